Background: an optimization exercise with open tools, aiming at small area, a short achievable clock period and few clock cycles per item. Do not read the settings as production practice.
Where RTL was checked, it was by simulation tests only, not by an equivalence proof against the original.
The runs stand in the order in which they began. Some may have run side by side, so a run need not build on the results above it, and the first need not be the original design.
Some runs may be left out. An edit can pass the tests and still lose a function that they never use.
The RTL of runs 2 to 5 was laid out without a check of its function.
No activity file was given, so power comes from the tool's default toggle rates.

## design/flow/config.mk

```make
export PLATFORM = sky130hd
export DESIGN_NAME = MIPS_DLX
export DESIGN_NICKNAME = MIPS_DLX
export VERILOG_FILES = /design/flow/design.v
export SDC_FILE = /design/flow/constraint.sdc
export NUM_CORES = 8
export LEC_CHECK = 0
export CAP_MARGIN = 20
export CORE_MARGIN = 2
export CORE_UTILIZATION = 40
export SLEW_MARGIN = 20
```

## design/flow/constraint.sdc

```tcl
create_clock -name core_clock -period 9.0 [get_ports {clock}]
set_input_delay 1.8000 -clock core_clock [delete_from_list [all_inputs] [get_ports {clock}]]
set_output_delay 1.8000 -clock core_clock [all_outputs]
set_load 0.01 [all_outputs]
```

## design/flow/run.sh

```bash
#!/bin/bash
# synth_recipe.tcl (not shown) runs the flow's synth.tcl, then flattens the netlist and writes it again
# the make line also repeats each setting of config.mk as NAME=value (left out here)
make -C /OpenROAD-flow-scripts/flow DESIGN_CONFIG=/design/flow/config.mk WORK_HOME=/design/flow/orfs CLKGATE_MAP_FILE= SYNTH_SCRIPT=/design/flow/synth_recipe.tcl finish
```

## design/flow/design.v

```verilog
`timescale 1ps / 1ps
module adder(
							in_a,
							in_b,
							sum
							);
parameter width = 10;
input  [width-1:0]in_a;
input  [width-1:0]in_b;
output [width-1:0]sum;
assign sum = in_a + in_b;
endmodule
`timescale 1ps / 1ps
module mux_2to1(in_a,in_b,sel,out);
parameter bus_size = 10;
input [bus_size-1:0]in_a;
input [bus_size-1:0]in_b;
input sel;
output reg [bus_size-1:0]out;
always@(sel,in_a,in_b)
begin
	case (sel)
	1'b0: out = in_a;
	1'b1: out = in_b;
	endcase
end
endmodule
`timescale 1ns / 1ps
module mux_3to1(in_a,in_b,in_c,sel,out);
parameter bus_size = 10;
input [bus_size-1:0]in_a;
input [bus_size-1:0]in_b;
input [bus_size-1:0]in_c;
input [1:0]sel;
output reg [bus_size-1:0]out;
always@(sel,in_a,in_b, in_c)
begin
	case (sel)
	2'b00: out = in_a;	
	2'b10: out = in_b;
	2'b01: out = in_c;
	default: out = in_a;
	endcase
end
endmodule
`timescale 1ps / 1ps
module PC(
					input clock,
					input reset,
					input PC_write,
					input [9:0] PC_new,			 
					output reg [9:0]PC_current		 
					);
always@ (posedge clock)
begin
	if(reset)
		PC_current<=0;
	else if(PC_write)
		PC_current<=PC_new;
	else
		PC_current<=PC_current;
end
endmodule
`timescale 1ns / 1ps
module instruction_fetch(
												input clock,
												input reset,
												input PC_sel,
												input jump_sel,
												input PC_write,
												input [9:0] branch_address,
												input [9:0] jump_address,
												input [31:0] imem_data,
												output [9:0] imem_addr,
												output [31:0]instruc,
												output [9:0]PC_current
												);
wire [9:0] PC;
wire [9:0] PC_plus_1;
assign imem_addr = PC_current;
assign instruc = imem_data;
mux_3to1 #(10) mux_PC (
    .in_a(PC_plus_1),
    .in_b(branch_address),
    .in_c(jump_address),
    .sel({PC_sel,jump_sel}),
    .out(PC)
    );
PC pc_reg(
					.clock(clock),
					.reset(reset),
					.PC_write(PC_write),
					.PC_new(PC),			 
					.PC_current(PC_current)		 
					 );
adder #(10) add_1(
									.in_a(PC_current),
									.in_b(10'b1),
									.sum(PC_plus_1)
									 );
endmodule
`timescale 1ns / 1ps
module IF_ID(
							input clock,
							input reset,
							input [31:0]instruc_in,
							input [9:0]PC_plus_1_in,
							input IF_ID_write,
							input branch_taken,
							input jump_sel,
							output reg[31:0]instruc_out,
							output reg[9:0]PC_plus_1_out
							);
always@(posedge clock)
begin
	if(reset || branch_taken || jump_sel)  
		begin
			instruc_out <= 0;
			PC_plus_1_out <= 0;
		end
	else
		begin
			if(!IF_ID_write)
				begin
					instruc_out <= instruc_out;
					PC_plus_1_out <= PC_plus_1_out;
				end
			else
				begin
					instruc_out <= instruc_in;
					PC_plus_1_out <= PC_plus_1_in;  
				end
		end
end
endmodule
`timescale 1ns / 1ps
module comparer(a,b,cmp_out);
parameter BUS_SIZE = 10;
input [BUS_SIZE-1:0] a,b;
output cmp_out;
assign cmp_out = (a == b);
endmodule
`timescale 1ns / 1ps
module branch_logic(
							input [1:0] DE_control,
							input cmp,
							output reg PC_sel
							);
always @(*)
PC_sel = ((DE_control[0] ~^ cmp) & DE_control[1]);
endmodule
`timescale 1ps / 1ps
module control_unit(input [5:0] opcode,
							output reg [1:0] DE_control,	 
							output reg [3:0] EX_control,	 
							output reg [1:0] M_control,	 
							output reg [1:0] WB_control	 
    );
always@(opcode)
begin
	case (opcode)
	6'b100011:  
		begin
			EX_control = 4'b0100;
			M_control = 2'b10;
			WB_control = 2'b10;
			DE_control = 2'b00;
		end
	6'b101011:   
		begin
			EX_control = 4'b0100;
			M_control = 2'b01;
			WB_control = 2'b00;
			DE_control = 2'b00;
		end
	6'b000100:  
		begin
			EX_control = 4'b0001;
			M_control = 2'b00;
			WB_control = 2'b00;
			DE_control = 2'b11;
		end
	6'b000101:  
		begin
			EX_control = 4'b0001;
			M_control = 2'b00;
			WB_control = 2'b00;
			DE_control = 2'b10;
		end
	6'b000000:  
		begin
			EX_control = 4'b1010;
			M_control = 2'b00;
			WB_control = 2'b11;
			DE_control = 2'b00;
		end
	6'b001000,  
	6'b001100,  
	6'b001010,  
	6'b001101,  
	6'b001110:  
		begin
			EX_control = 4'b0111;  
			M_control = 2'b00;
			WB_control = 2'b11;
			DE_control = 2'b00;
		end
	default:
		begin
			EX_control = 4'b0000;
			M_control = 2'b00;
			WB_control = 2'b00;
			DE_control = 2'b00;
		end
	endcase
end
endmodule
`timescale 1ns / 1ps
module jump_decode(
											input [5:0] opcode,
											output reg jump_sel
										);
always@(opcode)
begin
	case (opcode)
	6'b000010:  
		begin
			jump_sel = 1;
		end
	default:
		begin
			jump_sel = 0;
		end
	endcase
end
endmodule
`timescale 1ps / 1ps
module register_bank(input reg_write,
							input clock,
							input [4:0] ra,
							input [4:0] rb,
							input [4:0] rw,
							input [31:0] busw,
							output [31:0] bus_a,
							output [31:0] bus_b
    );
reg [31:0] registro[1:31];  
wire write_ok = reg_write && (rw != 0);
assign bus_a = (ra == 0) ? 32'b0 : (write_ok && (rw == ra)) ? busw : registro[ra];
assign bus_b = (rb == 0) ? 32'b0 : (write_ok && (rw == rb)) ? busw : registro[rb];
always @(posedge clock)
	begin
		if(write_ok)
			registro[rw] <= busw;
	end
endmodule
`timescale 1ps / 1ps
module instruction_decode(
									input [31:0] instruc,
									input clock,
									input [9:0] current_PC,
									input [4:0] rw,
									input reg_write,
									input [31:0] busw,
									input mux_ctrl_signal_sel,
									output [3:0] EX_control,
									output [1:0] M_control,
									output [1:0] WB_control,
									output [31:0] bus_a,
									output [31:0] bus_b,
									output reg [31:0] immed_ext,
									output [9:0] branch_address,
									output [9:0] jump_address,
									output branch_sel, 
									output jump_sel,
									output is_branch
									);
always @(instruc)  
begin
	if(instruc[31:28] == 4'b0011)
		immed_ext = {16'b0,{instruc[15:0]}};
	else
		immed_ext = {{16{instruc[15]}},{instruc[15:0]}};
end
wire cmp_out;
wire [1:0] DE_control;
wire branch_out;
wire jump_out;
comparer #(32) branch_cmp(
														.a(bus_a),
														.b(bus_b),
														.cmp_out(cmp_out)
														);
branch_logic branch_log(
							.DE_control(DE_control),
							.cmp(cmp_out),
							.PC_sel(branch_out)
							);
adder #(10) add(
								.in_a(current_PC),
								.in_b(immed_ext[9:0]),
								.sum(branch_address)
								 );
register_bank registers(
							.reg_write(reg_write),
							.clock(clock),
							.ra(instruc[25:21]),
							.rb(instruc[20:16]),
							.rw(rw),
							.busw(busw),
							.bus_a(bus_a),
							.bus_b(bus_b)
    );
wire [3:0] EX_control_out;
wire [1:0] M_control_out;
wire [1:0] WB_control_out;
control_unit ctrl_unit( .opcode(instruc[31:26]),
							.DE_control(DE_control),
							.EX_control(EX_control_out),
							.M_control(M_control_out),
							.WB_control(WB_control_out)
    );
wire [7:0] control;
mux_2to1 #(8) mux_ctrl_signal (
    .in_a(8'b0),
    .in_b({EX_control_out,M_control_out,WB_control_out}),
    .sel(mux_ctrl_signal_sel),
    .out(control)
    );
assign EX_control = control[7:4];
assign M_control = control[3:2];
assign WB_control = control[1:0];
jump_decode jump_decode (
													 .opcode(instruc[31:26]),
													 .jump_sel(jump_out)
													 );
assign jump_address = instruc[9:0];
assign is_branch = DE_control[1];
assign branch_sel = branch_out & mux_ctrl_signal_sel;
assign jump_sel = jump_out & mux_ctrl_signal_sel;
endmodule
`timescale 1ns / 1ps
module ID_EX(
							input clock,
							input reset,
							input [3:0] EX_control_in,
							input [1:0] M_control_in,
							input [1:0] WB_control_in,
							input [31:0] bus_a_in,
							input [31:0] bus_b_in,
							input [31:0] immed_ext_in,
							input [31:0] instruc_in,
							output reg [3:0] EX_control_out,
							output reg [1:0] M_control_out,
							output reg [1:0] WB_control_out,
							output reg [31:0] bus_a_out,
							output reg [31:0] bus_b_out,
							output reg [31:0] immed_ext_out,
							output reg [31:0] instruc_out
							);
always@(posedge clock)
	begin
		if(reset)
			begin
				EX_control_out <= 0;
				M_control_out <= 0;
				WB_control_out <= 0;
				bus_a_out <= 0;
				bus_b_out <= 0;
				immed_ext_out <= 0;
				instruc_out <= 0;
			end
		else
			begin
				EX_control_out <= EX_control_in;
				M_control_out <= M_control_in;
				WB_control_out <= WB_control_in;
				bus_a_out <= bus_a_in;
				bus_b_out <= bus_b_in;
				immed_ext_out <= immed_ext_in;
				instruc_out <= instruc_in;
			end
	end
endmodule
`timescale 1ps / 1ps
module alu(a,b,op,rdo,zero);
	parameter b_dat = 32;
	parameter b_op = 4;
	input [b_dat-1:0] a,b;
	output [b_dat-1:0] rdo; 
	output zero ; 
	input [b_op-1:0] op ; 
	wire [b_dat:0] resultado;
	assign resultado = funcion_alu(a,b,op);
	assign rdo = resultado[b_dat-1:0]; 
	assign zero = bandera_Z(rdo) ; 
function [b_dat:0] funcion_alu; 
	input [b_dat-1:0] a,b ;
	input [b_op-1:0] op ; 
	case ( op ) 
		4'b0010: funcion_alu = a + b;
		4'b0110: funcion_alu = a - b;
		4'b0000: funcion_alu = a & b;
		4'b0001: funcion_alu = a | b;
		4'b0011: funcion_alu = {1'b0,~(a | b)}; 
		4'b0100: funcion_alu = a ^ b;
		4'b1100: funcion_alu = $signed(a) >>> b;
		4'b1010: funcion_alu = a >> b;
		4'b0101: funcion_alu = a << b;
		4'b1001: funcion_alu = $signed(a) << b[4:0];
		4'b1011: funcion_alu = a >> b[4:0];
		4'b1101: funcion_alu = $signed(a) >>> b[4:0];
		4'b1110: funcion_alu = $unsigned(a) + $unsigned(b);
		4'b1111: funcion_alu = $unsigned(a) - $unsigned(b);
		4'b0111: funcion_alu = $signed(a) < $signed(b);
		4'b1000: funcion_alu = $unsigned(a) < $unsigned(b);
		default : begin
			funcion_alu = {b_dat+1{1'b0}};
			$display("Operacion Ilegal Detectada!!"); 
		end
	endcase
endfunction
function bandera_Z ; 
	input [b_dat-1:0] res ;
	begin
		bandera_Z = (res == {b_dat+1{1'b0}});
	end 
endfunction 
endmodule
`timescale 1ps / 1ps
module ALU_ctrl(input [5:0] op,
					input [5:0] funct,
					input [1:0] ALU_op,
					output reg [3:0] ALU_ctrl
    );
always@(op, funct, ALU_op)
begin
	casez({funct,ALU_op})
	8'b??????00:  
		begin
			ALU_ctrl = 4'b0010;
		end
	8'b??????01:  
		begin
			ALU_ctrl = 4'b0110;
		end
	8'b??????11:  
		begin
			case (op)
			6'b001100: ALU_ctrl = 4'b0000;	 
			6'b001101: ALU_ctrl = 4'b0001;		 
			6'b001110: ALU_ctrl = 4'b0100;	 
			6'b001010: ALU_ctrl = 4'b0111;	 
			default:   ALU_ctrl = 4'b0010;	 
			endcase
		end
	8'b10000010:  
		begin
			ALU_ctrl = 4'b0010;
		end
	8'b10001010:  
		begin
			ALU_ctrl = 4'b0110;
		end
	8'b10010010:  
		begin
			ALU_ctrl = 4'b0000;
		end
	8'b10010110:  
		begin
			ALU_ctrl = 4'b0001;
		end
	8'b10101010:  
		begin
			ALU_ctrl = 4'b0111;
		end
	8'b00010010:  
		begin
			ALU_ctrl = 4'b1001;
		end
	8'b10011110:  
		begin
			ALU_ctrl = 4'b0011;
		end
	8'b10011010:  
		begin
			ALU_ctrl = 4'b0100;
		end
	8'b00011010:  
		begin
			ALU_ctrl = 4'b1011;
		end
	8'b00011110:  
		begin
			ALU_ctrl = 4'b1101;
		end
	8'b00000010:  
		begin
			ALU_ctrl = 4'b0101;
		end
	8'b00001010:  
		begin
			ALU_ctrl = 4'b1010;
		end
	8'b00001110:  
		begin
			ALU_ctrl = 4'b1100;
		end
	8'b10000110:  
		begin
			ALU_ctrl = 4'b1110;
		end
	8'b10001110:  
		begin
			ALU_ctrl = 4'b1111;
		end
	8'b10101110:  
		begin
			ALU_ctrl = 4'b1000;
		end
	default:
		begin
			ALU_ctrl = 4'b0000; 
		end
	endcase
end
endmodule
`timescale 1ps / 1ps
module execution( 
									input  [3:0] EX_control,
									input  [1:0] sel_a_forwarding,
									input  [1:0] sel_b_forwarding,
									input [31:0] bus_a,
									input [31:0] bus_b,
									input	[31:0] alu_out_forwarded,
									input	[31:0] bus_w_forwarded,
									input [31:0] immed_ext,
									input [31:0] instruc,
									output zero,
									output [31:0] ALU_out,
									output [31:0] data_write,  
									output [4:0] WB_register  
									);
wire [3:0] ALU_ctrl;
wire [31:0] ALU_a;
wire [31:0] ALU_b;
wire [31:0] mux_b_mux;
assign data_write=mux_b_mux;
alu ALU(
				.a(ALU_a),
				.b(ALU_b),
				.op(ALU_ctrl),
				.rdo(ALU_out),
				.zero(zero)
				);
mux_3to1 #(32) mux_op_a (
													 .in_a(bus_a), 
													 .in_b(alu_out_forwarded), 
													 .in_c(bus_w_forwarded), 
													 .sel(sel_a_forwarding), 
													 .out(ALU_a)
													 );
mux_3to1 #(32) mux_op_b (
													 .in_a(bus_b), 
													 .in_b(alu_out_forwarded), 
													 .in_c(bus_w_forwarded), 
													 .sel(sel_b_forwarding), 
													 .out(mux_b_mux)
													 );
mux_2to1 #(32) mux_alu_src (
														.in_a(mux_b_mux),
														.in_b(immed_ext),
														.sel(EX_control[2]), 
														.out(ALU_b)
														 );
mux_2to1 #(5) mux_reg_dst (
														.in_a(instruc[20:16]),
														.in_b(instruc[15:11]),
														.sel(EX_control[3]),
														.out(WB_register)
														 );
ALU_ctrl alu_ctrl(
								.op(instruc[31:26]),
								.funct(instruc[5:0]),
								.ALU_op(EX_control[1:0]),
								.ALU_ctrl(ALU_ctrl)
								);
endmodule
`timescale 1ns / 1ps
module EX_MEM(
								input clock,
								input reset,
								input [1:0] M_control_in,
								input [1:0] WB_control_in,
								input [31:0] ALU_out_in,
								input [31:0] data_write_in,
								input [4:0] rw_in,
								output reg [1:0] M_control_out,
								output reg [1:0] WB_control_out,
								output reg [31:0] ALU_out_out,
								output reg [31:0] data_write_out,
								output reg [4:0] rw_out
								);
always@(posedge clock)
	begin
		if(reset)
			begin
				M_control_out <= 0;
				WB_control_out <= 0;
				ALU_out_out <= 0;
				data_write_out <= 0;
				rw_out <= 0;
			end
		else
			begin
				M_control_out <= M_control_in;
				WB_control_out <= WB_control_in;
				ALU_out_out <= ALU_out_in;
				data_write_out <= data_write_in;
				rw_out <= rw_in;
			end
	end
endmodule
`timescale 1ns / 1ps
module data_memory(
						input [1:0]M_control,
						input [31:0]data_write,
						input [31:0]ALU_out,	 
						input [31:0]dmem_rdata,
						output [9:0]dmem_addr,
						output [31:0]dmem_wdata,
						output dmem_we,
						output [31:0]data_from_mem,
						output [31:0]data_from_ALU
    );
assign data_from_ALU=ALU_out;  
assign dmem_addr = ALU_out[9:0];
assign dmem_wdata = data_write;
assign dmem_we = M_control[0];  
assign data_from_mem = dmem_rdata;
endmodule
`timescale 1ns / 1ps
module MEM_WB(
									input clock,
									input reset,
									input [1:0] WB_control_in,
									input [31:0] data_from_mem_in,
									input [31:0] data_from_ALU_in,
									input [4:0] rw_in,
									output reg[1:0] WB_control_out,
									output reg[31:0] data_from_mem_out,
									output reg[31:0] data_from_ALU_out,
									output reg [4:0] rw_out
									);
always@(posedge clock)
	begin
		if(reset)
			begin
				WB_control_out <= 0;
				data_from_mem_out <= 0;
				data_from_ALU_out <= 0;
				rw_out <= 0;
			end
		else
			begin
				WB_control_out <= WB_control_in;
				data_from_mem_out <= data_from_mem_in;
				data_from_ALU_out <= data_from_ALU_in;
				rw_out <= rw_in;
			end
	end
endmodule
`timescale 1ns / 1ps
module write_back(
						input WB_control,
						input [31:0]data_from_mem,
						input [31:0]data_from_ALU,
						output [31:0]bus_w
    );
mux_2to1 #(32) mux (
	.in_a(data_from_mem),
	.in_b(data_from_ALU),
	.sel(WB_control),
	.out(bus_w)
    );
endmodule
`timescale 1ns / 1ps
module forwarding_unit(input [4:0] rt,
							  input [4:0] rs,
							  input [4:0] rw_EX_MEM,
							  input [4:0] rw_MEM_WB,
							  input reg_write_MEM_ctrl,
							  input write_reg_WB_ctrl,
							  output reg [1:0] mux_ALU_a,
							  output reg [1:0] mux_ALU_b);
	always @ (*)
	begin
		if(reg_write_MEM_ctrl
		&& (rw_EX_MEM !=0)
		&& (rw_EX_MEM == rs))
			mux_ALU_a = 2'b10;
		else if(write_reg_WB_ctrl
				&& (rw_MEM_WB !=0)
				&& (rw_MEM_WB == rs))
					mux_ALU_a = 2'b01;
		else
			mux_ALU_a = 2'b00;
		if(reg_write_MEM_ctrl
			&& (rw_EX_MEM !=0)
			&& (rw_EX_MEM == rt))
			mux_ALU_b = 2'b10;
		else if(write_reg_WB_ctrl
			&& (rw_MEM_WB !=0)
			&& (rw_MEM_WB == rt))
			mux_ALU_b = 2'b01;
		else
			mux_ALU_b = 2'b00;
	end
endmodule
`timescale 1ns / 1ps
module hazard_detection_unit(input mem_read_MEM_ctrl,
										input [4:0] rs_IF_ID,
										input [4:0] rt_IF_ID,
										input [4:0] rt_ID_EX,
										input is_branch,
										input reg_write_EX,
										input [4:0] rw_EX,
										input reg_write_MEM,
										input [4:0] rw_MEM,
										output reg PC_write,
										output reg mux_ctrl_signal_sel,
										output reg IF_ID_write
										);
wire branch_hazard = is_branch
	&& ((reg_write_EX && (rw_EX != 0) && ((rw_EX == rs_IF_ID) || (rw_EX == rt_IF_ID)))
	|| (reg_write_MEM && (rw_MEM != 0) && ((rw_MEM == rs_IF_ID) || (rw_MEM == rt_IF_ID))));
always @ *
begin
	if( (mem_read_MEM_ctrl
	&& ((rt_ID_EX == rs_IF_ID)
	||(rt_ID_EX == rt_IF_ID)))
	|| branch_hazard)
		begin
			PC_write = 0;
			mux_ctrl_signal_sel = 0;
			IF_ID_write = 0;
		end
	else
		begin
			PC_write = 1;
			mux_ctrl_signal_sel = 1;
			IF_ID_write = 1;
		end
end
endmodule
`timescale 1ns / 1ps
module MIPS_DLX(
									input clock,
									input reset,
									output [9:0] imem_addr,
									input [31:0] imem_data,
									output [9:0] dmem_addr,
									output [31:0] dmem_wdata,
									output dmem_we,
									input [31:0] dmem_rdata
									);
wire [31:0] instruc;
wire [9:0] PC_plus_1;
wire [9:0] branch_address;
wire [9:0] jump_address;
wire PC_sel;
wire jump_sel;
wire PC_write;
instruction_fetch IF_instance (
														.clock(clock),
														.reset(reset),
														.PC_sel(PC_sel),
														.jump_sel(jump_sel),
														.PC_write(PC_write),
														.branch_address(branch_address),
														.jump_address(jump_address),
														.imem_data(imem_data),
														.imem_addr(imem_addr),
														.instruc(instruc),
														.PC_current(PC_plus_1)
														);
wire [31:0] instruc_latch_IF_ID;
wire [9:0] PC_plus_1_latch;
wire IF_ID_write;
IF_ID IF_ID_latch(
								.clock(clock),
								.reset(reset),
								.instruc_in(instruc),
								.IF_ID_write(IF_ID_write),
								.branch_taken(PC_sel),
								.jump_sel(jump_sel),
								.PC_plus_1_in(PC_plus_1),
								.instruc_out(instruc_latch_IF_ID),
								.PC_plus_1_out(PC_plus_1_latch)
								);
wire [31:0] bus_a, bus_b, immed_ext;
wire [3:0]EX_control;
wire [1:0]M_control;
wire [1:0]WB_control;
wire [31:0] busw;
wire [4:0] rw_latch_MEM_WB;
wire [1:0] WB_control_latch_MEM_WB;
wire mux_ctrl_signal_sel;
wire branch_stall;
wire is_branch;
instruction_decode ID_instance(
									.instruc(instruc_latch_IF_ID),
									.clock(clock),
									.rw(rw_latch_MEM_WB),
									.current_PC(PC_plus_1_latch),
									.busw(busw),
									.mux_ctrl_signal_sel(mux_ctrl_signal_sel),
									.reg_write(WB_control_latch_MEM_WB[1]),
									.EX_control(EX_control),
									.M_control(M_control),
									.WB_control(WB_control),
									.bus_a(bus_a),
									.bus_b(bus_b),
									.immed_ext(immed_ext),
									.branch_address(branch_address),
									.jump_address(jump_address),
									.branch_sel(PC_sel),
									.jump_sel(jump_sel),
									.is_branch(is_branch)
    );
wire [31:0] instruc_latch_ID_EX;
wire [31:0] bus_a_latch, bus_b_latch, immed_ext_latch;
wire [3:0]EX_control_latch;
wire [1:0]M_control_latch_ID_EX;
wire [1:0]WB_control_latch_ID_EX;
ID_EX ID_EX_latch (
									.clock(clock),
									.reset(reset),
									.EX_control_in(EX_control),
									.M_control_in(M_control),
									.WB_control_in(WB_control),
									.bus_a_in(bus_a),
									.bus_b_in(bus_b),
									.immed_ext_in(immed_ext),
									.instruc_in(instruc_latch_IF_ID),
									.EX_control_out(EX_control_latch),
									.M_control_out(M_control_latch_ID_EX),
									.WB_control_out(WB_control_latch_ID_EX),
									.bus_a_out(bus_a_latch),
									.bus_b_out(bus_b_latch),
									.immed_ext_out(immed_ext_latch),
									.instruc_out(instruc_latch_ID_EX)
									);
wire [31:0] data_write;
wire [31:0]ALU_out;
wire [31:0] ALU_out_latch;
wire [4:0] rw;
wire [1:0] forward_sel_a;
wire [1:0] forward_sel_b;
execution EX_instance (
							 .EX_control(EX_control_latch),
							 .sel_a_forwarding(forward_sel_a),
							 .sel_b_forwarding(forward_sel_b),
							 .bus_a(bus_a_latch),
							 .bus_b(bus_b_latch),
							 .alu_out_forwarded(ALU_out_latch),
							 .bus_w_forwarded(busw),
							 .immed_ext(immed_ext_latch),
							 .instruc(instruc_latch_ID_EX),
							 .zero(),
							 .ALU_out(ALU_out),
							 .data_write(data_write),
							 .WB_register(rw)
							 );
wire [31:0] data_write_latch;
wire [1:0] M_control_latch_EX_MEM;
wire [1:0] WB_control_latch_EX_MEM;
wire [4:0] rw_latch_EX_MEM;
EX_MEM EX_MEM_latch (
												.clock(clock),
												.reset(reset),
												.M_control_in(M_control_latch_ID_EX),
												.WB_control_in(WB_control_latch_ID_EX),
												.ALU_out_in(ALU_out),
												.data_write_in(data_write),
												.rw_in(rw),
												.M_control_out(M_control_latch_EX_MEM),
												.WB_control_out(WB_control_latch_EX_MEM),
												.ALU_out_out(ALU_out_latch),
												.data_write_out(data_write_latch),
												.rw_out(rw_latch_EX_MEM)
												);
wire[31:0]data_from_mem;
wire[31:0]data_from_ALU;
data_memory DM_instance(
													.M_control(M_control_latch_EX_MEM),
													.data_write(data_write_latch),
													.ALU_out(ALU_out_latch),	 
													.dmem_rdata(dmem_rdata),
													.dmem_addr(dmem_addr),
													.dmem_wdata(dmem_wdata),
													.dmem_we(dmem_we),
													.data_from_mem(data_from_mem),
													.data_from_ALU(data_from_ALU)
													);
wire[31:0] data_from_mem_latch;
wire[31:0] data_from_ALU_latch;
MEM_WB MEM_WB_latch  (
													.clock(clock),
													.reset(reset),
													.WB_control_in(WB_control_latch_EX_MEM),
													.data_from_mem_in(data_from_mem),
													.data_from_ALU_in(data_from_ALU),
													.rw_in(rw_latch_EX_MEM),
													.WB_control_out(WB_control_latch_MEM_WB),
													.data_from_mem_out(data_from_mem_latch),
													.data_from_ALU_out(data_from_ALU_latch),
													.rw_out(rw_latch_MEM_WB)
													);
write_back WB_instance(
												.WB_control(WB_control_latch_MEM_WB[0]),
												.data_from_mem(data_from_mem_latch),
												.data_from_ALU(data_from_ALU_latch),
												.bus_w(busw)
												);
forwarding_unit forward_unit (
														 .rt(instruc_latch_ID_EX[20:16]),
														 .rs(instruc_latch_ID_EX[25:21]),
														 .rw_EX_MEM(rw_latch_EX_MEM),
														 .rw_MEM_WB(rw_latch_MEM_WB),
														 .reg_write_MEM_ctrl(WB_control_latch_EX_MEM[1]),
														 .write_reg_WB_ctrl(WB_control_latch_MEM_WB[1]),
														 .mux_ALU_a(forward_sel_a),
														 .mux_ALU_b(forward_sel_b)
														 );
hazard_detection_unit hazard_detection_unit (
																					 .mem_read_MEM_ctrl(M_control_latch_ID_EX[1]),
																					 .rs_IF_ID(instruc_latch_IF_ID[25:21]),
																					 .rt_IF_ID(instruc_latch_IF_ID[20:16]),
																					 .rt_ID_EX(instruc_latch_ID_EX[20:16]),
																					 .is_branch(is_branch),
																					 .reg_write_EX(WB_control_latch_ID_EX[1]),
																					 .rw_EX(rw),
																					 .reg_write_MEM(WB_control_latch_EX_MEM[1]),
																					 .rw_MEM(rw_latch_EX_MEM),
																					 .PC_write(PC_write),
																					 .mux_ctrl_signal_sel(mux_ctrl_signal_sel),
																					 .IF_ID_write(IF_ID_write)
																					 );
endmodule
```

==> summary.txt, run 1 <==
Netlist Area Pre-Place: 69200 µm²
Startpoint Class: flop
Worst-skew pair later-pin latency: 0.82 ns
Clock Pin Slew Worst Setup and Hold Paths: 0.06 ns
Setup violators final: 0
Reg power frac: 0.428
Hold slack: 0.444 ns
Syn Inst Count: 5149
Hold WC Path Type: reg -> reg
Crit path arrival time: 8.47 ns
Crit path cell chain: or3_1 -> o31ai_1 -> buf_4 -> or4_1 -> or2_2 -> o221ai_1 -> inv_1 -> ha_1 -> o21ai_0 -> nand2b_1 -> a2111oi_0 -> o41ai_1 -> buf_4 -> a31oi_1 -> a21oi_1 -> and3_1 -> a31oi_1 -> nor2_1 -> a2111oi_0 -> a221oi_1
Max VDD drop: 0.189 mV
Io pins: 119
Maximum clock frequency: 0.127 GHz
Top delay family on crit path: compound AO/OA/AOI/OAI gates
Total number of H-tree levels: 4
Largest family of logic cells by synthesized area: multiplexers
Port bufs: 118
Top FF cell, synth: edfxtp_1
Row count: 152
Unrepaired setup endpoints after global routing: no
Final worst path period need: 7.85 ns
DR vias: 49056
Initial antenna violation count: 13
Share of cells above drive strength 1: 0.203
Mux cell area share after synthesis: 0.236
Post-Synth Adder-Cell Area: 0.0206
Yosys warning count: 19
Layout area overhead: 13.1%
DRT iter0 DRCs: 7174
CP max stage cell: a2111oi_0
Post-CTS Resized: 0
Initial Utilization: 0.403
Setup tns final: 0 ns
Leak pwr: 0.0264 µW
Worst reg-to-reg path cell count: 20
Cts hold-fix bufs: 0
Post-CTS Setup Bufs: 0
CP Buf/Inv Count: 3
Relative slew margins: 0.178
Max cap viols: 0
Post-route setup slack: 1.15 ns
Clock tree buffer depth: 3
DRC violation count after routing: 0
CP Class: reg -> reg
FILL cells: 15130
Setup Skew: 0.0376 ns
Vias in the first global route: 47505
Clock root cell: clkbuf_16
Combinational fraction of design power: 0.186
# nets final: 5341
GRT overflow: 0
Outcome: no timing/DRC/antenna violations
Synth Area in Simple Gates: 0.0786
Clock power frac: 0.386
Synth async-reset ratio: 0
Switching Fraction: 0.291
Internal: 11300 µW
Sink Count: 1302
Die Ht: 420 µm
Routed WL: 252000 µm
Post-synthesis net count: 5327
Tcrit/Tclk final: 0.872
Largest net degree at the start of global routing: 90
Routed Antenna Nets: 0
Psw: 4630 µW
Design Area, Final: 78200 µm²
Die Wd: 420 µm
Tot GR Track Use: 0.283
Core Box Area: 172000 µm²
Worst Path Required: 9.63 ns
Vias per cell: 6.46
Commonest non-fill, non-tap cell in the layout: edfxtp_1
Slew @ Worst Pin: 1.23 ns
Sequential fraction of the synthesis area: 0.520
Hold path depth: 1
Dpl hpwl: 162000 µm
Power per cell area: 204 nW/µm²
First-pass GRT wire length: 356000 µm
Crit-path max FO: 32
Routability cong.: 1.07
Most frequent cells in the layout: edfxtp_1 (992), mux4_2 (550), nor2_1 (382)
DP Worst Slack: 1.39 ns
Worst path max stage delay: 0.95 ns
Synth Register Bits: 1302
Critical Path End Type: flop
Final core occ: 0.455
CTS tree: yes
Wire length per cell: 33.2 µm
Yosys cell types: 94
Area post-placement: 73300 µm²
Drt first pass iters: 6
Die ar.: 176000 µm²
XOR/XNOR share of the synthesized area: 0.0137
Critical path depth: 20
Complex-gate fraction of the synthesized area: 0.0982
Syn Area/Cell: 13.4 µm²
Flop-to-flop setup slack: 1.15 ns
Max Transition Viols Final: 0
Number of synthesized flops with an enable pin: 992
Total CTS buffers: 144
Final Hold Viols: 0
==> layout make-up <==
cell class                 instances  area, µm²  area share
timing repair buffer             288       2600      0.0333
inverter                         123        462     0.00590
sequential                      1302      36000       0.461
antenna                            6       15.0    0.000192
tap                             2310       2890      0.0370
clock buffer                     192       3960      0.0507
clock inverter                    69        887      0.0113
multi-input combinational       3304      31300       0.401
==> synthesized netlist by cell type, types with 10 or more instances <==
cell type / number / share of area
mux4_2: 550 / 0.18
ha_1: 109 / 0.020
o221ai_1: 45 / 0.0057
edfxtp_1: 992 / 0.43
and2_1: 79 / 0.0071
o211ai_1: 23 / 0.0025
a21o_1: 19 / 0.0021
clkbuf_1: 267 / 0.014
buf_4: 14 / 0.0015
xnor2_1: 72 / 0.0091
a211o_1: 10 / 0.0013
nand2b_1: 49 / 0.0044
buf_2: 88 / 0.0064
a22oi_1: 26 / 0.0028
a211oi_1: 115 / 0.012
a311oi_1: 14 / 0.0018
a2111oi_0: 17 / 0.0022
xor2_1: 36 / 0.0046
mux2_2: 41 / 0.0067
nand3_1: 60 / 0.0043
buf_1: 48 / 0.0026
nor4_1: 22 / 0.0020
a221o_1: 13 / 0.0019
or3_1: 16 / 0.0014
o21bai_1: 24 / 0.0026
o31ai_1: 42 / 0.0046
nand4_1: 17 / 0.0015
o221a_2: 12 / 0.0020
o32ai_1: 17 / 0.0022
dfxtp_1: 310 / 0.090
inv_1: 121 / 0.0066
a21oi_1: 221 / 0.016
o2111ai_1: 14 / 0.0018
o21a_1: 21 / 0.0023
a221oi_1: 13 / 0.0016
o21ai_0: 220 / 0.016
a31oi_1: 31 / 0.0028
nand2_1: 216 / 0.012
nor2_1: 416 / 0.023
o22ai_1: 38 / 0.0034
nor2b_1: 110 / 0.010
nor3_1: 78 / 0.0056
mux2i_1: 347 / 0.050
and3_1: 26 / 0.0024
==> metrics by stage <==
| step | std cells | power, µW |
|---|---|---|
| floorplan | 5149 | 8680 |
| global placement | 7325 | 9800 |
| detailed placement | 7326 | 9790 |
| CTS | 7587 | 15900 |
| global route | 7589 | 16400 |
| finish | 7594 | 15900 |
==> layer usage <==
layer | track usage | wire, µm | up-vias
li1 | - | - | 20346
met4 | 0.132 | 13500 | 8
met2 | 0.453 | 118000 | 2832
met3 | 0.0577 | 22900 | 628
met1 | 0.370 | 97800 | 25242
met5 | 0 | 57 | -
==> worst paths after layout <==
check / startpoint / end
setup / recovery: MEM_WB_latch.rw_out[4]$_SDFF_PP0_ / EX_MEM_latch.ALU_out_out[25]$_SDFF_PP0_
hold / removal: EX_MEM_latch.WB_control_out[0]$_SDFF_PP0_ / MEM_WB_latch.WB_control_out[0]$_SDFF_PP0_
setup reg to reg: MEM_WB_latch.rw_out[4]$_SDFF_PP0_ / EX_MEM_latch.ALU_out_out[25]$_SDFF_PP0_
hold reg to reg: EX_MEM_latch.WB_control_out[0]$_SDFF_PP0_ / MEM_WB_latch.WB_control_out[0]$_SDFF_PP0_
==> registers in the layout (all words and copies together) (netlist names), 10 cells and up, named ones only <==
signal / count
IF_ID_latch.PC_plus_1_out: 10
ID_instance.registers.registro: 992
ID_EX_latch.immed_ext_out: 16
ID_EX_latch.bus_a_out: 32
EX_MEM_latch.ALU_out_out: 32
ID_EX_latch.bus_b_out: 32
EX_MEM_latch.data_write_out: 32
IF_ID_latch.instruc_out: 32
MEM_WB_latch.data_from_mem_out: 32
MEM_WB_latch.data_from_ALU_out: 32
IF_instance.pc_reg.PC_current: 10
ID_EX_latch.instruc_out: 17
==> power by group through the flow <==
stage               Sequential, µW  Clock (µW)  Combinational [µW]
finish                        6810        6150                2970
global route                  6810        6440                3100
CTS                           6800        6210                2870
detailed placement            6930           0                2860
global placement              6930           0                2870
floorplan                     6770           0                1910
==> kinds of logic after synthesis <==
family	Yosys count
buf+inv	543
compound gates	1008
fa+ha+maj	112
mux	940
flops	1302
simple gates	1136
xor+xnor	108
Testbench counts, summed over its fixed seeds: cycles 176,310, instrs 122,234.
==> inputs of run 2 (changes only) <==
==> design/flow/design.v (replaced) <==
`timescale 1ns / 1ps
module register_bank(
	input clock,
	input we,
	input [4:0] wa,
	input [31:0] wd,
	input [4:0] ra,
	input [4:0] rb,
	output reg [31:0] qa,
	output reg [31:0] qb
	);
reg [31:0] r [1:31];
genvar g;
generate
	for (g = 1; g < 32; g = g + 1) begin : wr
		always @(posedge clock)
			if (we && wa == g)
				r[g] <= wd;
	end
endgenerate
integer i;
always @* begin
	qa = 32'b0;
	qb = 32'b0;
	for (i = 1; i < 32; i = i + 1) begin
		qa = qa | ({32{ra == i}} & r[i]);
		qb = qb | ({32{rb == i}} & r[i]);
	end
end
endmodule
`timescale 1ns / 1ps
module alu(
	input [31:0] a,
	input [31:0] b,       
	input [31:0] sh_b,    
	input sub,
	input sel_add,
	input sel_logic,
	input sel_shift,
	input sel_slt,
	input [1:0] lop,
	input sltu,
	input sleft,
	input sarith,
	input sfull,
	output [31:0] sum,
	output [31:0] y
	);
wire [31:0] bx = b ^ {32{sub}};
wire [32:0] s33 = {1'b0, a} + {1'b0, bx} + {32'b0, sub};
assign sum = s33[31:0];
wire lt = sltu ? ~s33[32] : ((a[31] ^ b[31]) ? a[31] : s33[31]);
reg [31:0] lg;
always @* begin
	case (lop)
		2'b00: lg = a & b;
		2'b01: lg = a | b;
		2'b10: lg = a ^ b;
		default: lg = ~(a | b);
	endcase
end
wire fill = sarith & a[31];
wire big = sfull & (|sh_b[31:5]);
reg [31:0] xin, xout;
integer k;
always @* begin
	for (k = 0; k < 32; k = k + 1)
		xin[k] = sleft ? a[31-k] : a[k];
end
wire [63:0] xs = {{32{fill}}, xin} >> sh_b[4:0];
always @* begin
	for (k = 0; k < 32; k = k + 1)
		xout[k] = sleft ? xs[31-k] : xs[k];
end
wire [31:0] shr = big ? {32{fill}} : xout;
assign y = ({32{sel_add}} & sum)
         | ({32{sel_logic}} & lg)
         | ({32{sel_shift}} & shr)
         | {31'b0, sel_slt & lt};
endmodule
`timescale 1ns / 1ps
module MIPS_DLX(
	input clock,
	input reset,
	output [9:0] imem_addr,
	input [31:0] imem_data,
	output [9:0] dmem_addr,
	output [31:0] dmem_wdata,
	output dmem_we,
	input [31:0] dmem_rdata
	);
reg        e_wen;           
reg [4:0]  e_wa;
reg        e_load, e_store, e_br, e_bne, e_pt;
reg [9:0]  e_alt;           
reg [31:0] e_a, e_b;
reg [15:0] e_imm;
reg        e_useimm, e_sext;
reg        e_sub, e_sadd, e_slog, e_ssh, e_sslt, e_sltu, e_sleft, e_sarith, e_sfull;
reg [1:0]  e_lop;
wire [31:0] e_bop = e_useimm ? {{16{e_sext & e_imm[15]}}, e_imm} : e_b;
wire [31:0] alu_sum, alu_y;
alu ALU (
	.a(e_a), .b(e_bop), .sh_b(e_b),
	.sub(e_sub), .sel_add(e_sadd), .sel_logic(e_slog), .sel_shift(e_ssh), .sel_slt(e_sslt),
	.lop(e_lop), .sltu(e_sltu), .sleft(e_sleft), .sarith(e_sarith), .sfull(e_sfull),
	.sum(alu_sum), .y(alu_y)
	);
assign dmem_addr  = alu_sum[9:0];
assign dmem_wdata = e_b;
assign dmem_we    = e_store;
wire [31:0] e_res = e_load ? dmem_rdata : alu_y;
wire e_taken = e_bne ^ (e_a == e_b);
wire mispredict = e_br & (e_taken ^ e_pt);
reg [9:0] pc;
assign imem_addr = pc;
wire [31:0] ins = imem_data;
wire [5:0] op = ins[31:26];
wire [4:0] rs = ins[25:21];
wire [4:0] rt = ins[20:16];
wire [4:0] rd = ins[15:11];
wire [5:0] fn = ins[5:0];
wire d_rtype = ~op[5] & ~op[3] & ~op[2] & ~op[1];
wire d_j     = ~op[5] & ~op[3] & ~op[2] &  op[1];
wire d_br    = ~op[5] & ~op[3] &  op[2];
wire d_immal = ~op[5] &  op[3];
wire d_load  =  op[5] & ~op[3];
wire d_store =  op[5] &  op[3];
wire [4:0] d_wa = d_rtype ? rd : rt;
wire d_wen = (d_rtype | d_immal | d_load) & (d_wa != 5'd0);
wire valid = ~mispredict;
wire [31:0] rf_a, rf_b;
register_bank RF (
	.clock(clock),
	.we(e_wen), .wa(e_wa), .wd(e_res),
	.ra(rs), .rb(rt),
	.qa(rf_a), .qb(rf_b)
	);
wire byp_a = e_wen & (e_wa == rs);
wire byp_b = e_wen & (e_wa == rt);
wire [31:0] d_a = byp_a ? e_res : rf_a;
wire [31:0] d_b = byp_b ? e_res : rf_b;
wire [9:0] pc_inc = pc + 10'd1;
wire [9:0] pc_br  = pc + ins[9:0];
wire d_pt = ins[9] | (op[0] ^ (rs == rt));
reg [9:0] pc_next;
always @* begin
	if (mispredict)            pc_next = e_alt;
	else if (d_j)              pc_next = ins[9:0];
	else if (d_br & d_pt)      pc_next = pc_br;
	else                       pc_next = pc_inc;
end
always @(posedge clock) begin
	if (reset)
		pc <= 10'd0;
	else
		pc <= pc_next;
end
always @(posedge clock) begin
	if (reset) begin
		e_wen   <= 1'b0;
		e_load  <= 1'b0;
		e_store <= 1'b0;
		e_br    <= 1'b0;
	end else begin
		e_wen   <= valid & d_wen;
		e_load  <= valid & d_load;
		e_store <= valid & d_store;
		e_br    <= valid & d_br;
	end
end
always @(posedge clock) begin
	e_wa     <= d_wa;
	e_bne    <= op[0];
	e_pt     <= d_pt;
	e_alt    <= d_pt ? pc_inc : pc_br;
	e_a      <= d_a;
	e_b      <= d_b;
	e_imm    <= ins[15:0];
	e_useimm <= ~d_rtype;
	e_sext   <= ~(d_immal & op[2]);
	e_sub    <= d_rtype ? fn[1] : (d_immal & ~op[2] & op[1]);
	e_sadd   <= d_rtype ? (fn[5] & ~fn[3] & ~fn[2]) : ~(d_immal & (op[2] | op[1]));
	e_slog   <= d_rtype ? (fn[5] & ~fn[3] & fn[2]) : (d_immal & op[2]);
	e_ssh    <= d_rtype & ~fn[5];
	e_sslt   <= d_rtype ? (fn[5] & fn[3]) : (d_immal & ~op[2] & op[1]);
	e_lop    <= d_rtype ? fn[1:0] : op[1:0];
	e_sltu   <= d_rtype & fn[0];
	e_sleft  <= ~fn[1];
	e_sarith <= fn[0];
	e_sfull  <= ~fn[2];
end
endmodule
==> summary.txt, run 2 <==
Outcome: no timing/DRC/antenna violations (unchanged)
Hold WC Path Type: reg -> reg (unchanged)
Clock tree buffer depth: 3 (unchanged)
Wire length per cell: 42.1 µm (was 33.2 µm)
Area post-placement: 59400 µm² (was 73300 µm²)
Most used cell, CP: nand2_1
Sink Count: 1115 (was 1302)
Initial antenna violation count: 13 (unchanged)
Core Box Area: 137000 µm² (was 172000 µm²)
Flop-to-flop setup slack: 2.71 ns (was 1.15 ns)
DRT iter0 DRCs: 10116 (was 7174)
Vias in the first global route: 45122 (was 47505)
DRC violation count after routing: 0 (unchanged)
Io pins: 119 (unchanged)
Post-Synth Adder-Cell Area: 0.0246 (was 0.0206)
Switching Fraction: 0.309 (was 0.291)
XOR/XNOR share of the synthesized area: 0.0179 (was 0.0137)
Setup tns final: 0 ns (unchanged)
Leak pwr: 0.0218 µW (was 0.0264 µW)
Top FF cell, synth: edfxtp_1 (unchanged)
CP Buf/Inv Count: 1 (was 3)
Fin cells: 6534 (was 7594)
Largest net degree at the start of global routing: 59 (was 90)
Sequential fraction of the synthesis area: 0.585 (was 0.520)
Hold Startpoint: e_alt[1]$_DFF_P_ (was EX_MEM_latch.WB_control_out[0]$_SDFF_PP0_)
Setup violators final: 0 (unchanged)
Routed Antenna Nets: 0 (unchanged)
CP max stage cell: o41ai_2 (was a2111oi_0)
Combinational fraction of design power: 0.211 (was 0.186)
FILL cells: 12363 (was 15130)
Largest registers: RF.r: 992 flops, e_a: 32 flops, e_b: 32 flops
Layout area overhead: 14.6% (was 13.1%)
Hold EP: pc[1]$_SDFF_PP0_ (was MEM_WB_latch.WB_control_out[0]$_SDFF_PP0_)
Crit path arrival time: 6.56 ns (was 8.47 ns)
Slew @ Worst Pin: 1.24 ns (was 1.23 ns)
FF-to-FF Start: e_imm[15]$_DFF_P_ (was MEM_WB_latch.rw_out[4]$_SDFF_PP0_)
Mux cell area share after synthesis: 0.0455 (was 0.236)
Design Area, Final: 63200 µm² (was 78200 µm²)
Synth async-reset ratio: 0 (unchanged)
Critical Path End Type: flop (unchanged)
Syn Area/Cell: 12.1 µm² (was 13.4 µm²)
Post-synthesis net count: 4737 (was 5327)
Tcrit/Tclk final: 0.699 (was 0.872)
Synth Area in Simple Gates: 0.0966 (was 0.0786)
Dpl hpwl: 159000 µm (was 162000 µm)
Die Wd: 375 µm (was 420 µm)
Share of cells above drive strength 1: 0.123 (was 0.203)
Startpoint Class: flop (unchanged)
Area leader, netlist: edfxtp_1 (unchanged)
Clock root cell: clkbuf_16 (unchanged)
Yosys warning count: 4 (was 19)
Commonest non-fill, non-tap cell in the layout: edfxtp_1 (unchanged)
Power per cell area: 228 nW/µm² (was 204 nW/µm²)
Max cap viols: 0 (unchanged)
CTS tree: yes (unchanged)
Maximum clock frequency: 0.159 GHz (was 0.127 GHz)
Final worst path period need: 6.29 ns (was 7.85 ns)
Area contributors post-synth: edfxtp_1 (54%), a22oi_1 (12%), dfxtp_1 (4.5%), nand2_1 (2.6%), ha_1 (2.4%) (was edfxtp_1 (43%), mux4_2 (18%), dfxtp_1 (9.0%), mux2i_1 (5.0%), nor2_1 (2.3%))
Crit-path max FO: 31 (was 32)
Syn Inst Count: 4564 (was 5149)
Netlist Area Pre-Place: 55100 µm² (was 69200 µm²)
Max VDD drop: 0.165 mV (was 0.189 mV)
Post-CTS Resized: 0 (unchanged)
Row count: 136 (was 152)
Port bufs: 117 (was 118)
Post-CTS Setup Bufs: 0 (unchanged)
Setup Skew: 0.0434 ns (was 0.0376 ns)
Drt first pass iters: 13 (was 6)
Relative slew margins: 0.169 (was 0.178)
Total number of H-tree levels: 3 (was 4)
Worst reg-to-reg path cell count: 12 (was 20)
Top reg by flops: RF.r (was ID_instance.registers.registro)
Worst path max stage delay: 0.98 ns (was 0.95 ns)
CP Class: reg -> reg (unchanged)
Largest family of logic cells by synthesized area: compound AO/OA/AOI/OAI gates (was multiplexers)
Routability cong.: 0.996 (was 1.07)
Routed WL: 275000 µm (was 252000 µm)
Crit Reg-Reg Endpoint: RF.r[16][25]$_DFFE_PP_ (was EX_MEM_latch.ALU_out_out[25]$_SDFF_PP0_)
Synth top cells by count: edfxtp_1 (992), a22oi_1 (879), nand2_1 (378) (was edfxtp_1 (992), mux4_2 (550), nor2_1 (416))
Total CTS buffers: 109 (was 144)
GRT overflow: 0 (unchanged)
Yosys cell types: 98 (was 94)
Internal: 9970 µW (was 11300 µW)
Reg power frac: 0.453 (was 0.428)
Psw: 4450 µW (was 4630 µW)
Hold path depth: 2 (was 1)
Area share of the largest cell type after synthesis: 0.540 (was 0.431)
Post-placement cell count: 6323 (was 7326)
Max reg flops: 992 (unchanged)
Unrepaired setup endpoints after global routing: no (unchanged)
Most frequent cells in the layout: edfxtp_1 (992), a22oi_1 (879), nand2_1 (378) (was edfxtp_1 (992), mux4_2 (550), nor2_1 (382))
Top delay family on crit path: compound AO/OA/AOI/OAI gates (unchanged)
Worst-skew pair later-pin latency: 0.75 ns (was 0.82 ns)
Total power: 14400 µW (was 15900 µW)
Vias per cell: 7.35 (was 6.46)
DR vias: 48049 (was 49056)
Cts hold-fix bufs: 0 (unchanged)
Die ar.: 141000 µm² (was 176000 µm²)
Tot GR Track Use: 0.379 (was 0.283)
Number of synthesized flops with an enable pin: 992 (unchanged)
First-pass GRT wire length: 370000 µm (was 356000 µm)
# nets final: 4814 (was 5341)
Max Transition Viols Final: 0 (unchanged)
Complex-gate fraction of the synthesized area: 0.198 (was 0.0982)
Synth Register Bits: 1115 (was 1302)
Most numerous cell in the Yosys netlist: edfxtp_1 (unchanged)
Clock Pin Slew Worst Setup and Hold Paths: 0.06 ns (about the same)
Crit path cell chain: nand2_1 -> nand2_1 -> o21ai_0 -> xnor2_1 -> ha_1 -> nand2_1 -> a211o_1 -> a31oi_1 -> o21ai_0 -> o2111a_1 -> o41ai_2 -> inv_1 (was or3_1 -> o31ai_1 -> buf_4 -> or4_1 -> or2_2 -> o221ai_1 -> inv_1 -> ha_1 -> o21ai_0 -> nand2b_1 -> a2111oi_0 -> o41ai_1 -> buf_4 -> a31oi_1 -> a21oi_1 -> and3_1 -> a31oi_1 -> nor2_1 -> a2111oi_0 -> a221oi_1)
Final Hold Viols: 0 (unchanged)
Die Ht: 375 µm (was 420 µm)
Initial Utilization: 0.402 (was 0.403)
Worst Path Required: 9.27 ns (was 9.63 ns)
Clock power frac: 0.336 (was 0.386)
## run 2: cell count changes after synthesis, moves of 62 or more
cell	delta
a22oi_1	+853
mux4_2	-503
mux2i_1	-236
nor2_1	-194
dfxtp_1	-187
nand2_1	+162
o21ai_0	-112
a21oi_1	-105
nor2b_1	-99
a211oi_1	-91
buf_2	-77
nand4_1	+66
and2_1	-63
a222oi_1	+62
## run 2: cell type report
cell class,instances,area (µm²),area share
Inverter,140,526,0.00832
Clock buffer,125,2930,0.0463
Timing Repair Buffer,286,2480,0.0393
Multi-Input combinational cell,2989,21900,0.347
Clock inverter,79,817,0.0129
Sequential cell,1115,32300,0.511
Tap cell,1794,2240,0.0355
Antenna cell,6,15.0,0.000238
## run 2: layer usage
metal | vias up | share of wire | global-route usage
li1 | 18463 | - | -
met1 | 23031 | 0.33 | 0.449
met2 | 4987 | 0.41 | 0.549
met3 | 1554 | 0.17 | 0.170
met4 | 14 | 0.094 | 0.260
met5 | - | 0.00059 | 0
## run 2: worst max path at each step
stage	start	endpoint	cells after the start
2_1_floorplan	e_b[2]$_DFF_P_	RF.r[10][0]$_DFFE_PP_	14
5_1_grt	e_useimm$_DFF_P_	RF.r[5][29]$_DFFE_PP_	12
6_report	e_imm[15]$_DFF_P_	RF.r[16][25]$_DFFE_PP_	12
4_1_cts	e_b[2]$_DFF_P_	dmem_addr[8]	10
3_3_place_gp	e_useimm$_DFF_P_	RF.r[28][29]$_DFFE_PP_	11
3_5_place_dp	e_useimm$_DFF_P_	RF.r[24][29]$_DFFE_PP_	11
## run 2: cell families after synthesis
kind of cell | Yosys count
AOI/OAI and AO/OA | 1473
xor gates and xnor gates | 112
adders and majority gates | 107
buffers and inverters | 460
DFF | 1115
muxes | 187
and+or+nand+nor | 1110
## run 2: worst register-to-register path, cell delays in order, from the launching register on
cell and delay (ns):
dfxtp_1 0.49, nand2_1 0.10, nand2_1 0.55, o21ai_0 0.37, xnor2_1 0.21, ha_1 0.42
nand2_1 0.22, a211o_1 0.31, a31oi_1 0.70, o21ai_0 0.39, o2111a_1 0.34, o41ai_2 0.98
inv_1 0.72
## run 2: per-stage QoR
stage	hold slack [ns]	util	setup slack, ns
2_1_floorplan	0.446	-	3.85
3_3_place_gp	0.451	0.433	3.04
3_5_place_dp	0.463	0.433	3.04
4_1_cts	0.469	0.460	2.97
5_1_grt	0.510	0.461	2.57
6_report	0.472	0.461	2.71
## run 2: power groups by stage
stage                     Sequential, µW  Clock, µW  Combinational [µW]
final                               6530       4840                3050
after global routing                6540       5030                3190
after CTS                           6520       4820                2910
after detailed placement            6630          0                2900
after global placement              6630          0                2890
after floorplan                     6530          0                1680
==> inputs of run 3 (changes only) <==
--- a/design/flow/config.mk
+++ b/design/flow/config.mk
@@ -5,7 +5,9 @@
 export SDC_FILE = /design/flow/constraint.sdc
 export NUM_CORES = 8
 export LEC_CHECK = 0
+export ABC_CLOCK_PERIOD_IN_PS = 4000
 export CAP_MARGIN = 20
 export CORE_MARGIN = 2
 export CORE_UTILIZATION = 40
+export SETUP_SLACK_MARGIN = 5
 export SLEW_MARGIN = 20
==> summary.txt, run 3 <==
Clock root cell: clkbuf_16 (unchanged)
Area contributors post-synth: edfxtp_1 (54%), a22oi_1 (12%), dfxtp_1 (4.5%), nand2_1 (2.6%), ha_1 (2.4%) (unchanged)
Final worst path period need: 5.09 ns (was 6.29 ns)
DRT iter0 DRCs: 10614 (was 10116)
DRC violation count after routing: 0 (unchanged)
Top reg by flops: RF.r (unchanged)
Most numerous cell in the Yosys netlist: edfxtp_1 (unchanged)
Max reg flops: 992 (unchanged)
Hold slack: 0.466 ns (was 0.472 ns)
Routed WL: 287000 µm (was 275000 µm)
Synth top cells by count: edfxtp_1 (992), a22oi_1 (879), nand2_1 (378) (unchanged)
Worst Path Required: 7.20 ns (was 9.27 ns)
Yosys warning count: 4 (unchanged)
Setup tns final: 0 ns (unchanged)
Share of cells above drive strength 1: 0.205 (was 0.123)
Slew @ Worst Pin: 1.20 ns (was 1.24 ns)
Routability cong.: 1.03 (was 0.996)
Crit path cell chain: buf_12 -> mux2i_4 -> nor2_2 -> a21oi_2 -> fa_2 -> nor2b_4 -> o31a_1 -> a221o_1 -> a21oi_2 -> xnor2_2 -> buf_4 (was nand2_1 -> nand2_1 -> o21ai_0 -> xnor2_1 -> ha_1 -> nand2_1 -> a211o_1 -> a31oi_1 -> o21ai_0 -> o2111a_1 -> o41ai_2 -> inv_1)
Max VDD drop: 0.159 mV (was 0.165 mV)
Area post-placement: 59400 µm² (about the same)
Total CTS buffers: 110 (was 109)
Post-synthesis net count: 4737 (unchanged)
Initial Utilization: 0.402 (unchanged)
CP Buf/Inv Count: 2 (was 1)
Relative slew margins: 0.199 (was 0.169)
Die ar.: 141000 µm² (unchanged)
Worst path max stage delay: 0.42 ns (was 0.98 ns)
Worst reg-to-reg path cell count: 19 (was 12)
Max cap viols: 0 (unchanged)
Outcome: no timing/DRC/antenna violations (unchanged)
Commonest non-fill, non-tap cell in the layout: edfxtp_1 (unchanged)
Die Wd: 375 µm (unchanged)
Top delay family on crit path: compound AO/OA/AOI/OAI gates (unchanged)
FILL cells: 11869 (was 12363)
Hold path depth: 2 (unchanged)
Vias per cell: 7.49 (was 7.35)
Critical path depth: 11 (was 12)
Top FF cell, synth: edfxtp_1 (unchanged)
Sink Count: 1115 (unchanged)
Drt first pass iters: 14 (was 13)
Setup Skew: 0.0339 ns (was 0.0434 ns)
Area leader, netlist: edfxtp_1 (unchanged)
Synth async-reset ratio: 0 (unchanged)
CTS tree: yes (unchanged)
Sequential Area: 32300 µm² (about the same)
Wire length per cell: 42.4 µm (was 42.1 µm)
Largest registers: RF.r: 992 flops, e_a: 32 flops, e_b: 32 flops (unchanged)
Most used cell, CP: a21oi_2 (was nand2_1)
Multi-input logic area: 23500 µm² (was 21900 µm²)
Vias in the first global route: 46381 (was 45122)
Tcrit/Tclk final: 0.565 (was 0.699)
First-pass GRT wire length: 380000 µm (was 370000 µm)
Tot GR Track Use: 0.388 (was 0.379)
Dpl hpwl: 161000 µm (was 159000 µm)
Crit path arrival time: 3.29 ns (was 6.56 ns)
Power per cell area: 229 nW/µm² (was 228 nW/µm²)
Startpoint Class: flop (unchanged)
Total number of H-tree levels: 3 (unchanged)
DR vias: 50627 (was 48049)
Netlist Area Pre-Place: 55100 µm² (unchanged)
Routed Antenna Nets: 0 (unchanged)
Row count: 136 (unchanged)
Initial antenna violation count: 13 (unchanged)
Area share of the largest cell type after synthesis: 0.540 (unchanged)
Unrepaired setup endpoints after global routing: yes (was no)
Syn Inst Count: 4564 (unchanged)
Crit-path max FO: 5 (was 31)
Leak pwr: 0.0233 µW (was 0.0218 µW)
Number of synthesized flops with an enable pin: 992 (unchanged)
Worst-skew pair later-pin latency: 0.74 ns (was 0.75 ns)
Largest net degree at the start of global routing: 47 (was 59)
Yosys cell types: 98 (unchanged)
Design Area, Final: 67500 µm² (was 63200 µm²)
Sequential fraction of the synthesis area: 0.585 (unchanged)
Synth Register Bits: 1115 (unchanged)
Final Hold Viols: 0 (unchanged)
Port bufs: 117 (unchanged)
CP Class: reg -> out (was reg -> reg)
CP max stage cell: dfxtp_4 (was o41ai_2)
Most frequent cells in the layout: edfxtp_1 (992), a22oi_1 (877), nand2_1 (372) (was edfxtp_1 (992), a22oi_1 (879), nand2_1 (378))
Maximum clock frequency: 0.197 GHz (was 0.159 GHz)
Io pins: 119 (unchanged)
Final core occ: 0.492 (was 0.461)
Syn Area/Cell: 12.1 µm² (unchanged)
Core Box Area: 137000 µm² (unchanged)
# nets final: 5033 (was 4814)
Die Ht: 375 µm (unchanged)
Clock Pin Slew Worst Setup and Hold Paths: 0.06 ns (about the same)
Cts hold-fix bufs: 0 (unchanged)
Hold WC Path Type: reg -> reg (unchanged)
Max Transition Viols Final: 0 (unchanged)
Clock tree buffer depth: 3 (unchanged)
GRT overflow: 0 (unchanged)
Layout area overhead: 22.3% (was 14.6%)
Setup violators final: 0 (unchanged)
Critical Path End Type: output pin (was flop)
run 3: cells by family (layout without fill, tap and decap cells):
| family | after synthesis | count (layout) | synth area share |
|---|---|---|---|
| adder cells (fa/ha/maj) | 107 | 107 | 0.0246 |
| buffers and inverters | 460 | 844 | 0.0329 |
| AND/OR/NAND/NOR | 1110 | 1110 | 0.0966 |
| multiplexers | 187 | 187 | 0.0455 |
| flip-flops | 1115 | 1115 | 0.585 |
| AO/OA/AOI/OAI | 1473 | 1478 | 0.198 |
| XOR/XNOR | 112 | 112 | 0.0179 |
| other | 0 | 9 | 0 |
run 3: power by group:
| group | leakage, µW | switching [µW] | internal, µW |
|---|---|---|---|
| Combinational | 0.0115 | 2560 | 1500 |
| Sequential | 0.00997 | 227 | 6300 |
| Clock | 0.00182 | 2090 | 2810 |
| Total | 0.0233 | 4880 | 10600 |
run 3: path summary, 6_finish.rpt:
path	slack (ns)	startpoint	endpoint
setup / recovery	3.91	e_useimm$_DFF_P_	dmem_addr[8]
hold / removal	0.47	e_alt[0]$_DFF_P_	pc[0]$_SDFF_PP0_
setup reg to reg	4.72	e_useimm$_DFF_P_	RF.r[23][25]$_DFFE_PP_
hold reg to reg	0.47	e_alt[0]$_DFF_P_	pc[0]$_SDFF_PP0_
run 3: tightest hold or removal path, stage by stage, from the launching register on:
cell and delay (ns):
dfxtp_1 0.30, nand2b_1 0.05, o22ai_1 0.06
run 3: layout make-up:
class / instances / share of cell area
Antenna cell: 9 / 0.000334
Clock buffer: 135 / 0.0441
Clock inverter: 70 / 0.0119
Inverter: 140 / 0.00868
Multi-Input combinational cell: 2994 / 0.349
Sequential cell: 1115 / 0.478
Tap cell: 1794 / 0.0333
Timing Repair Buffer: 474 / 0.0715
Timing Repair inverter: 25 / 0.00278
run 3: repair_timing:
| item | in CTS | in global routing |
|---|---|---|
| setup endpoints to repair | 915 | 696 |
| pin swaps | 62 | 58 |
| gates resized for setup | 294 | 232 |
| buffers inserted | 115 | 64 |
| gates cloned | 27 | 16 |
run 3: layer usage:
layer	share of wire	up-vias	global-route usage
li1	-	18929	-
met5	0.0019	-	0.00858
met2	0.40	5696	0.560
met3	0.17	1747	0.168
met1	0.32	24227	0.458
met4	0.10	28	0.285
run 3: through the flow:
| step | power [µW] | std cells | setup slack, ns |
|---|---|---|---|
| global route | 15800 | 6749 | 3.84 |
| detailed placement | 9530 | 6318 | 3.04 |
| global placement | 9500 | 6318 | 3.06 |
| finish | 15500 | 6756 | 3.91 |
| CTS | 14800 | 6665 | 3.82 |
| floorplan | 8240 | 4564 | 4.72 |
==> inputs of run 4 (changes only) <==
--- a/design/flow/config.mk
+++ b/design/flow/config.mk
@@ -8,6 +8,7 @@
 export ABC_CLOCK_PERIOD_IN_PS = 4000
 export CAP_MARGIN = 20
 export CORE_MARGIN = 2
-export CORE_UTILIZATION = 40
+export CORE_UTILIZATION = 50
+export CTS_BUF_LIST = sky130_fd_sc_hd__clkbuf_8
 export SETUP_SLACK_MARGIN = 5
 export SLEW_MARGIN = 20
==> summary.txt, run 4 <==
Relative slew margins: 0.212 (was 0.199)
Fin cells: 6643 (was 6756)
Internal: 10200 µW (was 10600 µW)
Final Hold Viols: 0 (unchanged)
Post-route setup slack: 3.71 ns (was 3.91 ns)
M2 GR Usage: 0.709 (was 0.560)
Die Ht: 336 µm (was 375 µm)
Vias per cell: 7.76 (was 7.49)
Reg power frac: 0.424 (was 0.421)
Area share of the largest cell type after synthesis: 0.540 (unchanged)
Port bufs: 117 (unchanged)
Area post-placement: 59100 µm² (was 59400 µm²)
Synth async-reset ratio: 0 (unchanged)
Sink Count: 1115 (unchanged)
Clock power frac: 0.281 (was 0.316)
CP Class: reg -> out (unchanged)
Initial antenna violation count: 15 (was 13)
Wire length per cell: 44.4 µm (was 42.4 µm)
CP max stage cell: dfxtp_4 (unchanged)
Max reg flops: 992 (unchanged)
Total number of H-tree levels: 4 (was 3)
DR vias: 51544 (was 50627)
Vias in the first global route: 47418 (was 46381)
Switching Fraction: 0.339 (was 0.315)
Maximum clock frequency: 0.189 GHz (was 0.197 GHz)
Clock Pin Slew Worst Setup and Hold Paths: 0.06 ns (about the same)
CTS tree: yes (unchanged)
Synth top cells by count: edfxtp_1 (992), a22oi_1 (879), nand2_1 (378) (unchanged)
Area leader, netlist: edfxtp_1 (unchanged)
Yosys warning count: 4 (unchanged)
Area contributors post-synth: edfxtp_1 (54%), a22oi_1 (12%), dfxtp_1 (4.5%), nand2_1 (2.6%), ha_1 (2.4%) (unchanged)
Dpl hpwl: 160000 µm (was 161000 µm)
Clock root cell: clkbuf_8 (was clkbuf_16)
Largest registers: RF.r: 992 flops, e_a: 32 flops, e_b: 32 flops (unchanged)
Setup Skew: 0.0447 ns (was 0.0339 ns)
Clock tree buffer depth: 3 (unchanged)
Crit path arrival time: 3.49 ns (was 3.29 ns)
Worst-skew pair later-pin latency: 0.91 ns (was 0.74 ns)
Final core occ: 0.619 (was 0.492)
DRC violation count after routing: 0 (unchanged)
Syn Inst Count: 4564 (unchanged)
Sequential fraction of the synthesis area: 0.585 (unchanged)
Top delay family on crit path: buffers and inverters (was compound AO/OA/AOI/OAI gates)
Io pins: 119 (unchanged)
Top reg by flops: RF.r (unchanged)
Commonest non-fill, non-tap cell in the layout: edfxtp_1 (unchanged)
Startpoint Class: flop (unchanged)
Setup tns final: 0 ns (unchanged)
Core Box Area: 109000 µm² (was 137000 µm²)
Design Area, Final: 67600 µm² (was 67500 µm²)
Routed Antenna Nets: 0 (unchanged)
Die Wd: 336 µm (was 375 µm)
Max VDD drop: 0.136 mV (was 0.159 mV)
Setup violators final: 0 (unchanged)
Number of synthesized flops with an enable pin: 992 (unchanged)
Tot GR Track Use: 0.508 (was 0.388)
Largest net degree at the start of global routing: 52 (was 47)
Layout area overhead: 22.6% (was 22.3%)
Netlist Area Pre-Place: 55100 µm² (unchanged)
Worst Path Required: 7.20 ns (about the same)
Slew @ Worst Pin: 1.18 ns (was 1.20 ns)
Psw: 5220 µW (was 4880 µW)
Power per cell area: 228 nW/µm² (was 229 nW/µm²)
Met3 Track Usage GR: 0.258 (was 0.168)
Worst path max stage delay: 0.37 ns (was 0.42 ns)
CP Buf/Inv Count: 5 (was 2)
Die ar.: 113000 µm² (was 141000 µm²)
Outcome: no timing/DRC/antenna violations (unchanged)
Crit path cell chain: buf_12 -> mux2i_4 -> xnor2_2 -> ha_1 -> buf_6 -> buf_6 -> buf_6 -> nand4b_1 -> and3b_2 -> o21bai_1 -> xor2_1 -> buf_2 (was buf_12 -> mux2i_4 -> nor2_2 -> a21oi_2 -> fa_2 -> nor2b_4 -> o31a_1 -> a221o_1 -> a21oi_2 -> xnor2_2 -> buf_4)
Max cap viols: 0 (unchanged)
Syn Area/Cell: 12.1 µm² (unchanged)
First-pass GRT wire length: 389000 µm (was 380000 µm)
DRT iter0 DRCs: 10841 (was 10614)
Top FF cell, synth: edfxtp_1 (unchanged)
Critical Path End Type: output pin (unchanged)
Combinational fraction of design power: 0.295 (was 0.262)
Row count: 121 (was 136)
Final worst path period need: 5.29 ns (was 5.09 ns)
Routability cong.: 1.04 (was 1.03)
Yosys cell types: 98 (unchanged)
Most used cell, CP: buf_6 (was a21oi_2)
Most Used Layer, Global Route: met2 (unchanged)
Met1 layer usage reported by global route: 0.595 (was 0.458)
Share of cells above drive strength 1: 0.226 (was 0.205)
Post-synthesis net count: 4737 (unchanged)
Total CTS buffers: 181 (was 110)
Most numerous cell in the Yosys netlist: edfxtp_1 (unchanged)
Flop-to-flop setup slack: 4.52 ns (was 4.72 ns)
Max Transition Viols Final: 0 (unchanged)
Crit-path max FO: 6 (was 5)
Routed WL: 295000 µm (was 287000 µm)
DP Worst Slack: 2.84 ns (was 3.04 ns)
Post-placement cell count: 6009 (was 6318)
# nets final: 5177 (was 5033)
GRT overflow: 0 (unchanged)
Unrepaired setup endpoints after global routing: yes (unchanged)
Hold WC Path Type: reg -> reg (unchanged)
Synth Register Bits: 1115 (unchanged)
Leak pwr: 0.0238 µW (was 0.0233 µW)
Initial Utilization: 0.505 (was 0.402)
Drt first pass iters: 16 (was 14)
Tcrit/Tclk final: 0.588 (was 0.565)
Most frequent cells in the layout: edfxtp_1 (992), a22oi_1 (875), nand2_1 (369) (was edfxtp_1 (992), a22oi_1 (877), nand2_1 (372))
==> run 4: cell types whose count changed in the layout (fill, tap and decap cells not counted), sizes merged <==
| cell | delta |
|---|---|
| buf | +65 |
| bufinv | -10 |
| clkbuf | +54 |
| clkdlybuf4s15 | -4 |
| clkdlybuf4s50 | -1 |
| clkinv | +26 |
| clkinvlp | +2 |
| diode | +8 |
| dlygate4sd2 | +3 |
| dlymetal6s2s | +3 |
| inv | +60 |
| nand3 | +1 |
| o32a | -2 |
==> run 4: power groups by stage <==
stage          Combinational [µW]  Clock (µW)  Sequential, µW
5_1_grt                      4620        4520            6530
6_report                     4540        4330            6530
3_5_place_dp                 2970           0            6640
3_3_place_gp                 2960           0            6630
2_1_floorplan                1710           0            6530
4_1_cts                      3730        4290            6510
==> run 4: layout make-up <==
class                           count  area [µm²]
Antenna cell                       17        42.5
Clock buffer                      191        2630
Clock inverter                    138         828
Fill cell                        8551       41600
Inverter                          140         604
Multi-Input combinational cell   2993       23600
Sequential cell                  1115       32300
Tap cell                         1476        1850
Timing Repair Buffer              538        5510
Timing Repair inverter             35         279
==> run 4: worst paths after layout <==
check | depth (start not counted) | to | start
worst max-delay path | 12 | dmem_addr[5] | e_useimm$_DFF_P_
worst min-delay path | 2 | pc[0]$_SDFF_PP0_ | e_alt[0]$_DFF_P_
worst max register to register | 23 | RF.r[15][25]$_DFFE_PP_ | e_useimm$_DFF_P_
worst min register to register | 2 | pc[0]$_SDFF_PP0_ | e_alt[0]$_DFF_P_
==> run 4: kinds of logic (layout without fill, tap and decap cells) <==
group           Yosys count  in the layout  synth area share
compound gates         1473           1476             0.198
xor+xnor                112            112            0.0179
fa+ha+maj               107            107            0.0246
buf+inv                 460           1042            0.0329
flops                  1115           1115             0.585
mux                     187            187            0.0455
other cells               0             17                 0
simple gates           1110           1111            0.0966
==> run 4: timing repair <==
| item | in CTS | in global routing |
|---|---|---|
| buffers inserted | 184 | 52 |
| resized for setup | 377 | 205 |
| gates cloned | 29 | 23 |
| hold buffers | 0 | 0 |
| setup endpoints to repair | 1047 | 712 |
| pin swaps | 92 | 65 |
==> run 4: worst reg2reg max path: stages (launching register included) <==
cell and delay (ns):
dfxtp_4 0.36, buf_6 0.14, buf_6 0.11, buf_6 0.11
buf_12 0.13, buf_12 0.12, buf_4 0.16, nand2_2 0.08
buf_12 0.15, o21ai_4 0.09, xnor2_1 0.22, ha_2 0.33
buf_4 0.18, a21oi_4 0.17, nand2_1 0.06, o21ai_0 0.16
buf_4 0.22, nand2_1 0.08, o21ai_2 0.21, o41ai_2 0.12
o41ai_4 0.40, buf_12 0.21, buf_12 0.17, clkinvlp_4 0.18
==> run 4: metrics by stage <==
stage	power, µW	hold slack, ns
3_3_place_gp	9590	0.451
3_5_place_dp	9600	0.458
2_1_floorplan	8240	0.446
6_report	15400	0.465
4_1_cts	14500	0.464
5_1_grt	15700	0.485
==> run 4: metal layers <==
layer  wire length (µm)  vias up  share of wire
met3              53500     1793           0.18
li1                   -    19278              -
met1              93900    24557           0.32
met5                728        -         0.0025
met4              29600       28           0.10
met2             117000     5888           0.40
==> inputs of run 5 (changes only) <==
==> design/flow/design.v (replaced) <==
`timescale 1ns / 1ps
module ksadd #(parameter W = 32) (
	input [W-1:0] a,
	input [W-1:0] b,
	input ci,
	output [W-1:0] s,
	output co
	);
localparam L = $clog2(W);
wire [W-1:0] p0 = a ^ b;
wire [W-1:0] g [0:L];
wire [W-1:0] p [0:L];
assign g[0] = (a & b) | {{(W-1){1'b0}}, p0[0] & ci};
assign p[0] = p0;
genvar l, i;
generate
	for (l = 0; l < L; l = l + 1) begin : lvl
		for (i = 0; i < W; i = i + 1) begin : bit_
			if (i >= (1 << l)) begin : m
				assign g[l+1][i] = g[l][i] | (p[l][i] & g[l][i-(1<<l)]);
				assign p[l+1][i] = p[l][i] & p[l][i-(1<<l)];
			end else begin : c
				assign g[l+1][i] = g[l][i];
				assign p[l+1][i] = p[l][i];
			end
		end
	end
endgenerate
wire [W:0] c = {g[L], ci};
assign s = p0 ^ c[W-1:0];
assign co = c[W];
endmodule
`timescale 1ns / 1ps
module register_bank(
	input clock,
	input we,
	input [4:0] wa,
	input [31:0] wd,
	input [4:0] ra,
	input [4:0] rb,
	output reg [31:0] qa,
	output reg [31:0] qb
	);
reg [31:0] r [1:31];
genvar g;
generate
	for (g = 1; g < 32; g = g + 1) begin : wr
		always @(posedge clock)
			if (we && wa == g)
				r[g] <= wd;
	end
endgenerate
integer i;
always @* begin
	qa = 32'b0;
	qb = 32'b0;
	for (i = 1; i < 32; i = i + 1) begin
		qa = qa | ({32{ra == i}} & r[i]);
		qb = qb | ({32{rb == i}} & r[i]);
	end
end
endmodule
`timescale 1ns / 1ps
module alu(
	input [31:0] a,
	input [31:0] bx,
	input sub,
	input sel_add,
	input sel_logic,
	input sel_shift,
	input sel_slt,
	input [1:0] lop,
	input sltu,
	input sleft,
	input sarith,
	input sfull,
	output [31:0] y
	);
wire [31:0] sum;
wire cout;
ksadd #(32) add (.a(a), .b(bx), .ci(sub), .s(sum), .co(cout));
wire [32:0] s33 = {cout, sum};
wire b31 = bx[31] ^ sub;
wire lt = sltu ? ~s33[32] : ((a[31] ^ b31) ? a[31] : s33[31]);
reg [31:0] lg;
always @* begin
	case (lop)
		2'b00: lg = a & bx;
		2'b01: lg = a | bx;
		2'b10: lg = a ^ bx;
		default: lg = ~(a | bx);
	endcase
end
wire fill = sarith & a[31];
wire big = sfull & (|bx[31:5]);
reg [31:0] xin, xout;
integer k;
always @* begin
	for (k = 0; k < 32; k = k + 1)
		xin[k] = sleft ? a[31-k] : a[k];
end
wire [63:0] xs = {{32{fill}}, xin} >> bx[4:0];
always @* begin
	for (k = 0; k < 32; k = k + 1)
		xout[k] = sleft ? xs[31-k] : xs[k];
end
wire [31:0] shr = big ? {32{fill}} : xout;
assign y = ({32{sel_add}} & sum)
         | ({32{sel_logic}} & lg)
         | ({32{sel_shift}} & shr)
         | {31'b0, sel_slt & lt};
endmodule
`timescale 1ns / 1ps
module MIPS_DLX(
	input clock,
	input reset,
	output [9:0] imem_addr,
	input [31:0] imem_data,
	output [9:0] dmem_addr,
	output [31:0] dmem_wdata,
	output dmem_we,
	input [31:0] dmem_rdata
	);
reg [9:0]  pc;
reg        d_v;             
reg [31:0] d_ir;
reg        d_bpa, d_bpb;    
reg        d_wen;           
reg [4:0]  d_wa;
reg        d_pt;            
reg [9:0]  d_alt;           
reg        e_wen;
reg [4:0]  e_wa;
reg        e_load, e_store, e_br, e_bne, e_pt;
reg [9:0]  e_alt;
reg [9:0]  e_addr;          
reg [31:0] e_a;             
reg [31:0] e_b;             
reg        e_sub, e_sadd, e_slog, e_ssh, e_sslt, e_sltu, e_sleft, e_sarith, e_sfull;
reg [1:0]  e_lop;
wire [31:0] alu_y;
alu ALU (
	.a(e_a), .bx(e_b),
	.sub(e_sub), .sel_add(e_sadd), .sel_logic(e_slog), .sel_shift(e_ssh), .sel_slt(e_sslt),
	.lop(e_lop), .sltu(e_sltu), .sleft(e_sleft), .sarith(e_sarith), .sfull(e_sfull),
	.y(alu_y)
	);
assign dmem_addr  = e_addr;
assign dmem_wdata = e_b;
assign dmem_we    = e_store;
wire [31:0] e_res = e_load ? dmem_rdata : alu_y;
wire e_taken = e_bne ^ (e_a == e_b);
wire mispredict = e_br & (e_taken ^ e_pt);
wire [5:0] op = d_ir[31:26];
wire [5:0] fn = d_ir[5:0];
wire d_rtype = ~op[5] & ~op[3] & ~op[2] & ~op[1];
wire d_br    = ~op[5] & ~op[3] &  op[2];
wire d_immal = ~op[5] &  op[3];
wire d_load  =  op[5] & ~op[3];
wire d_store =  op[5] &  op[3];
wire [31:0] rf_a, rf_b;
register_bank RF (
	.clock(clock),
	.we(e_wen), .wa(e_wa), .wd(e_res),
	.ra(d_ir[25:21]), .rb(d_ir[20:16]),
	.qa(rf_a), .qb(rf_b)
	);
wire byp_a = d_bpa & e_wen;
wire byp_b = d_bpb & e_wen;
wire stall = d_v & op[5] & byp_a;
wire go = d_v & ~stall & ~mispredict;
wire [31:0] d_a = byp_a ? e_res : rf_a;
wire [31:0] d_rtv = byp_b ? e_res : rf_b;
wire d_useimm = d_immal | d_load;
wire d_sext = ~(d_immal & op[2]);
wire d_sub = d_rtype ? (fn[5] & fn[1] & (fn[3] | ~fn[2])) : (d_immal & ~op[2] & op[1]);
wire [31:0] d_imm = {{16{d_sext & d_ir[15]}}, d_ir[15:0]};
wire [31:0] d_b = (d_useimm ? d_imm : d_rtv) ^ {32{d_sub}};
wire [9:0] d_addr;
ksadd #(10) add_ad (.a(rf_a[9:0]), .b(d_ir[9:0]), .ci(1'b0), .s(d_addr), .co());
always @(posedge clock) begin
	if (reset) begin
		e_wen   <= 1'b0;
		e_load  <= 1'b0;
		e_store <= 1'b0;
		e_br    <= 1'b0;
	end else begin
		e_wen   <= go & d_wen;
		e_load  <= go & d_load;
		e_store <= go & d_store;
		e_br    <= go & d_br;
	end
end
always @(posedge clock) begin
	e_wa     <= d_wa;
	e_bne    <= op[0];
	e_pt     <= d_pt;
	e_alt    <= d_alt;
	e_addr   <= d_addr;
	e_a      <= d_a;
	e_b      <= d_b;
	e_sub    <= d_sub;
	e_sadd   <= d_rtype ? (fn[5] & ~fn[3] & ~fn[2]) : ~(d_immal & (op[2] | op[1]));
	e_slog   <= d_rtype ? (fn[5] & ~fn[3] & fn[2]) : (d_immal & op[2]);
	e_ssh    <= d_rtype & ~fn[5];
	e_sslt   <= d_rtype ? (fn[5] & fn[3]) : (d_immal & ~op[2] & op[1]);
	e_lop    <= d_rtype ? fn[1:0] : op[1:0];
	e_sltu   <= d_rtype & fn[0];
	e_sleft  <= ~fn[1];
	e_sarith <= fn[0];
	e_sfull  <= ~fn[2];
end
assign imem_addr = pc;
wire [31:0] ins = imem_data;
wire [5:0] f_op = ins[31:26];
wire [4:0] f_rs = ins[25:21];
wire [4:0] f_rt = ins[20:16];
wire [4:0] f_rd = ins[15:11];
wire f_rtype = ~f_op[5] & ~f_op[3] & ~f_op[2] & ~f_op[1];
wire f_j     = ~f_op[5] & ~f_op[3] & ~f_op[2] &  f_op[1];
wire f_br    = ~f_op[5] & ~f_op[3] &  f_op[2];
wire f_writes = f_rtype | (~f_op[5] & f_op[3]) | (f_op[5] & ~f_op[3]);
wire [4:0] f_wa = f_rtype ? f_rd : f_rt;
wire f_wen = f_writes & (f_wa != 5'd0);
wire [9:0] pc_inc = pc + 10'd1;
wire [9:0] pc_br;
ksadd #(10) add_br (.a(pc), .b(ins[9:0]), .ci(1'b0), .s(pc_br), .co());
wire f_pt = ins[9] | (f_op[0] ^ (f_rs == f_rt));
reg [9:0] pc_next;
always @* begin
	if (mispredict)            pc_next = e_alt;
	else if (stall)            pc_next = pc;
	else if (f_j)              pc_next = ins[9:0];
	else if (f_br & f_pt)      pc_next = pc_br;
	else                       pc_next = pc_inc;
end
always @(posedge clock) begin
	if (reset) begin
		pc  <= 10'd0;
		d_v <= 1'b0;
	end else begin
		pc <= pc_next;
		if (mispredict)
			d_v <= 1'b0;
		else if (!stall)
			d_v <= 1'b1;
	end
end
always @(posedge clock) begin
	if (!stall) begin
		d_ir  <= ins;
		d_bpa <= d_v & d_wen & (d_wa == f_rs);
		d_bpb <= d_v & d_wen & (d_wa == f_rt);
		d_wen <= f_wen;
		d_wa  <= f_wa;
		d_pt  <= f_pt;
		d_alt <= f_pt ? pc_inc : pc_br;
	end
end
endmodule
==> design/flow/config.mk (replaced) <==
export PLATFORM = sky130hd
export DESIGN_NAME = MIPS_DLX
export DESIGN_NICKNAME = MIPS_DLX
export VERILOG_FILES = /design/flow/design.v
export SDC_FILE = /design/flow/constraint.sdc
export NUM_CORES = 8
export LEC_CHECK = 0
export CAP_MARGIN = 20
export CORE_MARGIN = 2
export CORE_UTILIZATION = 40
export SETUP_SLACK_MARGIN = 5
export SLEW_MARGIN = 20
==> summary.txt, run 5 <==
Routed Antenna Nets: 0 (unchanged)
Maximum clock frequency: 0.248 GHz (was 0.189 GHz)
Cts hold-fix bufs: 0 (unchanged)
Tot GR Track Use: 0.370 (was 0.508)
Flop-to-flop setup slack: 4.97 ns (was 4.52 ns)
Die ar.: 140000 µm² (was 113000 µm²)
Yosys warning count: 6 (was 4)
Startpoint Class: flop (unchanged)
Syn Area/Cell: 13.1 µm² (was 12.1 µm²)
Vias in the first global route: 43866 (was 47418)
Post-placement cell count: 5950 (was 6009)
Area post-placement: 59100 µm² (about the same)
Tcrit/Tclk final: 0.448 (was 0.588)
DP Worst Slack: 3.26 ns (was 2.84 ns)
DRC violation count after routing: 0 (unchanged)
DR vias: 47517 (was 51544)
Synth async-reset ratio: 0 (unchanged)
Die Wd: 375 µm (was 336 µm)
Wire length per cell: 43.1 µm (was 44.4 µm)
Design Area, Final: 65500 µm² (was 67600 µm²)
Initial Utilization: 0.404 (was 0.505)
Slew @ Worst Pin: 1.23 ns (was 1.18 ns)
Most frequent cells in the layout: edfxtp_1 (1042), a221oi_1 (332), a22o_1 (323) (was edfxtp_1 (992), a22oi_1 (875), nand2_1 (369))
Worst path max stage delay: 0.57 ns (was 0.37 ns)
Worst Path Required: 9.63 ns (was 7.20 ns)
Die Ht: 375 µm (was 336 µm)
Total CTS buffers: 118 (was 181)
CP Launch Point: e_b[0]$_DFF_P_ (was e_useimm$_DFF_P_)
Final Hold Viols: 0 (unchanged)
CTS tree: yes (unchanged)
Total number of H-tree levels: 3 (was 4)
Number of synthesized flops with an enable pin: 1042 (was 992)
Netlist Area Pre-Place: 54900 µm² (was 55100 µm²)
Hold WC Path Type: reg -> reg (unchanged)
Routed WL: 272000 µm (was 295000 µm)
Crit path cell chain: buf_12 -> buf_4 -> mux4_2 -> mux2_4 -> o21a_1 -> mux4_2 -> o211ai_1 -> nand4_1 -> buf_4 -> mux2_4 -> nor2_1 -> nor2_1 (was buf_12 -> mux2i_4 -> xnor2_2 -> ha_1 -> buf_6 -> buf_6 -> buf_6 -> nand4b_1 -> and3b_2 -> o21bai_1 -> xor2_1 -> buf_2)
Power per cell area: 237 nW/µm² (was 228 nW/µm²)
GRT overflow: 0 (unchanged)
Share of cells above drive strength 1: 0.181 (was 0.226)
Drt first pass iters: 11 (was 16)
Sequential fraction of the synthesis area: 0.612 (was 0.585)
Crit Reg-Reg Endpoint: e_a[4]$_DFF_P_ (was RF.r[15][25]$_DFFE_PP_)
Layout area overhead: 19.1% (was 22.6%)
Critical Path End Type: flop (was output pin)
Post-synthesis net count: 4350 (was 4737)
FILL cells: 11680 (was 8551)
Relative slew margins: 0.177 (was 0.212)
Setup violators final: 0 (unchanged)
Commonest non-fill, non-tap cell in the layout: edfxtp_1 (unchanged)
Hold path depth: 0 (was 2)
Vias per cell: 7.55 (was 7.76)
Fin cells: 6296 (was 6643)
Row count: 135 (was 121)
Clock Pin Slew Worst Setup and Hold Paths: 0.06 ns (about the same)
Area share of the largest cell type after synthesis: 0.569 (was 0.540)
Unrepaired setup endpoints after global routing: yes (unchanged)
Worst-skew pair later-pin latency: 0.76 ns (was 0.91 ns)
Crit path arrival time: 4.66 ns (was 3.49 ns)
Synth Register Bits: 1159 (was 1115)
Post-route setup slack: 4.97 ns (was 3.71 ns)
Yosys cell types: 92 (was 98)
# nets final: 4557 (was 5177)
Top FF cell, synth: edfxtp_1 (unchanged)
Most numerous cell in the Yosys netlist: edfxtp_1 (unchanged)
Final worst path period need: 4.03 ns (was 5.29 ns)
CP max stage cell: mux4_2 (was dfxtp_4)
DRT iter0 DRCs: 10086 (was 10841)
Max VDD drop: 0.167 mV (was 0.136 mV)
Max Transition Viols Final: 0 (unchanged)
Dpl hpwl: 151000 µm (was 160000 µm)
Worst setup endpoint: e_a[4]$_DFF_P_ (was dmem_addr[5])
Routability cong.: 0.993 (was 1.04)
Largest net degree at the start of global routing: 72 (was 52)
Port bufs: 117 (unchanged)
Clock root cell: clkbuf_16 (was clkbuf_8)
Top reg by flops: RF.r (unchanged)
Worst reg-to-reg path cell count: 12 (was 23)
Crit-path max FO: 10 (was 6)
Synth top cells by count: edfxtp_1 (1042), a221oi_1 (341), a22o_1 (323) (was edfxtp_1 (992), a22oi_1 (879), nand2_1 (378))
Setup tns final: 0 ns (unchanged)
Area leader, netlist: edfxtp_1 (unchanged)
Outcome: no timing/DRC/antenna violations (unchanged)
Max reg flops: 992 (unchanged)
Clock tree buffer depth: 3 (unchanged)
Setup Skew: 0.0329 ns (was 0.0447 ns)
Sink Count: 1159 (was 1115)
First-pass GRT wire length: 359000 µm (was 389000 µm)
Largest registers: RF.r: 992 flops, e_a: 32 flops, e_b: 32 flops (unchanged)
FF-to-FF Start: e_b[0]$_DFF_P_ (was e_useimm$_DFF_P_)
Core Box Area: 136000 µm² (was 109000 µm²)
Leak pwr: 0.0219 µW (was 0.0238 µW)
Syn Inst Count: 4193 (was 4564)
Io pins: 119 (unchanged)
Max cap viols: 0 (unchanged)
Initial antenna violation count: 9 (was 15)
Area contributors post-synth: edfxtp_1 (57%), a221oi_1 (5.4%), a22o_1 (5.1%), dfxtp_1 (4.3%), a22oi_1 (4.1%) (was edfxtp_1 (54%), a22oi_1 (12%), dfxtp_1 (4.5%), nand2_1 (2.6%), ha_1 (2.4%))
CP Class: reg -> reg (was reg -> out)
run 5: cell types whose count changed after synthesis, moves of 38 or more:
cell,delta
a221oi_1,+313
a22o_1,+308
a222oi_1,-49
mux2i_1,-57
nand2_1,-210
nor3_1,-38
a22oi_1,-581
edfxtp_1,+50
clkbuf_1,-39
run 5: critical path, delay by kind of cell (launching register included):
family | cells | cell delay [ns]
buffers and inverters | 3 | 0.58
AND/OR/NAND/NOR | 3 | 0.51
multiplexers | 4 | 1.79
AO/OA/AOI/OAI | 2 | 0.62
flip-flops | 1 | 0.41
run 5: per-stage QoR:
step           power, µW  utilization  hold slack (ns)
2_1_floorplan       8590            -            0.323
3_3_place_gp        9830        0.435            0.325
3_5_place_dp        9850        0.435            0.328
4_1_cts            15200        0.474            0.339
5_1_grt            15800        0.481            0.339
6_report           15500        0.481            0.336
run 5: how the worst min path moves through the flow:
stage                             startpoint               end  slack (ns)
after floorplan           d_alt[0]$_DFFE_PN_  e_alt[0]$_DFF_P_        0.32
after global placement    d_alt[1]$_DFFE_PN_  e_alt[1]$_DFF_P_        0.32
after detailed placement  d_alt[1]$_DFFE_PN_  e_alt[1]$_DFF_P_        0.33
after CTS                 d_alt[9]$_DFFE_PN_  e_alt[9]$_DFF_P_        0.34
after global routing      d_alt[9]$_DFFE_PN_  e_alt[9]$_DFF_P_        0.34
final                     d_alt[9]$_DFFE_PN_  e_alt[9]$_DFF_P_        0.34
run 5: repair_timing:
action	4_1_cts	5_1_grt
cloned	9	6
buffers inserted	52	44
gates resized for setup	162	113
pin swaps	27	31
endpoints found under the setup margin	913	330
run 5: metal layers:
layer / track usage / up-vias / wire length (µm)
li1: - / 17763 / -
met1: 0.445 / 23043 / 88800
met2: 0.523 / 5026 / 108000
met3: 0.178 / 1655 / 48600
met4: 0.246 / 30 / 25100
met5: 0.00617 / - / 724
run 5: cell type report:
cell class	count	area, µm²	area share
Sequential cell	1159	33700	0.514
Multi-Input combinational cell	2610	21100	0.322
Timing Repair Buffer	376	3790	0.0580
Clock buffer	141	3190	0.0487
Tap cell	1781	2230	0.0340
Clock inverter	83	932	0.0142
Inverter	132	523	0.00799
Antenna cell	11	27.5	0.000421
Timing Repair inverter	3	20.0	0.000306
run 5: logic make-up after synthesis:
logic type,after synthesis,synth area share
adder cells (fa/ha/maj),92,0.0215
buffers and inverters,428,0.0310
XOR/XNOR,91,0.0145
multiplexers,154,0.0437
flip-flops,1159,0.612
AND/OR/NAND/NOR,790,0.0696
AO/OA/AOI/OAI,1479,0.208
run 5: power by group:
group          total (µW)  internal (µW)  switching, µW
Clock                5280           3040           2240
Sequential           6860           6660            198
Combinational        3380           1130           2250
==> inputs of run 6 (changes only) <==
--- a/design/flow/design.v
+++ b/design/flow/design.v
@@ -1,12 +1,11 @@
 `timescale 1ns / 1ps
-module ksadd #(parameter W = 32) (
+module ksadd #(parameter W = 32, parameter L = 5) (   
 	input [W-1:0] a,
 	input [W-1:0] b,
 	input ci,
 	output [W-1:0] s,
 	output co
 	);
-localparam L = $clog2(W);
 wire [W-1:0] p0 = a ^ b;
 wire [W-1:0] g [0:L];
 wire [W-1:0] p [0:L];
@@ -148,7 +147,7 @@
 assign dmem_addr  = e_addr;
 assign dmem_wdata = e_b;
 assign dmem_we    = e_store;
-wire [31:0] e_res = e_load ? dmem_rdata : alu_y;
+wire [31:0] e_res = alu_y | (dmem_rdata & {32{e_load}});
 wire e_taken = e_bne ^ (e_a == e_b);
 wire mispredict = e_br & (e_taken ^ e_pt);
 wire [5:0] op = d_ir[31:26];
@@ -177,7 +176,7 @@
 wire [31:0] d_imm = {{16{d_sext & d_ir[15]}}, d_ir[15:0]};
 wire [31:0] d_b = (d_useimm ? d_imm : d_rtv) ^ {32{d_sub}};
 wire [9:0] d_addr;
-ksadd #(10) add_ad (.a(rf_a[9:0]), .b(d_ir[9:0]), .ci(1'b0), .s(d_addr), .co());
+ksadd #(10, 4) add_ad (.a(rf_a[9:0]), .b(d_ir[9:0]), .ci(1'b0), .s(d_addr), .co());
 always @(posedge clock) begin
 	if (reset) begin
 		e_wen   <= 1'b0;
@@ -200,7 +199,7 @@
 	e_a      <= d_a;
 	e_b      <= d_b;
 	e_sub    <= d_sub;
-	e_sadd   <= d_rtype ? (fn[5] & ~fn[3] & ~fn[2]) : ~(d_immal & (op[2] | op[1]));
+	e_sadd   <= d_rtype ? (fn[5] & ~fn[3] & ~fn[2]) : (d_immal & ~op[2] & ~op[1]);
 	e_slog   <= d_rtype ? (fn[5] & ~fn[3] & fn[2]) : (d_immal & op[2]);
 	e_ssh    <= d_rtype & ~fn[5];
 	e_sslt   <= d_rtype ? (fn[5] & fn[3]) : (d_immal & ~op[2] & op[1]);
@@ -224,7 +223,7 @@
 wire f_wen = f_writes & (f_wa != 5'd0);
 wire [9:0] pc_inc = pc + 10'd1;
 wire [9:0] pc_br;
-ksadd #(10) add_br (.a(pc), .b(ins[9:0]), .ci(1'b0), .s(pc_br), .co());
+ksadd #(10, 4) add_br (.a(pc), .b(ins[9:0]), .ci(1'b0), .s(pc_br), .co());
 wire f_pt = ins[9] | (f_op[0] ^ (f_rs == f_rt));
 reg [9:0] pc_next;
 always @* begin
--- a/design/flow/config.mk
+++ b/design/flow/config.mk
@@ -8,5 +8,7 @@
 export CAP_MARGIN = 20
 export CORE_MARGIN = 2
 export CORE_UTILIZATION = 40
+export CTS_CLUSTER_DIAMETER = 100
+export CTS_CLUSTER_SIZE = 20
 export SETUP_SLACK_MARGIN = 5
 export SLEW_MARGIN = 20
==> summary.txt, run 6 <==
Startpoint Class: flop (unchanged)
Max cap viols: 0 (unchanged)
Yosys warning count: 6 (unchanged)
Slew @ Worst Pin: 1.29 ns (was 1.23 ns)
GRT overflow: 0 (unchanged)
Critical path depth: 9 (was 12)
Dpl hpwl: 150000 µm (was 151000 µm)
Drt first pass iters: 9 (was 11)
Clock Pin Slew Worst Setup and Hold Paths: 0.08 ns (was 0.06 ns)
Most frequent cells in the layout: edfxtp_1 (1042), a22oi_1 (642), nand2_1 (407) (was edfxtp_1 (1042), a221oi_1 (332), a22o_1 (323))
Setup tns final: 0 ns (unchanged)
Number of synthesized flops with an enable pin: 1042 (unchanged)
Core Box Area: 137000 µm² (was 136000 µm²)
Worst reg-to-reg path cell count: 9 (was 12)
Area contributors post-synth: edfxtp_1 (57%), a22oi_1 (8.7%), dfxtp_1 (4.2%), nand2_1 (2.8%), a221oi_1 (2.7%) (was edfxtp_1 (57%), a221oi_1 (5.4%), a22o_1 (5.1%), dfxtp_1 (4.3%), a22oi_1 (4.1%))
# nets final: 4718 (was 4557)
Synth top cells by count: edfxtp_1 (1042), a22oi_1 (644), nand2_1 (414) (was edfxtp_1 (1042), a221oi_1 (341), a22o_1 (323))
Hold WC Path Type: reg -> reg (unchanged)
Final worst path period need: 4.17 ns (was 4.03 ns)
Vias in the first global route: 43932 (was 43866)
Die ar.: 141000 µm² (was 140000 µm²)
Complex-gate fraction of the synthesized area: 0.200 (was 0.208)
Crit-path max FO: 20 (was 10)
Die Wd: 376 µm (was 375 µm)
Routed Antenna Nets: 0 (unchanged)
Max VDD drop: 0.138 mV (was 0.167 mV)
Mux cell area share after synthesis: 0.0397 (was 0.0437)
Top delay family on crit path: simple AND/OR/NAND/NOR gates (was multiplexers)
Largest family of logic cells by synthesized area: compound AO/OA/AOI/OAI gates (unchanged)
CP Buf/Inv Count: 1 (was 3)
Share of cells above drive strength 1: 0.134 (was 0.181)
Sequential fraction of the synthesis area: 0.608 (was 0.612)
Largest net degree at the start of global routing: 68 (was 72)
Crit path arrival time: 4.74 ns (was 4.66 ns)
Maximum clock frequency: 0.240 GHz (was 0.248 GHz)
Area share of the largest cell type after synthesis: 0.566 (was 0.569)
Largest registers: RF.r: 992 flops, e_a: 32 flops, e_b: 32 flops (unchanged)
Crit path cell chain: or3b_2 -> nor2_4 -> buf_4 -> a22oi_1 -> nand2_1 -> nor4_1 -> a21oi_1 -> o21ai_1 -> xnor2_1 (was buf_12 -> buf_4 -> mux4_2 -> mux2_4 -> o21a_1 -> mux4_2 -> o211ai_1 -> nand4_1 -> buf_4 -> mux2_4 -> nor2_1 -> nor2_1)
Io pins: 119 (unchanged)
Row count: 136 (was 135)
Layout area overhead: 14.4% (was 19.1%)
Syn Inst Count: 4432 (was 4193)
Initial Utilization: 0.403 (was 0.404)
Synth Register Bits: 1159 (unchanged)
Syn Area/Cell: 12.5 µm² (was 13.1 µm²)
Synth Area in Simple Gates: 0.0883 (was 0.0696)
Post-Synth Adder-Cell Area: 0.0211 (was 0.0215)
DRT iter0 DRCs: 10195 (was 10086)
DRC violation count after routing: 0 (unchanged)
Setup violators final: 0 (unchanged)
Synth async-reset ratio: 0 (unchanged)
Tcrit/Tclk final: 0.463 (was 0.448)
Outcome: no timing/DRC/antenna violations (unchanged)
Area leader, netlist: edfxtp_1 (unchanged)
Max reg flops: 992 (unchanged)
Routability cong.: 1.01 (was 0.993)
CP Class: reg -> reg (unchanged)
Top FF cell, synth: edfxtp_1 (unchanged)
Top reg by flops: RF.r (unchanged)
Post-synthesis net count: 4589 (was 4350)
Area post-placement: 59500 µm² (was 59100 µm²)
Hold path depth: 0 (unchanged)
Flop-to-flop setup slack: 4.83 ns (was 4.97 ns)
Commonest non-fill, non-tap cell in the layout: edfxtp_1 (unchanged)
Worst path max stage delay: 0.72 ns (was 0.57 ns)
Setup Skew: 0.0564 ns (was 0.0329 ns)
Yosys cell types: 90 (was 92)
Worst Path Required: 9.57 ns (was 9.63 ns)
Final Hold Viols: 0 (unchanged)
Total CTS buffers: 69 (was 118)
Vias per cell: 7.46 (was 7.55)
First-pass GRT wire length: 361000 µm (was 359000 µm)
Design Area, Final: 63200 µm² (was 65500 µm²)
Cts hold-fix bufs: 0 (unchanged)
Max Transition Viols Final: 0 (unchanged)
Power per cell area: 191 nW/µm² (was 237 nW/µm²)
Critical Path End Type: flop (unchanged)
Port bufs: 117 (unchanged)
CP max stage cell: a21oi_1 (was mux4_2)
CTS tree: yes (unchanged)
Routed WL: 271000 µm (was 272000 µm)
XOR/XNOR share of the synthesized area: 0.0133 (was 0.0145)
Unrepaired setup endpoints after global routing: yes (unchanged)
DR vias: 47787 (was 47517)
Clock root cell: clkbuf_16 (unchanged)
Netlist Area Pre-Place: 55300 µm² (was 54900 µm²)
Tot GR Track Use: 0.370 (about the same)
Clock tree buffer depth: 3 (unchanged)
Die Ht: 376 µm (was 375 µm)
Leak pwr: 0.0216 µW (was 0.0219 µW)
Total number of H-tree levels: 3 (unchanged)
Most numerous cell in the Yosys netlist: edfxtp_1 (unchanged)
Relative slew margins: 0.134 (was 0.177)
Sink Count: 1159 (unchanged)
Worst-skew pair later-pin latency: 0.73 ns (was 0.76 ns)
Initial antenna violation count: 5 (was 9)
Wire length per cell: 42.3 µm (was 43.1 µm)
[run 6: metal layers]
| metal | vias up | routed length (µm) | GRT usage |
|---|---|---|---|
| li1 | 18121 | - | - |
| met1 | 23256 | 90000 | 0.453 |
| met2 | 4942 | 108000 | 0.521 |
| met3 | 1457 | 48700 | 0.176 |
| met4 | 11 | 23400 | 0.230 |
| met5 | - | 416 | 0.0151 |
[run 6: area by class of cell]
type / instances / area (µm²)
tap: 1794 / 2240
timing repair inverter: 3 / 20.0
inverter: 110 / 443
multi-input combinational: 2860 / 21300
timing repair buffer: 358 / 3470
clock inverter: 9 / 170
antenna: 14 / 35.0
sequential: 1159 / 33700
fill: 12211 / 74100
clock buffer: 95 / 1870
[run 6: power by group]
group	internal [µW]	switching, µW
combinational	888	1550
sequential	6080	203
clock	1510	1880
total	8480	3630
[run 6: repair_timing]
item | 4_1_cts | 5_1_grt
pin swaps | 15 | 23
setup endpoints to repair | 877 | 303
gates resized for setup | 131 | 59
gates cloned | 7 | 3
buffers inserted | 44 | 41
[run 6: through the flow]
step | total power, µW | cells | utilization | worst slack [ns] | hold slack, ns
6_report | 12100 | 6402 | 0.460 | 4.83 | 0.345
5_1_grt | 12400 | 6397 | 0.460 | 4.78 | 0.352
4_1_cts | 11900 | 6344 | 0.456 | 5.00 | 0.346
3_5_place_dp | 8600 | 6189 | 0.433 | 3.81 | 0.327
3_3_place_gp | 8580 | 6189 | 0.433 | 3.79 | 0.324
2_1_floorplan | 7660 | 4432 | - | 5.00 | 0.323
[run 6: path summary, 6_finish.rpt]
path	from	to
worst max-delay path	d_ir[20]$_DFFE_PN_	e_b[23]$_DFF_P_
worst min-delay path	d_alt[7]$_DFFE_PN_	e_alt[7]$_DFF_P_
worst max register to register	d_ir[20]$_DFFE_PN_	e_b[23]$_DFF_P_
worst min register to register	d_alt[7]$_DFFE_PN_	e_alt[7]$_DFF_P_
[run 6: logic make-up (layout without fill, tap and decap cells)]
family                   count (synthesis)  in the layout
AND/OR/NAND/NOR                       1059           1061
multiplexers                           136            136
adder cells (fa/ha/maj)                 91             91
AO/OA/AOI/OAI                         1488           1488
other                                    0             14
flip-flops                            1159           1159
buffers and inverters                  415            575
XOR/XNOR                                84             84
Testbench counts for the RTL of run 6, summed over its fixed seeds: cycles 134,075, instrs 122,234.
==> inputs of run 7 (changes only) <==
--- a/design/flow/design.v
+++ b/design/flow/design.v
@@ -35,7 +35,7 @@
 	input we,
 	input [4:0] wa,
 	input [31:0] wd,
-	input [4:0] ra,
+	input [31:1] sa,      
 	input [4:0] rb,
 	output reg [31:0] qa,
 	output reg [31:0] qb
@@ -54,7 +54,7 @@
 	qa = 32'b0;
 	qb = 32'b0;
 	for (i = 1; i < 32; i = i + 1) begin
-		qa = qa | ({32{ra == i}} & r[i]);
+		qa = qa | ({32{sa[i]}} & r[i]);
 		qb = qb | ({32{rb == i}} & r[i]);
 	end
 end
@@ -92,7 +92,7 @@
 end
 wire fill = sarith & a[31];
 wire big = sfull & (|bx[31:5]);
-reg [31:0] xin, xout;
+reg [31:0] xin, xrev;
 integer k;
 always @* begin
 	for (k = 0; k < 32; k = k + 1)
@@ -101,12 +101,16 @@
 wire [63:0] xs = {{32{fill}}, xin} >> bx[4:0];
 always @* begin
 	for (k = 0; k < 32; k = k + 1)
-		xout[k] = sleft ? xs[31-k] : xs[k];
-end
-wire [31:0] shr = big ? {32{fill}} : xout;
+		xrev[k] = xs[31-k];
+end
+wire shr = sel_shift & ~sleft & ~big;
+wire shl = sel_shift & sleft & ~big;
+wire shf = sel_shift & big & fill;
 assign y = ({32{sel_add}} & sum)
          | ({32{sel_logic}} & lg)
-         | ({32{sel_shift}} & shr)
+         | ({32{shr}} & xs[31:0])
+         | ({32{shl}} & xrev)
+         | {32{shf}}
          | {31'b0, sel_slt & lt};
 endmodule
 `timescale 1ns / 1ps
@@ -123,6 +127,7 @@
 reg [9:0]  pc;
 reg        d_v;             
 reg [31:0] d_ir;
+reg [31:1] d_sa;            
 reg        d_bpa, d_bpb;    
 reg        d_wen;           
 reg [4:0]  d_wa;
@@ -161,20 +166,22 @@
 register_bank RF (
 	.clock(clock),
 	.we(e_wen), .wa(e_wa), .wd(e_res),
-	.ra(d_ir[25:21]), .rb(d_ir[20:16]),
+	.sa(d_sa), .rb(d_ir[20:16]),
 	.qa(rf_a), .qb(rf_b)
 	);
 wire byp_a = d_bpa & e_wen;
 wire byp_b = d_bpb & e_wen;
 wire stall = d_v & op[5] & byp_a;
 wire go = d_v & ~stall & ~mispredict;
-wire [31:0] d_a = byp_a ? e_res : rf_a;
-wire [31:0] d_rtv = byp_b ? e_res : rf_b;
+wire [31:0] d_a = ({32{byp_a}} & e_res) | ({32{~byp_a}} & rf_a);
 wire d_useimm = d_immal | d_load;
 wire d_sext = ~(d_immal & op[2]);
 wire d_sub = d_rtype ? (fn[5] & fn[1] & (fn[3] | ~fn[2])) : (d_immal & ~op[2] & op[1]);
 wire [31:0] d_imm = {{16{d_sext & d_ir[15]}}, d_ir[15:0]};
-wire [31:0] d_b = (d_useimm ? d_imm : d_rtv) ^ {32{d_sub}};
+wire bpb_n = byp_b & ~d_useimm & ~d_sub;
+wire bpb_i = byp_b & ~d_useimm & d_sub;
+wire [31:0] d_b0 = ((d_useimm ? d_imm : rf_b) ^ {32{d_sub}}) & {32{~(byp_b & ~d_useimm)}};
+wire [31:0] d_b = ({32{bpb_n}} & e_res) | ({32{bpb_i}} & ~e_res) | d_b0;
 wire [9:0] d_addr;
 ksadd #(10, 4) add_ad (.a(rf_a[9:0]), .b(d_ir[9:0]), .ci(1'b0), .s(d_addr), .co());
 always @(posedge clock) begin
@@ -225,6 +232,12 @@
 wire [9:0] pc_br;
 ksadd #(10, 4) add_br (.a(pc), .b(ins[9:0]), .ci(1'b0), .s(pc_br), .co());
 wire f_pt = ins[9] | (f_op[0] ^ (f_rs == f_rt));
+reg [31:1] f_sa;
+integer k;
+always @* begin
+	for (k = 1; k < 32; k = k + 1)
+		f_sa[k] = (f_rs == k);
+end
 reg [9:0] pc_next;
 always @* begin
 	if (mispredict)            pc_next = e_alt;
@@ -248,6 +261,7 @@
 always @(posedge clock) begin
 	if (!stall) begin
 		d_ir  <= ins;
+		d_sa  <= f_sa;
 		d_bpa <= d_v & d_wen & (d_wa == f_rs);
 		d_bpb <= d_v & d_wen & (d_wa == f_rt);
 		d_wen <= f_wen;
==> summary.txt, run 7 <==
Outcome: no timing/DRC/antenna violations (unchanged)
# nets final: 4665 (was 4718)
DR vias: 47429 (was 47787)
Die Ht: 377 µm (was 376 µm)
M2 GR Usage: 0.519 (was 0.521)
Most Used Layer, Global Route: met2 (unchanged)
CP max stage cell: o21ai_2 (was a21oi_1)
Initial Utilization: 0.401 (was 0.403)
Clock Pin Slew Worst Setup and Hold Paths: 0.08 ns (about the same)
Tot GR Track Use: 0.365 (was 0.370)
Top reg by flops: RF.r (unchanged)
Vias per cell: 7.37 (was 7.46)
CTS tree: yes (unchanged)
Port bufs: 117 (unchanged)
Met1 layer usage reported by global route: 0.444 (was 0.453)
Netlist Area Pre-Place: 55800 µm² (was 55300 µm²)
Setup Skew: 0.0412 ns (was 0.0564 ns)
Post-placement cell count: 6263 (was 6189)
Row count: 137 (was 136)
Max cap viols: 0 (unchanged)
GRT overflow: 0 (unchanged)
Slew @ Worst Pin: 1.16 ns (was 1.29 ns)
Fin cells: 6432 (was 6402)
Hold WC Path Type: reg -> reg (unchanged)
Max Transition Viols Final: 0 (unchanged)
Setup tns final: 0 ns (unchanged)
Unrepaired setup endpoints after global routing: yes (unchanged)
Routed WL: 269000 µm (was 271000 µm)
DRC violation count after routing: 0 (unchanged)
Met3 Track Usage GR: 0.153 (was 0.176)
Yosys cell types: 84 (was 90)
Number of synthesized flops with an enable pin: 1068 (was 1042)
Initial antenna violation count: 21 (was 5)
Core Box Area: 139000 µm² (was 137000 µm²)
Dpl hpwl: 144000 µm (was 150000 µm)
Most frequent cells in the layout: edfxtp_1 (1068), a22oi_1 (614), nand2_1 (384) (was edfxtp_1 (1042), a22oi_1 (642), nand2_1 (407))
Die Wd: 377 µm (was 376 µm)
Tcrit/Tclk final: 0.453 (was 0.463)
Total power: 12400 µW (was 12100 µW)
Worst-skew pair later-pin latency: 0.72 ns (was 0.73 ns)
Layout area overhead: 13.0% (was 14.4%)
Io pins: 119 (unchanged)
Commonest non-fill, non-tap cell in the layout: edfxtp_1 (unchanged)
CP Class: reg -> reg (unchanged)
Top FF cell, synth: edfxtp_1 (unchanged)
Worst Path Required: 9.56 ns (was 9.57 ns)
Syn Area/Cell: 12.6 µm² (was 12.5 µm²)
First-pass GRT wire length: 358000 µm (was 361000 µm)
Synth Register Bits: 1185 (was 1159)
DRT iter0 DRCs: 10239 (was 10195)
Final Hold Viols: 0 (unchanged)
Setup violators final: 0 (unchanged)
Top delay family on crit path: multiplexers (was simple AND/OR/NAND/NOR gates)
Routed Antenna Nets: 0 (unchanged)
Largest net degree at the start of global routing: 77 (was 68)
Sequential Area: 34400 µm² (was 33700 µm²)
Wire length per cell: 41.9 µm (was 42.3 µm)
Die ar.: 143000 µm² (was 141000 µm²)
Critical Path End Type: flop (unchanged)
Clock tree buffer depth: 3 (unchanged)
Drt first pass iters: 10 (was 9)
Largest registers: RF.r: 992 flops, e_a: 32 flops, e_b: 32 flops (unchanged)
Sink Count: 1185 (was 1159)
Total CTS buffers: 70 (was 69)
Area contributors post-synth: edfxtp_1 (57%), a22oi_1 (8.3%), dfxtp_1 (4.2%), a221oi_1 (3.1%), nand2_1 (2.6%) (was edfxtp_1 (57%), a22oi_1 (8.7%), dfxtp_1 (4.2%), nand2_1 (2.8%), a221oi_1 (2.7%))
Most numerous cell in the Yosys netlist: edfxtp_1 (unchanged)
Clock root cell: clkbuf_16 (unchanged)
Sequential fraction of the synthesis area: 0.617 (was 0.608)
FILL cells: 12436 (was 12211)
Max VDD drop: 0.143 mV (was 0.138 mV)
Worst path max stage delay: 0.81 ns (was 0.72 ns)
Final worst path period need: 4.08 ns (was 4.17 ns)
Synth top cells by count: edfxtp_1 (1068), a22oi_1 (614), nand2_1 (390) (was edfxtp_1 (1042), a22oi_1 (644), nand2_1 (414))
Vias in the first global route: 43792 (was 43932)
Area share of the largest cell type after synthesis: 0.575 (was 0.566)
Share of cells above drive strength 1: 0.123 (was 0.134)
Routability cong.: 0.996 (was 1.01)
Relative slew margins: 0.218 (was 0.134)
Multi-input logic area: 20600 µm² (was 21300 µm²)
Syn Inst Count: 4414 (was 4432)
Crit path arrival time: 4.64 ns (was 4.74 ns)
Maximum clock frequency: 0.245 GHz (was 0.240 GHz)
Max reg flops: 992 (unchanged)
Power per cell area: 197 nW/µm² (was 191 nW/µm²)
Area leader, netlist: edfxtp_1 (unchanged)
Crit-path max FO: 42 (was 20)
Post-synthesis net count: 4571 (was 4589)
Startpoint Class: flop (unchanged)
Leak pwr: 0.0214 µW (was 0.0216 µW)
Synth async-reset ratio: 0 (unchanged)
CP Buf/Inv Count: 2 (was 1)
Total number of H-tree levels: 3 (unchanged)
Crit path cell chain: buf_12 -> mux2_2 -> mux4_2 -> mux2i_1 -> mux2i_1 -> o21ai_2 -> mux2_2 -> o211ai_1 -> buf_4 -> a21oi_1 -> xnor2_1 (was or3b_2 -> nor2_4 -> buf_4 -> a22oi_1 -> nand2_1 -> nor4_1 -> a21oi_1 -> o21ai_1 -> xnor2_1)
Yosys warning count: 6 (unchanged)
[run 7: area by class of cell]
| class | instances | share of cell area |
|---|---|---|
| sequential | 1185 | 0.546 |
| multi-input combinational | 2795 | 0.327 |
| timing repair buffer | 315 | 0.0464 |
| tap | 1876 | 0.0372 |
| clock buffer | 107 | 0.0313 |
| inverter | 132 | 0.00861 |
| clock inverter | 6 | 0.00153 |
| timing repair inverter | 9 | 0.00103 |
| antenna | 7 | 0.000278 |
[run 7: timing repair]
item / 4_1_cts / 5_1_grt
setup endpoints to repair: 1067 / 301
pin swaps: 11 / 22
resized for setup: 73 / 85
buffers inserted: 13 / 21
cloned: 6 / 9
hold buffers: 0 / 0
[run 7: final timing paths]
check                                        end  slack [ns]  depth (start not counted)               start
worst max register to register    e_b[6]$_DFF_P_        4.92                         11     e_sleft$_DFF_P_
worst min-delay path            e_alt[4]$_DFF_P_        0.35                          0  d_alt[4]$_DFFE_PN_
worst max-delay path              e_b[6]$_DFF_P_        4.92                         11     e_sleft$_DFF_P_
worst min register to register  e_alt[4]$_DFF_P_        0.35                          0  d_alt[4]$_DFFE_PN_
[run 7: kinds of logic after synthesis]
family / after synthesis / synth area share
AOI/OAI and AO/OA: 1498 / 0.198
xor gates and xnor gates: 96 / 0.0151
adders and majority gates: 91 / 0.0209
buffers and inverters: 438 / 0.0314
DFF: 1185 / 0.617
muxes: 145 / 0.0382
and+or+nand+nor: 961 / 0.0795
[run 7: metrics by stage]
step                instance area [µm²]  worst slack (ns)  utilization  hold WS, ns
finish                            63100              4.92        0.454        0.345
global route                      63100              4.88        0.454        0.356
CTS                               62500              5.01        0.449        0.348
detailed placement                59900              3.49        0.431        0.327
global placement                  59900              3.46        0.431        0.325
floorplan                         55900              4.97            -        0.323
[run 7: report_power, final]
part | internal (µW) | switching [µW] | leakage [µW] | total (µW)
logic | 905 | 1630 | 0.00937 | 2530
registers | 6210 | 218 | 0.0110 | 6430
clock network | 1560 | 1880 | 0.000996 | 3440
total | 8680 | 3720 | 0.0214 | 12400
[run 7: per-layer routing]
layer	wire, µm	part of all wire	vias to the layer above
met4	26300	0.098	18
met2	108000	0.40	5102
met1	87700	0.33	22760
met5	368	0.0014	-
li1	-	-	17947
met3	47300	0.18	1602
Testbench counts for the RTL of run 7, summed over its fixed seeds: cycles 134,075, instrs 122,234.
==> inputs of run 8 (changes only) <==
==> design/flow/flow/run.sh (new file) <==
#!/bin/bash
set -euo pipefail
cd "$(dirname "$0")/.."
bash standard.sh ADDER_MAP_FILE= SETUP_SLACK_MARGIN=5.4 finish > orfs_make.log 2>&1
==> design/flow/standard.sh (new file) <==
#!/bin/bash
# synth_recipe.tcl (not shown) runs the flow's synth.tcl, then flattens the netlist and writes it again
# the make line also repeats each setting of config.mk as NAME=value (left out here)
make -C /OpenROAD-flow-scripts/flow DESIGN_CONFIG=/design/flow/config.mk WORK_HOME=/design/flow/orfs CLKGATE_MAP_FILE= SYNTH_SCRIPT=/design/flow/synth_recipe.tcl "${@:-finish}"
removed: design/flow/run.sh
==> summary.txt, run 8 <==
Outcome: no timing/DRC/antenna violations (unchanged)
Crit path cell chain: buf_12 -> mux4_1 -> mux2i_2 -> mux2_2 -> nor2_1 -> a31oi_2 -> mux2_2 -> o22a_1 -> nand3_2 -> or3_4 -> o22a_1 (was buf_12 -> mux2_2 -> mux4_2 -> mux2i_1 -> mux2i_1 -> o21ai_2 -> mux2_2 -> o211ai_1 -> buf_4 -> a21oi_1 -> xnor2_1)
Yosys cell types: 84 (unchanged)
Synth top cells by count: edfxtp_1 (1068), a22oi_1 (493), nand2_1 (299) (was edfxtp_1 (1068), a22oi_1 (614), nand2_1 (390))
FILL cells: 12485 (was 12436)
Relative slew margins: 0.172 (was 0.218)
Drt first pass iters: 8 (was 10)
Vias in the first global route: 44307 (was 43792)
Die Ht: 378 µm (was 377 µm)
Switching Fraction: 0.301 (was 0.300)
Sequential fraction of the synthesis area: 0.615 (was 0.617)
Syn Inst Count: 4370 (was 4414)
Top FF cell, synth: edfxtp_1 (unchanged)
Routed Antenna Nets: 0 (unchanged)
Worst Path Required: 9.54 ns (was 9.56 ns)
Largest family of logic cells by synthesized area: compound AO/OA/AOI/OAI gates (unchanged)
Most numerous cell in the Yosys netlist: edfxtp_1 (unchanged)
CP Class: reg -> reg (unchanged)
Psw: 3760 µW (was 3720 µW)
Setup Skew: 0.0537 ns (was 0.0412 ns)
Initial Utilization: 0.402 (was 0.401)
Setup violators final: 0 (unchanged)
Startpoint Class: flop (unchanged)
Crit-path max FO: 11 (was 42)
Crit path arrival time: 4.21 ns (was 4.64 ns)
Die ar.: 143000 µm² (about the same)
Met1 layer usage reported by global route: 0.447 (was 0.444)
Clock Pin Slew Worst Setup and Hold Paths: 0.09 ns (was 0.08 ns)
Port bufs: 117 (unchanged)
Share of cells above drive strength 1: 0.163 (was 0.123)
Synth async-reset ratio: 0 (unchanged)
XOR/XNOR share of the synthesized area: 0.0291 (was 0.0151)
CP max stage cell: mux4_1 (was o21ai_2)
Unrepaired setup endpoints after global routing: yes (unchanged)
Most Used Layer, Global Route: met2 (unchanged)
CTS tree: yes (unchanged)
Vias per cell: 7.57 (was 7.37)
Area contributors post-synth: edfxtp_1 (57%), a22oi_1 (6.6%), dfxtp_1 (4.2%), a22o_1 (3.8%), a221oi_1 (3.1%) (was edfxtp_1 (57%), a22oi_1 (8.3%), dfxtp_1 (4.2%), a221oi_1 (3.1%), nand2_1 (2.6%))
Layout area overhead: 15.0% (was 13.0%)
Slew @ Worst Pin: 1.24 ns (was 1.16 ns)
Clock power frac: 0.272 (was 0.278)
Design Area, Final: 64300 µm² (was 63100 µm²)
Area post-placement: 59900 µm² (about the same)
Power per cell area: 194 nW/µm² (was 197 nW/µm²)
Met3 Track Usage GR: 0.170 (was 0.153)
# nets final: 4541 (was 4665)
Post-synthesis net count: 4436 (was 4571)
Yosys warning count: 6 (unchanged)
Final worst path period need: 3.67 ns (was 4.08 ns)
Synth Register Bits: 1185 (unchanged)
Total power: 12500 µW (was 12400 µW)
Core Box Area: 139000 µm² (about the same)
Internal: 8720 µW (was 8680 µW)
Complex-gate fraction of the synthesized area: 0.213 (was 0.198)
Final Hold Viols: 0 (unchanged)
Worst-skew pair later-pin latency: 0.72 ns (about the same)
Clock root cell: clkbuf_16 (unchanged)
Hold WC Path Type: reg -> reg (unchanged)
Die Wd: 378 µm (was 377 µm)
Total number of H-tree levels: 3 (unchanged)
Total CTS buffers: 70 (unchanged)
Max reg flops: 992 (unchanged)
Reg power frac: 0.521 (was 0.518)
Top reg by flops: RF.r (unchanged)
Routability cong.: 0.976 (was 0.996)
Wire length per cell: 42.7 µm (was 41.9 µm)
Largest registers: RF.r: 992 flops, e_a: 32 flops, e_b: 32 flops (unchanged)
Maximum clock frequency: 0.272 GHz (was 0.245 GHz)
Clock tree buffer depth: 3 (unchanged)
Max VDD drop: 0.137 mV (was 0.143 mV)
Sink Count: 1185 (unchanged)
First-pass GRT wire length: 364000 µm (was 358000 µm)
Max cap viols: 0 (unchanged)
Dpl hpwl: 147000 µm (was 144000 µm)
Post-Synth Adder-Cell Area: 0.00324 (was 0.0209)
Tcrit/Tclk final: 0.408 (was 0.453)
Area share of the largest cell type after synthesis: 0.573 (was 0.575)
Leak pwr: 0.0214 µW (about the same)
DR vias: 48431 (was 47429)
GRT overflow: 0 (unchanged)
DRT iter0 DRCs: 9773 (was 10239)
Netlist Area Pre-Place: 55900 µm² (was 55800 µm²)
Hold slack: 0.340 ns (was 0.345 ns)
Largest net degree at the start of global routing: 70 (was 77)
Critical Path End Type: flop (unchanged)
DRC violation count after routing: 0 (unchanged)
Worst path max stage delay: 0.67 ns (was 0.81 ns)
Max Transition Viols Final: 0 (unchanged)
Io pins: 119 (unchanged)
Row count: 137 (unchanged)
Syn Area/Cell: 12.8 µm² (was 12.6 µm²)
Tot GR Track Use: 0.369 (was 0.365)
Most frequent cells in the layout: edfxtp_1 (1068), a22oi_1 (490), nand2_1 (291) (was edfxtp_1 (1068), a22oi_1 (614), nand2_1 (384))
Synth Area in Simple Gates: 0.0753 (was 0.0795)
Commonest non-fill, non-tap cell in the layout: edfxtp_1 (unchanged)
Routed WL: 273000 µm (was 269000 µm)
Area leader, netlist: edfxtp_1 (unchanged)
Setup tns final: 0 ns (unchanged)
Initial antenna violation count: 13 (was 21)
Mux cell area share after synthesis: 0.0364 (was 0.0382)
M2 GR Usage: 0.524 (was 0.519)
Combinational fraction of design power: 0.207 (was 0.204)
Number of synthesized flops with an enable pin: 1068 (unchanged)
run 8: cell count changes in the layout (fill, tap and decap cells not counted), sizes merged, moves of 32 or more:
cell,before,now
a22oi,614,493
xor2,16,90
ha,87,0
buf,196,253
nand2,390,302
a221o,15,82
inv,126,36
a22o,161,243
a21oi,170,138
run 8: path summary, 6_finish.rpt:
check                           slack, ns  depth (start not counted)               start                to
worst max-delay path                 5.33                         11      e_b[0]$_DFF_P_   e_a[25]$_DFF_P_
worst min-delay path                 0.34                          0  d_alt[3]$_DFFE_PN_  e_alt[3]$_DFF_P_
worst max register to register       5.33                         11      e_b[0]$_DFF_P_   e_a[25]$_DFF_P_
worst min register to register       0.34                          0  d_alt[3]$_DFFE_PN_  e_alt[3]$_DFF_P_
run 8: repair_timing:
action / in CTS / in global routing
setup endpoints to repair: 903 / 554
buffers inserted: 51 / 40
resized for setup: 271 / 156
hold buffers: 0 / 0
gates cloned: 17 / 12
endpoints found under the hold margin: 0 / 0
pin swaps: 38 / 43
run 8: cell type report:
class                      instances  area [µm²]  area share
antenna                           15        37.5    0.000583
timing repair buffer             372        3680      0.0573
inverter                          40         190     0.00296
clock buffer                      98        1900      0.0295
clock inverter                     8         133     0.00206
multi-input combinational       2795       21400       0.333
tap                             1876        2350      0.0365
timing repair inverter            11        82.6     0.00128
sequential                      1185       34500       0.537
run 8: critical path: cells and delay by family (launching register included):
family,cells,cell delay [ns]
compound gates,3,0.74
buf+inv,1,0.16
flops,1,0.39
mux,4,1.38
simple gates,3,0.84
run 8: kinds of logic after synthesis:
group | after synthesis
XOR/XNOR | 186
buffers and inverters | 400
AO/OA/AOI/OAI | 1551
AND/OR/NAND/NOR | 893
multiplexers | 137
flip-flops | 1185
adder cells (fa/ha/maj) | 18
run 8: through the flow:
step	utilization	setup WS, ns	cells
2_1_floorplan	-	5.10	4370
3_3_place_gp	0.430	3.95	6159
3_5_place_dp	0.430	3.88	6159
4_1_cts	0.456	5.40	6333
5_1_grt	0.462	5.30	6389
6_report	0.462	5.33	6400
run 8: layer usage:
metal | wire length [µm] | vias to the layer above
li1 | - | 18067
met1 | 89100 | 23445
met2 | 110000 | 5261
met3 | 47900 | 1642
met4 | 26300 | 16
met5 | 228 | -
run 8: power by group through the flow:
stage	Combinational, µW	Sequential [µW]	Clock (µW)
global route	2670	6510	3560
CTS	2360	6500	3380
finish	2590	6500	3400
global placement	2130	6610	0
floorplan	1440	6440	0
detailed placement	2140	6620	0
==> inputs of run 9 (changes only) <==
--- a/design/flow/design.v
+++ b/design/flow/design.v
@@ -28,36 +28,6 @@
 wire [W:0] c = {g[L], ci};
 assign s = p0 ^ c[W-1:0];
 assign co = c[W];
-endmodule
-`timescale 1ns / 1ps
-module register_bank(
-	input clock,
-	input we,
-	input [4:0] wa,
-	input [31:0] wd,
-	input [31:1] sa,      
-	input [4:0] rb,
-	output reg [31:0] qa,
-	output reg [31:0] qb
-	);
-reg [31:0] r [1:31];
-genvar g;
-generate
-	for (g = 1; g < 32; g = g + 1) begin : wr
-		always @(posedge clock)
-			if (we && wa == g)
-				r[g] <= wd;
-	end
-endgenerate
-integer i;
-always @* begin
-	qa = 32'b0;
-	qb = 32'b0;
-	for (i = 1; i < 32; i = i + 1) begin
-		qa = qa | ({32{sa[i]}} & r[i]);
-		qb = qb | ({32{rb == i}} & r[i]);
-	end
-end
 endmodule
 `timescale 1ns / 1ps
 module alu(
@@ -128,10 +98,13 @@
 reg        d_v;             
 reg [31:0] d_ir;
 reg [31:1] d_sa;            
+reg        d_lbyp;          
 reg        d_bpa, d_bpb;    
 reg        d_wen;           
 reg [4:0]  d_wa;
 reg        d_pt;            
+reg        d_fuse;          
+reg        d_azero;         
 reg [9:0]  d_alt;           
 reg        e_wen;
 reg [4:0]  e_wa;
@@ -155,6 +128,7 @@
 wire [31:0] e_res = alu_y | (dmem_rdata & {32{e_load}});
 wire e_taken = e_bne ^ (e_a == e_b);
 wire mispredict = e_br & (e_taken ^ e_pt);
+wire d_redirect;
 wire [5:0] op = d_ir[31:26];
 wire [5:0] fn = d_ir[5:0];
 wire d_rtype = ~op[5] & ~op[3] & ~op[2] & ~op[1];
@@ -162,16 +136,29 @@
 wire d_immal = ~op[5] &  op[3];
 wire d_load  =  op[5] & ~op[3];
 wire d_store =  op[5] &  op[3];
-wire [31:0] rf_a, rf_b;
-register_bank RF (
-	.clock(clock),
-	.we(e_wen), .wa(e_wa), .wd(e_res),
-	.sa(d_sa), .rb(d_ir[20:16]),
-	.qa(rf_a), .qb(rf_b)
-	);
+reg [31:0] rf [1:31];
+genvar g;
+generate
+	for (g = 1; g < 32; g = g + 1) begin : wr
+		always @(posedge clock)
+			if (e_wen && e_wa == g)
+				rf[g] <= e_res;
+	end
+endgenerate
+reg [31:0] rf_a, rf_b;
+integer i;
+always @* begin
+	rf_a = 32'b0;
+	rf_b = 32'b0;
+	for (i = 1; i < 32; i = i + 1) begin
+		rf_a = rf_a | ({32{d_sa[i]}} & rf[i]);
+	rf_a = rf_a | ({32{d_lbyp}} & dmem_rdata);
+		rf_b = rf_b | ({32{d_ir[20:16] == i}} & rf[i]);
+	end
+end
 wire byp_a = d_bpa & e_wen;
 wire byp_b = d_bpb & e_wen;
-wire stall = d_v & op[5] & byp_a;
+wire stall = d_v & op[5] & byp_a & ~e_load;
 wire go = d_v & ~stall & ~mispredict;
 wire [31:0] d_a = ({32{byp_a}} & e_res) | ({32{~byp_a}} & rf_a);
 wire d_useimm = d_immal | d_load;
@@ -182,6 +169,11 @@
 wire bpb_i = byp_b & ~d_useimm & d_sub;
 wire [31:0] d_b0 = ((d_useimm ? d_imm : rf_b) ^ {32{d_sub}}) & {32{~(byp_b & ~d_useimm)}};
 wire [31:0] d_b = ({32{bpb_n}} & e_res) | ({32{bpb_i}} & ~e_res) | d_b0;
+wire d_addi = d_immal & ~op[2] & ~op[1];
+wire d_fuse_ok = d_v & d_addi & (d_ir[15:0] == 16'hffff) & d_wen & ~byp_a;
+wire d_addi_zero = (rf_a == 32'd1);
+wire d_fpt = op[0] ^ d_azero;
+assign d_redirect = d_v & d_fuse & (d_fpt ^ d_pt) & ~mispredict;
 wire [9:0] d_addr;
 ksadd #(10, 4) add_ad (.a(rf_a[9:0]), .b(d_ir[9:0]), .ci(1'b0), .s(d_addr), .co());
 always @(posedge clock) begin
@@ -200,8 +192,8 @@
 always @(posedge clock) begin
 	e_wa     <= d_wa;
 	e_bne    <= op[0];
-	e_pt     <= d_pt;
-	e_alt    <= d_alt;
+	e_pt     <= d_fuse ? d_fpt : d_pt;
+	e_alt    <= d_redirect ? pc : d_alt;
 	e_addr   <= d_addr;
 	e_a      <= d_a;
 	e_b      <= d_b;
@@ -231,7 +223,9 @@
 wire [9:0] pc_inc = pc + 10'd1;
 wire [9:0] pc_br;
 ksadd #(10, 4) add_br (.a(pc), .b(ins[9:0]), .ci(1'b0), .s(pc_br), .co());
+wire f_fuse = f_br & (f_rt == 5'd0) & (f_rs == d_wa) & d_fuse_ok;
 wire f_pt = ins[9] | (f_op[0] ^ (f_rs == f_rt));
+wire f_lbyp = d_v & d_load & d_wen & (d_wa == f_rs);
 reg [31:1] f_sa;
 integer k;
 always @* begin
@@ -241,6 +235,7 @@
 reg [9:0] pc_next;
 always @* begin
 	if (mispredict)            pc_next = e_alt;
+	else if (d_redirect)       pc_next = d_alt;
 	else if (stall)            pc_next = pc;
 	else if (f_j)              pc_next = ins[9:0];
 	else if (f_br & f_pt)      pc_next = pc_br;
@@ -252,22 +247,26 @@
 		d_v <= 1'b0;
 	end else begin
 		pc <= pc_next;
-		if (mispredict)
+		if (mispredict | d_redirect)
 			d_v <= 1'b0;
 		else if (!stall)
 			d_v <= 1'b1;
 	end
 end
+always @(posedge clock)
+	d_azero <= d_addi_zero;
 always @(posedge clock) begin
 	if (!stall) begin
 		d_ir  <= ins;
-		d_sa  <= f_sa;
+		d_sa  <= f_sa & ~{31{f_lbyp}};
+		d_lbyp <= f_lbyp;
 		d_bpa <= d_v & d_wen & (d_wa == f_rs);
 		d_bpb <= d_v & d_wen & (d_wa == f_rt);
 		d_wen <= f_wen;
 		d_wa  <= f_wa;
 		d_pt  <= f_pt;
 		d_alt <= f_pt ? pc_inc : pc_br;
+		d_fuse <= f_fuse;
 	end
 end
 endmodule
==> design/flow/flow/run.sh (replaced) <==
#!/bin/bash
set -euo pipefail
cd "$(dirname "$0")/.."
bash standard.sh SETUP_SLACK_MARGIN=5.4 finish > orfs_make.log 2>&1
==> summary.txt, run 9 <==
Die ar.: 144000 µm² (was 143000 µm²)
Wire length per cell: 44.0 µm (was 42.7 µm)
Sink Count: 1188 (was 1185)
Critical Path End Type: flop (unchanged)
Setup violators final: 0 (unchanged)
DP Worst Slack: 3.77 ns (was 3.88 ns)
Worst path max stage delay: 0.76 ns (was 0.67 ns)
Port bufs: 117 (unchanged)
Max Transition Viols Final: 0 (unchanged)
Post-route setup slack: 5.21 ns (was 5.33 ns)
Yosys warning count: 5 (was 6)
GRT overflow: 0 (unchanged)
Clock power frac: 0.265 (was 0.272)
Power per cell area: 196 nW/µm² (was 194 nW/µm²)
Io pins: 119 (unchanged)
Unrepaired setup endpoints after global routing: yes (unchanged)
CTS tree: yes (unchanged)
Combinational fraction of design power: 0.231 (was 0.207)
Most used cell, CP: a21oi_1
# nets final: 4839 (was 4541)
Tcrit/Tclk final: 0.421 (was 0.408)
Crit path cell chain: nand3b_1 -> nor2_4 -> buf_6 -> a22oi_1 -> nand2_1 -> nor4_1 -> a21oi_1 -> a21oi_1 -> xnor2_1 (was buf_12 -> mux4_1 -> mux2i_2 -> mux2_2 -> nor2_1 -> a31oi_2 -> mux2_2 -> o22a_1 -> nand3_2 -> or3_4 -> o22a_1)
Syn Inst Count: 4525 (was 4370)
Clock tree buffer depth: 3 (unchanged)
Synth async-reset ratio: 0 (unchanged)
Max VDD drop: 0.159 mV (was 0.137 mV)
Reg power frac: 0.504 (was 0.521)
Maximum clock frequency: 0.264 GHz (was 0.272 GHz)
Crit-path max FO: 24 (was 11)
Area share of the largest cell type after synthesis: 0.569 (was 0.573)
Max cap viols: 0 (unchanged)
DRC violation count after routing: 0 (unchanged)
Most frequent cells in the layout: edfxtp_1 (1070), a22oi_1 (865), nand2_1 (358) (was edfxtp_1 (1068), a22oi_1 (490), nand2_1 (291))
First-pass GRT wire length: 384000 µm (was 364000 µm)
Routed WL: 291000 µm (was 273000 µm)
Netlist Area Pre-Place: 56500 µm² (was 55900 µm²)
Layout area overhead: 15.7% (was 15.0%)
Yosys cell types: 86 (was 84)
Dpl hpwl: 158000 µm (was 147000 µm)
Clock Pin Slew Worst Setup and Hold Paths: 0.09 ns (about the same)
Setup Skew: 0.0423 ns (was 0.0537 ns)
Largest registers: rf: 992 flops, e_a: 32 flops, e_b: 32 flops (was RF.r: 992 flops, e_a: 32 flops, e_b: 32 flops)
Startpoint Class: flop (unchanged)
Total number of H-tree levels: 3 (unchanged)
Setup tns final: 0 ns (unchanged)
Internal: 8790 µW (was 8720 µW)
Initial Utilization: 0.404 (was 0.402)
Routability cong.: 1.02 (was 0.976)
Post-synthesis net count: 4682 (was 4436)
Synth top cells by count: edfxtp_1 (1070), a22oi_1 (868), nand2_1 (361) (was edfxtp_1 (1068), a22oi_1 (493), nand2_1 (299))
Area leader, netlist: edfxtp_1 (unchanged)
Top FF cell, synth: edfxtp_1 (unchanged)
Vias in the first global route: 45618 (was 44307)
Die Wd: 380 µm (was 378 µm)
Final worst path period need: 3.79 ns (was 3.67 ns)
Commonest non-fill, non-tap cell in the layout: edfxtp_1 (unchanged)
Crit path arrival time: 4.39 ns (was 4.21 ns)
Worst-skew pair later-pin latency: 0.74 ns (was 0.72 ns)
CP Class: reg -> reg (unchanged)
Worst Path Required: 9.60 ns (was 9.54 ns)
Row count: 137 (unchanged)
Relative slew margins: 0.212 (was 0.172)
Total power: 12800 µW (was 12500 µW)
Routed Antenna Nets: 0 (unchanged)
Area contributors post-synth: edfxtp_1 (57%), a22oi_1 (12%), dfxtp_1 (4.2%), nand2_1 (2.4%), ha_1 (1.9%) (was edfxtp_1 (57%), a22oi_1 (6.6%), dfxtp_1 (4.2%), a22o_1 (3.8%), a221oi_1 (3.1%))
Clock root cell: clkbuf_16 (unchanged)
Psw: 4020 µW (was 3760 µW)
Largest net degree at the start of global routing: 80 (was 70)
Slew @ Worst Pin: 1.18 ns (was 1.24 ns)
Leak pwr: 0.0221 µW (was 0.0214 µW)
Sequential fraction of the synthesis area: 0.611 (was 0.615)
Cts hold-fix bufs: 0 (unchanged)
Syn Area/Cell: 12.5 µm² (was 12.8 µm²)
Outcome: no timing/DRC/antenna violations (unchanged)
Tot GR Track Use: 0.384 (was 0.369)
Vias per cell: 7.62 (was 7.57)
Number of synthesized flops with an enable pin: 1070 (was 1068)
Switching Fraction: 0.314 (was 0.301)
Share of cells above drive strength 1: 0.173 (was 0.163)
Die Ht: 380 µm (was 378 µm)
DR vias: 50406 (was 48431)
Initial antenna violation count: 23 (was 13)
CP max stage cell: a21oi_1 (was mux4_1)
Synth Register Bits: 1188 (was 1185)
Final Hold Viols: 0 (unchanged)
DRT iter0 DRCs: 11620 (was 9773)
Max reg flops: 992 (unchanged)
Total CTS buffers: 70 (unchanged)
Core Box Area: 140000 µm² (was 139000 µm²)
Drt first pass iters: 10 (was 8)
Top reg by flops: rf (was RF.r)
Hold WC Path Type: reg -> reg (unchanged)
Most numerous cell in the Yosys netlist: edfxtp_1 (unchanged)
-- run 9: changes by cell type after synthesis, moves of 26 or more --
cell and delta:
nor2_1 -42, a221oi_1 -96, ha_1 +87, xor2_1 -68, a22oi_1 +375, inv_1 +87
buf_1 -56, mux2_2 +37, nand3_1 +53, o21ai_0 -26, a22o_1 -177, or4_1 +31
nand2_1 +62, a221o_1 -72
-- run 9: cells by family after synthesis --
logic type,after synthesis,synth area share
AO/OA/AOI/OAI,1518,0.195
adder cells (fa/ha/maj),91,0.0207
buffers and inverters,435,0.0300
AND/OR/NAND/NOR,1030,0.0880
multiplexers,167,0.0406
XOR/XNOR,96,0.0149
flip-flops,1188,0.611
-- run 9: routing by layer --
layer	routed length [µm]	vias up	track usage
li1	-	18596	-
met1	94500	24341	0.460
met2	116000	5700	0.545
met3	52900	1741	0.183
met4	26900	28	0.259
met5	495	-	0.00926
-- run 9: worst paths after layout --
kind	start	to	slack, ns	depth (start not counted)
hold reg to reg	e_alt[0]$_DFF_P_	pc[0]$_SDFFE_PP0P_	0.45	2
hold / removal	e_alt[0]$_DFF_P_	pc[0]$_SDFFE_PP0P_	0.45	2
setup reg to reg	d_ir[18]$_DFFE_PN_	e_b[25]$_DFF_P_	5.21	9
setup / recovery	d_ir[18]$_DFFE_PN_	e_b[25]$_DFF_P_	5.21	9
-- run 9: cell type report --
cell class | instances | area, µm²
diodes | 19 | 47.5
flip-flops and latches | 1188 | 34600
fillers | 12430 | 74500
clock buffers | 96 | 1870
repair inverters | 2 | 10.0
clock inverters | 10 | 135
multi-input cells | 2912 | 22100
repair buffers | 381 | 3680
inverters | 127 | 505
well taps | 1876 | 2350
-- run 9: what timing repair did --
item / 4_1_cts / 5_1_grt
buffers inserted: 64 / 34
setup endpoints to repair: 1072 / 357
resized for setup: 227 / 190
cloned: 14 / 7
pin swaps: 48 / 41
-- run 9: per-stage QoR --
stage	cell area [µm²]	std cells	hold slack, ns	util
2_1_floorplan	56800	4525	0.385	-
3_3_place_gp	60700	6366	0.432	0.434
3_5_place_dp	60800	6367	0.444	0.434
4_1_cts	64200	6551	0.455	0.459
5_1_grt	65300	6592	0.484	0.467
6_report	65300	6611	0.450	0.467
-- run 9: power groups by stage --
stage	sequential, µW	clock, µW	combinational, µW
detailed placement	6580	0	2350
floorplan	6470	0	1460
global placement	6580	0	2340
finish	6460	3400	2960
global route	6460	3540	3030
CTS	6440	3360	2640
-- run 9: worst max-delay path, delay by kind of cell (launching register included) --
kind,cells,cell delay [ns]
compound gates,3,1.09
xor+xnor,1,0.17
flops,1,0.52
simple gates,4,1.26
buf+inv,1,0.56
Testbench counts for the RTL of run 9, summed over its fixed seeds: cycles 129,100, instrs 122,234.
==> inputs of run 10 (changes only) <==
==> design/flow/flow/run.sh (replaced) <==
#!/bin/bash
set -euo pipefail
cd "$(dirname "$0")/.."
bash standard.sh SETUP_SLACK_MARGIN=5.55 finish > orfs_make.log 2>&1
==> summary.txt, run 10 <==
Outcome: no timing/DRC/antenna violations (unchanged)
M2 GR Usage: 0.544 (was 0.545)
Vias per cell: 7.61 (was 7.62)
Final core occ: 0.477 (was 0.467)
Max reg flops: 992 (unchanged)
CTS tree: yes (unchanged)
Routability cong.: 0.994 (was 1.02)
Drt first pass iters: 11 (was 10)
Die Ht: 380 µm (unchanged)
Largest registers: rf: 992 flops, e_a: 32 flops, e_b: 32 flops (unchanged)
Switching Fraction: 0.316 (was 0.314)
Clock power frac: 0.255 (was 0.265)
Syn Inst Count: 4525 (unchanged)
Dpl hpwl: 154000 µm (was 158000 µm)
Clock Pin Slew Worst Setup and Hold Paths: 0.09 ns (about the same)
DRT iter0 DRCs: 11506 (was 11620)
Clock tree buffer depth: 3 (unchanged)
Worst Path Required: 9.62 ns (was 9.60 ns)
Commonest non-fill, non-tap cell in the layout: edfxtp_1 (unchanged)
Total number of H-tree levels: 3 (unchanged)
Most frequent cells in the layout: edfxtp_1 (1070), a22oi_1 (866), nand2_1 (349) (was edfxtp_1 (1070), a22oi_1 (865), nand2_1 (358))
Fin cells: 6654 (was 6611)
Area leader, netlist: edfxtp_1 (unchanged)
Core Box Area: 140000 µm² (unchanged)
Yosys cell types: 86 (unchanged)
Total power: 13000 µW (was 12800 µW)
Design Area, Final: 66700 µm² (was 65300 µm²)
Final worst path period need: 3.80 ns (was 3.79 ns)
Crit-path max FO: 22 (was 24)
DR vias: 50662 (was 50406)
# nets final: 4882 (was 4839)
Max VDD drop: 0.143 mV (was 0.159 mV)
Met1 layer usage reported by global route: 0.463 (was 0.460)
Port bufs: 117 (unchanged)
Critical Path End Type: flop (unchanged)
Tot GR Track Use: 0.389 (was 0.384)
Largest net degree at the start of global routing: 81 (was 80)
Clock root cell: clkbuf_16 (unchanged)
Unrepaired setup endpoints after global routing: yes (unchanged)
Synth async-reset ratio: 0 (unchanged)
Crit path arrival time: 4.42 ns (was 4.39 ns)
Worst-skew pair later-pin latency: 0.71 ns (was 0.74 ns)
Vias in the first global route: 46077 (was 45618)
Post-placement cell count: 6356 (was 6367)
Routed Antenna Nets: 0 (unchanged)
Post-synthesis net count: 4682 (unchanged)
Die ar.: 144000 µm² (unchanged)
Max cap viols: 0 (unchanged)
Slew @ Worst Pin: 1.44 ns (was 1.18 ns)
Syn Area/Cell: 12.5 µm² (unchanged)
Setup Skew: 0.0415 ns (was 0.0423 ns)
Leak pwr: 0.0226 µW (was 0.0221 µW)
Hold WC Path Type: reg -> reg (unchanged)
Power per cell area: 196 nW/µm² (about the same)
Number of synthesized flops with an enable pin: 1070 (unchanged)
Hold Startpoint: e_alt[0]$_DFF_P_ (unchanged)
Yosys warning count: 5 (unchanged)
Maximum clock frequency: 0.263 GHz (was 0.264 GHz)
Initial antenna violation count: 19 (was 23)
Layout area overhead: 18.1% (was 15.7%)
Internal: 8920 µW (was 8790 µW)
Area share of the largest cell type after synthesis: 0.569 (unchanged)
Synth top cells by count: edfxtp_1 (1070), a22oi_1 (868), nand2_1 (361) (unchanged)
Synth Register Bits: 1188 (unchanged)
Met3 Track Usage GR: 0.191 (was 0.183)
Setup violators final: 0 (unchanged)
Max Transition Viols Final: 0 (unchanged)
FF-to-FF Start: d_sa[19]$_DFFE_PN_ (was d_ir[18]$_DFFE_PN_)
Setup tns final: 0 ns (unchanged)
Reg power frac: 0.496 (was 0.504)
Combinational fraction of design power: 0.249 (was 0.231)
Startpoint Class: flop (unchanged)
Initial Utilization: 0.404 (unchanged)
Sink Count: 1188 (unchanged)
Most numerous cell in the Yosys netlist: edfxtp_1 (unchanged)
GRT overflow: 0 (unchanged)
Sequential fraction of the synthesis area: 0.611 (unchanged)
First-pass GRT wire length: 389000 µm (was 384000 µm)
Share of cells above drive strength 1: 0.198 (was 0.173)
Most Used Layer, Global Route: met2 (unchanged)
CP Launch Point: d_sa[19]$_DFFE_PN_ (was d_ir[18]$_DFFE_PN_)
Wire length per cell: 44.2 µm (was 44.0 µm)
Area contributors post-synth: edfxtp_1 (57%), a22oi_1 (12%), dfxtp_1 (4.2%), nand2_1 (2.4%), ha_1 (1.9%) (unchanged)
Row count: 137 (unchanged)
Io pins: 119 (unchanged)
Total CTS buffers: 69 (was 70)
Tcrit/Tclk final: 0.423 (was 0.421)
Routed WL: 294000 µm (was 291000 µm)
Relative slew margins: 0.0407 (was 0.212)
Area post-placement: 60800 µm² (about the same)
CP Class: reg -> reg (unchanged)
Final Hold Viols: 0 (unchanged)
Netlist Area Pre-Place: 56500 µm² (unchanged)
Top FF cell, synth: edfxtp_1 (unchanged)
Top reg by flops: rf (unchanged)
Die Wd: 380 µm (unchanged)
Psw: 4120 µW (was 4020 µW)
DRC violation count after routing: 0 (unchanged)
## run 10: cell counts after synthesis
No cell type changed its count.
## run 10: layout make-up
type | instances | area (µm²)
flip-flops and latches | 1188 | 34700
repair buffers | 418 | 4310
inverters | 127 | 517
multi-input cells | 2921 | 22900
diodes | 16 | 40.0
well taps | 1876 | 2350
clock inverters | 6 | 75.1
clock buffers | 102 | 1850
fillers | 12416 | 73200
## run 10: critical path, cell delays in order, from the launching register on
cell and delay, ns:
edfxtp_1 0.38, buf_4 0.25, buf_4 0.44, a22oi_1 0.30, nand3_1 0.13, or4_4 0.59
ha_4 0.20, fa_2 0.37, a21oi_2 0.16, nor2_2 0.06, nor2_2 0.12, o21bai_1 0.11
a21oi_2 0.16, o21bai_1 0.09, a21oi_1 0.18, xnor2_1 0.16
## run 10: worst paths after layout
kind / slack (ns) / depth (start not counted) / to
worst max-delay path: 5.20 / 15 / e_addr[8]$_DFF_P_
worst min-delay path: 0.47 / 2 / pc[0]$_SDFFE_PP0P_
worst max register to register: 5.20 / 15 / e_addr[8]$_DFF_P_
worst min register to register: 0.47 / 2 / pc[0]$_SDFFE_PP0P_
## run 10: timing repair
action / 4_1_cts / 5_1_grt
pin swaps: 65 / 88
setup buffers: 93 / 44
gates cloned: 25 / 12
setup endpoints to repair: 1169 / 468
hold buffers: 0 / 0
resized for setup: 421 / 250
## run 10: per-layer routing
| metal | routed length [µm] | vias up | part of all wire |
|---|---|---|---|
| li1 | - | 18721 | - |
| met1 | 94700 | 24457 | 0.32 |
| met2 | 117000 | 5760 | 0.40 |
| met3 | 54000 | 1697 | 0.18 |
| met4 | 28000 | 27 | 0.095 |
| met5 | 269 | - | 0.00091 |
## run 10: through the flow
step / hold slack [ns] / worst slack [ns]
2_1_floorplan: 0.385 / 5.08
6_report: 0.468 / 5.20
5_1_grt: 0.503 / 5.19
4_1_cts: 0.446 / 5.32
3_3_place_gp: 0.435 / 3.36
3_5_place_dp: 0.442 / 3.38
## run 10: kinds of logic after synthesis
kind of cell,share of synthesized area
buffers and inverters,0.0300
adders and majority gates,0.0207
xor gates and xnor gates,0.0149
muxes,0.0406
and+or+nand+nor,0.0880
AOI/OAI and AO/OA,0.195
DFF,0.611
## run 10: power groups by stage
stage,Sequential [µW],Combinational [µW],Clock (µW)
2_1_floorplan,6480,1490,0
3_3_place_gp,6590,2360,0
3_5_place_dp,6590,2360,0
4_1_cts,6450,2830,3280
5_1_grt,6470,3340,3450
6_report,6470,3250,3330
==> inputs of run 11 (changes only) <==
==> design/flow/flow/run.sh (replaced) <==
#!/bin/bash
set -euo pipefail
cd "$(dirname "$0")/.."
bash standard.sh ADDER_MAP_FILE= SETUP_SLACK_MARGIN=5.4 finish > orfs_make.log 2>&1
==> summary.txt, run 11 <==
Outcome: no timing/DRC/antenna violations (unchanged)
Worst-skew pair later-pin latency: 0.71 ns (about the same)
Die Wd: 376 µm (was 380 µm)
CP Buf/Inv Count: 1 (was 2)
Routability cong.: 0.994 (unchanged)
DR vias: 48621 (was 50662)
Final worst path period need: 4.23 ns (was 3.80 ns)
CP Class: in -> reg (was reg -> reg)
Total number of H-tree levels: 3 (unchanged)
Hold WC Path Type: reg -> reg (unchanged)
Cts hold-fix bufs: 0 (unchanged)
Switching Fraction: 0.300 (was 0.316)
Synth top cells by count: edfxtp_1 (1070), a22oi_1 (606), clkbuf_1 (327) (was edfxtp_1 (1070), a22oi_1 (868), nand2_1 (361))
Area share of the largest cell type after synthesis: 0.581 (was 0.569)
Routed WL: 276000 µm (was 294000 µm)
Top delay family on crit path: adder cells (was compound AO/OA/AOI/OAI gates)
Design Area, Final: 63600 µm² (was 66700 µm²)
Top FF cell, synth: edfxtp_1 (unchanged)
Number of synthesized flops with an enable pin: 1070 (unchanged)
Flop-to-flop setup slack: 5.10 ns (was 5.20 ns)
Commonest non-fill, non-tap cell in the layout: edfxtp_1 (unchanged)
Sink Count: 1188 (unchanged)
Crit path arrival time: 4.81 ns (was 4.42 ns)
Critical Path End Type: flop (unchanged)
Largest registers: rf: 992 flops, e_a: 32 flops, e_b: 32 flops (unchanged)
Yosys cell types: 75 (was 86)
Area post-placement: 59500 µm² (was 60800 µm²)
Netlist Area Pre-Place: 55300 µm² (was 56500 µm²)
Met1 layer usage reported by global route: 0.447 (was 0.463)
M2 GR Usage: 0.526 (was 0.544)
Crit-path max FO: 3 (was 22)
Slew @ Worst Pin: 1.24 ns (was 1.44 ns)
Met3 Track Usage GR: 0.195 (was 0.191)
Startpoint Class: primary input (was flop)
CP Launch Point: imem_data[1] (was d_sa[19]$_DFFE_PN_)
Die ar.: 141000 µm² (was 144000 µm²)
Max VDD drop: 0.137 mV (was 0.143 mV)
Max Transition Viols Final: 0 (unchanged)
Hold Startpoint: e_alt[3]$_DFF_P_ (was e_alt[0]$_DFF_P_)
Initial antenna violation count: 16 (was 19)
CP max stage cell: maj3_2 (was or4_4)
Setup Skew: 0.0405 ns (was 0.0415 ns)
Post-synthesis net count: 4410 (was 4682)
Leak pwr: 0.0206 µW (was 0.0226 µW)
Area contributors post-synth: edfxtp_1 (58%), a22oi_1 (8.2%), dfxtp_1 (4.3%), a221oi_1 (3.5%), a22o_1 (3.5%) (was edfxtp_1 (57%), a22oi_1 (12%), dfxtp_1 (4.2%), nand2_1 (2.4%), ha_1 (1.9%))
Top reg by flops: rf (unchanged)
GRT overflow: 0 (unchanged)
Initial Utilization: 0.403 (was 0.404)
Most used cell, CP: maj3_2
Reg power frac: 0.524 (was 0.496)
Setup violators final: 0 (unchanged)
Synth async-reset ratio: 0 (unchanged)
Tcrit/Tclk final: 0.470 (was 0.423)
Core Box Area: 137000 µm² (was 140000 µm²)
Dpl hpwl: 158000 µm (was 154000 µm)
# nets final: 4495 (was 4882)
Clock root cell: clkbuf_16 (unchanged)
Wire length per cell: 44.1 µm (was 44.2 µm)
Final Hold Viols: 0 (unchanged)
CTS tree: yes (unchanged)
Worst path max stage delay: 0.35 ns (was 0.59 ns)
Layout area overhead: 15.0% (was 18.1%)
Hold path depth: 2 (unchanged)
First-pass GRT wire length: 366000 µm (was 389000 µm)
Internal: 8720 µW (was 8920 µW)
Maximum clock frequency: 0.236 GHz (was 0.263 GHz)
Clock tree buffer depth: 3 (unchanged)
DRC violation count after routing: 0 (unchanged)
Routed Antenna Nets: 0 (unchanged)
Total CTS buffers: 69 (unchanged)
Die Ht: 376 µm (was 380 µm)
Worst reg-to-reg path cell count: 14 (was 15)
Drt first pass iters: 12 (was 11)
Power per cell area: 196 nW/µm² (about the same)
DRT iter0 DRCs: 10657 (was 11506)
Worst Path Required: 9.57 ns (was 9.62 ns)
FILL cells: 12066 (was 12416)
Max cap viols: 0 (unchanged)
Vias per cell: 7.76 (was 7.61)
Port bufs: 117 (unchanged)
Psw: 3740 µW (was 4120 µW)
Tot GR Track Use: 0.375 (was 0.389)
Row count: 136 (was 137)
FF-to-FF Start: d_sa[3]$_DFFE_PN_ (was d_sa[19]$_DFFE_PN_)
Relative slew margins: 0.171 (was 0.0407)
Syn Area/Cell: 12.7 µm² (was 12.5 µm²)
Synth Register Bits: 1188 (unchanged)
Area leader, netlist: edfxtp_1 (unchanged)
Yosys warning count: 5 (unchanged)
Sequential fraction of the synthesis area: 0.624 (was 0.611)
Vias in the first global route: 43733 (was 46077)
Clock Pin Slew Worst Setup and Hold Paths: 0.09 ns (about the same)
Syn Inst Count: 4344 (was 4525)
Crit path cell chain: buf_12 -> a22oi_2 -> o21ai_2 -> a31o_4 -> maj3_2 -> maj3_2 -> maj3_2 -> maj3_2 -> maj3_2 -> xor2_1 -> a21oi_2 -> mux2i_1 -> a211oi_1 (was buf_4 -> buf_4 -> a22oi_1 -> nand3_1 -> or4_4 -> ha_4 -> fa_2 -> a21oi_2 -> nor2_2 -> nor2_2 -> o21bai_1 -> a21oi_2 -> o21bai_1 -> a21oi_1 -> xnor2_1)
Unrepaired setup endpoints after global routing: yes (unchanged)
Largest net degree at the start of global routing: 73 (was 81)
Io pins: 119 (unchanged)
Critical path depth: 13 (was 15)
Share of cells above drive strength 1: 0.160 (was 0.198)
Max reg flops: 992 (unchanged)
Most numerous cell in the Yosys netlist: edfxtp_1 (unchanged)
Combinational fraction of design power: 0.207 (was 0.249)
Most frequent cells in the layout: edfxtp_1 (1070), a22oi_1 (600), nor2_1 (218), a22o_1 (218), a221oi_1 (218) (was edfxtp_1 (1070), a22oi_1 (866), nand2_1 (349))
Clock power frac: 0.269 (was 0.255)
Most Used Layer, Global Route: met2 (unchanged)
Setup tns final: 0 ns (unchanged)
[run 11: cell types whose count changed after synthesis, sizes merged, moves of 87 or more]
| cell | before | now |
|---|---|---|
| inv | 126 | 28 |
| nor2 | 179 | 287 |
| a22o | 66 | 218 |
| nand2 | 361 | 176 |
| a221oi | 101 | 221 |
| ha | 87 | 0 |
| a22oi | 868 | 607 |
[run 11: area by class of cell]
type | count | area [µm²] | area share
sequential | 1188 | 34600 | 0.544
multi-input combinational | 2769 | 21000 | 0.331
timing repair buffer | 368 | 3550 | 0.0558
tap | 1794 | 2240 | 0.0353
clock buffer | 95 | 1890 | 0.0297
inverter | 29 | 121 | 0.00191
clock inverter | 6 | 81.3 | 0.00128
antenna | 13 | 32.5 | 0.000511
timing repair inverter | 4 | 30.0 | 0.000472
[run 11: cell families after synthesis]
logic type / after synthesis / share of synthesized area
and+or+nand+nor: 906 / 0.0794
AOI/OAI and AO/OA: 1514 / 0.204
xor gates and xnor gates: 196 / 0.0310
DFF: 1188 / 0.624
buffers and inverters: 391 / 0.0266
adders and majority gates: 26 / 0.00482
muxes: 123 / 0.0301
[run 11: worst paths after layout]
path	endpoint
worst max-delay path	pc[9]$_SDFFE_PP0P_
worst min-delay path	pc[3]$_SDFFE_PP0P_
worst min register to register	pc[3]$_SDFFE_PP0P_
worst max register to register	e_addr[9]$_DFF_P_
[run 11: per-layer routing]
metal  vias up  part of all wire
li1      17893                 -
met1     23478              0.32
met2      5534              0.40
met3      1696              0.18
met4        20             0.091
met5         -            0.0024
[run 11: what timing repair did]
item                       CTS  global route
hold endpoints to repair     0             0
pin swaps                   39            53
setup endpoints to repair  767           291
resized for setup          261           137
setup buffers               38            36
cloned                       8             5
[run 11: power by group through the flow]
stage          clock [µW]  sequential (µW)  combinational (µW)
2_1_floorplan           0             6460                1360
3_3_place_gp            0             6640                2080
3_5_place_dp            0             6640                2090
4_1_cts              3320             6520                2340
5_1_grt              3520             6540                2650
6_report             3350             6530                2580
[run 11: worst reg2reg max path, delay by kind of cell (launching register included)]
family / cells / cell delay (ns)
adders and majority gates: 2 / 0.62
DFF: 1 / 0.38
buffers and inverters: 2 / 0.64
xor gates and xnor gates: 1 / 0.12
and+or+nand+nor: 2 / 0.60
AOI/OAI and AO/OA: 7 / 1.42
[run 11: stage by stage]
stage               std cells  utilization  hold WS [ns]  setup slack [ns]  total power, µW
CTS                      6210        0.457         0.482              4.83            12200
floorplan                4344            -         0.385              4.24             7820
detailed placement       6063        0.434         0.458              3.41             8730
global route             6254        0.463         0.499              4.66            12700
global placement         6061        0.433         0.459              3.40             8710
finish                   6266        0.463         0.478              4.77            12500
==> inputs of run 12 (changes only) <==
--- a/design/flow/design.v
+++ b/design/flow/design.v
@@ -103,12 +103,11 @@
 reg        d_wen;           
 reg [4:0]  d_wa;
 reg        d_pt;            
-reg        d_fuse;          
-reg        d_azero;         
 reg [9:0]  d_alt;           
 reg        e_wen;
 reg [4:0]  e_wa;
 reg        e_load, e_store, e_br, e_bne, e_pt;
+reg        e_addi;          
 reg [9:0]  e_alt;
 reg [9:0]  e_addr;          
 reg [31:0] e_a;             
@@ -128,7 +127,18 @@
 wire [31:0] e_res = alu_y | (dmem_rdata & {32{e_load}});
 wire e_taken = e_bne ^ (e_a == e_b);
 wire mispredict = e_br & (e_taken ^ e_pt);
-wire d_redirect;
+wire [31:0] o_x = e_a ^ e_b;
+wire [31:0] o_c = {e_a[30:1] | e_b[30:1], e_a[0] & e_b[0], 1'b1};
+wire e_one = e_addi & (o_x == o_c);
+reg [31:1] one_r;
+genvar go_;
+generate
+	for (go_ = 1; go_ < 32; go_ = go_ + 1) begin : one_w
+		always @(posedge clock)
+			if (e_wen && e_wa == go_)
+				one_r[go_] <= e_one;
+	end
+endgenerate
 wire [5:0] op = d_ir[31:26];
 wire [5:0] fn = d_ir[5:0];
 wire d_rtype = ~op[5] & ~op[3] & ~op[2] & ~op[1];
@@ -145,17 +155,17 @@
 				rf[g] <= e_res;
 	end
 endgenerate
-reg [31:0] rf_a, rf_b;
+reg [31:0] rf_a0, rf_b;
 integer i;
 always @* begin
-	rf_a = 32'b0;
+	rf_a0 = 32'b0;
 	rf_b = 32'b0;
 	for (i = 1; i < 32; i = i + 1) begin
-		rf_a = rf_a | ({32{d_sa[i]}} & rf[i]);
-	rf_a = rf_a | ({32{d_lbyp}} & dmem_rdata);
+		rf_a0 = rf_a0 | ({32{d_sa[i]}} & rf[i]);
 		rf_b = rf_b | ({32{d_ir[20:16] == i}} & rf[i]);
 	end
 end
+wire [31:0] rf_a = rf_a0 | ({32{d_lbyp}} & dmem_rdata);
 wire byp_a = d_bpa & e_wen;
 wire byp_b = d_bpb & e_wen;
 wire stall = d_v & op[5] & byp_a & ~e_load;
@@ -171,9 +181,7 @@
 wire [31:0] d_b = ({32{bpb_n}} & e_res) | ({32{bpb_i}} & ~e_res) | d_b0;
 wire d_addi = d_immal & ~op[2] & ~op[1];
 wire d_fuse_ok = d_v & d_addi & (d_ir[15:0] == 16'hffff) & d_wen & ~byp_a;
-wire d_addi_zero = (rf_a == 32'd1);
-wire d_fpt = op[0] ^ d_azero;
-assign d_redirect = d_v & d_fuse & (d_fpt ^ d_pt) & ~mispredict;
+wire d_addi_zero = |(d_sa & one_r);
 wire [9:0] d_addr;
 ksadd #(10, 4) add_ad (.a(rf_a[9:0]), .b(d_ir[9:0]), .ci(1'b0), .s(d_addr), .co());
 always @(posedge clock) begin
@@ -192,8 +200,9 @@
 always @(posedge clock) begin
 	e_wa     <= d_wa;
 	e_bne    <= op[0];
-	e_pt     <= d_fuse ? d_fpt : d_pt;
-	e_alt    <= d_redirect ? pc : d_alt;
+	e_addi   <= d_addi;
+	e_pt     <= d_pt;
+	e_alt    <= d_alt;
 	e_addr   <= d_addr;
 	e_a      <= d_a;
 	e_b      <= d_b;
@@ -224,7 +233,8 @@
 wire [9:0] pc_br;
 ksadd #(10, 4) add_br (.a(pc), .b(ins[9:0]), .ci(1'b0), .s(pc_br), .co());
 wire f_fuse = f_br & (f_rt == 5'd0) & (f_rs == d_wa) & d_fuse_ok;
-wire f_pt = ins[9] | (f_op[0] ^ (f_rs == f_rt));
+wire f_pt_static = ins[9] | (f_op[0] ^ (f_rs == f_rt));
+wire f_pt = f_fuse ? (f_op[0] ^ d_addi_zero) : f_pt_static;
 wire f_lbyp = d_v & d_load & d_wen & (d_wa == f_rs);
 reg [31:1] f_sa;
 integer k;
@@ -235,7 +245,6 @@
 reg [9:0] pc_next;
 always @* begin
 	if (mispredict)            pc_next = e_alt;
-	else if (d_redirect)       pc_next = d_alt;
 	else if (stall)            pc_next = pc;
 	else if (f_j)              pc_next = ins[9:0];
 	else if (f_br & f_pt)      pc_next = pc_br;
@@ -247,14 +256,12 @@
 		d_v <= 1'b0;
 	end else begin
 		pc <= pc_next;
-		if (mispredict | d_redirect)
+		if (mispredict)
 			d_v <= 1'b0;
 		else if (!stall)
 			d_v <= 1'b1;
 	end
 end
-always @(posedge clock)
-	d_azero <= d_addi_zero;
 always @(posedge clock) begin
 	if (!stall) begin
 		d_ir  <= ins;
@@ -266,7 +273,6 @@
 		d_wa  <= f_wa;
 		d_pt  <= f_pt;
 		d_alt <= f_pt ? pc_inc : pc_br;
-		d_fuse <= f_fuse;
 	end
 end
 endmodule
==> design/flow/flow/run.sh (replaced) <==
#!/bin/bash
set -euo pipefail
cd "$(dirname "$0")/.."
bash standard.sh SETUP_SLACK_MARGIN=5.4 finish > orfs_make.log 2>&1
==> summary.txt, run 12 <==
Multi-input logic area: 22200 µm² (was 21000 µm²)
Row count: 139 (was 136)
Dpl hpwl: 163000 µm (was 158000 µm)
Initial Utilization: 0.402 (was 0.403)
Area share of the largest cell type after synthesis: 0.575 (was 0.581)
Hold WC Path Type: reg -> reg (unchanged)
Relative slew margins: 0.162 (was 0.171)
Syn Area/Cell: 12.4 µm² (was 12.7 µm²)
Vias per cell: 7.60 (was 7.76)
Yosys cell types: 81 (was 75)
Sequential fraction of the synthesis area: 0.616 (was 0.624)
# nets final: 4947 (was 4495)
Setup Skew: 0.0411 ns (was 0.0405 ns)
Crit path arrival time: 4.33 ns (was 4.81 ns)
Worst Path Required: 9.53 ns (was 9.57 ns)
First-pass GRT wire length: 398000 µm (was 366000 µm)
Complex-gate fraction of the synthesized area: 0.196 (was 0.204)
Cts hold-fix bufs: 0 (unchanged)
Leak pwr: 0.0225 µW (was 0.0206 µW)
DRC violation count after routing: 0 (unchanged)
Share of cells above drive strength 1: 0.168 (was 0.160)
DRT iter0 DRCs: 11903 (was 10657)
Outcome: no timing/DRC/antenna violations (unchanged)
Final worst path period need: 3.80 ns (was 4.23 ns)
Wire length per cell: 44.4 µm (was 44.1 µm)
FILL cells: 12585 (was 12066)
Power per cell area: 200 nW/µm² (was 196 nW/µm²)
Routability cong.: 1.01 (was 0.994)
Max reg flops: 992 (unchanged)
Synth Area in Simple Gates: 0.0866 (was 0.0794)
Maximum clock frequency: 0.263 GHz (was 0.236 GHz)
XOR/XNOR share of the synthesized area: 0.0194 (was 0.0310)
Max VDD drop: 0.159 mV (was 0.137 mV)
Clock root cell: clkbuf_16 (unchanged)
Crit-path max FO: 27 (was 3)
Number of synthesized flops with an enable pin: 1100 (was 1070)
Vias in the first global route: 47431 (was 43733)
Synth Register Bits: 1218 (was 1188)
GRT overflow: 0 (unchanged)
Unrepaired setup endpoints after global routing: yes (unchanged)
Largest registers: rf: 992 flops, e_a: 32 flops, e_b: 32 flops (unchanged)
Most numerous cell in the Yosys netlist: edfxtp_1 (unchanged)
Startpoint Class: flop (was primary input)
Largest net degree at the start of global routing: 69 (was 73)
Critical Path End Type: flop (unchanged)
Die Ht: 383 µm (was 376 µm)
Total power: 13400 µW (was 12500 µW)
Clock tree buffer depth: 3 (unchanged)
CP max stage cell: or3b_2 (was maj3_2)
Post-synthesis net count: 4787 (was 4410)
CP Class: reg -> reg (was in -> reg)
Sequential Area: 35500 µm² (was 34600 µm²)
CTS tree: yes (unchanged)
Post-Synth Adder-Cell Area: 0.0203 (was 0.00482)
Clock Pin Slew Worst Setup and Hold Paths: 0.09 ns (about the same)
Total number of H-tree levels: 3 (unchanged)
Synth top cells by count: edfxtp_1 (1100), a22oi_1 (865), nand2_1 (367) (was edfxtp_1 (1070), a22oi_1 (606), clkbuf_1 (327))
Port bufs: 117 (unchanged)
Max Transition Viols Final: 0 (unchanged)
Slew @ Worst Pin: 1.26 ns (was 1.24 ns)
Die ar.: 147000 µm² (was 141000 µm²)
Drt first pass iters: 10 (was 12)
Setup tns final: 0 ns (unchanged)
Commonest non-fill, non-tap cell in the layout: edfxtp_1 (unchanged)
Worst path max stage delay: 0.65 ns (was 0.35 ns)
Top FF cell, synth: edfxtp_1 (unchanged)
Tot GR Track Use: 0.394 (was 0.375)
Routed Antenna Nets: 0 (unchanged)
Syn Inst Count: 4630 (was 4344)
Sink Count: 1218 (was 1188)
Top reg by flops: rf (unchanged)
Area contributors post-synth: edfxtp_1 (57%), a22oi_1 (11%), dfxtp_1 (4.1%), nand2_1 (2.4%), ha_1 (1.9%) (was edfxtp_1 (58%), a22oi_1 (8.2%), dfxtp_1 (4.3%), a221oi_1 (3.5%), a22o_1 (3.5%))
Mux cell area share after synthesis: 0.0315 (was 0.0301)
Routed WL: 300000 µm (was 276000 µm)
Layout area overhead: 16.2% (was 15.0%)
Yosys warning count: 5 (unchanged)
Most frequent cells in the layout: edfxtp_1 (1100), a22oi_1 (861), nand2_1 (363) (was edfxtp_1 (1070), a22oi_1 (600), nor2_1 (218), a22o_1 (218), a221oi_1 (218))
Max cap viols: 0 (unchanged)
Area leader, netlist: edfxtp_1 (unchanged)
Die Wd: 383 µm (was 376 µm)
Io pins: 119 (unchanged)
Largest family of logic cells by synthesized area: compound AO/OA/AOI/OAI gates (unchanged)
Total CTS buffers: 71 (was 69)
Crit path cell chain: or3b_2 -> nor2_4 -> buf_6 -> a22oi_1 -> nand4_1 -> nor3_1 -> a221oi_1 -> a21oi_1 -> xnor2_1 (was buf_12 -> a22oi_2 -> o21ai_2 -> a31o_4 -> maj3_2 -> maj3_2 -> maj3_2 -> maj3_2 -> maj3_2 -> xor2_1 -> a21oi_2 -> mux2i_1 -> a211oi_1)
Initial antenna violation count: 26 (was 16)
Netlist Area Pre-Place: 57500 µm² (was 55300 µm²)
DR vias: 51397 (was 48621)
Worst-skew pair later-pin latency: 0.70 ns (was 0.71 ns)
Synth async-reset ratio: 0 (unchanged)
Setup violators final: 0 (unchanged)
Hold slack: 0.347 ns (was 0.478 ns)
Core Box Area: 143000 µm² (was 137000 µm²)
Final Hold Viols: 0 (unchanged)
Tcrit/Tclk final: 0.422 (was 0.470)
[run 12: timing repair]
action / 4_1_cts / 5_1_grt
endpoints found under the setup margin: 1093 / 574
pin swaps: 68 / 67
cloned: 30 / 8
gates resized for setup: 360 / 164
setup buffers: 59 / 46
[run 12: cell families after synthesis]
group                    count (synthesis)
buffers and inverters                  461
multiplexers                           119
AND/OR/NAND/NOR                       1052
flip-flops                            1218
AO/OA/AOI/OAI                         1562
adder cells (fa/ha/maj)                 91
XOR/XNOR                               127
[run 12: final cells by class]
cell class                 count  share of cell area
tap                         1903              0.0357
clock inverter                 5             0.00120
inverter                     136             0.00843
timing repair inverter        19             0.00210
multi-input combinational   2962               0.333
clock buffer                 120              0.0310
timing repair buffer         382              0.0566
sequential                  1218               0.532
antenna                       16            0.000600
[run 12: path summary, 6_finish.rpt]
| check | cells after the start | to | slack, ns | from |
|---|---|---|---|---|
| hold reg to reg | 0 | e_alt[3]$_DFF_P_ | 0.35 | d_alt[3]$_DFFE_PN_ |
| hold / removal | 0 | e_alt[3]$_DFF_P_ | 0.35 | d_alt[3]$_DFFE_PN_ |
| setup reg to reg | 9 | e_b[12]$_DFF_P_ | 5.20 | d_ir[18]$_DFFE_PN_ |
| setup / recovery | 9 | e_b[12]$_DFF_P_ | 5.20 | d_ir[18]$_DFFE_PN_ |
[run 12: per-stage QoR]
step / std cells / utilization / setup slack [ns] / cell area (µm²)
floorplan: 4630 / - / 5.08 / 57700
global placement: 6477 / 0.431 / 3.81 / 61600
detailed placement: 6477 / 0.431 / 3.78 / 61600
CTS: 6691 / 0.459 / 5.29 / 65700
global route: 6746 / 0.466 / 5.27 / 66700
finish: 6761 / 0.467 / 5.20 / 66800
[run 12: routing by layer]
layer  global-route usage  wire [µm]
met1                0.482      97900
met2                0.541     117000
met3                0.184      55600
met4                0.285      29000
met5              0.00231        357
[run 12: power breakdown]
group	leakage, µW	switching, µW	internal [µW]
clock network	0.00103	1940	1620
logic	0.0102	2020	1170
registers	0.0113	235	6400
total	0.0225	4190	9180
[run 12: worst max-delay path, delay by kind of cell, from the launching register on]
family | cells | cell delay [ns]
and+or+nand+nor | 4 | 1.29
buffers and inverters | 1 | 0.59
DFF | 1 | 0.54
AOI/OAI and AO/OA | 3 | 0.79
xor gates and xnor gates | 1 | 0.38
Testbench counts for the RTL of run 12, summed over its fixed seeds: cycles 125,917, instrs 122,234.
==> inputs of run 13 (changes only) <==
--- a/design/flow/config.mk
+++ b/design/flow/config.mk
@@ -10,5 +10,6 @@
 export CORE_UTILIZATION = 40
 export CTS_CLUSTER_DIAMETER = 100
 export CTS_CLUSTER_SIZE = 20
+export PLACE_DENSITY = 0.7
 export SETUP_SLACK_MARGIN = 5
 export SLEW_MARGIN = 20
==> summary.txt, run 13 <==
Post-placement cell count: 6487 (was 6477)
Crit-path max FO: 17 (was 27)
Largest net degree at the start of global routing: 71 (was 69)
Worst reg-to-reg path cell count: 14 (was 9)
Worst-skew pair later-pin latency: 0.69 ns (was 0.70 ns)
Routed Antenna Nets: 0 (unchanged)
Area contributors post-synth: edfxtp_1 (57%), a22oi_1 (11%), dfxtp_1 (4.1%), nand2_1 (2.4%), ha_1 (1.9%) (unchanged)
Vias per cell: 7.80 (was 7.60)
Total number of H-tree levels: 3 (unchanged)
Max Transition Viols Final: 0 (unchanged)
Vias in the first global route: 47408 (was 47431)
Maximum clock frequency: 0.259 GHz (was 0.263 GHz)
Wire length per cell: 42.4 µm (was 44.4 µm)
Yosys warning count: 5 (unchanged)
Commonest non-fill, non-tap cell in the layout: edfxtp_1 (unchanged)
First-pass GRT wire length: 380000 µm (was 398000 µm)
# nets final: 4953 (was 4947)
Row count: 139 (unchanged)
Synth async-reset ratio: 0 (unchanged)
Clock tree buffer depth: 3 (unchanged)
Layout area overhead: 15.9% (was 16.2%)
Sequential fraction of the synthesis area: 0.616 (unchanged)
Largest registers: rf: 992 flops, e_a: 32 flops, e_b: 32 flops (unchanged)
Sink Count: 1218 (unchanged)
Startpoint Class: flop (unchanged)
Clock root cell: clkbuf_16 (unchanged)
Drt first pass iters: 15 (was 10)
Max VDD drop: 0.139 mV (was 0.159 mV)
Fin cells: 6773 (was 6761)
Top FF cell, synth: edfxtp_1 (unchanged)
GRT overflow: 0 (unchanged)
Hold path depth: 0 (unchanged)
Most numerous cell in the Yosys netlist: edfxtp_1 (unchanged)
Core Box Area: 143000 µm² (unchanged)
CP Class: reg -> reg (unchanged)
Io pins: 119 (unchanged)
Max reg flops: 992 (unchanged)
Setup tns final: 0 ns (unchanged)
Final core occ: 0.466 (was 0.467)
Routability cong.: 1.04 (was 1.01)
Initial antenna violation count: 19 (was 26)
Most frequent cells in the layout: edfxtp_1 (1100), a22oi_1 (861), nand2_1 (362) (was edfxtp_1 (1100), a22oi_1 (861), nand2_1 (363))
Max cap viols: 0 (unchanged)
Hold WC Path Type: reg -> reg (unchanged)
Tot GR Track Use: 0.374 (was 0.394)
Port bufs: 117 (unchanged)
Relative slew margins: 0.207 (was 0.162)
Slew @ Worst Pin: 1.18 ns (was 1.26 ns)
Setup violators final: 0 (unchanged)
Die Wd: 383 µm (unchanged)
Synth Register Bits: 1218 (unchanged)
Cts hold-fix bufs: 0 (unchanged)
Total CTS buffers: 71 (unchanged)
DRC violation count after routing: 0 (unchanged)
Leak pwr: 0.0225 µW (about the same)
Dpl hpwl: 160000 µm (was 163000 µm)
Initial Utilization: 0.402 (unchanged)
DRT iter0 DRCs: 13897 (was 11903)
Area leader, netlist: edfxtp_1 (unchanged)
Power per cell area: 197 nW/µm² (was 200 nW/µm²)
Tcrit/Tclk final: 0.429 (was 0.422)
Setup Skew: 0.0445 ns (was 0.0411 ns)
Final worst path period need: 3.86 ns (was 3.80 ns)
Critical Path End Type: flop (unchanged)
DR vias: 52801 (was 51397)
Post-synthesis net count: 4787 (unchanged)
Final Hold Viols: 0 (unchanged)
Syn Area/Cell: 12.4 µm² (unchanged)
Area share of the largest cell type after synthesis: 0.575 (unchanged)
Top reg by flops: rf (unchanged)
Yosys cell types: 81 (unchanged)
Synth top cells by count: edfxtp_1 (1100), a22oi_1 (865), nand2_1 (367) (unchanged)
Routed WL: 287000 µm (was 300000 µm)
Die ar.: 147000 µm² (unchanged)
CTS tree: yes (unchanged)
Unrepaired setup endpoints after global routing: yes (unchanged)
Number of synthesized flops with an enable pin: 1100 (unchanged)
Outcome: no timing/DRC/antenna violations (unchanged)
Clock Pin Slew Worst Setup and Hold Paths: 0.09 ns (about the same)
Syn Inst Count: 4630 (unchanged)
Die Ht: 383 µm (unchanged)
Share of cells above drive strength 1: 0.169 (was 0.168)
Worst Path Required: 9.54 ns (was 9.53 ns)
Netlist Area Pre-Place: 57500 µm² (unchanged)
Crit path arrival time: 4.40 ns (was 4.33 ns)
run 13: cell counts after synthesis:
No cell type changed its count.
run 13: logic make-up (layout without fill, tap and decap cells):
| family | after synthesis | after routing | share of synthesized area |
|---|---|---|---|
| AO/OA/AOI/OAI | 1562 | 1569 | 0.196 |
| flip-flops | 1218 | 1218 | 0.616 |
| AND/OR/NAND/NOR | 1052 | 1054 | 0.0866 |
| buffers and inverters | 461 | 660 | 0.0308 |
| XOR/XNOR | 127 | 127 | 0.0194 |
| multiplexers | 119 | 119 | 0.0315 |
| adder cells (fa/ha/maj) | 91 | 91 | 0.0203 |
| other | 0 | 32 | 0 |
run 13: worst max-delay path, cell delays in order, from the launching register on:
cell,delay (ns)
dfxtp_4,0.41
buf_12,0.14
fa_2,0.28
inv_2,0.06
fa_2,0.39
nand2b_4,0.16
a21oi_4,0.19
o21ai_4,0.12
a2111o_1,0.43
buf_6,0.16
buf_4,0.13
nand3_2,0.23
a31o_4,0.41
nor2_1,0.13
a21oi_4,0.41
run 13: final timing paths:
check	start	to	slack [ns]
setup / recovery	e_b[0]$_DFF_P_	e_a[22]$_DFF_P_	5.14
hold reg to reg	d_alt[1]$_DFFE_PN_	e_alt[1]$_DFF_P_	0.35
hold / removal	d_alt[1]$_DFFE_PN_	e_alt[1]$_DFF_P_	0.35
setup reg to reg	e_b[0]$_DFF_P_	e_a[22]$_DFF_P_	5.14
run 13: area by class of cell:
cell class                      count  area, µm²
Antenna cell                       32       80.1
Clock buffer                      110       1990
Clock inverter                      5       58.8
Fill cell                       12468      76500
Inverter                          136        576
Multi-Input combinational cell   2960      22200
Sequential cell                  1218      35500
Tap cell                         1903       2380
Timing Repair Buffer              387       3680
Timing Repair inverter             22        160
run 13: routing by layer:
metal	global-route usage	up-vias	part of all wire
met5	0.0599	-	0.0050
met1	0.431	24648	0.31
met4	0.284	46	0.11
met3	0.225	2236	0.20
li1	-	18934	-
met2	0.493	6937	0.37
run 13: what timing repair did:
action / in CTS / in global routing
buffers inserted: 59 / 45
endpoints found under the setup margin: 1150 / 567
cloned: 28 / 7
pin swaps: 65 / 68
gates resized for setup: 319 / 190
run 13: metrics by stage:
stage	hold WS, ns	area [µm²]	power [µW]	worst slack (ns)
6_report	0.346	66600	13100	5.14
5_1_grt	0.357	66600	13300	5.25
4_1_cts	0.347	65500	12700	5.31
3_5_place_dp	0.327	61700	9160	3.57
3_3_place_gp	0.324	61700	9150	3.59
2_1_floorplan	0.323	57700	8130	5.08
run 13: power breakdown:
part	total [µW]	internal [µW]	leakage (µW)	switching [µW]
Clock	3430	1540	0.000982	1890
Combinational	3080	1110	0.0102	1970
Sequential	6620	6390	0.0113	225
Total	13100	9050	0.0225	4090
==> inputs of run 14 (changes only) <==
==> design/flow/flow/run.sh (replaced) <==
#!/bin/bash
set -euo pipefail
cd "$(dirname "$0")/.."
bash standard.sh SETUP_SLACK_MARGIN=5.25 finish > orfs_make.log 2>&1
==> summary.txt, run 14 <==
Outcome: no timing/DRC/antenna violations (unchanged)
Yosys cell types: 81 (unchanged)
CP max stage cell: a2111o_1 (unchanged)
First-pass GRT wire length: 381000 µm (was 380000 µm)
Unrepaired setup endpoints after global routing: yes (unchanged)
CTS tree: yes (unchanged)
CP Class: reg -> reg (unchanged)
Tot GR Track Use: 0.374 (about the same)
Commonest non-fill, non-tap cell in the layout: edfxtp_1 (unchanged)
Synth top cells by count: edfxtp_1 (1100), a22oi_1 (865), nand2_1 (367) (unchanged)
Area contributors post-synth: edfxtp_1 (57%), a22oi_1 (11%), dfxtp_1 (4.1%), nand2_1 (2.4%), ha_1 (1.9%) (unchanged)
Max VDD drop: 0.138 mV (was 0.139 mV)
Area post-placement: 61600 µm² (was 61700 µm²)
Max reg flops: 992 (unchanged)
Clock root cell: clkbuf_16 (unchanged)
Startpoint Class: flop (unchanged)
Hold WC Path Type: reg -> reg (unchanged)
Routed wl met2: 108000 µm (was 107000 µm)
Routability cong.: 1.04 (about the same)
Port bufs: 117 (unchanged)
Cts hold-fix bufs: 0 (unchanged)
DP Worst Slack: 3.31 ns (was 3.57 ns)
Netlist Area Pre-Place: 57500 µm² (unchanged)
DRC violation count after routing: 0 (unchanged)
Largest registers: rf: 992 flops, e_a: 32 flops, e_b: 32 flops (unchanged)
Tcrit/Tclk final: 0.434 (was 0.429)
Largest net degree at the start of global routing: 73 (was 71)
Top delay family on crit path: compound AO/OA/AOI/OAI gates (unchanged)
Drt first pass iters: 15 (unchanged)
Clock Pin Slew Worst Setup and Hold Paths: 0.09 ns (about the same)
Critical Path End Type: flop (unchanged)
Slew @ Worst Pin: 1.19 ns (was 1.18 ns)
DRT iter0 DRCs: 14181 (was 13897)
Layout area overhead: 14.1% (was 15.9%)
Initial Utilization: 0.402 (unchanged)
Post-synthesis net count: 4787 (unchanged)
GRT overflow: 0 (unchanged)
CP Buf/Inv Count: 2 (was 4)
Vias per cell: 7.77 (was 7.80)
Io pins: 119 (unchanged)
Max cap viols: 0 (unchanged)
Initial antenna violation count: 21 (was 19)
Total number of H-tree levels: 3 (unchanged)
Sink Count: 1218 (unchanged)
Most frequent cells in the layout: edfxtp_1 (1100), a22oi_1 (863), nand2_1 (363) (was edfxtp_1 (1100), a22oi_1 (861), nand2_1 (362))
Top reg by flops: rf (unchanged)
Synth Register Bits: 1218 (unchanged)
Routed Antenna Nets: 0 (unchanged)
Core Box Area: 143000 µm² (unchanged)
Syn Inst Count: 4630 (unchanged)
Post-route setup slack: 5.10 ns (was 5.14 ns)
Area share of the largest cell type after synthesis: 0.575 (unchanged)
Setup Skew: 0.0471 ns (was 0.0445 ns)
Final worst path period need: 3.90 ns (was 3.86 ns)
Setup violators final: 0 (unchanged)
Number of synthesized flops with an enable pin: 1100 (unchanged)
Clock tree buffer depth: 3 (unchanged)
Routed WL: 287000 µm (about the same)
Routed wl met3: 59000 µm (was 58500 µm)
Post-placement cell count: 6484 (was 6487)
Crit-path max FO: 17 (unchanged)
Crit path arrival time: 4.46 ns (was 4.40 ns)
Row count: 139 (unchanged)
Design Area, Final: 65600 µm² (was 66600 µm²)
Fin cells: 6711 (was 6773)
Max Transition Viols Final: 0 (unchanged)
Syn Area/Cell: 12.4 µm² (unchanged)
Power per cell area: 199 nW/µm² (was 197 nW/µm²)
Die Ht: 383 µm (unchanged)
Sequential fraction of the synthesis area: 0.616 (unchanged)
Yosys warning count: 5 (unchanged)
Total CTS buffers: 71 (unchanged)
# nets final: 4910 (was 4953)
Crit path cell chain: inv_1 -> ha_2 -> nand4_1 -> a211oi_2 -> o21ai_4 -> a2111o_1 -> buf_6 -> nand3_1 -> a31o_4 -> nor2_1 -> a21oi_4 (was buf_12 -> fa_2 -> inv_2 -> fa_2 -> nand2b_4 -> a21oi_4 -> o21ai_4 -> a2111o_1 -> buf_6 -> buf_4 -> nand3_2 -> a31o_4 -> nor2_1 -> a21oi_4)
Leak pwr: 0.0222 µW (was 0.0225 µW)
Final Hold Viols: 0 (unchanged)
Vias in the first global route: 47514 (was 47408)
Worst-skew pair later-pin latency: 0.71 ns (was 0.69 ns)
FILL cells: 12707 (was 12468)
Synth async-reset ratio: 0 (unchanged)
Final core occ: 0.458 (was 0.466)
Max layer used: met5 (unchanged)
Die Wd: 383 µm (unchanged)
Setup tns final: 0 ns (unchanged)
Area leader, netlist: edfxtp_1 (unchanged)
Worst Path Required: 9.55 ns (was 9.54 ns)
Wire length per cell: 42.8 µm (was 42.4 µm)
Relative slew margins: 0.207 (about the same)
Met1 wire length: 87500 µm (was 87700 µm)
Dpl hpwl: 158000 µm (was 160000 µm)
Worst path max stage delay: 0.52 ns (was 0.43 ns)
DR vias: 52146 (was 52801)
Maximum clock frequency: 0.256 GHz (was 0.259 GHz)
Die ar.: 147000 µm² (unchanged)
Most numerous cell in the Yosys netlist: edfxtp_1 (unchanged)
Share of cells above drive strength 1: 0.143 (was 0.169)
Top FF cell, synth: edfxtp_1 (unchanged)
[run 14: cell counts after synthesis]
No cell type changed its count.
[run 14: where the power goes]
part / switching, µW / internal, µW
Clock: 1920 / 1550
Sequential: 222 / 6390
Combinational: 1910 / 1050
[run 14: worst paths after layout]
check	from	endpoint	slack [ns]	cells after the start
setup / recovery	e_b[12]$_DFF_P_	e_a[22]$_DFF_P_	5.10	11
hold reg to reg	d_alt[2]$_DFFE_PN_	e_alt[2]$_DFF_P_	0.35	0
hold / removal	d_alt[2]$_DFFE_PN_	e_alt[2]$_DFF_P_	0.35	0
setup reg to reg	e_b[12]$_DFF_P_	e_a[22]$_DFF_P_	5.10	11
[run 14: routing by layer]
metal / global-route usage / vias to the layer above
li1: - / 18782
met1: 0.434 / 24562
met2: 0.496 / 6551
met3: 0.220 / 2202
met4: 0.288 / 49
met5: 0.0311 / -
[run 14: cell type report]
type	count	area, µm²	area share
Sequential cell	1218	35500	0.541
Inverter	136	556	0.00847
Tap cell	1903	2380	0.0363
Antenna cell	9	22.5	0.000343
Multi-Input combinational cell	2956	21700	0.332
Timing Repair inverter	15	110	0.00168
Clock inverter	8	88.8	0.00135
Clock buffer	111	1970	0.0300
Timing Repair Buffer	355	3260	0.0497
[run 14: what timing repair did]
item	in CTS	in global routing
gates cloned	16	7
gates resized for setup	186	148
pin swaps	38	38
setup buffers	52	23
setup endpoints to repair	1032	442
[run 14: worst register-to-register path: cells and delay by family, from the launching register on]
kind	cells	cell delay, ns
AOI/OAI and AO/OA	5	1.75
and+or+nand+nor	3	0.78
DFF	1	0.49
adders and majority gates	1	0.47
buffers and inverters	2	0.26
[run 14: logic make-up after synthesis]
group                    share of synthesized area
buffers and inverters                       0.0308
AO/OA/AOI/OAI                                0.196
adder cells (fa/ha/maj)                     0.0203
XOR/XNOR                                    0.0194
AND/OR/NAND/NOR                             0.0866
multiplexers                                0.0315
flip-flops                                   0.616
[run 14: stage by stage]
step	hold slack, ns	total power, µW
6_report	0.346	13000
5_1_grt	0.355	13200
4_1_cts	0.348	12700
3_5_place_dp	0.330	9180
3_3_place_gp	0.324	9150
2_1_floorplan	0.323	8120
==> inputs of run 15 (changes only) <==
==> design/flow/design.v: back to that of run 7 <==
==> design/flow/flow/run.sh (replaced) <==
#!/bin/bash
set -euo pipefail
cd "$(dirname "$0")/.."
bash standard.sh ADDER_MAP_FILE= SETUP_SLACK_MARGIN=5.4 finish > orfs_make.log 2>&1
==> summary.txt, run 15 <==
Final worst path period need: 3.86 ns (was 3.90 ns)
Setup tns final: 0 ns (unchanged)
Setup Skew: 0.0599 ns (was 0.0471 ns)
Initial Utilization: 0.402 (about the same)
Critical Path End Type: flop (unchanged)
Area leader, netlist: edfxtp_1 (unchanged)
Hold WC Path Type: reg -> reg (unchanged)
Port bufs: 117 (unchanged)
Commonest non-fill, non-tap cell in the layout: edfxtp_1 (unchanged)
DRT iter0 DRCs: 10640 (was 14181)
Max Transition Viols Final: 0 (unchanged)
Post-synthesis net count: 4436 (was 4787)
Synth Area in Simple Gates: 0.0753 (was 0.0866)
Post-placement cell count: 6143 (was 6484)
Setup violators final: 0 (unchanged)
Drt first pass iters: 13 (was 15)
Flop-to-flop setup slack: 5.14 ns (was 5.10 ns)
Top delay family on crit path: compound AO/OA/AOI/OAI gates (unchanged)
FF-to-FF Start: d_sa[31]$_DFFE_PN_ (was e_b[12]$_DFF_P_)
Crit path arrival time: 4.44 ns (was 4.46 ns)
Crit-path max FO: 5 (was 17)
Worst Path Required: 9.57 ns (was 9.55 ns)
Mux cell area share after synthesis: 0.0364 (was 0.0315)
Total power: 12300 µW (was 13000 µW)
Crit Reg-Reg Endpoint: e_addr[9]$_DFF_P_ (was e_a[22]$_DFF_P_)
Tot GR Track Use: 0.347 (was 0.374)
Unrepaired setup endpoints after global routing: yes (unchanged)
First-pass GRT wire length: 347000 µm (was 381000 µm)
Synth async-reset ratio: 0 (unchanged)
Clock Pin Slew Worst Setup and Hold Paths: 0.09 ns (about the same)
Routed WL: 258000 µm (was 287000 µm)
# nets final: 4503 (was 4910)
Maximum clock frequency: 0.259 GHz (was 0.256 GHz)
Tcrit/Tclk final: 0.429 (was 0.434)
Die Wd: 378 µm (was 383 µm)
FILL cells: 12307 (was 12707)
Yosys cell types: 84 (was 81)
Sequential fraction of the synthesis area: 0.615 (was 0.616)
Most used cell, CP: buf_4
Most frequent cells in the layout: edfxtp_1 (1068), a22oi_1 (492), nand2_1 (291) (was edfxtp_1 (1100), a22oi_1 (863), nand2_1 (363))
Layout area overhead: 13.9% (was 14.1%)
Core Box Area: 139000 µm² (was 143000 µm²)
Top reg by flops: RF.r (was rf)
CP Buf/Inv Count: 3 (was 2)
Relative slew margins: 0.221 (was 0.207)
Max reg flops: 992 (unchanged)
Io pins: 119 (unchanged)
CP max stage cell: or4_1 (was a2111o_1)
DR vias: 48435 (was 52146)
CP Class: reg -> reg (unchanged)
Sink Count: 1185 (was 1218)
CTS tree: yes (unchanged)
Top FF cell, synth: edfxtp_1 (unchanged)
Power per cell area: 193 nW/µm² (was 199 nW/µm²)
Vias per cell: 7.63 (was 7.77)
Final core occ: 0.458 (about the same)
Slew @ Worst Pin: 1.16 ns (was 1.19 ns)
Dpl hpwl: 134000 µm (was 158000 µm)
Hold Startpoint: d_alt[5]$_DFFE_PN_ (was d_alt[2]$_DFFE_PN_)
Final Hold Viols: 0 (unchanged)
Leak pwr: 0.0212 µW (was 0.0222 µW)
Vias in the first global route: 44412 (was 47514)
Largest family of logic cells by synthesized area: compound AO/OA/AOI/OAI gates (unchanged)
Syn Inst Count: 4370 (was 4630)
Max VDD drop: 0.190 mV (was 0.138 mV)
Worst-skew pair later-pin latency: 0.70 ns (was 0.71 ns)
Total number of H-tree levels: 3 (unchanged)
Largest registers: RF.r: 992 flops, e_a: 32 flops, e_b: 32 flops (was rf: 992 flops, e_a: 32 flops, e_b: 32 flops)
Area share of the largest cell type after synthesis: 0.573 (was 0.575)
Clock root cell: clkbuf_16 (unchanged)
Cts hold-fix bufs: 0 (unchanged)
Clock tree buffer depth: 3 (unchanged)
Die Ht: 378 µm (was 383 µm)
Fin cells: 6352 (was 6711)
Worst reg-to-reg path cell count: 11 (unchanged)
Row count: 137 (was 139)
Startpoint Class: flop (unchanged)
Initial antenna violation count: 12 (was 21)
CP Launch Point: d_sa[31]$_DFFE_PN_ (was e_b[12]$_DFF_P_)
Most numerous cell in the Yosys netlist: edfxtp_1 (unchanged)
Crit path cell chain: buf_4 -> buf_4 -> a22o_1 -> a221oi_1 -> nand3_1 -> or4_1 -> inv_1 -> a2111o_1 -> a21oi_1 -> o31ai_2 -> xor2_1 (was inv_1 -> ha_2 -> nand4_1 -> a211oi_2 -> o21ai_4 -> a2111o_1 -> buf_6 -> nand3_1 -> a31o_4 -> nor2_1 -> a21oi_4)
Yosys warning count: 6 (was 5)
Number of synthesized flops with an enable pin: 1068 (was 1100)
Routed Antenna Nets: 0 (unchanged)
DP Worst Slack: 3.90 ns (was 3.31 ns)
Wire length per cell: 40.7 µm (was 42.8 µm)
Post-route setup slack: 5.14 ns (was 5.10 ns)
XOR/XNOR share of the synthesized area: 0.0291 (was 0.0194)
Hold EP: e_alt[5]$_DFF_P_ (was e_alt[2]$_DFF_P_)
Outcome: no timing/DRC/antenna violations (unchanged)
GRT overflow: 0 (unchanged)
Routability cong.: 0.999 (was 1.04)
Post-Synth Adder-Cell Area: 0.00324 (was 0.0203)
Die ar.: 143000 µm² (was 147000 µm²)
Synth Register Bits: 1185 (was 1218)
Max cap viols: 0 (unchanged)
Syn Area/Cell: 12.8 µm² (was 12.4 µm²)
Total CTS buffers: 69 (was 71)
Netlist Area Pre-Place: 55900 µm² (was 57500 µm²)
Area contributors post-synth: edfxtp_1 (57%), a22oi_1 (6.6%), dfxtp_1 (4.2%), a22o_1 (3.8%), a221oi_1 (3.1%) (was edfxtp_1 (57%), a22oi_1 (11%), dfxtp_1 (4.1%), nand2_1 (2.4%), ha_1 (1.9%))
Largest net degree at the start of global routing: 78 (was 73)
Hold path depth: 0 (unchanged)
Complex-gate fraction of the synthesized area: 0.213 (was 0.196)
DRC violation count after routing: 0 (unchanged)
Synth top cells by count: edfxtp_1 (1068), a22oi_1 (493), nand2_1 (299) (was edfxtp_1 (1100), a22oi_1 (865), nand2_1 (367))
Share of cells above drive strength 1: 0.156 (was 0.143)
Worst path max stage delay: 0.74 ns (was 0.52 ns)
[run 15: cell count changes after synthesis, moves of 32 or more]
cell      before   now
nand2_1      367   299
inv_1        132    36
a221oi_1      79   197
a21oi_1      200   138
a22oi_1      865   493
ha_1          87     0
a22o_1        53   243
nand3_1      110    54
edfxtp_1    1100  1068
xor2_1        34    90
a221o_1       18    82
[run 15: worst max-delay path by stage]
stage	end	slack (ns)	depth (start not counted)
final	e_addr[9]$_DFF_P_	5.14	11
after global routing	e_addr[9]$_DFF_P_	5.27	11
after CTS	RF.r[8][27]$_DFFE_PP_	5.37	11
after detailed placement	RF.r[30][30]$_DFFE_PP_	3.90	9
after global placement	pc[1]$_SDFFE_PP0P_	3.99	12
after floorplan	pc[1]$_SDFFE_PP0P_	5.10	12
[run 15: kinds of logic (layout without fill, tap and decap cells)]
| family | after synthesis | after routing |
|---|---|---|
| AOI/OAI and AO/OA | 1551 | 1553 |
| adders and majority gates | 18 | 18 |
| other | 0 | 5 |
| DFF | 1185 | 1185 |
| muxes | 137 | 137 |
| and+or+nand+nor | 893 | 896 |
| xor gates and xnor gates | 186 | 186 |
| buffers and inverters | 400 | 496 |
[run 15: worst reg2reg max path, stage by stage, from the launching register on]
cell,delay [ns]
edfxtp_1,0.56
buf_4,0.27
buf_4,0.20
a22o_1,0.24
a221oi_1,0.38
nand3_1,0.15
or4_1,0.74
inv_1,0.17
a2111o_1,0.21
a21oi_1,0.14
o31ai_2,0.40
xor2_1,0.29
[run 15: per-stage QoR]
step | area [µm²] | hold slack [ns]
6_report | 63700 | 0.346
3_3_place_gp | 59800 | 0.325
5_1_grt | 63700 | 0.356
4_1_cts | 62900 | 0.349
2_1_floorplan | 56100 | 0.323
3_5_place_dp | 59800 | 0.330
[run 15: what timing repair did]
item | in CTS | in global routing
pin swaps | 30 | 20
buffers inserted | 43 | 34
setup endpoints to repair | 962 | 400
resized for setup | 247 | 155
cloned | 12 | 10
[run 15: layer usage]
| metal | GRT usage | wire length (µm) | vias to the layer above |
|---|---|---|---|
| li1 | - | - | 17966 |
| met1 | 0.412 | 80300 | 22910 |
| met2 | 0.477 | 99700 | 5674 |
| met3 | 0.181 | 50900 | 1859 |
| met4 | 0.250 | 27000 | 26 |
| met5 | 0.0144 | 515 | - |
[run 15: report_power, final]
| part | leakage, µW | internal (µW) | switching, µW | total (µW) |
|---|---|---|---|---|
| clock | 0.000946 | 1460 | 1850 | 3310 |
| sequential | 0.0110 | 6240 | 269 | 6510 |
| combinational | 0.00924 | 954 | 1550 | 2500 |
| total | 0.0212 | 8650 | 3670 | 12300 |
[run 15: final cells by class]
class / count / area (µm²) / area share
clock buffer: 96 / 1850 / 0.0290
sequential: 1185 / 34500 / 0.542
timing repair inverter: 12 / 90.1 / 0.00141
multi-input combinational: 2790 / 21300 / 0.334
tap: 1876 / 2350 / 0.0368
timing repair buffer: 339 / 3290 / 0.0516
clock inverter: 9 / 116 / 0.00183
antenna: 5 / 12.5 / 0.000196
inverter: 40 / 180 / 0.00283
Testbench counts for the RTL of run 15, summed over its fixed seeds: cycles 134,075, instrs 122,234.
==> inputs of run 16 (changes only) <==
--- a/design/flow/design.v
+++ b/design/flow/design.v
@@ -128,6 +128,7 @@
 reg        d_v;             
 reg [31:0] d_ir;
 reg [31:1] d_sa;            
+reg        d_lbyp;          
 reg        d_bpa, d_bpb;    
 reg        d_wen;           
 reg [4:0]  d_wa;
@@ -162,16 +163,17 @@
 wire d_immal = ~op[5] &  op[3];
 wire d_load  =  op[5] & ~op[3];
 wire d_store =  op[5] &  op[3];
-wire [31:0] rf_a, rf_b;
+wire [31:0] rf_a0, rf_b;
 register_bank RF (
 	.clock(clock),
 	.we(e_wen), .wa(e_wa), .wd(e_res),
 	.sa(d_sa), .rb(d_ir[20:16]),
-	.qa(rf_a), .qb(rf_b)
-	);
+	.qa(rf_a0), .qb(rf_b)
+	);
+wire [31:0] rf_a = rf_a0 | ({32{d_lbyp}} & dmem_rdata);
 wire byp_a = d_bpa & e_wen;
 wire byp_b = d_bpb & e_wen;
-wire stall = d_v & op[5] & byp_a;
+wire stall = d_v & op[5] & byp_a & ~e_load;
 wire go = d_v & ~stall & ~mispredict;
 wire [31:0] d_a = ({32{byp_a}} & e_res) | ({32{~byp_a}} & rf_a);
 wire d_useimm = d_immal | d_load;
@@ -232,6 +234,7 @@
 wire [9:0] pc_br;
 ksadd #(10, 4) add_br (.a(pc), .b(ins[9:0]), .ci(1'b0), .s(pc_br), .co());
 wire f_pt = ins[9] | (f_op[0] ^ (f_rs == f_rt));
+wire f_lbyp = d_v & d_load & d_wen & (d_wa == f_rs);
 reg [31:1] f_sa;
 integer k;
 always @* begin
@@ -261,7 +264,8 @@
 always @(posedge clock) begin
 	if (!stall) begin
 		d_ir  <= ins;
-		d_sa  <= f_sa;
+		d_sa  <= f_sa & ~{31{f_lbyp}};
+		d_lbyp <= f_lbyp;
 		d_bpa <= d_v & d_wen & (d_wa == f_rs);
 		d_bpb <= d_v & d_wen & (d_wa == f_rt);
 		d_wen <= f_wen;
--- a/design/flow/config.mk
+++ b/design/flow/config.mk
@@ -10,6 +10,5 @@
 export CORE_UTILIZATION = 40
 export CTS_CLUSTER_DIAMETER = 100
 export CTS_CLUSTER_SIZE = 20
-export PLACE_DENSITY = 0.7
 export SETUP_SLACK_MARGIN = 5
 export SLEW_MARGIN = 20
==> summary.txt, run 16 <==
Worst Path Required: 9.44 ns (was 9.57 ns)
Vias in the first global route: 44124 (was 44412)
Setup Skew: 0.0340 ns (was 0.0599 ns)
Die ar.: 140000 µm² (was 143000 µm²)
Max cap viols: 0 (unchanged)
Initial antenna violation count: 5 (was 12)
FF-to-FF Start: e_b[0]$_DFF_P_ (was d_sa[31]$_DFFE_PN_)
DR vias: 48203 (was 48435)
Max reg flops: 992 (unchanged)
Netlist Area Pre-Place: 54900 µm² (was 55900 µm²)
Syn Inst Count: 4273 (was 4370)
Post-synthesis net count: 4339 (was 4436)
Unrepaired setup endpoints after global routing: yes (unchanged)
Worst-skew pair later-pin latency: 0.70 ns (about the same)
Mux cell area share after synthesis: 0.0288 (was 0.0364)
Post-Synth Adder-Cell Area: 0.00533 (was 0.00324)
Total CTS buffers: 69 (unchanged)
Setup tns final: 0 ns (unchanged)
Clock tree buffer depth: 3 (unchanged)
Largest family of logic cells by synthesized area: compound AO/OA/AOI/OAI gates (unchanged)
Tcrit/Tclk final: 0.461 (was 0.429)
Hold Startpoint: d_alt[9]$_DFFE_PN_ (was d_alt[5]$_DFFE_PN_)
Critical Path End Type: flop (unchanged)
DRC violation count after routing: 0 (unchanged)
Routed wl met3: 49600 µm (was 50900 µm)
Final worst path period need: 4.15 ns (was 3.86 ns)
Syn Area/Cell: 12.9 µm² (was 12.8 µm²)
Die Wd: 375 µm (was 378 µm)
Synth top cells by count: edfxtp_1 (1069), a22oi_1 (557), clkbuf_1 (295) (was edfxtp_1 (1068), a22oi_1 (493), nand2_1 (299))
Post-route setup slack: 4.85 ns (was 5.14 ns)
Yosys warning count: 6 (unchanged)
Crit path arrival time: 4.58 ns (was 4.44 ns)
CP Launch Point: imem_data[2] (was d_sa[31]$_DFFE_PN_)
DRT iter0 DRCs: 10368 (was 10640)
Row count: 135 (was 137)
Relative slew margins: 0.212 (was 0.221)
Area leader, netlist: edfxtp_1 (unchanged)
XOR/XNOR share of the synthesized area: 0.0309 (was 0.0291)
Total power: 12500 µW (was 12300 µW)
Top FF cell, synth: edfxtp_1 (unchanged)
Area share of the largest cell type after synthesis: 0.584 (was 0.573)
Synth Register Bits: 1186 (was 1185)
Cts hold-fix bufs: 0 (unchanged)
DP Worst Slack: 3.43 ns (was 3.90 ns)
Top reg by flops: RF.r (unchanged)
Crit Reg-Reg Endpoint: RF.r[11][30]$_DFFE_PP_ (was e_addr[9]$_DFF_P_)
Share of cells above drive strength 1: 0.180 (was 0.156)
Crit-path max FO: 4 (was 5)
Power per cell area: 195 nW/µm² (was 193 nW/µm²)
Hold WC Path Type: reg -> reg (unchanged)
Outcome: no timing/DRC/antenna violations (unchanged)
Worst setup endpoint: d_alt[8]$_DFFE_PN_ (was e_addr[9]$_DFF_P_)
Worst reg-to-reg path cell count: 14 (was 11)
Complex-gate fraction of the synthesized area: 0.206 (was 0.213)
CTS tree: yes (unchanged)
CP Class: in -> reg (was reg -> reg)
Die Ht: 375 µm (was 378 µm)
Largest net degree at the start of global routing: 70 (was 78)
Max Transition Viols Final: 0 (unchanged)
Most numerous cell in the Yosys netlist: edfxtp_1 (unchanged)
Sink Count: 1186 (was 1185)
Maximum clock frequency: 0.241 GHz (was 0.259 GHz)
Yosys cell types: 76 (was 84)
Slew @ Worst Pin: 1.18 ns (was 1.16 ns)
Startpoint Class: primary input (was flop)
First-pass GRT wire length: 368000 µm (was 347000 µm)
Most frequent cells in the layout: edfxtp_1 (1069), a22oi_1 (549), a221oi_1 (232) (was edfxtp_1 (1068), a22oi_1 (492), nand2_1 (291))
Sequential fraction of the synthesis area: 0.627 (was 0.615)
Setup violators final: 0 (unchanged)
Max layer used: met5 (unchanged)
Synth Area in Simple Gates: 0.0747 (was 0.0753)
Routability cong.: 1.01 (was 0.999)
Routed WL: 278000 µm (was 258000 µm)
Commonest non-fill, non-tap cell in the layout: edfxtp_1 (unchanged)
Initial Utilization: 0.404 (was 0.402)
Drt first pass iters: 11 (was 13)
# nets final: 4466 (was 4503)
FILL cells: 11931 (was 12307)
Max VDD drop: 0.140 mV (was 0.190 mV)
Flop-to-flop setup slack: 5.00 ns (was 5.14 ns)
Vias per cell: 7.74 (was 7.63)
Clock Pin Slew Worst Setup and Hold Paths: 0.09 ns (about the same)
Clock root cell: clkbuf_16 (unchanged)
Met1 wire length: 89400 µm (was 80300 µm)
Synth async-reset ratio: 0 (unchanged)
Io pins: 119 (unchanged)
Routed Antenna Nets: 0 (unchanged)
Area contributors post-synth: edfxtp_1 (58%), a22oi_1 (7.6%), dfxtp_1 (4.3%), a221oi_1 (3.8%), a22o_1 (3.5%) (was edfxtp_1 (57%), a22oi_1 (6.6%), dfxtp_1 (4.2%), a22o_1 (3.8%), a221oi_1 (3.1%))
Largest registers: RF.r: 992 flops, e_a: 32 flops, e_b: 32 flops (unchanged)
Leak pwr: 0.0208 µW (was 0.0212 µW)
Total number of H-tree levels: 3 (unchanged)
Dpl hpwl: 147000 µm (was 134000 µm)
Wire length per cell: 44.6 µm (was 40.7 µm)
Final Hold Viols: 0 (unchanged)
Core Box Area: 136000 µm² (was 139000 µm²)
Routed wl met2: 110000 µm (was 99700 µm)
Layout area overhead: 16.7% (was 13.9%)
Number of synthesized flops with an enable pin: 1069 (was 1068)
Port bufs: 117 (unchanged)
Tot GR Track Use: 0.380 (was 0.347)
GRT overflow: 0 (unchanged)
==> run 16: cells by family (layout without fill, tap and decap cells) <==
| group | count (synthesis) | in the layout |
|---|---|---|
| compound gates | 1510 | 1520 |
| flops | 1186 | 1186 |
| simple gates | 848 | 850 |
| buf+inv | 391 | 539 |
| xor+xnor | 194 | 194 |
| mux | 116 | 116 |
| fa+ha+maj | 28 | 28 |
| other cells | 0 | 12 |
==> run 16: cell type report <==
type,count,area [µm²],area share
Sequential cell,1186,34600,0.539
Multi-Input combinational cell,2708,21000,0.327
Timing Repair Buffer,398,4220,0.0658
Tap cell,1781,2230,0.0348
Clock buffer,101,1890,0.0295
Inverter,30,154,0.00240
Timing Repair inverter,7,52.6,0.000820
Antenna cell,12,30.0,0.000468
Clock inverter,3,28.8,0.000449
==> run 16: per-stage QoR <==
step / std cells / area (µm²) / utilization / hold slack [ns]
after floorplan: 4273 / 55100 / - / 0.323
after global placement: 5964 / 58800 / 0.433 / 0.325
after detailed placement: 5965 / 58800 / 0.433 / 0.329
after CTS: 6164 / 63000 / 0.463 / 0.339
after global routing: 6214 / 64100 / 0.471 / 0.350
final: 6226 / 64100 / 0.472 / 0.338
==> run 16: layer usage <==
metal  up-vias  GRT usage
met5         -     0.0141
li1      17737          -
met3      1667      0.171
met2      5467      0.534
met1     23304      0.459
met4        28      0.273
==> run 16: power breakdown <==
| part | internal (µW) | leakage, µW | switching (µW) |
|---|---|---|---|
| Sequential | 6240 | 0.0110 | 259 |
| Combinational | 1050 | 0.00888 | 1650 |
| Clock | 1460 | 0.000923 | 1830 |
==> run 16: timing repair <==
action	4_1_cts	5_1_grt
endpoints found under the setup margin	1023	632
resized for setup	383	147
cloned	25	8
endpoints found under the hold margin	0	0
pin swaps	62	44
setup buffers	70	40
==> run 16: worst min-delay path by stage <==
stage	cells after the start	to	slack, ns
2_1_floorplan	0	e_alt[0]$_DFF_P_	0.32
3_3_place_gp	0	e_alt[5]$_DFF_P_	0.32
3_5_place_dp	0	e_alt[4]$_DFF_P_	0.33
4_1_cts	0	e_alt[9]$_DFF_P_	0.34
5_1_grt	0	e_alt[9]$_DFF_P_	0.35
6_report	0	e_alt[9]$_DFF_P_	0.34
==> run 16: critical path, cell delays in order <==
cell and delay (ns):
dlygate4sd2_1 0.30, maj3_2 0.35, maj3_2 0.33, maj3_2 0.31, maj3_2 0.34, maj3_2 0.34
maj3_2 0.35, xnor2_1 0.16, nor2_1 0.06, a21oi_1 0.14, xnor2_1 0.09
Testbench counts for the RTL of run 16, summed over its fixed seeds: cycles 132,283, instrs 122,234.
==> inputs of run 17 (changes only) <==
--- a/design/flow/design.v
+++ b/design/flow/design.v
@@ -133,6 +133,8 @@
 reg        d_wen;           
 reg [4:0]  d_wa;
 reg        d_pt;            
+reg        d_fuse;          
+reg        d_azero;         
 reg [9:0]  d_alt;           
 reg        e_wen;
 reg [4:0]  e_wa;
@@ -156,6 +158,7 @@
 wire [31:0] e_res = alu_y | (dmem_rdata & {32{e_load}});
 wire e_taken = e_bne ^ (e_a == e_b);
 wire mispredict = e_br & (e_taken ^ e_pt);
+wire d_redirect;
 wire [5:0] op = d_ir[31:26];
 wire [5:0] fn = d_ir[5:0];
 wire d_rtype = ~op[5] & ~op[3] & ~op[2] & ~op[1];
@@ -175,6 +178,11 @@
 wire byp_b = d_bpb & e_wen;
 wire stall = d_v & op[5] & byp_a & ~e_load;
 wire go = d_v & ~stall & ~mispredict;
+wire d_fuse_ok = d_v & d_immal & ~op[2] & ~op[1] & (d_ir[15:0] == 16'hffff) & d_wen & ~byp_a;
+always @(posedge clock)
+	d_azero <= (rf_a0 == 32'd1);
+wire d_fpt = op[0] ^ d_azero;
+assign d_redirect = d_v & d_fuse & (d_fpt ^ d_pt) & ~mispredict;
 wire [31:0] d_a = ({32{byp_a}} & e_res) | ({32{~byp_a}} & rf_a);
 wire d_useimm = d_immal | d_load;
 wire d_sext = ~(d_immal & op[2]);
@@ -202,8 +210,8 @@
 always @(posedge clock) begin
 	e_wa     <= d_wa;
 	e_bne    <= op[0];
-	e_pt     <= d_pt;
-	e_alt    <= d_alt;
+	e_pt     <= d_fuse ? d_fpt : d_pt;
+	e_alt    <= d_redirect ? pc : d_alt;
 	e_addr   <= d_addr;
 	e_a      <= d_a;
 	e_b      <= d_b;
@@ -244,6 +252,7 @@
 reg [9:0] pc_next;
 always @* begin
 	if (mispredict)            pc_next = e_alt;
+	else if (d_redirect)       pc_next = d_alt;
 	else if (stall)            pc_next = pc;
 	else if (f_j)              pc_next = ins[9:0];
 	else if (f_br & f_pt)      pc_next = pc_br;
@@ -255,7 +264,7 @@
 		d_v <= 1'b0;
 	end else begin
 		pc <= pc_next;
-		if (mispredict)
+		if (mispredict | d_redirect)
 			d_v <= 1'b0;
 		else if (!stall)
 			d_v <= 1'b1;
@@ -272,6 +281,7 @@
 		d_wa  <= f_wa;
 		d_pt  <= f_pt;
 		d_alt <= f_pt ? pc_inc : pc_br;
-	end
-end
-endmodule
+		d_fuse <= f_br & (f_rt == 5'd0) & (f_rs == d_wa) & d_fuse_ok;
+	end
+end
+endmodule
==> summary.txt, run 17 <==
Die ar.: 142000 µm² (was 140000 µm²)
CP Class: in -> reg (unchanged)
Critical Path End Type: flop (unchanged)
CTS tree: yes (unchanged)
Setup Skew: 0.0353 ns (was 0.0340 ns)
FILL cells: 12078 (was 11931)
Largest registers: RF.r: 992 flops, e_a: 32 flops, e_b: 32 flops (unchanged)
Setup tns final: 0 ns (unchanged)
Power per cell area: 194 nW/µm² (was 195 nW/µm²)
Slew @ Worst Pin: 1.22 ns (was 1.18 ns)
Outcome: no timing/DRC/antenna violations (unchanged)
Relative slew margins: 0.190 (was 0.212)
Sink Count: 1188 (was 1186)
Port bufs: 117 (unchanged)
Largest net degree at the start of global routing: 77 (was 70)
First-pass GRT wire length: 364000 µm (was 368000 µm)
Final Hold Viols: 0 (unchanged)
Max cap viols: 0 (unchanged)
Netlist Area Pre-Place: 55600 µm² (was 54900 µm²)
Routability cong.: 0.951 (was 1.01)
Yosys cell types: 85 (was 76)
Yosys warning count: 6 (unchanged)
Synth top cells by count: edfxtp_1 (1070), a22oi_1 (514), clkbuf_1 (303) (was edfxtp_1 (1069), a22oi_1 (557), clkbuf_1 (295))
Core Box Area: 138000 µm² (was 136000 µm²)
Total number of H-tree levels: 3 (unchanged)
Routed WL: 274000 µm (was 278000 µm)
Routed Antenna Nets: 0 (unchanged)
# nets final: 4525 (was 4466)
Vias per cell: 7.61 (was 7.74)
Final worst path period need: 4.18 ns (was 4.15 ns)
Area share of the largest cell type after synthesis: 0.578 (was 0.584)
Area post-placement: 59600 µm² (was 58800 µm²)
Syn Area/Cell: 12.8 µm² (was 12.9 µm²)
Worst Path Required: 9.46 ns (was 9.44 ns)
Cts hold-fix bufs: 0 (unchanged)
Die Wd: 377 µm (was 375 µm)
Commonest non-fill, non-tap cell in the layout: edfxtp_1 (unchanged)
Setup violators final: 0 (unchanged)
DRC violation count after routing: 0 (unchanged)
Max VDD drop: 0.159 mV (was 0.140 mV)
Post-synthesis net count: 4404 (was 4339)
Total power: 12500 µW (about the same)
Initial antenna violation count: 11 (was 5)
Vias in the first global route: 44368 (was 44124)
Worst-skew pair later-pin latency: 0.72 ns (was 0.70 ns)
Row count: 136 (was 135)
Sequential fraction of the synthesis area: 0.621 (was 0.627)
Sequential Area: 34600 µm² (about the same)
Clock root cell: clkbuf_16 (unchanged)
Top reg by flops: RF.r (unchanged)
Maximum clock frequency: 0.239 GHz (was 0.241 GHz)
Crit-path max FO: 4 (unchanged)
Max reg flops: 992 (unchanged)
Syn Inst Count: 4338 (was 4273)
Multi-input logic area: 21200 µm² (was 21000 µm²)
Clock Pin Slew Worst Setup and Hold Paths: 0.09 ns (about the same)
Die Ht: 377 µm (was 375 µm)
Hold slack: 0.440 ns (was 0.338 ns)
Wire length per cell: 43.6 µm (was 44.6 µm)
Max Transition Viols Final: 0 (unchanged)
Most frequent cells in the layout: edfxtp_1 (1070), a22oi_1 (512), a22o_1 (235) (was edfxtp_1 (1069), a22oi_1 (549), a221oi_1 (232))
Tcrit/Tclk final: 0.464 (was 0.461)
Area contributors post-synth: edfxtp_1 (58%), a22oi_1 (6.9%), dfxtp_1 (4.2%), a221oi_1 (3.7%), a22o_1 (3.7%) (was edfxtp_1 (58%), a22oi_1 (7.6%), dfxtp_1 (4.3%), a221oi_1 (3.8%), a22o_1 (3.5%))
Total CTS buffers: 70 (was 69)
Leak pwr: 0.0210 µW (was 0.0208 µW)
DR vias: 47895 (was 48203)
Design Area, Final: 64500 µm² (was 64100 µm²)
Share of cells above drive strength 1: 0.167 (was 0.180)
Post-placement cell count: 6058 (was 5965)
GRT overflow: 0 (unchanged)
Most numerous cell in the Yosys netlist: edfxtp_1 (unchanged)
Top FF cell, synth: edfxtp_1 (unchanged)
Synth Register Bits: 1188 (was 1186)
Area leader, netlist: edfxtp_1 (unchanged)
Io pins: 119 (unchanged)
Fin cells: 6292 (was 6226)
Startpoint Class: primary input (unchanged)
Hold WC Path Type: reg -> reg (unchanged)
DRT iter0 DRCs: 9891 (was 10368)
Number of synthesized flops with an enable pin: 1070 (was 1069)
Synth async-reset ratio: 0 (unchanged)
Initial Utilization: 0.404 (about the same)
Drt first pass iters: 9 (was 11)
Unrepaired setup endpoints after global routing: yes (unchanged)
Clock tree buffer depth: 3 (unchanged)
Tot GR Track Use: 0.371 (was 0.380)
Crit path arrival time: 4.64 ns (was 4.58 ns)
Layout area overhead: 16.0% (was 16.7%)
Dpl hpwl: 150000 µm (was 147000 µm)
-- run 17: what timing repair did --
item,in CTS,in global routing
gates resized for setup,296,157
endpoints found under the setup margin,928,492
pin swaps,43,50
gates cloned,11,6
setup buffers,64,42
-- run 17: path summary, 6_finish.rpt --
check | start | to | slack, ns | cells after the start
setup / recovery | imem_data[0] | d_alt[9]$_DFFE_PN_ | 4.82 | 12
hold / removal | e_alt[2]$_DFF_P_ | pc[2]$_SDFFE_PP0P_ | 0.44 | 2
setup reg to reg | d_ir[19]$_DFFE_PN_ | e_b[21]$_DFF_P_ | 5.28 | 10
hold reg to reg | e_alt[2]$_DFF_P_ | pc[2]$_SDFFE_PP0P_ | 0.44 | 2
-- run 17: cell families after synthesis --
family                   after synthesis  synth area share
multiplexers                         130            0.0315
flip-flops                          1188             0.621
AND/OR/NAND/NOR                      875            0.0769
buffers and inverters                382            0.0262
XOR/XNOR                             194            0.0307
adder cells (fa/ha/maj)               28           0.00518
AO/OA/AOI/OAI                       1541             0.209
-- run 17: final cells by class --
type,instances,area share
clock buffer,96,0.0300
multi-input combinational,2771,0.329
antenna,8,0.000311
sequential,1188,0.537
timing repair buffer,402,0.0659
clock inverter,7,0.00120
inverter,23,0.00153
timing repair inverter,3,0.000349
tap,1794,0.0348
-- run 17: critical path, cell delays in order --
cell and delay (ns):
buf_12 0.11, a31oi_4 0.20, o31ai_4 0.08, maj3_2 0.32, maj3_2 0.33, maj3_2 0.33
maj3_2 0.35, maj3_2 0.33, maj3_2 0.33, xnor2_2 0.19, mux2i_1 0.11, xor2_1 0.16
-- run 17: layer usage --
layer | vias up | routed length [µm] | track usage
met1 | 23299 | 90600 | 0.452
met3 | 1501 | 48200 | 0.163
met4 | 12 | 24500 | 0.245
li1 | 18026 | - | -
met2 | 5057 | 110000 | 0.532
met5 | - | 284 | 0
-- run 17: through the flow --
| step | setup slack (ns) | util |
|---|---|---|
| after floorplan | 4.34 | - |
| after global placement | 3.38 | 0.433 |
| after detailed placement | 3.35 | 0.433 |
| after CTS | 4.86 | 0.460 |
| after global routing | 4.76 | 0.468 |
| final | 4.82 | 0.468 |
-- run 17: power by group --
part           switching, µW  internal [µW]  leakage [µW]  total (µW)
logic                   1590            992       0.00901        2580
registers                280           6250        0.0110        6530
clock network           1880           1520      0.000971        3400
Testbench counts for the RTL of run 17, summed over its fixed seeds: cycles 129,100, instrs 122,234.
==> inputs of run 18 (changes only) <==
--- a/design/flow/design.v
+++ b/design/flow/design.v
@@ -28,36 +28,6 @@
 wire [W:0] c = {g[L], ci};
 assign s = p0 ^ c[W-1:0];
 assign co = c[W];
-endmodule
-`timescale 1ns / 1ps
-module register_bank(
-	input clock,
-	input we,
-	input [4:0] wa,
-	input [31:0] wd,
-	input [31:1] sa,      
-	input [4:0] rb,
-	output reg [31:0] qa,
-	output reg [31:0] qb
-	);
-reg [31:0] r [1:31];
-genvar g;
-generate
-	for (g = 1; g < 32; g = g + 1) begin : wr
-		always @(posedge clock)
-			if (we && wa == g)
-				r[g] <= wd;
-	end
-endgenerate
-integer i;
-always @* begin
-	qa = 32'b0;
-	qb = 32'b0;
-	for (i = 1; i < 32; i = i + 1) begin
-		qa = qa | ({32{sa[i]}} & r[i]);
-		qb = qb | ({32{rb == i}} & r[i]);
-	end
-end
 endmodule
 `timescale 1ns / 1ps
 module alu(
@@ -128,17 +98,17 @@
 reg        d_v;             
 reg [31:0] d_ir;
 reg [31:1] d_sa;            
+reg [31:1] d_sb;            
 reg        d_lbyp;          
 reg        d_bpa, d_bpb;    
 reg        d_wen;           
 reg [4:0]  d_wa;
 reg        d_pt;            
-reg        d_fuse;          
-reg        d_azero;         
 reg [9:0]  d_alt;           
 reg        e_wen;
 reg [4:0]  e_wa;
 reg        e_load, e_store, e_br, e_bne, e_pt;
+reg        e_addi;          
 reg [9:0]  e_alt;
 reg [9:0]  e_addr;          
 reg [31:0] e_a;             
@@ -158,7 +128,18 @@
 wire [31:0] e_res = alu_y | (dmem_rdata & {32{e_load}});
 wire e_taken = e_bne ^ (e_a == e_b);
 wire mispredict = e_br & (e_taken ^ e_pt);
-wire d_redirect;
+wire [31:0] o_x = e_a ^ e_b;
+wire [31:0] o_c = {e_a[30:1] | e_b[30:1], e_a[0] & e_b[0], 1'b1};
+wire e_one = e_addi & (o_x == o_c);
+reg [31:1] one_r;
+genvar go_;
+generate
+	for (go_ = 1; go_ < 32; go_ = go_ + 1) begin : one_w
+		always @(posedge clock)
+			if (e_wen && e_wa == go_)
+				one_r[go_] <= e_one;
+	end
+endgenerate
 wire [5:0] op = d_ir[31:26];
 wire [5:0] fn = d_ir[5:0];
 wire d_rtype = ~op[5] & ~op[3] & ~op[2] & ~op[1];
@@ -166,23 +147,30 @@
 wire d_immal = ~op[5] &  op[3];
 wire d_load  =  op[5] & ~op[3];
 wire d_store =  op[5] &  op[3];
-wire [31:0] rf_a0, rf_b;
-register_bank RF (
-	.clock(clock),
-	.we(e_wen), .wa(e_wa), .wd(e_res),
-	.sa(d_sa), .rb(d_ir[20:16]),
-	.qa(rf_a0), .qb(rf_b)
-	);
+reg [31:0] rf [1:31];
+genvar g;
+generate
+	for (g = 1; g < 32; g = g + 1) begin : wr
+		always @(posedge clock)
+			if (e_wen && e_wa == g)
+				rf[g] <= e_res;
+	end
+endgenerate
+reg [31:0] rf_a0, rf_b;
+integer i;
+always @* begin
+	rf_a0 = 32'b0;
+	rf_b = 32'b0;
+	for (i = 1; i < 32; i = i + 1) begin
+		rf_a0 = rf_a0 | ({32{d_sa[i]}} & rf[i]);
+		rf_b = rf_b | ({32{d_sb[i]}} & rf[i]);
+	end
+end
 wire [31:0] rf_a = rf_a0 | ({32{d_lbyp}} & dmem_rdata);
 wire byp_a = d_bpa & e_wen;
 wire byp_b = d_bpb & e_wen;
 wire stall = d_v & op[5] & byp_a & ~e_load;
 wire go = d_v & ~stall & ~mispredict;
-wire d_fuse_ok = d_v & d_immal & ~op[2] & ~op[1] & (d_ir[15:0] == 16'hffff) & d_wen & ~byp_a;
-always @(posedge clock)
-	d_azero <= (rf_a0 == 32'd1);
-wire d_fpt = op[0] ^ d_azero;
-assign d_redirect = d_v & d_fuse & (d_fpt ^ d_pt) & ~mispredict;
 wire [31:0] d_a = ({32{byp_a}} & e_res) | ({32{~byp_a}} & rf_a);
 wire d_useimm = d_immal | d_load;
 wire d_sext = ~(d_immal & op[2]);
@@ -192,6 +180,9 @@
 wire bpb_i = byp_b & ~d_useimm & d_sub;
 wire [31:0] d_b0 = ((d_useimm ? d_imm : rf_b) ^ {32{d_sub}}) & {32{~(byp_b & ~d_useimm)}};
 wire [31:0] d_b = ({32{bpb_n}} & e_res) | ({32{bpb_i}} & ~e_res) | d_b0;
+wire d_addi = d_immal & ~op[2] & ~op[1];
+wire d_fuse_ok = d_v & d_addi & (d_ir[15:0] == 16'hffff) & d_wen & ~byp_a;
+wire d_addi_zero = |(d_sa & one_r);
 wire [9:0] d_addr;
 ksadd #(10, 4) add_ad (.a(rf_a[9:0]), .b(d_ir[9:0]), .ci(1'b0), .s(d_addr), .co());
 always @(posedge clock) begin
@@ -210,8 +201,9 @@
 always @(posedge clock) begin
 	e_wa     <= d_wa;
 	e_bne    <= op[0];
-	e_pt     <= d_fuse ? d_fpt : d_pt;
-	e_alt    <= d_redirect ? pc : d_alt;
+	e_addi   <= d_addi;
+	e_pt     <= d_pt;
+	e_alt    <= d_alt;
 	e_addr   <= d_addr;
 	e_a      <= d_a;
 	e_b      <= d_b;
@@ -241,18 +233,21 @@
 wire [9:0] pc_inc = pc + 10'd1;
 wire [9:0] pc_br;
 ksadd #(10, 4) add_br (.a(pc), .b(ins[9:0]), .ci(1'b0), .s(pc_br), .co());
-wire f_pt = ins[9] | (f_op[0] ^ (f_rs == f_rt));
+wire f_fuse = f_br & (f_rt == 5'd0) & (f_rs == d_wa) & d_fuse_ok;
+wire f_pt_static = ins[9] | (f_op[0] ^ (f_rs == f_rt));
+wire f_pt = f_fuse ? (f_op[0] ^ d_addi_zero) : f_pt_static;
 wire f_lbyp = d_v & d_load & d_wen & (d_wa == f_rs);
-reg [31:1] f_sa;
+reg [31:1] f_sa, f_sb;
 integer k;
 always @* begin
 	for (k = 1; k < 32; k = k + 1)
 		f_sa[k] = (f_rs == k);
+	for (k = 1; k < 32; k = k + 1)
+		f_sb[k] = (f_rt == k);
 end
 reg [9:0] pc_next;
 always @* begin
 	if (mispredict)            pc_next = e_alt;
-	else if (d_redirect)       pc_next = d_alt;
 	else if (stall)            pc_next = pc;
 	else if (f_j)              pc_next = ins[9:0];
 	else if (f_br & f_pt)      pc_next = pc_br;
@@ -264,7 +259,7 @@
 		d_v <= 1'b0;
 	end else begin
 		pc <= pc_next;
-		if (mispredict | d_redirect)
+		if (mispredict)
 			d_v <= 1'b0;
 		else if (!stall)
 			d_v <= 1'b1;
@@ -274,6 +269,7 @@
 	if (!stall) begin
 		d_ir  <= ins;
 		d_sa  <= f_sa & ~{31{f_lbyp}};
+		d_sb  <= f_sb;
 		d_lbyp <= f_lbyp;
 		d_bpa <= d_v & d_wen & (d_wa == f_rs);
 		d_bpb <= d_v & d_wen & (d_wa == f_rt);
@@ -281,7 +277,6 @@
 		d_wa  <= f_wa;
 		d_pt  <= f_pt;
 		d_alt <= f_pt ? pc_inc : pc_br;
-		d_fuse <= f_br & (f_rt == 5'd0) & (f_rs == d_wa) & d_fuse_ok;
 	end
 end
 endmodule
==> design/flow/flow/run.sh (replaced) <==
#!/bin/bash
set -euo pipefail
cd "$(dirname "$0")/.."
bash standard.sh SETUP_SLACK_MARGIN=5.4 finish > orfs_make.log 2>&1
==> summary.txt, run 18 <==
Syn Inst Count: 4457 (was 4338)
Die ar.: 148000 µm² (was 142000 µm²)
Vias per cell: 7.73 (was 7.61)
Final core occ: 0.466 (was 0.468)
Leak pwr: 0.0223 µW (was 0.0210 µW)
Power per cell area: 203 nW/µm² (was 194 nW/µm²)
# nets final: 4764 (was 4525)
Max cap viols: 0 (unchanged)
Sequential fraction of the synthesis area: 0.624 (was 0.621)
Initial Utilization: 0.404 (about the same)
Die Ht: 385 µm (was 377 µm)
Total CTS buffers: 72 (was 70)
Multi-input logic area: 21800 µm² (was 21200 µm²)
Worst setup endpoint: pc[1]$_SDFFE_PP0P_ (was d_alt[9]$_DFFE_PN_)
Flop-to-flop setup slack: 5.24 ns (was 5.28 ns)
FF-to-FF Start: e_a[22]$_DFF_P_ (was d_ir[19]$_DFFE_PN_)
Largest net degree at the start of global routing: 85 (was 77)
Outcome: no timing/DRC/antenna violations (unchanged)
Routed Antenna Nets: 0 (unchanged)
Final Hold Viols: 0 (unchanged)
GRT overflow: 0 (unchanged)
Tot GR Track Use: 0.389 (was 0.371)
CP Class: reg -> reg (was in -> reg)
Synth async-reset ratio: 0 (unchanged)
Final worst path period need: 3.76 ns (was 4.18 ns)
Synth top cells by count: edfxtp_1 (1126), a22oi_1 (552), clkbuf_1 (256) (was edfxtp_1 (1070), a22oi_1 (514), clkbuf_1 (303))
Drt first pass iters: 10 (was 9)
Critical Path End Type: flop (unchanged)
Worst reg-to-reg path cell count: 10 (unchanged)
Dpl hpwl: 162000 µm (was 150000 µm)
Maximum clock frequency: 0.266 GHz (was 0.239 GHz)
Crit-path max FO: 21 (was 4)
Io pins: 119 (unchanged)
Port bufs: 117 (unchanged)
Sequential Area: 36300 µm² (was 34600 µm²)
DRC violation count after routing: 0 (unchanged)
Clock root cell: clkbuf_16 (unchanged)
DRT iter0 DRCs: 12108 (was 9891)
Worst Path Required: 9.62 ns (was 9.46 ns)
Crit Reg-Reg Endpoint: pc[1]$_SDFFE_PP0P_ (was e_b[21]$_DFF_P_)
Setup violators final: 0 (unchanged)
Clock tree buffer depth: 3 (unchanged)
FILL cells: 12737 (was 12078)
Area share of the largest cell type after synthesis: 0.583 (was 0.578)
Top FF cell, synth: edfxtp_1 (unchanged)
Die Wd: 385 µm (was 377 µm)
Hold WC Path Type: reg -> reg (unchanged)
Startpoint Class: flop (was primary input)
Area contributors post-synth: edfxtp_1 (58%), a22oi_1 (7.1%), dfxtp_1 (4.1%), a221oi_1 (3.4%), a22o_1 (3.2%) (was edfxtp_1 (58%), a22oi_1 (6.9%), dfxtp_1 (4.2%), a221oi_1 (3.7%), a22o_1 (3.7%))
Number of synthesized flops with an enable pin: 1126 (was 1070)
Max Transition Viols Final: 0 (unchanged)
Max VDD drop: 0.129 mV (was 0.159 mV)
Tcrit/Tclk final: 0.418 (was 0.464)
DR vias: 50828 (was 47895)
Yosys warning count: 5 (was 6)
Area leader, netlist: edfxtp_1 (unchanged)
CTS tree: yes (unchanged)
Post-synthesis net count: 4614 (was 4404)
Vias in the first global route: 46179 (was 44368)
Commonest non-fill, non-tap cell in the layout: edfxtp_1 (unchanged)
Routability cong.: 0.992 (was 0.951)
Sink Count: 1244 (was 1188)
Syn Area/Cell: 13.0 µm² (was 12.8 µm²)
Layout area overhead: 15.4% (was 16.0%)
Largest registers: rf: 992 flops, e_a: 32 flops, e_b: 32 flops (was RF.r: 992 flops, e_a: 32 flops, e_b: 32 flops)
First-pass GRT wire length: 392000 µm (was 364000 µm)
Core Box Area: 144000 µm² (was 138000 µm²)
Wire length per cell: 45.3 µm (was 43.6 µm)
Row count: 139 (was 136)
Total number of H-tree levels: 3 (unchanged)
Crit path arrival time: 4.38 ns (was 4.64 ns)
Most frequent cells in the layout: edfxtp_1 (1126), a22oi_1 (549), a221oi_1 (221) (was edfxtp_1 (1070), a22oi_1 (512), a22o_1 (235))
Slew @ Worst Pin: 1.25 ns (was 1.22 ns)
Yosys cell types: 84 (was 85)
CP Launch Point: e_a[22]$_DFF_P_ (was imem_data[0])
Netlist Area Pre-Place: 58000 µm² (was 55600 µm²)
Initial antenna violation count: 20 (was 11)
Share of cells above drive strength 1: 0.160 (was 0.167)
Top reg by flops: rf (was RF.r)
Clock Pin Slew Worst Setup and Hold Paths: 0.09 ns (about the same)
Setup Skew: 0.0332 ns (was 0.0353 ns)
Most numerous cell in the Yosys netlist: edfxtp_1 (unchanged)
Setup tns final: 0 ns (unchanged)
Routed WL: 298000 µm (was 274000 µm)
Worst-skew pair later-pin latency: 0.72 ns (about the same)
Unrepaired setup endpoints after global routing: yes (unchanged)
Relative slew margins: 0.163 (was 0.190)
Synth Register Bits: 1244 (was 1188)
Max reg flops: 992 (unchanged)
[run 18: cell types whose count changed after synthesis, moves of 17 or more]
cell / previous run / this run
a21boi_0: 22 / 3
mux4_2: 32 / 49
xor2_1: 88 / 31
maj3_1: 22 / 0
a22o_1: 235 / 211
edfxtp_1: 1070 / 1126
inv_1: 19 / 119
clkbuf_1: 303 / 256
nand4_1: 115 / 139
ha_1: 0 / 87
a22oi_1: 514 / 552
o211ai_1: 37 / 17
nor4_1: 25 / 48
[run 18: kinds of logic after synthesis]
group,Yosys count,synth area share
compound gates,1505,0.196
flops,1244,0.624
simple gates,907,0.0769
buf+inv,448,0.0298
mux,132,0.0340
xor+xnor,130,0.0196
fa+ha+maj,91,0.0202
[run 18: layer usage]
layer	GRT usage	wire length, µm
met5	0.00715	593
met4	0.294	29300
met2	0.536	119000
met1	0.467	97100
met3	0.183	52500
[run 18: area by class of cell]
type,instances,area share
clock buffer,119,0.0302
timing repair inverter,1,0.0000935
clock inverter,5,0.000861
tap,1903,0.0356
multi-input combinational,2782,0.326
antenna,15,0.000561
inverter,123,0.00718
timing repair buffer,383,0.0573
sequential,1244,0.542
[run 18: where the power goes]
part           switching (µW)  total (µW)  internal, µW
sequential                237        6760          6520
combinational            2080        3330          1250
clock                    1950        3510          1550
[run 18: worst min path at each step]
stage / from / to / slack (ns) / depth (start not counted)
final: d_alt[9]$_DFFE_PN_ / e_alt[9]$_DFF_P_ / 0.34 / 0
after detailed placement: d_alt[6]$_DFFE_PN_ / e_alt[6]$_DFF_P_ / 0.33 / 0
after global routing: d_alt[6]$_DFFE_PN_ / e_alt[6]$_DFF_P_ / 0.35 / 0
after CTS: d_alt[9]$_DFFE_PN_ / e_alt[9]$_DFF_P_ / 0.35 / 0
after floorplan: d_alt[0]$_DFFE_PN_ / e_alt[0]$_DFF_P_ / 0.32 / 0
after global placement: d_alt[3]$_DFFE_PN_ / e_alt[3]$_DFF_P_ / 0.32 / 0
[run 18: through the flow]
| stage | hold slack [ns] | total power (µW) | setup slack [ns] | cell area [µm²] | instances |
|---|---|---|---|---|---|
| 2_1_floorplan | 0.323 | 8300 | 4.71 | 58300 | 4457 |
| 3_3_place_gp | 0.324 | 9370 | 3.65 | 62000 | 6313 |
| 3_5_place_dp | 0.327 | 9370 | 3.64 | 62000 | 6314 |
| 4_1_cts | 0.345 | 13200 | 5.13 | 65900 | 6519 |
| 5_1_grt | 0.350 | 13800 | 5.13 | 66800 | 6561 |
| 6_report | 0.341 | 13600 | 5.24 | 66900 | 6575 |
[run 18: critical path, stage by stage (launching register included)]
cell and delay, ns:
dfxtp_4 0.55, inv_1 0.08, ha_1 0.46, nor4_1 0.46, nand4_1 0.49, nor2_1 0.39, xnor2_1 0.22, nand2_4 0.25
and2_1 0.45, o211ai_1 0.16, a21oi_1 0.15
[run 18: timing repair]
item                                    4_1_cts  5_1_grt
pin swaps                                    66       69
endpoints found under the setup margin     1078      440
hold buffers                                  0        0
resized for setup                           271      142
gates cloned                                 21        6
setup buffers                                60       31
Testbench counts for the RTL of run 18, summed over its fixed seeds: cycles 125,917, instrs 122,234.
==> inputs of run 19 (changes only) <==
==> design/flow/design.v: back to that of run 17 <==
==> summary.txt, run 19 <==
Unrepaired setup endpoints after global routing: yes (unchanged)
CTS tree: yes (unchanged)
Synth async-reset ratio: 0 (unchanged)
Critical Path End Type: flop (unchanged)
Max reg flops: 992 (unchanged)
Wire length per cell: 43.0 µm (was 45.3 µm)
Synth top cells by count: edfxtp_1 (1070), a22oi_1 (802), nand2_1 (365) (was edfxtp_1 (1126), a22oi_1 (552), clkbuf_1 (256))
Commonest non-fill, non-tap cell in the layout: edfxtp_1 (unchanged)
Slew @ Worst Pin: 1.17 ns (was 1.25 ns)
Worst Path Required: 9.64 ns (was 9.62 ns)
DRC violation count after routing: 0 (unchanged)
Worst-skew pair later-pin latency: 0.74 ns (was 0.72 ns)
Max VDD drop: 0.148 mV (was 0.129 mV)
Max cap viols: 0 (unchanged)
Cts hold-fix bufs: 0 (unchanged)
Routed WL: 287000 µm (was 298000 µm)
Vias in the first global route: 46128 (was 46179)
Share of cells above drive strength 1: 0.177 (was 0.160)
Area contributors post-synth: edfxtp_1 (57%), a22oi_1 (11%), dfxtp_1 (4.2%), nand2_1 (2.4%), ha_1 (1.9%) (was edfxtp_1 (58%), a22oi_1 (7.1%), dfxtp_1 (4.1%), a221oi_1 (3.4%), a22o_1 (3.2%))
Yosys cell types: 76 (was 84)
Hold WC Path Type: reg -> reg (unchanged)
Largest registers: RF.r: 992 flops, e_a: 32 flops, e_b: 32 flops (was rf: 992 flops, e_a: 32 flops, e_b: 32 flops)
Yosys warning count: 6 (was 5)
Clock tree buffer depth: 3 (unchanged)
FILL cells: 12323 (was 12737)
Drt first pass iters: 10 (unchanged)
Top FF cell, synth: edfxtp_1 (unchanged)
FF-to-FF Start: d_sa[14]$_DFFE_PN_ (was e_a[22]$_DFF_P_)
Tcrit/Tclk final: 0.418 (about the same)
CP Class: reg -> reg (unchanged)
Setup violators final: 0 (unchanged)
Multi-input logic area: 21900 µm² (was 21800 µm²)
Final Hold Viols: 0 (unchanged)
Area share of the largest cell type after synthesis: 0.572 (was 0.583)
Tot GR Track Use: 0.388 (was 0.389)
Most numerous cell in the Yosys netlist: edfxtp_1 (unchanged)
Clock root cell: clkbuf_16 (unchanged)
Setup Skew: 0.0385 ns (was 0.0332 ns)
Netlist Area Pre-Place: 56200 µm² (was 58000 µm²)
Port bufs: 117 (unchanged)
Die Wd: 379 µm (was 385 µm)
Routability cong.: 1.01 (was 0.992)
DRT iter0 DRCs: 10137 (was 12108)
CP Launch Point: d_sa[14]$_DFFE_PN_ (was e_a[22]$_DFF_P_)
Max Transition Viols Final: 0 (unchanged)
Total CTS buffers: 71 (was 72)
Final worst path period need: 3.76 ns (about the same)
Crit path arrival time: 4.40 ns (was 4.38 ns)
Largest net degree at the start of global routing: 66 (was 85)
Die Ht: 379 µm (was 385 µm)
GRT overflow: 0 (unchanged)
Die ar.: 144000 µm² (was 148000 µm²)
Vias per cell: 7.47 (was 7.73)
Post-synthesis net count: 4688 (was 4614)
Leak pwr: 0.0226 µW (was 0.0223 µW)
Crit-path max FO: 9 (was 21)
Routed Antenna Nets: 0 (unchanged)
Io pins: 119 (unchanged)
Layout area overhead: 17.5% (was 15.4%)
Clock Pin Slew Worst Setup and Hold Paths: 0.09 ns (about the same)
Most frequent cells in the layout: edfxtp_1 (1070), a22oi_1 (799), nand2_1 (356) (was edfxtp_1 (1126), a22oi_1 (549), a221oi_1 (221))
Total number of H-tree levels: 3 (unchanged)
Number of synthesized flops with an enable pin: 1070 (was 1126)
Syn Inst Count: 4531 (was 4457)
Initial antenna violation count: 15 (was 20)
Maximum clock frequency: 0.266 GHz (about the same)
DR vias: 49826 (was 50828)
First-pass GRT wire length: 381000 µm (was 392000 µm)
Hold slack: 0.439 ns (was 0.341 ns)
Power per cell area: 196 nW/µm² (was 203 nW/µm²)
Hold Startpoint: e_alt[8]$_DFF_P_ (was d_alt[9]$_DFFE_PN_)
Dpl hpwl: 158000 µm (was 162000 µm)
Sequential Area: 34600 µm² (was 36300 µm²)
Synth Register Bits: 1188 (was 1244)
Sequential fraction of the synthesis area: 0.614 (was 0.624)
Initial Utilization: 0.403 (was 0.404)
Area leader, netlist: edfxtp_1 (unchanged)
Outcome: no timing/DRC/antenna violations (unchanged)
Sink Count: 1188 (was 1244)
Row count: 137 (was 139)
Startpoint Class: flop (unchanged)
Syn Area/Cell: 12.4 µm² (was 13.0 µm²)
Top reg by flops: RF.r (was rf)
Core Box Area: 140000 µm² (was 144000 µm²)
# nets final: 4899 (was 4764)
Setup tns final: 0 ns (unchanged)
Relative slew margins: 0.223 (was 0.163)
-- run 19: path summary, 6_finish.rpt --
kind,end,slack [ns],cells after the start
min,pc[8]$_SDFFE_PP0P_,0.44,2
max reg2reg,e_addr[9]$_DFF_P_,5.24,18
max,e_addr[9]$_DFF_P_,5.24,18
min reg2reg,pc[8]$_SDFFE_PP0P_,0.44,2
-- run 19: layout make-up --
type	count	share of cell area
flip-flops and latches	1188	0.524
well taps	1876	0.0355
diodes	19	0.000720
clock inverters	11	0.00250
multi-input cells	2894	0.331
clock buffers	96	0.0286
inverters	147	0.00894
repair inverters	9	0.00102
repair buffers	431	0.0678
-- run 19: timing repair --
item                       4_1_cts  5_1_grt
gates cloned                    20       11
resized for setup              305      189
setup endpoints to repair     1124      576
pin swaps                       51       46
buffers inserted                92       49
-- run 19: worst max-delay path, stage by stage, from the launching register on --
cell and delay [ns]:
edfxtp_1 0.43, buf_12 0.17, buf_12 0.16, buf_4 0.24
a22oi_2 0.20, nand4_1 0.11, or4_4 0.52, a21o_1 0.23
ha_1 0.27, a21o_1 0.17, a21oi_2 0.16, o21bai_1 0.09
a21oi_2 0.16, nor2b_1 0.06, o21a_1 0.19, o21ai_1 0.13
nand2b_1 0.08, a21oi_2 0.14, xnor2_1 0.14
-- run 19: cell families (layout without fill, tap and decap cells) --
group                    count (synthesis)  after routing  synth area share
multiplexers                           128            128            0.0364
XOR/XNOR                                97             97            0.0151
adder cells (fa/ha/maj)                 91             91            0.0208
AO/OA/AOI/OAI                         1537           1542             0.197
AND/OR/NAND/NOR                       1033           1036            0.0856
buffers and inverters                  457            694            0.0317
flip-flops                            1188           1188             0.614
other                                    0             19                 0
-- run 19: stage by stage --
stage,power [µW],setup slack (ns),std cells,area (µm²),util
after floorplan,7930,5.08,4531,56600,-
after CTS,12500,5.24,6592,64900,0.465
after global placement,8930,3.49,6373,60500,0.434
after global routing,13200,5.13,6658,66000,0.473
final,12900,5.24,6671,66000,0.473
after detailed placement,8940,3.42,6373,60500,0.434
-- run 19: per-layer routing --
metal	wire length [µm]	vias up	track usage	share of wire
met5	214	-	0.000686	0.00075
met4	29600	12	0.299	0.10
met3	50500	1710	0.183	0.18
met2	116000	5453	0.551	0.40
met1	90500	24011	0.451	0.32
li1	-	18640	-	-
-- run 19: where the power goes --
group	internal (µW)	switching (µW)	total, µW	leakage, µW
Sequential	6240	209	6440	0.0110
Clock	1530	1940	3470	0.000995
Combinational	1100	1930	3020	0.0107
Testbench counts for the RTL of run 19, summed over its fixed seeds: cycles 129,100, instrs 122,234.
==> inputs of run 20 (changes only) <==
==> design/flow/design.v: back to that of run 18 <==
==> design/flow/flow/run.sh (replaced) <==
#!/bin/bash
set -euo pipefail
cd "$(dirname "$0")/.."
bash standard.sh SETUP_SLACK_MARGIN=5.5 finish > orfs_make.log 2>&1
==> summary.txt, run 20 <==
Most used cell, CP: buf_4 (was a21oi_2)
Total CTS buffers: 72 (was 71)
FILL cells: 12589 (was 12323)
Yosys warning count: 5 (was 6)
Final core occ: 0.482 (was 0.473)
Io pins: 119 (unchanged)
Post-Synth Adder-Cell Area: 0.0202 (was 0.0208)
Row count: 139 (was 137)
Area contributors post-synth: edfxtp_1 (58%), a22oi_1 (7.1%), dfxtp_1 (4.1%), a221oi_1 (3.4%), a22o_1 (3.2%) (was edfxtp_1 (57%), a22oi_1 (11%), dfxtp_1 (4.2%), nand2_1 (2.4%), ha_1 (1.9%))
# nets final: 4885 (was 4899)
Total number of H-tree levels: 3 (unchanged)
Crit path arrival time: 4.40 ns (about the same)
Clock root cell: clkbuf_16 (unchanged)
Most frequent cells in the layout: edfxtp_1 (1126), a22oi_1 (549), buf_4 (251) (was edfxtp_1 (1070), a22oi_1 (799), nand2_1 (356))
Synth Area in Simple Gates: 0.0769 (was 0.0856)
Synth Register Bits: 1244 (was 1188)
Flop-to-flop setup slack: 5.20 ns (was 5.24 ns)
Reg power frac: 0.481 (was 0.498)
Largest registers: rf: 992 flops, e_a: 32 flops, e_b: 32 flops (was RF.r: 992 flops, e_a: 32 flops, e_b: 32 flops)
DRT iter0 DRCs: 12479 (was 10137)
Area share of the largest cell type after synthesis: 0.583 (was 0.572)
Multi-input logic area: 22500 µm² (was 21900 µm²)
Max Transition Viols Final: 0 (unchanged)
CTS tree: yes (unchanged)
Complex-gate fraction of the synthesized area: 0.196 (was 0.197)
Critical Path End Type: flop (unchanged)
Wire length per cell: 45.7 µm (was 43.0 µm)
Critical path depth: 17 (was 18)
Psw: 4490 µW (was 4070 µW)
CP max stage cell: or4_4 (unchanged)
Worst path max stage delay: 0.57 ns (was 0.52 ns)
DR vias: 51988 (was 49826)
Setup violators final: 0 (unchanged)
Mux cell area share after synthesis: 0.0340 (was 0.0364)
Unrepaired setup endpoints after global routing: yes (unchanged)
Netlist Area Pre-Place: 58000 µm² (was 56200 µm²)
Switching Fraction: 0.319 (was 0.315)
Port bufs: 117 (unchanged)
Post-route setup slack: 5.20 ns (was 5.24 ns)
Initial Utilization: 0.404 (was 0.403)
FF-to-FF Start: d_sa[17]$_DFFE_PN_ (was d_sa[14]$_DFFE_PN_)
Design Area, Final: 69200 µm² (was 66000 µm²)
Crit path cell chain: buf_4 -> buf_4 -> a22oi_1 -> nand4_1 -> or4_4 -> ha_4 -> fa_2 -> a21oi_2 -> nor2_1 -> nor2_1 -> buf_4 -> buf_4 -> buf_4 -> buf_4 -> buf_4 -> buf_6 -> xnor2_2 (was buf_12 -> buf_12 -> buf_4 -> a22oi_2 -> nand4_1 -> or4_4 -> a21o_1 -> ha_1 -> a21o_1 -> a21oi_2 -> o21bai_1 -> a21oi_2 -> nor2b_1 -> o21a_1 -> o21ai_1 -> nand2b_1 -> a21oi_2 -> xnor2_1)
Top FF cell, synth: edfxtp_1 (unchanged)
Die Wd: 385 µm (was 379 µm)
Area leader, netlist: edfxtp_1 (unchanged)
Combinational fraction of design power: 0.268 (was 0.234)
Slew @ Worst Pin: 1.31 ns (was 1.17 ns)
Power per cell area: 204 nW/µm² (was 196 nW/µm²)
Relative slew margins: 0.121 (was 0.223)
Die Ht: 385 µm (was 379 µm)
Top delay family on crit path: buffers and inverters (was compound AO/OA/AOI/OAI gates)
First-pass GRT wire length: 399000 µm (was 381000 µm)
Core Box Area: 144000 µm² (was 140000 µm²)
Share of cells above drive strength 1: 0.197 (was 0.177)
Maximum clock frequency: 0.263 GHz (was 0.266 GHz)
Top reg by flops: rf (was RF.r)
Max reg flops: 992 (unchanged)
Tot GR Track Use: 0.395 (was 0.388)
Drt first pass iters: 10 (unchanged)
Clock power frac: 0.252 (was 0.268)
Sequential fraction of the synthesis area: 0.624 (was 0.614)
Routed Antenna Nets: 0 (unchanged)
Dpl hpwl: 166000 µm (was 158000 µm)
Max VDD drop: 0.150 mV (was 0.148 mV)
Worst setup endpoint: e_addr[4]$_DFF_P_ (was e_addr[9]$_DFF_P_)
Sink Count: 1244 (was 1188)
CP Class: reg -> reg (unchanged)
Clock tree buffer depth: 3 (unchanged)
Post-synthesis net count: 4614 (was 4688)
Worst reg-to-reg path cell count: 17 (was 18)
Setup tns final: 0 ns (unchanged)
Largest net degree at the start of global routing: 86 (was 66)
Hold path depth: 0 (was 2)
Number of synthesized flops with an enable pin: 1126 (was 1070)
Syn Area/Cell: 13.0 µm² (was 12.4 µm²)
Tcrit/Tclk final: 0.422 (was 0.418)
Area post-placement: 62100 µm² (was 60500 µm²)
Most numerous cell in the Yosys netlist: edfxtp_1 (unchanged)
Crit-path max FO: 24 (was 9)
Vias in the first global route: 46885 (was 46128)
Cts hold-fix bufs: 0 (unchanged)
Final Hold Viols: 0 (unchanged)
Synth top cells by count: edfxtp_1 (1126), a22oi_1 (552), clkbuf_1 (256) (was edfxtp_1 (1070), a22oi_1 (802), nand2_1 (365))
Leak pwr: 0.0234 µW (was 0.0226 µW)
Final worst path period need: 3.80 ns (was 3.76 ns)
Hold WC Path Type: reg -> reg (unchanged)
Yosys cell types: 84 (was 76)
DRC violation count after routing: 0 (unchanged)
Sequential Area: 36300 µm² (was 34600 µm²)
Internal: 9590 µW (was 8870 µW)
Commonest non-fill, non-tap cell in the layout: edfxtp_1 (unchanged)
CP Buf/Inv Count: 8 (was 3)
Outcome: no timing/DRC/antenna violations (unchanged)
Worst Path Required: 9.60 ns (was 9.64 ns)
Clock Pin Slew Worst Setup and Hold Paths: 0.09 ns (about the same)
Routed WL: 307000 µm (was 287000 µm)
Largest family of logic cells by synthesized area: compound AO/OA/AOI/OAI gates (unchanged)
Synth async-reset ratio: 0 (unchanged)
Vias per cell: 7.75 (was 7.47)
GRT overflow: 0 (unchanged)
Initial antenna violation count: 21 (was 15)
Worst-skew pair later-pin latency: 0.72 ns (was 0.74 ns)
Crit Reg-Reg Endpoint: e_addr[4]$_DFF_P_ (was e_addr[9]$_DFF_P_)
CP Launch Point: d_sa[17]$_DFFE_PN_ (was d_sa[14]$_DFFE_PN_)
Layout area overhead: 19.4% (was 17.5%)
Die ar.: 148000 µm² (was 144000 µm²)
Max cap viols: 0 (unchanged)
Startpoint Class: flop (unchanged)
Syn Inst Count: 4457 (was 4531)
Routability cong.: 1.01 (about the same)
DP Worst Slack: 3.65 ns (was 3.42 ns)
XOR/XNOR share of the synthesized area: 0.0196 (was 0.0151)
Setup Skew: 0.0413 ns (was 0.0385 ns)
## run 20: cell count changes after synthesis, moves of 21 or more
| cell | before | now |
|---|---|---|
| a22oi_1 | 802 | 552 |
| nand2_1 | 365 | 176 |
| a22o_1 | 64 | 211 |
| a221oi_1 | 100 | 227 |
| nand4_1 | 78 | 139 |
| edfxtp_1 | 1070 | 1126 |
| buf_1 | 24 | 56 |
| nor3_1 | 67 | 40 |
| o21ai_0 | 157 | 131 |
| nand3_1 | 127 | 151 |
| or4_1 | 37 | 15 |
| inv_1 | 140 | 119 |
| xnor2_1 | 78 | 99 |
## run 20: worst min-delay path by stage
stage,start,to,slack (ns)
finish,d_alt[2]$_DFFE_PN_,e_alt[2]$_DFF_P_,0.33
global route,d_alt[2]$_DFFE_PN_,e_alt[2]$_DFF_P_,0.35
CTS,d_alt[2]$_DFFE_PN_,e_alt[2]$_DFF_P_,0.33
detailed placement,d_alt[5]$_DFFE_PN_,e_alt[5]$_DFF_P_,0.33
global placement,d_alt[3]$_DFFE_PN_,e_alt[3]$_DFF_P_,0.32
floorplan,d_alt[0]$_DFFE_PN_,e_alt[0]$_DFF_P_,0.32
## run 20: logic make-up (layout without fill, tap and decap cells)
group                      Yosys count  count (layout)
DFF                               1244            1244
and+or+nand+nor                    907             912
AOI/OAI and AO/OA                 1505            1523
adders and majority gates           91              91
muxes                              132             132
buffers and inverters              448             753
other                                0              22
xor gates and xnor gates           130             130
## run 20: per-layer routing
layer  vias up  wire (µm)  GRT usage
met1     25103      97100      0.464
met2      6060     120000      0.550
met4        35      31600      0.289
li1      18823          -          -
met5         -        873     0.0218
met3      1967      56900      0.204
## run 20: per-stage QoR
stage	power, µW	std cells	hold WS, ns
6_report	14100	6710	0.334
5_1_grt	14300	6691	0.350
4_1_cts	13400	6582	0.335
2_1_floorplan	8310	4457	0.323
3_5_place_dp	9400	6322	0.327
3_3_place_gp	9400	6322	0.324
## run 20: repair_timing
action	CTS	global route
resized for setup	381	256
hold endpoints to repair	0	0
setup endpoints to repair	1183	636
gates cloned	28	17
pin swaps	80	111
buffers inserted	101	89
## run 20: layout make-up
class,count,share of cell area
antenna,22,0.000795
multi-input combinational,2788,0.325
inverter,123,0.00690
clock buffer,127,0.0299
sequential,1244,0.525
tap,1903,0.0344
timing repair buffer,499,0.0775
clock inverter,4,0.000759
## run 20: power groups by stage
stage / clock (µW) / sequential (µW) / combinational (µW)
after CTS: 3500 / 6750 / 3130
after global routing: 3690 / 6770 / 3830
after floorplan: 0 / 6760 / 1550
after global placement: 0 / 6880 / 2520
final: 3550 / 6770 / 3770
after detailed placement: 0 / 6880 / 2520
Testbench counts for the RTL of run 20, summed over its fixed seeds: cycles 125,917, instrs 122,234.
==> inputs of run 21 (changes only) <==
--- a/design/flow/design.v
+++ b/design/flow/design.v
@@ -96,6 +96,7 @@
 	);
 reg [9:0]  pc;
 reg        d_v;             
+reg [9:0]  d_pc;            
 reg [31:0] d_ir;
 reg [31:1] d_sa;            
 reg [31:1] d_sb;            
@@ -248,7 +249,7 @@
 reg [9:0] pc_next;
 always @* begin
 	if (mispredict)            pc_next = e_alt;
-	else if (stall)            pc_next = pc;
+	else if (stall)            pc_next = d_pc;
 	else if (f_j)              pc_next = ins[9:0];
 	else if (f_br & f_pt)      pc_next = pc_br;
 	else                       pc_next = pc_inc;
@@ -259,14 +260,12 @@
 		d_v <= 1'b0;
 	end else begin
 		pc <= pc_next;
-		if (mispredict)
-			d_v <= 1'b0;
-		else if (!stall)
-			d_v <= 1'b1;
-	end
-end
-always @(posedge clock) begin
-	if (!stall) begin
+		d_v <= ~(mispredict | stall);
+	end
+end
+always @(posedge clock) begin
+	begin
+		d_pc  <= pc;
 		d_ir  <= ins;
 		d_sa  <= f_sa & ~{31{f_lbyp}};
 		d_sb  <= f_sb;
==> design/flow/flow/run.sh (replaced) <==
#!/bin/bash
set -euo pipefail
cd "$(dirname "$0")/.."
bash standard.sh SETUP_SLACK_MARGIN=5.4 finish > orfs_make.log 2>&1
==> summary.txt, run 21 <==
Combinational fraction of design power: 0.232 (was 0.268)
GRT overflow: 0 (unchanged)
Routed WL: 297000 µm (was 307000 µm)
Share of cells above drive strength 1: 0.173 (was 0.197)
Die ar.: 147000 µm² (was 148000 µm²)
CP Class: in -> reg (was reg -> reg)
Setup violators final: 0 (unchanged)
Internal: 9280 µW (was 9590 µW)
Initial antenna violation count: 21 (unchanged)
Drt first pass iters: 10 (unchanged)
Flop-to-flop setup slack: 5.30 ns (was 5.20 ns)
Synth Register Bits: 1254 (was 1244)
Routed Antenna Nets: 0 (unchanged)
Startpoint Class: primary input (was flop)
Largest registers: rf: 992 flops, e_a: 32 flops, e_b: 32 flops (unchanged)
Critical Path End Type: flop (unchanged)
Most Used Layer, Global Route: met2 (unchanged)
DRT iter0 DRCs: 11910 (was 12479)
DR vias: 50594 (was 51988)
Max reg flops: 992 (unchanged)
Vias per cell: 7.66 (was 7.75)
Most frequent cells in the layout: edfxtp_1 (1023), a22oi_1 (551), a221oi_1 (223) (was edfxtp_1 (1126), a22oi_1 (549), buf_4 (251))
Most numerous cell in the Yosys netlist: edfxtp_1 (unchanged)
Maximum clock frequency: 0.267 GHz (was 0.263 GHz)
Clock power frac: 0.269 (was 0.252)
CTS tree: yes (unchanged)
Yosys cell types: 84 (unchanged)
First-pass GRT wire length: 391000 µm (was 399000 µm)
Largest family of logic cells by synthesized area: compound AO/OA/AOI/OAI gates (unchanged)
Core Box Area: 143000 µm² (was 144000 µm²)
Die Ht: 383 µm (was 385 µm)
Tot GR Track Use: 0.387 (was 0.395)
CP max stage cell: or4_4 (unchanged)
Sequential fraction of the synthesis area: 0.614 (was 0.624)
Crit path arrival time: 4.36 ns (was 4.40 ns)
Syn Area/Cell: 12.7 µm² (was 13.0 µm²)
Synth async-reset ratio: 0 (unchanged)
Leak pwr: 0.0217 µW (was 0.0234 µW)
Worst path max stage delay: 0.53 ns (was 0.57 ns)
Row count: 139 (unchanged)
Initial Utilization: 0.402 (was 0.404)
Psw: 4250 µW (was 4490 µW)
Total CTS buffers: 74 (was 72)
Tcrit/Tclk final: 0.416 (was 0.422)
Final Hold Viols: 0 (unchanged)
Final worst path period need: 3.74 ns (was 3.80 ns)
Complex-gate fraction of the synthesized area: 0.198 (was 0.196)
Commonest non-fill, non-tap cell in the layout: edfxtp_1 (unchanged)
Area share of the largest cell type after synthesis: 0.534 (was 0.583)
Setup Skew: 0.0328 ns (was 0.0413 ns)
DRC violation count after routing: 0 (unchanged)
FILL cells: 12680 (was 12589)
Number of synthesized flops with an enable pin: 1023 (was 1126)
# nets final: 4799 (was 4885)
Setup tns final: 0 ns (unchanged)
Worst-skew pair later-pin latency: 0.73 ns (was 0.72 ns)
Routability cong.: 1.02 (was 1.01)
Layout area overhead: 15.1% (was 19.4%)
Syn Inst Count: 4516 (was 4457)
Top FF cell, synth: edfxtp_1 (unchanged)
Port bufs: 117 (unchanged)
Hold WC Path Type: reg -> reg (unchanged)
Max cap viols: 0 (unchanged)
CP Buf/Inv Count: 2 (was 8)
Clock root cell: clkbuf_16 (unchanged)
XOR/XNOR share of the synthesized area: 0.0190 (was 0.0196)
Sink Count: 1254 (was 1244)
Power per cell area: 204 nW/µm² (about the same)
Relative slew margins: 0.101 (was 0.121)
Synth Area in Simple Gates: 0.0802 (was 0.0769)
M2 GR Usage: 0.554 (was 0.550)
Yosys warning count: 5 (unchanged)
Post-Synth Adder-Cell Area: 0.0203 (was 0.0202)
Worst Path Required: 9.62 ns (was 9.60 ns)
Sequential Area: 35600 µm² (was 36300 µm²)
Largest net degree at the start of global routing: 69 (was 86)
Vias in the first global route: 46000 (was 46885)
Area contributors post-synth: edfxtp_1 (53%), dfxtp_1 (8.0%), a22oi_1 (7.2%), a221oi_1 (3.5%), a22o_1 (3.2%) (was edfxtp_1 (58%), a22oi_1 (7.1%), dfxtp_1 (4.1%), a221oi_1 (3.4%), a22o_1 (3.2%))
Die Wd: 383 µm (was 385 µm)
Netlist Area Pre-Place: 57500 µm² (was 58000 µm²)
Clock Pin Slew Worst Setup and Hold Paths: 0.08 ns (was 0.09 ns)
Post-synthesis net count: 4673 (was 4614)
Final core occ: 0.463 (was 0.482)
Clock tree buffer depth: 3 (unchanged)
Max VDD drop: 0.152 mV (was 0.150 mV)
Cts hold-fix bufs: 0 (unchanged)
Wire length per cell: 44.9 µm (was 45.7 µm)
Reg power frac: 0.500 (was 0.481)
Met3 Track Usage GR: 0.182 (was 0.204)
Max Transition Viols Final: 0 (unchanged)
Hold slack: 0.331 ns (was 0.334 ns)
Crit-path max FO: 5 (was 24)
Switching Fraction: 0.314 (was 0.319)
Slew @ Worst Pin: 1.34 ns (was 1.31 ns)
Mux cell area share after synthesis: 0.0373 (was 0.0340)
Area leader, netlist: edfxtp_1 (unchanged)
Dpl hpwl: 170000 µm (was 166000 µm)
Top delay family on crit path: simple AND/OR/NAND/NOR gates (was buffers and inverters)
Met1 layer usage reported by global route: 0.454 (was 0.464)
Top reg by flops: rf (unchanged)
Unrepaired setup endpoints after global routing: yes (unchanged)
Synth top cells by count: edfxtp_1 (1023), a22oi_1 (555), clkbuf_1 (257) (was edfxtp_1 (1126), a22oi_1 (552), clkbuf_1 (256))
Crit path cell chain: buf_12 -> or3_4 -> or4_4 -> nor4_4 -> nor3_1 -> a211o_1 -> a21oi_4 -> buf_6 -> mux2i_1 -> nand2_1 -> a311oi_2 (was buf_4 -> buf_4 -> a22oi_1 -> nand4_1 -> or4_4 -> ha_4 -> fa_2 -> a21oi_2 -> nor2_1 -> nor2_1 -> buf_4 -> buf_4 -> buf_4 -> buf_4 -> buf_4 -> buf_6 -> xnor2_2)
Multi-input logic area: 21900 µm² (was 22500 µm²)
Io pins: 119 (unchanged)
Outcome: no timing/DRC/antenna violations (unchanged)
Total number of H-tree levels: 3 (unchanged)
[run 21: cell count changes in the layout (fill, tap and decap cells not counted), sizes merged, moves of 10 or more]
cell and delta:
a21oi +10, buf -126, clkbuf -16, clkdlybuf4s50 +28, dfxtp +113, diode -10, dlygate4sd2 -10, dlymetal6s2s -17
edfxtp -103, nand2 +20, o221ai -10
[run 21: layout make-up]
cell class                 instances  area share
antenna                           12    0.000453
clock buffer                     116      0.0310
clock inverter                     9     0.00176
inverter                         126     0.00795
multi-input combinational       2815       0.331
sequential                      1254       0.537
tap                             1903      0.0360
timing repair buffer             367      0.0551
timing repair inverter             4    0.000453
[run 21: timing repair]
action | 4_1_cts | 5_1_grt
resized for setup | 264 | 174
setup endpoints to repair | 1050 | 368
pin swaps | 42 | 61
cloned | 11 | 14
setup buffers | 41 | 48
[run 21: per-stage QoR]
step / cells / cell area [µm²] / power, µW / worst slack, ns
4_1_cts: 6532 / 65000 / 13100 / 5.17
2_1_floorplan: 4516 / 57900 / 8300 / 4.86
3_3_place_gp: 6355 / 61500 / 9370 / 3.65
6_report: 6606 / 66200 / 13500 / 5.26
5_1_grt: 6595 / 66200 / 13800 / 5.11
3_5_place_dp: 6355 / 61500 / 9370 / 3.66
[run 21: cells by family (layout without fill, tap and decap cells)]
kind of cell	count (synthesis)	count (layout)
XOR/XNOR	125	125
buffers and inverters	453	622
AND/OR/NAND/NOR	937	940
multiplexers	135	135
flip-flops	1254	1254
AO/OA/AOI/OAI	1521	1524
adder cells (fa/ha/maj)	91	91
other	0	12
[run 21: metal layers]
layer	share of wire	routed length (µm)	up-vias
met5	0.0022	667	-
met4	0.099	29500	28
met3	0.18	54100	1849
met2	0.40	119000	5799
met1	0.31	93300	24336
li1	-	-	18582
[run 21: worst paths after layout]
check	from	endpoint	depth (start not counted)
min	d_alt[8]$_DFF_P_	e_alt[8]$_DFF_P_	0
max reg2reg	e_b[0]$_DFF_P_	rf[14][0]$_DFFE_PP_	16
min reg2reg	d_alt[8]$_DFF_P_	e_alt[8]$_DFF_P_	0
max	imem_data[16]	pc[7]$_SDFF_PP0_	11
[run 21: power by group through the flow]
stage	Combinational (µW)	Sequential (µW)	Clock (µW)
after detailed placement	2480	6880	0
after floorplan	1560	6740	0
after global routing	3220	6760	3790
after global placement	2480	6880	0
final	3140	6760	3630
after CTS	2770	6740	3590
Testbench counts for the RTL of run 21, summed over its fixed seeds: cycles 127,628, instrs 122,234.
==> inputs of run 22 (changes only) <==
==> design/flow/flow/run.sh (replaced) <==
#!/bin/bash
set -euo pipefail
cd "$(dirname "$0")/.."
bash standard.sh SYNTH_WRAPPED_OPERATORS=1 OPENROAD_HIERARCHICAL=1 SETUP_SLACK_MARGIN=5.4 finish > orfs_make.log 2>&1
==> summary.txt, run 22 <==
Outcome: no timing/DRC/antenna violations (unchanged)
Largest net degree at the start of global routing: 41 (was 69)
Crit Reg-Reg Endpoint: e_addr[9]$_DFF_P_ (was rf[14][0]$_DFFE_PP_)
Area leader, netlist: edfxtp_1 (unchanged)
Final core occ: 0.474 (was 0.463)
Most frequent cells in the layout: edfxtp_1 (1023), a22oi_1 (577), nor2_1 (236) (was edfxtp_1 (1023), a22oi_1 (551), a221oi_1 (223))
Cts hold-fix bufs: 0 (unchanged)
Clock root cell: clkbuf_16 (unchanged)
Top reg by flops: rf (unchanged)
Initial Utilization: 0.403 (was 0.402)
DRC violation count after routing: 0 (unchanged)
Synth top cells by count: edfxtp_1 (1023), a22oi_1 (581), nor2_1 (274) (was edfxtp_1 (1023), a22oi_1 (555), clkbuf_1 (257))
Leak pwr: 0.0210 µW (was 0.0217 µW)
Top FF cell, synth: edfxtp_1 (unchanged)
Row count: 136 (was 139)
Unrepaired setup endpoints after global routing: yes (unchanged)
CTS tree: yes (unchanged)
FF-to-FF Start: d_sa[10]$_DFF_P_ (was e_b[0]$_DFF_P_)
Hold path depth: 0 (unchanged)
Worst Path Required: 9.61 ns (was 9.62 ns)
Worst reg-to-reg path cell count: 13 (was 16)
Layout area overhead: 17.4% (was 15.1%)
Final Hold Viols: 0 (unchanged)
Synth Register Bits: 1254 (unchanged)
Vias in the first global route: 45544 (was 46000)
Initial antenna violation count: 18 (was 21)
DRT iter0 DRCs: 11068 (was 11910)
Wire length per cell: 45.8 µm (was 44.9 µm)
Max reg flops: 992 (unchanged)
Drt first pass iters: 13 (was 10)
Crit path arrival time: 4.30 ns (was 4.36 ns)
Final worst path period need: 3.69 ns (was 3.74 ns)
Worst-skew pair later-pin latency: 0.75 ns (was 0.73 ns)
Tot GR Track Use: 0.396 (was 0.387)
Slew @ Worst Pin: 1.31 ns (was 1.34 ns)
Relative slew margins: 0.128 (was 0.101)
Io pins: 119 (unchanged)
GRT overflow: 0 (unchanged)
Total number of H-tree levels: 3 (unchanged)
Core Box Area: 137000 µm² (was 143000 µm²)
Startpoint Class: flop (was primary input)
Vias per cell: 7.79 (was 7.66)
Most numerous cell in the Yosys netlist: edfxtp_1 (unchanged)
Hold Startpoint: d_alt[6]$_DFF_P_ (was d_alt[8]$_DFF_P_)
Power per cell area: 204 nW/µm² (about the same)
Syn Area/Cell: 13.6 µm² (was 12.7 µm²)
Tcrit/Tclk final: 0.410 (was 0.416)
Port bufs: 117 (unchanged)
Netlist Area Pre-Place: 55500 µm² (was 57500 µm²)
Crit-path max FO: 32 (was 5)
Clock tree buffer depth: 3 (unchanged)
Setup violators final: 0 (unchanged)
Number of synthesized flops with an enable pin: 1023 (unchanged)
Die Ht: 376 µm (was 383 µm)
Routed Antenna Nets: 0 (unchanged)
Hold WC Path Type: reg -> reg (unchanged)
FILL cells: 12102 (was 12680)
Sequential fraction of the synthesis area: 0.637 (was 0.614)
Die ar.: 142000 µm² (was 147000 µm²)
Sink Count: 1254 (unchanged)
Clock Pin Slew Worst Setup and Hold Paths: 0.09 ns (was 0.08 ns)
Max Transition Viols Final: 0 (unchanged)
First-pass GRT wire length: 381000 µm (was 391000 µm)
Maximum clock frequency: 0.271 GHz (was 0.267 GHz)
Largest registers: rf: 992 flops, e_a: 32 flops, e_b: 32 flops (unchanged)
Total CTS buffers: 74 (unchanged)
Setup tns final: 0 ns (unchanged)
Max VDD drop: 0.144 mV (was 0.152 mV)
Commonest non-fill, non-tap cell in the layout: edfxtp_1 (unchanged)
Hold EP: e_alt[6]$_DFF_P_ (was e_alt[8]$_DFF_P_)
# nets final: 4661 (was 4799)
Critical Path End Type: flop (unchanged)
Routed WL: 292000 µm (was 297000 µm)
Flop-to-flop setup slack: 5.31 ns (was 5.30 ns)
Yosys warning count: 9 (was 5)
Setup Skew: 0.0468 ns (was 0.0328 ns)
Dpl hpwl: 153000 µm (was 170000 µm)
Post-synthesis net count: 4233 (was 4673)
Syn Inst Count: 4068 (was 4516)
Yosys cell types: 66 (was 84)
Max cap viols: 0 (unchanged)
Share of cells above drive strength 1: 0.162 (was 0.173)
CP Class: reg -> reg (was in -> reg)
Area contributors post-synth: edfxtp_1 (55%), dfxtp_1 (8.3%), a22oi_1 (7.9%), a221oi_1 (3.1%), a22o_1 (2.9%) (was edfxtp_1 (53%), dfxtp_1 (8.0%), a22oi_1 (7.2%), a221oi_1 (3.5%), a22o_1 (3.2%))
Die Wd: 376 µm (was 383 µm)
Synth async-reset ratio: 0 (unchanged)
Area share of the largest cell type after synthesis: 0.554 (was 0.534)
Routability cong.: 1.04 (was 1.02)
DR vias: 49578 (was 50594)
-- run 22: metrics by stage --
stage | power, µW | cell area [µm²] | std cells | hold slack, ns | setup slack [ns]
floorplan | 8120 | 55800 | 4068 | 0.310 | 4.75
global placement | 9120 | 60600 | 6106 | 0.311 | 3.51
detailed placement | 9110 | 60600 | 6106 | 0.312 | 3.41
CTS | 12900 | 64200 | 6311 | 0.327 | 5.32
global route | 13500 | 65100 | 6351 | 0.337 | 5.26
finish | 13300 | 65100 | 6367 | 0.327 | 5.31
-- run 22: kinds of logic after synthesis --
kind of cell	synth area share
mux	0.0329
buf+inv	0.00846
simple gates	0.0805
flops	0.637
compound gates	0.199
xor+xnor	0.0191
fa+ha+maj	0.0229
-- run 22: worst max path at each step --
| stage | from | to | slack (ns) | cells past startpoint |
|---|---|---|---|---|
| 2_1_floorplan | imem_data[16] | pc[2]$_SDFF_PP0_ | 4.75 | 10 |
| 3_3_place_gp | imem_data[16] | pc[2]$_SDFF_PP0_ | 3.51 | 11 |
| 3_5_place_dp | imem_data[16] | pc[2]$_SDFF_PP0_ | 3.41 | 11 |
| 4_1_cts | e_a[13]$_DFF_P_ | e_b[23]$_DFF_P_ | 5.32 | 12 |
| 5_1_grt | d_sa[13]$_DFF_P_ | e_addr[9]$_DFF_P_ | 5.26 | 13 |
| 6_report | d_sa[10]$_DFF_P_ | e_addr[9]$_DFF_P_ | 5.31 | 13 |
-- run 22: timing repair --
item / CTS / global route
pin swaps: 34 / 45
gates resized for setup: 233 / 164
setup buffers: 58 / 36
gates cloned: 10 / 4
endpoints found under the setup margin: 1020 / 590
-- run 22: final cells by class --
type,count,area (µm²),share of cell area
Antenna cell,16,40.0,0.000615
Clock buffer,128,2110,0.0324
Clock inverter,9,143,0.00219
Inverter,125,529,0.00813
Multi-Input combinational cell,2699,21200,0.326
Sequential cell,1254,35600,0.547
Tap cell,1794,2240,0.0345
Timing Repair Buffer,342,3180,0.0489
-- run 22: worst max-delay path, cell delays in order, from the launching register on --
cell and delay, ns:
dfxtp_2 0.33, buf_4 0.40, a22o_1 0.36, a221oi_1 0.26, nand4_1 0.15, or3_4 0.40
ha_4 0.22, a21o_1 0.17, a21oi_2 0.14, nor2b_1 0.06, o21a_2 0.25, o41ai_4 0.35
mux2i_1 0.12, or3_1 0.35
-- run 22: layer usage --
layer | routed length (µm) | up-vias | track usage
li1 | - | 18162 | -
met1 | 96600 | 23944 | 0.488
met2 | 111000 | 5771 | 0.523
met3 | 58200 | 1666 | 0.217
met4 | 25900 | 35 | 0.265
met5 | 527 | - | 0.0281
-- run 22: power breakdown --
part	switching [µW]	internal, µW	total, µW
clock	2050	1660	3710
combinational	1750	1060	2820
sequential	287	6490	6780
==> inputs of run 23 (changes only) <==
--- a/design/flow/design.v
+++ b/design/flow/design.v
@@ -96,6 +96,9 @@
 	);
 reg [9:0]  pc;
 reg        d_v;             
+reg        d_useimm;        
+reg        d_sub;           
+reg        d_immhi;         
 reg [9:0]  d_pc;            
 reg [31:0] d_ir;
 reg [31:1] d_sa;            
@@ -173,10 +176,7 @@
 wire stall = d_v & op[5] & byp_a & ~e_load;
 wire go = d_v & ~stall & ~mispredict;
 wire [31:0] d_a = ({32{byp_a}} & e_res) | ({32{~byp_a}} & rf_a);
-wire d_useimm = d_immal | d_load;
-wire d_sext = ~(d_immal & op[2]);
-wire d_sub = d_rtype ? (fn[5] & fn[1] & (fn[3] | ~fn[2])) : (d_immal & ~op[2] & op[1]);
-wire [31:0] d_imm = {{16{d_sext & d_ir[15]}}, d_ir[15:0]};
+wire [31:0] d_imm = {{16{d_immhi}}, d_ir[15:0]};
 wire bpb_n = byp_b & ~d_useimm & ~d_sub;
 wire bpb_i = byp_b & ~d_useimm & d_sub;
 wire [31:0] d_b0 = ((d_useimm ? d_imm : rf_b) ^ {32{d_sub}}) & {32{~(byp_b & ~d_useimm)}};
@@ -231,6 +231,11 @@
 wire f_writes = f_rtype | (~f_op[5] & f_op[3]) | (f_op[5] & ~f_op[3]);
 wire [4:0] f_wa = f_rtype ? f_rd : f_rt;
 wire f_wen = f_writes & (f_wa != 5'd0);
+wire [5:0] f_fn = ins[5:0];
+wire f_immal = ~f_op[5] & f_op[3];
+wire f_useimm = f_immal | (f_op[5] & ~f_op[3]);
+wire f_immhi = ~(f_immal & f_op[2]) & ins[15];
+wire f_sub = f_rtype ? (f_fn[5] & f_fn[1] & (f_fn[3] | ~f_fn[2])) : (f_immal & ~f_op[2] & f_op[1]);
 wire [9:0] pc_inc = pc + 10'd1;
 wire [9:0] pc_br;
 ksadd #(10, 4) add_br (.a(pc), .b(ins[9:0]), .ci(1'b0), .s(pc_br), .co());
@@ -267,6 +272,9 @@
 	begin
 		d_pc  <= pc;
 		d_ir  <= ins;
+		d_useimm <= f_useimm;
+		d_sub <= f_sub;
+		d_immhi <= f_immhi;
 		d_sa  <= f_sa & ~{31{f_lbyp}};
 		d_sb  <= f_sb;
 		d_lbyp <= f_lbyp;
==> summary.txt, run 23 <==
CP Class: in -> reg (was reg -> reg)
Final Hold Viols: 0 (unchanged)
Clock Pin Slew Worst Setup and Hold Paths: 0.09 ns (about the same)
Vias per cell: 7.58 (was 7.79)
Final worst path period need: 3.69 ns (about the same)
Hold EP: e_alt[0]$_DFF_P_ (was e_alt[6]$_DFF_P_)
Startpoint Class: primary input (was flop)
First-pass GRT wire length: 371000 µm (was 381000 µm)
Tcrit/Tclk final: 0.410 (about the same)
Hold slack: 0.331 ns (was 0.327 ns)
Sequential Area: 35600 µm² (about the same)
Setup Skew: 0.0561 ns (was 0.0468 ns)
Crit path arrival time: 4.03 ns (was 4.30 ns)
Sink Count: 1257 (was 1254)
Area contributors post-synth: edfxtp_1 (55%), a22oi_1 (8.8%), dfxtp_1 (8.4%), a221oi_1 (2.5%), a22o_1 (2.2%) (was edfxtp_1 (55%), dfxtp_1 (8.3%), a22oi_1 (7.9%), a221oi_1 (3.1%), a22o_1 (2.9%))
Io pins: 119 (unchanged)
CTS tree: yes (unchanged)
Synth async-reset ratio: 0 (unchanged)
Design Area, Final: 65000 µm² (was 65100 µm²)
Clock root cell: clkbuf_16 (unchanged)
Crit Reg-Reg Endpoint: rf[11][29]$_DFFE_PP_ (was e_addr[9]$_DFF_P_)
Syn Area/Cell: 13.6 µm² (about the same)
FILL cells: 12349 (was 12102)
Syn Inst Count: 4105 (was 4068)
Top FF cell, synth: edfxtp_1 (unchanged)
Max Transition Viols Final: 0 (unchanged)
Core Box Area: 139000 µm² (was 137000 µm²)
Largest net degree at the start of global routing: 53 (was 41)
Sequential fraction of the synthesis area: 0.635 (was 0.637)
Vias in the first global route: 45040 (was 45544)
Multi-input logic area: 21300 µm² (was 21200 µm²)
Worst Path Required: 9.34 ns (was 9.61 ns)
Synth Register Bits: 1257 (was 1254)
Most numerous cell in the Yosys netlist: edfxtp_1 (unchanged)
Dpl hpwl: 160000 µm (was 153000 µm)
Area share of the largest cell type after synthesis: 0.551 (was 0.554)
Hold WC Path Type: reg -> reg (unchanged)
Power per cell area: 202 nW/µm² (was 204 nW/µm²)
Total number of H-tree levels: 3 (unchanged)
Routed Antenna Nets: 0 (unchanged)
FF-to-FF Start: e_b[0]$_DFF_P_ (was d_sa[10]$_DFF_P_)
Commonest non-fill, non-tap cell in the layout: edfxtp_1 (unchanged)
Leak pwr: 0.0209 µW (was 0.0210 µW)
Slew @ Worst Pin: 1.28 ns (was 1.31 ns)
Yosys warning count: 9 (unchanged)
Worst reg-to-reg path cell count: 10 (was 13)
Area post-placement: 61000 µm² (was 60600 µm²)
Tot GR Track Use: 0.380 (was 0.396)
Relative slew margins: 0.144 (was 0.128)
Max reg flops: 992 (unchanged)
Routability cong.: 1.00 (was 1.04)
Die Wd: 377 µm (was 376 µm)
Port bufs: 117 (unchanged)
Largest registers: rf: 992 flops, e_a: 32 flops, e_b: 32 flops (unchanged)
Row count: 137 (was 136)
Yosys cell types: 69 (was 66)
GRT overflow: 0 (unchanged)
DRT iter0 DRCs: 11144 (was 11068)
Synth top cells by count: edfxtp_1 (1023), a22oi_1 (655), nor2_1 (242) (was edfxtp_1 (1023), a22oi_1 (581), nor2_1 (274))
Layout area overhead: 16.6% (was 17.4%)
Worst-skew pair later-pin latency: 0.72 ns (was 0.75 ns)
Die ar.: 142000 µm² (about the same)
Wire length per cell: 43.6 µm (was 45.8 µm)
Final core occ: 0.468 (was 0.474)
Netlist Area Pre-Place: 55800 µm² (was 55500 µm²)
Initial antenna violation count: 19 (was 18)
Area leader, netlist: edfxtp_1 (unchanged)
Crit-path max FO: 16 (was 32)
Die Ht: 377 µm (was 376 µm)
Unrepaired setup endpoints after global routing: yes (unchanged)
Total CTS buffers: 73 (was 74)
Outcome: no timing/DRC/antenna violations (unchanged)
Clock tree buffer depth: 3 (unchanged)
Share of cells above drive strength 1: 0.152 (was 0.162)
Critical Path End Type: flop (unchanged)
Setup violators final: 0 (unchanged)
Max cap viols: 0 (unchanged)
DRC violation count after routing: 0 (unchanged)
Post-synthesis net count: 4269 (was 4233)
Most frequent cells in the layout: edfxtp_1 (1023), a22oi_1 (651), nor2_1 (204) (was edfxtp_1 (1023), a22oi_1 (577), nor2_1 (236))
Maximum clock frequency: 0.271 GHz (about the same)
Routed WL: 282000 µm (was 292000 µm)
Max VDD drop: 0.128 mV (was 0.144 mV)
Initial Utilization: 0.401 (was 0.403)
Drt first pass iters: 9 (was 13)
Number of synthesized flops with an enable pin: 1023 (unchanged)
Hold path depth: 0 (unchanged)
# nets final: 4680 (was 4661)
Setup tns final: 0 ns (unchanged)
Flop-to-flop setup slack: 5.40 ns (was 5.31 ns)
DR vias: 49007 (was 49578)
Hold Startpoint: d_alt[0]$_DFF_P_ (was d_alt[6]$_DFF_P_)
Top reg by flops: rf (unchanged)
run 23: where the power goes:
group / switching [µW] / leakage, µW / total (µW) / internal (µW)
clock: 2010 / 0.00104 / 3610 / 1600
sequential: 262 / 0.0113 / 6780 / 6520
combinational: 1740 / 0.00852 / 2760 / 1020
run 23: per-stage QoR:
step	power [µW]	setup slack [ns]	cells
after floorplan	8170	5.11	4105
after global placement	9200	3.86	6239
after detailed placement	9220	3.78	6240
after CTS	12900	5.34	6424
after global routing	13400	5.33	6453
final	13200	5.31	6469
run 23: worst max path at each step:
stage	from	slack [ns]	to	cells past startpoint
6_report	dmem_rdata[24]	5.31	rf[7][24]$_DFFE_PP_	5
5_1_grt	e_a[1]$_DFF_P_	5.33	e_a[13]$_DFF_P_	12
4_1_cts	e_b[0]$_DFF_P_	5.34	e_a[13]$_DFF_P_	13
3_3_place_gp	e_b[4]$_DFF_P_	3.86	rf[23][29]$_DFFE_PP_	10
3_5_place_dp	e_b[4]$_DFF_P_	3.78	rf[23][29]$_DFFE_PP_	10
2_1_floorplan	e_b[0]$_DFF_P_	5.11	e_b[18]$_DFF_P_	11
run 23: area by class of cell:
type | count | share of cell area
sequential | 1257 | 0.548
multi-input combinational | 2735 | 0.328
timing repair buffer | 328 | 0.0467
tap | 1876 | 0.0361
clock buffer | 127 | 0.0320
inverter | 121 | 0.00756
clock inverter | 8 | 0.00154
antenna | 17 | 0.000654
run 23: cell families (layout without fill, tap and decap cells):
kind of cell / after synthesis / in the layout / share of synthesized area
buf+inv: 121 / 584 / 0.00815
flops: 1257 / 1257 / 0.635
other cells: 0 / 17 / 0
simple gates: 897 / 904 / 0.0809
mux: 130 / 130 / 0.0345
fa+ha+maj: 98 / 98 / 0.0225
xor+xnor: 113 / 113 / 0.0177
compound gates: 1489 / 1490 / 0.201
run 23: routing by layer:
| layer | vias to the layer above | share of wire | global-route usage |
|---|---|---|---|
| met1 | 23762 | 0.33 | 0.470 |
| met2 | 5401 | 0.40 | 0.524 |
| met5 | - | 0.0016 | 0.00172 |
| met4 | 24 | 0.086 | 0.259 |
| met3 | 1538 | 0.18 | 0.179 |
| li1 | 18282 | - | - |
run 23: critical path: stages:
cell             delay (ns)
clkdlybuf4s50_1        0.67
a222oi_1               0.59
o211ai_1               0.22
nor2_4                 0.36
nand3_2                0.37
run 23: repair_timing:
| item | in CTS | in global routing |
|---|---|---|
| hold buffers | 0 | 0 |
| resized for setup | 232 | 155 |
| pin swaps | 23 | 29 |
| cloned | 7 | 6 |
| setup buffers | 42 | 22 |
| setup endpoints to repair | 1083 | 359 |
Testbench counts for the RTL of run 23, summed over its fixed seeds: cycles 127,628, instrs 122,234.
==> inputs of run 24 (changes only) <==
--- a/design/flow/design.v
+++ b/design/flow/design.v
@@ -99,6 +99,7 @@
 reg        d_useimm;        
 reg        d_sub;           
 reg        d_immhi;         
+reg        d_dec;           
 reg [9:0]  d_pc;            
 reg [31:0] d_ir;
 reg [31:1] d_sa;            
@@ -182,7 +183,7 @@
 wire [31:0] d_b0 = ((d_useimm ? d_imm : rf_b) ^ {32{d_sub}}) & {32{~(byp_b & ~d_useimm)}};
 wire [31:0] d_b = ({32{bpb_n}} & e_res) | ({32{bpb_i}} & ~e_res) | d_b0;
 wire d_addi = d_immal & ~op[2] & ~op[1];
-wire d_fuse_ok = d_v & d_addi & (d_ir[15:0] == 16'hffff) & d_wen & ~byp_a;
+wire d_fuse_ok = d_v & d_dec & ~byp_a;
 wire d_addi_zero = |(d_sa & one_r);
 wire [9:0] d_addr;
 ksadd #(10, 4) add_ad (.a(rf_a[9:0]), .b(d_ir[9:0]), .ci(1'b0), .s(d_addr), .co());
@@ -275,6 +276,7 @@
 		d_useimm <= f_useimm;
 		d_sub <= f_sub;
 		d_immhi <= f_immhi;
+		d_dec <= f_immal & ~f_op[2] & ~f_op[1] & (ins[15:0] == 16'hffff) & f_wen;
 		d_sa  <= f_sa & ~{31{f_lbyp}};
 		d_sb  <= f_sb;
 		d_lbyp <= f_lbyp;
==> summary.txt, run 24 <==
Outcome: no timing/DRC/antenna violations (unchanged)
Tot GR Track Use: 0.385 (was 0.380)
Synth top cells by count: edfxtp_1 (1023), a22oi_1 (689), nor2_1 (269) (was edfxtp_1 (1023), a22oi_1 (655), nor2_1 (242))
Sequential Area: 35700 µm² (was 35600 µm²)
Yosys warning count: 9 (unchanged)
Routed WL: 283000 µm (was 282000 µm)
Die Wd: 376 µm (was 377 µm)
XOR/XNOR share of the synthesized area: 0.0190 (was 0.0177)
Setup tns final: 0 ns (unchanged)
Area contributors post-synth: edfxtp_1 (56%), a22oi_1 (9.4%), dfxtp_1 (8.5%), a221oi_1 (2.3%), ha_1 (2.1%) (was edfxtp_1 (55%), a22oi_1 (8.8%), dfxtp_1 (8.4%), a221oi_1 (2.5%), a22o_1 (2.2%))
Initial antenna violation count: 17 (was 19)
Synth Area in Simple Gates: 0.0797 (was 0.0809)
DR vias: 48972 (was 49007)
Sink Count: 1258 (was 1257)
CP Class: in -> reg (unchanged)
Vias per cell: 7.69 (was 7.58)
Clock tree buffer depth: 3 (unchanged)
Syn Area/Cell: 13.6 µm² (about the same)
Share of cells above drive strength 1: 0.162 (was 0.152)
Netlist Area Pre-Place: 55200 µm² (was 55800 µm²)
Drt first pass iters: 10 (was 9)
Clock Pin Slew Worst Setup and Hold Paths: 0.09 ns (about the same)
Largest family of logic cells by synthesized area: compound AO/OA/AOI/OAI gates (unchanged)
Top FF cell, synth: edfxtp_1 (unchanged)
Multi-input logic area: 20800 µm² (was 21300 µm²)
FILL cells: 12000 (was 12349)
Dpl hpwl: 158000 µm (was 160000 µm)
Commonest non-fill, non-tap cell in the layout: edfxtp_1 (unchanged)
Tcrit/Tclk final: 0.421 (was 0.410)
Setup Skew: 0.0462 ns (was 0.0561 ns)
Routed Antenna Nets: 0 (unchanged)
Power per cell area: 205 nW/µm² (was 202 nW/µm²)
Max reg flops: 992 (unchanged)
Synth async-reset ratio: 0 (unchanged)
Core Box Area: 137000 µm² (was 139000 µm²)
Complex-gate fraction of the synthesized area: 0.202 (was 0.201)
Yosys cell types: 66 (was 69)
Maximum clock frequency: 0.264 GHz (was 0.271 GHz)
Crit path cell chain: clkdlybuf4s50_1 -> a21oi_2 -> o221ai_1 -> a21oi_1 -> o21ai_2 -> buf_4 -> o21ai_0 -> xnor2_1 (was clkdlybuf4s50_1 -> a222oi_1 -> o211ai_1 -> nor2_4 -> nand3_2)
Top reg by flops: rf (unchanged)
Max VDD drop: 0.145 mV (was 0.128 mV)
Max cap viols: 0 (unchanged)
CP max stage cell: clkdlybuf4s50_1 (unchanged)
Post-Synth Adder-Cell Area: 0.0227 (was 0.0225)
Area leader, netlist: edfxtp_1 (unchanged)
Hold slack: 0.320 ns (was 0.331 ns)
Design Area, Final: 64800 µm² (was 65000 µm²)
Syn Inst Count: 4061 (was 4105)
Hold WC Path Type: reg -> reg (unchanged)
Worst Path Required: 9.58 ns (was 9.34 ns)
Layout area overhead: 17.4% (was 16.6%)
Critical Path End Type: flop (unchanged)
Slew @ Worst Pin: 1.21 ns (was 1.28 ns)
Area share of the largest cell type after synthesis: 0.556 (was 0.551)
Synth Register Bits: 1258 (was 1257)
Area post-placement: 60400 µm² (was 61000 µm²)
Post-route setup slack: 5.21 ns (was 5.31 ns)
Wire length per cell: 44.4 µm (was 43.6 µm)
Number of synthesized flops with an enable pin: 1023 (unchanged)
Total power: 13300 µW (was 13200 µW)
Crit-path max FO: 33 (was 16)
Total number of H-tree levels: 3 (unchanged)
Port bufs: 117 (unchanged)
Worst path max stage delay: 0.85 ns (was 0.67 ns)
Unrepaired setup endpoints after global routing: yes (unchanged)
Worst-skew pair later-pin latency: 0.75 ns (was 0.72 ns)
Vias in the first global route: 44597 (was 45040)
Die ar.: 141000 µm² (was 142000 µm²)
Sequential fraction of the synthesis area: 0.641 (was 0.635)
Leak pwr: 0.0208 µW (was 0.0209 µW)
Startpoint Class: primary input (unchanged)
Final worst path period need: 3.79 ns (was 3.69 ns)
Total CTS buffers: 75 (was 73)
Crit path arrival time: 4.37 ns (was 4.03 ns)
Relative slew margins: 0.192 (was 0.144)
Io pins: 119 (unchanged)
Largest net degree at the start of global routing: 65 (was 53)
Setup violators final: 0 (unchanged)
Most numerous cell in the Yosys netlist: edfxtp_1 (unchanged)
Routability cong.: 0.969 (was 1.00)
Clock root cell: clkbuf_16 (unchanged)
Die Ht: 376 µm (was 377 µm)
First-pass GRT wire length: 372000 µm (was 371000 µm)
Initial Utilization: 0.402 (was 0.401)
GRT overflow: 0 (unchanged)
Final Hold Viols: 0 (unchanged)
Hold path depth: 0 (unchanged)
# nets final: 4671 (was 4680)
Max Transition Viols Final: 0 (unchanged)
DRT iter0 DRCs: 10589 (was 11144)
Most frequent cells in the layout: edfxtp_1 (1023), a22oi_1 (683), nor2_1 (235) (was edfxtp_1 (1023), a22oi_1 (651), nor2_1 (204))
DRC violation count after routing: 0 (unchanged)
CTS tree: yes (unchanged)
Row count: 136 (was 137)
Largest registers: rf: 992 flops, e_a: 32 flops, e_b: 32 flops (unchanged)
DP Worst Slack: 3.73 ns (was 3.78 ns)
Mux cell area share after synthesis: 0.0267 (was 0.0345)
Worst reg-to-reg path cell count: 13 (was 10)
Post-synthesis net count: 4225 (was 4269)
## run 24: worst paths after layout
check / from / end / slack (ns)
worst max-delay path: dmem_rdata[19] / e_b[19]$_DFF_P_ / 5.21
worst min-delay path: d_pt$_DFF_P_ / e_pt$_DFF_P_ / 0.32
worst max register to register: e_b[0]$_DFF_P_ / e_b[19]$_DFF_P_ / 5.28
worst min register to register: d_pt$_DFF_P_ / e_pt$_DFF_P_ / 0.32
## run 24: worst max-delay path: cells and delay by family
kind	cells	cell delay, ns
AO/OA/AOI/OAI	5	1.31
XOR/XNOR	1	0.11
buffers and inverters	2	1.11
## run 24: layer usage
metal,up-vias,global-route usage,share of wire
met5,-,0.00652,0.0014
met3,1551,0.184,0.18
li1,18182,-,-
met2,5547,0.532,0.40
met1,23670,0.465,0.33
met4,22,0.283,0.092
## run 24: final cells by class
class | instances | area share
antenna | 17 | 0.000656
clock buffer | 119 | 0.0325
clock inverter | 9 | 0.00189
inverter | 130 | 0.00847
multi-input combinational | 2679 | 0.321
sequential | 1258 | 0.551
tap | 1794 | 0.0346
timing repair buffer | 359 | 0.0494
timing repair inverter | 4 | 0.000483
## run 24: cell families (layout without fill, tap and decap cells)
group,count (synthesis),count (layout)
compound gates,1473,1477
flops,1258,1258
simple gates,888,890
buf+inv,130,621
xor+xnor,120,120
fa+ha+maj,98,98
mux,94,94
other cells,0,17
## run 24: timing repair
item / CTS / global route
pin swaps: 30 / 41
gates resized for setup: 265 / 140
buffers inserted: 61 / 46
gates cloned: 8 / 2
endpoints found under the setup margin: 1116 / 217
hold buffers: 0 / 0
## run 24: where the power goes
| group | total (µW) | switching (µW) | leakage, µW | internal, µW |
|---|---|---|---|---|
| clock | 3710 | 2070 | 0.00107 | 1640 |
| sequential | 6780 | 251 | 0.0115 | 6520 |
| combinational | 2810 | 1760 | 0.00828 | 1050 |
| total | 13300 | 4070 | 0.0208 | 9220 |
## run 24: metrics by stage
stage / utilization / std cells
2_1_floorplan: - / 4061
3_3_place_gp: 0.440 / 6107
3_5_place_dp: 0.440 / 6107
4_1_cts: 0.466 / 6304
5_1_grt: 0.472 / 6354
6_report: 0.472 / 6369
Testbench counts for the RTL of run 24, summed over its fixed seeds: cycles 127,628, instrs 122,234.
==> inputs of run 25 (changes only) <==
--- a/design/flow/design.v
+++ b/design/flow/design.v
@@ -99,7 +99,6 @@
 reg        d_useimm;        
 reg        d_sub;           
 reg        d_immhi;         
-reg        d_dec;           
 reg [9:0]  d_pc;            
 reg [31:0] d_ir;
 reg [31:1] d_sa;            
@@ -183,7 +182,7 @@
 wire [31:0] d_b0 = ((d_useimm ? d_imm : rf_b) ^ {32{d_sub}}) & {32{~(byp_b & ~d_useimm)}};
 wire [31:0] d_b = ({32{bpb_n}} & e_res) | ({32{bpb_i}} & ~e_res) | d_b0;
 wire d_addi = d_immal & ~op[2] & ~op[1];
-wire d_fuse_ok = d_v & d_dec & ~byp_a;
+wire d_fuse_ok = d_v & d_addi & (d_ir[15:0] == 16'hffff) & d_wen & ~byp_a;
 wire d_addi_zero = |(d_sa & one_r);
 wire [9:0] d_addr;
 ksadd #(10, 4) add_ad (.a(rf_a[9:0]), .b(d_ir[9:0]), .ci(1'b0), .s(d_addr), .co());
@@ -276,7 +275,6 @@
 		d_useimm <= f_useimm;
 		d_sub <= f_sub;
 		d_immhi <= f_immhi;
-		d_dec <= f_immal & ~f_op[2] & ~f_op[1] & (ins[15:0] == 16'hffff) & f_wen;
 		d_sa  <= f_sa & ~{31{f_lbyp}};
 		d_sb  <= f_sb;
 		d_lbyp <= f_lbyp;
==> design/flow/flow/run.sh (replaced) <==
#!/bin/bash
set -euo pipefail
cd "$(dirname "$0")/.."
bash standard.sh SYNTH_WRAPPED_OPERATORS=1 OPENROAD_HIERARCHICAL=1 \
	"BUFFER_PORTS_ARGS=-buffer_cell sky130_fd_sc_hd__buf_4" \
	SETUP_SLACK_MARGIN=5.4 finish > orfs_make.log 2>&1
==> summary.txt, run 25 <==
DR vias: 48905 (was 48972)
Die Wd: 377 µm (was 376 µm)
Post-synthesis net count: 4269 (was 4225)
Switching Fraction: 0.307 (was 0.306)
DRC violation count after routing: 0 (unchanged)
Sequential Area: 35600 µm² (was 35700 µm²)
Sink Count: 1257 (was 1258)
Tot GR Track Use: 0.382 (was 0.385)
Core Box Area: 139000 µm² (was 137000 µm²)
Outcome: no timing/DRC/antenna violations (unchanged)
Top FF cell, synth: edfxtp_1 (unchanged)
Hold WC Path Type: reg -> reg (unchanged)
Setup tns final: 0 ns (unchanged)
Critical Path End Type: flop (unchanged)
Yosys warning count: 9 (unchanged)
Wire length per cell: 43.6 µm (was 44.4 µm)
Sequential fraction of the synthesis area: 0.635 (was 0.641)
Unrepaired setup endpoints after global routing: yes (unchanged)
FILL cells: 12339 (was 12000)
Initial antenna violation count: 22 (was 17)
DRT iter0 DRCs: 9727 (was 10589)
Relative slew margins: 0.243 (was 0.192)
Drt first pass iters: 10 (unchanged)
Die Ht: 377 µm (was 376 µm)
Layout area overhead: 16.4% (was 17.4%)
Synth async-reset ratio: 0 (unchanged)
Leak pwr: 0.0209 µW (was 0.0208 µW)
Final Hold Viols: 0 (unchanged)
Share of cells above drive strength 1: 0.175 (was 0.162)
Internal: 9110 µW (was 9220 µW)
Maximum clock frequency: 0.268 GHz (was 0.264 GHz)
Worst Path Required: 9.56 ns (was 9.58 ns)
Psw: 4040 µW (was 4070 µW)
Setup violators final: 0 (unchanged)
Crit path arrival time: 4.30 ns (was 4.37 ns)
Max reg flops: 992 (unchanged)
Vias in the first global route: 45270 (was 44597)
Routability cong.: 0.999 (was 0.969)
Max Transition Viols Final: 0 (unchanged)
CTS tree: yes (unchanged)
Max cap viols: 0 (unchanged)
Total number of H-tree levels: 3 (unchanged)
Max VDD drop: 0.134 mV (was 0.145 mV)
Dpl hpwl: 162000 µm (was 158000 µm)
Clock Pin Slew Worst Setup and Hold Paths: 0.09 ns (about the same)
Commonest non-fill, non-tap cell in the layout: edfxtp_1 (unchanged)
Port bufs: 117 (unchanged)
Clock tree buffer depth: 3 (unchanged)
Initial Utilization: 0.401 (was 0.402)
Total CTS buffers: 74 (was 75)
Largest registers: rf: 992 flops, e_a: 32 flops, e_b: 32 flops (unchanged)
Tcrit/Tclk final: 0.415 (was 0.421)
Vias per cell: 7.55 (was 7.69)
Synth Register Bits: 1257 (was 1258)
Clock power frac: 0.272 (was 0.279)
Area share of the largest cell type after synthesis: 0.551 (was 0.556)
# nets final: 4699 (was 4671)
Total power: 13200 µW (was 13300 µW)
Area leader, netlist: edfxtp_1 (unchanged)
Power per cell area: 203 nW/µm² (was 205 nW/µm²)
Syn Inst Count: 4105 (was 4061)
Slew @ Worst Pin: 1.14 ns (was 1.21 ns)
Row count: 137 (was 136)
Worst-skew pair later-pin latency: 0.73 ns (was 0.75 ns)
Area contributors post-synth: edfxtp_1 (55%), a22oi_1 (8.8%), dfxtp_1 (8.4%), a221oi_1 (2.5%), a22o_1 (2.2%) (was edfxtp_1 (56%), a22oi_1 (9.4%), dfxtp_1 (8.5%), a221oi_1 (2.3%), ha_1 (2.1%))
Largest net degree at the start of global routing: 58 (was 65)
Startpoint Class: flop (was primary input)
Final worst path period need: 3.74 ns (was 3.79 ns)
First-pass GRT wire length: 371000 µm (was 372000 µm)
Routed Antenna Nets: 0 (unchanged)
Die ar.: 142000 µm² (was 141000 µm²)
Most frequent cells in the layout: edfxtp_1 (1023), a22oi_1 (653), buf_4 (296) (was edfxtp_1 (1023), a22oi_1 (683), nor2_1 (235))
Reg power frac: 0.514 (was 0.510)
Final core occ: 0.467 (was 0.472)
Number of synthesized flops with an enable pin: 1023 (unchanged)
Most numerous cell in the Yosys netlist: edfxtp_1 (unchanged)
Crit-path max FO: 17 (was 33)
Setup Skew: 0.0541 ns (was 0.0462 ns)
Netlist Area Pre-Place: 55800 µm² (was 55200 µm²)
Combinational fraction of design power: 0.214 (was 0.211)
Routed WL: 282000 µm (was 283000 µm)
Syn Area/Cell: 13.6 µm² (about the same)
Io pins: 119 (unchanged)
Clock root cell: clkbuf_16 (unchanged)
Yosys cell types: 69 (was 66)
Synth top cells by count: edfxtp_1 (1023), a22oi_1 (655), nor2_1 (242) (was edfxtp_1 (1023), a22oi_1 (689), nor2_1 (269))
Top reg by flops: rf (unchanged)
Multi-input logic area: 21400 µm² (was 20800 µm²)
GRT overflow: 0 (unchanged)
CP Class: reg -> reg (was in -> reg)
run 25: cell types whose count changed after synthesis, sizes merged, moves of 8 or more:
cell / before / now
a21oi: 116 / 134
nor2: 269 / 242
mux2i: 38 / 46
a221oi: 144 / 161
o221ai: 25 / 2
clkinv: 130 / 121
nor2b: 12 / 23
mux2: 15 / 38
a22oi: 689 / 655
nand2: 139 / 149
a21o: 21 / 29
a22o: 125 / 141
run 25: path summary, 6_finish.rpt:
check	start	end	slack, ns	cells after the start
worst max-delay path	e_b[0]$_DFF_P_	e_a[16]$_DFF_P_	5.26	16
worst min-delay path	d_alt[4]$_DFF_P_	e_alt[4]$_DFF_P_	0.33	0
worst max register to register	e_b[0]$_DFF_P_	e_a[16]$_DFF_P_	5.26	16
worst min register to register	d_alt[4]$_DFF_P_	e_alt[4]$_DFF_P_	0.33	0
run 25: area by class of cell:
type / instances / share of cell area
multi-input cells: 2738 / 0.330
inverters: 121 / 0.00761
flip-flops and latches: 1257 / 0.548
clock buffers: 115 / 0.0312
clock inverters: 8 / 0.00125
diodes: 16 / 0.000617
repair buffers: 343 / 0.0456
well taps: 1876 / 0.0362
run 25: stage by stage:
stage / std cells / setup WS [ns] / area, µm² / hold WS [ns]
after CTS: 6413 / 5.36 / 64100 / 0.332
final: 6474 / 5.26 / 64900 / 0.331
after detailed placement: 6237 / 3.43 / 60700 / 0.312
after global placement: 6237 / 3.57 / 60700 / 0.312
after floorplan: 4105 / 5.11 / 56000 / 0.310
after global routing: 6460 / 5.26 / 64900 / 0.341
run 25: logic make-up after synthesis:
| family | Yosys count | share of synthesized area |
|---|---|---|
| compound gates | 1489 | 0.201 |
| xor+xnor | 113 | 0.0177 |
| fa+ha+maj | 98 | 0.0225 |
| buf+inv | 121 | 0.00815 |
| flops | 1257 | 0.635 |
| mux | 130 | 0.0345 |
| simple gates | 897 | 0.0809 |
run 25: critical path, cell delays in order, from the launching register on:
cell	delay, ns
dfxtp_4	0.36
buf_12	0.13
buf_16	0.14
buf_4	0.13
buf_4	0.14
nor2_1	0.12
o21ai_0	0.08
mux2_2	0.35
a21bo_1	0.24
mux4_2	0.54
nor2_1	0.16
a221oi_1	0.07
o211ai_1	0.13
buf_4	0.19
clkbuf_8	0.24
nor2_1	0.10
a21oi_4	0.40
run 25: power groups by stage:
stage	sequential, µW	clock, µW	combinational (µW)
floorplan	6840	0	1330
global placement	6920	0	2250
finish	6760	3580	2810
CTS	6750	3530	2530
detailed placement	6930	0	2260
global route	6760	3720	2900
run 25: per-layer routing:
metal | vias to the layer above | track usage | part of all wire
li1 | 18312 | - | -
met1 | 23841 | 0.459 | 0.33
met2 | 5248 | 0.529 | 0.40
met3 | 1480 | 0.188 | 0.19
met4 | 24 | 0.271 | 0.091
met5 | - | 0 | 0.00064
run 25: repair_timing:
action | 4_1_cts | 5_1_grt
pin swaps | 28 | 21
endpoints found under the setup margin | 1081 | 336
cloned | 11 | 5
hold buffers | 0 | 0
buffers inserted | 42 | 40
gates resized for setup | 170 | 119
Testbench counts for the RTL of run 25, summed over its fixed seeds: cycles 127,628, instrs 122,234.
==> inputs of run 26 (changes only) <==
--- a/design/flow/design.v
+++ b/design/flow/design.v
@@ -33,6 +33,7 @@
 module alu(
 	input [31:0] a,
 	input [31:0] bx,
+	input [4:0] amt,       
 	input sub,
 	input sel_add,
 	input sel_logic,
@@ -68,7 +69,7 @@
 	for (k = 0; k < 32; k = k + 1)
 		xin[k] = sleft ? a[31-k] : a[k];
 end
-wire [63:0] xs = {{32{fill}}, xin} >> bx[4:0];
+wire [63:0] xs = {{32{fill}}, xin} >> amt;
 always @* begin
 	for (k = 0; k < 32; k = k + 1)
 		xrev[k] = xs[31-k];
@@ -99,6 +100,7 @@
 reg        d_useimm;        
 reg        d_sub;           
 reg        d_immhi;         
+reg        d_dec;           
 reg [9:0]  d_pc;            
 reg [31:0] d_ir;
 reg [31:1] d_sa;            
@@ -117,11 +119,12 @@
 reg [9:0]  e_addr;          
 reg [31:0] e_a;             
 reg [31:0] e_b;             
+reg [4:0]  e_amt;           
 reg        e_sub, e_sadd, e_slog, e_ssh, e_sslt, e_sltu, e_sleft, e_sarith, e_sfull;
 reg [1:0]  e_lop;
 wire [31:0] alu_y;
 alu ALU (
-	.a(e_a), .bx(e_b),
+	.a(e_a), .bx(e_b), .amt(e_amt),
 	.sub(e_sub), .sel_add(e_sadd), .sel_logic(e_slog), .sel_shift(e_ssh), .sel_slt(e_sslt),
 	.lop(e_lop), .sltu(e_sltu), .sleft(e_sleft), .sarith(e_sarith), .sfull(e_sfull),
 	.y(alu_y)
@@ -182,7 +185,7 @@
 wire [31:0] d_b0 = ((d_useimm ? d_imm : rf_b) ^ {32{d_sub}}) & {32{~(byp_b & ~d_useimm)}};
 wire [31:0] d_b = ({32{bpb_n}} & e_res) | ({32{bpb_i}} & ~e_res) | d_b0;
 wire d_addi = d_immal & ~op[2] & ~op[1];
-wire d_fuse_ok = d_v & d_addi & (d_ir[15:0] == 16'hffff) & d_wen & ~byp_a;
+wire d_fuse_ok = d_v & d_dec & ~byp_a;
 wire d_addi_zero = |(d_sa & one_r);
 wire [9:0] d_addr;
 ksadd #(10, 4) add_ad (.a(rf_a[9:0]), .b(d_ir[9:0]), .ci(1'b0), .s(d_addr), .co());
@@ -208,6 +211,7 @@
 	e_addr   <= d_addr;
 	e_a      <= d_a;
 	e_b      <= d_b;
+	e_amt    <= byp_b ? e_res[4:0] : rf_b[4:0];
 	e_sub    <= d_sub;
 	e_sadd   <= d_rtype ? (fn[5] & ~fn[3] & ~fn[2]) : (d_immal & ~op[2] & ~op[1]);
 	e_slog   <= d_rtype ? (fn[5] & ~fn[3] & fn[2]) : (d_immal & op[2]);
@@ -275,6 +279,7 @@
 		d_useimm <= f_useimm;
 		d_sub <= f_sub;
 		d_immhi <= f_immhi;
+		d_dec <= f_immal & ~f_op[2] & ~f_op[1] & (ins[15:0] == 16'hffff) & f_wen;
 		d_sa  <= f_sa & ~{31{f_lbyp}};
 		d_sb  <= f_sb;
 		d_lbyp <= f_lbyp;
==> summary.txt, run 26 <==
Area share of the largest cell type after synthesis: 0.549 (was 0.551)
Row count: 137 (unchanged)
Io pins: 119 (unchanged)
Clock root cell: clkbuf_16 (unchanged)
Area leader, netlist: edfxtp_1 (unchanged)
Number of synthesized flops with an enable pin: 1023 (unchanged)
First-pass GRT wire length: 378000 µm (was 371000 µm)
Cts hold-fix bufs: 0 (unchanged)
Clock Pin Slew Worst Setup and Hold Paths: 0.09 ns (about the same)
Maximum clock frequency: 0.274 GHz (was 0.268 GHz)
CP Buf/Inv Count: 3 (was 6)
Drt first pass iters: 10 (unchanged)
Top delay family on crit path: compound AO/OA/AOI/OAI gates (was buffers and inverters)
Sequential fraction of the synthesis area: 0.635 (about the same)
Syn Area/Cell: 13.4 µm² (was 13.6 µm²)
Tot GR Track Use: 0.389 (was 0.382)
Synth top cells by count: edfxtp_1 (1023), a22oi_1 (648), nor2_1 (276) (was edfxtp_1 (1023), a22oi_1 (655), nor2_1 (242))
Max cap viols: 0 (unchanged)
Relative slew margins: 0.152 (was 0.243)
# nets final: 4713 (was 4699)
Sink Count: 1263 (was 1257)
Vias in the first global route: 45202 (was 45270)
Setup violators final: 0 (unchanged)
Final core occ: 0.463 (was 0.467)
Power per cell area: 202 nW/µm² (was 203 nW/µm²)
Routed WL: 289000 µm (was 282000 µm)
Synth Register Bits: 1263 (was 1257)
Startpoint Class: flop (unchanged)
Unrepaired setup endpoints after global routing: yes (unchanged)
Total CTS buffers: 74 (unchanged)
Most numerous cell in the Yosys netlist: edfxtp_1 (unchanged)
Clock tree buffer depth: 3 (unchanged)
Die Wd: 378 µm (was 377 µm)
Crit-path max FO: 33 (was 17)
Area contributors post-synth: edfxtp_1 (55%), a22oi_1 (8.7%), dfxtp_1 (8.6%), a221oi_1 (2.6%), a22o_1 (2.3%) (was edfxtp_1 (55%), a22oi_1 (8.8%), dfxtp_1 (8.4%), a221oi_1 (2.5%), a22o_1 (2.2%))
Die ar.: 143000 µm² (was 142000 µm²)
DRT iter0 DRCs: 11574 (was 9727)
Share of cells above drive strength 1: 0.163 (was 0.175)
Largest net degree at the start of global routing: 58 (unchanged)
CP Class: reg -> reg (unchanged)
Tcrit/Tclk final: 0.405 (was 0.415)
GRT overflow: 0 (unchanged)
Initial Utilization: 0.402 (was 0.401)
Slew @ Worst Pin: 1.27 ns (was 1.14 ns)
FILL cells: 12509 (was 12339)
Routed Antenna Nets: 0 (unchanged)
Syn Inst Count: 4163 (was 4105)
DRC violation count after routing: 0 (unchanged)
Max VDD drop: 0.149 mV (was 0.134 mV)
Dpl hpwl: 155000 µm (was 162000 µm)
Commonest non-fill, non-tap cell in the layout: edfxtp_1 (unchanged)
Worst path max stage delay: 0.52 ns (was 0.54 ns)
Multi-input logic area: 21200 µm² (was 21400 µm²)
Worst Path Required: 9.53 ns (was 9.56 ns)
Die Ht: 378 µm (was 377 µm)
Crit path arrival time: 4.17 ns (was 4.30 ns)
Post-synthesis net count: 4327 (was 4269)
Yosys cell types: 66 (was 69)
Wire length per cell: 44.4 µm (was 43.6 µm)
DR vias: 49764 (was 48905)
Final Hold Viols: 0 (unchanged)
Final worst path period need: 3.65 ns (was 3.74 ns)
Crit path cell chain: nor4_2 -> nand4_1 -> o21ai_0 -> nand3b_1 -> buf_4 -> buf_4 -> a211o_1 -> o2111ai_2 -> buf_4 -> nor2_1 -> a21oi_1 (was buf_12 -> buf_16 -> buf_4 -> buf_4 -> nor2_1 -> o21ai_0 -> mux2_2 -> a21bo_1 -> mux4_2 -> nor2_1 -> a221oi_1 -> o211ai_1 -> buf_4 -> clkbuf_8 -> nor2_1 -> a21oi_4)
Layout area overhead: 15.2% (was 16.4%)
Worst-skew pair later-pin latency: 0.75 ns (was 0.73 ns)
Port bufs: 117 (unchanged)
Top FF cell, synth: edfxtp_1 (unchanged)
Critical Path End Type: flop (unchanged)
Routability cong.: 0.973 (was 0.999)
Most frequent cells in the layout: edfxtp_1 (1023), a22oi_1 (646), buf_4 (278) (was edfxtp_1 (1023), a22oi_1 (653), buf_4 (296))
Yosys warning count: 9 (unchanged)
Netlist Area Pre-Place: 56000 µm² (was 55800 µm²)
CP max stage cell: a21oi_1 (was mux4_2)
Max Transition Viols Final: 0 (unchanged)
Flop-to-flop setup slack: 5.35 ns (was 5.26 ns)
Top reg by flops: rf (unchanged)
Synth async-reset ratio: 0 (unchanged)
Hold WC Path Type: reg -> reg (unchanged)
Total number of H-tree levels: 3 (unchanged)
Sequential Area: 35700 µm² (was 35600 µm²)
Largest registers: rf: 992 flops, e_a: 32 flops, e_b: 32 flops (unchanged)
Max reg flops: 992 (unchanged)
Core Box Area: 139000 µm² (about the same)
Outcome: no timing/DRC/antenna violations (unchanged)
Leak pwr: 0.0208 µW (was 0.0209 µW)
Most used cell, CP: buf_4
Vias per cell: 7.66 (was 7.55)
Initial antenna violation count: 14 (was 22)
Setup Skew: 0.0537 ns (was 0.0541 ns)
Setup tns final: 0 ns (unchanged)
CTS tree: yes (unchanged)
run 26: cell types whose count changed after synthesis, moves of 12 or more:
| cell | previous run | this run |
|---|---|---|
| o21ai_0 | 129 | 106 |
| xor2_1 | 29 | 43 |
| nor2_1 | 242 | 276 |
| a222oi_1 | 91 | 78 |
| a21o_1 | 29 | 17 |
| nand2_1 | 149 | 174 |
| a21oi_1 | 134 | 163 |
run 26: worst paths after layout:
check             depth (start not counted)              from          endpoint
setup / recovery                         11    e_b[5]$_DFF_P_   e_a[12]$_DFF_P_
hold / removal                            0  d_alt[9]$_DFF_P_  e_alt[9]$_DFF_P_
setup reg to reg                         11    e_b[5]$_DFF_P_   e_a[12]$_DFF_P_
hold reg to reg                           0  d_alt[9]$_DFF_P_  e_alt[9]$_DFF_P_
run 26: layout make-up:
cell class / instances / area share
clock buffers: 125 / 0.0327
diodes: 14 / 0.000543
clock inverters: 8 / 0.00161
flip-flops and latches: 1263 / 0.554
well taps: 1876 / 0.0364
repair buffers: 305 / 0.0388
multi-input cells: 2782 / 0.328
inverters: 123 / 0.00745
run 26: worst reg2reg max path, cell delays in order (launching register included):
cell	delay, ns
dfxtp_4	0.44
nor4_2	0.36
nand4_1	0.22
o21ai_0	0.38
nand3b_1	0.20
buf_4	0.20
buf_4	0.21
a211o_1	0.30
o2111ai_2	0.08
buf_4	0.40
nor2_1	0.12
a21oi_1	0.52
run 26: timing repair:
item / in CTS / in global routing
gates cloned: 4 / 6
pin swaps: 10 / 21
setup endpoints to repair: 783 / 173
buffers inserted: 20 / 19
gates resized for setup: 117 / 120
run 26: kinds of logic (layout without fill, tap and decap cells):
| logic type | after synthesis | in the layout | share of synthesized area |
|---|---|---|---|
| adder cells (fa/ha/maj) | 98 | 98 | 0.0224 |
| multiplexers | 121 | 121 | 0.0319 |
| XOR/XNOR | 117 | 117 | 0.0183 |
| AO/OA/AOI/OAI | 1484 | 1487 | 0.200 |
| AND/OR/NAND/NOR | 957 | 959 | 0.0847 |
| buffers and inverters | 123 | 561 | 0.00825 |
| other | 0 | 14 | 0 |
| flip-flops | 1263 | 1263 | 0.635 |
run 26: metal layers:
layer | vias up | GRT usage | routed length (µm)
met5 | - | 0.00412 | 657
met4 | 34 | 0.254 | 26000
met3 | 1699 | 0.192 | 54100
met2 | 5486 | 0.540 | 114000
met1 | 24149 | 0.475 | 93600
li1 | 18396 | - | -
run 26: stage by stage:
step           instance area, µm²  setup WS [ns]  total power (µW)  cells  hold WS (ns)
2_1_floorplan               56300           5.00              8160   4163         0.310
3_3_place_gp                61000           4.35              9130   6300         0.311
3_5_place_dp                61000           4.34              9150   6300         0.314
4_1_cts                     63800           5.30             12800   6457         0.323
5_1_grt                     64400           5.32             13300   6484         0.332
6_report                    64500           5.35             13000   6496         0.323
run 26: report_power, final:
part           total (µW)  switching (µW)  leakage, µW  internal [µW]
clock network        3660            2030      0.00105           1630
logic                2540            1640      0.00834            900
registers            6840             284       0.0114           6550
total               13000            3960       0.0208           9080
Testbench counts for the RTL of run 26, summed over its fixed seeds: cycles 127,628, instrs 122,234.
==> inputs of run 27 (changes only) <==
--- a/design/flow/design.v
+++ b/design/flow/design.v
@@ -106,6 +106,11 @@
 reg [31:1] d_sa;            
 reg [31:1] d_sb;            
 reg        d_lbyp;          
+reg        d_wsa, d_wsb;    
+reg        w_wen;           
+reg [4:0]  w_wa;
+reg [31:0] w_res;
+reg        w_one;
 reg        d_bpa, d_bpb;    
 reg        d_wen;           
 reg [4:0]  d_wa;
@@ -143,8 +148,8 @@
 generate
 	for (go_ = 1; go_ < 32; go_ = go_ + 1) begin : one_w
 		always @(posedge clock)
-			if (e_wen && e_wa == go_)
-				one_r[go_] <= e_one;
+			if (w_wen && w_wa == go_)
+				one_r[go_] <= w_one;
 	end
 endgenerate
 wire [5:0] op = d_ir[31:26];
@@ -159,8 +164,8 @@
 generate
 	for (g = 1; g < 32; g = g + 1) begin : wr
 		always @(posedge clock)
-			if (e_wen && e_wa == g)
-				rf[g] <= e_res;
+			if (w_wen && w_wa == g)
+				rf[g] <= w_res;
 	end
 endgenerate
 reg [31:0] rf_a0, rf_b;
@@ -172,6 +177,8 @@
 		rf_a0 = rf_a0 | ({32{d_sa[i]}} & rf[i]);
 		rf_b = rf_b | ({32{d_sb[i]}} & rf[i]);
 	end
+	rf_a0 = rf_a0 | ({32{d_wsa}} & w_res);
+	rf_b = rf_b | ({32{d_wsb}} & w_res);
 end
 wire [31:0] rf_a = rf_a0 | ({32{d_lbyp}} & dmem_rdata);
 wire byp_a = d_bpa & e_wen;
@@ -186,10 +193,16 @@
 wire [31:0] d_b = ({32{bpb_n}} & e_res) | ({32{bpb_i}} & ~e_res) | d_b0;
 wire d_addi = d_immal & ~op[2] & ~op[1];
 wire d_fuse_ok = d_v & d_dec & ~byp_a;
-wire d_addi_zero = |(d_sa & one_r);
+wire d_addi_zero = |(d_sa & one_r) | (d_wsa & w_one);
 wire [9:0] d_addr;
 ksadd #(10, 4) add_ad (.a(rf_a[9:0]), .b(d_ir[9:0]), .ci(1'b0), .s(d_addr), .co());
 always @(posedge clock) begin
+	w_wen <= ~reset & e_wen;
+	w_wa  <= e_wa;
+	w_res <= e_res;
+	w_one <= e_one;
+end
+always @(posedge clock) begin
 	if (reset) begin
 		e_wen   <= 1'b0;
 		e_load  <= 1'b0;
@@ -247,6 +260,8 @@
 wire f_pt_static = ins[9] | (f_op[0] ^ (f_rs == f_rt));
 wire f_pt = f_fuse ? (f_op[0] ^ d_addi_zero) : f_pt_static;
 wire f_lbyp = d_v & d_load & d_wen & (d_wa == f_rs);
+wire f_wbpa = e_wen & (e_wa == f_rs);
+wire f_wbpb = e_wen & (e_wa == f_rt);
 reg [31:1] f_sa, f_sb;
 integer k;
 always @* begin
@@ -280,8 +295,10 @@
 		d_sub <= f_sub;
 		d_immhi <= f_immhi;
 		d_dec <= f_immal & ~f_op[2] & ~f_op[1] & (ins[15:0] == 16'hffff) & f_wen;
-		d_sa  <= f_sa & ~{31{f_lbyp}};
-		d_sb  <= f_sb;
+		d_sa  <= f_sa & ~{31{f_lbyp | f_wbpa}};
+		d_sb  <= f_sb & ~{31{f_wbpb}};
+		d_wsa <= f_wbpa & ~f_lbyp;
+		d_wsb <= f_wbpb;
 		d_lbyp <= f_lbyp;
 		d_bpa <= d_v & d_wen & (d_wa == f_rs);
 		d_bpb <= d_v & d_wen & (d_wa == f_rt);
==> summary.txt, run 27 <==
Switching Fraction: 0.299 (was 0.303)
Max reg flops: 992 (unchanged)
Multi-input logic area: 21300 µm² (was 21200 µm²)
Outcome: no timing/DRC/antenna violations (unchanged)
Hold Startpoint: d_alt[2]$_DFF_P_ (was d_alt[9]$_DFF_P_)
Most frequent cells in the layout: edfxtp_1 (1023), a22oi_1 (580), buf_4 (298) (was edfxtp_1 (1023), a22oi_1 (646), buf_4 (278))
Syn Area/Cell: 13.7 µm² (was 13.4 µm²)
Sequential fraction of the synthesis area: 0.634 (was 0.635)
Hold EP: e_alt[2]$_DFF_P_ (was e_alt[9]$_DFF_P_)
Worst Path Required: 9.58 ns (was 9.53 ns)
DRC violation count after routing: 0 (unchanged)
FILL cells: 12773 (was 12509)
Startpoint Class: flop (unchanged)
Worst-skew pair later-pin latency: 0.75 ns (about the same)
Combinational fraction of design power: 0.182 (was 0.195)
Initial antenna violation count: 18 (was 14)
Drt first pass iters: 7 (was 10)
Power per cell area: 202 nW/µm² (about the same)
Fin cells: 6557 (was 6496)
Total CTS buffers: 76 (was 74)
Io pins: 119 (unchanged)
Crit-path max FO: 8 (was 33)
Initial Utilization: 0.404 (was 0.402)
Area leader, netlist: edfxtp_1 (unchanged)
CP Launch Point: e_a[27]$_DFF_P_ (was e_b[5]$_DFF_P_)
Most used cell, CP: mux2i_1 (was buf_4)
Post-synthesis net count: 4361 (was 4327)
Sink Count: 1304 (was 1263)
Layout area overhead: 14.1% (was 15.2%)
Worst reg-to-reg path cell count: 10 (was 11)
Sequential Area: 36500 µm² (was 35700 µm²)
Relative slew margins: 0.143 (was 0.152)
Area contributors post-synth: edfxtp_1 (54%), dfxtp_1 (9.8%), a22oi_1 (7.6%), a221oi_1 (3.6%), a22o_1 (3.4%) (was edfxtp_1 (55%), a22oi_1 (8.7%), dfxtp_1 (8.6%), a221oi_1 (2.6%), a22o_1 (2.3%))
Tot GR Track Use: 0.375 (was 0.389)
Routability cong.: 1.04 (was 0.973)
Post-placement cell count: 6380 (was 6300)
Post-route setup slack: 5.29 ns (was 5.35 ns)
Psw: 3950 µW (was 3960 µW)
Most numerous cell in the Yosys netlist: edfxtp_1 (unchanged)
Routed Antenna Nets: 0 (unchanged)
Clock Pin Slew Worst Setup and Hold Paths: 0.08 ns (was 0.09 ns)
Synth async-reset ratio: 0 (unchanged)
Hold slack: 0.331 ns (was 0.323 ns)
Row count: 138 (was 137)
Synth top cells by count: edfxtp_1 (1023), a22oi_1 (580), dfxtp_1 (281) (was edfxtp_1 (1023), a22oi_1 (648), nor2_1 (276))
Unrepaired setup endpoints after global routing: yes (unchanged)
DR vias: 49123 (was 49764)
Share of cells above drive strength 1: 0.147 (was 0.163)
Setup tns final: 0 ns (unchanged)
Clock tree buffer depth: 3 (unchanged)
Port bufs: 117 (unchanged)
Yosys warning count: 9 (unchanged)
First-pass GRT wire length: 379000 µm (was 378000 µm)
Critical Path End Type: flop (unchanged)
Top reg by flops: rf (unchanged)
Clock root cell: clkbuf_16 (unchanged)
Vias in the first global route: 45607 (was 45202)
Die Wd: 383 µm (was 378 µm)
CP max stage cell: dfxtp_1 (was a21oi_1)
Total number of H-tree levels: 3 (unchanged)
Worst path max stage delay: 0.74 ns (was 0.52 ns)
Tcrit/Tclk final: 0.413 (was 0.405)
GRT overflow: 0 (unchanged)
Internal: 9240 µW (was 9080 µW)
Wire length per cell: 43.3 µm (was 44.4 µm)
DRT iter0 DRCs: 9577 (was 11574)
# nets final: 4756 (was 4713)
Core Box Area: 142000 µm² (was 139000 µm²)
Final Hold Viols: 0 (unchanged)
Hold path depth: 0 (unchanged)
Total power: 13200 µW (was 13000 µW)
Flop-to-flop setup slack: 5.29 ns (was 5.35 ns)
Netlist Area Pre-Place: 57300 µm² (was 56000 µm²)
FF-to-FF Start: e_a[27]$_DFF_P_ (was e_b[5]$_DFF_P_)
Yosys cell types: 68 (was 66)
Max cap viols: 0 (unchanged)
Reg power frac: 0.535 (was 0.524)
Crit Reg-Reg Endpoint: e_b[3]$_DFF_P_ (was e_a[12]$_DFF_P_)
Syn Inst Count: 4197 (was 4163)
Final worst path period need: 3.71 ns (was 3.65 ns)
DP Worst Slack: 4.05 ns (was 4.34 ns)
Maximum clock frequency: 0.269 GHz (was 0.274 GHz)
Crit path arrival time: 4.30 ns (was 4.17 ns)
Dpl hpwl: 169000 µm (was 155000 µm)
Slew @ Worst Pin: 1.27 ns (about the same)
Crit path cell chain: mux4_2 -> mux2i_1 -> mux2_1 -> mux2i_1 -> a21oi_2 -> o21ai_0 -> a211o_1 -> a2bb2oi_2 -> mux2i_1 -> xnor2_1 (was nor4_2 -> nand4_1 -> o21ai_0 -> nand3b_1 -> buf_4 -> buf_4 -> a211o_1 -> o2111ai_2 -> buf_4 -> nor2_1 -> a21oi_1)
Number of synthesized flops with an enable pin: 1023 (unchanged)
Leak pwr: 0.0214 µW (was 0.0208 µW)
Routed WL: 284000 µm (was 289000 µm)
Max VDD drop: 0.162 mV (was 0.149 mV)
Area share of the largest cell type after synthesis: 0.536 (was 0.549)
Largest net degree at the start of global routing: 68 (was 58)
Top FF cell, synth: edfxtp_1 (unchanged)
Hold WC Path Type: reg -> reg (unchanged)
Vias per cell: 7.49 (was 7.66)
CTS tree: yes (unchanged)
Synth Register Bits: 1304 (was 1263)
Die ar.: 146000 µm² (was 143000 µm²)
Setup Skew: 0.0454 ns (was 0.0537 ns)
Setup violators final: 0 (unchanged)
Clock power frac: 0.283 (was 0.281)
Commonest non-fill, non-tap cell in the layout: edfxtp_1 (unchanged)
Die Ht: 383 µm (was 378 µm)
CP Class: reg -> reg (unchanged)
Max Transition Viols Final: 0 (unchanged)
==> run 27: per-stage QoR <==
| step | utilization | area (µm²) |
|---|---|---|
| after CTS | 0.458 | 65000 |
| after floorplan | - | 57400 |
| after detailed placement | 0.439 | 62300 |
| final | 0.461 | 65400 |
| after global routing | 0.460 | 65300 |
| after global placement | 0.439 | 62300 |
==> run 27: worst max-delay path, delay by kind of cell (launching register included) <==
kind	cells	cell delay (ns)
flip-flops	1	0.74
AO/OA/AOI/OAI	4	1.25
XOR/XNOR	1	0.15
multiplexers	5	1.41
==> run 27: worst max-delay path by stage <==
stage,end
2_1_floorplan,pc[7]$_SDFF_PP0_
3_3_place_gp,e_br$_SDFF_PP0_
3_5_place_dp,e_br$_SDFF_PP0_
4_1_cts,e_a[22]$_DFF_P_
5_1_grt,e_b[3]$_DFF_P_
6_report,e_b[3]$_DFF_P_
==> run 27: area by class of cell <==
type | count | share of cell area
Antenna cell | 18 | 0.000689
Clock buffer | 126 | 0.0323
Clock inverter | 9 | 0.00159
Inverter | 130 | 0.00756
Multi-Input combinational cell | 2764 | 0.325
Sequential cell | 1304 | 0.558
Tap cell | 1890 | 0.0362
Timing Repair Buffer | 316 | 0.0387
==> run 27: power by group through the flow <==
stage,sequential [µW],clock (µW),combinational (µW)
floorplan,7150,0,1200
finish,7060,3730,2400
global route,7080,3880,2490
detailed placement,7190,0,2160
CTS,7040,3680,2250
global placement,7190,0,2160
==> run 27: what timing repair did <==
action | in CTS | in global routing
resized for setup | 87 | 72
hold endpoints to repair | 0 | 0
setup endpoints to repair | 109 | 44
hold buffers | 0 | 0
setup buffers | 8 | 13
cloned | 0 | 2
pin swaps | 4 | 14
==> run 27: routing by layer <==
metal,routed length [µm],GRT usage,vias to the layer above
li1,-,-,18605
met1,91700,0.443,23881
met2,115000,0.537,5035
met3,48300,0.168,1586
met4,28000,0.282,16
met5,120,0.00198,-
==> run 27: logic make-up after synthesis <==
| logic type | count (synthesis) | share of synthesized area |
|---|---|---|
| AO/OA/AOI/OAI | 1500 | 0.201 |
| flip-flops | 1304 | 0.634 |
| AND/OR/NAND/NOR | 887 | 0.0775 |
| multiplexers | 155 | 0.0386 |
| buffers and inverters | 130 | 0.00851 |
| XOR/XNOR | 122 | 0.0186 |
| adder cells (fa/ha/maj) | 99 | 0.0221 |
Testbench counts for the RTL of run 27, summed over its fixed seeds: cycles 127,628, instrs 122,234.

-- re-timing with driven ports --
In the flow no input, the clock included, has a driving cell. The finished layouts below were timed again as built, in two steps. Step 1 assumes that a clkbuf_16 drives the clock port and a buf_2 every other input. Step 2 adds t to the input delays and takes it off the output delays; t is the mean of the earliest and latest rising clock arrival at the registers after step 1. Input paths then give back, and output paths get back, about the clock's delay inside the block. a / b / c = ideal / step 1 / step 2; a / b = the first two.
| run | t (ns) | setup WS [ns] | worst hold slack (ns) | worst setup path at the end |
|---|---|---|---|---|
| run 1 | 0.887 | 1.155 / 1.155 / 1.155 | 0.444 / 0.444 / 0.444 | register to register |
| run 2 | 0.813 | 2.708 / 2.708 / 2.708 | 0.472 / 0.472 / 0.472 | register to register |
| run 3 | 0.803 | 3.912 / 3.837 / 4.072 | 0.466 / 0.466 / 0.466 | input to register |
| run 4 | 0.958 | 3.707 / 3.639 / 3.850 | 0.465 / 0.465 / 0.465 | input to register |
| run 5 | 0.814 | 4.968 / 4.960 / 4.370 | 0.336 / 0.336 / 0.336 | input to register |
| run 6 | 0.772 | 4.831 / 4.831 / 4.429 | 0.345 / 0.345 / 0.345 | input to register |
| run 7 | 0.777 | 4.922 / 4.922 / 4.383 | 0.345 / 0.345 / 0.345 | input to register |
| run 8 | 0.767 | 5.330 / 5.330 / 4.779 | 0.340 / 0.340 / 0.340 | input to register |
| run 9 | 0.805 | 5.212 / 5.212 / 4.599 | 0.450 / 0.450 / 0.450 | input to register |
| run 10 | 0.764 | 5.196 / 5.196 / 4.556 | 0.468 / 0.468 / 0.468 | input to register |
| run 11 | 0.764 | 4.767 / 4.792 / 4.027 | 0.478 / 0.478 / 0.478 | input to register |
| run 12 | 0.764 | 5.201 / 5.201 / 4.632 | 0.347 / 0.347 / 0.347 | input to register |
| run 13 | 0.758 | 5.140 / 5.140 / 4.631 | 0.346 / 0.346 / 0.346 | input to register |
| run 14 | 0.763 | 5.096 / 5.096 / 4.475 | 0.346 / 0.346 / 0.346 | input to register |
| run 15 | 0.745 | 5.136 / 5.136 / 4.758 | 0.346 / 0.346 / 0.346 | input to register |
| run 16 | 0.770 | 4.852 / 4.887 / 4.118 | 0.338 / 0.338 / 0.338 | input to register |
| run 17 | 0.784 | 4.822 / 4.845 / 4.061 | 0.440 / 0.440 / 0.440 | input to register |
| run 18 | 0.787 | 5.237 / 5.237 / 4.528 | 0.341 / 0.341 / 0.341 | input to register |
| run 19 | 0.797 | 5.240 / 5.240 / 4.717 | 0.439 / 0.439 / 0.439 | input to register |
| run 20 | 0.783 | 5.199 / 5.199 / 4.497 | 0.334 / 0.334 / 0.334 | input to register |
| run 21 | 0.796 | 5.258 / 5.291 / 4.495 | 0.331 / 0.331 / 0.331 | input to register |
| run 22 | 0.804 | 5.312 / 5.305 / 4.590 | 0.327 / 0.327 / 0.327 | input to register |
| run 23 | 0.781 | 5.314 / 5.244 / 4.603 | 0.331 / 0.331 / 0.331 | input to register |
| run 24 | 0.804 | 5.211 / 5.256 / 4.463 | 0.320 / 0.320 / 0.320 | input to register |
| run 25 | 0.789 | 5.262 / 5.262 / 4.724 | 0.331 / 0.331 / 0.331 | input to register |
| run 26 | 0.811 | 5.354 / 5.354 / 4.715 | 0.323 / 0.323 / 0.323 | input to register |
| run 27 | 0.796 | 5.287 / 5.287 / 4.621 | 0.331 / 0.331 / 0.331 | input to register |
After both steps every run listed still meets setup and hold. The setup slack of run 21, which loses most, moves by +0.033 ns with the drivers and by -0.763 ns with both steps.
